Source: an optimization exercise on an open RTL-to-GDS flow (aim: small area). Production flows keep margins and buffers that such runs may drop.
At most, simulation tests tie the RTL to the original design; equivalence was not proved.
The runs stand in the order in which they began. Some may have run side by side, so a run need not build on the results above it, and the first need not be the original design.
The series may have gaps, and a smaller design here may also do less where the tests do not look.
The RTL of runs 5 to 7 was laid out without a check of its function.

<file path="flow/config.mk">
export PLATFORM = sky130hd
export DESIGN_NAME = qam_rx
export DESIGN_NICKNAME = qam_rx
export VERILOG_FILES = /design/flow/design.v
export SDC_FILE = /design/flow/constraint.sdc
export NUM_CORES = 8
export LEC_CHECK = 0
export CAP_MARGIN = 20
export CORE_MARGIN = 2
export CORE_UTILIZATION = 40
export SLEW_MARGIN = 20
</file>
<file path="flow/constraint.sdc">
create_clock -name core_clock -period 12.0 [get_ports {clk}]
set_input_delay 2.4000 -clock core_clock [delete_from_list [all_inputs] [get_ports {clk}]]
set_output_delay 2.4000 -clock core_clock [all_outputs]
set_load 0.01 [all_outputs]
</file>
<file path="flow/design.v">
module down_sampler_2_1(input clk,
	input reset,
	input clk_en,
	input signed [17:0] x_in,
	output reg signed [17:0] y
);
reg sampler;
reg [1:0] counter;
always @ (posedge clk)
if(clk_en)
    y <= x_in;
endmodule
module down_sampler_2_2(input clk,
	input reset,
	input clk_en,
	input signed [17:0] x_in,
	output reg signed [17:0] y
);
reg sampler;
reg [1:0] counter;
always @ (posedge clk)
if(clk_en)
    y <= x_in;
endmodule
module down_sampler_4(input clk,
	input reset,
	input clk_en,
	input signed [17:0] x_in,
	output reg signed [17:0] y
);
reg sampler;
reg [1:0] counter;
always @ (posedge clk)
if(clk_en)
    y <= x_in;
endmodule
module half_band_filter_1(
        input clk,
        input clk_en,
		input reset,
		input signed [17:0] x_in,
		output reg signed [17:0] y 
);
wire signed [17:0] b = -18'sd16941;
wire signed [17:0] b1 = 18'sd105834;
reg signed [17:0] x[8:0];
reg signed [35:0] mult_out,mult_acc;
reg signed [17:0] sum_1, sum_2,mult_in,mult_val;
reg count;
integer i;
always @ (posedge clk)
if(reset||clk_en)
count <= 1'b1;
else
count <= count + 1'b1;
always @ (posedge clk)
if(clk_en)
x[0] <= {x_in[17],x_in[17:1]};
always @ (posedge clk)
if(clk_en)
for(i = 1; i < 9; i = i +1)
x[i]<= x[i-1];
always @ *
sum_1 <= x[1]+x[7];
always @ *
sum_2 <= x[3]+x[5];
always @ *
case(count)
1'b0: mult_in <= sum_1;
1'b1: mult_in <= sum_2;
endcase
always @ *
case(count)
1'b0: mult_val <= b;
1'b1: mult_val <= b1;
endcase
always @ (posedge clk)
mult_out <= mult_in*mult_val;
always @ (posedge clk)
if(clk_en)
mult_acc <= mult_out;
else
mult_acc <= mult_acc + mult_out;
reg signed [17:0] peak_delay;
always @ (posedge clk)
peak_delay <= x[5];
always @ (posedge clk)
if(clk_en)
y <= mult_acc[35:18] + $signed({peak_delay[17],peak_delay[17:1]})+$signed({{3{peak_delay[17]}},peak_delay[17:3]})+$signed({{4{peak_delay[17]}},peak_delay[17:4]})+$signed({{5{peak_delay[17]}},peak_delay[17:5]});
endmodule
module half_band_filter_2(
        input clk,
		input reset,
		input signed [17:0] x_in,
		output reg signed [17:0] y 
);
wire signed [17:0] b = -18'sd16941;
wire signed [17:0] b1 = 18'sd105834;
reg signed [17:0] x[8:0];
reg signed [35:0] mult_out[1:0];
reg signed [17:0] sum_1, sum_2;
integer i;
always @ (posedge clk)
x[0] <= {x_in[17],x_in[17:1]};
always @ (posedge clk)
for(i = 1; i < 9; i = i +1)
x[i]<= x[i-1];
always @ *
sum_1 <= x[1]+x[7];
always @ *
sum_2 <= x[3]+x[5];
always @ *
mult_out[0] <= sum_2*b1;
always @ *
mult_out[1] <= sum_1*b;
always @ (posedge clk)
y <= mult_out[1][35:18] + mult_out[0][35:18] + $signed({x[4][17],x[4][17:1]})+$signed({{3{x[4][17]}},x[4][17:3]})+$signed({{4{x[4][17]}},x[4][17:4]});
endmodule
module rx_red2(
          input clk,
          input clk_en,
          input sym_clk,
		input reset,
		   input signed [17:0] x_in,
		   output reg signed [17:0] y   );
integer i;
localparam signed [17:0] B_0 = -18'sd91;
localparam signed [17:0] B_1 = -18'sd35;
localparam signed [17:0] B_2 = 18'sd53;
localparam signed [17:0] B_3 = 18'sd110;
localparam signed [17:0] B_4 = 18'sd92;
localparam signed [17:0] B_5 = 18'sd6;
localparam signed [17:0] B_6 = -18'sd92;
localparam signed [17:0] B_7 = -18'sd130;
localparam signed [17:0] B_8 = -18'sd79;
localparam signed [17:0] B_9 = 18'sd32;
localparam signed [17:0] B_10 = 18'sd126;
localparam signed [17:0] B_11 = 18'sd135;
localparam signed [17:0] B_12 = 18'sd48;
localparam signed [17:0] B_13 = -18'sd77;
localparam signed [17:0] B_14 = -18'sd150;
localparam signed [17:0] B_15 = -18'sd117;
localparam signed [17:0] B_16 = 18'sd3;
localparam signed [17:0] B_17 = 18'sd123;
localparam signed [17:0] B_18 = 18'sd154;
localparam signed [17:0] B_19 = 18'sd68;
localparam signed [17:0] B_20 = -18'sd73;
localparam signed [17:0] B_21 = -18'sd164;
localparam signed [17:0] B_22 = -18'sd128;
localparam signed [17:0] B_23 = 18'sd17;
localparam signed [17:0] B_24 = 18'sd164;
localparam signed [17:0] B_25 = 18'sd191;
localparam signed [17:0] B_26 = 18'sd60;
localparam signed [17:0] B_27 = -18'sd146;
localparam signed [17:0] B_28 = -18'sd271;
localparam signed [17:0] B_29 = -18'sd194;
localparam signed [17:0] B_30 = 18'sd61;
localparam signed [17:0] B_31 = 18'sd327;
localparam signed [17:0] B_32 = 18'sd391;
localparam signed [17:0] B_33 = 18'sd160;
localparam signed [17:0] B_34 = -18'sd252;
localparam signed [17:0] B_35 = -18'sd566;
localparam signed [17:0] B_36 = -18'sd520;
localparam signed [17:0] B_37 = -18'sd72;
localparam signed [17:0] B_38 = 18'sd532;
localparam signed [17:0] B_39 = 18'sd875;
localparam signed [17:0] B_40 = 18'sd651;
localparam signed [17:0] B_41 = -18'sd95;
localparam signed [17:0] B_42 = -18'sd931;
localparam signed [17:0] B_43 = -18'sd1274;
localparam signed [17:0] B_44 = -18'sd778;
localparam signed [17:0] B_45 = 18'sd376;
localparam signed [17:0] B_46 = 18'sd1504;
localparam signed [17:0] B_47 = 18'sd1804;
localparam signed [17:0] B_48 = 18'sd893;
localparam signed [17:0] B_49 = -18'sd843;
localparam signed [17:0] B_50 = -18'sd2364;
localparam signed [17:0] B_51 = -18'sd2559;
localparam signed [17:0] B_52 = -18'sd991;
localparam signed [17:0] B_53 = 18'sd1661;
localparam signed [17:0] B_54 = 18'sd3809;
localparam signed [17:0] B_55 = 18'sd3816;
localparam signed [17:0] B_56 = 18'sd1065;
localparam signed [17:0] B_57 = -18'sd3370;
localparam signed [17:0] B_58 = -18'sd6943;
localparam signed [17:0] B_59 = -18'sd6760;
localparam signed [17:0] B_60 = -18'sd1111;
localparam signed [17:0] B_61 = 18'sd9397;
localparam signed [17:0] B_62 = 18'sd21758;
localparam signed [17:0] B_63 = 18'sd31692;
localparam signed [17:0] B_64 = 18'sd35490;
reg signed [17:0]	x[128:0];	
reg signed [35:0] mult_out;
reg signed [17:0] sum_level_0[64:0];
reg signed [17:0] sum_level_1[64:0];
reg signed [35:0] sum_level_5;
always @ (posedge clk)
if(clk_en)
x[0] <= {x_in[17],x_in[17:1]};
else
x[0] <= x[0];
always @ (posedge clk)
if(clk_en)
for(i=1; i<129;i=i+1)
x[i] <= x[i-1];
else
for(i=1; i<129;i=i+1)
x[i] <= x[i];
always @ *
for(i=0;i<=63;i=i+1)
sum_level_0[i] <= x[i]+x[128-i];
always @ *
sum_level_0[64] <= x[64];
always @ (posedge clk)
for(i=0;i<65;i=i+1)
sum_level_1[i] <= sum_level_0[i];
reg [1:0] sam_mult_count,sys_mult_count;
always @ (posedge clk)
if(reset)
sys_mult_count <= 2'b0;
else
sys_mult_count <= sys_mult_count +1'b1;
always @ (posedge clk)
if(reset)
sam_mult_count <= 2'b0;
else  
sam_mult_count <= sam_mult_count +1'b1;
reg signed [35:0] mult_1,mult_2,mult_3,mult_4,mult_5,mult_6,mult_7,mult_8,mult_9,mult_10,mult_11,mult_12,mult_13,mult_14,mult_15,mult_16;
reg signed [17:0] sam_out0,sam_out1,sam_out2,sam_out3,sam_out4,sam_out5,sam_out6,sam_out7,sam_out8,sam_out9,sam_out10,sam_out11,sam_out12,sam_out13,sam_out14,sam_out15;
reg signed [17:0] sam_out0a,sam_out1a,sam_out2a,sam_out3a,sam_out4a,sam_out5a,sam_out6a,sam_out7a,sam_out8a,sam_out9a,sam_out10a,sam_out11a,sam_out12a,sam_out13a,sam_out14a,sam_out15a;
reg signed [17:0] b_out0a,b_out1a,b_out2a,b_out3a,b_out4a,b_out5a,b_out6a,b_out7a,b_out8a,b_out9a,b_out10a,b_out11a,b_out12a,b_out13a,b_out14a,b_out15a;
reg signed [17:0] b_out0,b_out1,b_out2,b_out3,b_out4,b_out5,b_out6,b_out7,b_out8,b_out9,b_out10,b_out11,b_out12,b_out13,b_out14,b_out15;
reg signed [17:0] sys_out0,sys_out1,sys_out2,sys_out3;
reg signed [17:0] b_sys_out0,b_sys_out1,b_sys_out2,b_sys_out3;
always @ (*)
begin
case(sam_mult_count)
2'b00: sam_out0<= sum_level_1[0];
2'b01: sam_out0<= sum_level_1[1];
2'b10: sam_out0<= sum_level_1[2];
2'b11: sam_out0<= sum_level_1[3];
endcase
end
always @ (*)
begin
case(sam_mult_count)
2'b00: sam_out1<= sum_level_1[4];
2'b01: sam_out1<= sum_level_1[5];
2'b10: sam_out1<= sum_level_1[6];
2'b11: sam_out1<= sum_level_1[7];
endcase
end
always @ (*)
begin
case(sam_mult_count)
2'b00: sam_out2<= sum_level_1[8];
2'b01: sam_out2<= sum_level_1[9];
2'b10: sam_out2<= sum_level_1[10];
2'b11: sam_out2<= sum_level_1[11];
endcase
end
always @ (*)
begin
case(sam_mult_count)
2'b00: sam_out3<= sum_level_1[12];
2'b01: sam_out3<= sum_level_1[13];
2'b10: sam_out3<= sum_level_1[14];
2'b11: sam_out3<= sum_level_1[15];
endcase
end
always @ (*)
begin
case(sam_mult_count)
2'b00: sam_out4<= sum_level_1[16];
2'b01: sam_out4<= sum_level_1[17];
2'b10: sam_out4<= sum_level_1[18];
2'b11: sam_out4<= sum_level_1[19];
endcase
end
always @ (*)
begin
case(sam_mult_count)
2'b00: sam_out5<= sum_level_1[20];
2'b01: sam_out5<= sum_level_1[21];
2'b10: sam_out5<= sum_level_1[22];
2'b11: sam_out5<= sum_level_1[23];
endcase
end
always @ (*)
begin
case(sam_mult_count)
2'b00: sam_out6<= sum_level_1[24];
2'b01: sam_out6<= sum_level_1[25];
2'b10: sam_out6<= sum_level_1[26];
2'b11: sam_out6<= sum_level_1[27];
endcase
end
always @ (*)
begin
case(sam_mult_count)
2'b00: sam_out7<= sum_level_1[28];
2'b01: sam_out7<= sum_level_1[29];
2'b10: sam_out7<= sum_level_1[30];
2'b11: sam_out7<= sum_level_1[31];
endcase
end
always @ (*)
begin
case(sam_mult_count)
2'b00: sam_out8<= sum_level_1[32];
2'b01: sam_out8<= sum_level_1[33];
2'b10: sam_out8<= sum_level_1[34];
2'b11: sam_out8<= sum_level_1[35];
endcase
end
always @ (*)
begin
case(sam_mult_count)
2'b00: sam_out9<= sum_level_1[36];
2'b01: sam_out9<= sum_level_1[37];
2'b10: sam_out9<= sum_level_1[38];
2'b11: sam_out9<= sum_level_1[39];
endcase
end
always @ (*)
begin
case(sam_mult_count)
2'b00: sam_out10<= sum_level_1[40];
2'b01: sam_out10<= sum_level_1[41];
2'b10: sam_out10<= sum_level_1[42];
2'b11: sam_out10<= sum_level_1[43];
endcase
end
always @ (*)
begin
case(sam_mult_count)
2'b00: sam_out11<= sum_level_1[44];
2'b01: sam_out11<= sum_level_1[45];
2'b10: sam_out11<= sum_level_1[46];
2'b11: sam_out11<= sum_level_1[47];
endcase
end
always @ (*)
begin
case(sam_mult_count)
2'b00: sam_out12<= sum_level_1[48];
2'b01: sam_out12<= sum_level_1[49];
2'b10: sam_out12<= sum_level_1[50];
2'b11: sam_out12<= sum_level_1[51];
endcase
end
always @ (*)
begin
case(sam_mult_count)
2'b00: sam_out13<= sum_level_1[52];
2'b01: sam_out13<= sum_level_1[53];
2'b10: sam_out13<= sum_level_1[54];
2'b11: sam_out13<= sum_level_1[55];
endcase
end
always @ (*)
begin
case(sam_mult_count)
2'b00: sam_out14<= sum_level_1[56];
2'b01: sam_out14<= sum_level_1[57];
2'b10: sam_out14<= sum_level_1[58];
2'b11: sam_out14<= sum_level_1[59];
endcase
end
always @ (*)
begin
case(sam_mult_count)
2'b00: sam_out15<= sum_level_1[60];
2'b01: sam_out15<= sum_level_1[61];
2'b10: sam_out15<= sum_level_1[62];
2'b11: sam_out15<= sum_level_1[63];
endcase
end
always @ (posedge clk)
sam_out0a <= sam_out0;
always @ (posedge clk)
sam_out1a <= sam_out1;
always @ (posedge clk)
sam_out2a <= sam_out2;
always @ (posedge clk)
sam_out3a <= sam_out3;
always @ (posedge clk)
sam_out4a <= sam_out4;
always @ (posedge clk)
sam_out5a <= sam_out5;
always @ (posedge clk)
sam_out6a <= sam_out6;
always @ (posedge clk)
sam_out7a <= sam_out7;
always @ (posedge clk)
sam_out8a <= sam_out8;
always @ (posedge clk)
sam_out9a <= sam_out9;
always @ (posedge clk)
sam_out10a <= sam_out10;
always @ (posedge clk)
sam_out11a <= sam_out11;
always @ (posedge clk)
sam_out12a <= sam_out12;
always @ (posedge clk)
sam_out13a <= sam_out13;
always @ (posedge clk)
sam_out14a <= sam_out14;
always @ (posedge clk)
sam_out15a <= sam_out15;
always @ (*)
begin
case(sam_mult_count)
2'b00: b_out0<= B_0;
2'b01: b_out0<= B_1;
2'b10: b_out0<= B_2;
2'b11: b_out0<= B_3;
endcase
end
always @ (*)
begin
case(sam_mult_count)
2'b00: b_out1<= B_4;
2'b01: b_out1<= B_5;
2'b10: b_out1<= B_6;
2'b11: b_out1<= B_7;
endcase
end
always @ (*)
begin
case(sam_mult_count)
2'b00: b_out2<= B_8;
2'b01: b_out2<= B_9;
2'b10: b_out2<= B_10;
2'b11: b_out2<= B_11;
endcase
end
always @ (*)
begin
case(sam_mult_count)
2'b00: b_out3<= B_12;
2'b01: b_out3<= B_13;
2'b10: b_out3<= B_14;
2'b11: b_out3<= B_15;
endcase
end
always @ (*)
begin
case(sam_mult_count)
2'b00: b_out4<= B_16;
2'b01: b_out4<= B_17;
2'b10: b_out4<= B_18;
2'b11: b_out4<= B_19;
endcase
end
always @ (*)
begin
case(sam_mult_count)
2'b00: b_out5<= B_20;
2'b01: b_out5<= B_21;
2'b10: b_out5<= B_22;
2'b11: b_out5<= B_23;
endcase
end
always @ (*)
begin
case(sam_mult_count)
2'b00: b_out6<= B_24;
2'b01: b_out6<= B_25;
2'b10: b_out6<= B_26;
2'b11: b_out6<= B_27;
endcase
end
always @ (*)
begin
case(sam_mult_count)
2'b00: b_out7<= B_28;
2'b01: b_out7<= B_29;
2'b10: b_out7<= B_30;
2'b11: b_out7<= B_31;
endcase
end
always @ (*)
begin
case(sam_mult_count)
2'b00: b_out8<= B_32;
2'b01: b_out8<= B_33;
2'b10: b_out8<= B_34;
2'b11: b_out8<= B_35;
endcase
end
always @ (*)
begin
case(sam_mult_count)
2'b00: b_out9<= B_36;
2'b01: b_out9<= B_37;
2'b10: b_out9<= B_38;
2'b11: b_out9<= B_39;
endcase
end
always @ (*)
begin
case(sam_mult_count)
2'b00: b_out10<= B_40;
2'b01: b_out10<= B_41;
2'b10: b_out10<= B_42;
2'b11: b_out10<= B_43;
endcase
end
always @ (*)
begin
case(sam_mult_count)
2'b00: b_out11<= B_44;
2'b01: b_out11<= B_45;
2'b10: b_out11<= B_46;
2'b11: b_out11<= B_47;
endcase
end
always @ (*)
begin
case(sam_mult_count)
2'b00: b_out12<= B_48;
2'b01: b_out12<= B_49;
2'b10: b_out12<= B_50;
2'b11: b_out12<= B_51;
endcase
end
always @ (*)
begin
case(sam_mult_count)
2'b00: b_out13<= B_52;
2'b01: b_out13<= B_53;
2'b10: b_out13<= B_54;
2'b11: b_out13<= B_55;
endcase
end
always @ (*)
begin
case(sam_mult_count)
2'b00: b_out14<= B_56;
2'b01: b_out14<= B_57;
2'b10: b_out14<= B_58;
2'b11: b_out14<= B_59;
endcase
end
always @ (*)
begin
case(sam_mult_count)
2'b00: b_out15<= B_60;
2'b01: b_out15<= B_61;
2'b10: b_out15<= B_62;
2'b11: b_out15<= B_63;
endcase
end
always @ (posedge clk)
b_out0a <= b_out0;
always @ (posedge clk)
b_out1a <= b_out1;
always @ (posedge clk)
b_out2a <= b_out2;
always @ (posedge clk)
b_out3a <= b_out3;
always @ (posedge clk)
b_out4a <= b_out4;
always @ (posedge clk)
b_out5a <= b_out5;
always @ (posedge clk)
b_out6a <= b_out6;
always @ (posedge clk)
b_out7a <= b_out7;
always @ (posedge clk)
b_out8a <= b_out8;
always @ (posedge clk)
b_out9a <= b_out9;
always @ (posedge clk)
b_out10a <= b_out10;
always @ (posedge clk)
b_out11a <= b_out11;
always @ (posedge clk)
b_out12a <= b_out12;
always @ (posedge clk)
b_out13a <= b_out13;
always @ (posedge clk)
b_out14a <= b_out14;
always @ (posedge clk)
b_out15a <= b_out15;
reg signed [17:0] sys_out0a,sys_out1a,sys_out2a,sys_out3a,sys_out4a,sys_out5a,sys_out6a,sys_out7a;
reg signed [17:0] b_sys_out0a,b_sys_out1a,b_sys_out2a,b_sys_out3a,b_sys_out4a,b_sys_out5a,b_sys_out6a,b_sys_out7a;
always @ (posedge clk)
mult_1 <= sam_out0a*b_out0a;
always @ (posedge clk)
mult_2 <= sam_out1a*b_out1a;
always @ (posedge clk)
mult_3 <= sam_out2a*b_out2a;
always @ (posedge clk)
mult_4 <= sam_out3a*b_out3a;
always @ (posedge clk)
mult_5 <= sam_out4a*b_out4a;
always @ (posedge clk)
mult_6 <= sam_out5a*b_out5a;
always @ (posedge clk)
mult_7 <= sam_out6a*b_out6a;
always @ (posedge clk)
mult_8 <= sam_out7a*b_out7a;
always @ (posedge clk)
mult_9 <= sam_out8a*b_out8a;
always @ (posedge clk)
mult_10 <= sam_out9a*b_out9a;
always @ (posedge clk)
mult_11 <= sam_out10a*b_out10a;
always @ (posedge clk)
mult_12 <= sam_out11a*b_out11a;
always @ (posedge clk)
mult_13 <= sam_out12a*b_out12a;
always @ (posedge clk)
mult_14 <= sam_out13a*b_out13a;
always @ (posedge clk)
mult_15 <= sam_out14a*b_out14a;
always @ (posedge clk)
mult_16 <= sam_out15a*b_out15a;
reg signed [35:0] mult_acc1, mult_acc2, mult_acc3, mult_acc4,mult_acc5, mult_acc6, mult_acc7, mult_acc8,mult_acc9, mult_acc10, mult_acc11, mult_acc12,mult_acc13, mult_acc14, mult_acc15, mult_acc16;
reg signed [35:0] mult_acc1_delayed[2:0], mult_acc2_delayed[2:0], mult_acc3_delayed[2:0], mult_acc4_delayed[2:0],mult_out_delayed[2:0],mult_acc5_delayed[2:0], mult_acc6_delayed[2:0], mult_acc7_delayed[2:0], mult_acc8_delayed[2:0],mult_acc9_delayed[2:0], mult_acc10_delayed[2:0], mult_acc11_delayed[2:0], mult_acc12_delayed[2:0],mult_acc13_delayed[2:0], mult_acc14_delayed[2:0], mult_acc15_delayed[2:0], mult_acc16_delayed[2:0];
always @ (posedge clk)
if(clk_en)
mult_acc1 <= mult_1;
else
mult_acc1 <= mult_acc1 + mult_1;
always @ (posedge clk)
if(clk_en)
mult_acc2 <= mult_2;
else
mult_acc2 <= mult_acc2 + mult_2;
always @ (posedge clk)
if(clk_en)
mult_acc3 <= mult_3;
else
mult_acc3 <= mult_acc3 + mult_3;
always @ (posedge clk)
if(clk_en)
mult_acc4 <= mult_4;
else
mult_acc4 <= mult_acc4 + mult_4;
always @ (posedge clk)
if(clk_en)
mult_acc5 <= mult_5;
else
mult_acc5 <= mult_acc5 + mult_5;
always @ (posedge clk)
if(clk_en)
mult_acc6 <= mult_6;
else
mult_acc6 <= mult_acc6 + mult_6;
always @ (posedge clk)
if(clk_en)
mult_acc7 <= mult_7;
else
mult_acc7 <= mult_acc7 + mult_7;
always @ (posedge clk)
if(clk_en)
mult_acc8 <= mult_8;
else
mult_acc8 <= mult_acc8 + mult_8;
always @ (posedge clk)
if(clk_en)
mult_acc9 <= mult_9;
else
mult_acc9 <= mult_acc9 + mult_9;
always @ (posedge clk)
if(clk_en)
mult_acc10 <= mult_10;
else
mult_acc10 <= mult_acc10 + mult_10;
always @ (posedge clk)
if(clk_en)
mult_acc11 <= mult_11;
else
mult_acc11 <= mult_acc11 + mult_11;
always @ (posedge clk)
if(clk_en)
mult_acc12 <= mult_12;
else
mult_acc12 <= mult_acc12 + mult_12;
always @ (posedge clk)
if(clk_en)
mult_acc13 <= mult_13;
else
mult_acc13 <= mult_acc13 + mult_13;
always @ (posedge clk)
if(clk_en)
mult_acc14 <= mult_14;
else
mult_acc14 <= mult_acc14 + mult_14;
always @ (posedge clk)
if(clk_en)
mult_acc15 <= mult_15;
else
mult_acc15 <= mult_acc15 + mult_15;
always @ (posedge clk)
if(clk_en)
mult_acc16 <= mult_16;
else
mult_acc16 <= mult_acc16 + mult_16;
always @ (posedge clk)
if(clk_en)
mult_out <= sum_level_1[64] * B_64;
always @ (posedge clk)
if(clk_en)
mult_acc1_delayed[0] <= mult_acc1;
always @ (posedge clk)
if(clk_en)
mult_acc2_delayed[0] <= mult_acc2;
always @ (posedge clk)
if(clk_en)
mult_acc3_delayed[0] <= mult_acc3;
always @ (posedge clk)
if(clk_en)
mult_acc4_delayed[0] <= mult_acc4;
always @ (posedge clk)
if(clk_en)
mult_acc5_delayed[0] <= mult_acc5;
always @ (posedge clk)
if(clk_en)
mult_acc6_delayed[0] <= mult_acc6;
always @ (posedge clk)
if(clk_en)
mult_acc7_delayed[0] <= mult_acc7;
always @ (posedge clk)
if(clk_en)
mult_acc8_delayed[0] <= mult_acc8;
always @ (posedge clk)
if(clk_en)
mult_acc9_delayed[0] <= mult_acc9;
always @ (posedge clk)
if(clk_en)
mult_acc10_delayed[0] <= mult_acc10;
always @ (posedge clk)
if(clk_en)
mult_acc11_delayed[0] <= mult_acc11;
always @ (posedge clk)
if(clk_en)
mult_acc12_delayed[0] <= mult_acc12;
always @ (posedge clk)
if(clk_en)
mult_acc13_delayed[0] <= mult_acc13;
always @ (posedge clk)
if(clk_en)
mult_acc14_delayed[0] <= mult_acc14;
always @ (posedge clk)
if(clk_en)
mult_acc15_delayed[0] <= mult_acc15;
always @ (posedge clk)
if(clk_en)
mult_acc16_delayed[0] <= mult_acc16;
always @ (posedge clk)
if(clk_en)
mult_out_delayed[0] <= mult_out;
always @ (posedge clk)
for(i=1;i<3;i=i+1)
mult_acc1_delayed[i]<=mult_acc1_delayed[i-1];
always @ (posedge clk)
for(i=1;i<3;i=i+1)
mult_acc2_delayed[i]<=mult_acc2_delayed[i-1];
always @ (posedge clk)
for(i=1;i<3;i=i+1)
mult_acc3_delayed[i]<=mult_acc3_delayed[i-1];
always @ (posedge clk)
for(i=1;i<3;i=i+1)
mult_acc4_delayed[i]<=mult_acc4_delayed[i-1];
always @ (posedge clk)
for(i=1;i<3;i=i+1)
mult_out_delayed[i]<=mult_out_delayed[i-1];
always @ *
sum_level_5 <= mult_acc1_delayed[0]+mult_acc2_delayed[0]+mult_acc3_delayed[0]+mult_acc4_delayed[0]+mult_out_delayed[0]+mult_acc5_delayed[0]+mult_acc6_delayed[0]+mult_acc7_delayed[0]+mult_acc8_delayed[0]+mult_acc9_delayed[0]+mult_acc10_delayed[0]+mult_acc11_delayed[0]+mult_acc12_delayed[0]+mult_acc13_delayed[0]+mult_acc14_delayed[0]+mult_acc15_delayed[0]+mult_acc16_delayed[0];
always @ (posedge clk)
if(clk_en)
y <= sum_level_5[35:18];
   endmodule
module i_rx(
    input clk,
    input clk_50,
    input clear_accum,
	 input [3:0] sw,
    input sym_clk,
    input sam_clk,
    input clk_int,
    input signed [17:0] data_in,
    input reset,
    output reg signed [17:0] data_out
);
wire signed [17:0] data_up, tx_data, rx_data, data_down, tx_data1;
reg signed [17:0] delayed_rx1, delayed_rx2,delayed_rx3,delayed_rx4, rx, delayed_in;
always @ *
data_out <= data_down;
always @ (posedge clk)
if(sam_clk)
delayed_rx1 <= rx_data;
always @ (posedge clk)
if(sam_clk)
delayed_rx2 <= delayed_rx1;
always @ (posedge clk)
if(sam_clk)
delayed_rx3 <= delayed_rx2;
always @ (posedge clk)
if(sam_clk)
delayed_rx4 <= delayed_rx3;
always @ *
case(sw[2:0])
2'd0: rx <= delayed_rx1;
2'd1:rx <= delayed_rx2;
2'd2:rx <= delayed_rx3;
2'd3: rx <= delayed_rx4;
3'd4: rx <= rx_data;
default: rx <= rx_data;
endcase
wire signed [17:0] up1,half1,up2,half2,down1,half3,down2,half4;
always @ (posedge clk)
delayed_in <= data_in;
half_band_filter_2 HALF3(
    .clk(clk),
    .reset(reset),
    .x_in(delayed_in),
    .y(half3)
);
down_sampler_2_1 DOWN1(
    .clk(clk),
    .reset(reset),
    .clk_en(clk_int),
    .x_in(half3),
    .y(down1)
);
half_band_filter_1 HALF4(
    .clk(clk),
    .clk_en(clk_int),
    .reset(reset),
    .x_in(down1),
    .y(half4)
);
reg signed [17:0] half4_delay;
always @ (posedge clk)
if(clk_int)
half4_delay <= half4;
down_sampler_2_2 DOWN2(
    .clk(clk),
    .reset(reset),
    .clk_en(sam_clk),
    .x_in(half4),
    .y(down2)
);
rx_red2 RECEIVER(
    .clk(clk),
    .clk_en(sam_clk),
	 .sym_clk(sym_clk),
    .reset(reset),
    .x_in(down2),
    .y(rx_data)
);
down_sampler_4 DOWNER(
    .clk(clk),
    .clk_en(sym_clk),
    .x_in(rx),
    .y(data_down)
);
endmodule
module q_rx(
    input clk,
    input clk_50,
    input clear_accum,
	 input [3:0] sw,
    input sym_clk,
    input sam_clk,
    input clk_int,
    input signed [17:0] data_in,
    input reset,
    output reg signed [17:0] data_out
);
wire signed [17:0] data_up, tx_data, rx_data, data_down, tx_data1;
reg signed [17:0] delayed_rx1, delayed_rx2,delayed_rx3,delayed_rx4, rx;
always @ *
data_out <= data_down;
always @ (posedge clk)
if(sam_clk)
delayed_rx1 <= rx_data;
always @ (posedge clk)
if(sam_clk)
delayed_rx2 <= delayed_rx1;
always @ (posedge clk)
if(sam_clk)
delayed_rx3 <= delayed_rx2;
always @ (posedge clk)
if(sam_clk)
delayed_rx4 <= delayed_rx3;
always @ *
case(sw[2:0])
2'd0: rx <= delayed_rx1;
2'd1:rx <= delayed_rx2;
2'd2:rx <= delayed_rx3;
2'd3: rx <= delayed_rx4;
3'd4: rx <= rx_data;
default: rx <= rx_data;
endcase
wire signed [17:0] up1,half1,up2,half2,down1,half3,down2,half4;
half_band_filter_2 HALF3(
    .clk(clk),
    .reset(reset),
    .x_in(data_in),
    .y(half3)
);
down_sampler_2_1 DOWN1(
    .clk(clk),
    .reset(reset),
    .clk_en(clk_int),
    .x_in(half3),
    .y(down1)
);
half_band_filter_1 HALF4(
    .clk(clk),
    .clk_en(clk_int),
    .reset(reset),
    .x_in(down1),
    .y(half4)
);
reg signed [17:0] half4_delay;
always @ (posedge clk)
if(clk_int)
half4_delay <= half4;
down_sampler_2_2 DOWN2(
    .clk(clk),
    .reset(reset),
    .clk_en(sam_clk),
    .x_in(half4_delay),
    .y(down2)
);
rx_red2 RECEIVER(
    .clk(clk),
    .clk_en(sam_clk),
	 .sym_clk(sym_clk),
    .reset(reset),
    .x_in(down2),
    .y(rx_data)
);
down_sampler_4 DOWNER(
    .clk(clk),
    .clk_en(sym_clk),
    .x_in(rx),
    .y(data_down)
);
endmodule
module qam_rx(
    input clk,
    input reset,
    input [2:0] sw,
    input signed [17:0] rf_in,
    output signed [17:0] dec_var_i,
    output signed [17:0] dec_var_q
);
reg clk_smp, clk_sym, clk_int;
reg [3:0] clk_phase;
wire clear_accum_i = 1'b0;
always @ *
case(clk_phase[1:0])
2'b11: clk_smp <= 1'b1;
default: clk_smp <= 1'b0;
endcase
always @ *
case(clk_phase[0])
1'b1: clk_int <= 1'b1;
default: clk_int <= 1'b0;
endcase
always @ *
case(clk_phase)
4'b1111: clk_sym <= 1'b1;
default: clk_sym <= 1'b0;
endcase
always @ (posedge clk)
if(reset)
clk_phase <= 0;
else
clk_phase <= clk_phase +1'b1;
reg [1:0] up_counter;
always @ (posedge clk)
if(reset||clear_accum_i)
up_counter <= 1'b0;
else
up_counter <= up_counter + 1'b1;
wire signed [17:0] ch_out = rf_in;
reg signed [17:0] down_i,down_q;
always @ *
case(up_counter)
2'd0: down_i <= ch_out;
2'd2: down_i <= -ch_out;
default: down_i <= 18'sd0;
endcase
always @ *
case(up_counter)
2'd1: down_q <= -ch_out;
2'd3: down_q <= ch_out;
default: down_q <= 18'sd0;
endcase
i_rx RXI(
    .clk(clk),
    .clk_50(1'b0),
    .clk_int(clk_int),
    .clear_accum(clear_accum_i),
    .sw({1'b0,sw}),
    .sym_clk(clk_sym),
    .sam_clk(clk_smp),
    .reset(reset),
    .data_in(down_i),
    .data_out(dec_var_i)
);
q_rx RXQ(
    .clk(clk),
    .clk_50(1'b0),
    .clk_int(clk_int),
    .clear_accum(clear_accum_i),
    .sw({1'b0,sw}),
    .sym_clk(clk_sym),
    .sam_clk(clk_smp),
    .reset(reset),
    .data_in(down_q),
    .data_out(dec_var_q)
);
endmodule
</file>
<file path="flow/run.sh">
#!/bin/bash
# synth_recipe.tcl (not shown) runs the flow's synth.tcl, then flattens the netlist and writes it again
# the make line also repeats each setting of config.mk as NAME=value (left out here)
make -C /OpenROAD-flow-scripts/flow DESIGN_CONFIG=/design/flow/config.mk WORK_HOME=/design/flow/orfs CLKGATE_MAP_FILE= SYNTH_SCRIPT=/design/flow/synth_recipe.tcl finish
</file>
==> results of run 1 <==
state kept, by name, indices dropped and copies added, names as in the netlist, 136 cells and up:
register	flops
RXQ.RECEIVER.sum_level_1	1169
RXQ.RECEIVER.x	2193
RXQ.HALF4.x	136
RXQ.HALF3.x	136
RXI.HALF4.x	136
RXI.RECEIVER.sum_level_1	1169
RXI.RECEIVER.x	2193
RXI.HALF3.x	136
critical path, delay by kind of cell (launching register included):
| kind | cells | cell delay (ns) |
|---|---|---|
| buffers and inverters | 10 | 1.02 |
| AO/OA/AOI/OAI | 15 | 2.64 |
| adder cells (fa/ha/maj) | 13 | 5.15 |
| XOR/XNOR | 5 | 0.93 |
| AND/OR/NAND/NOR | 9 | 1.24 |
| flip-flops | 1 | 0.31 |
placed cells by master, fill, tap and decap left out, drive strengths merged, types with 138 or more instances in the layout:
cell and instances:
fa 11600, nor4 138, nor3 693, and2 2434, o21bai 404, a31oi 218
a222oi 578, a21oi 3511, clkbuf 1960, inv 16300, and3 289, or3 208
nor2b 637, xnor2 2891, o31ai 196, nand3 440, xor2 1136, o21ai 3591
edfxtp 6273, a211oi 410, buf 807, dfxtp 5749, nor2 3296, nand2 5213
o21a 354, ha 8020, a21o 1263, a21boi 559, clkinv 405, nand2b 915
timing repair:
action,in CTS,in global routing
pin swaps,0,8
setup endpoints to repair,2,7
setup buffers,0,2
gates resized for setup,3,27
endpoints found under the hold margin,0,0
worst max path at each step:
stage,startpoint,endpoint,slack [ns]
finish,RXQ.HALF3.x[1][0],RXQ.HALF3.y[17],0.66
global route,RXI.HALF3.x[1][0],RXI.HALF3.y[17],-0.04
CTS,RXI.HALF3.x[1][0],RXI.HALF3.y[17],0.02
detailed placement,RXQ.HALF3.x[1][0],RXQ.HALF3.y[17],-0.02
global placement,RXQ.HALF3.x[1][0],RXQ.HALF3.y[17],-0.33
floorplan,clk_phase[1],RXI.DOWN2.y[10],-128.44
kinds of logic (layout without fill, tap and decap cells):
kind of cell / count (synthesis) / after routing / share of synthesized area, %
muxes: 233 / 233 / 0.331
other: 1 / 139 / 0.000423
adders and majority gates: 19600 / 19600 / 37.4
xor gates and xnor gates: 4030 / 4030 / 3.98
DFF: 12000 / 12000 / 34.2
buffers and inverters: 17700 / 19700 / 7.50
AOI/OAI and AO/OA: 12200 / 12200 / 8.68
and+or+nand+nor: 14700 / 14700 / 7.86
layer usage:
metal | up-vias | global-route usage [%] | wire length [um]
met5 | - | 0 | 380
met4 | 58 | 4.94 | 60800
met3 | 2697 | 4.02 | 161000
met2 | 13600 | 32.7 | 1040000
met1 | 281000 | 30.4 | 1100000
li1 | 263000 | - | -
through the flow:
| stage | worst slack, ns | cell area [um^2] | util (%) | hold WS [ns] |
|---|---|---|---|---|
| floorplan | -128.44 | 887000 | - | 0.310 |
| global placement | -0.332 | 926000 | 41.8 | 0.313 |
| detailed placement | -0.0219 | 926000 | 41.8 | 0.312 |
| CTS | 0.0180 | 972000 | 43.9 | 0.324 |
| global route | -0.0408 | 972000 | 43.9 | 0.331 |
| finish | 0.657 | 973000 | 43.9 | 0.326 |
cells in the mapped netlist (54+ instances only):
library cell / count
a211o_1: 123
o211ai_1: 104
a221oi_1: 79
edfxtp_1: 6273
a21oi_1: 3510
nand4_1: 128
a311oi_1: 59
a21boi_0: 559
a31o_2: 64
nand3_1: 440
nand2_1: 5213
a211oi_1: 410
and3_1: 289
a31oi_1: 218
nor2_1: 3296
mux2_2: 121
nand2b_1: 915
dfxtp_1: 5749
nor2b_1: 637
clkbuf_1: 1350
inv_1: 16200
mux2i_1: 76
o21ai_0: 3590
a2111oi_0: 54
a311o_1: 86
xnor2_1: 2891
o21a_1: 354
fa_1: 11600
a22o_1: 67
ha_1: 8020
a21o_1: 1263
nor3_1: 692
or2_2: 122
buf_1: 109
a222oi_1: 578
or3_1: 202
and2_1: 2433
o31ai_1: 196
nor4_1: 138
xor2_1: 1136
o21bai_1: 404
area by class of cell:
type                    instances  area [um^2]
fillers                    207000      1240000
multi-input cells           50800       517000
flip-flops and latches      12000       304000
inverters                   16200        60900
clock buffers                1960        39400
well taps                   29400        36700
repair buffers                861         7320
clock inverters               609         7000
diodes                        135          338
==> out/results.txt, run 1 <==
Entering global routing, the biggest net connects 216 pins. The largest incremental delay on the critical path is 0.54 ns. TritonCTS built the clock tree. The area growth from synthesis to layout came out at 9.68%. The finished layout holds 112000 standard cells, fillers aside. The die width was 1490 um.

The startpoint of the worst-slack reg-to-reg timing path is RXQ.HALF3.x[1][0]. The run gives 0 as the residual overflow from global routing. In this run, post-CTS hold repair placed 0 buffers. For this configuration, the core starts out at a cell density of 40.0%.

The worst setup path is launched from a flop. The DRC marker count from the first detailed-route iteration was 43100; the total clock buffers created by CTS was 1374. By startpoint and endpoint, the worst setup path is classified as flop to flop.

The run gives 560000 as the number of vias in the routed layout. Cell with the largest stage delay on the worst path: fa_1. Static timing analysis puts the maximum clock frequency at 88.2 MHz. Routability-driven placement finished with a final weighted congestion of 0.932. The sequential share of the synthesized area was 34.2%. The logs give 584000 for the number of global-route vias before repair and 0 for the max-capacitance violation count. The logs give 21.0% for the overall fraction of global-route tracks in use and 0.144 ns for the clock tree skew after final layout. The final layout contains routed wiring with a total length of 2360000 um.

The run gives 0 as the final setup violation count. For the initial antenna violation count, the log shows 275. The synthesis-stage register bit count was 12000.

Each instance of the synthesized netlist takes up on average 11.0 um^2. The tools report the capture endpoint of the worst hold path as RXI.HALF3.x[1][5]. For the cell count after synthesis, the log shows 80500.

At the later pin of the worst-skew pair, clock insertion delay measures 1.58 ns. The count of buffers added on input and output ports is 58. The slack of the worst reg-to-reg path was 0.66 ns; the share of flip-flops with an asynchronous set or reset was 0%.

The number of levels the H-tree was split into came out at 7. The share of cells above drive strength 1 came out at 4.17%. The Yosys step of the flow raised 32 warnings. In this run the worst path has a maximum fanout of 4.

Sorting the synthesized cells by area gives the leading types as fa_1 26%, edfxtp_1 21%, dfxtp_1 13%. The depth of the worst hold-timing path is 0, and the remaining antenna violation count is 0. No sink is reached through more buffers than the 6 on the longest clock path.

The run gives 0 as the number of pins exceeding their max-slew limit in the final report. The data arrival time of the critical path was 12.75 ns; the clock transition time at the flip-flop clock pins of the worst setup and hold paths was 0.06 ns. The first global-routing pass estimated 3590000 um of wire.

The run finished with no timing, DRC or antenna violations. The required time at the worst-slack endpoint is 13.40 ns, and the net total in the final layout is 101000. The worst slew margin relative to its limit is 17.9%.

The placement row count is 547, and the time the final worst path needs with I/O delays and setup is 11.34 ns. The path class of the tightest hold or removal check is flop to flop. The residual DRC count came out at 0. The startpoint of the tightest hold check path was RXI.HALF3.x[0][5]. The tools report the number of search-and-repair iterations in the first detailed-routing pass as 9. The vertical die dimension is 1490 um. During I/O placement, the number of pins put on the boundary was 59. For this design, the sink count on the clock tree is 12000.

Endpoint class of the critical path: a flop. The logs give 0 for the final number of hold-violating endpoints and 1910000 um for the HPWL after detailed placement. The full die area is 2230000 um^2, and the transition time at the pin with the least slew margin is 1.23 ns.

The synthesized design devotes to its leading area cell type 26.1% of total area. The post-synthesis instance area was 887000 um^2; the ratio of routed vias to standard cells was 5.00. Average routed wire per standard cell: 21.0 um. The core region is 2210000 um^2. After layout, the worst path uses 94.5% of the clock period. Counting tap cells, the placed design contains a total of 109000 instances. Yosys mapped a number of flops with a built-in enable equal to 6273. The path depth of the worst reg2reg path came out at 52.

Cell seen most often among critical-path stages: fa_1. Clock tree synthesis selected as its root buffer the cell clkbuf_16. Adding up every negative setup slack in the final design gives 0 ns. The main flop type after synthesis is edfxtp_1.

In this run the critical register-to-register path is captured at RXQ.HALF3.y[17]. The post-synthesis cell type with the largest combined area was fa_1. For the number of distinct library cell variants in the gate-level netlist after synthesis, the log shows 92.
Power of run 1 is left out: the tool's default activity adds up to more than one toggle a clock period on the data nets, which glitch-free logic cannot reach.
==> run 2: too many edits to list; what changed since run 1 <==
flow/design.v: 1023 -> 5188 lines; modules unchanged: 0
  qr_fa: new, 4 lines
  qr_ha: new, 4 lines
  qr_out: new, 19 lines
  qr_hbf: new, 582 lines, not shown
  qr_th: new, 604 lines, not shown
  qr_engine: new, 3911 lines, shown in part
  qam_rx: edited, 76 -> 64 lines
  removed: down_sampler_2_1, down_sampler_2_2, down_sampler_4, half_band_filter_1, half_band_filter_2, rx_red2, i_rx, q_rx
==> module qr_fa as of run 2 <==
module qr_fa(input a, input b, input c, output s, output k);
assign s = a ^ b ^ c;
assign k = (a & b) | (a & c) | (b & c);
endmodule
==> module qr_ha as of run 2 <==
module qr_ha(input a, input b, output s, output k);
assign s = a ^ b;
assign k = a & b;
endmodule
==> module qr_out as of run 2 <==
module qr_out(
    input clk,
    input tick,
    input sym,
    input [2:0] sw,
    input signed [17:0] x,
    output reg signed [17:0] y
);
reg signed [17:0] r1, r2, r3, r4, rx;
always @(posedge clk) if (tick) begin r1 <= x; r2 <= r1; r3 <= r2; r4 <= r3; end
always @* case (sw)
    3'd0: rx = r1;
    3'd1: rx = r2;
    3'd2: rx = r3;
    3'd3: rx = r4;
    default: rx = x;
endcase
always @(posedge clk) if (sym) y <= rx;
endmodule
==> module qr_engine as of run 2, first 65 of 3911 lines <==
module qr_engine(
  input clk,
  input tick,         
  input act,          
  input [1:0] ph,     
  input wst,          
  input ptk,          
  input init,         
  input itv,          
  input [1:0] icl,    
  input signed [16:0] din,   
  output reg signed [17:0] y   
);
reg signed [16:0] ds, ds2;
always @(posedge clk) if (tick) begin ds <= din; ds2 <= ds; end
wire [16:0] src = ptk ? ds2 : ds;
wire [16:0] su = {~src[16], src[15:0]};
wire p0 = (ph == 2'd0);
wire np0 = ~p0;
wire p3 = (ph == 2'd3);
wire ph12 = ph[0] ^ ph[1];
reg [3:0] sdig;
always @* case (ph) 2'd0: sdig = su[3:0]; 2'd1: sdig = su[8:5]; 2'd2: sdig = su[12:9]; default: sdig = su[16:13]; endcase
reg [15:0] rg0; reg sd0;
reg [15:0] rg1; reg sd1;
reg [15:0] rg2; reg sd2;
reg [15:0] rg3; reg sd3;
reg [15:0] rg4; reg sd4;
reg [15:0] rg5; reg sd5;
reg [15:0] rg6; reg sd6;
reg [15:0] rg7; reg sd7;
reg [15:0] rg8; reg sd8;
reg [15:0] rg9; reg sd9;
reg [15:0] rg10; reg sd10;
reg [15:0] rg11; reg sd11;
reg [15:0] rg12; reg sd12;
reg [15:0] rg13; reg sd13;
reg [15:0] rg14; reg sd14;
reg [15:0] rg15; reg sd15;
reg [15:0] rg16; reg sd16;
reg [15:0] rg17; reg sd17;
reg [15:0] rg18; reg sd18;
reg [15:0] rg19; reg sd19;
reg [15:0] rg20; reg sd20;
reg [15:0] rg21; reg sd21;
reg [15:0] rg22; reg sd22;
reg [15:0] rg23; reg sd23;
reg [15:0] rg24; reg sd24;
reg [15:0] rg25; reg sd25;
reg [15:0] rg26; reg sd26;
reg [15:0] rg27; reg sd27;
reg [15:0] rg28; reg sd28;
reg [15:0] rg29; reg sd29;
reg [15:0] rg30; reg sd30;
reg [15:0] rg31; reg sd31;
reg [15:0] rg32; reg sd32;
reg [15:0] rg33; reg sd33;
reg [15:0] rg34; reg sd34;
reg [15:0] rg35; reg sd35;
reg [15:0] rg36; reg sd36;
reg [15:0] rg37; reg sd37;
reg [15:0] rg38; reg sd38;
reg [15:0] rg39; reg sd39;
reg [15:0] rg40; reg sd40;
reg [15:0] rg41; reg sd41;
==> module qam_rx as of run 2 <==
module qam_rx(
    input clk,
    input reset,
    input [2:0] sw,
    input signed [17:0] rf_in,
    output signed [17:0] dec_var_i,
    output signed [17:0] dec_var_q
);
reg [3:0] p;
always @(posedge clk) p <= reset ? 4'd0 : p + 4'd1;
wire [1:0] q = p[1:0];
wire tick = &q;
wire sym = &p;
wire p0 = p[0];
reg pp0;
always @(posedge clk) pp0 <= p0;
wire neg = q[1] ^ q[0];
wire [17:0] val = neg ? -rf_in : rf_in;
reg [17:0] fl0, fl1, fl2, fl3, fl4, fl5, fl6, fl7, fl8;
always @(posedge clk) begin
    fl0 <= {q[0], val[17:1]};
    fl1 <= fl0; fl2 <= fl1; fl3 <= fl2; fl4 <= fl3;
    fl5 <= fl4; fl6 <= fl5; fl7 <= fl6; fl8 <= fl7;
end
function signed [17:0] g(input [17:0] f, input b);
    g = (f[17] == b) ? {f[16], f[16:0]} : 18'd0;
endfunction
wire signed [17:0] ta = g(fl2, p0), tc = g(fl4, p0), te = g(fl5, p0), td = g(fl6, p0), tb = g(fl8, p0);
wire [17:0] th;
qr_th TH (.a(ta), .b(tb), .c(tc), .d(td), .e(te), .y(th));
reg signed [17:0] d1i, d1q;
always @(posedge clk) begin
    if (!p0) d1i <= th;
    if (p0) d1q <= th;
end
wire signed [17:0] y4i, y4q;
qr_hbf #(.OFF(1)) HI (.clk(clk), .p0(p0), .pp0(pp0), .din(d1i), .y(y4i));
qr_hbf #(.OFF(0)) HQ (.clk(clk), .p0(p0), .pp0(pp0), .din(d1q), .y(y4q));
reg signed [16:0] h4d;
always @(posedge clk) if (p0) h4d <= y4q[17:1];
reg [1:0] ph;                  
always @(posedge clk) ph <= ph + 2'd1;
reg pend, win, ptk;
reg [3:0] tk;
reg [1:0] qd1, qd2, qd3;
wire act = (ph == 2'd0) ? pend : win;
wire wst = (ph == 2'd0) & pend;
always @(posedge clk) begin
    pend <= tick | (pend & ~wst);
    win <= act & (ph != 2'd3);
    ptk <= act & (ph != 2'd3) & (ptk | tick);
    tk <= {tk[2:0], tick};
    qd1 <= q; qd2 <= qd1; qd3 <= qd2;
end
wire init = tk[0];
wire itv = ~|tk;
wire signed [17:0] yi, yq;
qr_engine EI (.clk(clk), .tick(tick), .act(act), .ph(ph), .wst(wst), .ptk(ptk), .init(init),
              .itv(itv), .icl(qd3), .din(y4i[17:1]), .y(yi));
qr_engine EQ (.clk(clk), .tick(tick), .act(act), .ph(ph), .wst(wst), .ptk(ptk), .init(init),
              .itv(itv), .icl(qd3), .din(h4d), .y(yq));
qr_out OI (.clk(clk), .tick(tick), .sym(sym), .sw(sw), .x(yi), .y(dec_var_i));
qr_out OQ (.clk(clk), .tick(tick), .sym(sym), .sw(sw), .x(yq), .y(dec_var_q));
endmodule
--- a/flow/config.mk
+++ b/flow/config.mk
@@ -11 +11,3 @@
 export SLEW_MARGIN = 20
+export SYNTH_HIERARCHICAL = 1
+export SYNTH_MINIMUM_KEEP_SIZE = 0
==> run 2 against run 1 <==
Net effect: critical path type unchanged; sequential share of layout area rose by 14 points; non-clock buffer count shrank 658; critical path depth fell by 24; still clean on timing, DRC and antenna; clock skew is 0.023 ns lower; die area fell by 69%.
==> out/results.txt, run 2 <==
The clock root buffer was clkbuf_16. In the final layout, the share of cells above drive strength 1 is 12.4%. The die width is 827 um.

The routed length on met3 was 36900 um; the vertical die dimension was 827 um. The worst register-to-register path has a setup slack of 1.0 ns. For the worst setup path, the data arrival time is 11.86 ns. Path type of the worst setup path: flop to flop.

Counting stages on the worst path, the most repeated cell is fa_1. The final critical path takes up 91.7% of the cycle. The residual overflow from global routing was 0.

The layout filler cell count was 59900; the total length of routed met2 wires was 346000 um. The clock passes through at most 4 buffers. The wire length of the first global-routing pass was 1070000 um; the post-synthesis average cell area was 14.9 um^2.

After detailed routing, the wire length on met1 is 320000 um. Together, buffers and inverters on the worst path number 3. The largest single stage delay on the critical path is 0.77 ns. The depth of the worst hold-timing path works out to 0. In the layout the commonest cells are 4469 x dfxtp_1, 3647 x fa_1, 1590 x edfxtp_1. CTS saw 6064 sinks. Detailed routing inserted a total of 139000 vias. Global routing used 21.7% of the available tracks. The routed design has 739000 um of wire.

The number of flip-flops in the largest register came out at 170. STA classifies the critical path startpoint as a flop. The tool flagged a number of max-cap violations equal to 0. Yosys printed 11 warnings.

Terminus of the critical flop-to-flop path: EI.A3[11]. The cell with the largest stage delay on the worst path was nor2b_1. The most common library cell in the layout ignoring fill and taps was dfxtp_1. The initial antenna violation count came out at 35. The endpoint class of the critical path was a flop. Tracing the worst setup path back leads to its startpoint at ph[0]. For the worst flop-to-flop path, the logic depth is 28. TritonCTS built the clock tree. The die covers 684000 um^2. The worst pin sits at a relative slew slack of 20.3%.

Entering global routing, the biggest net connects 149 pins. The clock period could shrink to 11.00 ns. Buffers placed on the I/O ports in this run total 58. Along the worst path, the maximum fanout reaches 49. The startpoint identified for the worst hold timing path is EI.rg23[4]. For the worst-skew pair, the clock arrives at the later sink with an insertion delay of 1.18 ns. The floorplan core area is 676000 um^2. Timing would allow up to 90.9 MHz.

From synthesis to final layout, the design area changed by 12.0%. Total clock buffers created by CTS: 600. The startpoint identified for the worst register-to-register timing path is ph[0]. The highest metal layer carrying signal wires in the routed design is met5.

The number of levels the H-tree was split into was 6; the final setup violation count was 0. For this block, the initial DRC count from the detailed router was 10300. Register with the most flip-flops: HI.xf. Once the clock tree was built, the resizer swapped 0 gates to a different size. Data on the critical path is required at its endpoint by 12.86 ns. The run gives 0 as the final number of hold-violating endpoints. The initial utilization of the core area, before any placement, comes to 40.1%.

The residual DRC count is 0. In this run, post-CTS hold repair placed 0 buffers. The number of global-route vias before repair was 149000. After detailed routing, the average wire length per cell comes to 26.3 um.

Routability-driven placement finished with a final weighted congestion of 0.965. Setup repair after global routing left no endpoint under its margin. The synthesized netlist occupies a cell area of 271000 um^2. The largest registers in the layout are HI.xf (170), HQ.xf (153).

The cell count after synthesis came out at 18200. For the remaining antenna violation count, the log shows 0. Once the clock tree was built, the setup fixing pass inserted 0 buffers. The run finished with no timing, DRC or antenna violations. The logs give 0 ns for the final setup TNS and 59 for the top-level I/O count. The ratio of routed vias to standard cells came out at 4.96.

Clock-pin slew was measured on the worst setup and hold paths at 0.06 ns. For this run, the post-layout net count is 23200. On the critical path the largest part of the delay comes from adder cells.

The first detailed-routing pass ran for 7 iterations. Number of pins exceeding their max-slew limit in the final report: 0. The path with the worst hold slack has its endpoint at EI.rg23[8]. The wire-length estimate of the detail-placed layout is 601000 um. At the pin with the least slew margin, the transition time is 1.19 ns.

The path type of the worst min-delay path is flop to flop. The clock arrives with 0.121 ns of skew. In this run the core area contains 302 standard-cell rows.
## run 2: changes by cell type in the layout (fill, tap and decap cells not counted), moves of 1249 or more
cell      previous run  this run
inv_1            16213      1409
fa_1             11564      3647
ha_1              8013       915
nand2_1           5213       503
edfxtp_1          6273      1590
o21ai_0           3586       348
a21oi_1           3460       407
nor2_1            3296       321
xnor2_1           2884       305
and2_1            2433       378
dfxtp_1           5718      4469
## run 2: how the worst max path moves through the flow
stage,slack [ns],to,cells after the start
after floorplan,0.07,d1i[14],34
after global placement,1.10,EI.A3[11],28
after detailed placement,1.10,EI.A3[11],28
after CTS,1.10,EI.A3[11],28
after global routing,0.60,d1i[16],32
final,1.0,EI.A3[11],28
## run 2: layout make-up
class,count,area [um^2],area share [%]
clock inverters,280,3700,1.22
multi-input cells,10300,127000,41.8
repair buffers,203,1780,0.588
clock buffers,815,17200,5.67
well taps,8968,11200,3.70
inverters,1411,5300,1.75
diodes,9,22.5,0.00743
flip-flops and latches,6064,137000,45.3
## run 2: per-stage QoR
stage	utilization (%)	hold WS [ns]	setup WS (ns)	instance area (um^2)	std cells
after floorplan	-	0.310	0.0716	271000	18200
after global placement	41.8	0.310	1.10	282000	27000
after detailed placement	41.8	0.312	1.10	282000	27000
after CTS	44.9	0.238	1.10	303000	28100
after global routing	44.9	0.247	0.603	303000	28100
final	44.9	0.246	0.998	303000	28100
## run 2: metal layers
metal | GRT usage, % | up-vias
li1 | - | 61400
met1 | 29.5 | 73200
met4 | 8.59 | 12
met2 | 35.1 | 3485
met3 | 3.25 | 1021
met5 | 0 | -
Power of run 2 is not shown: the default activity estimate is doubtful for this run.
==> inputs of run 3 (changes only) <==
--- a/flow/config.mk
+++ b/flow/config.mk
@@ -9,3 +9,5 @@
 export CORE_MARGIN = 2
-export CORE_UTILIZATION = 40
+export CORE_UTILIZATION = 65
+export CTS_BUF_LIST = sky130_fd_sc_hd__clkbuf_8
+export CTS_CLUSTER_SIZE = 24
 export SLEW_MARGIN = 20
==> run 3 against run 2 <==
Net effect: global-route usage up 14 points; largest cell class unchanged; count of clock-buffer cells in the layout up 275; still clean; core utilization up 27 points; synthesized cell count unchanged; via count up 3.7%; flip-flop and latch count unchanged; cell count down 11%; wire length down 1.1%; critical path depth down 1.
==> out/results.txt, run 3 <==
Before CTS, the worst setup slack after placement is 1.28 ns. At the end of the flow, the number of nets in the layout was 23400. The largest registers in the layout are HI.xf (170), HQ.xf (153). For this run the aggregate overflow at the end of global routing stands at 0.

The tools report the fmax as 92.2 MHz. The register with the most flip-flops in the final layout is HI.xf. Leaving out fill and tap cells, the most frequent cells in the layout are 4469 x dfxtp_1, 3647 x fa_1, 1680 x inv_1. In the routed design, unresolved DRC markers number 0. The worst pin sits at a relative slew slack of 27.0%. The longest clock path from root to sink contains 4 buffers.

Summed over all nets, wire length on met3 after detailed routing comes to 67200 um. Top-level I/O count: 59. The logs give 11 for the synthesis warning total and 0.107 ns for the clock tree skew after final layout.

The die width is 650 um. The final number of hold-violating endpoints is 0, and the number of I/O port buffers is 58. The logs give 11.85 ns for the data arrival time of the critical path and 873 for the total clock buffers created by CTS. The number of setup buffers added after CTS was 0. For the final setup violation count, the log shows 0. Setup repair after global routing left no endpoint under its margin.

TritonCTS built the clock tree. Across every metal layer, demand over resource in global routing totals 35.2%. After legalization and detailed placement, the total HPWL measured 586000 um.

The area taken by multi-input logic gates is 127000 um^2, and the number of search-and-repair iterations in the first detailed-routing pass is 9. The path type of the worst min-delay path was flop to flop. For the wire length of the first global-routing pass, the log shows 1060000 um. The post-synthesis instance area was 271000 um^2; the vertical die dimension was 650 um. The worst setup path is launched from a flop. Adding up every negative setup slack in the final design gives 0 ns. The run finished with no timing, DRC or antenna violations. The clock network latency to the later pin of the worst-skew pair was 1.32 ns. Clock-pin slew was measured on the worst setup and hold paths at 0.07 ns. The highest metal layer used by the detailed router is met5. The floorplan step defined a die boundary enclosing 422000 um^2.

At the end of routability-driven placement, the weighted congestion stood at 1.02. The final route contains 144000 vias. At the worst endpoint, the required time is 13.01 ns.

Entering global routing, the biggest net connects 170 pins. Counting I/O delays and the setup requirement, the final critical path takes 10.85 ns. After floorplanning, the core was sized to cover 416000 um^2. The path type of the worst setup path is flop to flop. In the final routing, the length of wire on met1 measures 316000 um. The area growth from synthesis to layout is 9.64%.

Cells fill 71.4% of the core in the end. The share of the cycle needed by the critical path after routing is 90.4%, and the number of global-route vias before repair is 153000. Starting density of the core: 65.2%.

The total length of routed met2 wires is 323000 um, and the ratio of routed vias to standard cells is 5.75. The root buffer cell chosen for the clock tree is clkbuf_8. For this design, the CTS-stage hold fixing added 0 buffers. The logs give 0 for the max-capacitance violation count and 237 for the placement row count. The library cell used most frequently in the layout, excluding fill and tap cells, is dfxtp_1.

The number of pins exceeding their max-slew limit in the final report is 0, and the average routed wire per standard cell is 29.1 um. The layout filler cell count came out at 26300. For the sequential cell area, the log shows 137000 um^2. The initial antenna violation count is 30, and the transition time at the pin with the least slew margin is 1.09 ns. The clock tree synthesis step divided the H-tree into 6 levels.

The share of cells above drive strength 1 was 13.7%; the worst-case setup margin in the final layout was 1.15 ns. The average instance in the mapped netlist occupies 14.9 um^2. The number of flip-flops in the largest register came out at 170. The clock sink count came out at 6064. STA classifies the critical path endpoint as a flop.

The number of gates resized after CTS was 0. For the final wirelength, the log shows 731000 um. The run gives 18200 as the cell count after synthesis. The top fanout value on the critical path was 32. Once detail routing completed, the nets flagged for antenna violations numbered 0.

The DRC marker count from the first detailed-route iteration came out at 14400.
run 3: changes by cell type in the layout (fill, tap and decap cells not counted), moves of 5 or more:
cell        before   now
buf_4          135   102
clkbuf_1        98     0
clkbuf_16      620     0
clkbuf_8        94  1090
clkinv_16       36    16
clkinv_2        97   105
clkinv_4        21     8
clkinv_8         9     2
clkinvlp_4      23    17
inv_1         1409  1680
inv_12           0    13
inv_4            9     2
inv_8            1     6
run 3: final timing paths:
check | startpoint | endpoint | slack, ns | cells past startpoint
max | ph[0] | EQ.A3[20] | 1.15 | 27
min | EQ.rg112[8] | EQ.rg112[12] | 0.25 | 0
max reg2reg | ph[0] | EQ.A3[20] | 1.15 | 27
min reg2reg | EQ.rg112[8] | EQ.rg112[12] | 0.25 | 0
run 3: layout make-up:
| cell class | instances | area share [%] |
|---|---|---|
| Multi-Input combinational cell | 10300 | 42.7 |
| Tap cell | 5497 | 2.32 |
| Clock inverter | 520 | 1.38 |
| Sequential cell | 6064 | 46.2 |
| Inverter | 1411 | 1.78 |
| Timing Repair Buffer | 172 | 0.531 |
| Clock buffer | 1090 | 5.05 |
| Antenna cell | 9 | 0.00758 |
run 3: worst max-delay path: stages, from the launching register on:
cell and delay [ns]:
dfxtp_1 0.46, inv_1 0.20, ha_4 0.47, buf_4 0.39
nor2b_1 0.10, fa_1 0.39, fa_1 0.40, fa_1 0.41
fa_1 0.42, fa_1 0.89, nand2b_1 0.36, fa_1 0.49
fa_1 0.61, fa_1 0.44, fa_1 0.41, fa_1 0.51
fa_1 0.43, fa_1 0.53, fa_1 0.41, ha_1 0.39
and3_1 0.24, o211ai_1 0.17, and2_1 0.21, o41ai_2 0.41
o21ai_1 0.15, xnor2_1 0.26, nor2_1 0.13, a21o_1 0.22
run 3: routing by layer:
metal  vias up  track usage (%)
met5         -                0
li1      62000                -
met3      1071             9.25
met4        14             10.7
met2      5853             52.2
met1     75300             51.6
run 3: stage by stage:
step                instances  hold WS (ns)  instance area (um^2)
floorplan               18200         0.310                271000
global placement        23500         0.309                278000
detailed placement      23500         0.312                278000
CTS                     25100         0.238                297000
global route            25100         0.250                297000
finish                  25100         0.249                297000
Power of run 3 is not shown: the default activity estimate is doubtful for this run.
==> inputs of run 4 (changes only) <==
--- a/flow/config.mk
+++ b/flow/config.mk
@@ -10,4 +10,2 @@
 export CORE_UTILIZATION = 65
-export CTS_BUF_LIST = sky130_fd_sc_hd__clkbuf_8
-export CTS_CLUSTER_SIZE = 24
 export SLEW_MARGIN = 20
==> run 4 against run 3 <==
Net effect: critical path type unchanged; design area is 0.15% higher; cell count is 2.3% lower; still clean on timing, DRC and antenna; first-iteration DRC count is 2.7% lower; highest routed layer unchanged; non-clock buffer count stayed put; count of clock-buffer cells in the layout is 267 lower; setup slack worse by 0.041 ns; largest cell class unchanged.
==> out/results.txt, run 4 <==
At the end of routability-driven placement, the weighted congestion stood at 1.02. The worst setup path is of the flop to flop kind. TritonCTS built the clock tree. The die is 650 um tall.

Fmax: 91.8 MHz. After synthesis, the mean cell area works out to 14.9 um^2. Buffers added to address setup during post-CTS repair amount to 0.

For the number of pins exceeding their max-slew limit in the final report, the log shows 0. After routing, the total negative slack on setup checks comes to 0 ns. For this run, the total global-route usage over all layers was measured as 35.7%. The run gives 152000 as the number of global-route vias before repair.

The pre-antenna-repair detailed-routing pass consisted of 9 iterations. The count of instances resized after the clock tree is built came out at 0. Along the worst hold path, the cell count comes to 0.

59 I/O pins were placed. Clock transition time at the flip-flop clock pins of the worst setup and hold paths: 0.07 ns. The flow ran to the end and the layout has no timing, DRC or antenna violations. In the layout the commonest cells are 4469 x dfxtp_1, 3647 x fa_1, 1590 x edfxtp_1.

By instance count, the cell type seen most on the critical path is fa_1. Cell count after synthesis: 18200. The transition time at the pin with the least slew margin was 1.12 ns; the residual overflow from global routing was 0. Setup repair after global routing left no endpoint under its margin.

For the worst-case clock buffer depth, the log shows 4. The post-synthesis instance area was 271000 um^2; the starting density of the core was 65.2%. For this block, the initial DRC count from the detailed router was 14000.

The worst register-to-register path has a depth of 27. The full die area was 422000 um^2; the ratio of routed vias to standard cells was 5.86. From synthesis to final layout, the design area changed by 9.81%. Clock skew on the completed layout was measured at 0.0540 ns. Clock root buffer: clkbuf_16. The synthesis warning total is 11. Measured against its own limit, the worst slew margin works out to 25.2%. The final number of hold-violating endpoints was 0; the number of flip-flops in the largest register was 170. The number of buffers and inverters on the critical path came out at 2.

The placement row count is 237. The cell with the largest stage delay on the worst path is fa_1. The logs give 23 for the initial antenna violation count and 144000 for the number of vias in the routed layout.

The tools report the HPWL after detailed placement as 586000 um. Path type of the worst min-delay path: flop to flop. The clock sink count was 6064; the wire length of the first global-routing pass was 1070000 um. The final layout contains routed wiring with a total length of 741000 um. The share of cells above drive strength 1 was 11.9%; the clock network latency to the later pin of the worst-skew pair was 1.08 ns.

The run gives 170 as the maximum number of pins on one net before global-route repair. The most common library cell in the layout ignoring fill and taps is dfxtp_1. The die width came out at 650 um.

Dividing the detail-routed wire length by the instance count gives 30.2 um. The cell depth of the worst setup path was 27. After layout, the worst path uses 90.7% of the clock period. Counting the buffers created by CTS gives 568.

The number of levels the H-tree was split into is 6. The top fanout value on the critical path was 32; the floorplan core area was 416000 um^2. The run gives 12.79 ns as the required time at the worst-slack endpoint. The post-cts hold buffer count is 0, and the remaining antenna violation count is 0. For flop-to-flop paths, the worst setup slack is 1.11 ns. Setup violations remaining at the end of the flow were counted as 0. Max-cap violations in this run came to 0.

The register with the most flip-flops was HI.xf. The worst setup path is launched from a flop. The routed design could run at a clock period as short as 10.89 ns.

The number of I/O port buffers was 58; the net total in the final layout was 23100. The largest incremental delay on the critical path was 0.97 ns. The data arrival time of the critical path was 11.68 ns. STA classifies the critical path endpoint as a flop.

Kind of cell with the highest combined delay on the critical path: adder cells. The residual DRC count was 0. The largest registers in the layout are HI.xf (170), HQ.xf (153).
==> run 4: area by class of cell <==
| cell class | instances | area (um^2) |
|---|---|---|
| Sequential cell | 6064 | 137000 |
| Multi-Input combinational cell | 10300 | 127000 |
| Fill cell | 26100 | 118000 |
| Clock buffer | 823 | 16800 |
| Tap cell | 5497 | 6880 |
| Inverter | 1411 | 5300 |
| Clock inverter | 217 | 2770 |
| Timing Repair Buffer | 172 | 1580 |
| Antenna cell | 14 | 35.0 |
==> run 4: routing by layer <==
| layer | global-route usage, % | part of all wire (%) | vias up | routed length, um |
|---|---|---|---|---|
| met3 | 9.72 | 9.6 | 1162 | 71100 |
| met5 | 0 | 0.0097 | - | 72 |
| met4 | 11.4 | 3.7 | 10 | 27500 |
| li1 | - | - | 61300 | - |
| met2 | 53.1 | 44 | 5927 | 329000 |
| met1 | 51.7 | 42 | 75300 | 314000 |
==> run 4: worst paths after layout <==
path,endpoint,from
min reg2reg,EQ.rg110[15],EQ.rg110[11]
min,EQ.rg110[15],EQ.rg110[11]
max,EQ.A3[21],ph[0]
max reg2reg,EQ.A3[21],ph[0]
==> run 4: stage by stage <==
step / cells / instance area, um^2 / hold WS, ns / utilization, % / setup slack [ns]
2_1_floorplan: 18200 / 271000 / 0.310 / - / 0.0716
3_3_place_gp: 23500 / 278000 / 0.309 / 66.8 / 1.33
3_5_place_dp: 23500 / 278000 / 0.312 / 66.8 / 1.28
4_1_cts: 24500 / 297000 / 0.279 / 71.5 / 1.23
5_1_grt: 24500 / 297000 / 0.288 / 71.5 / 0.764
6_report: 24500 / 297000 / 0.287 / 71.5 / 1.11
Power of run 4 is not shown: the default activity estimate is doubtful for this run.
==> run 5: too many edits to list; what changed since run 4 <==
flow/design.v: 5188 -> 6269 lines; modules unchanged: 4
  qr_hbf: edited, 582 -> 832 lines, not shown
  qr_th: edited, 604 -> 902 lines, not shown
  qr_engine: edited, 3911 -> 4444 lines, shown in part
==> module qr_engine, changes in run 5, first 19 of 563 lines <==
@@ -1890,3 +1890,63 @@
 wire [17:0] x0_rb = {x0_s581, x0_s579, x0_s577, x0_s575, x0_s573, x0_s571, x0_s569, x0_s567, x0_s565, x0_s563, x0_s561, x0_s559, x0_s557, x0_s555, x0_s553, x0_s551, x0_s549, x0_s547};
-wire signed [17:0] acc0 = x0_ra + x0_rb;
+wire ka0_g0, ka0_p0; qr_ha ka0_h0 (.a(x0_ra[0]), .b(x0_rb[0]), .s(ka0_p0), .k(ka0_g0));
+wire ka0_g1, ka0_p1; qr_ha ka0_h1 (.a(x0_ra[1]), .b(x0_rb[1]), .s(ka0_p1), .k(ka0_g1));
+wire ka0_g2, ka0_p2; qr_ha ka0_h2 (.a(x0_ra[2]), .b(x0_rb[2]), .s(ka0_p2), .k(ka0_g2));
+wire ka0_g3, ka0_p3; qr_ha ka0_h3 (.a(x0_ra[3]), .b(x0_rb[3]), .s(ka0_p3), .k(ka0_g3));
+wire ka0_g4, ka0_p4; qr_ha ka0_h4 (.a(x0_ra[4]), .b(x0_rb[4]), .s(ka0_p4), .k(ka0_g4));
+wire ka0_g5, ka0_p5; qr_ha ka0_h5 (.a(x0_ra[5]), .b(x0_rb[5]), .s(ka0_p5), .k(ka0_g5));
+wire ka0_g6, ka0_p6; qr_ha ka0_h6 (.a(x0_ra[6]), .b(x0_rb[6]), .s(ka0_p6), .k(ka0_g6));
+wire ka0_g7, ka0_p7; qr_ha ka0_h7 (.a(x0_ra[7]), .b(x0_rb[7]), .s(ka0_p7), .k(ka0_g7));
+wire ka0_g8, ka0_p8; qr_ha ka0_h8 (.a(x0_ra[8]), .b(x0_rb[8]), .s(ka0_p8), .k(ka0_g8));
+wire ka0_g9, ka0_p9; qr_ha ka0_h9 (.a(x0_ra[9]), .b(x0_rb[9]), .s(ka0_p9), .k(ka0_g9));
+wire ka0_g10, ka0_p10; qr_ha ka0_h10 (.a(x0_ra[10]), .b(x0_rb[10]), .s(ka0_p10), .k(ka0_g10));
+wire ka0_g11, ka0_p11; qr_ha ka0_h11 (.a(x0_ra[11]), .b(x0_rb[11]), .s(ka0_p11), .k(ka0_g11));
+wire ka0_g12, ka0_p12; qr_ha ka0_h12 (.a(x0_ra[12]), .b(x0_rb[12]), .s(ka0_p12), .k(ka0_g12));
+wire ka0_g13, ka0_p13; qr_ha ka0_h13 (.a(x0_ra[13]), .b(x0_rb[13]), .s(ka0_p13), .k(ka0_g13));
+wire ka0_g14, ka0_p14; qr_ha ka0_h14 (.a(x0_ra[14]), .b(x0_rb[14]), .s(ka0_p14), .k(ka0_g14));
+wire ka0_g15, ka0_p15; qr_ha ka0_h15 (.a(x0_ra[15]), .b(x0_rb[15]), .s(ka0_p15), .k(ka0_g15));
--- a/flow/config.mk
+++ b/flow/config.mk
@@ -9,3 +9,4 @@
 export CORE_MARGIN = 2
-export CORE_UTILIZATION = 65
+export CORE_UTILIZATION = 75
+export CTS_CLUSTER_SIZE = 30
 export SLEW_MARGIN = 20
==> run 5 against run 4 <==
Net effect: first-iteration DRC count up 27%; design area down 2.3%; cell count down 7.3%; sequential share of layout area up 1.1 points; hold slack better by 0.0020 ns; count of clock-buffer cells in the layout down 34; synthesized area down 2.1%; critical path type unchanged.
==> out/results.txt, run 5 <==
The flow ran to the end and the layout has no timing, DRC or antenna violations. The H-tree generated during clock tree synthesis spans 6 levels. The ratio of routed vias to standard cells is 6.30. Summed over all failing endpoints, the final setup total negative slack is 0 ns. In this run, post-CTS repair resized a total of 0 instances.

The largest incremental delay on the critical path was 0.88 ns; the number of setup buffers added after CTS was 0. In this run the remaining antenna-violating nets after routing total 0. The number of global-route vias before repair was 157000. The library cell used most frequently in the layout, excluding fill and tap cells, is dfxtp_1. For this configuration, the core starts out at a cell density of 75.3%. Post-synthesis average cell area: 15.5 um^2.

Ranked by flip-flop count, first place goes to HI.xf. In this run the critical register-to-register path is launched from ph[0]. The critical path crosses 32 cells after its start point. The total clock buffers created by CTS was 558; the HPWL after detailed placement was 557000 um. In this run the cell area of the synthesized design comes to 265000 um^2.

The placement row count was 218. The residual overflow from global routing was 0. The run gives 352000 um^2 as the floorplan core area. The transition time at the pin with the least slew margin was 1.18 ns; the clock transition time at the flip-flop clock pins of the worst setup and hold paths was 0.07 ns. In the routed design, unresolved DRC markers number 0. The later pin in the worst-skew pair is clocked with a latency of 1.08 ns.

Entering global routing, the biggest net connects 158 pins. The tool flagged a number of max-cap violations equal to 0. After routing the design area is 291000 um^2. In the final layout, flip-flops and latches occupy 137000 um^2.

The time the final worst path needs with I/O delays and setup was 11.16 ns; the number of search-and-repair iterations in the first detailed-routing pass was 10. In the final layout, the registers with the most flip-flops are HI.xf (170), HQ.xf (153). Number of buffers and inverters on the critical path: 2. TritonCTS built the clock tree.

The kind of cell with the highest combined delay along the critical path is adder cells. The run gives 143000 as the number of vias in the routed layout. Full die area: 358000 um^2.

The run gives 89.6 MHz as the fmax. The final critical path takes up 93.0% of the cycle. The tools report the kind of start point of the critical path as a flop.

Global routing consumed, over all layers together, 43.8% of the routing resources. The cell that appears most often on the critical path is fa_1. The number of flip-flops in the largest register is 170. The final wirelength is 768000 um, and the worst-case clock buffer depth is 4. The worst slew margin relative to its limit is 21.5%. The post-cts hold buffer count is 0. Clock tree synthesis selected as its root buffer the cell clkbuf_16. Along the worst path, the maximum fanout reaches 96. After filler insertion, the fill cell instance count of the layout stands at 16000.

The endpoint class of the critical path was a flop. The area taken by multi-input logic gates was 122000 um^2. The final number of hold-violating endpoints was 0.

Clock skew on the completed layout was measured at 0.0634 ns. Once placement finished, the instance area stood at 271000 um^2. From left edge to right edge, the die measures 599 um. Last element of the critical path: EQ.A3[14].

After detailed routing, the average wire length per cell comes to 33.8 um. The run gives 37 as the initial antenna violation count. The tools report the terminus of the critical flop-to-flop path as EQ.A3[14].

Data on the critical path is required at its endpoint by 12.77 ns. For this design the top-level I/O count stands at 59. On the critical path, the stage with the largest delay is an instance of fa_1. For the net total in the final layout, the log shows 22300. Setup repair after global routing left no endpoint under its margin. Leaving out fill and tap cells, the most frequent cells in the layout are 4469 x dfxtp_1, 3626 x fa_1, 1590 x edfxtp_1. In this run the vertical extent of the chip is 599 um.

The share of cells above drive strength 1 works out to 12.5%. For this block, the initial DRC count from the detailed router was 17900. The path type of the worst min-delay path was flop to flop. The setup path with the least slack is of type flop to flop. Data arrives at the worst endpoint at 11.93 ns. The first global-routing pass estimated 1100000 um of wire.

The slack of the worst reg-to-reg path was 0.84 ns; the synthesis warning total was 11. Synthesis produced 17100 cells. The clock sink count was 6064. The run gives 0 as the number of pins exceeding their max-slew limit in the final report. Tracing the worst setup path back leads to its startpoint at ph[0]. The count of buffers added on input and output ports is 58.

Setup violations remaining at the end of the flow were counted as 0. The path depth of the worst reg2reg path was 32. The area growth from synthesis to layout is 9.56%.

The congestion estimate from routability-driven global placement came to 1.05.
-- run 5: layout make-up --
| class | instances | share of cell area, % |
|---|---|---|
| antenna | 29 | 0.0250 |
| clock buffer | 789 | 5.58 |
| sequential | 6064 | 47.3 |
| inverter | 1320 | 1.70 |
| multi-input combinational | 9377 | 41.9 |
| clock inverter | 246 | 1.01 |
| timing repair buffer | 161 | 0.497 |
| tap | 4730 | 2.04 |
-- run 5: stage by stage --
step / setup WS, ns / hold WS (ns) / cells / utilization [%]
2_1_floorplan: 0.0728 / 0.310 / 17100 / -
3_3_place_gp: 1.46 / 0.309 / 21700 / 77.0
3_5_place_dp: 1.16 / 0.312 / 21700 / 77.0
4_1_cts: 0.951 / 0.276 / 22700 / 82.4
5_1_grt: 0.400 / 0.275 / 22700 / 82.4
6_report: 0.842 / 0.289 / 22700 / 82.5
-- run 5: layer usage --
layer  track usage, %  vias up  wire length (um)
li1                 -    57200                 -
met1             56.8    74600            279000
met2             66.7     9092            350000
met3             15.2     2222             92300
met4             21.6       18             46400
met5                0        -               116
-- run 5: worst min-delay path by stage --
stage | to | from | cells after the start | slack [ns]
after floorplan | EI.rg0[10] | EI.rg0[6] | 0 | 0.31
after global placement | qd3[0] | qd2[0] | 0 | 0.31
after detailed placement | EQ.rg1[4] | EQ.rg1[0] | 0 | 0.31
after CTS | EI.rg47[4] | EI.rg47[0] | 0 | 0.28
after global routing | EI.rg80[13] | EI.rg80[9] | 0 | 0.28
final | EI.rg6[5] | EI.rg6[1] | 0 | 0.29
Power of run 5 is not shown: the default activity estimate is doubtful for this run.
--- run 6: outline of the changes from run 5 ---
flow/design.v: 6269 -> 6173 lines; modules unchanged: 6
  qr_hbf: edited, 832 -> 736 lines, shown in part
==> module qr_hbf, changes in run 6, first 30 of 869 lines <==
@@ -78,159 +78,159 @@
 wire h_s1, h_c2;
-qr_ha uh_s1 (.a(~(pp0 & sa[15])), .b((npp0 & sa[14])), .s(h_s1), .k(h_c2));
+qr_ha uh_s1 (.a((pp0 & sa[13])), .b(sa[12]), .s(h_s1), .k(h_c2));
 wire h_s3, h_c4;
-qr_ha uh_s3 (.a(~(pp0 & sa[16])), .b((npp0 & sa[15])), .s(h_s3), .k(h_c4));
+qr_fa uh_s3 (.a((pp0 & sa[14])), .b(sa[13]), .c((npp0 & sa[11])), .s(h_s3), .k(h_c4));
 wire h_s5, h_c6;
-qr_fa uh_s5 (.a((pp0 & sa[17])), .b((npp0 & sa[16])), .c((pp0 & sa[15])), .s(h_s5), .k(h_c6));
+qr_ha uh_s5 (.a(~(pp0 & sa[10])), .b(~sa[9]), .s(h_s5), .k(h_c6));
 wire h_s7, h_c8;
-qr_ha uh_s7 (.a((npp0 & sa[14])), .b((pp0 & sa[13])), .s(h_s7), .k(h_c8));
+qr_fa uh_s7 (.a((pp0 & sa[15])), .b(sa[14]), .c((npp0 & sa[12])), .s(h_s7), .k(h_c8));
 wire h_s9, h_c10;
-qr_fa uh_s9 (.a(~(npp0 & sa[17])), .b((pp0 & sa[16])), .c((npp0 & sa[15])), .s(h_s9), .k(h_c10));
+qr_ha uh_s9 (.a(~(pp0 & sa[11])), .b(~sa[10]), .s(h_s9), .k(h_c10));
 wire h_s11, h_c12;
-qr_ha uh_s11 (.a(~(pp0 & sa[7])), .b((npp0 & sa[6])), .s(h_s11), .k(h_c12));
+qr_fa uh_s11 (.a((pp0 & sa[16])), .b(sa[15]), .c((npp0 & sa[13])), .s(h_s11), .k(h_c12));
 wire h_s13, h_c14;
-qr_ha uh_s13 (.a(~(pp0 & sa[8])), .b((npp0 & sa[7])), .s(h_s13), .k(h_c14));
+qr_ha uh_s13 (.a(~(pp0 & sa[12])), .b(~sa[11]), .s(h_s13), .k(h_c14));
 wire h_s15, h_c16;
-qr_fa uh_s15 (.a(~(pp0 & sa[9])), .b((npp0 & sa[8])), .c((pp0 & sa[7])), .s(h_s15), .k(h_c16));
+qr_fa uh_s15 (.a(~(pp0 & sa[17])), .b(sa[16]), .c((npp0 & sa[14])), .s(h_s15), .k(h_c16));
 wire h_s17, h_c18;
-qr_ha uh_s17 (.a((npp0 & sa[6])), .b((pp0 & sa[5])), .s(h_s17), .k(h_c18));
+qr_fa uh_s17 (.a(~(pp0 & sa[13])), .b(~sa[12]), .c(~(npp0 & sa[10])), .s(h_s17), .k(h_c18));
 wire h_s19, h_c20;
-qr_fa uh_s19 (.a(~(pp0 & sa[10])), .b((npp0 & sa[9])), .c((pp0 & sa[8])), .s(h_s19), .k(h_c20));
--- a/flow/config.mk
+++ b/flow/config.mk
@@ -9,4 +9,5 @@
 export CORE_MARGIN = 2
-export CORE_UTILIZATION = 75
-export CTS_CLUSTER_SIZE = 30
+export CORE_UTILIZATION = 70
+export CTS_CLUSTER_DIAMETER = 60
+export CTS_CLUSTER_SIZE = 28
 export SLEW_MARGIN = 20
==> run 6 against run 5 <==
Net effect: core utilization fell by 7.2 points; first-iteration DRC count fell by 31%; flip-flop and latch count did not move; maximum frequency rose by 3.1%; non-clock buffer count fell by 1; count of clock-buffer cells in the layout fell by 393; setup slack improved by 0.34 ns; global-route usage fell by 7.2 points; critical path depth fell by 1; sequential share of layout area rose by 1.4 points; wire length fell by 11%; critical endpoint is now EI.A3[15]; highest routed layer unchanged.
==> out/results.txt, run 6 <==
For this run, the number of Yosys warnings is 11. The register with the most flip-flops is HI.xf. Counting I/O delays and the setup requirement, the final critical path takes 10.82 ns.

In this run the vertical extent of the chip is 617 um. The run gives 92.4 MHz as the fmax. The transition time at the pin with the least slew margin is 1.17 ns, and the clock network latency to the later pin of the worst-skew pair is 1.05 ns. In the routed design, unresolved DRC markers number 0.

The net total in the final layout is 21900. From synthesis to final layout, the design area changed by 7.22%. The number of global-route vias before repair is 140000. Port buffering added 58 buffers. The cell count after synthesis is 17000.

After routing the design area is 282000 um^2. After clock tree synthesis, the flow added hold-fix buffers numbering 0. Detailed placement finished with a half-perimeter wire length of 546000 um. On the critical path, the stage with the largest delay is an instance of fa_1. The library cell used most frequently in the layout, excluding fill and tap cells, is dfxtp_1.

Between clock sinks in the finished design, the worst skew comes to 0.117 ns. The pre-antenna-repair detailed-routing pass consisted of 8 iterations. Dividing the final minimum period by the clock period gives 90.1%. In this run the worst path has a maximum fanout of 58. In this run the worst hold path is classified as flop to flop.

The total clock buffers created by CTS is 341. Dividing the detail-routed via count by the number of cells gives 5.86. The tools report the kind of start point of the critical path as a flop. In this run the number of H-tree levels came out at 5. The tools report the number of pins exceeding their max-slew limit in the final report as 0.

The logs give 681000 um for the final wirelength and 0.270 ns for the worst hold-check slack. In the final layout, flip-flops and latches occupy 137000 um^2. The number of setup buffers added after CTS is 0. After clock tree synthesis, the clock-pin slew on the worst setup and hold paths is 0.10 ns.

Setup repair after global routing left no endpoint under its margin. At the end of routability-driven placement, the weighted congestion stood at 1.00. Global routing used 36.6% of the available tracks. The max-capacitance violation count was 0. The path type of the worst setup path is flop to flop. The die is 617 um wide.

The post-synthesis instance area was 263000 um^2. STA classifies the critical path endpoint as a flop. Entering global routing, the biggest net connects 174 pins. The average routed wire per standard cell works out to 30.3 um.

The cell seen most often among critical-path stages is fa_1. 59 I/O pins were placed. The remaining antenna violation count is 0, and the clock sink count is 6064.

In the layout the commonest cells are 4469 x dfxtp_1, 3522 x fa_1, 1590 x edfxtp_1. Wire length of the first global-routing pass: 985000 um. Final number of hold-violating endpoints: 0. For the placed instance area, the log shows 270000 um^2. The largest single stage delay on the critical path is 0.66 ns.

A synthesized cell averages 15.5 um^2. The run finished with no timing, DRC or antenna violations. The number of placed instances, taps included is 21800, and the final setup violation count is 0.

The tools report the final setup TNS as 0 ns. The run gives 132000 as the number of vias in the routed layout. The number of gates resized after CTS was 0.

TritonCTS built the clock tree. Fill cells in the final layout number 21900. The required time at the worst-slack endpoint was 12.69 ns.

For the residual overflow from global routing, the log shows 0. The count of cells in the finished layout, fillers not included, comes to 22500. The run gives 21.6% as the worst slew margin relative to its limit. The largest registers in the layout are HI.xf (170), HQ.xf (153). The logs give 4 for the worst-case clock buffer depth and 375000 um^2 for the floorplan core area. The share of cells above drive strength 1 was 11.2%.

The first routing iteration left 12300 violations. The full die area was 381000 um^2; the number of flip-flops in the largest register was 170. The area taken by multi-input logic gates was 120000 um^2. The slack of the worst reg-to-reg path was 1.18 ns. Starting density of the core: 70.2%.

The tools report the placement row count as 225. Data arrival time of the critical path: 11.51 ns. Initial antenna violation count: 48.

Clock root buffer: clkbuf_16.
==> run 6: layout make-up <==
cell class              count  area share, %
multi-input cells        9271           42.4
diodes                     39         0.0346
clock inverters           221           1.18
well taps                4994           2.21
inverters                1330           1.77
flip-flops and latches   6064           48.7
repair buffers            160          0.532
clock buffers             396           3.20
==> run 6: final timing paths <==
| kind | start | to | cells after the start |
|---|---|---|---|
| worst max-delay path | ph[0] | EI.A3[15] | 31 |
| worst min-delay path | EI.rg18[1] | EI.rg18[5] | 0 |
| worst max register to register | ph[0] | EI.A3[15] | 31 |
| worst min register to register | EI.rg18[1] | EI.rg18[5] | 0 |
==> run 6: metal layers <==
metal  global-route usage [%]  vias up  wire (um)
met5                        0        -        148
met4                     8.96       22      19300
met3                     12.5      894      75400
met2                     54.7     5176     305000
met1                     52.4    69300     281000
li1                         -    56300          -
==> run 6: through the flow <==
step	worst slack (ns)	utilization [%]
3_3_place_gp	1.42	71.9
2_1_floorplan	0.105	-
6_report	1.18	75.3
3_5_place_dp	1.28	71.9
4_1_cts	1.18	75.2
5_1_grt	0.749	75.2
==> run 6: worst max-delay path: cells and delay by family, from the launching register on <==
| family | cells | cell delay, ns |
|---|---|---|
| compound gates | 6 | 1.28 |
| xor+xnor | 1 | 0.14 |
| fa+ha+maj | 16 | 6.93 |
| buf+inv | 2 | 0.70 |
| flops | 1 | 0.46 |
| simple gates | 6 | 0.92 |
Power of run 6 is not shown: the default activity estimate is doubtful for this run.
==> inputs of run 7 (changes only) <==
--- a/flow/config.mk
+++ b/flow/config.mk
@@ -10,4 +10,4 @@
 export CORE_UTILIZATION = 70
-export CTS_CLUSTER_DIAMETER = 60
-export CTS_CLUSTER_SIZE = 28
+export CTS_CLUSTER_DIAMETER = 80
+export CTS_CLUSTER_SIZE = 24
 export SLEW_MARGIN = 20
==> run 7 against run 6 <==
Net effect: still clean on timing, DRC and antenna; synthesized area unchanged; clock skew shrank 0.055 ns; die area is the same; non-clock buffer count is 1 higher; global-route usage fell by 0.34 points; count of clock-buffer cells in the layout increased by 60; design area shrank 1.1%; via count fell by 0.56%; critical path type unchanged; largest cell class unchanged.
==> out/results.txt, run 7 <==
For this block, the via count after detailed routing is 131000. The first global-routing pass estimated 975000 um of wire. The congestion estimate from routability-driven global placement came to 1.00. For this design, the slowest cell found on the critical path is fa_1. The net total in the final layout is 21900, and the maximum number of pins on one net before global-route repair is 174.

The post-synthesis instance area came out at 263000 um^2. The worst path needs 10.76 ns of the cycle, external delays included. The tree built by TritonCTS fans out to 6064 sinks.

For the worst setup path, the data arrival time is 11.56 ns. In this run the register-to-register setup slack is 1.24 ns. For the max-capacitance violation count, the log shows 0.

Global routing used 36.3% of the available tracks across all layers. Measured along the y axis, the die boundary spans 617 um. In this run the post-CTS setup repair buffer count came out at 0. The ratio of routed vias to standard cells was 5.86. The run gives 0 as the residual overflow from global routing. Leaving out fill and tap cells, the most frequent cells in the layout are 4469 x dfxtp_1, 3522 x fa_1, 1590 x edfxtp_1. The library cell used most frequently in the layout, excluding fill and tap cells, is dfxtp_1.

The path depth of the worst reg2reg path was 31; the final setup violation count was 0. The worst setup path is launched from a flop. Number of pins exceeding their max-slew limit in the final report: 0. The routing usage on met1 was 52.8%; the number of I/O port buffers was 58. The die is 617 um wide. After routing, the total negative slack on setup checks comes to 0 ns. In this run the worst hold path is classified as flop to flop.

The tools report the startpoint of the tightest hold check path as EQ.rg37[3]. In this run, post-CTS hold repair placed 0 buffers. The clock tree skew after final layout is 0.0619 ns.

The average routed wire per standard cell works out to 30.1 um. Timing would allow up to 92.9 MHz. TritonCTS built the clock tree.

The first routing iteration left 13300 violations. The startpoint of the worst-slack reg-to-reg timing path was ph[0]. The cell count after synthesis is 17000, and the total clock buffers created by CTS is 304. For met3 alone, demand over resource in global routing was 11.2%. No sink is reached through more buffers than the 4 on the longest clock path. The worst path uses 89.7% of the clock period. The number of flip-flops in the largest register was 170; the share of cells above drive strength 1 was 9.98%. The run gives 0 as the remaining antenna violation count. The largest single stage delay on the critical path is 0.66 ns. The starting density of the core is 70.2%. The run gives 0 as the final number of hold-violating endpoints. Layer with the highest usage: met2. Global routing used 54.1% of the available met2 tracks.

The tools report the placement row count as 225. Setup repair after global routing left no endpoint under its margin. Post-synthesis average cell area: 15.5 um^2. During synthesis, Yosys emitted a total of 11 warnings. Clock-pin slew was measured on the worst setup and hold paths at 0.09 ns.

The cell that appears most often on the critical path is fa_1. Depth of the worst hold-timing path: 0. The worst setup path is captured at a flop. For the pin with the worst max-slew slack, the measured transition is 1.16 ns.

The tools report the final wirelength as 674000 um. In this run the cell area measured after placement is 270000 um^2. Clock latency on the worst-skew pair, taken at its later pin, is 0.98 ns. The cell sitting at the root of the clock tree is a clkbuf_16. In this run the worst path has a maximum fanout of 58. The run finished with no timing, DRC or antenna violations.

The largest registers in the layout are HI.xf (170), HQ.xf (153). Headroom to the max-slew limit came out at 22.4%. Relative to the synthesized area, the layout overhead comes to 5.99%.

Required time at the worst-slack endpoint: 12.80 ns. In the routed design, unresolved DRC markers number 0. The endpoint identified for the worst register-to-register timing path is EI.A3[15]. The setup path with the least slack is of type flop to flop. The die covers 381000 um^2.

After clock tree synthesis, the repair step resized 0 gates. The tools report the HPWL after detailed placement as 546000 um. The register with the most flip-flops was HI.xf. The clock tree synthesis step divided the H-tree into 5 levels. The tools report the capture endpoint of the worst hold path as EQ.rg37[7]. The core region is 375000 um^2.

The first TritonRoute pass finished after 10 iterations. For the initial antenna violation count, the log shows 48. The tools report the number of global-route vias before repair as 139000.

The finished cells cover 279000 um^2. 59 I/O pins were placed.
==> run 7: how the worst max path moves through the flow <==
stage	from	end	slack, ns	cells past startpoint
detailed placement	p[0]	d1q[15]	1.28	34
global placement	ph[0]	EQ.A0[12]	1.42	33
global route	ph[1]	EI.A3[15]	0.84	31
CTS	p[0]	d1i[15]	1.25	34
floorplan	p[0]	d1i[15]	0.10	35
finish	ph[0]	EI.A3[15]	1.24	31
==> run 7: through the flow <==
| step | instances | hold slack (ns) | util [%] | setup WS [ns] |
|---|---|---|---|---|
| floorplan | 17000 | 0.310 | - | 0.105 |
| global placement | 21800 | 0.310 | 71.9 | 1.42 |
| detailed placement | 21800 | 0.312 | 71.9 | 1.28 |
| CTS | 22300 | 0.289 | 74.4 | 1.25 |
| global route | 22300 | 0.301 | 74.4 | 0.845 |
| finish | 22400 | 0.287 | 74.4 | 1.24 |
==> run 7: per-layer routing <==
layer  share of wire [%]  up-vias
li1                    -    56100
met1                  42    69000
met2                  45     5045
met3                  11      834
met4                 2.8       26
met5               0.027        -
==> run 7: cell type report <==
class,instances,area [um^2]
tap,4994,6250
clock inverter,48,796
clock buffer,456,8350
fill,22400,96000
multi-input combinational,9271,120000
sequential,6064,137000
inverter,1330,4990
timing repair buffer,161,1510
antenna,28,70.1
==> run 7: critical path, delay by kind of cell, from the launching register on <==
family / cells / cell delay [ns]
xor+xnor: 1 / 0.21
buf+inv: 2 / 0.71
flops: 1 / 0.46
simple gates: 6 / 0.93
compound gates: 6 / 1.26
fa+ha+maj: 16 / 6.94
Power of run 7 is not shown: the default activity estimate is doubtful for this run.
--- run 8: outline of the changes from run 7 ---
flow/design.v: 6173 -> 6110 lines; modules unchanged: 6
  qr_engine: edited, 4444 -> 4381 lines, shown in part
==> module qr_engine, changes in run 8, first 39 of 1096 lines <==
@@ -279,133 +279,133 @@
 always @(posedge clk) begin rg127 <= {rg127[11:0], act ? rg126[15:12] : rg127[15:12]}; if (act & p0) sd127 <= sd126; end
-wire [4:0] tp0 = {p0 & su[4], sdig};
-wire [4:0] tp1 = {p0 & sd0, rg0[15:12]};
-wire [4:0] tp2 = {p0 & sd1, rg1[15:12]};
-wire [4:0] tp3 = {p0 & sd2, rg2[15:12]};
-wire [4:0] tp4 = {p0 & sd3, rg3[15:12]};
-wire [4:0] tp5 = {p0 & sd4, rg4[15:12]};
-wire [4:0] tp6 = {p0 & sd5, rg5[15:12]};
-wire [4:0] tp7 = {p0 & sd6, rg6[15:12]};
-wire [4:0] tp8 = {p0 & sd7, rg7[15:12]};
-wire [4:0] tp9 = {p0 & sd8, rg8[15:12]};
-wire [4:0] tp10 = {p0 & sd9, rg9[15:12]};
-wire [4:0] tp11 = {p0 & sd10, rg10[15:12]};
-wire [4:0] tp12 = {p0 & sd11, rg11[15:12]};
-wire [4:0] tp13 = {p0 & sd12, rg12[15:12]};
-wire [4:0] tp14 = {p0 & sd13, rg13[15:12]};
-wire [4:0] tp15 = {p0 & sd14, rg14[15:12]};
-wire [4:0] tp16 = {p0 & sd15, rg15[15:12]};
-wire [4:0] tp17 = {p0 & sd16, rg16[15:12]};
-wire [4:0] tp18 = {p0 & sd17, rg17[15:12]};
-wire [4:0] tp19 = {p0 & sd18, rg18[15:12]};
-wire [4:0] tp20 = {p0 & sd19, rg19[15:12]};
-wire [4:0] tp21 = {p0 & sd20, rg20[15:12]};
-wire [4:0] tp22 = {p0 & sd21, rg21[15:12]};
-wire [4:0] tp23 = {p0 & sd22, rg22[15:12]};
-wire [4:0] tp24 = {p0 & sd23, rg23[15:12]};
-wire [4:0] tp25 = {p0 & sd24, rg24[15:12]};
-wire [4:0] tp26 = {p0 & sd25, rg25[15:12]};
-wire [4:0] tp27 = {p0 & sd26, rg26[15:12]};
-wire [4:0] tp28 = {p0 & sd27, rg27[15:12]};
-wire [4:0] tp29 = {p0 & sd28, rg28[15:12]};
-wire [4:0] tp30 = {p0 & sd29, rg29[15:12]};
-wire [4:0] tp31 = {p0 & sd30, rg30[15:12]};
-wire [4:0] tp32 = {p0 & sd31, rg31[15:12]};
-wire [4:0] tp33 = {p0 & sd32, rg32[15:12]};
-wire [4:0] tp34 = {p0 & sd33, rg33[15:12]};
-wire [4:0] tp35 = {p0 & sd34, rg34[15:12]};
-wire [4:0] tp36 = {p0 & sd35, rg35[15:12]};
==> run 8 against run 7 <==
Net effect: critical path depth shrank 1; first-iteration DRC count grew 7.6%; die area shrank 0.26%; wire length grew 2.0%; flip-flop and latch count is the same; critical path type unchanged.
==> out/results.txt, run 8 <==
Dividing the detail-routed via count by the number of cells gives 5.97. The worst register-to-register path begins at ph[0]. Path type of the worst min-delay path: flop to flop. The time the final worst path needs with I/O delays and setup was 10.96 ns; the area growth from synthesis to layout was 6.18%. Measured against its own limit, the worst slew margin works out to 20.1%. Routability congestion estimate: 1.05. The number of pins exceeding their max-slew limit in the final report is 0, and the net total in the final layout is 22000. The remaining antenna violation count was 0. STA puts the critical path data required time at 12.68 ns. The run finished with no timing, DRC or antenna violations. The clock root buffer was clkbuf_16. The vertical die dimension was 616 um. The clock network latency to the later pin of the worst-skew pair is 1.02 ns, and the residual overflow from global routing is 0.

Yosys printed 11 warnings. Dividing the synthesized area by the synthesized cell count gives 15.4 um^2. The logs give 11.64 ns for the data arrival time of the critical path and 133000 for the number of vias in the routed layout.

The path type of the worst setup path is flop to flop. The region available for standard cell placement spans 373000 um^2. The first global-routing pass estimated 998000 um of wire. Cell seen most often among critical-path stages: fa_1.

The logs give 0 for the post-cts hold buffer count and 0 ns for the final setup TNS. The transition time at the pin with the least slew margin was 1.19 ns; the worst-case clock buffer depth was 4. The cell count after synthesis came out at 17000.

Max-cap violations in this run came to 0. The largest individual stage delay along the critical path comes from the cell dfxtp_1. Startpoint of the tightest hold check path: EI.rg96[4]. The number of clock buffers added by TritonCTS is 311. The logs give 0 for the final setup violation count and 0 for the number of setup buffers added after CTS. Wires add up to 687000 um. After the first detailed-routing iteration, the DRC count stood at 14300.

In the routed design, unresolved DRC markers number 0. Number of I/O port buffers: 58. The filler cells instantiated in the layout total 22000. The tree built by TritonCTS fans out to 6064 sinks. In this run the number of H-tree levels came out at 5.

Post-CTS repair changed the size of 0 cells. Dividing the detail-routed wire length by the instance count gives 30.7 um. The worst setup path is captured at a flop. For the overall fraction of global-route tracks in use, the log shows 37.1%. The largest registers in the layout are HI.xf (170), HQ.xf (153). In this run the horizontal extent of the chip is 616 um.

Clock-pin slew was measured on the worst setup and hold paths at 0.10 ns. For this run, the detailed router's first-pass iteration total came to 10. For the top-level I/O count, the log shows 59. The top cell types in the final layout, fill and taps aside, are 4469 x dfxtp_1, 3394 x fa_1, 1590 x edfxtp_1. The initial antenna violation count was 41. Summing every instance area after synthesis gives 263000 um^2. The register with the most flip-flops in the layout has 170 of them. More flip-flops sit in one register than any other, and that register is HI.xf. HPWL after detailed placement: 553000 um.

The run gives 91.2 MHz as the fmax. The share of cells above drive strength 1 was 10.2%. On the final layout, the worst clock skew is 0.0867 ns.

TritonCTS built the clock tree. The share of the cycle needed by the critical path after routing was 91.3%. STA classifies the critical path startpoint as a flop. Of all nets on the critical path, the largest fanout is 9.

The most critical setup path has its startpoint at ph[0]. The maximum number of pins on one net before global-route repair is 156, and the placement row count is 224. Leaving out fill and tap cells, the most frequent cell in the layout is dfxtp_1. For this configuration, the core starts out at a cell density of 70.4%. Setup repair after global routing left no endpoint under its margin.

The largest incremental delay on the critical path came out at 0.65 ns. The die covers 380000 um^2. For the final number of hold-violating endpoints, the log shows 0. The number of global-route vias before repair was 143000.
==> run 8: changes by cell type in the layout (fill, tap and decap cells not counted), sizes merged, moves of 86 or more <==
cell    change
and2      -266
ha        +256
nand2     +226
nor2b     -130
fa        -128
o21ai     +128
nand2b    -116
a22o      +114
a21o       -86
==> run 8: area by class of cell <==
| cell class | instances | area [um^2] | area share (%) |
|---|---|---|---|
| Antenna cell | 22 | 55.1 | 0.0197 |
| Clock buffer | 448 | 8400 | 3.01 |
| Clock inverter | 66 | 1200 | 0.430 |
| Inverter | 1330 | 4990 | 1.79 |
| Multi-Input combinational cell | 9289 | 119000 | 42.7 |
| Sequential cell | 6064 | 137000 | 49.3 |
| Tap cell | 4972 | 6220 | 2.23 |
| Timing Repair Buffer | 171 | 1500 | 0.539 |
==> run 8: path summary, 6_finish.rpt <==
kind,endpoint,slack (ns),cells after the start
worst max-delay path,EQ.A0[12],1.04,30
worst min-delay path,EI.rg96[8],0.28,0
worst max register to register,EQ.A0[12],1.04,30
worst min register to register,EI.rg96[8],0.28,0
==> run 8: metrics by stage <==
step	hold WS (ns)	setup slack [ns]	instance area, um^2	cells	utilization, %
floorplan	0.310	0.105	263000	17000	-
global placement	0.310	1.24	269000	21800	72.2
detailed placement	0.312	1.21	269000	21800	72.2
CTS	0.281	1.13	279000	22300	74.8
global route	0.294	0.710	279000	22300	74.8
finish	0.280	1.04	279000	22400	74.8
==> run 8: per-layer routing <==
metal  up-vias  routed length (um)  track usage, %  part of all wire [%]
met1     70100              284000            53.3                    41
met4        26               22000            9.98                   3.2
met2      5654              307000            55.7                    45
met5         -                 143               0                 0.021
met3      1044               73900            11.4                    11
li1      56700                   -               -                     -
==> run 8: worst max-delay path: cells and delay by family (launching register included) <==
family	cells	cell delay [ns]
AO/OA/AOI/OAI	9	2.38
XOR/XNOR	1	0.10
adder cells (fa/ha/maj)	15	6.19
buffers and inverters	2	0.28
flip-flops	1	0.65
multiplexers	1	0.52
AND/OR/NAND/NOR	2	0.50
Power of run 8 is not shown: the default activity estimate is doubtful for this run.
==> inputs of run 9 (changes only) <==
--- a/flow/config.mk
+++ b/flow/config.mk
@@ -11,3 +11,3 @@
 export CTS_CLUSTER_DIAMETER = 80
-export CTS_CLUSTER_SIZE = 24
+export CTS_CLUSTER_SIZE = 30
 export SLEW_MARGIN = 20
==> run 9 against run 8 <==
Net effect: design area decreased by 0.34%; first-iteration DRC count rose by 0.16%; synthesized cell count is the same; clock skew down 0.029 ns; sequential share of layout area increased by 0.17 points; register-to-register slack got worse by 0.07 ns; global-route usage down 0.19 points; via count shrank 0.21%; die area stayed put; core utilization down 0.25 points; critical endpoint unchanged.
==> out/results.txt, run 9 <==
The run finished with no timing, DRC or antenna violations. Clock tree synthesis inserted a total of 265 buffers. The run gives 553000 um as the HPWL after detailed placement. After clock tree synthesis, the repair step resized 0 gates. The tools report the starting density of the core as 70.4%. In this run, post-CTS hold repair placed 0 buffers.

The post-synthesis average cell area works out to 15.4 um^2. The worst setup path is captured at a flop. The max-capacitance violation count was 0.

No sink is reached through more buffers than the 4 on the longest clock path. In this run the remaining antenna-violating nets after routing total 0. Synthesis produced 17000 cells. The number of pins exceeding their max-slew limit in the final report is 0. The residual overflow from global routing is 0, and the full die area is 380000 um^2. The run gives 142000 as the number of global-route vias before repair. In this run the worst path has a maximum fanout of 9. Path type of the worst setup path: flop to flop.

The die is 616 um wide. The cell seen most often among critical-path stages was fa_1. In this design, the stage delay of the slowest critical-path cell is 0.65 ns. The path type of the worst min-delay path was flop to flop.

The run gives 11.67 ns as the data arrival time of the critical path. CTS built an H-tree with a depth of 5. The routability congestion estimate is 1.05, and the number of I/O port buffers is 58. The cell with the largest stage delay on the worst path is dfxtp_1. Ranked by flip-flop count, first place goes to HI.xf. DRC marker count from the first detailed-route iteration: 14300.

Cells fill 74.5% of the core in the end. The run gives 156 as the maximum number of pins on one net before global-route repair. Setup violations remaining at the end of the flow were counted as 0.

The clock transition time at the flip-flop clock pins of the worst setup and hold paths was 0.11 ns. The tools report the fmax as 90.7 MHz. Initial antenna violation count: 42. Global routing used 36.9% of the available tracks across all layers. The logs give 0 for the final number of hold-violating endpoints and 224 for the placement row count. Of the available clock period, the critical path in the final layout requires 91.9%. The tools report the slack of the worst reg-to-reg path as 0.97 ns.

For the final database, setup skew stands at 0.0578 ns. The register with the most flip-flops in the layout has 170 of them. Headroom to the max-slew limit came out at 18.2%. In the routed design, unresolved DRC markers number 0. The tree is rooted in a clkbuf_16. The routed layout has 133000 vias. The average routed wire per standard cell is 30.7 um, and the final setup TNS is 0 ns. The wire length of the first global-routing pass is 993000 um.

TritonCTS built the clock tree. For this design the top-level I/O count stands at 59. Clock latency on the worst-skew pair, taken at its later pin, is 0.97 ns. The Yosys step of the flow raised 11 warnings.

Area growth from synthesis to layout: 5.82%. The largest registers in the layout are HI.xf (170), HQ.xf (153). After synthesis the cells add up to 263000 um^2. Leaving out fill and tap cells, the most frequent cells in the layout are 4469 x dfxtp_1, 3394 x fa_1, 1590 x edfxtp_1. Summed over all layers, the routed wires come to 683000 um.

Leaving out fill and tap cells, the most frequent cell in the layout is dfxtp_1. The post-route netlist has 10.0% of its cells at a drive strength greater than 1. Transition time at the pin with the least slew margin: 1.21 ns. The ratio of routed vias to standard cells was 5.98. The kind of start point of the critical path was a flop. Before antenna repair, the detailed router went through 10 iterations. The number of setup buffers added after CTS is 0. The clock period could shrink to 11.03 ns.

Setup repair after global routing left no endpoint under its margin. The clock sink count is 6064, and the floorplan core area is 373000 um^2. For the required time at the worst-slack endpoint, the log shows 12.65 ns.

After the last flow step, the layout net total stands at 22000. In this run the vertical extent of the chip is 616 um.
-- run 9: cell count changes in the layout (fill, tap and decap cells not counted), moves of 4 or more --
cell	change
clkbuf_1	-32
clkbuf_16	-42
clkinv_16	+5
clkinv_8	+8
diode_2	-4
inv_12	-5
-- run 9: worst paths after layout --
kind / start / end / depth (start not counted)
worst max register to register: ph[0] / EQ.A0[12] / 30
worst max-delay path: ph[0] / EQ.A0[12] / 30
worst min register to register: EQ.rg62[7] / EQ.rg62[11] / 0
worst min-delay path: EQ.rg62[7] / EQ.rg62[11] / 0
-- run 9: worst max-delay path, delay by kind of cell, from the launching register on --
family	cells	cell delay [ns]
simple gates	2	0.51
fa+ha+maj	15	6.25
compound gates	9	2.39
buf+inv	2	0.27
mux	1	0.51
flops	1	0.65
xor+xnor	1	0.10
-- run 9: through the flow --
stage          cells  setup WS, ns  area [um^2]  hold slack [ns]
2_1_floorplan  17000         0.105       263000            0.310
3_3_place_gp   21800          1.24       269000            0.310
3_5_place_dp   21800          1.21       269000            0.312
4_1_cts        22300          1.06       278000            0.296
5_1_grt        22300         0.712       278000            0.290
6_report       22300         0.973       278000            0.291
-- run 9: layout make-up --
| class | instances | area (um^2) |
|---|---|---|
| flip-flops and latches | 6064 | 137000 |
| multi-input cells | 9289 | 119000 |
| fillers | 22200 | 94900 |
| clock buffers | 375 | 7250 |
| well taps | 4972 | 6220 |
| inverters | 1330 | 4990 |
| repair buffers | 170 | 1470 |
| clock inverters | 73 | 1450 |
| diodes | 18 | 45.0 |
-- run 9: routing by layer --
layer | global-route usage, % | share of wire, % | up-vias
met4 | 9.76 | 3.2 | 22
met1 | 53.3 | 42 | 70000
li1 | - | - | 56600
met5 | 0 | 0.022 | -
met2 | 55.4 | 45 | 5618
met3 | 11.1 | 11 | 1016
Power of run 9 is not shown: the default activity estimate is doubtful for this run.
--- run 10: outline of the changes from run 9 ---
flow/design.v: 6110 -> 5925 lines; modules unchanged: 5
  qr_hbf: edited, 736 -> 695 lines, not shown
  qr_engine: edited, 4381 -> 4237 lines, shown in part
==> module qr_engine, changes in run 10, first 18 of 382 lines <==
@@ -4114,132 +4114,60 @@
 wire [35:0] xf_rb = {1'b0, xf_c2552, xf_s2551, xf_s2549, xf_s2547, xf_s2545, xf_s2543, xf_s2541, xf_s2539, xf_s2537, xf_s2535, xf_s2533, xf_s2531, xf_s2529, xf_s2527, xf_s2525, xf_s2523, xf_s2521, xf_s2519, xf_s2517, xf_s2515, xf_s2513, xf_s2511, xf_s2509, xf_s2507, xf_s2505, xf_s2503, xf_s2501, xf_s2499, xf_s2497, xf_s2495, xf_s2493, xf_s2491, xf_s2489, xf_s2487, xf_s2485};
-wire kf_g0, kf_p0; qr_ha kf_h0 (.a(xf_ra[0]), .b(xf_rb[0]), .s(kf_p0), .k(kf_g0));
-wire kf_g1, kf_p1; qr_ha kf_h1 (.a(xf_ra[1]), .b(xf_rb[1]), .s(kf_p1), .k(kf_g1));
-wire kf_g2, kf_p2; qr_ha kf_h2 (.a(xf_ra[2]), .b(xf_rb[2]), .s(kf_p2), .k(kf_g2));
-wire kf_g3, kf_p3; qr_ha kf_h3 (.a(xf_ra[3]), .b(xf_rb[3]), .s(kf_p3), .k(kf_g3));
-wire kf_g4, kf_p4; qr_ha kf_h4 (.a(xf_ra[4]), .b(xf_rb[4]), .s(kf_p4), .k(kf_g4));
-wire kf_g5, kf_p5; qr_ha kf_h5 (.a(xf_ra[5]), .b(xf_rb[5]), .s(kf_p5), .k(kf_g5));
-wire kf_g6, kf_p6; qr_ha kf_h6 (.a(xf_ra[6]), .b(xf_rb[6]), .s(kf_p6), .k(kf_g6));
-wire kf_g7, kf_p7; qr_ha kf_h7 (.a(xf_ra[7]), .b(xf_rb[7]), .s(kf_p7), .k(kf_g7));
-wire kf_g8, kf_p8; qr_ha kf_h8 (.a(xf_ra[8]), .b(xf_rb[8]), .s(kf_p8), .k(kf_g8));
-wire kf_g9, kf_p9; qr_ha kf_h9 (.a(xf_ra[9]), .b(xf_rb[9]), .s(kf_p9), .k(kf_g9));
-wire kf_g10, kf_p10; qr_ha kf_h10 (.a(xf_ra[10]), .b(xf_rb[10]), .s(kf_p10), .k(kf_g10));
-wire kf_g11, kf_p11; qr_ha kf_h11 (.a(xf_ra[11]), .b(xf_rb[11]), .s(kf_p11), .k(kf_g11));
-wire kf_g12, kf_p12; qr_ha kf_h12 (.a(xf_ra[12]), .b(xf_rb[12]), .s(kf_p12), .k(kf_g12));
-wire kf_g13, kf_p13; qr_ha kf_h13 (.a(xf_ra[13]), .b(xf_rb[13]), .s(kf_p13), .k(kf_g13));
-wire kf_g14, kf_p14; qr_ha kf_h14 (.a(xf_ra[14]), .b(xf_rb[14]), .s(kf_p14), .k(kf_g14));
-wire kf_g15, kf_p15; qr_ha kf_h15 (.a(xf_ra[15]), .b(xf_rb[15]), .s(kf_p15), .k(kf_g15));
--- a/flow/config.mk
+++ b/flow/config.mk
@@ -11,3 +11,3 @@
 export CTS_CLUSTER_DIAMETER = 80
-export CTS_CLUSTER_SIZE = 30
+export CTS_CLUSTER_SIZE = 24
 export SLEW_MARGIN = 20
==> run 10 against run 9 <==
Net effect: still clean on timing, DRC and antenna; via count shrank 3.1%; cell count down 1.7%; wire length down 3.5%; clock skew up 0.012 ns; count of clock-buffer cells in the layout grew 63; register-to-register slack better by 0.35 ns; global-route usage decreased by 1.2 points; core utilization rose by 0.089 points; critical path type unchanged.
==> out/results.txt, run 10 <==
The register with the most flip-flops in the layout has 170 of them. The final setup violation count was 0. For this block, the routed nets add up to 659000 um of wire. In the final timing run, aggregate negative setup slack is 0 ns. The routed length on met3 was 69600 um. The area growth from synthesis to layout came out at 6.07%.

Synthesis produced 16600 cells. The number of gates resized after CTS was 0. In the detailed route, the total length drawn on met2 is 292000 um. On the final layout, the worst hold slack is 0.293 ns. In this run the worst path has a maximum fanout of 9. By instance count, the cell type seen most on the critical path is fa_1. The run gives 29 as the initial antenna violation count. The number of vias in the routed layout came out at 129000. The number of pins exceeding their max-slew limit in the final report was 0; the largest incremental delay on the critical path was 0.62 ns. Once detail routing completed, the nets flagged for antenna violations numbered 0. CTS saw 6064 sinks.

Counting I/O delays and the setup requirement, the final critical path takes 10.68 ns. Cells with a size suffix above 1 make up 10.2% of the layout. A synthesized cell averages 15.8 um^2. In the layout the commonest cells are 4469 x dfxtp_1, 3634 x fa_1, 1590 x edfxtp_1.

Headroom to the max-slew limit came out at 26.9%. The logs give 959000 um for the wire length of the first global-routing pass and 5 for the number of levels the H-tree was split into. The worst hold path belongs to the class flop to flop. The run gives 93.6 MHz as the fmax. For the required time at the worst-slack endpoint, the log shows 12.66 ns. After legalization and detailed placement, the total HPWL measured 534000 um. The die is 616 um wide.

Highest metal layer used by the detailed router: met5. The flow ran to the end and the layout has no timing, DRC or antenna violations. The clock root buffer is clkbuf_16. The largest registers in the layout are HI.xf (170), HQ.xf (153). The register with the most flip-flops in the final layout is HI.xf.

The run gives 0 as the post-cts hold buffer count. The path type of the worst setup path was flop to flop. For the max-capacitance violation count, the log shows 0. Routability-driven placement finished with a final weighted congestion of 1.03. Measured along the y axis, the die boundary spans 616 um. Buffers placed on the I/O ports in this run total 58.

The largest individual stage delay along the critical path comes from the cell dfxtp_1. The detailed router finished its first iteration with 13300 violations. The ratio of routed vias to standard cells works out to 5.89. Setup repair after global routing left no endpoint under its margin. For this configuration, the core starts out at a cell density of 70.4%.

The number of search-and-repair iterations in the first detailed-routing pass is 8. For this run the aggregate overflow at the end of global routing stands at 0. The logs give 74.6% for the core utilization of the finished layout and 59 for the top-level I/O count. Across every metal layer, demand over resource in global routing totals 35.8%. At the pin with the least slew margin, the transition time is 1.10 ns. No sink is reached through more buffers than the 4 on the longest clock path.

For the placement row count, the log shows 224. The data arrival time of the critical path came out at 11.34 ns. The floorplan step defined a die boundary enclosing 379000 um^2.

The tools report the clock tree skew after final layout as 0.0694 ns. Kind of start point of the critical path: a flop. TritonCTS built the clock tree. In the finished design, the share of the clock period the worst path needs comes to 89.0%. The clock network latency to the later pin of the worst-skew pair is 1.00 ns, and the layout filler cell count is 22700.

The length of routed wiring on met1 is 278000 um, and the clock transition time at the flip-flop clock pins of the worst setup and hold paths is 0.10 ns. Yosys printed 11 warnings. Buffers inserted during clock tree synthesis total 305. Kind of cell with the highest combined delay on the critical path: adder cells. The final number of hold-violating endpoints was 0. The logs give 262000 um^2 for the post-synthesis instance area and 21600 for the net total in the final layout. The endpoint class of the critical path was a flop. The number of buffers and inverters on the critical path is 4. The number of setup buffers added after CTS came out at 0. The average routed wire per standard cell was 30.1 um; the number of global-route vias before repair was 137000. Most common library cell in the layout ignoring fill and taps: dfxtp_1. The run gives 153 as the maximum number of pins on one net before global-route repair. In the routed design, unresolved DRC markers number 0. The floorplan core area is 372000 um^2.
run 10: path summary, 6_finish.rpt:
path / from / end / slack (ns) / depth (start not counted)
min: EI.rg40[7] / EI.rg40[11] / 0.29 / 0
max: ph[0] / EQ.A0[11] / 1.32 / 32
min reg2reg: EI.rg40[7] / EI.rg40[11] / 0.29 / 0
max reg2reg: ph[0] / EQ.A0[11] / 1.32 / 32
run 10: layer usage:
metal,global-route usage [%],vias to the layer above
li1,-,54900
met1,52.3,68100
met2,53.0,5095
met3,10.9,965
met4,9.27,10
met5,0,-
run 10: cell type report:
class | count | area [um^2] | share of cell area (%)
inverter | 1302 | 4890 | 1.76
clock inverter | 60 | 1170 | 0.423
clock buffer | 438 | 8210 | 2.96
tap | 4972 | 6220 | 2.24
antenna | 8 | 20.0 | 0.00721
sequential | 6064 | 137000 | 49.4
timing repair buffer | 164 | 1450 | 0.523
multi-input combinational | 8903 | 118000 | 42.6
run 10: metrics by stage:
stage,area (um^2),instances,setup slack [ns]
final,278000,21900,1.32
after CTS,278000,21900,1.40
after global placement,268000,21400,1.52
after global routing,278000,21900,0.893
after floorplan,262000,16600,0.0583
after detailed placement,268000,21400,1.48
Power of run 10 is not shown: the default activity estimate is doubtful for this run.
==> inputs of run 11 (changes only) <==
--- a/flow/design.v
+++ b/flow/design.v
@@ -5799,3 +5799,3 @@
 reg [35:0] gsel;
-always @* case (icl) 2'd0: gsel = {{5{GR0[30]}}, GR0}; 2'd1: gsel = {{3{GR1[32]}}, GR1}; default: gsel = {{2{GR2[33]}}, GR2}; endcase
+always @* if (!itv) gsel = 36'd0; else case (icl) 2'd0: gsel = {{5{GR0[30]}}, GR0}; 2'd1: gsel = {{3{GR1[32]}}, GR1}; default: gsel = {{2{GR2[33]}}, GR2}; endcase
 wire ki_ls0, ki_lk0; qr_ha ki_lu0 (.a(IA[0]), .b(gsel[0]), .s(ki_ls0), .k(ki_lk0));
@@ -5858,3 +5858,4 @@
 wire [35:0] IAn = {ki_lk17 ? ki_h1 : ki_h0, ki_lo};
-always @(posedge clk) if (init) begin IA <= FR; Z <= IA[35:18]; end else if (itv) IA <= IAn;
+always @(posedge clk) IA <= init ? FR : IAn;
+always @(posedge clk) if (init) Z <= IA[35:18];
 always @(posedge clk) if (tick) y <= Z;
==> run 11 against run 10 <==
Net effect: the layout now fails its checks (antenna rules); register-to-register slack gained 0.14 ns; maximum frequency increased by 1.3%; hold slack lost 0.016 ns; count of clock-buffer cells in the layout down 10; core utilization is 0.090 points lower; first-iteration DRC count increased by 3.4%; via count about the same; critical endpoint is now EI.A0[12]; highest routed layer unchanged.
==> out/results.txt, run 11 <==
The flow ran to the end, but the layout failed its checks. For the top-level I/O count, the log shows 59. The tools report the starting density of the core as 70.3%. Register with the most flip-flops: HI.xf.

The number of pins exceeding their max-slew limit in the final report was 0. The die covers 378000 um^2. The tools report the number of search-and-repair iterations in the first detailed-routing pass as 14. The final setup TNS was 0 ns. In this run, post-CTS repair resized a total of 0 instances. For the HPWL after detailed placement, the log shows 539000 um. The logs give 137000 for the number of global-route vias before repair and 0.0860 ns for the clock tree skew after final layout. The DRC marker count from the first detailed-route iteration was 13700; the fmax was 94.8 MHz. The number of flip-flops in the largest register works out to 170. The time the final worst path needs with I/O delays and setup came out at 10.54 ns.

The post-synthesis average cell area is 15.8 um^2. The final layout contains routed wiring with a total length of 661000 um. The overall fraction of global-route tracks in use came out at 35.8%. The ratio of routed vias to standard cells is 5.89.

TritonCTS built the clock tree. At the worst endpoint, the required time is 12.70 ns. After layout, the worst path uses 87.9% of the clock period.

Across the run, the number of max-cap violations was 0. The area growth from synthesis to layout was 6.10%; the vertical die dimension was 615 um. The worst-case clock buffer depth is 4, and the number of levels the H-tree was split into is 5.

The routability congestion estimate came out at 1.05. The most numerous cell type found on the critical path is fa_1. The top cell types in the final layout, fill and taps aside, are 4542 x dfxtp_1, 3636 x fa_1, 1518 x edfxtp_1. Clock tree synthesis found a total of 6064 sinks. The later pin in the worst-skew pair is clocked with a latency of 1.01 ns. The tools report the initial antenna violation count as 46.

The die width was 615 um. The first global-routing pass estimated 958000 um of wire. Entering global routing, the biggest net connects 181 pins. Hold repair after CTS inserted 0 buffers. The final number of hold-violating endpoints came out at 0.

In this run the worst hold path is classified as flop to flop. The largest registers in the layout are HI.xf (170), HQ.xf (153). After the last flow step, the layout net total stands at 21600. The logs give 224 for the placement row count and 372000 um^2 for the floorplan core area.

Of all nets on the critical path, the largest fanout is 38. The remaining antenna violation count was 1; the residual overflow from global routing was 0. The run gives 16600 as the cell count after synthesis. STA classifies the critical path endpoint as a flop.

The clock transition time at the flip-flop clock pins of the worst setup and hold paths works out to 0.10 ns. Setup repair after global routing left no endpoint under its margin. The largest incremental delay on the critical path is 0.63 ns, and the data arrival time of the critical path is 11.25 ns. Number of vias in the routed layout: 129000.

STA classifies the critical path startpoint as a flop. Cell with the largest stage delay on the worst path: fa_1. The average routed wire per standard cell works out to 30.2 um. Transition time at the pin with the least slew margin: 1.22 ns.

The path type of the worst setup path was flop to flop. Cells with a size suffix above 1 make up 10.3% of the layout. The final setup violation count is 0. The tools report the post-synthesis instance area as 261000 um^2. Headroom to the max-slew limit came out at 18.6%. In this run the tool buffered the top-level ports with 58 buffer cells.

Leaving out fill and tap cells, the most frequent cell in the layout is dfxtp_1. The synthesis warning total is 11. For the number of setup buffers added after CTS, the log shows 0. Clock root buffer: clkbuf_16.

The tools report the residual DRC count as 0. The checks that failed: antenna rules. For the total clock buffers created by CTS, the log shows 307.
[run 11: critical path: cells and delay by family, from the launching register on]
kind                       cells  cell delay (ns)
AOI/OAI and AO/OA             10             2.56
buffers and inverters          4             0.33
and+or+nand+nor                1             0.12
muxes                          1             0.54
adders and majority gates     15             6.01
xor gates and xnor gates       1             0.12
DFF                            1             0.62
[run 11: layer usage]
metal	vias up	share of wire (%)	global-route usage (%)
met1	68000	42	52.6
met4	24	3.3	9.82
met2	5192	44	52.4
li1	54900	-	-
met5	-	0.076	0.669
met3	979	11	11.2
[run 11: through the flow]
| step | utilization (%) | instance area [um^2] | worst slack [ns] | hold WS [ns] | instances |
|---|---|---|---|---|---|
| floorplan | - | 262000 | 0.0583 | 0.310 | 16600 |
| global placement | 72.0 | 268000 | 1.50 | 0.309 | 21400 |
| detailed placement | 72.0 | 268000 | 1.35 | 0.312 | 21400 |
| CTS | 74.5 | 277000 | 1.40 | 0.262 | 21900 |
| global route | 74.5 | 277000 | 0.971 | 0.290 | 21900 |
| finish | 74.5 | 277000 | 1.46 | 0.277 | 21900 |
[run 11: final timing paths]
check / start / end / slack [ns] / depth (start not counted)
hold / removal: EI.rg123[9] / EI.rg123[13] / 0.28 / 0
setup reg to reg: ph[0] / EI.A0[12] / 1.46 / 32
hold reg to reg: EI.rg123[9] / EI.rg123[13] / 0.28 / 0
setup / recovery: ph[0] / EI.A0[12] / 1.46 / 32
[run 11: area by class of cell]
class / instances / area, um^2
inverter: 1304 / 4890
sequential: 6064 / 137000
multi-input combinational: 8905 / 119000
timing repair buffer: 172 / 1500
fill: 22800 / 94800
clock inverter: 62 / 1140
clock buffer: 428 / 8230
antenna: 20 / 50.0
tap: 4972 / 6220
Power of run 11 is not shown: the default activity estimate is doubtful for this run.
==> inputs of run 12 (changes only) <==
--- a/flow/config.mk
+++ b/flow/config.mk
@@ -12,2 +12,3 @@
 export CTS_CLUSTER_SIZE = 24
+export PLACE_DENSITY = 0.75
 export SLEW_MARGIN = 20
==> run 12 against run 11 <==
Net effect: still fails the layout checks on antenna rules; core utilization did not move; cell count stayed put; wire length unchanged; synthesized area is the same; hold slack stayed put; count of clock-buffer cells in the layout unchanged; non-clock buffer count did not move; maximum frequency is the same; die area is the same; first-iteration DRC count unchanged; critical endpoint unchanged; highest routed layer unchanged.
==> out/results.txt, run 12 <==
The longest clock path from root to sink contains 4 buffers. The time the final worst path needs with I/O delays and setup came out at 10.54 ns. The logs give 378000 um^2 for the full die area and 74.5% for the core utilization of the finished layout.

The min-delay analysis places its worst path in the category flop to flop. Transition time at the pin with the least slew margin: 1.22 ns. The final number of hold-violating endpoints is 0. The clock tree skew after final layout came out at 0.0860 ns. Endpoint class of the critical path: a flop. The average routed wire per standard cell was 30.2 um. Global routing used 35.8% of the available tracks across all layers. In this run the cell area measured after placement is 268000 um^2. After floorplanning, the core was sized to cover 372000 um^2. Synthesis handed over a netlist of 16600 instances. For this run, design rule violations remaining after detail routing come to 0. The area taken by multi-input logic gates is 119000 um^2, and the share of the cycle needed by the critical path after routing is 87.9%. Global routing consumed, on the met1 layer, 52.6% of the routing resources. The tool flagged a number of max-cap violations equal to 0. Setup violations remaining at the end of the flow were counted as 0. Residual overflow from global routing: 0. The startpoint of the tightest hold check path is EI.rg123[9]. The clock transition time at the flip-flop clock pins of the worst setup and hold paths came out at 0.10 ns. The logs give 261000 um^2 for the post-synthesis instance area and 129000 for the number of vias in the routed layout.

The count of instances resized after the clock tree is built is 0. CTS built an H-tree with a depth of 5. Across the whole layout, storage elements account for 137000 um^2. The top fanout value on the critical path is 38, and the clock sink count is 6064. The most common library cell in the layout ignoring fill and taps was dfxtp_1. The tools report the start point of the critical path as ph[0].

The ratio of routed vias to standard cells is 5.89, and the worst slew margin relative to its limit is 18.6%. Detailed placement finished with a half-perimeter wire length of 539000 um. Input and output buffers added on the ports amount to 58. Data on the critical path is required at its endpoint by 12.70 ns.

The tools report the clock root buffer as clkbuf_16. By instance count, the cell type seen most on the critical path is fa_1. The placement row count was 224; the layout filler cell count was 22800. The tools report the number of global-route vias before repair as 137000. Path type of the worst setup path: flop to flop. The run gives 11.2% as the global routing met3 resource utilization.

The run gives 307 as the total clock buffers created by CTS. The area growth from synthesis to layout is 6.10%. The number of flip-flops in the largest register was 170; the routability congestion estimate was 1.05. For this block, the initial DRC count from the detailed router was 13700.

The maximum number of pins on one net before global-route repair came out at 181. In this run the critical register-to-register path is launched from ph[0]. The logs give 0 for the number of pins exceeding their max-slew limit in the final report and 1.01 ns for the clock network latency to the later pin of the worst-skew pair.

Before antenna repair, the detailed router went through 14 iterations. Setup slack closes at 1.46 ns. The kind of start point of the critical path is a flop.

For the post-cts hold buffer count, the log shows 0. The register with the most flip-flops in the final layout is HI.xf. The final wirelength came out at 661000 um.

The number of setup buffers added after CTS is 0, and the remaining antenna violation count is 1. Summing all non-filler instances in the final layout gives an area of 277000 um^2. OpenSTA, run right after detailed placement, puts the worst setup slack at 1.35 ns.

Die width: 615 um. Data on the critical path arrives at its endpoint at 11.25 ns. The layer with the highest usage is met1. The run did not pass the layout checks because of antenna rules.

For this run, global-route usage on met2 was measured as 52.4%. The largest incremental delay on the critical path works out to 0.63 ns. Setup repair after global routing left no endpoint under its margin. Cells with a size suffix above 1 make up 10.3% of the layout. Leaving out fill and tap cells, the most frequent cells in the layout are 4542 x dfxtp_1, 3636 x fa_1, 1518 x edfxtp_1.

For this run, the post-layout net count is 21600. TritonCTS built the clock tree. The cell with the largest stage delay on the worst path was fa_1. Measured along the y axis, the die boundary spans 615 um. In the final layout, the registers with the most flip-flops are HI.xf (170), HQ.xf (153). During synthesis, Yosys emitted a total of 11 warnings. For the wire length of the first global-routing pass, the log shows 958000 um. Static timing analysis puts the maximum clock frequency at 94.8 MHz. The final setup TNS was 0 ns.

For this design the top-level I/O count stands at 59. In this run the mean area of a mapped cell was 15.8 um^2. The flow ran to the end, but the layout failed its checks.

The tools report the initial antenna violation count as 46. The tools report the starting density of the core as 70.3%.
==> run 12: critical path, delay by kind of cell (launching register included) <==
family | cells | cell delay (ns)
flip-flops | 1 | 0.62
AND/OR/NAND/NOR | 1 | 0.12
buffers and inverters | 4 | 0.33
multiplexers | 1 | 0.54
XOR/XNOR | 1 | 0.12
AO/OA/AOI/OAI | 10 | 2.56
adder cells (fa/ha/maj) | 15 | 6.01
==> run 12: final cells by class <==
type                       instances  share of cell area, %
sequential                      6064                   49.2
multi-input combinational       8905                   42.8
clock buffer                     428                   2.97
tap                             4972                   2.24
inverter                        1304                   1.76
timing repair buffer             172                  0.541
clock inverter                    62                  0.412
antenna                           20                 0.0180
==> run 12: path summary, 6_finish.rpt <==
kind | end | cells past startpoint | slack [ns]
worst min register to register | EI.rg123[13] | 0 | 0.28
worst max-delay path | EI.A0[12] | 32 | 1.46
worst max register to register | EI.A0[12] | 32 | 1.46
worst min-delay path | EI.rg123[13] | 0 | 0.28
==> run 12: routing by layer <==
| layer | vias to the layer above | share of wire (%) |
|---|---|---|
| li1 | 54900 | - |
| met1 | 68000 | 42 |
| met2 | 5192 | 44 |
| met3 | 979 | 11 |
| met4 | 24 | 3.3 |
| met5 | - | 0.076 |
==> run 12: through the flow <==
| step | cells | hold WS, ns |
|---|---|---|
| after floorplan | 16600 | 0.310 |
| after global placement | 21400 | 0.309 |
| after detailed placement | 21400 | 0.312 |
| after CTS | 21900 | 0.262 |
| after global routing | 21900 | 0.290 |
| final | 21900 | 0.277 |
Power of run 12 is not shown: the default activity estimate is doubtful for this run.
==> inputs of run 13 (changes only) <==
--- a/flow/design.v
+++ b/flow/design.v
@@ -32,3 +32,3 @@
     input signed [17:0] din,
-    output reg signed [17:0] y
+    output signed [16:0] yh    
 );
@@ -720,3 +720,5 @@
 wire [17:0] yn = {ky_s17, ky_s16, ky_s15, ky_s14, ky_s13, ky_s12, ky_s11, ky_s10, ky_s9, ky_s8, ky_s7, ky_s6, ky_s5, ky_s4, ky_s3, ky_s2, ky_s1, ky_s0};
-always @(posedge clk) if (p0) y <= yn;
+reg [17:1] y;
+always @(posedge clk) if (p0) y <= yn[17:1];
+assign yh = y;
 endmodule
@@ -1637,5 +1639,5 @@
 );
-reg signed [16:0] ds, ds2;
-always @(posedge clk) if (tick) begin ds <= din; ds2 <= ds; end
-wire [16:0] src = ptk ? ds2 : ds;
+reg signed [16:0] ds; reg [16:5] ds2;   
+always @(posedge clk) if (tick) begin ds <= din; ds2 <= ds[16:5]; end
+wire [16:0] src = ptk ? {ds2, ds[4:0]} : ds;
 wire [16:0] su = {~src[16], src[15:0]};
@@ -5897,7 +5899,7 @@
 end
-wire signed [17:0] y4i, y4q;
-qr_hbf #(.OFF(1)) HI (.clk(clk), .p0(p0), .pp0(pp0), .din(d1i), .y(y4i));
-qr_hbf #(.OFF(0)) HQ (.clk(clk), .p0(p0), .pp0(pp0), .din(d1q), .y(y4q));
+wire signed [16:0] y4i, y4q;
+qr_hbf #(.OFF(1)) HI (.clk(clk), .p0(p0), .pp0(pp0), .din(d1i), .yh(y4i));
+qr_hbf #(.OFF(0)) HQ (.clk(clk), .p0(p0), .pp0(pp0), .din(d1q), .yh(y4q));
 reg signed [16:0] h4d;
-always @(posedge clk) if (p0) h4d <= y4q[17:1];
+always @(posedge clk) if (p0) h4d <= y4q;
 reg [1:0] ph;                  
@@ -5920,3 +5922,3 @@
 qr_engine EI (.clk(clk), .tick(tick), .act(act), .ph(ph), .wst(wst), .ptk(ptk), .init(init),
-              .itv(itv), .icl(qd3), .din(y4i[17:1]), .y(yi));
+              .itv(itv), .icl(qd3), .din(y4i), .y(yi));
 qr_engine EQ (.clk(clk), .tick(tick), .act(act), .ph(ph), .wst(wst), .ptk(ptk), .init(init),
--- a/flow/config.mk
+++ b/flow/config.mk
@@ -12,3 +12,2 @@
 export CTS_CLUSTER_SIZE = 24
-export PLACE_DENSITY = 0.75
 export SLEW_MARGIN = 20
==> run 13 against run 12 <==
Net effect: now clean on timing, DRC and antenna; first-iteration DRC count up 5.6%; die area shrank 0.12%; design area is 0.17% lower; clock skew up 0.0011 ns; hold slack got worse by 0.012 ns; via count is 0.80% higher; synthesized cell count about the same; synthesized area shrank 0.12%; flip-flop and latch count is 10 lower; sequential share of layout area hardly changed; critical path depth decreased by 1; critical path type unchanged; largest cell class unchanged.
==> out/results.txt, run 13 <==
Summed over all layers, the routed wires come to 677000 um. The run gives 0 as the number of pins exceeding their max-slew limit in the final report. Cells fill 74.5% of the core in the end. Static timing analysis puts the maximum clock frequency at 97.6 MHz. At the end of the flow, the number of nets in the layout was 21600.

The logs give 10.93 ns for the data arrival time of the critical path and 0 for the final number of hold-violating endpoints. The run gives 0 as the number of setup buffers added after CTS. The clock transition time at the flip-flop clock pins of the worst setup and hold paths was 0.10 ns; the post-synthesis instance area was 261000 um^2. The ratio of routed vias to standard cells is 5.94, and the worst-case setup margin in the final layout is 1.75 ns.

The tools report the length of routed wiring on met1 as 285000 um. The number of vias in the routed layout is 130000. From left edge to right edge, the die measures 615 um. The largest registers in the layout are HI.xf (170), HQ.xf (153). For the residual DRC count, the log shows 0. Setup violations remaining at the end of the flow were counted as 0. In the detailed route, the total length drawn on met2 is 299000 um.

Max-cap violations in this run came to 0. The share of cells above drive strength 1 works out to 10.2%. The logs give 1.75 ns for the slack of the worst reg-to-reg path and 0.0871 ns for the clock tree skew after final layout.

In this run, post-CTS hold repair placed 0 buffers. The setup path with the least slack is of type flop to flop. Pin placement for this block handled 59 I/O pins. The most critical setup path has its endpoint at EI.A0[12].

Measured against its own limit, the worst slew margin works out to 18.5%. The initial antenna violation count came out at 52. The flow ran to the end and the layout has no timing, DRC or antenna violations. The tools report the startpoint of the worst-slack reg-to-reg timing path as ptk.

The routability congestion estimate was 1.03; the DRC marker count from the first detailed-route iteration was 14500. Timing analysis after detailed placement gives a worst setup slack of 1.54 ns. The placement row count came out at 224. STA classifies the critical path startpoint as a flop. The terminus of the critical flop-to-flop path was EI.A0[12]. The register with the most flip-flops in the final layout is HI.xf. The wire length of the first global-routing pass was 980000 um.

Once the clock tree was built, the resizer swapped 0 gates to a different size. Once detailed placement completed, the half-perimeter wirelength came to 548000 um. CTS built an H-tree with a depth of 5. By instance count, the cell type seen most on the critical path is fa_1.

The clock sink count was 6054; the number of search-and-repair iterations in the first detailed-routing pass was 9. For the residual overflow from global routing, the log shows 0. Setup repair after global routing left no endpoint under its margin.

The top fanout value on the critical path was 16; the full die area was 378000 um^2. TritonCTS built the clock tree. The post-synthesis average cell area was 15.7 um^2; the area growth from synthesis to layout was 6.05%.

The synthesis warning total is 11. The path type of the worst min-delay path was flop to flop. The time the final worst path needs with I/O delays and setup came out at 10.25 ns. For the number of global-route vias before repair, the log shows 139000.

The worst-case clock buffer depth was 4. The remaining antenna violation count came out at 0. Global routing used 36.7% of the available tracks.

Measured in cells, the most critical reg-to-reg path has a length of 31. Leaving out fill and tap cells, the most frequent cell in the layout is dfxtp_1. On the worst path, the slowest cell contributes a delay of 0.72 ns. The clock network latency to the later pin of the worst-skew pair is 0.99 ns, and the vertical die dimension is 615 um. The average routed wire per standard cell is 30.9 um, and the floorplan core area is 372000 um^2.

For the worst setup path, the data required time is 12.68 ns. In the layout the commonest cells are 4542 x dfxtp_1, 3636 x fa_1, 1508 x edfxtp_1. In the synthesized netlist, the number of instances is 16600. The tree is rooted in a clkbuf_16. In this run the worst setup path begins at ptk. Entering global routing, the biggest net connects 148 pins.

Share of the cycle needed by the critical path after routing: 85.4%. The total clock buffers created by CTS was 304; the transition time at the pin with the least slew margin was 1.21 ns. The final setup TNS is 0 ns. Number of flip-flops in the largest register: 170. The highest metal layer used by the detailed router is met5. The cell with the largest stage delay on the worst path was dfxtp_1. The initial utilization of the core area, before any placement, comes to 70.2%.

The tools report the routed length on met3 as 70800 um. The worst setup path is captured at a flop. In this run the tool buffered the top-level ports with 58 buffer cells.
-- run 13: final cells by class --
| cell class | instances | area [um^2] |
|---|---|---|
| tap | 4972 | 6220 |
| multi-input combinational | 8925 | 119000 |
| sequential | 6054 | 136000 |
| inverter | 1290 | 4840 |
| clock buffer | 437 | 8260 |
| antenna | 18 | 45.0 |
| timing repair buffer | 166 | 1480 |
| fill | 22300 | 95000 |
| clock inverter | 57 | 958 |
-- run 13: worst max-delay path: cells and delay by family, from the launching register on --
kind | cells | cell delay [ns]
AND/OR/NAND/NOR | 1 | 0.12
adder cells (fa/ha/maj) | 14 | 5.67
multiplexers | 1 | 0.36
buffers and inverters | 3 | 0.43
XOR/XNOR | 1 | 0.10
flip-flops | 1 | 0.72
AO/OA/AOI/OAI | 11 | 2.58
-- run 13: worst min path at each step --
| stage | startpoint | cells after the start | to | slack, ns |
|---|---|---|---|---|
| CTS | EI.rg46[4] | 0 | EI.rg46[8] | 0.28 |
| detailed placement | EQ.rg48[9] | 0 | EQ.rg48[13] | 0.31 |
| global route | EQ.rg27[8] | 0 | EQ.rg27[12] | 0.30 |
| global placement | EQ.rg25[5] | 0 | EQ.rg25[9] | 0.31 |
| finish | EI.rg46[4] | 0 | EI.rg46[8] | 0.26 |
| floorplan | EI.rg0[6] | 0 | EI.rg0[10] | 0.31 |
-- run 13: stage by stage --
step / instance area [um^2] / std cells / hold slack [ns]
global placement: 268000 / 21400 / 0.310
detailed placement: 268000 / 21400 / 0.312
global route: 277000 / 21900 / 0.301
floorplan: 261000 / 16600 / 0.310
CTS: 277000 / 21900 / 0.282
finish: 277000 / 21900 / 0.264
-- run 13: layer usage --
layer,vias up,GRT usage [%]
met5,-,0
met4,20,10.2
met3,1033,10.2
met2,5595,54.1
met1,68600,54.3
li1,54900,-
Power of run 13 is not shown: the default activity estimate is doubtful for this run.
==> inputs of run 14 (changes only) <==
--- a/flow/design.v
+++ b/flow/design.v
@@ -910,3 +910,3 @@
 qr_fa um1_s61 (.a(s1[16]), .b(~s1[14]), .c(~s1[11]), .s(m1_s61), .k(m1_c62));
-wire m1_s63 = ~~s1[6];
+wire m1_s63 = s1[6];
 wire m1_c64 = ~s1[6];
@@ -1002,9 +1002,9 @@
 qr_fa um1_s153 (.a(s1[17]), .b(~s1[12]), .c(m1_c108), .s(m1_s153), .k(m1_c154));
-wire m1_s155 = ~~s1[13];
+wire m1_s155 = s1[13];
 wire m1_c156 = ~s1[13];
-wire m1_s157 = ~~s1[14];
+wire m1_s157 = s1[14];
 wire m1_c158 = ~s1[14];
-wire m1_s159 = ~~s1[15];
+wire m1_s159 = s1[15];
 wire m1_c160 = ~s1[15];
-wire m1_s161 = ~~s1[16];
+wire m1_s161 = s1[16];
 wire m1_c162 = ~s1[16];
==> run 14 against run 13 <==
Net effect: still clean on timing, DRC and antenna; non-clock buffer count is the same; count of clock-buffer cells in the layout is the same; core utilization did not move; sequential share of layout area unchanged; clock skew is the same; cell count did not move.
==> out/results.txt, run 14 <==
The worst slew margin relative to its limit is 18.5%. The vertical die dimension was 615 um; the cell count after synthesis was 16600. The cell with the largest stage delay on the worst path is dfxtp_1. The floorplan has 224 rows.

Data on the critical path arrives at its endpoint at 10.93 ns. In this run, CTS created clock tree buffers numbering 304. At the later pin of the worst-skew pair, clock insertion delay measures 0.99 ns. The tools report the number of global-route vias before repair as 139000. The run gives 0 as the final number of hold-violating endpoints.

The tools report the number of setup buffers added after CTS as 0. In the routed layout, each cell is associated on average with a via count of 5.94. Startpoint of the worst-slack reg-to-reg timing path: ptk. In this run the horizontal extent of the chip is 615 um. The clock transition time at the flip-flop clock pins of the worst setup and hold paths is 0.10 ns. The final layout contains 21600 nets. The floorplan step defined a die boundary enclosing 378000 um^2. After synthesis the cells add up to 261000 um^2.

Wires add up to 677000 um. The transition time at the pin with the least slew margin was 1.21 ns. The tool flagged a number of max-cap violations equal to 0.

TritonCTS built the clock tree. The largest registers in the layout are HI.xf (170), HQ.xf (153). In the final layout, the share of cells above drive strength 1 is 10.2%. Setup repair after global routing left no endpoint under its margin. Clock tree synthesis selected as its root buffer the cell clkbuf_16. For the HPWL after detailed placement, the log shows 548000 um. The wire length of the first global-routing pass is 980000 um, and the clock tree skew after final layout is 0.0871 ns.

Setup violations remaining at the end of the flow were counted as 0. The tools report the initial antenna violation count as 52. The flow ran to the end and the layout has no timing, DRC or antenna violations.

In this run the number of H-tree levels came out at 5. In this run the worst setup path begins at ptk. Remaining antenna violation count: 0. Along the worst path, the maximum fanout reaches 16. The post-cts hold buffer count is 0, and the largest incremental delay on the critical path is 0.72 ns. In this run, post-CTS repair resized a total of 0 instances. In the layout the commonest cells are 4542 x dfxtp_1, 3636 x fa_1, 1508 x edfxtp_1. 59 I/O pins were placed.

The number of pins exceeding their max-slew limit in the final report was 0. In the finished design, the share of the clock period the worst path needs comes to 85.4%. The run gives 130000 as the number of vias in the routed layout. Startpoint of the tightest hold check path: EI.rg46[4]. Counting I/O delays and the setup requirement, the final critical path takes 10.25 ns.

Counting the fill cells in the layout gives 22300. The min-delay analysis places its worst path in the category flop to flop. The synthesis warning total is 11, and the routability congestion estimate is 1.03. The tools report the floorplan core area as 372000 um^2. Summed over all layers, the global routing overflow is 0.

The number of flip-flops in the largest register works out to 170. The logs give 1.75 ns for the slack of the worst reg-to-reg path and 14500 for the DRC marker count from the first detailed-route iteration. The tools report the clock sink count as 6054. Most common library cell in the layout ignoring fill and taps: dfxtp_1.

The area growth from synthesis to layout is 6.05%. By instance count, the cell type seen most on the critical path is fa_1. The run gives 36.7% as the overall fraction of global-route tracks in use. More flip-flops sit in one register than any other, and that register is HI.xf.

Entering global routing, the biggest net connects 148 pins. The worst setup path is captured at a flop. Dividing the detail-routed wire length by the instance count gives 30.9 um. The fmax was 97.6 MHz. In this run the tool buffered the top-level ports with 58 buffer cells. At the worst endpoint, the required time is 12.68 ns.

No sink is reached through more buffers than the 4 on the longest clock path. The logs give 0 ns for the final setup TNS and 70.2% for the starting density of the core. The tools report the number of search-and-repair iterations in the first detailed-routing pass as 9.

The worst setup path is launched from a flop. The path type of the worst setup path was flop to flop. For this run, design rule violations remaining after detail routing come to 0. A synthesized cell averages 15.7 um^2.
run 14: cell counts in the layout (fill, tap and decap cells not counted):
No cell type changed its count.
run 14: metrics by stage:
| stage | std cells | hold slack [ns] | cell area, um^2 | utilization [%] | worst slack [ns] |
|---|---|---|---|---|---|
| after floorplan | 16600 | 0.310 | 261000 | - | 0.0583 |
| after global placement | 21400 | 0.310 | 268000 | 72.0 | 1.50 |
| after detailed placement | 21400 | 0.312 | 268000 | 72.0 | 1.54 |
| after CTS | 21900 | 0.282 | 277000 | 74.4 | 1.56 |
| after global routing | 21900 | 0.301 | 277000 | 74.5 | 1.12 |
| final | 21900 | 0.264 | 277000 | 74.5 | 1.75 |
run 14: critical path: cells and delay by family, from the launching register on:
family,cells,cell delay (ns)
adder cells (fa/ha/maj),14,5.67
AO/OA/AOI/OAI,11,2.58
flip-flops,1,0.72
buffers and inverters,3,0.43
multiplexers,1,0.36
AND/OR/NAND/NOR,1,0.12
XOR/XNOR,1,0.10
run 14: area by class of cell:
cell class	instances	area [um^2]	share of cell area, %
diodes	18	45.0	0.0163
flip-flops and latches	6054	136000	49.2
clock inverters	57	958	0.346
multi-input cells	8925	119000	42.9
clock buffers	437	8260	2.98
well taps	4972	6220	2.25
repair buffers	166	1480	0.535
inverters	1290	4840	1.75
run 14: worst paths after layout:
check / end / cells past startpoint
worst max-delay path: EI.A0[12] / 31
worst min-delay path: EI.rg46[8] / 0
worst max register to register: EI.A0[12] / 31
worst min register to register: EI.rg46[8] / 0
run 14: metal layers:
layer  share of wire, %  vias to the layer above  GRT usage, %
met4                3.4                       20          10.2
met1                 42                    68600          54.3
met5              0.020                        -             0
met3                 10                     1033          10.2
met2                 44                     5595          54.1
li1                   -                    54900             -
Power of run 14 is not shown: the default activity estimate is doubtful for this run.
==> inputs of run 15 (changes only) <==
--- a/flow/design.v
+++ b/flow/design.v
@@ -1631,4 +1631,2 @@
   input [1:0] ph,     
-  input wst,          
-  input ptk,          
   input init,         
@@ -1639,5 +1637,5 @@
 );
-reg signed [16:0] ds; reg [16:5] ds2;   
-always @(posedge clk) if (tick) begin ds <= din; ds2 <= ds[16:5]; end
-wire [16:0] src = ptk ? {ds2, ds[4:0]} : ds;
+reg signed [16:0] ds, x0;   
+always @(posedge clk) if (tick) begin ds <= din; x0 <= ds; end
+wire [16:0] src = x0;
 wire [16:0] su = {~src[16], src[15:0]};
@@ -1777,130 +1775,130 @@
 reg [15:0] rg127; reg sd127;
-always @(posedge clk) begin rg0 <= {rg0[11:0], act ? sdig : rg0[15:12]}; if (act & p0) sd0 <= su[4]; end
-always @(posedge clk) begin rg1 <= {rg1[11:0], act ? rg0[15:12] : rg1[15:12]}; if (act & p0) sd1 <= sd0; end
-always @(posedge clk) begin rg2 <= {rg2[11:0], act ? rg1[15:12] : rg2[15:12]}; if (act & p0) sd2 <= sd1; end
-always @(posedge clk) begin rg3 <= {rg3[11:0], act ? rg2[15:12] : rg3[15:12]}; if (act & p0) sd3 <= sd2; end
-always @(posedge clk) begin rg4 <= {rg4[11:0], act ? rg3[15:12] : rg4[15:12]}; if (act & p0) sd4 <= sd3; end
-always @(posedge clk) begin rg5 <= {rg5[11:0], act ? rg4[15:12] : rg5[15:12]}; if (act & p0) sd5 <= sd4; end
-always @(posedge clk) begin rg6 <= {rg6[11:0], act ? rg5[15:12] : rg6[15:12]}; if (act & p0) sd6 <= sd5; end
-always @(posedge clk) begin rg7 <= {rg7[11:0], act ? rg6[15:12] : rg7[15:12]}; if (act & p0) sd7 <= sd6; end
-always @(posedge clk) begin rg8 <= {rg8[11:0], act ? rg7[15:12] : rg8[15:12]}; if (act & p0) sd8 <= sd7; end
-always @(posedge clk) begin rg9 <= {rg9[11:0], act ? rg8[15:12] : rg9[15:12]}; if (act & p0) sd9 <= sd8; end
-always @(posedge clk) begin rg10 <= {rg10[11:0], act ? rg9[15:12] : rg10[15:12]}; if (act & p0) sd10 <= sd9; end
-always @(posedge clk) begin rg11 <= {rg11[11:0], act ? rg10[15:12] : rg11[15:12]}; if (act & p0) sd11 <= sd10; end
-always @(posedge clk) begin rg12 <= {rg12[11:0], act ? rg11[15:12] : rg12[15:12]}; if (act & p0) sd12 <= sd11; end
-always @(posedge clk) begin rg13 <= {rg13[11:0], act ? rg12[15:12] : rg13[15:12]}; if (act & p0) sd13 <= sd12; end
-always @(posedge clk) begin rg14 <= {rg14[11:0], act ? rg13[15:12] : rg14[15:12]}; if (act & p0) sd14 <= sd13; end
-always @(posedge clk) begin rg15 <= {rg15[11:0], act ? rg14[15:12] : rg15[15:12]}; if (act & p0) sd15 <= sd14; end
-always @(posedge clk) begin rg16 <= {rg16[11:0], act ? rg15[15:12] : rg16[15:12]}; if (act & p0) sd16 <= sd15; end
-always @(posedge clk) begin rg17 <= {rg17[11:0], act ? rg16[15:12] : rg17[15:12]}; if (act & p0) sd17 <= sd16; end
-always @(posedge clk) begin rg18 <= {rg18[11:0], act ? rg17[15:12] : rg18[15:12]}; if (act & p0) sd18 <= sd17; end
-always @(posedge clk) begin rg19 <= {rg19[11:0], act ? rg18[15:12] : rg19[15:12]}; if (act & p0) sd19 <= sd18; end
-always @(posedge clk) begin rg20 <= {rg20[11:0], act ? rg19[15:12] : rg20[15:12]}; if (act & p0) sd20 <= sd19; end
-always @(posedge clk) begin rg21 <= {rg21[11:0], act ? rg20[15:12] : rg21[15:12]}; if (act & p0) sd21 <= sd20; end
-always @(posedge clk) begin rg22 <= {rg22[11:0], act ? rg21[15:12] : rg22[15:12]}; if (act & p0) sd22 <= sd21; end
-always @(posedge clk) begin rg23 <= {rg23[11:0], act ? rg22[15:12] : rg23[15:12]}; if (act & p0) sd23 <= sd22; end
-always @(posedge clk) begin rg24 <= {rg24[11:0], act ? rg23[15:12] : rg24[15:12]}; if (act & p0) sd24 <= sd23; end
-always @(posedge clk) begin rg25 <= {rg25[11:0], act ? rg24[15:12] : rg25[15:12]}; if (act & p0) sd25 <= sd24; end
-always @(posedge clk) begin rg26 <= {rg26[11:0], act ? rg25[15:12] : rg26[15:12]}; if (act & p0) sd26 <= sd25; end
-always @(posedge clk) begin rg27 <= {rg27[11:0], act ? rg26[15:12] : rg27[15:12]}; if (act & p0) sd27 <= sd26; end
-always @(posedge clk) begin rg28 <= {rg28[11:0], act ? rg27[15:12] : rg28[15:12]}; if (act & p0) sd28 <= sd27; end
-always @(posedge clk) begin rg29 <= {rg29[11:0], act ? rg28[15:12] : rg29[15:12]}; if (act & p0) sd29 <= sd28; end
-always @(posedge clk) begin rg30 <= {rg30[11:0], act ? rg29[15:12] : rg30[15:12]}; if (act & p0) sd30 <= sd29; end
-always @(posedge clk) begin rg31 <= {rg31[11:0], act ? rg30[15:12] : rg31[15:12]}; if (act & p0) sd31 <= sd30; end
-always @(posedge clk) begin rg32 <= {rg32[11:0], act ? rg31[15:12] : rg32[15:12]}; if (act & p0) sd32 <= sd31; end
-always @(posedge clk) begin rg33 <= {rg33[11:0], act ? rg32[15:12] : rg33[15:12]}; if (act & p0) sd33 <= sd32; end
-always @(posedge clk) begin rg34 <= {rg34[11:0], act ? rg33[15:12] : rg34[15:12]}; if (act & p0) sd34 <= sd33; end
-always @(posedge clk) begin rg35 <= {rg35[11:0], act ? rg34[15:12] : rg35[15:12]}; if (act & p0) sd35 <= sd34; end
-always @(posedge clk) begin rg36 <= {rg36[11:0], act ? rg35[15:12] : rg36[15:12]}; if (act & p0) sd36 <= sd35; end
-always @(posedge clk) begin rg37 <= {rg37[11:0], act ? rg36[15:12] : rg37[15:12]}; if (act & p0) sd37 <= sd36; end
-always @(posedge clk) begin rg38 <= {rg38[11:0], act ? rg37[15:12] : rg38[15:12]}; if (act & p0) sd38 <= sd37; end
-always @(posedge clk) begin rg39 <= {rg39[11:0], act ? rg38[15:12] : rg39[15:12]}; if (act & p0) sd39 <= sd38; end
-always @(posedge clk) begin rg40 <= {rg40[11:0], act ? rg39[15:12] : rg40[15:12]}; if (act & p0) sd40 <= sd39; end
-always @(posedge clk) begin rg41 <= {rg41[11:0], act ? rg40[15:12] : rg41[15:12]}; if (act & p0) sd41 <= sd40; end
-always @(posedge clk) begin rg42 <= {rg42[11:0], act ? rg41[15:12] : rg42[15:12]}; if (act & p0) sd42 <= sd41; end
-always @(posedge clk) begin rg43 <= {rg43[11:0], act ? rg42[15:12] : rg43[15:12]}; if (act & p0) sd43 <= sd42; end
-always @(posedge clk) begin rg44 <= {rg44[11:0], act ? rg43[15:12] : rg44[15:12]}; if (act & p0) sd44 <= sd43; end
-always @(posedge clk) begin rg45 <= {rg45[11:0], act ? rg44[15:12] : rg45[15:12]}; if (act & p0) sd45 <= sd44; end
-always @(posedge clk) begin rg46 <= {rg46[11:0], act ? rg45[15:12] : rg46[15:12]}; if (act & p0) sd46 <= sd45; end
-always @(posedge clk) begin rg47 <= {rg47[11:0], act ? rg46[15:12] : rg47[15:12]}; if (act & p0) sd47 <= sd46; end
-always @(posedge clk) begin rg48 <= {rg48[11:0], act ? rg47[15:12] : rg48[15:12]}; if (act & p0) sd48 <= sd47; end
-always @(posedge clk) begin rg49 <= {rg49[11:0], act ? rg48[15:12] : rg49[15:12]}; if (act & p0) sd49 <= sd48; end
-always @(posedge clk) begin rg50 <= {rg50[11:0], act ? rg49[15:12] : rg50[15:12]}; if (act & p0) sd50 <= sd49; end
-always @(posedge clk) begin rg51 <= {rg51[11:0], act ? rg50[15:12] : rg51[15:12]}; if (act & p0) sd51 <= sd50; end
-always @(posedge clk) begin rg52 <= {rg52[11:0], act ? rg51[15:12] : rg52[15:12]}; if (act & p0) sd52 <= sd51; end
-always @(posedge clk) begin rg53 <= {rg53[11:0], act ? rg52[15:12] : rg53[15:12]}; if (act & p0) sd53 <= sd52; end
-always @(posedge clk) begin rg54 <= {rg54[11:0], act ? rg53[15:12] : rg54[15:12]}; if (act & p0) sd54 <= sd53; end
-always @(posedge clk) begin rg55 <= {rg55[11:0], act ? rg54[15:12] : rg55[15:12]}; if (act & p0) sd55 <= sd54; end
-always @(posedge clk) begin rg56 <= {rg56[11:0], act ? rg55[15:12] : rg56[15:12]}; if (act & p0) sd56 <= sd55; end
-always @(posedge clk) begin rg57 <= {rg57[11:0], act ? rg56[15:12] : rg57[15:12]}; if (act & p0) sd57 <= sd56; end
-always @(posedge clk) begin rg58 <= {rg58[11:0], act ? rg57[15:12] : rg58[15:12]}; if (act & p0) sd58 <= sd57; end
-always @(posedge clk) begin rg59 <= {rg59[11:0], act ? rg58[15:12] : rg59[15:12]}; if (act & p0) sd59 <= sd58; end
-always @(posedge clk) begin rg60 <= {rg60[11:0], act ? rg59[15:12] : rg60[15:12]}; if (act & p0) sd60 <= sd59; end
-always @(posedge clk) begin rg61 <= {rg61[11:0], act ? rg60[15:12] : rg61[15:12]}; if (act & p0) sd61 <= sd60; end
-always @(posedge clk) begin rg62 <= {rg62[11:0], act ? rg61[15:12] : rg62[15:12]}; if (act & p0) sd62 <= sd61; end
-always @(posedge clk) begin rg63 <= {rg63[11:0], act ? rg62[15:12] : rg63[15:12]}; if (act & p0) sd63 <= sd62; end
-always @(posedge clk) begin rg64 <= {rg64[11:0], act ? rg63[15:12] : rg64[15:12]}; if (act & p0) sd64 <= sd63; end
-always @(posedge clk) begin rg65 <= {rg65[11:0], act ? rg64[15:12] : rg65[15:12]}; if (act & p0) sd65 <= sd64; end
-always @(posedge clk) begin rg66 <= {rg66[11:0], act ? rg65[15:12] : rg66[15:12]}; if (act & p0) sd66 <= sd65; end
-always @(posedge clk) begin rg67 <= {rg67[11:0], act ? rg66[15:12] : rg67[15:12]}; if (act & p0) sd67 <= sd66; end
-always @(posedge clk) begin rg68 <= {rg68[11:0], act ? rg67[15:12] : rg68[15:12]}; if (act & p0) sd68 <= sd67; end
-always @(posedge clk) begin rg69 <= {rg69[11:0], act ? rg68[15:12] : rg69[15:12]}; if (act & p0) sd69 <= sd68; end
-always @(posedge clk) begin rg70 <= {rg70[11:0], act ? rg69[15:12] : rg70[15:12]}; if (act & p0) sd70 <= sd69; end
-always @(posedge clk) begin rg71 <= {rg71[11:0], act ? rg70[15:12] : rg71[15:12]}; if (act & p0) sd71 <= sd70; end
-always @(posedge clk) begin rg72 <= {rg72[11:0], act ? rg71[15:12] : rg72[15:12]}; if (act & p0) sd72 <= sd71; end
-always @(posedge clk) begin rg73 <= {rg73[11:0], act ? rg72[15:12] : rg73[15:12]}; if (act & p0) sd73 <= sd72; end
-always @(posedge clk) begin rg74 <= {rg74[11:0], act ? rg73[15:12] : rg74[15:12]}; if (act & p0) sd74 <= sd73; end
-always @(posedge clk) begin rg75 <= {rg75[11:0], act ? rg74[15:12] : rg75[15:12]}; if (act & p0) sd75 <= sd74; end
-always @(posedge clk) begin rg76 <= {rg76[11:0], act ? rg75[15:12] : rg76[15:12]}; if (act & p0) sd76 <= sd75; end
-always @(posedge clk) begin rg77 <= {rg77[11:0], act ? rg76[15:12] : rg77[15:12]}; if (act & p0) sd77 <= sd76; end
-always @(posedge clk) begin rg78 <= {rg78[11:0], act ? rg77[15:12] : rg78[15:12]}; if (act & p0) sd78 <= sd77; end
-always @(posedge clk) begin rg79 <= {rg79[11:0], act ? rg78[15:12] : rg79[15:12]}; if (act & p0) sd79 <= sd78; end
-always @(posedge clk) begin rg80 <= {rg80[11:0], act ? rg79[15:12] : rg80[15:12]}; if (act & p0) sd80 <= sd79; end
-always @(posedge clk) begin rg81 <= {rg81[11:0], act ? rg80[15:12] : rg81[15:12]}; if (act & p0) sd81 <= sd80; end
-always @(posedge clk) begin rg82 <= {rg82[11:0], act ? rg81[15:12] : rg82[15:12]}; if (act & p0) sd82 <= sd81; end
-always @(posedge clk) begin rg83 <= {rg83[11:0], act ? rg82[15:12] : rg83[15:12]}; if (act & p0) sd83 <= sd82; end
-always @(posedge clk) begin rg84 <= {rg84[11:0], act ? rg83[15:12] : rg84[15:12]}; if (act & p0) sd84 <= sd83; end
-always @(posedge clk) begin rg85 <= {rg85[11:0], act ? rg84[15:12] : rg85[15:12]}; if (act & p0) sd85 <= sd84; end
-always @(posedge clk) begin rg86 <= {rg86[11:0], act ? rg85[15:12] : rg86[15:12]}; if (act & p0) sd86 <= sd85; end
-always @(posedge clk) begin rg87 <= {rg87[11:0], act ? rg86[15:12] : rg87[15:12]}; if (act & p0) sd87 <= sd86; end
-always @(posedge clk) begin rg88 <= {rg88[11:0], act ? rg87[15:12] : rg88[15:12]}; if (act & p0) sd88 <= sd87; end
-always @(posedge clk) begin rg89 <= {rg89[11:0], act ? rg88[15:12] : rg89[15:12]}; if (act & p0) sd89 <= sd88; end
-always @(posedge clk) begin rg90 <= {rg90[11:0], act ? rg89[15:12] : rg90[15:12]}; if (act & p0) sd90 <= sd89; end
-always @(posedge clk) begin rg91 <= {rg91[11:0], act ? rg90[15:12] : rg91[15:12]}; if (act & p0) sd91 <= sd90; end
-always @(posedge clk) begin rg92 <= {rg92[11:0], act ? rg91[15:12] : rg92[15:12]}; if (act & p0) sd92 <= sd91; end
-always @(posedge clk) begin rg93 <= {rg93[11:0], act ? rg92[15:12] : rg93[15:12]}; if (act & p0) sd93 <= sd92; end
-always @(posedge clk) begin rg94 <= {rg94[11:0], act ? rg93[15:12] : rg94[15:12]}; if (act & p0) sd94 <= sd93; end
-always @(posedge clk) begin rg95 <= {rg95[11:0], act ? rg94[15:12] : rg95[15:12]}; if (act & p0) sd95 <= sd94; end
-always @(posedge clk) begin rg96 <= {rg96[11:0], act ? rg95[15:12] : rg96[15:12]}; if (act & p0) sd96 <= sd95; end
-always @(posedge clk) begin rg97 <= {rg97[11:0], act ? rg96[15:12] : rg97[15:12]}; if (act & p0) sd97 <= sd96; end
-always @(posedge clk) begin rg98 <= {rg98[11:0], act ? rg97[15:12] : rg98[15:12]}; if (act & p0) sd98 <= sd97; end
-always @(posedge clk) begin rg99 <= {rg99[11:0], act ? rg98[15:12] : rg99[15:12]}; if (act & p0) sd99 <= sd98; end
-always @(posedge clk) begin rg100 <= {rg100[11:0], act ? rg99[15:12] : rg100[15:12]}; if (act & p0) sd100 <= sd99; end
-always @(posedge clk) begin rg101 <= {rg101[11:0], act ? rg100[15:12] : rg101[15:12]}; if (act & p0) sd101 <= sd100; end
-always @(posedge clk) begin rg102 <= {rg102[11:0], act ? rg101[15:12] : rg102[15:12]}; if (act & p0) sd102 <= sd101; end
-always @(posedge clk) begin rg103 <= {rg103[11:0], act ? rg102[15:12] : rg103[15:12]}; if (act & p0) sd103 <= sd102; end
-always @(posedge clk) begin rg104 <= {rg104[11:0], act ? rg103[15:12] : rg104[15:12]}; if (act & p0) sd104 <= sd103; end
-always @(posedge clk) begin rg105 <= {rg105[11:0], act ? rg104[15:12] : rg105[15:12]}; if (act & p0) sd105 <= sd104; end
-always @(posedge clk) begin rg106 <= {rg106[11:0], act ? rg105[15:12] : rg106[15:12]}; if (act & p0) sd106 <= sd105; end
-always @(posedge clk) begin rg107 <= {rg107[11:0], act ? rg106[15:12] : rg107[15:12]}; if (act & p0) sd107 <= sd106; end
-always @(posedge clk) begin rg108 <= {rg108[11:0], act ? rg107[15:12] : rg108[15:12]}; if (act & p0) sd108 <= sd107; end
-always @(posedge clk) begin rg109 <= {rg109[11:0], act ? rg108[15:12] : rg109[15:12]}; if (act & p0) sd109 <= sd108; end
-always @(posedge clk) begin rg110 <= {rg110[11:0], act ? rg109[15:12] : rg110[15:12]}; if (act & p0) sd110 <= sd109; end
-always @(posedge clk) begin rg111 <= {rg111[11:0], act ? rg110[15:12] : rg111[15:12]}; if (act & p0) sd111 <= sd110; end
-always @(posedge clk) begin rg112 <= {rg112[11:0], act ? rg111[15:12] : rg112[15:12]}; if (act & p0) sd112 <= sd111; end
-always @(posedge clk) begin rg113 <= {rg113[11:0], act ? rg112[15:12] : rg113[15:12]}; if (act & p0) sd113 <= sd112; end
-always @(posedge clk) begin rg114 <= {rg114[11:0], act ? rg113[15:12] : rg114[15:12]}; if (act & p0) sd114 <= sd113; end
-always @(posedge clk) begin rg115 <= {rg115[11:0], act ? rg114[15:12] : rg115[15:12]}; if (act & p0) sd115 <= sd114; end
-always @(posedge clk) begin rg116 <= {rg116[11:0], act ? rg115[15:12] : rg116[15:12]}; if (act & p0) sd116 <= sd115; end
-always @(posedge clk) begin rg117 <= {rg117[11:0], act ? rg116[15:12] : rg117[15:12]}; if (act & p0) sd117 <= sd116; end
-always @(posedge clk) begin rg118 <= {rg118[11:0], act ? rg117[15:12] : rg118[15:12]}; if (act & p0) sd118 <= sd117; end
-always @(posedge clk) begin rg119 <= {rg119[11:0], act ? rg118[15:12] : rg119[15:12]}; if (act & p0) sd119 <= sd118; end
-always @(posedge clk) begin rg120 <= {rg120[11:0], act ? rg119[15:12] : rg120[15:12]}; if (act & p0) sd120 <= sd119; end
-always @(posedge clk) begin rg121 <= {rg121[11:0], act ? rg120[15:12] : rg121[15:12]}; if (act & p0) sd121 <= sd120; end
-always @(posedge clk) begin rg122 <= {rg122[11:0], act ? rg121[15:12] : rg122[15:12]}; if (act & p0) sd122 <= sd121; end
-always @(posedge clk) begin rg123 <= {rg123[11:0], act ? rg122[15:12] : rg123[15:12]}; if (act & p0) sd123 <= sd122; end
-always @(posedge clk) begin rg124 <= {rg124[11:0], act ? rg123[15:12] : rg124[15:12]}; if (act & p0) sd124 <= sd123; end
-always @(posedge clk) begin rg125 <= {rg125[11:0], act ? rg124[15:12] : rg125[15:12]}; if (act & p0) sd125 <= sd124; end
-always @(posedge clk) begin rg126 <= {rg126[11:0], act ? rg125[15:12] : rg126[15:12]}; if (act & p0) sd126 <= sd125; end
-always @(posedge clk) begin rg127 <= {rg127[11:0], act ? rg126[15:12] : rg127[15:12]}; if (act & p0) sd127 <= sd126; end
+always @(posedge clk) begin if (act) rg0 <= {rg0[11:0], sdig}; if (act & p0) sd0 <= su[4]; end
+always @(posedge clk) begin if (act) rg1 <= {rg1[11:0], rg0[15:12]}; if (act & p0) sd1 <= sd0; end
+always @(posedge clk) begin if (act) rg2 <= {rg2[11:0], rg1[15:12]}; if (act & p0) sd2 <= sd1; end
+always @(posedge clk) begin if (act) rg3 <= {rg3[11:0], rg2[15:12]}; if (act & p0) sd3 <= sd2; end
+always @(posedge clk) begin if (act) rg4 <= {rg4[11:0], rg3[15:12]}; if (act & p0) sd4 <= sd3; end
+always @(posedge clk) begin if (act) rg5 <= {rg5[11:0], rg4[15:12]}; if (act & p0) sd5 <= sd4; end
+always @(posedge clk) begin if (act) rg6 <= {rg6[11:0], rg5[15:12]}; if (act & p0) sd6 <= sd5; end
+always @(posedge clk) begin if (act) rg7 <= {rg7[11:0], rg6[15:12]}; if (act & p0) sd7 <= sd6; end
+always @(posedge clk) begin if (act) rg8 <= {rg8[11:0], rg7[15:12]}; if (act & p0) sd8 <= sd7; end
+always @(posedge clk) begin if (act) rg9 <= {rg9[11:0], rg8[15:12]}; if (act & p0) sd9 <= sd8; end
+always @(posedge clk) begin if (act) rg10 <= {rg10[11:0], rg9[15:12]}; if (act & p0) sd10 <= sd9; end
+always @(posedge clk) begin if (act) rg11 <= {rg11[11:0], rg10[15:12]}; if (act & p0) sd11 <= sd10; end
+always @(posedge clk) begin if (act) rg12 <= {rg12[11:0], rg11[15:12]}; if (act & p0) sd12 <= sd11; end
+always @(posedge clk) begin if (act) rg13 <= {rg13[11:0], rg12[15:12]}; if (act & p0) sd13 <= sd12; end
+always @(posedge clk) begin if (act) rg14 <= {rg14[11:0], rg13[15:12]}; if (act & p0) sd14 <= sd13; end
+always @(posedge clk) begin if (act) rg15 <= {rg15[11:0], rg14[15:12]}; if (act & p0) sd15 <= sd14; end
+always @(posedge clk) begin if (act) rg16 <= {rg16[11:0], rg15[15:12]}; if (act & p0) sd16 <= sd15; end
+always @(posedge clk) begin if (act) rg17 <= {rg17[11:0], rg16[15:12]}; if (act & p0) sd17 <= sd16; end
+always @(posedge clk) begin if (act) rg18 <= {rg18[11:0], rg17[15:12]}; if (act & p0) sd18 <= sd17; end
+always @(posedge clk) begin if (act) rg19 <= {rg19[11:0], rg18[15:12]}; if (act & p0) sd19 <= sd18; end
+always @(posedge clk) begin if (act) rg20 <= {rg20[11:0], rg19[15:12]}; if (act & p0) sd20 <= sd19; end
+always @(posedge clk) begin if (act) rg21 <= {rg21[11:0], rg20[15:12]}; if (act & p0) sd21 <= sd20; end
+always @(posedge clk) begin if (act) rg22 <= {rg22[11:0], rg21[15:12]}; if (act & p0) sd22 <= sd21; end
+always @(posedge clk) begin if (act) rg23 <= {rg23[11:0], rg22[15:12]}; if (act & p0) sd23 <= sd22; end
+always @(posedge clk) begin if (act) rg24 <= {rg24[11:0], rg23[15:12]}; if (act & p0) sd24 <= sd23; end
+always @(posedge clk) begin if (act) rg25 <= {rg25[11:0], rg24[15:12]}; if (act & p0) sd25 <= sd24; end
+always @(posedge clk) begin if (act) rg26 <= {rg26[11:0], rg25[15:12]}; if (act & p0) sd26 <= sd25; end
+always @(posedge clk) begin if (act) rg27 <= {rg27[11:0], rg26[15:12]}; if (act & p0) sd27 <= sd26; end
+always @(posedge clk) begin if (act) rg28 <= {rg28[11:0], rg27[15:12]}; if (act & p0) sd28 <= sd27; end
+always @(posedge clk) begin if (act) rg29 <= {rg29[11:0], rg28[15:12]}; if (act & p0) sd29 <= sd28; end
+always @(posedge clk) begin if (act) rg30 <= {rg30[11:0], rg29[15:12]}; if (act & p0) sd30 <= sd29; end
+always @(posedge clk) begin if (act) rg31 <= {rg31[11:0], rg30[15:12]}; if (act & p0) sd31 <= sd30; end
+always @(posedge clk) begin if (act) rg32 <= {rg32[11:0], rg31[15:12]}; if (act & p0) sd32 <= sd31; end
+always @(posedge clk) begin if (act) rg33 <= {rg33[11:0], rg32[15:12]}; if (act & p0) sd33 <= sd32; end
+always @(posedge clk) begin if (act) rg34 <= {rg34[11:0], rg33[15:12]}; if (act & p0) sd34 <= sd33; end
+always @(posedge clk) begin if (act) rg35 <= {rg35[11:0], rg34[15:12]}; if (act & p0) sd35 <= sd34; end
+always @(posedge clk) begin if (act) rg36 <= {rg36[11:0], rg35[15:12]}; if (act & p0) sd36 <= sd35; end
+always @(posedge clk) begin if (act) rg37 <= {rg37[11:0], rg36[15:12]}; if (act & p0) sd37 <= sd36; end
+always @(posedge clk) begin if (act) rg38 <= {rg38[11:0], rg37[15:12]}; if (act & p0) sd38 <= sd37; end
+always @(posedge clk) begin if (act) rg39 <= {rg39[11:0], rg38[15:12]}; if (act & p0) sd39 <= sd38; end
+always @(posedge clk) begin if (act) rg40 <= {rg40[11:0], rg39[15:12]}; if (act & p0) sd40 <= sd39; end
+always @(posedge clk) begin if (act) rg41 <= {rg41[11:0], rg40[15:12]}; if (act & p0) sd41 <= sd40; end
+always @(posedge clk) begin if (act) rg42 <= {rg42[11:0], rg41[15:12]}; if (act & p0) sd42 <= sd41; end
+always @(posedge clk) begin if (act) rg43 <= {rg43[11:0], rg42[15:12]}; if (act & p0) sd43 <= sd42; end
+always @(posedge clk) begin if (act) rg44 <= {rg44[11:0], rg43[15:12]}; if (act & p0) sd44 <= sd43; end
+always @(posedge clk) begin if (act) rg45 <= {rg45[11:0], rg44[15:12]}; if (act & p0) sd45 <= sd44; end
+always @(posedge clk) begin if (act) rg46 <= {rg46[11:0], rg45[15:12]}; if (act & p0) sd46 <= sd45; end
+always @(posedge clk) begin if (act) rg47 <= {rg47[11:0], rg46[15:12]}; if (act & p0) sd47 <= sd46; end
+always @(posedge clk) begin if (act) rg48 <= {rg48[11:0], rg47[15:12]}; if (act & p0) sd48 <= sd47; end
+always @(posedge clk) begin if (act) rg49 <= {rg49[11:0], rg48[15:12]}; if (act & p0) sd49 <= sd48; end
+always @(posedge clk) begin if (act) rg50 <= {rg50[11:0], rg49[15:12]}; if (act & p0) sd50 <= sd49; end
+always @(posedge clk) begin if (act) rg51 <= {rg51[11:0], rg50[15:12]}; if (act & p0) sd51 <= sd50; end
+always @(posedge clk) begin if (act) rg52 <= {rg52[11:0], rg51[15:12]}; if (act & p0) sd52 <= sd51; end
+always @(posedge clk) begin if (act) rg53 <= {rg53[11:0], rg52[15:12]}; if (act & p0) sd53 <= sd52; end
+always @(posedge clk) begin if (act) rg54 <= {rg54[11:0], rg53[15:12]}; if (act & p0) sd54 <= sd53; end
+always @(posedge clk) begin if (act) rg55 <= {rg55[11:0], rg54[15:12]}; if (act & p0) sd55 <= sd54; end
+always @(posedge clk) begin if (act) rg56 <= {rg56[11:0], rg55[15:12]}; if (act & p0) sd56 <= sd55; end
+always @(posedge clk) begin if (act) rg57 <= {rg57[11:0], rg56[15:12]}; if (act & p0) sd57 <= sd56; end
+always @(posedge clk) begin if (act) rg58 <= {rg58[11:0], rg57[15:12]}; if (act & p0) sd58 <= sd57; end
+always @(posedge clk) begin if (act) rg59 <= {rg59[11:0], rg58[15:12]}; if (act & p0) sd59 <= sd58; end
+always @(posedge clk) begin if (act) rg60 <= {rg60[11:0], rg59[15:12]}; if (act & p0) sd60 <= sd59; end
+always @(posedge clk) begin if (act) rg61 <= {rg61[11:0], rg60[15:12]}; if (act & p0) sd61 <= sd60; end
+always @(posedge clk) begin if (act) rg62 <= {rg62[11:0], rg61[15:12]}; if (act & p0) sd62 <= sd61; end
+always @(posedge clk) begin if (act) rg63 <= {rg63[11:0], rg62[15:12]}; if (act & p0) sd63 <= sd62; end
+always @(posedge clk) begin if (act) rg64 <= {rg64[11:0], rg63[15:12]}; if (act & p0) sd64 <= sd63; end
+always @(posedge clk) begin if (act) rg65 <= {rg65[11:0], rg64[15:12]}; if (act & p0) sd65 <= sd64; end
+always @(posedge clk) begin if (act) rg66 <= {rg66[11:0], rg65[15:12]}; if (act & p0) sd66 <= sd65; end
+always @(posedge clk) begin if (act) rg67 <= {rg67[11:0], rg66[15:12]}; if (act & p0) sd67 <= sd66; end
+always @(posedge clk) begin if (act) rg68 <= {rg68[11:0], rg67[15:12]}; if (act & p0) sd68 <= sd67; end
+always @(posedge clk) begin if (act) rg69 <= {rg69[11:0], rg68[15:12]}; if (act & p0) sd69 <= sd68; end
+always @(posedge clk) begin if (act) rg70 <= {rg70[11:0], rg69[15:12]}; if (act & p0) sd70 <= sd69; end
+always @(posedge clk) begin if (act) rg71 <= {rg71[11:0], rg70[15:12]}; if (act & p0) sd71 <= sd70; end
+always @(posedge clk) begin if (act) rg72 <= {rg72[11:0], rg71[15:12]}; if (act & p0) sd72 <= sd71; end
+always @(posedge clk) begin if (act) rg73 <= {rg73[11:0], rg72[15:12]}; if (act & p0) sd73 <= sd72; end
+always @(posedge clk) begin if (act) rg74 <= {rg74[11:0], rg73[15:12]}; if (act & p0) sd74 <= sd73; end
+always @(posedge clk) begin if (act) rg75 <= {rg75[11:0], rg74[15:12]}; if (act & p0) sd75 <= sd74; end
+always @(posedge clk) begin if (act) rg76 <= {rg76[11:0], rg75[15:12]}; if (act & p0) sd76 <= sd75; end
+always @(posedge clk) begin if (act) rg77 <= {rg77[11:0], rg76[15:12]}; if (act & p0) sd77 <= sd76; end
+always @(posedge clk) begin if (act) rg78 <= {rg78[11:0], rg77[15:12]}; if (act & p0) sd78 <= sd77; end
+always @(posedge clk) begin if (act) rg79 <= {rg79[11:0], rg78[15:12]}; if (act & p0) sd79 <= sd78; end
+always @(posedge clk) begin if (act) rg80 <= {rg80[11:0], rg79[15:12]}; if (act & p0) sd80 <= sd79; end
+always @(posedge clk) begin if (act) rg81 <= {rg81[11:0], rg80[15:12]}; if (act & p0) sd81 <= sd80; end
+always @(posedge clk) begin if (act) rg82 <= {rg82[11:0], rg81[15:12]}; if (act & p0) sd82 <= sd81; end
+always @(posedge clk) begin if (act) rg83 <= {rg83[11:0], rg82[15:12]}; if (act & p0) sd83 <= sd82; end
+always @(posedge clk) begin if (act) rg84 <= {rg84[11:0], rg83[15:12]}; if (act & p0) sd84 <= sd83; end
+always @(posedge clk) begin if (act) rg85 <= {rg85[11:0], rg84[15:12]}; if (act & p0) sd85 <= sd84; end
+always @(posedge clk) begin if (act) rg86 <= {rg86[11:0], rg85[15:12]}; if (act & p0) sd86 <= sd85; end
+always @(posedge clk) begin if (act) rg87 <= {rg87[11:0], rg86[15:12]}; if (act & p0) sd87 <= sd86; end
+always @(posedge clk) begin if (act) rg88 <= {rg88[11:0], rg87[15:12]}; if (act & p0) sd88 <= sd87; end
+always @(posedge clk) begin if (act) rg89 <= {rg89[11:0], rg88[15:12]}; if (act & p0) sd89 <= sd88; end
+always @(posedge clk) begin if (act) rg90 <= {rg90[11:0], rg89[15:12]}; if (act & p0) sd90 <= sd89; end
+always @(posedge clk) begin if (act) rg91 <= {rg91[11:0], rg90[15:12]}; if (act & p0) sd91 <= sd90; end
+always @(posedge clk) begin if (act) rg92 <= {rg92[11:0], rg91[15:12]}; if (act & p0) sd92 <= sd91; end
+always @(posedge clk) begin if (act) rg93 <= {rg93[11:0], rg92[15:12]}; if (act & p0) sd93 <= sd92; end
+always @(posedge clk) begin if (act) rg94 <= {rg94[11:0], rg93[15:12]}; if (act & p0) sd94 <= sd93; end
+always @(posedge clk) begin if (act) rg95 <= {rg95[11:0], rg94[15:12]}; if (act & p0) sd95 <= sd94; end
+always @(posedge clk) begin if (act) rg96 <= {rg96[11:0], rg95[15:12]}; if (act & p0) sd96 <= sd95; end
+always @(posedge clk) begin if (act) rg97 <= {rg97[11:0], rg96[15:12]}; if (act & p0) sd97 <= sd96; end
+always @(posedge clk) begin if (act) rg98 <= {rg98[11:0], rg97[15:12]}; if (act & p0) sd98 <= sd97; end
+always @(posedge clk) begin if (act) rg99 <= {rg99[11:0], rg98[15:12]}; if (act & p0) sd99 <= sd98; end
+always @(posedge clk) begin if (act) rg100 <= {rg100[11:0], rg99[15:12]}; if (act & p0) sd100 <= sd99; end
+always @(posedge clk) begin if (act) rg101 <= {rg101[11:0], rg100[15:12]}; if (act & p0) sd101 <= sd100; end
+always @(posedge clk) begin if (act) rg102 <= {rg102[11:0], rg101[15:12]}; if (act & p0) sd102 <= sd101; end
+always @(posedge clk) begin if (act) rg103 <= {rg103[11:0], rg102[15:12]}; if (act & p0) sd103 <= sd102; end
+always @(posedge clk) begin if (act) rg104 <= {rg104[11:0], rg103[15:12]}; if (act & p0) sd104 <= sd103; end
+always @(posedge clk) begin if (act) rg105 <= {rg105[11:0], rg104[15:12]}; if (act & p0) sd105 <= sd104; end
+always @(posedge clk) begin if (act) rg106 <= {rg106[11:0], rg105[15:12]}; if (act & p0) sd106 <= sd105; end
+always @(posedge clk) begin if (act) rg107 <= {rg107[11:0], rg106[15:12]}; if (act & p0) sd107 <= sd106; end
+always @(posedge clk) begin if (act) rg108 <= {rg108[11:0], rg107[15:12]}; if (act & p0) sd108 <= sd107; end
+always @(posedge clk) begin if (act) rg109 <= {rg109[11:0], rg108[15:12]}; if (act & p0) sd109 <= sd108; end
+always @(posedge clk) begin if (act) rg110 <= {rg110[11:0], rg109[15:12]}; if (act & p0) sd110 <= sd109; end
+always @(posedge clk) begin if (act) rg111 <= {rg111[11:0], rg110[15:12]}; if (act & p0) sd111 <= sd110; end
+always @(posedge clk) begin if (act) rg112 <= {rg112[11:0], rg111[15:12]}; if (act & p0) sd112 <= sd111; end
+always @(posedge clk) begin if (act) rg113 <= {rg113[11:0], rg112[15:12]}; if (act & p0) sd113 <= sd112; end
+always @(posedge clk) begin if (act) rg114 <= {rg114[11:0], rg113[15:12]}; if (act & p0) sd114 <= sd113; end
+always @(posedge clk) begin if (act) rg115 <= {rg115[11:0], rg114[15:12]}; if (act & p0) sd115 <= sd114; end
+always @(posedge clk) begin if (act) rg116 <= {rg116[11:0], rg115[15:12]}; if (act & p0) sd116 <= sd115; end
+always @(posedge clk) begin if (act) rg117 <= {rg117[11:0], rg116[15:12]}; if (act & p0) sd117 <= sd116; end
+always @(posedge clk) begin if (act) rg118 <= {rg118[11:0], rg117[15:12]}; if (act & p0) sd118 <= sd117; end
+always @(posedge clk) begin if (act) rg119 <= {rg119[11:0], rg118[15:12]}; if (act & p0) sd119 <= sd118; end
+always @(posedge clk) begin if (act) rg120 <= {rg120[11:0], rg119[15:12]}; if (act & p0) sd120 <= sd119; end
+always @(posedge clk) begin if (act) rg121 <= {rg121[11:0], rg120[15:12]}; if (act & p0) sd121 <= sd120; end
+always @(posedge clk) begin if (act) rg122 <= {rg122[11:0], rg121[15:12]}; if (act & p0) sd122 <= sd121; end
+always @(posedge clk) begin if (act) rg123 <= {rg123[11:0], rg122[15:12]}; if (act & p0) sd123 <= sd122; end
+always @(posedge clk) begin if (act) rg124 <= {rg124[11:0], rg123[15:12]}; if (act & p0) sd124 <= sd123; end
+always @(posedge clk) begin if (act) rg125 <= {rg125[11:0], rg124[15:12]}; if (act & p0) sd125 <= sd124; end
+always @(posedge clk) begin if (act) rg126 <= {rg126[11:0], rg125[15:12]}; if (act & p0) sd126 <= sd125; end
+always @(posedge clk) begin if (act) rg127 <= {rg127[11:0], rg126[15:12]}; if (act & p0) sd127 <= sd126; end
 wire [3:0] tp0 = sdig; wire tq0 = su[4];
@@ -5798,6 +5796,5 @@
 wire [35:0] F = {kf_lk17 ? kf_h1 : kf_h0, kf_lo};
-reg [30:0] GR0; reg [32:0] GR1; reg [33:0] GR2; reg [35:0] FR, IA; reg [17:0] Z;
-always @(posedge clk) if (wst) begin GR0 <= G0; GR1 <= G1; GR2 <= G2; FR <= F; end
+reg [35:0] IA; reg [17:0] Z;
 reg [35:0] gsel;
-always @* if (!itv) gsel = 36'd0; else case (icl) 2'd0: gsel = {{5{GR0[30]}}, GR0}; 2'd1: gsel = {{3{GR1[32]}}, GR1}; default: gsel = {{2{GR2[33]}}, GR2}; endcase
+always @* if (!itv) gsel = 36'd0; else case (icl) 2'd0: gsel = {{5{G0[30]}}, G0}; 2'd1: gsel = {{3{G1[32]}}, G1}; default: gsel = {{2{G2[33]}}, G2}; endcase
 wire ki_ls0, ki_lk0; qr_ha ki_lu0 (.a(IA[0]), .b(gsel[0]), .s(ki_ls0), .k(ki_lk0));
@@ -5860,3 +5857,3 @@
 wire [35:0] IAn = {ki_lk17 ? ki_h1 : ki_h0, ki_lo};
-always @(posedge clk) IA <= init ? FR : IAn;
+always @(posedge clk) IA <= init ? F : IAn;
 always @(posedge clk) if (init) Z <= IA[35:18];
@@ -5904,13 +5901,5 @@
 always @(posedge clk) if (p0) h4d <= y4q;
-reg [1:0] ph;                  
-always @(posedge clk) ph <= ph + 2'd1;
-reg pend, win, ptk;
-reg [3:0] tk;
+reg [3:0] tk;                  
 reg [1:0] qd1, qd2, qd3;
-wire act = (ph == 2'd0) ? pend : win;
-wire wst = (ph == 2'd0) & pend;
 always @(posedge clk) begin
-    pend <= tick | (pend & ~wst);
-    win <= act & (ph != 2'd3);
-    ptk <= act & (ph != 2'd3) & (ptk | tick);
     tk <= {tk[2:0], tick};
@@ -5918,2 +5907,4 @@
 end
+wire act = |tk;
+wire [1:0] ph = {~(tk[0] | tk[1]), ~(tk[0] | tk[2])};   
 wire init = tk[0];
@@ -5921,5 +5912,5 @@
 wire signed [17:0] yi, yq;
-qr_engine EI (.clk(clk), .tick(tick), .act(act), .ph(ph), .wst(wst), .ptk(ptk), .init(init),
+qr_engine EI (.clk(clk), .tick(tick), .act(act), .ph(ph), .init(init),
               .itv(itv), .icl(qd3), .din(y4i), .y(yi));
-qr_engine EQ (.clk(clk), .tick(tick), .act(act), .ph(ph), .wst(wst), .ptk(ptk), .init(init),
+qr_engine EQ (.clk(clk), .tick(tick), .act(act), .ph(ph), .init(init),
               .itv(itv), .icl(qd3), .din(h4d), .y(yq));
==> run 15 against run 14 <==
Net effect: highest routed layer unchanged; count of clock-buffer cells in the layout rose by 25; maximum frequency shrank 3.8%; die area grew 7.9%; global-route usage up 0.90 points; cell count is 4.3% lower; hold slack better by 0.068 ns; design area increased by 8.0%; core utilization barely moved; synthesized area grew 8.0%; critical path depth increased by 3; wire length increased by 10%; sequential share of layout area is 7.4 points higher.
==> out/results.txt, run 15 <==
Subtracting the final worst setup slack from the clock period gives 10.66 ns. In the final design database the tool counted 20300 nets. The detailed router put a total of 264000 um of wire on met1. The tools report the placement row count as 233. The total length of routed met2 wires is 357000 um. The run gives 20 as the initial antenna violation count.

The tools report the full die area as 408000 um^2. The tools report the final number of hold-violating endpoints as 0. At the later pin of the worst-skew pair, clock insertion delay measures 1.01 ns.

Once the floorplan was initialized, standard cells occupied 70.2% of the core. The largest registers in the layout are HI.xf (170), HQ.xf (153). The placed instance area was 290000 um^2.

The largest single stage delay on the critical path is 0.89 ns. The top fanout value on the critical path is 17, and the total clock buffers created by CTS is 296. The library cells used most frequently in the layout, excluding fill and tap cells, are 5346 x edfxtp_1, 3601 x fa_1, 1295 x inv_1. Fill cells in the final layout number 22000. The number of vias in the routed layout was 134000. The worst setup path is launched from a flop. Dividing the detail-routed wire length by the instance count gives 35.6 um. After floorplanning, the core was sized to cover 402000 um^2.

Register with the most flip-flops: HI.xf. Cell with the largest stage delay on the worst path: xnor2_1. The worst pin sits at a relative slew slack of 18.1%. The maximum number of pins on one net before global-route repair was 222. The run gives 1.01 as the routability congestion estimate. 59 I/O pins were placed. The final setup violation count came out at 0. Once detail routing completed, the nets flagged for antenna violations numbered 0.

For the worst hold-check slack, the log shows 0.333 ns. The library cell used most frequently in the layout, excluding fill and tap cells, is edfxtp_1. The number of flip-flops in the largest register was 170; the core utilization of the finished layout was 74.4%.

The routed length on met3 is 58100 um. The path type of the worst min-delay path is flop to flop. The clock net in this run drives a total of 5791 sinks. After detailed routing, the number of remaining DRC violations is 0. The tools report the required time at the worst-slack endpoint as 12.71 ns. On the final layout, the worst clock skew is 0.0572 ns. The ratio of routed vias to standard cells came out at 6.38. Each instance of the synthesized netlist takes up on average 18.6 um^2. In the final timing run, aggregate negative setup slack is 0 ns. Cell count after synthesis: 15200. The tools report the slack of the worst reg-to-reg path as 1.34 ns.

Number of search-and-repair iterations in the first detailed-routing pass: 10. The residual overflow from global routing was 0; the overall fraction of global-route tracks in use was 37.6%. The start point of the critical path was p[0]. Compared with the post-synthesis result, the final layout area differs by 6.09%.

The max-capacitance violation count was 0. The critical path in this run is classified as flop to flop. Signal routing reaches up to met5. The number of pins exceeding their max-slew limit in the final report came out at 0. The run gives 5 as the number of levels the H-tree was split into. In this run the critical register-to-register path is launched from p[0]. The floorplan step set the die height to 639 um.

The share of cells above drive strength 1 is 4.80%. The number of global-route vias before repair is 146000. Endpoint class of the critical path: a flop. For the pin with the worst max-slew slack, the measured transition is 1.23 ns. The worst hold path begins at fl1[14]. The logs give 4 for the worst-case clock buffer depth and 93.8 MHz for the fmax. For the worst setup path, the data arrival time is 11.37 ns. For the post-synthesis instance area, the log shows 282000 um^2. The die is 639 um wide. The first global-routing pass estimated 1060000 um of wire. For this run, the number of Yosys warnings is 11.

Of the available clock period, the critical path in the final layout requires 88.8%. Buffers placed on the I/O ports in this run total 58. Once the clock tree was built, the resizer swapped 0 gates to a different size.

Clock transition time at the flip-flop clock pins of the worst setup and hold paths: 0.11 ns. The run finished with no timing, DRC or antenna violations. TritonCTS built the clock tree.

Detailed placement finished with a half-perimeter wire length of 570000 um. Setup repair after global routing left no endpoint under its margin. For the number of setup buffers added after CTS, the log shows 0.

CTS placed an instance of clkbuf_16 at the clock tree root. The DRC marker count from the first detailed-route iteration was 16200. The final design instance area without fill is 299000 um^2. Summed over all layers, the routed wires come to 746000 um.

For this design, the CTS-stage hold fixing added 0 buffers.
-- run 15: worst paths after layout --
check	to	cells past startpoint
worst min register to register	fl2[14]	0
worst min-delay path	fl2[14]	0
worst max-delay path	d1q[15]	34
worst max register to register	d1q[15]	34
-- run 15: per-layer routing --
layer  global-route usage, %  vias to the layer above
li1                        -                    53700
met1                    48.3                    71300
met2                    59.3                     7135
met3                    6.74                     1608
met4                    26.2                       12
met5                       0                        -
-- run 15: critical path, delay by kind of cell (launching register included) --
family	cells	cell delay (ns)
AO/OA/AOI/OAI	11	2.21
adder cells (fa/ha/maj)	14	5.01
flip-flops	1	0.46
AND/OR/NAND/NOR	5	0.76
XOR/XNOR	3	1.56
buffers and inverters	1	0.32
-- run 15: layout make-up --
type	count	area, um^2	area share [%]
Timing Repair Buffer	202	1900	0.636
Sequential cell	5791	169000	56.6
Antenna cell	8	20.0	0.00669
Multi-Input combinational cell	7858	107000	35.8
Clock buffer	462	8120	2.71
Tap cell	5287	6620	2.21
Clock inverter	64	1020	0.342
Inverter	1300	4880	1.63
-- run 15: metrics by stage --
stage	instances	setup slack [ns]
2_1_floorplan	15200	-16.36
3_3_place_gp	20400	1.78
3_5_place_dp	20400	1.42
4_1_cts	21000	1.31
5_1_grt	21000	0.872
6_report	21000	1.34
Power of run 15 is not shown: default switching activity piles up to over one toggle a cycle in this logic, so the estimate is an artifact.
==> inputs of run 16 (changes only) <==
==> flow/design.v: back to that of run 14 <==
--- a/flow/config.mk
+++ b/flow/config.mk
@@ -9,3 +9,3 @@
 export CORE_MARGIN = 2
-export CORE_UTILIZATION = 70
+export CORE_UTILIZATION = 76
 export CTS_CLUSTER_DIAMETER = 80
==> run 16 against run 15 <==
Net effect: synthesized cell count rose by 9.5%; via count shrank 1.6%; maximum frequency is 0.59% higher; still clean on timing, DRC and antenna; register-to-register slack improved by 0.06 ns; design area decreased by 7.7%; die area fell by 15%; core utilization grew 6.3 points; first-iteration DRC count decreased by 11%; critical endpoint is now EQ.A0[10].
==> out/results.txt, run 16 <==
For this run, the number of Yosys warnings is 11. The tools report the final wirelength as 675000 um. Summing all flip-flop and latch instances after layout gives 136000 um^2. The logs give 0 for the remaining antenna violation count and 76.3% for the starting density of the core.

The tools report the cell count after synthesis as 16600. Summing all multi-input logic gate instances after layout gives 119000 um^2. Number of pins exceeding their max-slew limit in the final report: 0. The library cell used most frequently in the layout, excluding fill and tap cells, is dfxtp_1. The longest clock path from root to sink contains 4 buffers.

In the global route stage, overall resource usage came out at 39.9%. Number of global-route vias before repair: 142000. The clock network latency to the later pin of the worst-skew pair was 1.01 ns; the net total in the final layout was 21600. STA classifies the critical path endpoint as a flop. The register with the most flip-flops in the layout has 170 of them. Across all layers, the routed design uses 132000 vias. The run gives 342000 um^2 as the floorplan core area. The total clock buffers created by CTS is 304. The final cell count without fillers is 21500, and the vertical die dimension is 590 um. Entering global routing, the biggest net connects 164 pins. The tools report the top-level I/O count as 59.

Setup repair after global routing left no endpoint under its margin. In this run the worst path has a maximum fanout of 16. In the routed layout, each cell is associated on average with a via count of 6.13.

The routability congestion estimate was 1.06; the number of setup buffers added after CTS was 0. In the final routed layout, each cell accounts on average for 31.4 um. After clock tree synthesis, the repair step resized 0 gates. In the routed design, unresolved DRC markers number 0. The transition time at the pin with the least slew margin works out to 1.24 ns.

The post-synthesis average cell area works out to 15.7 um^2. For the global routing met3 resource utilization, the log shows 14.6%. STA puts the critical path data arrival time at 11.38 ns.

The tools report the placement row count as 215. For the number of search-and-repair iterations in the first detailed-routing pass, the log shows 10. The worst pin sits at a relative slew slack of 17.4%. The tools report the kind of start point of the critical path as a flop. For the finished layout, the period the worst path requires is 10.59 ns. The global routing usage on met2 came out at 59.5%. The initial antenna violation count came out at 42. Clock transition time at the flip-flop clock pins of the worst setup and hold paths: 0.09 ns. The largest registers in the layout are HI.xf (170), HQ.xf (153). Share of cells above drive strength 1: 10.1%. Summed over all nets, the half-perimeter wirelength after detailed placement is 534000 um.

During placement, the flow inserted port buffers numbering 58. The cell sitting at the root of the clock tree is a clkbuf_16. The die is 590 um wide.

Ranked by flip-flop count, first place goes to HI.xf. Largest incremental delay on the critical path: 0.75 ns. Static timing analysis puts the maximum clock frequency at 94.4 MHz. By startpoint and endpoint, the worst setup path is classified as flop to flop.

By instance count, the cell type seen most on the critical path is fa_1. The DRC marker count from the first detailed-route iteration came out at 14500. In this run the worst hold path is classified as flop to flop. Routing usage on met1: 54.8%.

The run finished with no timing, DRC or antenna violations. For the residual overflow from global routing, the log shows 0. In the layout the commonest cells are 4542 x dfxtp_1, 3634 x fa_1, 1508 x edfxtp_1.

The final number of hold-violating endpoints was 0. The filler cells instantiated in the layout total 17600. From synthesis to final layout, the design area changed by 5.79%. met2 is the most crowded layer. For the max-capacitance violation count, the log shows 0. The share of the cycle needed by the critical path after routing was 88.3%. TritonCTS built the clock tree. The required time at the worst-slack endpoint was 12.79 ns; the wire length of the first global-routing pass was 979000 um. The tools report the post-cts hold buffer count as 0. The number of levels the H-tree was split into was 5; the final setup violation count was 0. On the critical path, the stage with the largest delay is an instance of dfxtp_1.

The logs give 6054 for the clock sink count and 348000 um^2 for the full die area. Between clock sinks in the finished design, the worst skew comes to 0.0500 ns. For the final routed database, the setup TNS stands at 0 ns.

The post-synthesis instance area is 261000 um^2. The number of placed instances, taps included was 21000.
==> run 16: final cells by class <==
class / count / area share (%)
diodes: 16 / 0.0145
clock buffers: 449 / 3.03
clock inverters: 48 / 0.282
inverters: 1290 / 1.75
multi-input cells: 8925 / 43.0
flip-flops and latches: 6054 / 49.3
well taps: 4557 / 2.06
repair buffers: 153 / 0.505
==> run 16: final timing paths <==
| kind | from | slack [ns] | end | cells past startpoint |
|---|---|---|---|---|
| worst max-delay path | ptk | 1.41 | EQ.A0[10] | 31 |
| worst min-delay path | EI.rg30[8] | 0.31 | EI.rg30[12] | 0 |
| worst max register to register | ptk | 1.41 | EQ.A0[10] | 31 |
| worst min register to register | EI.rg30[8] | 0.31 | EI.rg30[12] | 0 |
==> run 16: per-stage QoR <==
stage,hold WS (ns),instance area [um^2],util [%],setup slack [ns]
floorplan,0.310,261000,-,0.0583
detailed placement,0.312,267000,78.0,1.63
CTS,0.307,276000,80.7,1.47
global route,0.310,276000,80.7,0.884
finish,0.307,276000,80.7,1.41
global placement,0.310,267000,78.0,1.75
==> run 16: metal layers <==
metal | vias to the layer above | part of all wire (%) | routed length [um]
met5 | - | 0.017 | 117
met4 | 14 | 4.4 | 29900
met3 | 1384 | 12 | 81700
met2 | 6313 | 45 | 303000
met1 | 69100 | 39 | 260000
li1 | 54900 | - | -
==> run 16: worst max-delay path, delay by kind of cell (launching register included) <==
family	cells	cell delay, ns
DFF	1	0.75
muxes	1	0.37
buffers and inverters	3	0.46
and+or+nand+nor	2	0.23
adders and majority gates	14	5.75
AOI/OAI and AO/OA	10	2.65
xor gates and xnor gates	1	0.19
Power of run 16 is not shown: the default activity estimate is doubtful for this run.
--- run 17: outline of the changes from run 16 ---
flow/design.v: 5928 -> 5610 lines; modules unchanged: 6
  qr_engine: edited, 4238 -> 3920 lines, shown in part
==> module qr_engine, changes in run 17, first 19 of 4252 lines <==
@@ -1242,189 +1242,231 @@
 wire [4:0] o64 = o64p;
+wire w52_60_s0, w52_60_k0; qr_ha w52_60_u0 (.a(o52[0]), .b(o60[0]), .s(w52_60_s0), .k(w52_60_k0));
+wire w52_60_s1, w52_60_k1; qr_fa w52_60_u1 (.a(o52[1]), .b(o60[1]), .c(w52_60_k0), .s(w52_60_s1), .k(w52_60_k1));
+wire w52_60_s2, w52_60_k2; qr_fa w52_60_u2 (.a(o52[2]), .b(o60[2]), .c(w52_60_k1), .s(w52_60_s2), .k(w52_60_k2));
+wire w52_60_s3, w52_60_k3; qr_fa w52_60_u3 (.a(o52[3]), .b(o60[3]), .c(w52_60_k2), .s(w52_60_s3), .k(w52_60_k3));
+wire w52_60_s4, w52_60_k4; qr_fa w52_60_u4 (.a(o52[4]), .b(o60[4]), .c(w52_60_k3), .s(w52_60_s4), .k(w52_60_k4));
+wire [4:0] w52_60s = {w52_60_s4, w52_60_s3, w52_60_s2, w52_60_s1, w52_60_s0};
+wire [5:0] w52_60 = {w52_60_k4, w52_60s};
+wire w4_24_s0, w4_24_k0; qr_fa w4_24_u0 (.a(o4[0]), .b(~o24[0]), .c(1'b1), .s(w4_24_s0), .k(w4_24_k0));
+wire w4_24_s1, w4_24_k1; qr_fa w4_24_u1 (.a(o4[1]), .b(~o24[1]), .c(w4_24_k0), .s(w4_24_s1), .k(w4_24_k1));
+wire w4_24_s2, w4_24_k2; qr_fa w4_24_u2 (.a(o4[2]), .b(~o24[2]), .c(w4_24_k1), .s(w4_24_s2), .k(w4_24_k2));
+wire w4_24_s3, w4_24_k3; qr_fa w4_24_u3 (.a(o4[3]), .b(~o24[3]), .c(w4_24_k2), .s(w4_24_s3), .k(w4_24_k3));
+wire w4_24_s4, w4_24_k4; qr_fa w4_24_u4 (.a(o4[4]), .b(~o24[4]), .c(w4_24_k3), .s(w4_24_s4), .k(w4_24_k4));
+wire [4:0] w4_24s = {w4_24_s4, w4_24_s3, w4_24_s2, w4_24_s1, w4_24_s0};
+wire [5:0] w4_24 = {~w4_24_k4, w4_24s};
+wire w8_28_s0, w8_28_k0; qr_ha w8_28_u0 (.a(o8[0]), .b(o28[0]), .s(w8_28_s0), .k(w8_28_k0));
+wire w8_28_s1, w8_28_k1; qr_fa w8_28_u1 (.a(o8[1]), .b(o28[1]), .c(w8_28_k0), .s(w8_28_s1), .k(w8_28_k1));
+wire w8_28_s2, w8_28_k2; qr_fa w8_28_u2 (.a(o8[2]), .b(o28[2]), .c(w8_28_k1), .s(w8_28_s2), .k(w8_28_k2));
--- a/flow/config.mk
+++ b/flow/config.mk
@@ -9,3 +9,3 @@
 export CORE_MARGIN = 2
-export CORE_UTILIZATION = 76
+export CORE_UTILIZATION = 70
 export CTS_CLUSTER_DIAMETER = 80
==> run 17 against run 16 <==
Net effect: via count fell by 3.4%; synthesized area fell by 1.6%; first-iteration DRC count fell by 8.7%; synthesized cell count fell by 0.46%; count of clock-buffer cells in the layout rose by 5; core utilization fell by 6.1 points; wire length fell by 3.7%; clock skew rose by 0.0075 ns.
==> out/results.txt, run 17 <==
The number of pins exceeding their max-slew limit in the final report is 0. On the critical path, the stage with the largest delay is an instance of xor2_1. The time the final worst path needs with I/O delays and setup came out at 9.98 ns.

The library cells used most frequently in the layout, excluding fill and tap cells, are 4542 x dfxtp_1, 3401 x fa_1, 1508 x edfxtp_1. The congestion estimate from routability-driven global placement came to 1.03. TritonCTS built the clock tree. For the DRC marker count from the first detailed-route iteration, the log shows 13200. The tools report the synthesis warning total as 11. After floorplanning, the core was sized to cover 366000 um^2. The share of cells above drive strength 1 works out to 10.1%. The die width was 610 um; the clock network latency to the later pin of the worst-skew pair was 0.98 ns. The logs give 163 for the maximum number of pins on one net before global-route repair and 0 for the max-capacitance violation count. The clock sink count was 6054; the final setup TNS was 0 ns. The tools report the total clock buffers created by CTS as 304. After detailed placement, the total cell area comes to 263000 um^2. Setup repair after global routing left no endpoint under its margin. The routed design has 650000 um of wire. Synthesis handed over a netlist of 16500 instances.

Before antenna repair, the detailed router went through 9 iterations. The number of vias in the routed layout came out at 127000. The HPWL after detailed placement is 528000 um. The tools report the clock root buffer as clkbuf_16. STA puts the critical path data arrival time at 10.69 ns. Headroom to the max-slew limit came out at 23.3%. The run finished with no timing, DRC or antenna violations. The transition time at the pin with the least slew margin was 1.15 ns. For the full die area, the log shows 372000 um^2. The run gives 0 as the number of setup buffers added after CTS. The number of flip-flops in the largest register works out to 170. Path type of the worst setup path: flop to flop. The overall fraction of global-route tracks in use was 35.8%.

The ratio of routed vias to standard cells was 5.85; the final setup violation count was 0. The first global-routing pass estimated 939000 um of wire. In this run the tool buffered the top-level ports with 58 buffer cells.

The number of global-route vias before repair is 134000, and the largest incremental delay on the critical path is 0.60 ns. The largest registers in the layout are HI.xf (170), HQ.xf (153). Path type of the worst min-delay path: flop to flop.

Compared with the post-synthesis result, the final layout area differs by 6.08%. The logs give 41 for the initial antenna violation count and 0 for the final number of hold-violating endpoints. Top-level I/O count: 59. The logs give 5 for the number of levels the H-tree was split into and 0 for the remaining antenna violation count. The library cell used most frequently in the layout, excluding fill and tap cells, is dfxtp_1. For the final design instance area without fill, the log shows 273000 um^2.

The endpoint class of the critical path is a flop. The clock tree skew after final layout came out at 0.0575 ns. STA classifies the critical path startpoint as a flop.

The average routed wire per standard cell came out at 29.9 um. For the starting density of the core, the log shows 70.3%. Each instance of the synthesized netlist takes up on average 15.6 um^2. Dividing the final minimum period by the clock period gives 83.2%. Of all nets on the critical path, the largest fanout is 17. The post-cts hold buffer count was 0. The register with the most flip-flops was HI.xf.

The fmax was 100 MHz; the worst-case clock buffer depth was 4. The run gives 0 as the count of instances resized after the clock tree is built. In the final design database the tool counted 21300 nets. The vertical die dimension is 610 um. The mapped netlist covers 257000 um^2. The logs give 0 for the residual overflow from global routing and 0 for the residual DRC count. For the worst setup path, the data required time is 12.70 ns. The floorplan has 222 rows. Clock-pin slew was measured on the worst setup and hold paths at 0.10 ns.
==> run 17: cell type report <==
cell class | instances | area (um^2)
fillers | 22100 | 92900
repair buffers | 159 | 1470
multi-input cells | 8720 | 114000
inverters | 1446 | 5430
clock buffers | 454 | 8210
well taps | 4816 | 6030
diodes | 14 | 35.0
flip-flops and latches | 6054 | 136000
clock inverters | 57 | 971
==> run 17: path summary, 6_finish.rpt <==
path | from | cells after the start | to | slack, ns
worst max-delay path | p[0] | 35 | d1q[15] | 2.02
worst min-delay path | EQ.rg81[11] | 0 | EQ.rg81[15] | 0.28
worst max register to register | p[0] | 35 | d1q[15] | 2.02
worst min register to register | EQ.rg81[11] | 0 | EQ.rg81[15] | 0.28
==> run 17: stage by stage <==
stage	util [%]	hold WS, ns	setup slack (ns)	cells
2_1_floorplan	-	0.310	0.0595	16600
3_3_place_gp	72.1	0.309	2.21	21200
3_5_place_dp	72.1	0.312	2.03	21200
4_1_cts	74.6	0.289	1.98	21700
5_1_grt	74.6	0.293	1.37	21700
6_report	74.6	0.278	2.02	21700
==> run 17: layer usage <==
| layer | up-vias | wire length (um) | GRT usage, % |
|---|---|---|---|
| li1 | 54500 | - | - |
| met3 | 892 | 68800 | 11.1 |
| met4 | 22 | 21500 | 10.2 |
| met1 | 66800 | 277000 | 52.8 |
| met2 | 4890 | 283000 | 52.0 |
| met5 | - | 133 | 0 |
==> run 17: critical path: cells and delay by family (launching register included) <==
kind | cells | cell delay (ns)
adders and majority gates | 14 | 5.02
AOI/OAI and AO/OA | 11 | 2.18
DFF | 1 | 0.53
buffers and inverters | 2 | 0.50
and+or+nand+nor | 5 | 0.66
xor gates and xnor gates | 3 | 0.82
Power of run 17 is not shown: the default activity estimate is doubtful for this run.
==> inputs of run 18 (changes only) <==
--- a/flow/design.v
+++ b/flow/design.v
@@ -1631,4 +1631,2 @@
   input [1:0] ph,     
-  input wst,          
-  input ptk,          
   input init,         
@@ -1639,5 +1637,5 @@
 );
-reg signed [16:0] ds; reg [16:5] ds2;   
-always @(posedge clk) if (tick) begin ds <= din; ds2 <= ds[16:5]; end
-wire [16:0] src = ptk ? {ds2, ds[4:0]} : ds;
+reg signed [16:0] ds, x0;   
+always @(posedge clk) if (tick) begin ds <= din; x0 <= ds; end
+wire [16:0] src = x0;
 wire [16:0] su = {~src[16], src[15:0]};
@@ -1777,130 +1775,130 @@
 reg [15:0] rg127; reg sd127;
-always @(posedge clk) begin rg0 <= {rg0[11:0], act ? sdig : rg0[15:12]}; if (act & p0) sd0 <= su[4]; end
-always @(posedge clk) begin rg1 <= {rg1[11:0], act ? rg0[15:12] : rg1[15:12]}; if (act & p0) sd1 <= sd0; end
-always @(posedge clk) begin rg2 <= {rg2[11:0], act ? rg1[15:12] : rg2[15:12]}; if (act & p0) sd2 <= sd1; end
-always @(posedge clk) begin rg3 <= {rg3[11:0], act ? rg2[15:12] : rg3[15:12]}; if (act & p0) sd3 <= sd2; end
-always @(posedge clk) begin rg4 <= {rg4[11:0], act ? rg3[15:12] : rg4[15:12]}; if (act & p0) sd4 <= sd3; end
-always @(posedge clk) begin rg5 <= {rg5[11:0], act ? rg4[15:12] : rg5[15:12]}; if (act & p0) sd5 <= sd4; end
-always @(posedge clk) begin rg6 <= {rg6[11:0], act ? rg5[15:12] : rg6[15:12]}; if (act & p0) sd6 <= sd5; end
-always @(posedge clk) begin rg7 <= {rg7[11:0], act ? rg6[15:12] : rg7[15:12]}; if (act & p0) sd7 <= sd6; end
-always @(posedge clk) begin rg8 <= {rg8[11:0], act ? rg7[15:12] : rg8[15:12]}; if (act & p0) sd8 <= sd7; end
-always @(posedge clk) begin rg9 <= {rg9[11:0], act ? rg8[15:12] : rg9[15:12]}; if (act & p0) sd9 <= sd8; end
-always @(posedge clk) begin rg10 <= {rg10[11:0], act ? rg9[15:12] : rg10[15:12]}; if (act & p0) sd10 <= sd9; end
-always @(posedge clk) begin rg11 <= {rg11[11:0], act ? rg10[15:12] : rg11[15:12]}; if (act & p0) sd11 <= sd10; end
-always @(posedge clk) begin rg12 <= {rg12[11:0], act ? rg11[15:12] : rg12[15:12]}; if (act & p0) sd12 <= sd11; end
-always @(posedge clk) begin rg13 <= {rg13[11:0], act ? rg12[15:12] : rg13[15:12]}; if (act & p0) sd13 <= sd12; end
-always @(posedge clk) begin rg14 <= {rg14[11:0], act ? rg13[15:12] : rg14[15:12]}; if (act & p0) sd14 <= sd13; end
-always @(posedge clk) begin rg15 <= {rg15[11:0], act ? rg14[15:12] : rg15[15:12]}; if (act & p0) sd15 <= sd14; end
-always @(posedge clk) begin rg16 <= {rg16[11:0], act ? rg15[15:12] : rg16[15:12]}; if (act & p0) sd16 <= sd15; end
-always @(posedge clk) begin rg17 <= {rg17[11:0], act ? rg16[15:12] : rg17[15:12]}; if (act & p0) sd17 <= sd16; end
-always @(posedge clk) begin rg18 <= {rg18[11:0], act ? rg17[15:12] : rg18[15:12]}; if (act & p0) sd18 <= sd17; end
-always @(posedge clk) begin rg19 <= {rg19[11:0], act ? rg18[15:12] : rg19[15:12]}; if (act & p0) sd19 <= sd18; end
-always @(posedge clk) begin rg20 <= {rg20[11:0], act ? rg19[15:12] : rg20[15:12]}; if (act & p0) sd20 <= sd19; end
-always @(posedge clk) begin rg21 <= {rg21[11:0], act ? rg20[15:12] : rg21[15:12]}; if (act & p0) sd21 <= sd20; end
-always @(posedge clk) begin rg22 <= {rg22[11:0], act ? rg21[15:12] : rg22[15:12]}; if (act & p0) sd22 <= sd21; end
-always @(posedge clk) begin rg23 <= {rg23[11:0], act ? rg22[15:12] : rg23[15:12]}; if (act & p0) sd23 <= sd22; end
-always @(posedge clk) begin rg24 <= {rg24[11:0], act ? rg23[15:12] : rg24[15:12]}; if (act & p0) sd24 <= sd23; end
-always @(posedge clk) begin rg25 <= {rg25[11:0], act ? rg24[15:12] : rg25[15:12]}; if (act & p0) sd25 <= sd24; end
-always @(posedge clk) begin rg26 <= {rg26[11:0], act ? rg25[15:12] : rg26[15:12]}; if (act & p0) sd26 <= sd25; end
-always @(posedge clk) begin rg27 <= {rg27[11:0], act ? rg26[15:12] : rg27[15:12]}; if (act & p0) sd27 <= sd26; end
-always @(posedge clk) begin rg28 <= {rg28[11:0], act ? rg27[15:12] : rg28[15:12]}; if (act & p0) sd28 <= sd27; end
-always @(posedge clk) begin rg29 <= {rg29[11:0], act ? rg28[15:12] : rg29[15:12]}; if (act & p0) sd29 <= sd28; end
-always @(posedge clk) begin rg30 <= {rg30[11:0], act ? rg29[15:12] : rg30[15:12]}; if (act & p0) sd30 <= sd29; end
-always @(posedge clk) begin rg31 <= {rg31[11:0], act ? rg30[15:12] : rg31[15:12]}; if (act & p0) sd31 <= sd30; end
-always @(posedge clk) begin rg32 <= {rg32[11:0], act ? rg31[15:12] : rg32[15:12]}; if (act & p0) sd32 <= sd31; end
-always @(posedge clk) begin rg33 <= {rg33[11:0], act ? rg32[15:12] : rg33[15:12]}; if (act & p0) sd33 <= sd32; end
-always @(posedge clk) begin rg34 <= {rg34[11:0], act ? rg33[15:12] : rg34[15:12]}; if (act & p0) sd34 <= sd33; end
-always @(posedge clk) begin rg35 <= {rg35[11:0], act ? rg34[15:12] : rg35[15:12]}; if (act & p0) sd35 <= sd34; end
-always @(posedge clk) begin rg36 <= {rg36[11:0], act ? rg35[15:12] : rg36[15:12]}; if (act & p0) sd36 <= sd35; end
-always @(posedge clk) begin rg37 <= {rg37[11:0], act ? rg36[15:12] : rg37[15:12]}; if (act & p0) sd37 <= sd36; end
-always @(posedge clk) begin rg38 <= {rg38[11:0], act ? rg37[15:12] : rg38[15:12]}; if (act & p0) sd38 <= sd37; end
-always @(posedge clk) begin rg39 <= {rg39[11:0], act ? rg38[15:12] : rg39[15:12]}; if (act & p0) sd39 <= sd38; end
-always @(posedge clk) begin rg40 <= {rg40[11:0], act ? rg39[15:12] : rg40[15:12]}; if (act & p0) sd40 <= sd39; end
-always @(posedge clk) begin rg41 <= {rg41[11:0], act ? rg40[15:12] : rg41[15:12]}; if (act & p0) sd41 <= sd40; end
-always @(posedge clk) begin rg42 <= {rg42[11:0], act ? rg41[15:12] : rg42[15:12]}; if (act & p0) sd42 <= sd41; end
-always @(posedge clk) begin rg43 <= {rg43[11:0], act ? rg42[15:12] : rg43[15:12]}; if (act & p0) sd43 <= sd42; end
-always @(posedge clk) begin rg44 <= {rg44[11:0], act ? rg43[15:12] : rg44[15:12]}; if (act & p0) sd44 <= sd43; end
-always @(posedge clk) begin rg45 <= {rg45[11:0], act ? rg44[15:12] : rg45[15:12]}; if (act & p0) sd45 <= sd44; end
-always @(posedge clk) begin rg46 <= {rg46[11:0], act ? rg45[15:12] : rg46[15:12]}; if (act & p0) sd46 <= sd45; end
-always @(posedge clk) begin rg47 <= {rg47[11:0], act ? rg46[15:12] : rg47[15:12]}; if (act & p0) sd47 <= sd46; end
-always @(posedge clk) begin rg48 <= {rg48[11:0], act ? rg47[15:12] : rg48[15:12]}; if (act & p0) sd48 <= sd47; end
-always @(posedge clk) begin rg49 <= {rg49[11:0], act ? rg48[15:12] : rg49[15:12]}; if (act & p0) sd49 <= sd48; end
-always @(posedge clk) begin rg50 <= {rg50[11:0], act ? rg49[15:12] : rg50[15:12]}; if (act & p0) sd50 <= sd49; end
-always @(posedge clk) begin rg51 <= {rg51[11:0], act ? rg50[15:12] : rg51[15:12]}; if (act & p0) sd51 <= sd50; end
-always @(posedge clk) begin rg52 <= {rg52[11:0], act ? rg51[15:12] : rg52[15:12]}; if (act & p0) sd52 <= sd51; end
-always @(posedge clk) begin rg53 <= {rg53[11:0], act ? rg52[15:12] : rg53[15:12]}; if (act & p0) sd53 <= sd52; end
-always @(posedge clk) begin rg54 <= {rg54[11:0], act ? rg53[15:12] : rg54[15:12]}; if (act & p0) sd54 <= sd53; end
-always @(posedge clk) begin rg55 <= {rg55[11:0], act ? rg54[15:12] : rg55[15:12]}; if (act & p0) sd55 <= sd54; end
-always @(posedge clk) begin rg56 <= {rg56[11:0], act ? rg55[15:12] : rg56[15:12]}; if (act & p0) sd56 <= sd55; end
-always @(posedge clk) begin rg57 <= {rg57[11:0], act ? rg56[15:12] : rg57[15:12]}; if (act & p0) sd57 <= sd56; end
-always @(posedge clk) begin rg58 <= {rg58[11:0], act ? rg57[15:12] : rg58[15:12]}; if (act & p0) sd58 <= sd57; end
-always @(posedge clk) begin rg59 <= {rg59[11:0], act ? rg58[15:12] : rg59[15:12]}; if (act & p0) sd59 <= sd58; end
-always @(posedge clk) begin rg60 <= {rg60[11:0], act ? rg59[15:12] : rg60[15:12]}; if (act & p0) sd60 <= sd59; end
-always @(posedge clk) begin rg61 <= {rg61[11:0], act ? rg60[15:12] : rg61[15:12]}; if (act & p0) sd61 <= sd60; end
-always @(posedge clk) begin rg62 <= {rg62[11:0], act ? rg61[15:12] : rg62[15:12]}; if (act & p0) sd62 <= sd61; end
-always @(posedge clk) begin rg63 <= {rg63[11:0], act ? rg62[15:12] : rg63[15:12]}; if (act & p0) sd63 <= sd62; end
-always @(posedge clk) begin rg64 <= {rg64[11:0], act ? rg63[15:12] : rg64[15:12]}; if (act & p0) sd64 <= sd63; end
-always @(posedge clk) begin rg65 <= {rg65[11:0], act ? rg64[15:12] : rg65[15:12]}; if (act & p0) sd65 <= sd64; end
-always @(posedge clk) begin rg66 <= {rg66[11:0], act ? rg65[15:12] : rg66[15:12]}; if (act & p0) sd66 <= sd65; end
-always @(posedge clk) begin rg67 <= {rg67[11:0], act ? rg66[15:12] : rg67[15:12]}; if (act & p0) sd67 <= sd66; end
-always @(posedge clk) begin rg68 <= {rg68[11:0], act ? rg67[15:12] : rg68[15:12]}; if (act & p0) sd68 <= sd67; end
-always @(posedge clk) begin rg69 <= {rg69[11:0], act ? rg68[15:12] : rg69[15:12]}; if (act & p0) sd69 <= sd68; end
-always @(posedge clk) begin rg70 <= {rg70[11:0], act ? rg69[15:12] : rg70[15:12]}; if (act & p0) sd70 <= sd69; end
-always @(posedge clk) begin rg71 <= {rg71[11:0], act ? rg70[15:12] : rg71[15:12]}; if (act & p0) sd71 <= sd70; end
-always @(posedge clk) begin rg72 <= {rg72[11:0], act ? rg71[15:12] : rg72[15:12]}; if (act & p0) sd72 <= sd71; end
-always @(posedge clk) begin rg73 <= {rg73[11:0], act ? rg72[15:12] : rg73[15:12]}; if (act & p0) sd73 <= sd72; end
-always @(posedge clk) begin rg74 <= {rg74[11:0], act ? rg73[15:12] : rg74[15:12]}; if (act & p0) sd74 <= sd73; end
-always @(posedge clk) begin rg75 <= {rg75[11:0], act ? rg74[15:12] : rg75[15:12]}; if (act & p0) sd75 <= sd74; end
-always @(posedge clk) begin rg76 <= {rg76[11:0], act ? rg75[15:12] : rg76[15:12]}; if (act & p0) sd76 <= sd75; end
-always @(posedge clk) begin rg77 <= {rg77[11:0], act ? rg76[15:12] : rg77[15:12]}; if (act & p0) sd77 <= sd76; end
-always @(posedge clk) begin rg78 <= {rg78[11:0], act ? rg77[15:12] : rg78[15:12]}; if (act & p0) sd78 <= sd77; end
-always @(posedge clk) begin rg79 <= {rg79[11:0], act ? rg78[15:12] : rg79[15:12]}; if (act & p0) sd79 <= sd78; end
-always @(posedge clk) begin rg80 <= {rg80[11:0], act ? rg79[15:12] : rg80[15:12]}; if (act & p0) sd80 <= sd79; end
-always @(posedge clk) begin rg81 <= {rg81[11:0], act ? rg80[15:12] : rg81[15:12]}; if (act & p0) sd81 <= sd80; end
-always @(posedge clk) begin rg82 <= {rg82[11:0], act ? rg81[15:12] : rg82[15:12]}; if (act & p0) sd82 <= sd81; end
-always @(posedge clk) begin rg83 <= {rg83[11:0], act ? rg82[15:12] : rg83[15:12]}; if (act & p0) sd83 <= sd82; end
-always @(posedge clk) begin rg84 <= {rg84[11:0], act ? rg83[15:12] : rg84[15:12]}; if (act & p0) sd84 <= sd83; end
-always @(posedge clk) begin rg85 <= {rg85[11:0], act ? rg84[15:12] : rg85[15:12]}; if (act & p0) sd85 <= sd84; end
-always @(posedge clk) begin rg86 <= {rg86[11:0], act ? rg85[15:12] : rg86[15:12]}; if (act & p0) sd86 <= sd85; end
-always @(posedge clk) begin rg87 <= {rg87[11:0], act ? rg86[15:12] : rg87[15:12]}; if (act & p0) sd87 <= sd86; end
-always @(posedge clk) begin rg88 <= {rg88[11:0], act ? rg87[15:12] : rg88[15:12]}; if (act & p0) sd88 <= sd87; end
-always @(posedge clk) begin rg89 <= {rg89[11:0], act ? rg88[15:12] : rg89[15:12]}; if (act & p0) sd89 <= sd88; end
-always @(posedge clk) begin rg90 <= {rg90[11:0], act ? rg89[15:12] : rg90[15:12]}; if (act & p0) sd90 <= sd89; end
-always @(posedge clk) begin rg91 <= {rg91[11:0], act ? rg90[15:12] : rg91[15:12]}; if (act & p0) sd91 <= sd90; end
-always @(posedge clk) begin rg92 <= {rg92[11:0], act ? rg91[15:12] : rg92[15:12]}; if (act & p0) sd92 <= sd91; end
-always @(posedge clk) begin rg93 <= {rg93[11:0], act ? rg92[15:12] : rg93[15:12]}; if (act & p0) sd93 <= sd92; end
-always @(posedge clk) begin rg94 <= {rg94[11:0], act ? rg93[15:12] : rg94[15:12]}; if (act & p0) sd94 <= sd93; end
-always @(posedge clk) begin rg95 <= {rg95[11:0], act ? rg94[15:12] : rg95[15:12]}; if (act & p0) sd95 <= sd94; end
-always @(posedge clk) begin rg96 <= {rg96[11:0], act ? rg95[15:12] : rg96[15:12]}; if (act & p0) sd96 <= sd95; end
-always @(posedge clk) begin rg97 <= {rg97[11:0], act ? rg96[15:12] : rg97[15:12]}; if (act & p0) sd97 <= sd96; end
-always @(posedge clk) begin rg98 <= {rg98[11:0], act ? rg97[15:12] : rg98[15:12]}; if (act & p0) sd98 <= sd97; end
-always @(posedge clk) begin rg99 <= {rg99[11:0], act ? rg98[15:12] : rg99[15:12]}; if (act & p0) sd99 <= sd98; end
-always @(posedge clk) begin rg100 <= {rg100[11:0], act ? rg99[15:12] : rg100[15:12]}; if (act & p0) sd100 <= sd99; end
-always @(posedge clk) begin rg101 <= {rg101[11:0], act ? rg100[15:12] : rg101[15:12]}; if (act & p0) sd101 <= sd100; end
-always @(posedge clk) begin rg102 <= {rg102[11:0], act ? rg101[15:12] : rg102[15:12]}; if (act & p0) sd102 <= sd101; end
-always @(posedge clk) begin rg103 <= {rg103[11:0], act ? rg102[15:12] : rg103[15:12]}; if (act & p0) sd103 <= sd102; end
-always @(posedge clk) begin rg104 <= {rg104[11:0], act ? rg103[15:12] : rg104[15:12]}; if (act & p0) sd104 <= sd103; end
-always @(posedge clk) begin rg105 <= {rg105[11:0], act ? rg104[15:12] : rg105[15:12]}; if (act & p0) sd105 <= sd104; end
-always @(posedge clk) begin rg106 <= {rg106[11:0], act ? rg105[15:12] : rg106[15:12]}; if (act & p0) sd106 <= sd105; end
-always @(posedge clk) begin rg107 <= {rg107[11:0], act ? rg106[15:12] : rg107[15:12]}; if (act & p0) sd107 <= sd106; end
-always @(posedge clk) begin rg108 <= {rg108[11:0], act ? rg107[15:12] : rg108[15:12]}; if (act & p0) sd108 <= sd107; end
-always @(posedge clk) begin rg109 <= {rg109[11:0], act ? rg108[15:12] : rg109[15:12]}; if (act & p0) sd109 <= sd108; end
-always @(posedge clk) begin rg110 <= {rg110[11:0], act ? rg109[15:12] : rg110[15:12]}; if (act & p0) sd110 <= sd109; end
-always @(posedge clk) begin rg111 <= {rg111[11:0], act ? rg110[15:12] : rg111[15:12]}; if (act & p0) sd111 <= sd110; end
-always @(posedge clk) begin rg112 <= {rg112[11:0], act ? rg111[15:12] : rg112[15:12]}; if (act & p0) sd112 <= sd111; end
-always @(posedge clk) begin rg113 <= {rg113[11:0], act ? rg112[15:12] : rg113[15:12]}; if (act & p0) sd113 <= sd112; end
-always @(posedge clk) begin rg114 <= {rg114[11:0], act ? rg113[15:12] : rg114[15:12]}; if (act & p0) sd114 <= sd113; end
-always @(posedge clk) begin rg115 <= {rg115[11:0], act ? rg114[15:12] : rg115[15:12]}; if (act & p0) sd115 <= sd114; end
-always @(posedge clk) begin rg116 <= {rg116[11:0], act ? rg115[15:12] : rg116[15:12]}; if (act & p0) sd116 <= sd115; end
-always @(posedge clk) begin rg117 <= {rg117[11:0], act ? rg116[15:12] : rg117[15:12]}; if (act & p0) sd117 <= sd116; end
-always @(posedge clk) begin rg118 <= {rg118[11:0], act ? rg117[15:12] : rg118[15:12]}; if (act & p0) sd118 <= sd117; end
-always @(posedge clk) begin rg119 <= {rg119[11:0], act ? rg118[15:12] : rg119[15:12]}; if (act & p0) sd119 <= sd118; end
-always @(posedge clk) begin rg120 <= {rg120[11:0], act ? rg119[15:12] : rg120[15:12]}; if (act & p0) sd120 <= sd119; end
-always @(posedge clk) begin rg121 <= {rg121[11:0], act ? rg120[15:12] : rg121[15:12]}; if (act & p0) sd121 <= sd120; end
-always @(posedge clk) begin rg122 <= {rg122[11:0], act ? rg121[15:12] : rg122[15:12]}; if (act & p0) sd122 <= sd121; end
-always @(posedge clk) begin rg123 <= {rg123[11:0], act ? rg122[15:12] : rg123[15:12]}; if (act & p0) sd123 <= sd122; end
-always @(posedge clk) begin rg124 <= {rg124[11:0], act ? rg123[15:12] : rg124[15:12]}; if (act & p0) sd124 <= sd123; end
-always @(posedge clk) begin rg125 <= {rg125[11:0], act ? rg124[15:12] : rg125[15:12]}; if (act & p0) sd125 <= sd124; end
-always @(posedge clk) begin rg126 <= {rg126[11:0], act ? rg125[15:12] : rg126[15:12]}; if (act & p0) sd126 <= sd125; end
-always @(posedge clk) begin rg127 <= {rg127[11:0], act ? rg126[15:12] : rg127[15:12]}; if (act & p0) sd127 <= sd126; end
+always @(posedge clk) begin if (act) rg0 <= {rg0[11:0], sdig}; if (act & p0) sd0 <= su[4]; end
+always @(posedge clk) begin if (act) rg1 <= {rg1[11:0], rg0[15:12]}; if (act & p0) sd1 <= sd0; end
+always @(posedge clk) begin if (act) rg2 <= {rg2[11:0], rg1[15:12]}; if (act & p0) sd2 <= sd1; end
+always @(posedge clk) begin if (act) rg3 <= {rg3[11:0], rg2[15:12]}; if (act & p0) sd3 <= sd2; end
+always @(posedge clk) begin if (act) rg4 <= {rg4[11:0], rg3[15:12]}; if (act & p0) sd4 <= sd3; end
+always @(posedge clk) begin if (act) rg5 <= {rg5[11:0], rg4[15:12]}; if (act & p0) sd5 <= sd4; end
+always @(posedge clk) begin if (act) rg6 <= {rg6[11:0], rg5[15:12]}; if (act & p0) sd6 <= sd5; end
+always @(posedge clk) begin if (act) rg7 <= {rg7[11:0], rg6[15:12]}; if (act & p0) sd7 <= sd6; end
+always @(posedge clk) begin if (act) rg8 <= {rg8[11:0], rg7[15:12]}; if (act & p0) sd8 <= sd7; end
+always @(posedge clk) begin if (act) rg9 <= {rg9[11:0], rg8[15:12]}; if (act & p0) sd9 <= sd8; end
+always @(posedge clk) begin if (act) rg10 <= {rg10[11:0], rg9[15:12]}; if (act & p0) sd10 <= sd9; end
+always @(posedge clk) begin if (act) rg11 <= {rg11[11:0], rg10[15:12]}; if (act & p0) sd11 <= sd10; end
+always @(posedge clk) begin if (act) rg12 <= {rg12[11:0], rg11[15:12]}; if (act & p0) sd12 <= sd11; end
+always @(posedge clk) begin if (act) rg13 <= {rg13[11:0], rg12[15:12]}; if (act & p0) sd13 <= sd12; end
+always @(posedge clk) begin if (act) rg14 <= {rg14[11:0], rg13[15:12]}; if (act & p0) sd14 <= sd13; end
+always @(posedge clk) begin if (act) rg15 <= {rg15[11:0], rg14[15:12]}; if (act & p0) sd15 <= sd14; end
+always @(posedge clk) begin if (act) rg16 <= {rg16[11:0], rg15[15:12]}; if (act & p0) sd16 <= sd15; end
+always @(posedge clk) begin if (act) rg17 <= {rg17[11:0], rg16[15:12]}; if (act & p0) sd17 <= sd16; end
+always @(posedge clk) begin if (act) rg18 <= {rg18[11:0], rg17[15:12]}; if (act & p0) sd18 <= sd17; end
+always @(posedge clk) begin if (act) rg19 <= {rg19[11:0], rg18[15:12]}; if (act & p0) sd19 <= sd18; end
+always @(posedge clk) begin if (act) rg20 <= {rg20[11:0], rg19[15:12]}; if (act & p0) sd20 <= sd19; end
+always @(posedge clk) begin if (act) rg21 <= {rg21[11:0], rg20[15:12]}; if (act & p0) sd21 <= sd20; end
+always @(posedge clk) begin if (act) rg22 <= {rg22[11:0], rg21[15:12]}; if (act & p0) sd22 <= sd21; end
+always @(posedge clk) begin if (act) rg23 <= {rg23[11:0], rg22[15:12]}; if (act & p0) sd23 <= sd22; end
+always @(posedge clk) begin if (act) rg24 <= {rg24[11:0], rg23[15:12]}; if (act & p0) sd24 <= sd23; end
+always @(posedge clk) begin if (act) rg25 <= {rg25[11:0], rg24[15:12]}; if (act & p0) sd25 <= sd24; end
+always @(posedge clk) begin if (act) rg26 <= {rg26[11:0], rg25[15:12]}; if (act & p0) sd26 <= sd25; end
+always @(posedge clk) begin if (act) rg27 <= {rg27[11:0], rg26[15:12]}; if (act & p0) sd27 <= sd26; end
+always @(posedge clk) begin if (act) rg28 <= {rg28[11:0], rg27[15:12]}; if (act & p0) sd28 <= sd27; end
+always @(posedge clk) begin if (act) rg29 <= {rg29[11:0], rg28[15:12]}; if (act & p0) sd29 <= sd28; end
+always @(posedge clk) begin if (act) rg30 <= {rg30[11:0], rg29[15:12]}; if (act & p0) sd30 <= sd29; end
+always @(posedge clk) begin if (act) rg31 <= {rg31[11:0], rg30[15:12]}; if (act & p0) sd31 <= sd30; end
+always @(posedge clk) begin if (act) rg32 <= {rg32[11:0], rg31[15:12]}; if (act & p0) sd32 <= sd31; end
+always @(posedge clk) begin if (act) rg33 <= {rg33[11:0], rg32[15:12]}; if (act & p0) sd33 <= sd32; end
+always @(posedge clk) begin if (act) rg34 <= {rg34[11:0], rg33[15:12]}; if (act & p0) sd34 <= sd33; end
+always @(posedge clk) begin if (act) rg35 <= {rg35[11:0], rg34[15:12]}; if (act & p0) sd35 <= sd34; end
+always @(posedge clk) begin if (act) rg36 <= {rg36[11:0], rg35[15:12]}; if (act & p0) sd36 <= sd35; end
+always @(posedge clk) begin if (act) rg37 <= {rg37[11:0], rg36[15:12]}; if (act & p0) sd37 <= sd36; end
+always @(posedge clk) begin if (act) rg38 <= {rg38[11:0], rg37[15:12]}; if (act & p0) sd38 <= sd37; end
+always @(posedge clk) begin if (act) rg39 <= {rg39[11:0], rg38[15:12]}; if (act & p0) sd39 <= sd38; end
+always @(posedge clk) begin if (act) rg40 <= {rg40[11:0], rg39[15:12]}; if (act & p0) sd40 <= sd39; end
+always @(posedge clk) begin if (act) rg41 <= {rg41[11:0], rg40[15:12]}; if (act & p0) sd41 <= sd40; end
+always @(posedge clk) begin if (act) rg42 <= {rg42[11:0], rg41[15:12]}; if (act & p0) sd42 <= sd41; end
+always @(posedge clk) begin if (act) rg43 <= {rg43[11:0], rg42[15:12]}; if (act & p0) sd43 <= sd42; end
+always @(posedge clk) begin if (act) rg44 <= {rg44[11:0], rg43[15:12]}; if (act & p0) sd44 <= sd43; end
+always @(posedge clk) begin if (act) rg45 <= {rg45[11:0], rg44[15:12]}; if (act & p0) sd45 <= sd44; end
+always @(posedge clk) begin if (act) rg46 <= {rg46[11:0], rg45[15:12]}; if (act & p0) sd46 <= sd45; end
+always @(posedge clk) begin if (act) rg47 <= {rg47[11:0], rg46[15:12]}; if (act & p0) sd47 <= sd46; end
+always @(posedge clk) begin if (act) rg48 <= {rg48[11:0], rg47[15:12]}; if (act & p0) sd48 <= sd47; end
+always @(posedge clk) begin if (act) rg49 <= {rg49[11:0], rg48[15:12]}; if (act & p0) sd49 <= sd48; end
+always @(posedge clk) begin if (act) rg50 <= {rg50[11:0], rg49[15:12]}; if (act & p0) sd50 <= sd49; end
+always @(posedge clk) begin if (act) rg51 <= {rg51[11:0], rg50[15:12]}; if (act & p0) sd51 <= sd50; end
+always @(posedge clk) begin if (act) rg52 <= {rg52[11:0], rg51[15:12]}; if (act & p0) sd52 <= sd51; end
+always @(posedge clk) begin if (act) rg53 <= {rg53[11:0], rg52[15:12]}; if (act & p0) sd53 <= sd52; end
+always @(posedge clk) begin if (act) rg54 <= {rg54[11:0], rg53[15:12]}; if (act & p0) sd54 <= sd53; end
+always @(posedge clk) begin if (act) rg55 <= {rg55[11:0], rg54[15:12]}; if (act & p0) sd55 <= sd54; end
+always @(posedge clk) begin if (act) rg56 <= {rg56[11:0], rg55[15:12]}; if (act & p0) sd56 <= sd55; end
+always @(posedge clk) begin if (act) rg57 <= {rg57[11:0], rg56[15:12]}; if (act & p0) sd57 <= sd56; end
+always @(posedge clk) begin if (act) rg58 <= {rg58[11:0], rg57[15:12]}; if (act & p0) sd58 <= sd57; end
+always @(posedge clk) begin if (act) rg59 <= {rg59[11:0], rg58[15:12]}; if (act & p0) sd59 <= sd58; end
+always @(posedge clk) begin if (act) rg60 <= {rg60[11:0], rg59[15:12]}; if (act & p0) sd60 <= sd59; end
+always @(posedge clk) begin if (act) rg61 <= {rg61[11:0], rg60[15:12]}; if (act & p0) sd61 <= sd60; end
+always @(posedge clk) begin if (act) rg62 <= {rg62[11:0], rg61[15:12]}; if (act & p0) sd62 <= sd61; end
+always @(posedge clk) begin if (act) rg63 <= {rg63[11:0], rg62[15:12]}; if (act & p0) sd63 <= sd62; end
+always @(posedge clk) begin if (act) rg64 <= {rg64[11:0], rg63[15:12]}; if (act & p0) sd64 <= sd63; end
+always @(posedge clk) begin if (act) rg65 <= {rg65[11:0], rg64[15:12]}; if (act & p0) sd65 <= sd64; end
+always @(posedge clk) begin if (act) rg66 <= {rg66[11:0], rg65[15:12]}; if (act & p0) sd66 <= sd65; end
+always @(posedge clk) begin if (act) rg67 <= {rg67[11:0], rg66[15:12]}; if (act & p0) sd67 <= sd66; end
+always @(posedge clk) begin if (act) rg68 <= {rg68[11:0], rg67[15:12]}; if (act & p0) sd68 <= sd67; end
+always @(posedge clk) begin if (act) rg69 <= {rg69[11:0], rg68[15:12]}; if (act & p0) sd69 <= sd68; end
+always @(posedge clk) begin if (act) rg70 <= {rg70[11:0], rg69[15:12]}; if (act & p0) sd70 <= sd69; end
+always @(posedge clk) begin if (act) rg71 <= {rg71[11:0], rg70[15:12]}; if (act & p0) sd71 <= sd70; end
+always @(posedge clk) begin if (act) rg72 <= {rg72[11:0], rg71[15:12]}; if (act & p0) sd72 <= sd71; end
+always @(posedge clk) begin if (act) rg73 <= {rg73[11:0], rg72[15:12]}; if (act & p0) sd73 <= sd72; end
+always @(posedge clk) begin if (act) rg74 <= {rg74[11:0], rg73[15:12]}; if (act & p0) sd74 <= sd73; end
+always @(posedge clk) begin if (act) rg75 <= {rg75[11:0], rg74[15:12]}; if (act & p0) sd75 <= sd74; end
+always @(posedge clk) begin if (act) rg76 <= {rg76[11:0], rg75[15:12]}; if (act & p0) sd76 <= sd75; end
+always @(posedge clk) begin if (act) rg77 <= {rg77[11:0], rg76[15:12]}; if (act & p0) sd77 <= sd76; end
+always @(posedge clk) begin if (act) rg78 <= {rg78[11:0], rg77[15:12]}; if (act & p0) sd78 <= sd77; end
+always @(posedge clk) begin if (act) rg79 <= {rg79[11:0], rg78[15:12]}; if (act & p0) sd79 <= sd78; end
+always @(posedge clk) begin if (act) rg80 <= {rg80[11:0], rg79[15:12]}; if (act & p0) sd80 <= sd79; end
+always @(posedge clk) begin if (act) rg81 <= {rg81[11:0], rg80[15:12]}; if (act & p0) sd81 <= sd80; end
+always @(posedge clk) begin if (act) rg82 <= {rg82[11:0], rg81[15:12]}; if (act & p0) sd82 <= sd81; end
+always @(posedge clk) begin if (act) rg83 <= {rg83[11:0], rg82[15:12]}; if (act & p0) sd83 <= sd82; end
+always @(posedge clk) begin if (act) rg84 <= {rg84[11:0], rg83[15:12]}; if (act & p0) sd84 <= sd83; end
+always @(posedge clk) begin if (act) rg85 <= {rg85[11:0], rg84[15:12]}; if (act & p0) sd85 <= sd84; end
+always @(posedge clk) begin if (act) rg86 <= {rg86[11:0], rg85[15:12]}; if (act & p0) sd86 <= sd85; end
+always @(posedge clk) begin if (act) rg87 <= {rg87[11:0], rg86[15:12]}; if (act & p0) sd87 <= sd86; end
+always @(posedge clk) begin if (act) rg88 <= {rg88[11:0], rg87[15:12]}; if (act & p0) sd88 <= sd87; end
+always @(posedge clk) begin if (act) rg89 <= {rg89[11:0], rg88[15:12]}; if (act & p0) sd89 <= sd88; end
+always @(posedge clk) begin if (act) rg90 <= {rg90[11:0], rg89[15:12]}; if (act & p0) sd90 <= sd89; end
+always @(posedge clk) begin if (act) rg91 <= {rg91[11:0], rg90[15:12]}; if (act & p0) sd91 <= sd90; end
+always @(posedge clk) begin if (act) rg92 <= {rg92[11:0], rg91[15:12]}; if (act & p0) sd92 <= sd91; end
+always @(posedge clk) begin if (act) rg93 <= {rg93[11:0], rg92[15:12]}; if (act & p0) sd93 <= sd92; end
+always @(posedge clk) begin if (act) rg94 <= {rg94[11:0], rg93[15:12]}; if (act & p0) sd94 <= sd93; end
+always @(posedge clk) begin if (act) rg95 <= {rg95[11:0], rg94[15:12]}; if (act & p0) sd95 <= sd94; end
+always @(posedge clk) begin if (act) rg96 <= {rg96[11:0], rg95[15:12]}; if (act & p0) sd96 <= sd95; end
+always @(posedge clk) begin if (act) rg97 <= {rg97[11:0], rg96[15:12]}; if (act & p0) sd97 <= sd96; end
+always @(posedge clk) begin if (act) rg98 <= {rg98[11:0], rg97[15:12]}; if (act & p0) sd98 <= sd97; end
+always @(posedge clk) begin if (act) rg99 <= {rg99[11:0], rg98[15:12]}; if (act & p0) sd99 <= sd98; end
+always @(posedge clk) begin if (act) rg100 <= {rg100[11:0], rg99[15:12]}; if (act & p0) sd100 <= sd99; end
+always @(posedge clk) begin if (act) rg101 <= {rg101[11:0], rg100[15:12]}; if (act & p0) sd101 <= sd100; end
+always @(posedge clk) begin if (act) rg102 <= {rg102[11:0], rg101[15:12]}; if (act & p0) sd102 <= sd101; end
+always @(posedge clk) begin if (act) rg103 <= {rg103[11:0], rg102[15:12]}; if (act & p0) sd103 <= sd102; end
+always @(posedge clk) begin if (act) rg104 <= {rg104[11:0], rg103[15:12]}; if (act & p0) sd104 <= sd103; end
+always @(posedge clk) begin if (act) rg105 <= {rg105[11:0], rg104[15:12]}; if (act & p0) sd105 <= sd104; end
+always @(posedge clk) begin if (act) rg106 <= {rg106[11:0], rg105[15:12]}; if (act & p0) sd106 <= sd105; end
+always @(posedge clk) begin if (act) rg107 <= {rg107[11:0], rg106[15:12]}; if (act & p0) sd107 <= sd106; end
+always @(posedge clk) begin if (act) rg108 <= {rg108[11:0], rg107[15:12]}; if (act & p0) sd108 <= sd107; end
+always @(posedge clk) begin if (act) rg109 <= {rg109[11:0], rg108[15:12]}; if (act & p0) sd109 <= sd108; end
+always @(posedge clk) begin if (act) rg110 <= {rg110[11:0], rg109[15:12]}; if (act & p0) sd110 <= sd109; end
+always @(posedge clk) begin if (act) rg111 <= {rg111[11:0], rg110[15:12]}; if (act & p0) sd111 <= sd110; end
+always @(posedge clk) begin if (act) rg112 <= {rg112[11:0], rg111[15:12]}; if (act & p0) sd112 <= sd111; end
+always @(posedge clk) begin if (act) rg113 <= {rg113[11:0], rg112[15:12]}; if (act & p0) sd113 <= sd112; end
+always @(posedge clk) begin if (act) rg114 <= {rg114[11:0], rg113[15:12]}; if (act & p0) sd114 <= sd113; end
+always @(posedge clk) begin if (act) rg115 <= {rg115[11:0], rg114[15:12]}; if (act & p0) sd115 <= sd114; end
+always @(posedge clk) begin if (act) rg116 <= {rg116[11:0], rg115[15:12]}; if (act & p0) sd116 <= sd115; end
+always @(posedge clk) begin if (act) rg117 <= {rg117[11:0], rg116[15:12]}; if (act & p0) sd117 <= sd116; end
+always @(posedge clk) begin if (act) rg118 <= {rg118[11:0], rg117[15:12]}; if (act & p0) sd118 <= sd117; end
+always @(posedge clk) begin if (act) rg119 <= {rg119[11:0], rg118[15:12]}; if (act & p0) sd119 <= sd118; end
+always @(posedge clk) begin if (act) rg120 <= {rg120[11:0], rg119[15:12]}; if (act & p0) sd120 <= sd119; end
+always @(posedge clk) begin if (act) rg121 <= {rg121[11:0], rg120[15:12]}; if (act & p0) sd121 <= sd120; end
+always @(posedge clk) begin if (act) rg122 <= {rg122[11:0], rg121[15:12]}; if (act & p0) sd122 <= sd121; end
+always @(posedge clk) begin if (act) rg123 <= {rg123[11:0], rg122[15:12]}; if (act & p0) sd123 <= sd122; end
+always @(posedge clk) begin if (act) rg124 <= {rg124[11:0], rg123[15:12]}; if (act & p0) sd124 <= sd123; end
+always @(posedge clk) begin if (act) rg125 <= {rg125[11:0], rg124[15:12]}; if (act & p0) sd125 <= sd124; end
+always @(posedge clk) begin if (act) rg126 <= {rg126[11:0], rg125[15:12]}; if (act & p0) sd126 <= sd125; end
+always @(posedge clk) begin if (act) rg127 <= {rg127[11:0], rg126[15:12]}; if (act & p0) sd127 <= sd126; end
 wire [3:0] tp0 = sdig; wire tq0 = su[4];
@@ -5480,6 +5478,5 @@
 wire [35:0] F = {kf_lk17 ? kf_h1 : kf_h0, kf_lo};
-reg [30:0] GR0; reg [32:0] GR1; reg [33:0] GR2; reg [35:0] FR, IA; reg [17:0] Z;
-always @(posedge clk) if (wst) begin GR0 <= G0; GR1 <= G1; GR2 <= G2; FR <= F; end
+reg [35:0] IA; reg [17:0] Z;
 reg [35:0] gsel;
-always @* if (!itv) gsel = 36'd0; else case (icl) 2'd0: gsel = {{5{GR0[30]}}, GR0}; 2'd1: gsel = {{3{GR1[32]}}, GR1}; default: gsel = {{2{GR2[33]}}, GR2}; endcase
+always @* if (!itv) gsel = 36'd0; else case (icl) 2'd0: gsel = {{5{G0[30]}}, G0}; 2'd1: gsel = {{3{G1[32]}}, G1}; default: gsel = {{2{G2[33]}}, G2}; endcase
 wire ki_ls0, ki_lk0; qr_ha ki_lu0 (.a(IA[0]), .b(gsel[0]), .s(ki_ls0), .k(ki_lk0));
@@ -5542,3 +5539,3 @@
 wire [35:0] IAn = {ki_lk17 ? ki_h1 : ki_h0, ki_lo};
-always @(posedge clk) IA <= init ? FR : IAn;
+always @(posedge clk) IA <= init ? F : IAn;
 always @(posedge clk) if (init) Z <= IA[35:18];
@@ -5586,13 +5583,5 @@
 always @(posedge clk) if (p0) h4d <= y4q;
-reg [1:0] ph;                  
-always @(posedge clk) ph <= ph + 2'd1;
-reg pend, win, ptk;
-reg [3:0] tk;
+reg [3:0] tk;                  
 reg [1:0] qd1, qd2, qd3;
-wire act = (ph == 2'd0) ? pend : win;
-wire wst = (ph == 2'd0) & pend;
 always @(posedge clk) begin
-    pend <= tick | (pend & ~wst);
-    win <= act & (ph != 2'd3);
-    ptk <= act & (ph != 2'd3) & (ptk | tick);
     tk <= {tk[2:0], tick};
@@ -5600,2 +5589,4 @@
 end
+wire act = |tk;
+wire [1:0] ph = {~(tk[0] | tk[1]), ~(tk[0] | tk[2])};   
 wire init = tk[0];
@@ -5603,5 +5594,5 @@
 wire signed [17:0] yi, yq;
-qr_engine EI (.clk(clk), .tick(tick), .act(act), .ph(ph), .wst(wst), .ptk(ptk), .init(init),
+qr_engine EI (.clk(clk), .tick(tick), .act(act), .ph(ph), .init(init),
               .itv(itv), .icl(qd3), .din(y4i), .y(yi));
-qr_engine EQ (.clk(clk), .tick(tick), .act(act), .ph(ph), .wst(wst), .ptk(ptk), .init(init),
+qr_engine EQ (.clk(clk), .tick(tick), .act(act), .ph(ph), .init(init),
               .itv(itv), .icl(qd3), .din(h4d), .y(yq));
==> run 18 against run 17 <==
Net effect: critical path depth decreased by 8; clock skew increased by 0.049 ns; maximum frequency decreased by 4.1%; cell count decreased by 3.9%; register-to-register slack got worse by 0.43 ns; still clean on timing, DRC and antenna; setup slack got worse by 0.43 ns; via count increased by 5.2%; synthesized area increased by 8.1%; critical path type unchanged; count of clock-buffer cells in the layout increased by 27; critical endpoint is now EI.A3[17]; flip-flop and latch count decreased by 263.
==> out/results.txt, run 18 <==
The run finished with no timing, DRC or antenna violations. The clock net in this run drives a total of 5791 sinks. The worst setup path is launched from a flop.

Data on the critical path is required at its endpoint by 12.75 ns. The tools report the startpoint of the tightest hold check path as fl3[16]. Setup repair after global routing left no endpoint under its margin. For this configuration, the core starts out at a cell density of 70.3%. The tools report the post-placement setup slack as 1.31 ns. Once detail routing completed, the nets flagged for antenna violations numbered 0. Clock tree synthesis selected as its root buffer the cell clkbuf_16. The register with the most flip-flops in the layout has 170 of them. Entering global routing, the biggest net connects 199 pins. Of all nets on the critical path, the largest fanout is 78. The number of pins exceeding their max-slew limit in the final report was 0; the number of levels the H-tree was split into was 5. The number of clock buffers added by TritonCTS is 298. The tool flagged a number of max-cap violations equal to 0.

The final number of hold-violating endpoints came out at 0. Cell with the largest stage delay on the worst path: nor2_1. The tools report the endpoint class of the critical path as a flop. At the end of routability-driven placement, the weighted congestion stood at 1.03. TritonCTS built the clock tree. The capture endpoint of the worst hold path is fl4[16].

The worst path uses 86.8% of the clock period. For this design, the CTS-stage hold fixing added 0 buffers. The run gives 1070000 um as the wire length of the first global-routing pass.

For the pin with the worst max-slew slack, the measured transition is 1.34 ns. For this run, design rule violations remaining after detail routing come to 0. Time the final worst path needs with I/O delays and setup: 10.41 ns. The clock network latency to the later pin of the worst-skew pair is 1.04 ns. The count of instances resized after the clock tree is built was 0; the DRC marker count from the first detailed-route iteration was 18500. Relative to the synthesized area, the layout overhead comes to 6.17%. The tools report the fmax as 96.1 MHz.

The tightest min-delay check is of the flop to flop type. For this design the top-level I/O count stands at 59. The placement row count was 231.

For the number of search-and-repair iterations in the first detailed-routing pass, the log shows 9. For this run, the post-layout net count is 20000. The worst register-to-register path has a depth of 27. Between clock sinks in the finished design, the worst skew comes to 0.106 ns. Register with the most flip-flops: HI.xf. The tools report the startpoint of the worst-slack reg-to-reg timing path as tk[0]. For the HPWL after detailed placement, the log shows 577000 um. In the final layout, the registers with the most flip-flops are HI.xf (170), HQ.xf (153). The final setup violation count was 0. The initial antenna violation count is 31, and the depth of the worst hold-timing path is 0. The floorplan step defined a die boundary enclosing 402000 um^2. The vertical die dimension came out at 634 um. During placement, the flow inserted port buffers numbering 58. For the worst slew margin relative to its limit, the log shows 10.9%. The final route contains 134000 vias. In this design, the stage delay of the slowest critical-path cell is 0.82 ns. The tools report the final setup TNS as 0 ns. The synthesis warning total was 11. Cell seen most often among critical-path stages: fa_1. The average routed wire per standard cell was 36.3 um. The overall fraction of global-route tracks in use was 38.9%. Number of setup buffers added after CTS: 0.

In this run the critical register-to-register path is captured at EI.A3[17]. Setup slack on the critical path of the routed design comes to 1.59 ns. The cell count after synthesis is 15100. The region available for standard cell placement spans 395000 um^2. The path type of the worst setup path was flop to flop. The setup check on the worst reg-to-reg path leaves a slack of 1.59 ns.

Including well taps, the total number of placed cells is 20300. For the number of global-route vias before repair, the log shows 143000. The clock transition time at the flip-flop clock pins of the worst setup and hold paths is 0.09 ns, and the die width is 634 um. The library cell used most frequently in the layout, excluding fill and tap cells, is edfxtp_1. The residual overflow from global routing came out at 0.

The logs give 278000 um^2 for the post-synthesis instance area and 4 for the worst-case clock buffer depth. Each instance of the synthesized netlist takes up on average 18.4 um^2. Leaving out fill and tap cells, the most frequent cells in the layout are 5346 x edfxtp_1, 3365 x fa_1, 1451 x inv_1.

In the final layout, the share of cells above drive strength 1 is 4.71%. The routed design has 757000 um of wire. Using the TritonRoute via totals, the vias-per-cell ratio works out to 6.41. The tools report the final cell count without fillers as 20900. At the worst endpoint, the arrival time is 11.16 ns.
==> run 18: final cells by class <==
class	count	area, um^2
repair buffers	179	1700
multi-input cells	7648	103000
fillers	21600	100000
clock inverters	61	961
clock buffers	481	8270
inverters	1456	5470
diodes	8	20.0
flip-flops and latches	5791	169000
well taps	5242	6560
==> run 18: worst max path at each step <==
| stage | start | end | slack [ns] | depth (start not counted) |
|---|---|---|---|---|
| 2_1_floorplan | tk[0] | EI.IA[35] | -16.36 | 25 |
| 3_3_place_gp | p[0] | d1i[15] | 1.36 | 36 |
| 3_5_place_dp | p[0] | d1q[15] | 1.31 | 34 |
| 4_1_cts | p[0] | d1q[15] | 1.22 | 34 |
| 5_1_grt | p[0] | d1q[15] | 1.03 | 34 |
| 6_report | tk[0] | EI.A3[17] | 1.59 | 27 |
==> run 18: stage by stage <==
stage / utilization [%] / cell area [um^2] / hold WS (ns)
after floorplan: - / 278000 / 0.310
after global placement: 72.2 / 286000 / 0.312
after detailed placement: 72.2 / 286000 / 0.312
after CTS: 74.6 / 295000 / 0.329
after global routing: 74.6 / 295000 / 0.334
final: 74.6 / 295000 / 0.329
==> run 18: worst max-delay path, delay by kind of cell, from the launching register on <==
kind	cells	cell delay, ns
AOI/OAI and AO/OA	6	1.59
xor gates and xnor gates	1	0.12
adders and majority gates	11	4.90
buffers and inverters	5	1.45
DFF	1	0.37
and+or+nand+nor	4	1.35
==> run 18: routing by layer <==
| metal | vias up | global-route usage [%] | share of wire (%) |
|---|---|---|---|
| met3 | 1933 | 7.67 | 8.9 |
| met2 | 8264 | 60.5 | 47 |
| li1 | 53300 | - | - |
| met5 | - | 0 | 0.012 |
| met1 | 70300 | 49.8 | 35 |
| met4 | 14 | 28.5 | 9.4 |
Power of run 18 is left out: the tool's default activity adds up to more than one toggle a clock period on the data nets, which glitch-free logic cannot reach.
==> inputs of run 19 (changes only) <==
--- a/flow/design.v
+++ b/flow/design.v
@@ -11,3 +11,5 @@
     input tick,
+    input ntick,
     input sym,
+    input nsym,
     input [2:0] sw,
@@ -17,3 +19,8 @@
 reg signed [17:0] r1, r2, r3, r4, rx;
-always @(posedge clk) if (tick) begin r1 <= x; r2 <= r1; r3 <= r2; r4 <= r3; end
+always @(posedge clk) begin
+    r1 <= ({18{tick}} & x) | ({18{ntick}} & r1);
+    r2 <= ({18{tick}} & r1) | ({18{ntick}} & r2);
+    r3 <= ({18{tick}} & r2) | ({18{ntick}} & r3);
+    r4 <= ({18{tick}} & r3) | ({18{ntick}} & r4);
+end
 always @* case (sw)
@@ -25,3 +32,3 @@
 endcase
-always @(posedge clk) if (sym) y <= rx;
+always @(posedge clk) y <= ({18{sym}} & rx) | ({18{nsym}} & y);
 endmodule
@@ -30,2 +37,3 @@
     input p0,
+    input np0,        
     input pp0,
@@ -36,3 +44,3 @@
 reg [17*N-1:0] xf;
-always @(posedge clk) if (p0) xf <= {xf[17*(N-1)-1:0], din[17:1]};
+always @(posedge clk) xf <= ({(17*N){p0}} & {xf[17*(N-1)-1:0], din[17:1]}) | ({(17*N){np0}} & xf);
 wire signed [16:0] x2 = xf[17*(2+OFF) +: 17], x3 = xf[17*(3+OFF) +: 17], x5 = xf[17*(5+OFF) +: 17], x8 = xf[17*(8+OFF) +: 17];
@@ -101,3 +109,2 @@
 wire [17:0] sa = {ks_p17 ^ ks_G16_0, ks_p16 ^ ks_G15_0, ks_p15 ^ ks_G14_0, ks_p14 ^ ks_G13_0, ks_p13 ^ ks_G12_0, ks_p12 ^ ks_G11_0, ks_p11 ^ ks_G10_0, ks_p10 ^ ks_G9_0, ks_p9 ^ ks_G8_0, ks_p8 ^ ks_G7_0, ks_p7 ^ ks_G6_0, ks_p6 ^ ks_G5_0, ks_p5 ^ ks_G4_0, ks_p4 ^ ks_G3_0, ks_p3 ^ ks_G2_0, ks_p2 ^ ks_G1_0, ks_p1 ^ ks_g0, ks_p0};
-wire np0 = ~p0;
 wire npp0 = ~pp0;
@@ -721,3 +728,3 @@
 reg [17:1] y;
-always @(posedge clk) if (p0) y <= yn[17:1];
+always @(posedge clk) y <= ({17{p0}} & yn[17:1]) | ({17{np0}} & y);
 assign yh = y;
@@ -1630,3 +1637,10 @@
   input act,          
+  input nact,         
+  input sden, nsden,  
+  input le1, nle1,    
+  input le2, nle2,    
+  input nwst, ninit, ntick,   
   input [1:0] ph,     
+  input wst,          
+  input ptk,          
   input init,         
@@ -1637,5 +1651,5 @@
 );
-reg signed [16:0] ds, x0;   
-always @(posedge clk) if (tick) begin ds <= din; x0 <= ds; end
-wire [16:0] src = x0;
+reg signed [16:0] ds; reg [16:5] ds2;   
+always @(posedge clk) begin ds <= ({17{tick}} & din) | ({17{ntick}} & ds); ds2 <= ({12{tick}} & ds[16:5]) | ({12{ntick}} & ds2); end
+wire [16:0] src = ptk ? {ds2, ds[4:0]} : ds;
 wire [16:0] su = {~src[16], src[15:0]};
@@ -1775,130 +1789,130 @@
 reg [15:0] rg127; reg sd127;
-always @(posedge clk) begin if (act) rg0 <= {rg0[11:0], sdig}; if (act & p0) sd0 <= su[4]; end
-always @(posedge clk) begin if (act) rg1 <= {rg1[11:0], rg0[15:12]}; if (act & p0) sd1 <= sd0; end
-always @(posedge clk) begin if (act) rg2 <= {rg2[11:0], rg1[15:12]}; if (act & p0) sd2 <= sd1; end
-always @(posedge clk) begin if (act) rg3 <= {rg3[11:0], rg2[15:12]}; if (act & p0) sd3 <= sd2; end
-always @(posedge clk) begin if (act) rg4 <= {rg4[11:0], rg3[15:12]}; if (act & p0) sd4 <= sd3; end
-always @(posedge clk) begin if (act) rg5 <= {rg5[11:0], rg4[15:12]}; if (act & p0) sd5 <= sd4; end
-always @(posedge clk) begin if (act) rg6 <= {rg6[11:0], rg5[15:12]}; if (act & p0) sd6 <= sd5; end
-always @(posedge clk) begin if (act) rg7 <= {rg7[11:0], rg6[15:12]}; if (act & p0) sd7 <= sd6; end
-always @(posedge clk) begin if (act) rg8 <= {rg8[11:0], rg7[15:12]}; if (act & p0) sd8 <= sd7; end
-always @(posedge clk) begin if (act) rg9 <= {rg9[11:0], rg8[15:12]}; if (act & p0) sd9 <= sd8; end
-always @(posedge clk) begin if (act) rg10 <= {rg10[11:0], rg9[15:12]}; if (act & p0) sd10 <= sd9; end
-always @(posedge clk) begin if (act) rg11 <= {rg11[11:0], rg10[15:12]}; if (act & p0) sd11 <= sd10; end
-always @(posedge clk) begin if (act) rg12 <= {rg12[11:0], rg11[15:12]}; if (act & p0) sd12 <= sd11; end
-always @(posedge clk) begin if (act) rg13 <= {rg13[11:0], rg12[15:12]}; if (act & p0) sd13 <= sd12; end
-always @(posedge clk) begin if (act) rg14 <= {rg14[11:0], rg13[15:12]}; if (act & p0) sd14 <= sd13; end
-always @(posedge clk) begin if (act) rg15 <= {rg15[11:0], rg14[15:12]}; if (act & p0) sd15 <= sd14; end
-always @(posedge clk) begin if (act) rg16 <= {rg16[11:0], rg15[15:12]}; if (act & p0) sd16 <= sd15; end
-always @(posedge clk) begin if (act) rg17 <= {rg17[11:0], rg16[15:12]}; if (act & p0) sd17 <= sd16; end
-always @(posedge clk) begin if (act) rg18 <= {rg18[11:0], rg17[15:12]}; if (act & p0) sd18 <= sd17; end
-always @(posedge clk) begin if (act) rg19 <= {rg19[11:0], rg18[15:12]}; if (act & p0) sd19 <= sd18; end
-always @(posedge clk) begin if (act) rg20 <= {rg20[11:0], rg19[15:12]}; if (act & p0) sd20 <= sd19; end
-always @(posedge clk) begin if (act) rg21 <= {rg21[11:0], rg20[15:12]}; if (act & p0) sd21 <= sd20; end
-always @(posedge clk) begin if (act) rg22 <= {rg22[11:0], rg21[15:12]}; if (act & p0) sd22 <= sd21; end
-always @(posedge clk) begin if (act) rg23 <= {rg23[11:0], rg22[15:12]}; if (act & p0) sd23 <= sd22; end
-always @(posedge clk) begin if (act) rg24 <= {rg24[11:0], rg23[15:12]}; if (act & p0) sd24 <= sd23; end
-always @(posedge clk) begin if (act) rg25 <= {rg25[11:0], rg24[15:12]}; if (act & p0) sd25 <= sd24; end
-always @(posedge clk) begin if (act) rg26 <= {rg26[11:0], rg25[15:12]}; if (act & p0) sd26 <= sd25; end
-always @(posedge clk) begin if (act) rg27 <= {rg27[11:0], rg26[15:12]}; if (act & p0) sd27 <= sd26; end
-always @(posedge clk) begin if (act) rg28 <= {rg28[11:0], rg27[15:12]}; if (act & p0) sd28 <= sd27; end
-always @(posedge clk) begin if (act) rg29 <= {rg29[11:0], rg28[15:12]}; if (act & p0) sd29 <= sd28; end
-always @(posedge clk) begin if (act) rg30 <= {rg30[11:0], rg29[15:12]}; if (act & p0) sd30 <= sd29; end
-always @(posedge clk) begin if (act) rg31 <= {rg31[11:0], rg30[15:12]}; if (act & p0) sd31 <= sd30; end
-always @(posedge clk) begin if (act) rg32 <= {rg32[11:0], rg31[15:12]}; if (act & p0) sd32 <= sd31; end
-always @(posedge clk) begin if (act) rg33 <= {rg33[11:0], rg32[15:12]}; if (act & p0) sd33 <= sd32; end
-always @(posedge clk) begin if (act) rg34 <= {rg34[11:0], rg33[15:12]}; if (act & p0) sd34 <= sd33; end
-always @(posedge clk) begin if (act) rg35 <= {rg35[11:0], rg34[15:12]}; if (act & p0) sd35 <= sd34; end
-always @(posedge clk) begin if (act) rg36 <= {rg36[11:0], rg35[15:12]}; if (act & p0) sd36 <= sd35; end
-always @(posedge clk) begin if (act) rg37 <= {rg37[11:0], rg36[15:12]}; if (act & p0) sd37 <= sd36; end
-always @(posedge clk) begin if (act) rg38 <= {rg38[11:0], rg37[15:12]}; if (act & p0) sd38 <= sd37; end
-always @(posedge clk) begin if (act) rg39 <= {rg39[11:0], rg38[15:12]}; if (act & p0) sd39 <= sd38; end
-always @(posedge clk) begin if (act) rg40 <= {rg40[11:0], rg39[15:12]}; if (act & p0) sd40 <= sd39; end
-always @(posedge clk) begin if (act) rg41 <= {rg41[11:0], rg40[15:12]}; if (act & p0) sd41 <= sd40; end
-always @(posedge clk) begin if (act) rg42 <= {rg42[11:0], rg41[15:12]}; if (act & p0) sd42 <= sd41; end
-always @(posedge clk) begin if (act) rg43 <= {rg43[11:0], rg42[15:12]}; if (act & p0) sd43 <= sd42; end
-always @(posedge clk) begin if (act) rg44 <= {rg44[11:0], rg43[15:12]}; if (act & p0) sd44 <= sd43; end
-always @(posedge clk) begin if (act) rg45 <= {rg45[11:0], rg44[15:12]}; if (act & p0) sd45 <= sd44; end
-always @(posedge clk) begin if (act) rg46 <= {rg46[11:0], rg45[15:12]}; if (act & p0) sd46 <= sd45; end
-always @(posedge clk) begin if (act) rg47 <= {rg47[11:0], rg46[15:12]}; if (act & p0) sd47 <= sd46; end
-always @(posedge clk) begin if (act) rg48 <= {rg48[11:0], rg47[15:12]}; if (act & p0) sd48 <= sd47; end
-always @(posedge clk) begin if (act) rg49 <= {rg49[11:0], rg48[15:12]}; if (act & p0) sd49 <= sd48; end
-always @(posedge clk) begin if (act) rg50 <= {rg50[11:0], rg49[15:12]}; if (act & p0) sd50 <= sd49; end
-always @(posedge clk) begin if (act) rg51 <= {rg51[11:0], rg50[15:12]}; if (act & p0) sd51 <= sd50; end
-always @(posedge clk) begin if (act) rg52 <= {rg52[11:0], rg51[15:12]}; if (act & p0) sd52 <= sd51; end
-always @(posedge clk) begin if (act) rg53 <= {rg53[11:0], rg52[15:12]}; if (act & p0) sd53 <= sd52; end
-always @(posedge clk) begin if (act) rg54 <= {rg54[11:0], rg53[15:12]}; if (act & p0) sd54 <= sd53; end
-always @(posedge clk) begin if (act) rg55 <= {rg55[11:0], rg54[15:12]}; if (act & p0) sd55 <= sd54; end
-always @(posedge clk) begin if (act) rg56 <= {rg56[11:0], rg55[15:12]}; if (act & p0) sd56 <= sd55; end
-always @(posedge clk) begin if (act) rg57 <= {rg57[11:0], rg56[15:12]}; if (act & p0) sd57 <= sd56; end
-always @(posedge clk) begin if (act) rg58 <= {rg58[11:0], rg57[15:12]}; if (act & p0) sd58 <= sd57; end
-always @(posedge clk) begin if (act) rg59 <= {rg59[11:0], rg58[15:12]}; if (act & p0) sd59 <= sd58; end
-always @(posedge clk) begin if (act) rg60 <= {rg60[11:0], rg59[15:12]}; if (act & p0) sd60 <= sd59; end
-always @(posedge clk) begin if (act) rg61 <= {rg61[11:0], rg60[15:12]}; if (act & p0) sd61 <= sd60; end
-always @(posedge clk) begin if (act) rg62 <= {rg62[11:0], rg61[15:12]}; if (act & p0) sd62 <= sd61; end
-always @(posedge clk) begin if (act) rg63 <= {rg63[11:0], rg62[15:12]}; if (act & p0) sd63 <= sd62; end
-always @(posedge clk) begin if (act) rg64 <= {rg64[11:0], rg63[15:12]}; if (act & p0) sd64 <= sd63; end
-always @(posedge clk) begin if (act) rg65 <= {rg65[11:0], rg64[15:12]}; if (act & p0) sd65 <= sd64; end
-always @(posedge clk) begin if (act) rg66 <= {rg66[11:0], rg65[15:12]}; if (act & p0) sd66 <= sd65; end
-always @(posedge clk) begin if (act) rg67 <= {rg67[11:0], rg66[15:12]}; if (act & p0) sd67 <= sd66; end
-always @(posedge clk) begin if (act) rg68 <= {rg68[11:0], rg67[15:12]}; if (act & p0) sd68 <= sd67; end
-always @(posedge clk) begin if (act) rg69 <= {rg69[11:0], rg68[15:12]}; if (act & p0) sd69 <= sd68; end
-always @(posedge clk) begin if (act) rg70 <= {rg70[11:0], rg69[15:12]}; if (act & p0) sd70 <= sd69; end
-always @(posedge clk) begin if (act) rg71 <= {rg71[11:0], rg70[15:12]}; if (act & p0) sd71 <= sd70; end
-always @(posedge clk) begin if (act) rg72 <= {rg72[11:0], rg71[15:12]}; if (act & p0) sd72 <= sd71; end
-always @(posedge clk) begin if (act) rg73 <= {rg73[11:0], rg72[15:12]}; if (act & p0) sd73 <= sd72; end
-always @(posedge clk) begin if (act) rg74 <= {rg74[11:0], rg73[15:12]}; if (act & p0) sd74 <= sd73; end
-always @(posedge clk) begin if (act) rg75 <= {rg75[11:0], rg74[15:12]}; if (act & p0) sd75 <= sd74; end
-always @(posedge clk) begin if (act) rg76 <= {rg76[11:0], rg75[15:12]}; if (act & p0) sd76 <= sd75; end
-always @(posedge clk) begin if (act) rg77 <= {rg77[11:0], rg76[15:12]}; if (act & p0) sd77 <= sd76; end
-always @(posedge clk) begin if (act) rg78 <= {rg78[11:0], rg77[15:12]}; if (act & p0) sd78 <= sd77; end
-always @(posedge clk) begin if (act) rg79 <= {rg79[11:0], rg78[15:12]}; if (act & p0) sd79 <= sd78; end
-always @(posedge clk) begin if (act) rg80 <= {rg80[11:0], rg79[15:12]}; if (act & p0) sd80 <= sd79; end
-always @(posedge clk) begin if (act) rg81 <= {rg81[11:0], rg80[15:12]}; if (act & p0) sd81 <= sd80; end
-always @(posedge clk) begin if (act) rg82 <= {rg82[11:0], rg81[15:12]}; if (act & p0) sd82 <= sd81; end
-always @(posedge clk) begin if (act) rg83 <= {rg83[11:0], rg82[15:12]}; if (act & p0) sd83 <= sd82; end
-always @(posedge clk) begin if (act) rg84 <= {rg84[11:0], rg83[15:12]}; if (act & p0) sd84 <= sd83; end
-always @(posedge clk) begin if (act) rg85 <= {rg85[11:0], rg84[15:12]}; if (act & p0) sd85 <= sd84; end
-always @(posedge clk) begin if (act) rg86 <= {rg86[11:0], rg85[15:12]}; if (act & p0) sd86 <= sd85; end
-always @(posedge clk) begin if (act) rg87 <= {rg87[11:0], rg86[15:12]}; if (act & p0) sd87 <= sd86; end
-always @(posedge clk) begin if (act) rg88 <= {rg88[11:0], rg87[15:12]}; if (act & p0) sd88 <= sd87; end
-always @(posedge clk) begin if (act) rg89 <= {rg89[11:0], rg88[15:12]}; if (act & p0) sd89 <= sd88; end
-always @(posedge clk) begin if (act) rg90 <= {rg90[11:0], rg89[15:12]}; if (act & p0) sd90 <= sd89; end
-always @(posedge clk) begin if (act) rg91 <= {rg91[11:0], rg90[15:12]}; if (act & p0) sd91 <= sd90; end
-always @(posedge clk) begin if (act) rg92 <= {rg92[11:0], rg91[15:12]}; if (act & p0) sd92 <= sd91; end
-always @(posedge clk) begin if (act) rg93 <= {rg93[11:0], rg92[15:12]}; if (act & p0) sd93 <= sd92; end
-always @(posedge clk) begin if (act) rg94 <= {rg94[11:0], rg93[15:12]}; if (act & p0) sd94 <= sd93; end
-always @(posedge clk) begin if (act) rg95 <= {rg95[11:0], rg94[15:12]}; if (act & p0) sd95 <= sd94; end
-always @(posedge clk) begin if (act) rg96 <= {rg96[11:0], rg95[15:12]}; if (act & p0) sd96 <= sd95; end
-always @(posedge clk) begin if (act) rg97 <= {rg97[11:0], rg96[15:12]}; if (act & p0) sd97 <= sd96; end
-always @(posedge clk) begin if (act) rg98 <= {rg98[11:0], rg97[15:12]}; if (act & p0) sd98 <= sd97; end
-always @(posedge clk) begin if (act) rg99 <= {rg99[11:0], rg98[15:12]}; if (act & p0) sd99 <= sd98; end
-always @(posedge clk) begin if (act) rg100 <= {rg100[11:0], rg99[15:12]}; if (act & p0) sd100 <= sd99; end
-always @(posedge clk) begin if (act) rg101 <= {rg101[11:0], rg100[15:12]}; if (act & p0) sd101 <= sd100; end
-always @(posedge clk) begin if (act) rg102 <= {rg102[11:0], rg101[15:12]}; if (act & p0) sd102 <= sd101; end
-always @(posedge clk) begin if (act) rg103 <= {rg103[11:0], rg102[15:12]}; if (act & p0) sd103 <= sd102; end
-always @(posedge clk) begin if (act) rg104 <= {rg104[11:0], rg103[15:12]}; if (act & p0) sd104 <= sd103; end
-always @(posedge clk) begin if (act) rg105 <= {rg105[11:0], rg104[15:12]}; if (act & p0) sd105 <= sd104; end
-always @(posedge clk) begin if (act) rg106 <= {rg106[11:0], rg105[15:12]}; if (act & p0) sd106 <= sd105; end
-always @(posedge clk) begin if (act) rg107 <= {rg107[11:0], rg106[15:12]}; if (act & p0) sd107 <= sd106; end
-always @(posedge clk) begin if (act) rg108 <= {rg108[11:0], rg107[15:12]}; if (act & p0) sd108 <= sd107; end
-always @(posedge clk) begin if (act) rg109 <= {rg109[11:0], rg108[15:12]}; if (act & p0) sd109 <= sd108; end
-always @(posedge clk) begin if (act) rg110 <= {rg110[11:0], rg109[15:12]}; if (act & p0) sd110 <= sd109; end
-always @(posedge clk) begin if (act) rg111 <= {rg111[11:0], rg110[15:12]}; if (act & p0) sd111 <= sd110; end
-always @(posedge clk) begin if (act) rg112 <= {rg112[11:0], rg111[15:12]}; if (act & p0) sd112 <= sd111; end
-always @(posedge clk) begin if (act) rg113 <= {rg113[11:0], rg112[15:12]}; if (act & p0) sd113 <= sd112; end
-always @(posedge clk) begin if (act) rg114 <= {rg114[11:0], rg113[15:12]}; if (act & p0) sd114 <= sd113; end
-always @(posedge clk) begin if (act) rg115 <= {rg115[11:0], rg114[15:12]}; if (act & p0) sd115 <= sd114; end
-always @(posedge clk) begin if (act) rg116 <= {rg116[11:0], rg115[15:12]}; if (act & p0) sd116 <= sd115; end
-always @(posedge clk) begin if (act) rg117 <= {rg117[11:0], rg116[15:12]}; if (act & p0) sd117 <= sd116; end
-always @(posedge clk) begin if (act) rg118 <= {rg118[11:0], rg117[15:12]}; if (act & p0) sd118 <= sd117; end
-always @(posedge clk) begin if (act) rg119 <= {rg119[11:0], rg118[15:12]}; if (act & p0) sd119 <= sd118; end
-always @(posedge clk) begin if (act) rg120 <= {rg120[11:0], rg119[15:12]}; if (act & p0) sd120 <= sd119; end
-always @(posedge clk) begin if (act) rg121 <= {rg121[11:0], rg120[15:12]}; if (act & p0) sd121 <= sd120; end
-always @(posedge clk) begin if (act) rg122 <= {rg122[11:0], rg121[15:12]}; if (act & p0) sd122 <= sd121; end
-always @(posedge clk) begin if (act) rg123 <= {rg123[11:0], rg122[15:12]}; if (act & p0) sd123 <= sd122; end
-always @(posedge clk) begin if (act) rg124 <= {rg124[11:0], rg123[15:12]}; if (act & p0) sd124 <= sd123; end
-always @(posedge clk) begin if (act) rg125 <= {rg125[11:0], rg124[15:12]}; if (act & p0) sd125 <= sd124; end
-always @(posedge clk) begin if (act) rg126 <= {rg126[11:0], rg125[15:12]}; if (act & p0) sd126 <= sd125; end
-always @(posedge clk) begin if (act) rg127 <= {rg127[11:0], rg126[15:12]}; if (act & p0) sd127 <= sd126; end
+always @(posedge clk) begin rg0 <= {rg0[11:0], ({4{act}} & sdig) | ({4{nact}} & rg0[15:12])}; sd0 <= (sden & su[4]) | (nsden & sd0); end
+always @(posedge clk) begin rg1 <= {rg1[11:0], ({4{act}} & rg0[15:12]) | ({4{nact}} & rg1[15:12])}; sd1 <= (sden & sd0) | (nsden & sd1); end
+always @(posedge clk) begin rg2 <= {rg2[11:0], ({4{act}} & rg1[15:12]) | ({4{nact}} & rg2[15:12])}; sd2 <= (sden & sd1) | (nsden & sd2); end
+always @(posedge clk) begin rg3 <= {rg3[11:0], ({4{act}} & rg2[15:12]) | ({4{nact}} & rg3[15:12])}; sd3 <= (sden & sd2) | (nsden & sd3); end
+always @(posedge clk) begin rg4 <= {rg4[11:0], ({4{act}} & rg3[15:12]) | ({4{nact}} & rg4[15:12])}; sd4 <= (sden & sd3) | (nsden & sd4); end
+always @(posedge clk) begin rg5 <= {rg5[11:0], ({4{act}} & rg4[15:12]) | ({4{nact}} & rg5[15:12])}; sd5 <= (sden & sd4) | (nsden & sd5); end
+always @(posedge clk) begin rg6 <= {rg6[11:0], ({4{act}} & rg5[15:12]) | ({4{nact}} & rg6[15:12])}; sd6 <= (sden & sd5) | (nsden & sd6); end
+always @(posedge clk) begin rg7 <= {rg7[11:0], ({4{act}} & rg6[15:12]) | ({4{nact}} & rg7[15:12])}; sd7 <= (sden & sd6) | (nsden & sd7); end
+always @(posedge clk) begin rg8 <= {rg8[11:0], ({4{act}} & rg7[15:12]) | ({4{nact}} & rg8[15:12])}; sd8 <= (sden & sd7) | (nsden & sd8); end
+always @(posedge clk) begin rg9 <= {rg9[11:0], ({4{act}} & rg8[15:12]) | ({4{nact}} & rg9[15:12])}; sd9 <= (sden & sd8) | (nsden & sd9); end
+always @(posedge clk) begin rg10 <= {rg10[11:0], ({4{act}} & rg9[15:12]) | ({4{nact}} & rg10[15:12])}; sd10 <= (sden & sd9) | (nsden & sd10); end
+always @(posedge clk) begin rg11 <= {rg11[11:0], ({4{act}} & rg10[15:12]) | ({4{nact}} & rg11[15:12])}; sd11 <= (sden & sd10) | (nsden & sd11); end
+always @(posedge clk) begin rg12 <= {rg12[11:0], ({4{act}} & rg11[15:12]) | ({4{nact}} & rg12[15:12])}; sd12 <= (sden & sd11) | (nsden & sd12); end
+always @(posedge clk) begin rg13 <= {rg13[11:0], ({4{act}} & rg12[15:12]) | ({4{nact}} & rg13[15:12])}; sd13 <= (sden & sd12) | (nsden & sd13); end
+always @(posedge clk) begin rg14 <= {rg14[11:0], ({4{act}} & rg13[15:12]) | ({4{nact}} & rg14[15:12])}; sd14 <= (sden & sd13) | (nsden & sd14); end
+always @(posedge clk) begin rg15 <= {rg15[11:0], ({4{act}} & rg14[15:12]) | ({4{nact}} & rg15[15:12])}; sd15 <= (sden & sd14) | (nsden & sd15); end
+always @(posedge clk) begin rg16 <= {rg16[11:0], ({4{act}} & rg15[15:12]) | ({4{nact}} & rg16[15:12])}; sd16 <= (sden & sd15) | (nsden & sd16); end
+always @(posedge clk) begin rg17 <= {rg17[11:0], ({4{act}} & rg16[15:12]) | ({4{nact}} & rg17[15:12])}; sd17 <= (sden & sd16) | (nsden & sd17); end
+always @(posedge clk) begin rg18 <= {rg18[11:0], ({4{act}} & rg17[15:12]) | ({4{nact}} & rg18[15:12])}; sd18 <= (sden & sd17) | (nsden & sd18); end
+always @(posedge clk) begin rg19 <= {rg19[11:0], ({4{act}} & rg18[15:12]) | ({4{nact}} & rg19[15:12])}; sd19 <= (sden & sd18) | (nsden & sd19); end
+always @(posedge clk) begin rg20 <= {rg20[11:0], ({4{act}} & rg19[15:12]) | ({4{nact}} & rg20[15:12])}; sd20 <= (sden & sd19) | (nsden & sd20); end
+always @(posedge clk) begin rg21 <= {rg21[11:0], ({4{act}} & rg20[15:12]) | ({4{nact}} & rg21[15:12])}; sd21 <= (sden & sd20) | (nsden & sd21); end
+always @(posedge clk) begin rg22 <= {rg22[11:0], ({4{act}} & rg21[15:12]) | ({4{nact}} & rg22[15:12])}; sd22 <= (sden & sd21) | (nsden & sd22); end
+always @(posedge clk) begin rg23 <= {rg23[11:0], ({4{act}} & rg22[15:12]) | ({4{nact}} & rg23[15:12])}; sd23 <= (sden & sd22) | (nsden & sd23); end
+always @(posedge clk) begin rg24 <= {rg24[11:0], ({4{act}} & rg23[15:12]) | ({4{nact}} & rg24[15:12])}; sd24 <= (sden & sd23) | (nsden & sd24); end
+always @(posedge clk) begin rg25 <= {rg25[11:0], ({4{act}} & rg24[15:12]) | ({4{nact}} & rg25[15:12])}; sd25 <= (sden & sd24) | (nsden & sd25); end
+always @(posedge clk) begin rg26 <= {rg26[11:0], ({4{act}} & rg25[15:12]) | ({4{nact}} & rg26[15:12])}; sd26 <= (sden & sd25) | (nsden & sd26); end
+always @(posedge clk) begin rg27 <= {rg27[11:0], ({4{act}} & rg26[15:12]) | ({4{nact}} & rg27[15:12])}; sd27 <= (sden & sd26) | (nsden & sd27); end
+always @(posedge clk) begin rg28 <= {rg28[11:0], ({4{act}} & rg27[15:12]) | ({4{nact}} & rg28[15:12])}; sd28 <= (sden & sd27) | (nsden & sd28); end
+always @(posedge clk) begin rg29 <= {rg29[11:0], ({4{act}} & rg28[15:12]) | ({4{nact}} & rg29[15:12])}; sd29 <= (sden & sd28) | (nsden & sd29); end
+always @(posedge clk) begin rg30 <= {rg30[11:0], ({4{act}} & rg29[15:12]) | ({4{nact}} & rg30[15:12])}; sd30 <= (sden & sd29) | (nsden & sd30); end
+always @(posedge clk) begin rg31 <= {rg31[11:0], ({4{act}} & rg30[15:12]) | ({4{nact}} & rg31[15:12])}; sd31 <= (sden & sd30) | (nsden & sd31); end
+always @(posedge clk) begin rg32 <= {rg32[11:0], ({4{act}} & rg31[15:12]) | ({4{nact}} & rg32[15:12])}; sd32 <= (sden & sd31) | (nsden & sd32); end
+always @(posedge clk) begin rg33 <= {rg33[11:0], ({4{act}} & rg32[15:12]) | ({4{nact}} & rg33[15:12])}; sd33 <= (sden & sd32) | (nsden & sd33); end
+always @(posedge clk) begin rg34 <= {rg34[11:0], ({4{act}} & rg33[15:12]) | ({4{nact}} & rg34[15:12])}; sd34 <= (sden & sd33) | (nsden & sd34); end
+always @(posedge clk) begin rg35 <= {rg35[11:0], ({4{act}} & rg34[15:12]) | ({4{nact}} & rg35[15:12])}; sd35 <= (sden & sd34) | (nsden & sd35); end
+always @(posedge clk) begin rg36 <= {rg36[11:0], ({4{act}} & rg35[15:12]) | ({4{nact}} & rg36[15:12])}; sd36 <= (sden & sd35) | (nsden & sd36); end
+always @(posedge clk) begin rg37 <= {rg37[11:0], ({4{act}} & rg36[15:12]) | ({4{nact}} & rg37[15:12])}; sd37 <= (sden & sd36) | (nsden & sd37); end
+always @(posedge clk) begin rg38 <= {rg38[11:0], ({4{act}} & rg37[15:12]) | ({4{nact}} & rg38[15:12])}; sd38 <= (sden & sd37) | (nsden & sd38); end
+always @(posedge clk) begin rg39 <= {rg39[11:0], ({4{act}} & rg38[15:12]) | ({4{nact}} & rg39[15:12])}; sd39 <= (sden & sd38) | (nsden & sd39); end
+always @(posedge clk) begin rg40 <= {rg40[11:0], ({4{act}} & rg39[15:12]) | ({4{nact}} & rg40[15:12])}; sd40 <= (sden & sd39) | (nsden & sd40); end
+always @(posedge clk) begin rg41 <= {rg41[11:0], ({4{act}} & rg40[15:12]) | ({4{nact}} & rg41[15:12])}; sd41 <= (sden & sd40) | (nsden & sd41); end
+always @(posedge clk) begin rg42 <= {rg42[11:0], ({4{act}} & rg41[15:12]) | ({4{nact}} & rg42[15:12])}; sd42 <= (sden & sd41) | (nsden & sd42); end
+always @(posedge clk) begin rg43 <= {rg43[11:0], ({4{act}} & rg42[15:12]) | ({4{nact}} & rg43[15:12])}; sd43 <= (sden & sd42) | (nsden & sd43); end
+always @(posedge clk) begin rg44 <= {rg44[11:0], ({4{act}} & rg43[15:12]) | ({4{nact}} & rg44[15:12])}; sd44 <= (sden & sd43) | (nsden & sd44); end
+always @(posedge clk) begin rg45 <= {rg45[11:0], ({4{act}} & rg44[15:12]) | ({4{nact}} & rg45[15:12])}; sd45 <= (sden & sd44) | (nsden & sd45); end
+always @(posedge clk) begin rg46 <= {rg46[11:0], ({4{act}} & rg45[15:12]) | ({4{nact}} & rg46[15:12])}; sd46 <= (sden & sd45) | (nsden & sd46); end
+always @(posedge clk) begin rg47 <= {rg47[11:0], ({4{act}} & rg46[15:12]) | ({4{nact}} & rg47[15:12])}; sd47 <= (sden & sd46) | (nsden & sd47); end
+always @(posedge clk) begin rg48 <= {rg48[11:0], ({4{act}} & rg47[15:12]) | ({4{nact}} & rg48[15:12])}; sd48 <= (sden & sd47) | (nsden & sd48); end
+always @(posedge clk) begin rg49 <= {rg49[11:0], ({4{act}} & rg48[15:12]) | ({4{nact}} & rg49[15:12])}; sd49 <= (sden & sd48) | (nsden & sd49); end
+always @(posedge clk) begin rg50 <= {rg50[11:0], ({4{act}} & rg49[15:12]) | ({4{nact}} & rg50[15:12])}; sd50 <= (sden & sd49) | (nsden & sd50); end
+always @(posedge clk) begin rg51 <= {rg51[11:0], ({4{act}} & rg50[15:12]) | ({4{nact}} & rg51[15:12])}; sd51 <= (sden & sd50) | (nsden & sd51); end
+always @(posedge clk) begin rg52 <= {rg52[11:0], ({4{act}} & rg51[15:12]) | ({4{nact}} & rg52[15:12])}; sd52 <= (sden & sd51) | (nsden & sd52); end
+always @(posedge clk) begin rg53 <= {rg53[11:0], ({4{act}} & rg52[15:12]) | ({4{nact}} & rg53[15:12])}; sd53 <= (sden & sd52) | (nsden & sd53); end
+always @(posedge clk) begin rg54 <= {rg54[11:0], ({4{act}} & rg53[15:12]) | ({4{nact}} & rg54[15:12])}; sd54 <= (sden & sd53) | (nsden & sd54); end
+always @(posedge clk) begin rg55 <= {rg55[11:0], ({4{act}} & rg54[15:12]) | ({4{nact}} & rg55[15:12])}; sd55 <= (sden & sd54) | (nsden & sd55); end
+always @(posedge clk) begin rg56 <= {rg56[11:0], ({4{act}} & rg55[15:12]) | ({4{nact}} & rg56[15:12])}; sd56 <= (sden & sd55) | (nsden & sd56); end
+always @(posedge clk) begin rg57 <= {rg57[11:0], ({4{act}} & rg56[15:12]) | ({4{nact}} & rg57[15:12])}; sd57 <= (sden & sd56) | (nsden & sd57); end
+always @(posedge clk) begin rg58 <= {rg58[11:0], ({4{act}} & rg57[15:12]) | ({4{nact}} & rg58[15:12])}; sd58 <= (sden & sd57) | (nsden & sd58); end
+always @(posedge clk) begin rg59 <= {rg59[11:0], ({4{act}} & rg58[15:12]) | ({4{nact}} & rg59[15:12])}; sd59 <= (sden & sd58) | (nsden & sd59); end
+always @(posedge clk) begin rg60 <= {rg60[11:0], ({4{act}} & rg59[15:12]) | ({4{nact}} & rg60[15:12])}; sd60 <= (sden & sd59) | (nsden & sd60); end
+always @(posedge clk) begin rg61 <= {rg61[11:0], ({4{act}} & rg60[15:12]) | ({4{nact}} & rg61[15:12])}; sd61 <= (sden & sd60) | (nsden & sd61); end
+always @(posedge clk) begin rg62 <= {rg62[11:0], ({4{act}} & rg61[15:12]) | ({4{nact}} & rg62[15:12])}; sd62 <= (sden & sd61) | (nsden & sd62); end
+always @(posedge clk) begin rg63 <= {rg63[11:0], ({4{act}} & rg62[15:12]) | ({4{nact}} & rg63[15:12])}; sd63 <= (sden & sd62) | (nsden & sd63); end
+always @(posedge clk) begin rg64 <= {rg64[11:0], ({4{act}} & rg63[15:12]) | ({4{nact}} & rg64[15:12])}; sd64 <= (sden & sd63) | (nsden & sd64); end
+always @(posedge clk) begin rg65 <= {rg65[11:0], ({4{act}} & rg64[15:12]) | ({4{nact}} & rg65[15:12])}; sd65 <= (sden & sd64) | (nsden & sd65); end
+always @(posedge clk) begin rg66 <= {rg66[11:0], ({4{act}} & rg65[15:12]) | ({4{nact}} & rg66[15:12])}; sd66 <= (sden & sd65) | (nsden & sd66); end
+always @(posedge clk) begin rg67 <= {rg67[11:0], ({4{act}} & rg66[15:12]) | ({4{nact}} & rg67[15:12])}; sd67 <= (sden & sd66) | (nsden & sd67); end
+always @(posedge clk) begin rg68 <= {rg68[11:0], ({4{act}} & rg67[15:12]) | ({4{nact}} & rg68[15:12])}; sd68 <= (sden & sd67) | (nsden & sd68); end
+always @(posedge clk) begin rg69 <= {rg69[11:0], ({4{act}} & rg68[15:12]) | ({4{nact}} & rg69[15:12])}; sd69 <= (sden & sd68) | (nsden & sd69); end
+always @(posedge clk) begin rg70 <= {rg70[11:0], ({4{act}} & rg69[15:12]) | ({4{nact}} & rg70[15:12])}; sd70 <= (sden & sd69) | (nsden & sd70); end
+always @(posedge clk) begin rg71 <= {rg71[11:0], ({4{act}} & rg70[15:12]) | ({4{nact}} & rg71[15:12])}; sd71 <= (sden & sd70) | (nsden & sd71); end
+always @(posedge clk) begin rg72 <= {rg72[11:0], ({4{act}} & rg71[15:12]) | ({4{nact}} & rg72[15:12])}; sd72 <= (sden & sd71) | (nsden & sd72); end
+always @(posedge clk) begin rg73 <= {rg73[11:0], ({4{act}} & rg72[15:12]) | ({4{nact}} & rg73[15:12])}; sd73 <= (sden & sd72) | (nsden & sd73); end
+always @(posedge clk) begin rg74 <= {rg74[11:0], ({4{act}} & rg73[15:12]) | ({4{nact}} & rg74[15:12])}; sd74 <= (sden & sd73) | (nsden & sd74); end
+always @(posedge clk) begin rg75 <= {rg75[11:0], ({4{act}} & rg74[15:12]) | ({4{nact}} & rg75[15:12])}; sd75 <= (sden & sd74) | (nsden & sd75); end
+always @(posedge clk) begin rg76 <= {rg76[11:0], ({4{act}} & rg75[15:12]) | ({4{nact}} & rg76[15:12])}; sd76 <= (sden & sd75) | (nsden & sd76); end
+always @(posedge clk) begin rg77 <= {rg77[11:0], ({4{act}} & rg76[15:12]) | ({4{nact}} & rg77[15:12])}; sd77 <= (sden & sd76) | (nsden & sd77); end
+always @(posedge clk) begin rg78 <= {rg78[11:0], ({4{act}} & rg77[15:12]) | ({4{nact}} & rg78[15:12])}; sd78 <= (sden & sd77) | (nsden & sd78); end
+always @(posedge clk) begin rg79 <= {rg79[11:0], ({4{act}} & rg78[15:12]) | ({4{nact}} & rg79[15:12])}; sd79 <= (sden & sd78) | (nsden & sd79); end
+always @(posedge clk) begin rg80 <= {rg80[11:0], ({4{act}} & rg79[15:12]) | ({4{nact}} & rg80[15:12])}; sd80 <= (sden & sd79) | (nsden & sd80); end
+always @(posedge clk) begin rg81 <= {rg81[11:0], ({4{act}} & rg80[15:12]) | ({4{nact}} & rg81[15:12])}; sd81 <= (sden & sd80) | (nsden & sd81); end
+always @(posedge clk) begin rg82 <= {rg82[11:0], ({4{act}} & rg81[15:12]) | ({4{nact}} & rg82[15:12])}; sd82 <= (sden & sd81) | (nsden & sd82); end
+always @(posedge clk) begin rg83 <= {rg83[11:0], ({4{act}} & rg82[15:12]) | ({4{nact}} & rg83[15:12])}; sd83 <= (sden & sd82) | (nsden & sd83); end
+always @(posedge clk) begin rg84 <= {rg84[11:0], ({4{act}} & rg83[15:12]) | ({4{nact}} & rg84[15:12])}; sd84 <= (sden & sd83) | (nsden & sd84); end
+always @(posedge clk) begin rg85 <= {rg85[11:0], ({4{act}} & rg84[15:12]) | ({4{nact}} & rg85[15:12])}; sd85 <= (sden & sd84) | (nsden & sd85); end
+always @(posedge clk) begin rg86 <= {rg86[11:0], ({4{act}} & rg85[15:12]) | ({4{nact}} & rg86[15:12])}; sd86 <= (sden & sd85) | (nsden & sd86); end
+always @(posedge clk) begin rg87 <= {rg87[11:0], ({4{act}} & rg86[15:12]) | ({4{nact}} & rg87[15:12])}; sd87 <= (sden & sd86) | (nsden & sd87); end
+always @(posedge clk) begin rg88 <= {rg88[11:0], ({4{act}} & rg87[15:12]) | ({4{nact}} & rg88[15:12])}; sd88 <= (sden & sd87) | (nsden & sd88); end
+always @(posedge clk) begin rg89 <= {rg89[11:0], ({4{act}} & rg88[15:12]) | ({4{nact}} & rg89[15:12])}; sd89 <= (sden & sd88) | (nsden & sd89); end
+always @(posedge clk) begin rg90 <= {rg90[11:0], ({4{act}} & rg89[15:12]) | ({4{nact}} & rg90[15:12])}; sd90 <= (sden & sd89) | (nsden & sd90); end
+always @(posedge clk) begin rg91 <= {rg91[11:0], ({4{act}} & rg90[15:12]) | ({4{nact}} & rg91[15:12])}; sd91 <= (sden & sd90) | (nsden & sd91); end
+always @(posedge clk) begin rg92 <= {rg92[11:0], ({4{act}} & rg91[15:12]) | ({4{nact}} & rg92[15:12])}; sd92 <= (sden & sd91) | (nsden & sd92); end
+always @(posedge clk) begin rg93 <= {rg93[11:0], ({4{act}} & rg92[15:12]) | ({4{nact}} & rg93[15:12])}; sd93 <= (sden & sd92) | (nsden & sd93); end
+always @(posedge clk) begin rg94 <= {rg94[11:0], ({4{act}} & rg93[15:12]) | ({4{nact}} & rg94[15:12])}; sd94 <= (sden & sd93) | (nsden & sd94); end
+always @(posedge clk) begin rg95 <= {rg95[11:0], ({4{act}} & rg94[15:12]) | ({4{nact}} & rg95[15:12])}; sd95 <= (sden & sd94) | (nsden & sd95); end
+always @(posedge clk) begin rg96 <= {rg96[11:0], ({4{act}} & rg95[15:12]) | ({4{nact}} & rg96[15:12])}; sd96 <= (sden & sd95) | (nsden & sd96); end
+always @(posedge clk) begin rg97 <= {rg97[11:0], ({4{act}} & rg96[15:12]) | ({4{nact}} & rg97[15:12])}; sd97 <= (sden & sd96) | (nsden & sd97); end
+always @(posedge clk) begin rg98 <= {rg98[11:0], ({4{act}} & rg97[15:12]) | ({4{nact}} & rg98[15:12])}; sd98 <= (sden & sd97) | (nsden & sd98); end
+always @(posedge clk) begin rg99 <= {rg99[11:0], ({4{act}} & rg98[15:12]) | ({4{nact}} & rg99[15:12])}; sd99 <= (sden & sd98) | (nsden & sd99); end
+always @(posedge clk) begin rg100 <= {rg100[11:0], ({4{act}} & rg99[15:12]) | ({4{nact}} & rg100[15:12])}; sd100 <= (sden & sd99) | (nsden & sd100); end
+always @(posedge clk) begin rg101 <= {rg101[11:0], ({4{act}} & rg100[15:12]) | ({4{nact}} & rg101[15:12])}; sd101 <= (sden & sd100) | (nsden & sd101); end
+always @(posedge clk) begin rg102 <= {rg102[11:0], ({4{act}} & rg101[15:12]) | ({4{nact}} & rg102[15:12])}; sd102 <= (sden & sd101) | (nsden & sd102); end
+always @(posedge clk) begin rg103 <= {rg103[11:0], ({4{act}} & rg102[15:12]) | ({4{nact}} & rg103[15:12])}; sd103 <= (sden & sd102) | (nsden & sd103); end
+always @(posedge clk) begin rg104 <= {rg104[11:0], ({4{act}} & rg103[15:12]) | ({4{nact}} & rg104[15:12])}; sd104 <= (sden & sd103) | (nsden & sd104); end
+always @(posedge clk) begin rg105 <= {rg105[11:0], ({4{act}} & rg104[15:12]) | ({4{nact}} & rg105[15:12])}; sd105 <= (sden & sd104) | (nsden & sd105); end
+always @(posedge clk) begin rg106 <= {rg106[11:0], ({4{act}} & rg105[15:12]) | ({4{nact}} & rg106[15:12])}; sd106 <= (sden & sd105) | (nsden & sd106); end
+always @(posedge clk) begin rg107 <= {rg107[11:0], ({4{act}} & rg106[15:12]) | ({4{nact}} & rg107[15:12])}; sd107 <= (sden & sd106) | (nsden & sd107); end
+always @(posedge clk) begin rg108 <= {rg108[11:0], ({4{act}} & rg107[15:12]) | ({4{nact}} & rg108[15:12])}; sd108 <= (sden & sd107) | (nsden & sd108); end
+always @(posedge clk) begin rg109 <= {rg109[11:0], ({4{act}} & rg108[15:12]) | ({4{nact}} & rg109[15:12])}; sd109 <= (sden & sd108) | (nsden & sd109); end
+always @(posedge clk) begin rg110 <= {rg110[11:0], ({4{act}} & rg109[15:12]) | ({4{nact}} & rg110[15:12])}; sd110 <= (sden & sd109) | (nsden & sd110); end
+always @(posedge clk) begin rg111 <= {rg111[11:0], ({4{act}} & rg110[15:12]) | ({4{nact}} & rg111[15:12])}; sd111 <= (sden & sd110) | (nsden & sd111); end
+always @(posedge clk) begin rg112 <= {rg112[11:0], ({4{act}} & rg111[15:12]) | ({4{nact}} & rg112[15:12])}; sd112 <= (sden & sd111) | (nsden & sd112); end
+always @(posedge clk) begin rg113 <= {rg113[11:0], ({4{act}} & rg112[15:12]) | ({4{nact}} & rg113[15:12])}; sd113 <= (sden & sd112) | (nsden & sd113); end
+always @(posedge clk) begin rg114 <= {rg114[11:0], ({4{act}} & rg113[15:12]) | ({4{nact}} & rg114[15:12])}; sd114 <= (sden & sd113) | (nsden & sd114); end
+always @(posedge clk) begin rg115 <= {rg115[11:0], ({4{act}} & rg114[15:12]) | ({4{nact}} & rg115[15:12])}; sd115 <= (sden & sd114) | (nsden & sd115); end
+always @(posedge clk) begin rg116 <= {rg116[11:0], ({4{act}} & rg115[15:12]) | ({4{nact}} & rg116[15:12])}; sd116 <= (sden & sd115) | (nsden & sd116); end
+always @(posedge clk) begin rg117 <= {rg117[11:0], ({4{act}} & rg116[15:12]) | ({4{nact}} & rg117[15:12])}; sd117 <= (sden & sd116) | (nsden & sd117); end
+always @(posedge clk) begin rg118 <= {rg118[11:0], ({4{act}} & rg117[15:12]) | ({4{nact}} & rg118[15:12])}; sd118 <= (sden & sd117) | (nsden & sd118); end
+always @(posedge clk) begin rg119 <= {rg119[11:0], ({4{act}} & rg118[15:12]) | ({4{nact}} & rg119[15:12])}; sd119 <= (sden & sd118) | (nsden & sd119); end
+always @(posedge clk) begin rg120 <= {rg120[11:0], ({4{act}} & rg119[15:12]) | ({4{nact}} & rg120[15:12])}; sd120 <= (sden & sd119) | (nsden & sd120); end
+always @(posedge clk) begin rg121 <= {rg121[11:0], ({4{act}} & rg120[15:12]) | ({4{nact}} & rg121[15:12])}; sd121 <= (sden & sd120) | (nsden & sd121); end
+always @(posedge clk) begin rg122 <= {rg122[11:0], ({4{act}} & rg121[15:12]) | ({4{nact}} & rg122[15:12])}; sd122 <= (sden & sd121) | (nsden & sd122); end
+always @(posedge clk) begin rg123 <= {rg123[11:0], ({4{act}} & rg122[15:12]) | ({4{nact}} & rg123[15:12])}; sd123 <= (sden & sd122) | (nsden & sd123); end
+always @(posedge clk) begin rg124 <= {rg124[11:0], ({4{act}} & rg123[15:12]) | ({4{nact}} & rg124[15:12])}; sd124 <= (sden & sd123) | (nsden & sd124); end
+always @(posedge clk) begin rg125 <= {rg125[11:0], ({4{act}} & rg124[15:12]) | ({4{nact}} & rg125[15:12])}; sd125 <= (sden & sd124) | (nsden & sd125); end
+always @(posedge clk) begin rg126 <= {rg126[11:0], ({4{act}} & rg125[15:12]) | ({4{nact}} & rg126[15:12])}; sd126 <= (sden & sd125) | (nsden & sd126); end
+always @(posedge clk) begin rg127 <= {rg127[11:0], ({4{act}} & rg126[15:12]) | ({4{nact}} & rg127[15:12])}; sd127 <= (sden & sd126) | (nsden & sd127); end
 wire [3:0] tp0 = sdig; wire tq0 = su[4];
@@ -3446,8 +3460,10 @@
 wire signed [17:0] acc0 = accu0;
-always @(posedge clk) if (act) case (ph)
-  2'd0: begin L0[4:0] <= acc0[4:0]; A0 <= acc0 >>> 5; end
-  2'd1: begin L0[8:5] <= acc0[3:0]; A0 <= acc0 >>> 4; end
-  2'd2: begin L0[12:9] <= acc0[3:0]; A0 <= acc0 >>> 4; end
-  default: A0 <= acc0;
-endcase
+reg signed [17:0] An0;
+always @* case (ph) 2'd0: An0 = acc0 >>> 5; 2'd1, 2'd2: An0 = acc0 >>> 4; default: An0 = acc0; endcase
+always @(posedge clk) begin
+  A0 <= ({18{act}} & An0) | ({18{nact}} & A0);
+  L0[4:0] <= ({5{sden}} & acc0[4:0]) | ({5{nsden}} & L0[4:0]);
+  L0[8:5] <= ({4{le1}} & acc0[3:0]) | ({4{nle1}} & L0[8:5]);
+  L0[12:9] <= ({4{le2}} & acc0[3:0]) | ({4{nle2}} & L0[12:9]);
+end
 wire [30:0] G0 = {A0[17:0], L0};
@@ -4023,8 +4039,10 @@
 wire signed [19:0] acc1 = accu1;
-always @(posedge clk) if (act) case (ph)
-  2'd0: begin L1[4:0] <= acc1[4:0]; A1 <= acc1 >>> 5; end
-  2'd1: begin L1[8:5] <= acc1[3:0]; A1 <= acc1 >>> 4; end
-  2'd2: begin L1[12:9] <= acc1[3:0]; A1 <= acc1 >>> 4; end
-  default: A1 <= acc1;
-endcase
+reg signed [19:0] An1;
+always @* case (ph) 2'd0: An1 = acc1 >>> 5; 2'd1, 2'd2: An1 = acc1 >>> 4; default: An1 = acc1; endcase
+always @(posedge clk) begin
+  A1 <= ({20{act}} & An1) | ({20{nact}} & A1);
+  L1[4:0] <= ({5{sden}} & acc1[4:0]) | ({5{nsden}} & L1[4:0]);
+  L1[8:5] <= ({4{le1}} & acc1[3:0]) | ({4{nle1}} & L1[8:5]);
+  L1[12:9] <= ({4{le2}} & acc1[3:0]) | ({4{nle2}} & L1[12:9]);
+end
 wire [32:0] G1 = {A1[19:0], L1};
@@ -4604,8 +4622,10 @@
 wire signed [20:0] acc2 = accu2;
-always @(posedge clk) if (act) case (ph)
-  2'd0: begin L2[4:0] <= acc2[4:0]; A2 <= acc2 >>> 5; end
-  2'd1: begin L2[8:5] <= acc2[3:0]; A2 <= acc2 >>> 4; end
-  2'd2: begin L2[12:9] <= acc2[3:0]; A2 <= acc2 >>> 4; end
-  default: A2 <= acc2;
-endcase
+reg signed [20:0] An2;
+always @* case (ph) 2'd0: An2 = acc2 >>> 5; 2'd1, 2'd2: An2 = acc2 >>> 4; default: An2 = acc2; endcase
+always @(posedge clk) begin
+  A2 <= ({21{act}} & An2) | ({21{nact}} & A2);
+  L2[4:0] <= ({5{sden}} & acc2[4:0]) | ({5{nsden}} & L2[4:0]);
+  L2[8:5] <= ({4{le1}} & acc2[3:0]) | ({4{nle1}} & L2[8:5]);
+  L2[12:9] <= ({4{le2}} & acc2[3:0]) | ({4{nle2}} & L2[12:9]);
+end
 wire [33:0] G2 = {A2[20:0], L2};
@@ -5273,8 +5293,10 @@
 wire signed [22:0] acc3 = accu3;
-always @(posedge clk) if (act) case (ph)
-  2'd0: begin L3[4:0] <= acc3[4:0]; A3 <= acc3 >>> 5; end
-  2'd1: begin L3[8:5] <= acc3[3:0]; A3 <= acc3 >>> 4; end
-  2'd2: begin L3[12:9] <= acc3[3:0]; A3 <= acc3 >>> 4; end
-  default: A3 <= acc3;
-endcase
+reg signed [21:0] An3;
+always @* case (ph) 2'd0: An3 = acc3 >>> 5; 2'd1, 2'd2: An3 = acc3 >>> 4; default: An3 = acc3; endcase
+always @(posedge clk) begin
+  A3 <= ({22{act}} & An3) | ({22{nact}} & A3);
+  L3[4:0] <= ({5{sden}} & acc3[4:0]) | ({5{nsden}} & L3[4:0]);
+  L3[8:5] <= ({4{le1}} & acc3[3:0]) | ({4{nle1}} & L3[8:5]);
+  L3[12:9] <= ({4{le2}} & acc3[3:0]) | ({4{nle2}} & L3[12:9]);
+end
 wire [34:0] G3 = {A3[21:0], L3};
@@ -5478,5 +5500,6 @@
 wire [35:0] F = {kf_lk17 ? kf_h1 : kf_h0, kf_lo};
-reg [35:0] IA; reg [17:0] Z;
+reg [30:0] GR0; reg [32:0] GR1; reg [33:0] GR2; reg [35:0] FR, IA; reg [17:0] Z;
+always @(posedge clk) begin GR0 <= ({31{wst}} & G0) | ({31{nwst}} & GR0); GR1 <= ({33{wst}} & G1) | ({33{nwst}} & GR1); GR2 <= ({34{wst}} & G2) | ({34{nwst}} & GR2); FR <= ({36{wst}} & F) | ({36{nwst}} & FR); end
 reg [35:0] gsel;
-always @* if (!itv) gsel = 36'd0; else case (icl) 2'd0: gsel = {{5{G0[30]}}, G0}; 2'd1: gsel = {{3{G1[32]}}, G1}; default: gsel = {{2{G2[33]}}, G2}; endcase
+always @* if (!itv) gsel = 36'd0; else case (icl) 2'd0: gsel = {{5{GR0[30]}}, GR0}; 2'd1: gsel = {{3{GR1[32]}}, GR1}; default: gsel = {{2{GR2[33]}}, GR2}; endcase
 wire ki_ls0, ki_lk0; qr_ha ki_lu0 (.a(IA[0]), .b(gsel[0]), .s(ki_ls0), .k(ki_lk0));
@@ -5539,5 +5562,4 @@
 wire [35:0] IAn = {ki_lk17 ? ki_h1 : ki_h0, ki_lo};
-always @(posedge clk) IA <= init ? F : IAn;
-always @(posedge clk) if (init) Z <= IA[35:18];
-always @(posedge clk) if (tick) y <= Z;
+always @(posedge clk) IA <= init ? FR : IAn;
+always @(posedge clk) begin Z <= ({18{init}} & IA[35:18]) | ({18{ninit}} & Z); y <= ({18{tick}} & Z) | ({18{ntick}} & y); end
 endmodule
@@ -5579,9 +5601,17 @@
 wire signed [16:0] y4i, y4q;
-qr_hbf #(.OFF(1)) HI (.clk(clk), .p0(p0), .pp0(pp0), .din(d1i), .yh(y4i));
-qr_hbf #(.OFF(0)) HQ (.clk(clk), .p0(p0), .pp0(pp0), .din(d1q), .yh(y4q));
+qr_hbf #(.OFF(1)) HI (.clk(clk), .p0(p0), .np0(~p0), .pp0(pp0), .din(d1i), .yh(y4i));
+qr_hbf #(.OFF(0)) HQ (.clk(clk), .p0(p0), .np0(~p0), .pp0(pp0), .din(d1q), .yh(y4q));
 reg signed [16:0] h4d;
 always @(posedge clk) if (p0) h4d <= y4q;
-reg [3:0] tk;                  
+reg [1:0] ph;                  
+always @(posedge clk) ph <= ph + 2'd1;
+reg pend, win, ptk;
+reg [3:0] tk;
 reg [1:0] qd1, qd2, qd3;
+wire act = (ph == 2'd0) ? pend : win;
+wire wst = (ph == 2'd0) & pend;
 always @(posedge clk) begin
+    pend <= tick | (pend & ~wst);
+    win <= act & (ph != 2'd3);
+    ptk <= act & (ph != 2'd3) & (ptk | tick);
     tk <= {tk[2:0], tick};
@@ -5589,13 +5619,16 @@
 end
-wire act = |tk;
-wire [1:0] ph = {~(tk[0] | tk[1]), ~(tk[0] | tk[2])};   
 wire init = tk[0];
 wire itv = ~|tk;
+wire sden = act & (ph == 2'd0), le1 = act & (ph == 2'd1), le2 = act & (ph == 2'd2);
 wire signed [17:0] yi, yq;
-qr_engine EI (.clk(clk), .tick(tick), .act(act), .ph(ph), .init(init),
+qr_engine EI (.clk(clk), .tick(tick), .act(act), .nact(~act), .sden(sden), .nsden(~sden),
+              .le1(le1), .nle1(~le1), .le2(le2), .nle2(~le2), .nwst(~wst), .ninit(~init), .ntick(~tick),
+              .ph(ph), .wst(wst), .ptk(ptk), .init(init),
               .itv(itv), .icl(qd3), .din(y4i), .y(yi));
-qr_engine EQ (.clk(clk), .tick(tick), .act(act), .ph(ph), .init(init),
+qr_engine EQ (.clk(clk), .tick(tick), .act(act), .nact(~act), .sden(sden), .nsden(~sden),
+              .le1(le1), .nle1(~le1), .le2(le2), .nle2(~le2), .nwst(~wst), .ninit(~init), .ntick(~tick),
+              .ph(ph), .wst(wst), .ptk(ptk), .init(init),
               .itv(itv), .icl(qd3), .din(h4d), .y(yq));
-qr_out OI (.clk(clk), .tick(tick), .sym(sym), .sw(sw), .x(yi), .y(dec_var_i));
-qr_out OQ (.clk(clk), .tick(tick), .sym(sym), .sw(sw), .x(yq), .y(dec_var_q));
+qr_out OI (.clk(clk), .tick(tick), .ntick(~tick), .sym(sym), .nsym(~sym), .sw(sw), .x(yi), .y(dec_var_i));
+qr_out OQ (.clk(clk), .tick(tick), .ntick(~tick), .sym(sym), .nsym(~sym), .sw(sw), .x(yq), .y(dec_var_q));
 endmodule
==> run 19 against run 18 <==
Net effect: wire length shrank 6.5%; cell count increased by 11%; via count is 8.5% higher; count of clock-buffer cells in the layout decreased by 158; sequential share of layout area decreased by 12 points; core utilization down 0.51 points; flip-flop and latch count grew 263; maximum frequency grew 1.6%; first-iteration DRC count fell by 10%; clock skew fell by 0.044 ns; critical endpoint is now EI.A0[16]; die area shrank 8.6%; non-clock buffer count grew 12.
==> out/results.txt, run 19 <==
The run gives 39.0% as the overall fraction of global-route tracks in use. For the worst setup path, the data required time is 12.91 ns. Number of pins exceeding their max-slew limit in the final report: 0. Average routed wire per standard cell: 30.7 um. On the critical path the largest part of the delay comes from adder cells.

Among all stages on the critical path, the largest delay is contributed by dfxtp_1. The tools report the layout filler cell count as 22900. TritonCTS built the clock tree. The layer with the highest usage was met2.

The tools report the clock root buffer as clkbuf_16. For this block, the via count after detailed routing is 145000. The vertical die dimension is 606 um. The run gives 149000 as the number of global-route vias before repair. The cell area that synthesis handed to floorplanning was 254000 um^2.

For the final database, setup skew stands at 0.0621 ns. Leaving out fill and tap cells, the most frequent cell in the layout is dfxtp_1. The tools report the number of levels the H-tree was split into as 5. The slack of the worst reg-to-reg path was 1.75 ns. Setup repair after global routing left no endpoint under its margin. The final critical path takes up 85.4% of the cycle. The critical path in this run is classified as flop to flop. The multi-input combinational cells in the finished layout cover a total of 124000 um^2. In the final layout, the share of cells above drive strength 1 is 4.05%. The residual overflow from global routing was 0. The worst register-to-register path ends at EI.A0[16]. The clock sink count is 6054. Across all hold checks on the routed design, the worst slack comes to 0.286 ns. Buffers inserted during clock tree synthesis total 307.

For the residual DRC count, the log shows 0. The congestion estimate from routability-driven global placement came to 1.04. The routed design has 708000 um of wire. In the global route stage, met2 resource usage came out at 56.9%.

The die covers 368000 um^2. The final setup TNS is 0 ns, and the post-synthesis average cell area is 13.8 um^2. The transition time at the pin with the least slew margin works out to 1.18 ns.

The worst slew margin relative to its limit is 21.3%, and the wire length of the first global-routing pass is 1030000 um. Row generation in the floorplan step produced 221 rows. During synthesis, Yosys emitted a total of 11 warnings. The kind of start point of the critical path is a flop. The number of buffers and inverters on the critical path was 1.

For the number of placed instances, taps included, the log shows 22700. The worst register-to-register path begins at ptk. Global routing used 10.6% of the available met3 tracks.

The path depth of the worst reg2reg path is 31, and the final number of hold-violating endpoints is 0. The run gives 122000 um^2 as the sequential cell area. For this block, the initial DRC count from the detailed router was 16600.

The startpoint identified for the worst hold timing path is EI.rg64[3]. The later pin in the worst-skew pair is clocked with a latency of 1.02 ns. The run gives 18400 as the cell count after synthesis.

The endpoint class of the critical path was a flop. Setup violations remaining at the end of the flow were counted as 0. The die is 606 um wide.

The critical path crosses 31 cells after its start point. The final layout contains 22800 nets. The number of flip-flops in the largest register was 170. The flow ran to the end and the layout has no timing, DRC or antenna violations.

The capture endpoint of the worst hold path is EI.rg64[7]. The top cell types in the final layout, fill and taps aside, are 5999 x dfxtp_1, 3400 x fa_1, 2393 x a22o_1. The number of setup buffers added after CTS is 0.

The run gives 4 as the worst-case clock buffer depth. Counting flops per register, the top entry is HI.xf. Data on the critical path arrives at its endpoint at 11.16 ns.

The number of I/O port buffers was 58. By instance count, the cell type seen most on the critical path is fa_1. After routing the design area is 268000 um^2. Across the run, the number of max-cap violations was 0.

The area growth from synthesis to layout was 5.55%. The starting density of the core is 70.2%. The clock period could shrink to 10.25 ns.

The run gives 59 as the top-level I/O count. The min-delay analysis places its worst path in the category flop to flop. In this run the remaining antenna-violating nets after routing total 0. Counting instances, the worst hold path has a depth of 0. The number of search-and-repair iterations in the first detailed-routing pass is 6. The ratio of routed vias to standard cells was 6.29; the HPWL after detailed placement was 556000 um.

The final cell count without fillers is 23100. Entering global routing, the biggest net connects 177 pins. The largest incremental delay on the critical path came out at 0.74 ns.

The largest registers in the layout are HI.xf (170), HQ.xf (153). Clock-pin slew was measured on the worst setup and hold paths at 0.11 ns. The total area inside the core boundary comes to 362000 um^2. The run gives 18 as the initial antenna violation count.

After clock tree synthesis, the flow added hold-fix buffers numbering 0. Fmax: 97.6 MHz. The top fanout value on the critical path was 16. In this run the cell area measured after placement is 259000 um^2. The run gives 0 as the count of instances resized after the clock tree is built. Global routing used 56.1% of the available met1 tracks.
run 19: how the worst max path moves through the flow:
stage,startpoint,to,slack [ns]
2_1_floorplan,ph[0],EI.A0[12],1.63
3_3_place_gp,ptk,EI.A0[15],1.83
6_report,ptk,EI.A0[16],1.75
3_5_place_dp,ptk,EI.A0[12],1.85
4_1_cts,ptk,EI.A0[12],1.77
5_1_grt,ptk,EI.A0[16],1.26
run 19: metrics by stage:
step / setup slack, ns / utilization, %
3_5_place_dp: 1.85 / 71.6
3_3_place_gp: 1.83 / 71.6
5_1_grt: 1.26 / 74.1
6_report: 1.75 / 74.1
2_1_floorplan: 1.63 / -
4_1_cts: 1.77 / 74.1
run 19: final cells by class:
type | count | area share [%]
Inverter | 1437 | 2.03
Sequential cell | 6054 | 45.4
Multi-Input combinational cell | 10200 | 46.3
Clock buffer | 323 | 2.90
Timing Repair Buffer | 191 | 0.635
Antenna cell | 8 | 0.00747
Tap cell | 4794 | 2.24
Clock inverter | 61 | 0.452
run 19: routing by layer:
layer	vias up	share of wire (%)
met3	1352	10
li1	61400	-
met5	-	0.028
met2	6768	43
met1	75600	41
met4	22	4.7
Power of run 19 is left out for the same reason.
==> inputs of run 20 (changes only) <==
--- a/flow/design.v
+++ b/flow/design.v
@@ -39,2 +39,3 @@
     input pp0,
+    input npp0,       
     input signed [17:0] din,
@@ -46,4 +47,4 @@
 wire signed [16:0] x2 = xf[17*(2+OFF) +: 17], x3 = xf[17*(3+OFF) +: 17], x5 = xf[17*(5+OFF) +: 17], x8 = xf[17*(8+OFF) +: 17];
-wire signed [16:0] ma = pp0 ? x2 : x3;
-wire signed [16:0] mb = pp0 ? x8 : x5;
+wire signed [16:0] ma = ({17{pp0}} & x2) | ({17{npp0}} & x3);
+wire signed [16:0] mb = ({17{pp0}} & x8) | ({17{npp0}} & x5);
 wire [17:0] mae = {ma[16], ma}, mbe = {mb[16], mb};
@@ -109,3 +110,2 @@
 wire [17:0] sa = {ks_p17 ^ ks_G16_0, ks_p16 ^ ks_G15_0, ks_p15 ^ ks_G14_0, ks_p14 ^ ks_G13_0, ks_p13 ^ ks_G12_0, ks_p12 ^ ks_G11_0, ks_p11 ^ ks_G10_0, ks_p10 ^ ks_G9_0, ks_p9 ^ ks_G8_0, ks_p8 ^ ks_G7_0, ks_p7 ^ ks_G6_0, ks_p6 ^ ks_G5_0, ks_p5 ^ ks_G4_0, ks_p4 ^ ks_G3_0, ks_p3 ^ ks_G2_0, ks_p2 ^ ks_G1_0, ks_p1 ^ ks_g0, ks_p0};
-wire npp0 = ~pp0;
 reg [35:0] acc;
@@ -1641,6 +1641,4 @@
   input le2, nle2,    
-  input nwst, ninit, ntick,   
+  input ninit, ntick,   
   input [1:0] ph,     
-  input wst,          
-  input ptk,          
   input init,         
@@ -1651,5 +1649,5 @@
 );
-reg signed [16:0] ds; reg [16:5] ds2;   
-always @(posedge clk) begin ds <= ({17{tick}} & din) | ({17{ntick}} & ds); ds2 <= ({12{tick}} & ds[16:5]) | ({12{ntick}} & ds2); end
-wire [16:0] src = ptk ? {ds2, ds[4:0]} : ds;
+reg signed [16:0] ds, x0;   
+always @(posedge clk) begin ds <= ({17{tick}} & din) | ({17{ntick}} & ds); x0 <= ({17{tick}} & ds) | ({17{ntick}} & x0); end
+wire [16:0] src = x0;
 wire [16:0] su = {~src[16], src[15:0]};
@@ -1789,130 +1787,130 @@
 reg [15:0] rg127; reg sd127;
-always @(posedge clk) begin rg0 <= {rg0[11:0], ({4{act}} & sdig) | ({4{nact}} & rg0[15:12])}; sd0 <= (sden & su[4]) | (nsden & sd0); end
-always @(posedge clk) begin rg1 <= {rg1[11:0], ({4{act}} & rg0[15:12]) | ({4{nact}} & rg1[15:12])}; sd1 <= (sden & sd0) | (nsden & sd1); end
-always @(posedge clk) begin rg2 <= {rg2[11:0], ({4{act}} & rg1[15:12]) | ({4{nact}} & rg2[15:12])}; sd2 <= (sden & sd1) | (nsden & sd2); end
-always @(posedge clk) begin rg3 <= {rg3[11:0], ({4{act}} & rg2[15:12]) | ({4{nact}} & rg3[15:12])}; sd3 <= (sden & sd2) | (nsden & sd3); end
-always @(posedge clk) begin rg4 <= {rg4[11:0], ({4{act}} & rg3[15:12]) | ({4{nact}} & rg4[15:12])}; sd4 <= (sden & sd3) | (nsden & sd4); end
-always @(posedge clk) begin rg5 <= {rg5[11:0], ({4{act}} & rg4[15:12]) | ({4{nact}} & rg5[15:12])}; sd5 <= (sden & sd4) | (nsden & sd5); end
-always @(posedge clk) begin rg6 <= {rg6[11:0], ({4{act}} & rg5[15:12]) | ({4{nact}} & rg6[15:12])}; sd6 <= (sden & sd5) | (nsden & sd6); end
-always @(posedge clk) begin rg7 <= {rg7[11:0], ({4{act}} & rg6[15:12]) | ({4{nact}} & rg7[15:12])}; sd7 <= (sden & sd6) | (nsden & sd7); end
-always @(posedge clk) begin rg8 <= {rg8[11:0], ({4{act}} & rg7[15:12]) | ({4{nact}} & rg8[15:12])}; sd8 <= (sden & sd7) | (nsden & sd8); end
-always @(posedge clk) begin rg9 <= {rg9[11:0], ({4{act}} & rg8[15:12]) | ({4{nact}} & rg9[15:12])}; sd9 <= (sden & sd8) | (nsden & sd9); end
-always @(posedge clk) begin rg10 <= {rg10[11:0], ({4{act}} & rg9[15:12]) | ({4{nact}} & rg10[15:12])}; sd10 <= (sden & sd9) | (nsden & sd10); end
-always @(posedge clk) begin rg11 <= {rg11[11:0], ({4{act}} & rg10[15:12]) | ({4{nact}} & rg11[15:12])}; sd11 <= (sden & sd10) | (nsden & sd11); end
-always @(posedge clk) begin rg12 <= {rg12[11:0], ({4{act}} & rg11[15:12]) | ({4{nact}} & rg12[15:12])}; sd12 <= (sden & sd11) | (nsden & sd12); end
-always @(posedge clk) begin rg13 <= {rg13[11:0], ({4{act}} & rg12[15:12]) | ({4{nact}} & rg13[15:12])}; sd13 <= (sden & sd12) | (nsden & sd13); end
-always @(posedge clk) begin rg14 <= {rg14[11:0], ({4{act}} & rg13[15:12]) | ({4{nact}} & rg14[15:12])}; sd14 <= (sden & sd13) | (nsden & sd14); end
-always @(posedge clk) begin rg15 <= {rg15[11:0], ({4{act}} & rg14[15:12]) | ({4{nact}} & rg15[15:12])}; sd15 <= (sden & sd14) | (nsden & sd15); end
-always @(posedge clk) begin rg16 <= {rg16[11:0], ({4{act}} & rg15[15:12]) | ({4{nact}} & rg16[15:12])}; sd16 <= (sden & sd15) | (nsden & sd16); end
-always @(posedge clk) begin rg17 <= {rg17[11:0], ({4{act}} & rg16[15:12]) | ({4{nact}} & rg17[15:12])}; sd17 <= (sden & sd16) | (nsden & sd17); end
-always @(posedge clk) begin rg18 <= {rg18[11:0], ({4{act}} & rg17[15:12]) | ({4{nact}} & rg18[15:12])}; sd18 <= (sden & sd17) | (nsden & sd18); end
-always @(posedge clk) begin rg19 <= {rg19[11:0], ({4{act}} & rg18[15:12]) | ({4{nact}} & rg19[15:12])}; sd19 <= (sden & sd18) | (nsden & sd19); end
-always @(posedge clk) begin rg20 <= {rg20[11:0], ({4{act}} & rg19[15:12]) | ({4{nact}} & rg20[15:12])}; sd20 <= (sden & sd19) | (nsden & sd20); end
-always @(posedge clk) begin rg21 <= {rg21[11:0], ({4{act}} & rg20[15:12]) | ({4{nact}} & rg21[15:12])}; sd21 <= (sden & sd20) | (nsden & sd21); end
-always @(posedge clk) begin rg22 <= {rg22[11:0], ({4{act}} & rg21[15:12]) | ({4{nact}} & rg22[15:12])}; sd22 <= (sden & sd21) | (nsden & sd22); end
-always @(posedge clk) begin rg23 <= {rg23[11:0], ({4{act}} & rg22[15:12]) | ({4{nact}} & rg23[15:12])}; sd23 <= (sden & sd22) | (nsden & sd23); end
-always @(posedge clk) begin rg24 <= {rg24[11:0], ({4{act}} & rg23[15:12]) | ({4{nact}} & rg24[15:12])}; sd24 <= (sden & sd23) | (nsden & sd24); end
-always @(posedge clk) begin rg25 <= {rg25[11:0], ({4{act}} & rg24[15:12]) | ({4{nact}} & rg25[15:12])}; sd25 <= (sden & sd24) | (nsden & sd25); end
-always @(posedge clk) begin rg26 <= {rg26[11:0], ({4{act}} & rg25[15:12]) | ({4{nact}} & rg26[15:12])}; sd26 <= (sden & sd25) | (nsden & sd26); end
-always @(posedge clk) begin rg27 <= {rg27[11:0], ({4{act}} & rg26[15:12]) | ({4{nact}} & rg27[15:12])}; sd27 <= (sden & sd26) | (nsden & sd27); end
-always @(posedge clk) begin rg28 <= {rg28[11:0], ({4{act}} & rg27[15:12]) | ({4{nact}} & rg28[15:12])}; sd28 <= (sden & sd27) | (nsden & sd28); end
-always @(posedge clk) begin rg29 <= {rg29[11:0], ({4{act}} & rg28[15:12]) | ({4{nact}} & rg29[15:12])}; sd29 <= (sden & sd28) | (nsden & sd29); end
-always @(posedge clk) begin rg30 <= {rg30[11:0], ({4{act}} & rg29[15:12]) | ({4{nact}} & rg30[15:12])}; sd30 <= (sden & sd29) | (nsden & sd30); end
-always @(posedge clk) begin rg31 <= {rg31[11:0], ({4{act}} & rg30[15:12]) | ({4{nact}} & rg31[15:12])}; sd31 <= (sden & sd30) | (nsden & sd31); end
-always @(posedge clk) begin rg32 <= {rg32[11:0], ({4{act}} & rg31[15:12]) | ({4{nact}} & rg32[15:12])}; sd32 <= (sden & sd31) | (nsden & sd32); end
-always @(posedge clk) begin rg33 <= {rg33[11:0], ({4{act}} & rg32[15:12]) | ({4{nact}} & rg33[15:12])}; sd33 <= (sden & sd32) | (nsden & sd33); end
-always @(posedge clk) begin rg34 <= {rg34[11:0], ({4{act}} & rg33[15:12]) | ({4{nact}} & rg34[15:12])}; sd34 <= (sden & sd33) | (nsden & sd34); end
-always @(posedge clk) begin rg35 <= {rg35[11:0], ({4{act}} & rg34[15:12]) | ({4{nact}} & rg35[15:12])}; sd35 <= (sden & sd34) | (nsden & sd35); end
-always @(posedge clk) begin rg36 <= {rg36[11:0], ({4{act}} & rg35[15:12]) | ({4{nact}} & rg36[15:12])}; sd36 <= (sden & sd35) | (nsden & sd36); end
-always @(posedge clk) begin rg37 <= {rg37[11:0], ({4{act}} & rg36[15:12]) | ({4{nact}} & rg37[15:12])}; sd37 <= (sden & sd36) | (nsden & sd37); end
-always @(posedge clk) begin rg38 <= {rg38[11:0], ({4{act}} & rg37[15:12]) | ({4{nact}} & rg38[15:12])}; sd38 <= (sden & sd37) | (nsden & sd38); end
-always @(posedge clk) begin rg39 <= {rg39[11:0], ({4{act}} & rg38[15:12]) | ({4{nact}} & rg39[15:12])}; sd39 <= (sden & sd38) | (nsden & sd39); end
-always @(posedge clk) begin rg40 <= {rg40[11:0], ({4{act}} & rg39[15:12]) | ({4{nact}} & rg40[15:12])}; sd40 <= (sden & sd39) | (nsden & sd40); end
-always @(posedge clk) begin rg41 <= {rg41[11:0], ({4{act}} & rg40[15:12]) | ({4{nact}} & rg41[15:12])}; sd41 <= (sden & sd40) | (nsden & sd41); end
-always @(posedge clk) begin rg42 <= {rg42[11:0], ({4{act}} & rg41[15:12]) | ({4{nact}} & rg42[15:12])}; sd42 <= (sden & sd41) | (nsden & sd42); end
-always @(posedge clk) begin rg43 <= {rg43[11:0], ({4{act}} & rg42[15:12]) | ({4{nact}} & rg43[15:12])}; sd43 <= (sden & sd42) | (nsden & sd43); end
-always @(posedge clk) begin rg44 <= {rg44[11:0], ({4{act}} & rg43[15:12]) | ({4{nact}} & rg44[15:12])}; sd44 <= (sden & sd43) | (nsden & sd44); end
-always @(posedge clk) begin rg45 <= {rg45[11:0], ({4{act}} & rg44[15:12]) | ({4{nact}} & rg45[15:12])}; sd45 <= (sden & sd44) | (nsden & sd45); end
-always @(posedge clk) begin rg46 <= {rg46[11:0], ({4{act}} & rg45[15:12]) | ({4{nact}} & rg46[15:12])}; sd46 <= (sden & sd45) | (nsden & sd46); end
-always @(posedge clk) begin rg47 <= {rg47[11:0], ({4{act}} & rg46[15:12]) | ({4{nact}} & rg47[15:12])}; sd47 <= (sden & sd46) | (nsden & sd47); end
-always @(posedge clk) begin rg48 <= {rg48[11:0], ({4{act}} & rg47[15:12]) | ({4{nact}} & rg48[15:12])}; sd48 <= (sden & sd47) | (nsden & sd48); end
-always @(posedge clk) begin rg49 <= {rg49[11:0], ({4{act}} & rg48[15:12]) | ({4{nact}} & rg49[15:12])}; sd49 <= (sden & sd48) | (nsden & sd49); end
-always @(posedge clk) begin rg50 <= {rg50[11:0], ({4{act}} & rg49[15:12]) | ({4{nact}} & rg50[15:12])}; sd50 <= (sden & sd49) | (nsden & sd50); end
-always @(posedge clk) begin rg51 <= {rg51[11:0], ({4{act}} & rg50[15:12]) | ({4{nact}} & rg51[15:12])}; sd51 <= (sden & sd50) | (nsden & sd51); end
-always @(posedge clk) begin rg52 <= {rg52[11:0], ({4{act}} & rg51[15:12]) | ({4{nact}} & rg52[15:12])}; sd52 <= (sden & sd51) | (nsden & sd52); end
-always @(posedge clk) begin rg53 <= {rg53[11:0], ({4{act}} & rg52[15:12]) | ({4{nact}} & rg53[15:12])}; sd53 <= (sden & sd52) | (nsden & sd53); end
-always @(posedge clk) begin rg54 <= {rg54[11:0], ({4{act}} & rg53[15:12]) | ({4{nact}} & rg54[15:12])}; sd54 <= (sden & sd53) | (nsden & sd54); end
-always @(posedge clk) begin rg55 <= {rg55[11:0], ({4{act}} & rg54[15:12]) | ({4{nact}} & rg55[15:12])}; sd55 <= (sden & sd54) | (nsden & sd55); end
-always @(posedge clk) begin rg56 <= {rg56[11:0], ({4{act}} & rg55[15:12]) | ({4{nact}} & rg56[15:12])}; sd56 <= (sden & sd55) | (nsden & sd56); end
-always @(posedge clk) begin rg57 <= {rg57[11:0], ({4{act}} & rg56[15:12]) | ({4{nact}} & rg57[15:12])}; sd57 <= (sden & sd56) | (nsden & sd57); end
-always @(posedge clk) begin rg58 <= {rg58[11:0], ({4{act}} & rg57[15:12]) | ({4{nact}} & rg58[15:12])}; sd58 <= (sden & sd57) | (nsden & sd58); end
-always @(posedge clk) begin rg59 <= {rg59[11:0], ({4{act}} & rg58[15:12]) | ({4{nact}} & rg59[15:12])}; sd59 <= (sden & sd58) | (nsden & sd59); end
-always @(posedge clk) begin rg60 <= {rg60[11:0], ({4{act}} & rg59[15:12]) | ({4{nact}} & rg60[15:12])}; sd60 <= (sden & sd59) | (nsden & sd60); end
-always @(posedge clk) begin rg61 <= {rg61[11:0], ({4{act}} & rg60[15:12]) | ({4{nact}} & rg61[15:12])}; sd61 <= (sden & sd60) | (nsden & sd61); end
-always @(posedge clk) begin rg62 <= {rg62[11:0], ({4{act}} & rg61[15:12]) | ({4{nact}} & rg62[15:12])}; sd62 <= (sden & sd61) | (nsden & sd62); end
-always @(posedge clk) begin rg63 <= {rg63[11:0], ({4{act}} & rg62[15:12]) | ({4{nact}} & rg63[15:12])}; sd63 <= (sden & sd62) | (nsden & sd63); end
-always @(posedge clk) begin rg64 <= {rg64[11:0], ({4{act}} & rg63[15:12]) | ({4{nact}} & rg64[15:12])}; sd64 <= (sden & sd63) | (nsden & sd64); end
-always @(posedge clk) begin rg65 <= {rg65[11:0], ({4{act}} & rg64[15:12]) | ({4{nact}} & rg65[15:12])}; sd65 <= (sden & sd64) | (nsden & sd65); end
-always @(posedge clk) begin rg66 <= {rg66[11:0], ({4{act}} & rg65[15:12]) | ({4{nact}} & rg66[15:12])}; sd66 <= (sden & sd65) | (nsden & sd66); end
-always @(posedge clk) begin rg67 <= {rg67[11:0], ({4{act}} & rg66[15:12]) | ({4{nact}} & rg67[15:12])}; sd67 <= (sden & sd66) | (nsden & sd67); end
-always @(posedge clk) begin rg68 <= {rg68[11:0], ({4{act}} & rg67[15:12]) | ({4{nact}} & rg68[15:12])}; sd68 <= (sden & sd67) | (nsden & sd68); end
-always @(posedge clk) begin rg69 <= {rg69[11:0], ({4{act}} & rg68[15:12]) | ({4{nact}} & rg69[15:12])}; sd69 <= (sden & sd68) | (nsden & sd69); end
-always @(posedge clk) begin rg70 <= {rg70[11:0], ({4{act}} & rg69[15:12]) | ({4{nact}} & rg70[15:12])}; sd70 <= (sden & sd69) | (nsden & sd70); end
-always @(posedge clk) begin rg71 <= {rg71[11:0], ({4{act}} & rg70[15:12]) | ({4{nact}} & rg71[15:12])}; sd71 <= (sden & sd70) | (nsden & sd71); end
-always @(posedge clk) begin rg72 <= {rg72[11:0], ({4{act}} & rg71[15:12]) | ({4{nact}} & rg72[15:12])}; sd72 <= (sden & sd71) | (nsden & sd72); end
-always @(posedge clk) begin rg73 <= {rg73[11:0], ({4{act}} & rg72[15:12]) | ({4{nact}} & rg73[15:12])}; sd73 <= (sden & sd72) | (nsden & sd73); end
-always @(posedge clk) begin rg74 <= {rg74[11:0], ({4{act}} & rg73[15:12]) | ({4{nact}} & rg74[15:12])}; sd74 <= (sden & sd73) | (nsden & sd74); end
-always @(posedge clk) begin rg75 <= {rg75[11:0], ({4{act}} & rg74[15:12]) | ({4{nact}} & rg75[15:12])}; sd75 <= (sden & sd74) | (nsden & sd75); end
-always @(posedge clk) begin rg76 <= {rg76[11:0], ({4{act}} & rg75[15:12]) | ({4{nact}} & rg76[15:12])}; sd76 <= (sden & sd75) | (nsden & sd76); end
-always @(posedge clk) begin rg77 <= {rg77[11:0], ({4{act}} & rg76[15:12]) | ({4{nact}} & rg77[15:12])}; sd77 <= (sden & sd76) | (nsden & sd77); end
-always @(posedge clk) begin rg78 <= {rg78[11:0], ({4{act}} & rg77[15:12]) | ({4{nact}} & rg78[15:12])}; sd78 <= (sden & sd77) | (nsden & sd78); end
-always @(posedge clk) begin rg79 <= {rg79[11:0], ({4{act}} & rg78[15:12]) | ({4{nact}} & rg79[15:12])}; sd79 <= (sden & sd78) | (nsden & sd79); end
-always @(posedge clk) begin rg80 <= {rg80[11:0], ({4{act}} & rg79[15:12]) | ({4{nact}} & rg80[15:12])}; sd80 <= (sden & sd79) | (nsden & sd80); end
-always @(posedge clk) begin rg81 <= {rg81[11:0], ({4{act}} & rg80[15:12]) | ({4{nact}} & rg81[15:12])}; sd81 <= (sden & sd80) | (nsden & sd81); end
-always @(posedge clk) begin rg82 <= {rg82[11:0], ({4{act}} & rg81[15:12]) | ({4{nact}} & rg82[15:12])}; sd82 <= (sden & sd81) | (nsden & sd82); end
-always @(posedge clk) begin rg83 <= {rg83[11:0], ({4{act}} & rg82[15:12]) | ({4{nact}} & rg83[15:12])}; sd83 <= (sden & sd82) | (nsden & sd83); end
-always @(posedge clk) begin rg84 <= {rg84[11:0], ({4{act}} & rg83[15:12]) | ({4{nact}} & rg84[15:12])}; sd84 <= (sden & sd83) | (nsden & sd84); end
-always @(posedge clk) begin rg85 <= {rg85[11:0], ({4{act}} & rg84[15:12]) | ({4{nact}} & rg85[15:12])}; sd85 <= (sden & sd84) | (nsden & sd85); end
-always @(posedge clk) begin rg86 <= {rg86[11:0], ({4{act}} & rg85[15:12]) | ({4{nact}} & rg86[15:12])}; sd86 <= (sden & sd85) | (nsden & sd86); end
-always @(posedge clk) begin rg87 <= {rg87[11:0], ({4{act}} & rg86[15:12]) | ({4{nact}} & rg87[15:12])}; sd87 <= (sden & sd86) | (nsden & sd87); end
-always @(posedge clk) begin rg88 <= {rg88[11:0], ({4{act}} & rg87[15:12]) | ({4{nact}} & rg88[15:12])}; sd88 <= (sden & sd87) | (nsden & sd88); end
-always @(posedge clk) begin rg89 <= {rg89[11:0], ({4{act}} & rg88[15:12]) | ({4{nact}} & rg89[15:12])}; sd89 <= (sden & sd88) | (nsden & sd89); end
-always @(posedge clk) begin rg90 <= {rg90[11:0], ({4{act}} & rg89[15:12]) | ({4{nact}} & rg90[15:12])}; sd90 <= (sden & sd89) | (nsden & sd90); end
-always @(posedge clk) begin rg91 <= {rg91[11:0], ({4{act}} & rg90[15:12]) | ({4{nact}} & rg91[15:12])}; sd91 <= (sden & sd90) | (nsden & sd91); end
-always @(posedge clk) begin rg92 <= {rg92[11:0], ({4{act}} & rg91[15:12]) | ({4{nact}} & rg92[15:12])}; sd92 <= (sden & sd91) | (nsden & sd92); end
-always @(posedge clk) begin rg93 <= {rg93[11:0], ({4{act}} & rg92[15:12]) | ({4{nact}} & rg93[15:12])}; sd93 <= (sden & sd92) | (nsden & sd93); end
-always @(posedge clk) begin rg94 <= {rg94[11:0], ({4{act}} & rg93[15:12]) | ({4{nact}} & rg94[15:12])}; sd94 <= (sden & sd93) | (nsden & sd94); end
-always @(posedge clk) begin rg95 <= {rg95[11:0], ({4{act}} & rg94[15:12]) | ({4{nact}} & rg95[15:12])}; sd95 <= (sden & sd94) | (nsden & sd95); end
-always @(posedge clk) begin rg96 <= {rg96[11:0], ({4{act}} & rg95[15:12]) | ({4{nact}} & rg96[15:12])}; sd96 <= (sden & sd95) | (nsden & sd96); end
-always @(posedge clk) begin rg97 <= {rg97[11:0], ({4{act}} & rg96[15:12]) | ({4{nact}} & rg97[15:12])}; sd97 <= (sden & sd96) | (nsden & sd97); end
-always @(posedge clk) begin rg98 <= {rg98[11:0], ({4{act}} & rg97[15:12]) | ({4{nact}} & rg98[15:12])}; sd98 <= (sden & sd97) | (nsden & sd98); end
-always @(posedge clk) begin rg99 <= {rg99[11:0], ({4{act}} & rg98[15:12]) | ({4{nact}} & rg99[15:12])}; sd99 <= (sden & sd98) | (nsden & sd99); end
-always @(posedge clk) begin rg100 <= {rg100[11:0], ({4{act}} & rg99[15:12]) | ({4{nact}} & rg100[15:12])}; sd100 <= (sden & sd99) | (nsden & sd100); end
-always @(posedge clk) begin rg101 <= {rg101[11:0], ({4{act}} & rg100[15:12]) | ({4{nact}} & rg101[15:12])}; sd101 <= (sden & sd100) | (nsden & sd101); end
-always @(posedge clk) begin rg102 <= {rg102[11:0], ({4{act}} & rg101[15:12]) | ({4{nact}} & rg102[15:12])}; sd102 <= (sden & sd101) | (nsden & sd102); end
-always @(posedge clk) begin rg103 <= {rg103[11:0], ({4{act}} & rg102[15:12]) | ({4{nact}} & rg103[15:12])}; sd103 <= (sden & sd102) | (nsden & sd103); end
-always @(posedge clk) begin rg104 <= {rg104[11:0], ({4{act}} & rg103[15:12]) | ({4{nact}} & rg104[15:12])}; sd104 <= (sden & sd103) | (nsden & sd104); end
-always @(posedge clk) begin rg105 <= {rg105[11:0], ({4{act}} & rg104[15:12]) | ({4{nact}} & rg105[15:12])}; sd105 <= (sden & sd104) | (nsden & sd105); end
-always @(posedge clk) begin rg106 <= {rg106[11:0], ({4{act}} & rg105[15:12]) | ({4{nact}} & rg106[15:12])}; sd106 <= (sden & sd105) | (nsden & sd106); end
-always @(posedge clk) begin rg107 <= {rg107[11:0], ({4{act}} & rg106[15:12]) | ({4{nact}} & rg107[15:12])}; sd107 <= (sden & sd106) | (nsden & sd107); end
-always @(posedge clk) begin rg108 <= {rg108[11:0], ({4{act}} & rg107[15:12]) | ({4{nact}} & rg108[15:12])}; sd108 <= (sden & sd107) | (nsden & sd108); end
-always @(posedge clk) begin rg109 <= {rg109[11:0], ({4{act}} & rg108[15:12]) | ({4{nact}} & rg109[15:12])}; sd109 <= (sden & sd108) | (nsden & sd109); end
-always @(posedge clk) begin rg110 <= {rg110[11:0], ({4{act}} & rg109[15:12]) | ({4{nact}} & rg110[15:12])}; sd110 <= (sden & sd109) | (nsden & sd110); end
-always @(posedge clk) begin rg111 <= {rg111[11:0], ({4{act}} & rg110[15:12]) | ({4{nact}} & rg111[15:12])}; sd111 <= (sden & sd110) | (nsden & sd111); end
-always @(posedge clk) begin rg112 <= {rg112[11:0], ({4{act}} & rg111[15:12]) | ({4{nact}} & rg112[15:12])}; sd112 <= (sden & sd111) | (nsden & sd112); end
-always @(posedge clk) begin rg113 <= {rg113[11:0], ({4{act}} & rg112[15:12]) | ({4{nact}} & rg113[15:12])}; sd113 <= (sden & sd112) | (nsden & sd113); end
-always @(posedge clk) begin rg114 <= {rg114[11:0], ({4{act}} & rg113[15:12]) | ({4{nact}} & rg114[15:12])}; sd114 <= (sden & sd113) | (nsden & sd114); end
-always @(posedge clk) begin rg115 <= {rg115[11:0], ({4{act}} & rg114[15:12]) | ({4{nact}} & rg115[15:12])}; sd115 <= (sden & sd114) | (nsden & sd115); end
-always @(posedge clk) begin rg116 <= {rg116[11:0], ({4{act}} & rg115[15:12]) | ({4{nact}} & rg116[15:12])}; sd116 <= (sden & sd115) | (nsden & sd116); end
-always @(posedge clk) begin rg117 <= {rg117[11:0], ({4{act}} & rg116[15:12]) | ({4{nact}} & rg117[15:12])}; sd117 <= (sden & sd116) | (nsden & sd117); end
-always @(posedge clk) begin rg118 <= {rg118[11:0], ({4{act}} & rg117[15:12]) | ({4{nact}} & rg118[15:12])}; sd118 <= (sden & sd117) | (nsden & sd118); end
-always @(posedge clk) begin rg119 <= {rg119[11:0], ({4{act}} & rg118[15:12]) | ({4{nact}} & rg119[15:12])}; sd119 <= (sden & sd118) | (nsden & sd119); end
-always @(posedge clk) begin rg120 <= {rg120[11:0], ({4{act}} & rg119[15:12]) | ({4{nact}} & rg120[15:12])}; sd120 <= (sden & sd119) | (nsden & sd120); end
-always @(posedge clk) begin rg121 <= {rg121[11:0], ({4{act}} & rg120[15:12]) | ({4{nact}} & rg121[15:12])}; sd121 <= (sden & sd120) | (nsden & sd121); end
-always @(posedge clk) begin rg122 <= {rg122[11:0], ({4{act}} & rg121[15:12]) | ({4{nact}} & rg122[15:12])}; sd122 <= (sden & sd121) | (nsden & sd122); end
-always @(posedge clk) begin rg123 <= {rg123[11:0], ({4{act}} & rg122[15:12]) | ({4{nact}} & rg123[15:12])}; sd123 <= (sden & sd122) | (nsden & sd123); end
-always @(posedge clk) begin rg124 <= {rg124[11:0], ({4{act}} & rg123[15:12]) | ({4{nact}} & rg124[15:12])}; sd124 <= (sden & sd123) | (nsden & sd124); end
-always @(posedge clk) begin rg125 <= {rg125[11:0], ({4{act}} & rg124[15:12]) | ({4{nact}} & rg125[15:12])}; sd125 <= (sden & sd124) | (nsden & sd125); end
-always @(posedge clk) begin rg126 <= {rg126[11:0], ({4{act}} & rg125[15:12]) | ({4{nact}} & rg126[15:12])}; sd126 <= (sden & sd125) | (nsden & sd126); end
-always @(posedge clk) begin rg127 <= {rg127[11:0], ({4{act}} & rg126[15:12]) | ({4{nact}} & rg127[15:12])}; sd127 <= (sden & sd126) | (nsden & sd127); end
+always @(posedge clk) begin rg0 <= ({16{act}} & {rg0[11:0], sdig}) | ({16{nact}} & rg0); sd0 <= (sden & su[4]) | (nsden & sd0); end
+always @(posedge clk) begin rg1 <= ({16{act}} & {rg1[11:0], rg0[15:12]}) | ({16{nact}} & rg1); sd1 <= (sden & sd0) | (nsden & sd1); end
+always @(posedge clk) begin rg2 <= ({16{act}} & {rg2[11:0], rg1[15:12]}) | ({16{nact}} & rg2); sd2 <= (sden & sd1) | (nsden & sd2); end
+always @(posedge clk) begin rg3 <= ({16{act}} & {rg3[11:0], rg2[15:12]}) | ({16{nact}} & rg3); sd3 <= (sden & sd2) | (nsden & sd3); end
+always @(posedge clk) begin rg4 <= ({16{act}} & {rg4[11:0], rg3[15:12]}) | ({16{nact}} & rg4); sd4 <= (sden & sd3) | (nsden & sd4); end
+always @(posedge clk) begin rg5 <= ({16{act}} & {rg5[11:0], rg4[15:12]}) | ({16{nact}} & rg5); sd5 <= (sden & sd4) | (nsden & sd5); end
+always @(posedge clk) begin rg6 <= ({16{act}} & {rg6[11:0], rg5[15:12]}) | ({16{nact}} & rg6); sd6 <= (sden & sd5) | (nsden & sd6); end
+always @(posedge clk) begin rg7 <= ({16{act}} & {rg7[11:0], rg6[15:12]}) | ({16{nact}} & rg7); sd7 <= (sden & sd6) | (nsden & sd7); end
+always @(posedge clk) begin rg8 <= ({16{act}} & {rg8[11:0], rg7[15:12]}) | ({16{nact}} & rg8); sd8 <= (sden & sd7) | (nsden & sd8); end
+always @(posedge clk) begin rg9 <= ({16{act}} & {rg9[11:0], rg8[15:12]}) | ({16{nact}} & rg9); sd9 <= (sden & sd8) | (nsden & sd9); end
+always @(posedge clk) begin rg10 <= ({16{act}} & {rg10[11:0], rg9[15:12]}) | ({16{nact}} & rg10); sd10 <= (sden & sd9) | (nsden & sd10); end
+always @(posedge clk) begin rg11 <= ({16{act}} & {rg11[11:0], rg10[15:12]}) | ({16{nact}} & rg11); sd11 <= (sden & sd10) | (nsden & sd11); end
+always @(posedge clk) begin rg12 <= ({16{act}} & {rg12[11:0], rg11[15:12]}) | ({16{nact}} & rg12); sd12 <= (sden & sd11) | (nsden & sd12); end
+always @(posedge clk) begin rg13 <= ({16{act}} & {rg13[11:0], rg12[15:12]}) | ({16{nact}} & rg13); sd13 <= (sden & sd12) | (nsden & sd13); end
+always @(posedge clk) begin rg14 <= ({16{act}} & {rg14[11:0], rg13[15:12]}) | ({16{nact}} & rg14); sd14 <= (sden & sd13) | (nsden & sd14); end
+always @(posedge clk) begin rg15 <= ({16{act}} & {rg15[11:0], rg14[15:12]}) | ({16{nact}} & rg15); sd15 <= (sden & sd14) | (nsden & sd15); end
+always @(posedge clk) begin rg16 <= ({16{act}} & {rg16[11:0], rg15[15:12]}) | ({16{nact}} & rg16); sd16 <= (sden & sd15) | (nsden & sd16); end
+always @(posedge clk) begin rg17 <= ({16{act}} & {rg17[11:0], rg16[15:12]}) | ({16{nact}} & rg17); sd17 <= (sden & sd16) | (nsden & sd17); end
+always @(posedge clk) begin rg18 <= ({16{act}} & {rg18[11:0], rg17[15:12]}) | ({16{nact}} & rg18); sd18 <= (sden & sd17) | (nsden & sd18); end
+always @(posedge clk) begin rg19 <= ({16{act}} & {rg19[11:0], rg18[15:12]}) | ({16{nact}} & rg19); sd19 <= (sden & sd18) | (nsden & sd19); end
+always @(posedge clk) begin rg20 <= ({16{act}} & {rg20[11:0], rg19[15:12]}) | ({16{nact}} & rg20); sd20 <= (sden & sd19) | (nsden & sd20); end
+always @(posedge clk) begin rg21 <= ({16{act}} & {rg21[11:0], rg20[15:12]}) | ({16{nact}} & rg21); sd21 <= (sden & sd20) | (nsden & sd21); end
+always @(posedge clk) begin rg22 <= ({16{act}} & {rg22[11:0], rg21[15:12]}) | ({16{nact}} & rg22); sd22 <= (sden & sd21) | (nsden & sd22); end
+always @(posedge clk) begin rg23 <= ({16{act}} & {rg23[11:0], rg22[15:12]}) | ({16{nact}} & rg23); sd23 <= (sden & sd22) | (nsden & sd23); end
+always @(posedge clk) begin rg24 <= ({16{act}} & {rg24[11:0], rg23[15:12]}) | ({16{nact}} & rg24); sd24 <= (sden & sd23) | (nsden & sd24); end
+always @(posedge clk) begin rg25 <= ({16{act}} & {rg25[11:0], rg24[15:12]}) | ({16{nact}} & rg25); sd25 <= (sden & sd24) | (nsden & sd25); end
+always @(posedge clk) begin rg26 <= ({16{act}} & {rg26[11:0], rg25[15:12]}) | ({16{nact}} & rg26); sd26 <= (sden & sd25) | (nsden & sd26); end
+always @(posedge clk) begin rg27 <= ({16{act}} & {rg27[11:0], rg26[15:12]}) | ({16{nact}} & rg27); sd27 <= (sden & sd26) | (nsden & sd27); end
+always @(posedge clk) begin rg28 <= ({16{act}} & {rg28[11:0], rg27[15:12]}) | ({16{nact}} & rg28); sd28 <= (sden & sd27) | (nsden & sd28); end
+always @(posedge clk) begin rg29 <= ({16{act}} & {rg29[11:0], rg28[15:12]}) | ({16{nact}} & rg29); sd29 <= (sden & sd28) | (nsden & sd29); end
+always @(posedge clk) begin rg30 <= ({16{act}} & {rg30[11:0], rg29[15:12]}) | ({16{nact}} & rg30); sd30 <= (sden & sd29) | (nsden & sd30); end
+always @(posedge clk) begin rg31 <= ({16{act}} & {rg31[11:0], rg30[15:12]}) | ({16{nact}} & rg31); sd31 <= (sden & sd30) | (nsden & sd31); end
+always @(posedge clk) begin rg32 <= ({16{act}} & {rg32[11:0], rg31[15:12]}) | ({16{nact}} & rg32); sd32 <= (sden & sd31) | (nsden & sd32); end
+always @(posedge clk) begin rg33 <= ({16{act}} & {rg33[11:0], rg32[15:12]}) | ({16{nact}} & rg33); sd33 <= (sden & sd32) | (nsden & sd33); end
+always @(posedge clk) begin rg34 <= ({16{act}} & {rg34[11:0], rg33[15:12]}) | ({16{nact}} & rg34); sd34 <= (sden & sd33) | (nsden & sd34); end
+always @(posedge clk) begin rg35 <= ({16{act}} & {rg35[11:0], rg34[15:12]}) | ({16{nact}} & rg35); sd35 <= (sden & sd34) | (nsden & sd35); end
+always @(posedge clk) begin rg36 <= ({16{act}} & {rg36[11:0], rg35[15:12]}) | ({16{nact}} & rg36); sd36 <= (sden & sd35) | (nsden & sd36); end
+always @(posedge clk) begin rg37 <= ({16{act}} & {rg37[11:0], rg36[15:12]}) | ({16{nact}} & rg37); sd37 <= (sden & sd36) | (nsden & sd37); end
+always @(posedge clk) begin rg38 <= ({16{act}} & {rg38[11:0], rg37[15:12]}) | ({16{nact}} & rg38); sd38 <= (sden & sd37) | (nsden & sd38); end
+always @(posedge clk) begin rg39 <= ({16{act}} & {rg39[11:0], rg38[15:12]}) | ({16{nact}} & rg39); sd39 <= (sden & sd38) | (nsden & sd39); end
+always @(posedge clk) begin rg40 <= ({16{act}} & {rg40[11:0], rg39[15:12]}) | ({16{nact}} & rg40); sd40 <= (sden & sd39) | (nsden & sd40); end
+always @(posedge clk) begin rg41 <= ({16{act}} & {rg41[11:0], rg40[15:12]}) | ({16{nact}} & rg41); sd41 <= (sden & sd40) | (nsden & sd41); end
+always @(posedge clk) begin rg42 <= ({16{act}} & {rg42[11:0], rg41[15:12]}) | ({16{nact}} & rg42); sd42 <= (sden & sd41) | (nsden & sd42); end
+always @(posedge clk) begin rg43 <= ({16{act}} & {rg43[11:0], rg42[15:12]}) | ({16{nact}} & rg43); sd43 <= (sden & sd42) | (nsden & sd43); end
+always @(posedge clk) begin rg44 <= ({16{act}} & {rg44[11:0], rg43[15:12]}) | ({16{nact}} & rg44); sd44 <= (sden & sd43) | (nsden & sd44); end
+always @(posedge clk) begin rg45 <= ({16{act}} & {rg45[11:0], rg44[15:12]}) | ({16{nact}} & rg45); sd45 <= (sden & sd44) | (nsden & sd45); end
+always @(posedge clk) begin rg46 <= ({16{act}} & {rg46[11:0], rg45[15:12]}) | ({16{nact}} & rg46); sd46 <= (sden & sd45) | (nsden & sd46); end
+always @(posedge clk) begin rg47 <= ({16{act}} & {rg47[11:0], rg46[15:12]}) | ({16{nact}} & rg47); sd47 <= (sden & sd46) | (nsden & sd47); end
+always @(posedge clk) begin rg48 <= ({16{act}} & {rg48[11:0], rg47[15:12]}) | ({16{nact}} & rg48); sd48 <= (sden & sd47) | (nsden & sd48); end
+always @(posedge clk) begin rg49 <= ({16{act}} & {rg49[11:0], rg48[15:12]}) | ({16{nact}} & rg49); sd49 <= (sden & sd48) | (nsden & sd49); end
+always @(posedge clk) begin rg50 <= ({16{act}} & {rg50[11:0], rg49[15:12]}) | ({16{nact}} & rg50); sd50 <= (sden & sd49) | (nsden & sd50); end
+always @(posedge clk) begin rg51 <= ({16{act}} & {rg51[11:0], rg50[15:12]}) | ({16{nact}} & rg51); sd51 <= (sden & sd50) | (nsden & sd51); end
+always @(posedge clk) begin rg52 <= ({16{act}} & {rg52[11:0], rg51[15:12]}) | ({16{nact}} & rg52); sd52 <= (sden & sd51) | (nsden & sd52); end
+always @(posedge clk) begin rg53 <= ({16{act}} & {rg53[11:0], rg52[15:12]}) | ({16{nact}} & rg53); sd53 <= (sden & sd52) | (nsden & sd53); end
+always @(posedge clk) begin rg54 <= ({16{act}} & {rg54[11:0], rg53[15:12]}) | ({16{nact}} & rg54); sd54 <= (sden & sd53) | (nsden & sd54); end
+always @(posedge clk) begin rg55 <= ({16{act}} & {rg55[11:0], rg54[15:12]}) | ({16{nact}} & rg55); sd55 <= (sden & sd54) | (nsden & sd55); end
+always @(posedge clk) begin rg56 <= ({16{act}} & {rg56[11:0], rg55[15:12]}) | ({16{nact}} & rg56); sd56 <= (sden & sd55) | (nsden & sd56); end
+always @(posedge clk) begin rg57 <= ({16{act}} & {rg57[11:0], rg56[15:12]}) | ({16{nact}} & rg57); sd57 <= (sden & sd56) | (nsden & sd57); end
+always @(posedge clk) begin rg58 <= ({16{act}} & {rg58[11:0], rg57[15:12]}) | ({16{nact}} & rg58); sd58 <= (sden & sd57) | (nsden & sd58); end
+always @(posedge clk) begin rg59 <= ({16{act}} & {rg59[11:0], rg58[15:12]}) | ({16{nact}} & rg59); sd59 <= (sden & sd58) | (nsden & sd59); end
+always @(posedge clk) begin rg60 <= ({16{act}} & {rg60[11:0], rg59[15:12]}) | ({16{nact}} & rg60); sd60 <= (sden & sd59) | (nsden & sd60); end
+always @(posedge clk) begin rg61 <= ({16{act}} & {rg61[11:0], rg60[15:12]}) | ({16{nact}} & rg61); sd61 <= (sden & sd60) | (nsden & sd61); end
+always @(posedge clk) begin rg62 <= ({16{act}} & {rg62[11:0], rg61[15:12]}) | ({16{nact}} & rg62); sd62 <= (sden & sd61) | (nsden & sd62); end
+always @(posedge clk) begin rg63 <= ({16{act}} & {rg63[11:0], rg62[15:12]}) | ({16{nact}} & rg63); sd63 <= (sden & sd62) | (nsden & sd63); end
+always @(posedge clk) begin rg64 <= ({16{act}} & {rg64[11:0], rg63[15:12]}) | ({16{nact}} & rg64); sd64 <= (sden & sd63) | (nsden & sd64); end
+always @(posedge clk) begin rg65 <= ({16{act}} & {rg65[11:0], rg64[15:12]}) | ({16{nact}} & rg65); sd65 <= (sden & sd64) | (nsden & sd65); end
+always @(posedge clk) begin rg66 <= ({16{act}} & {rg66[11:0], rg65[15:12]}) | ({16{nact}} & rg66); sd66 <= (sden & sd65) | (nsden & sd66); end
+always @(posedge clk) begin rg67 <= ({16{act}} & {rg67[11:0], rg66[15:12]}) | ({16{nact}} & rg67); sd67 <= (sden & sd66) | (nsden & sd67); end
+always @(posedge clk) begin rg68 <= ({16{act}} & {rg68[11:0], rg67[15:12]}) | ({16{nact}} & rg68); sd68 <= (sden & sd67) | (nsden & sd68); end
+always @(posedge clk) begin rg69 <= ({16{act}} & {rg69[11:0], rg68[15:12]}) | ({16{nact}} & rg69); sd69 <= (sden & sd68) | (nsden & sd69); end
+always @(posedge clk) begin rg70 <= ({16{act}} & {rg70[11:0], rg69[15:12]}) | ({16{nact}} & rg70); sd70 <= (sden & sd69) | (nsden & sd70); end
+always @(posedge clk) begin rg71 <= ({16{act}} & {rg71[11:0], rg70[15:12]}) | ({16{nact}} & rg71); sd71 <= (sden & sd70) | (nsden & sd71); end
+always @(posedge clk) begin rg72 <= ({16{act}} & {rg72[11:0], rg71[15:12]}) | ({16{nact}} & rg72); sd72 <= (sden & sd71) | (nsden & sd72); end
+always @(posedge clk) begin rg73 <= ({16{act}} & {rg73[11:0], rg72[15:12]}) | ({16{nact}} & rg73); sd73 <= (sden & sd72) | (nsden & sd73); end
+always @(posedge clk) begin rg74 <= ({16{act}} & {rg74[11:0], rg73[15:12]}) | ({16{nact}} & rg74); sd74 <= (sden & sd73) | (nsden & sd74); end
+always @(posedge clk) begin rg75 <= ({16{act}} & {rg75[11:0], rg74[15:12]}) | ({16{nact}} & rg75); sd75 <= (sden & sd74) | (nsden & sd75); end
+always @(posedge clk) begin rg76 <= ({16{act}} & {rg76[11:0], rg75[15:12]}) | ({16{nact}} & rg76); sd76 <= (sden & sd75) | (nsden & sd76); end
+always @(posedge clk) begin rg77 <= ({16{act}} & {rg77[11:0], rg76[15:12]}) | ({16{nact}} & rg77); sd77 <= (sden & sd76) | (nsden & sd77); end
+always @(posedge clk) begin rg78 <= ({16{act}} & {rg78[11:0], rg77[15:12]}) | ({16{nact}} & rg78); sd78 <= (sden & sd77) | (nsden & sd78); end
+always @(posedge clk) begin rg79 <= ({16{act}} & {rg79[11:0], rg78[15:12]}) | ({16{nact}} & rg79); sd79 <= (sden & sd78) | (nsden & sd79); end
+always @(posedge clk) begin rg80 <= ({16{act}} & {rg80[11:0], rg79[15:12]}) | ({16{nact}} & rg80); sd80 <= (sden & sd79) | (nsden & sd80); end
+always @(posedge clk) begin rg81 <= ({16{act}} & {rg81[11:0], rg80[15:12]}) | ({16{nact}} & rg81); sd81 <= (sden & sd80) | (nsden & sd81); end
+always @(posedge clk) begin rg82 <= ({16{act}} & {rg82[11:0], rg81[15:12]}) | ({16{nact}} & rg82); sd82 <= (sden & sd81) | (nsden & sd82); end
+always @(posedge clk) begin rg83 <= ({16{act}} & {rg83[11:0], rg82[15:12]}) | ({16{nact}} & rg83); sd83 <= (sden & sd82) | (nsden & sd83); end
+always @(posedge clk) begin rg84 <= ({16{act}} & {rg84[11:0], rg83[15:12]}) | ({16{nact}} & rg84); sd84 <= (sden & sd83) | (nsden & sd84); end
+always @(posedge clk) begin rg85 <= ({16{act}} & {rg85[11:0], rg84[15:12]}) | ({16{nact}} & rg85); sd85 <= (sden & sd84) | (nsden & sd85); end
+always @(posedge clk) begin rg86 <= ({16{act}} & {rg86[11:0], rg85[15:12]}) | ({16{nact}} & rg86); sd86 <= (sden & sd85) | (nsden & sd86); end
+always @(posedge clk) begin rg87 <= ({16{act}} & {rg87[11:0], rg86[15:12]}) | ({16{nact}} & rg87); sd87 <= (sden & sd86) | (nsden & sd87); end
+always @(posedge clk) begin rg88 <= ({16{act}} & {rg88[11:0], rg87[15:12]}) | ({16{nact}} & rg88); sd88 <= (sden & sd87) | (nsden & sd88); end
+always @(posedge clk) begin rg89 <= ({16{act}} & {rg89[11:0], rg88[15:12]}) | ({16{nact}} & rg89); sd89 <= (sden & sd88) | (nsden & sd89); end
+always @(posedge clk) begin rg90 <= ({16{act}} & {rg90[11:0], rg89[15:12]}) | ({16{nact}} & rg90); sd90 <= (sden & sd89) | (nsden & sd90); end
+always @(posedge clk) begin rg91 <= ({16{act}} & {rg91[11:0], rg90[15:12]}) | ({16{nact}} & rg91); sd91 <= (sden & sd90) | (nsden & sd91); end
+always @(posedge clk) begin rg92 <= ({16{act}} & {rg92[11:0], rg91[15:12]}) | ({16{nact}} & rg92); sd92 <= (sden & sd91) | (nsden & sd92); end
+always @(posedge clk) begin rg93 <= ({16{act}} & {rg93[11:0], rg92[15:12]}) | ({16{nact}} & rg93); sd93 <= (sden & sd92) | (nsden & sd93); end
+always @(posedge clk) begin rg94 <= ({16{act}} & {rg94[11:0], rg93[15:12]}) | ({16{nact}} & rg94); sd94 <= (sden & sd93) | (nsden & sd94); end
+always @(posedge clk) begin rg95 <= ({16{act}} & {rg95[11:0], rg94[15:12]}) | ({16{nact}} & rg95); sd95 <= (sden & sd94) | (nsden & sd95); end
+always @(posedge clk) begin rg96 <= ({16{act}} & {rg96[11:0], rg95[15:12]}) | ({16{nact}} & rg96); sd96 <= (sden & sd95) | (nsden & sd96); end
+always @(posedge clk) begin rg97 <= ({16{act}} & {rg97[11:0], rg96[15:12]}) | ({16{nact}} & rg97); sd97 <= (sden & sd96) | (nsden & sd97); end
+always @(posedge clk) begin rg98 <= ({16{act}} & {rg98[11:0], rg97[15:12]}) | ({16{nact}} & rg98); sd98 <= (sden & sd97) | (nsden & sd98); end
+always @(posedge clk) begin rg99 <= ({16{act}} & {rg99[11:0], rg98[15:12]}) | ({16{nact}} & rg99); sd99 <= (sden & sd98) | (nsden & sd99); end
+always @(posedge clk) begin rg100 <= ({16{act}} & {rg100[11:0], rg99[15:12]}) | ({16{nact}} & rg100); sd100 <= (sden & sd99) | (nsden & sd100); end
+always @(posedge clk) begin rg101 <= ({16{act}} & {rg101[11:0], rg100[15:12]}) | ({16{nact}} & rg101); sd101 <= (sden & sd100) | (nsden & sd101); end
+always @(posedge clk) begin rg102 <= ({16{act}} & {rg102[11:0], rg101[15:12]}) | ({16{nact}} & rg102); sd102 <= (sden & sd101) | (nsden & sd102); end
+always @(posedge clk) begin rg103 <= ({16{act}} & {rg103[11:0], rg102[15:12]}) | ({16{nact}} & rg103); sd103 <= (sden & sd102) | (nsden & sd103); end
+always @(posedge clk) begin rg104 <= ({16{act}} & {rg104[11:0], rg103[15:12]}) | ({16{nact}} & rg104); sd104 <= (sden & sd103) | (nsden & sd104); end
+always @(posedge clk) begin rg105 <= ({16{act}} & {rg105[11:0], rg104[15:12]}) | ({16{nact}} & rg105); sd105 <= (sden & sd104) | (nsden & sd105); end
+always @(posedge clk) begin rg106 <= ({16{act}} & {rg106[11:0], rg105[15:12]}) | ({16{nact}} & rg106); sd106 <= (sden & sd105) | (nsden & sd106); end
+always @(posedge clk) begin rg107 <= ({16{act}} & {rg107[11:0], rg106[15:12]}) | ({16{nact}} & rg107); sd107 <= (sden & sd106) | (nsden & sd107); end
+always @(posedge clk) begin rg108 <= ({16{act}} & {rg108[11:0], rg107[15:12]}) | ({16{nact}} & rg108); sd108 <= (sden & sd107) | (nsden & sd108); end
+always @(posedge clk) begin rg109 <= ({16{act}} & {rg109[11:0], rg108[15:12]}) | ({16{nact}} & rg109); sd109 <= (sden & sd108) | (nsden & sd109); end
+always @(posedge clk) begin rg110 <= ({16{act}} & {rg110[11:0], rg109[15:12]}) | ({16{nact}} & rg110); sd110 <= (sden & sd109) | (nsden & sd110); end
+always @(posedge clk) begin rg111 <= ({16{act}} & {rg111[11:0], rg110[15:12]}) | ({16{nact}} & rg111); sd111 <= (sden & sd110) | (nsden & sd111); end
+always @(posedge clk) begin rg112 <= ({16{act}} & {rg112[11:0], rg111[15:12]}) | ({16{nact}} & rg112); sd112 <= (sden & sd111) | (nsden & sd112); end
+always @(posedge clk) begin rg113 <= ({16{act}} & {rg113[11:0], rg112[15:12]}) | ({16{nact}} & rg113); sd113 <= (sden & sd112) | (nsden & sd113); end
+always @(posedge clk) begin rg114 <= ({16{act}} & {rg114[11:0], rg113[15:12]}) | ({16{nact}} & rg114); sd114 <= (sden & sd113) | (nsden & sd114); end
+always @(posedge clk) begin rg115 <= ({16{act}} & {rg115[11:0], rg114[15:12]}) | ({16{nact}} & rg115); sd115 <= (sden & sd114) | (nsden & sd115); end
+always @(posedge clk) begin rg116 <= ({16{act}} & {rg116[11:0], rg115[15:12]}) | ({16{nact}} & rg116); sd116 <= (sden & sd115) | (nsden & sd116); end
+always @(posedge clk) begin rg117 <= ({16{act}} & {rg117[11:0], rg116[15:12]}) | ({16{nact}} & rg117); sd117 <= (sden & sd116) | (nsden & sd117); end
+always @(posedge clk) begin rg118 <= ({16{act}} & {rg118[11:0], rg117[15:12]}) | ({16{nact}} & rg118); sd118 <= (sden & sd117) | (nsden & sd118); end
+always @(posedge clk) begin rg119 <= ({16{act}} & {rg119[11:0], rg118[15:12]}) | ({16{nact}} & rg119); sd119 <= (sden & sd118) | (nsden & sd119); end
+always @(posedge clk) begin rg120 <= ({16{act}} & {rg120[11:0], rg119[15:12]}) | ({16{nact}} & rg120); sd120 <= (sden & sd119) | (nsden & sd120); end
+always @(posedge clk) begin rg121 <= ({16{act}} & {rg121[11:0], rg120[15:12]}) | ({16{nact}} & rg121); sd121 <= (sden & sd120) | (nsden & sd121); end
+always @(posedge clk) begin rg122 <= ({16{act}} & {rg122[11:0], rg121[15:12]}) | ({16{nact}} & rg122); sd122 <= (sden & sd121) | (nsden & sd122); end
+always @(posedge clk) begin rg123 <= ({16{act}} & {rg123[11:0], rg122[15:12]}) | ({16{nact}} & rg123); sd123 <= (sden & sd122) | (nsden & sd123); end
+always @(posedge clk) begin rg124 <= ({16{act}} & {rg124[11:0], rg123[15:12]}) | ({16{nact}} & rg124); sd124 <= (sden & sd123) | (nsden & sd124); end
+always @(posedge clk) begin rg125 <= ({16{act}} & {rg125[11:0], rg124[15:12]}) | ({16{nact}} & rg125); sd125 <= (sden & sd124) | (nsden & sd125); end
+always @(posedge clk) begin rg126 <= ({16{act}} & {rg126[11:0], rg125[15:12]}) | ({16{nact}} & rg126); sd126 <= (sden & sd125) | (nsden & sd126); end
+always @(posedge clk) begin rg127 <= ({16{act}} & {rg127[11:0], rg126[15:12]}) | ({16{nact}} & rg127); sd127 <= (sden & sd126) | (nsden & sd127); end
 wire [3:0] tp0 = sdig; wire tq0 = su[4];
@@ -5500,6 +5498,5 @@
 wire [35:0] F = {kf_lk17 ? kf_h1 : kf_h0, kf_lo};
-reg [30:0] GR0; reg [32:0] GR1; reg [33:0] GR2; reg [35:0] FR, IA; reg [17:0] Z;
-always @(posedge clk) begin GR0 <= ({31{wst}} & G0) | ({31{nwst}} & GR0); GR1 <= ({33{wst}} & G1) | ({33{nwst}} & GR1); GR2 <= ({34{wst}} & G2) | ({34{nwst}} & GR2); FR <= ({36{wst}} & F) | ({36{nwst}} & FR); end
+reg [35:0] IA; reg [17:0] Z;
 reg [35:0] gsel;
-always @* if (!itv) gsel = 36'd0; else case (icl) 2'd0: gsel = {{5{GR0[30]}}, GR0}; 2'd1: gsel = {{3{GR1[32]}}, GR1}; default: gsel = {{2{GR2[33]}}, GR2}; endcase
+always @* if (!itv) gsel = 36'd0; else case (icl) 2'd0: gsel = {{5{G0[30]}}, G0}; 2'd1: gsel = {{3{G1[32]}}, G1}; default: gsel = {{2{G2[33]}}, G2}; endcase
 wire ki_ls0, ki_lk0; qr_ha ki_lu0 (.a(IA[0]), .b(gsel[0]), .s(ki_ls0), .k(ki_lk0));
@@ -5562,3 +5559,3 @@
 wire [35:0] IAn = {ki_lk17 ? ki_h1 : ki_h0, ki_lo};
-always @(posedge clk) IA <= init ? FR : IAn;
+always @(posedge clk) IA <= ({36{init}} & F) | ({36{ninit}} & IAn);
 always @(posedge clk) begin Z <= ({18{init}} & IA[35:18]) | ({18{ninit}} & Z); y <= ({18{tick}} & Z) | ({18{ntick}} & y); end
@@ -5601,17 +5598,9 @@
 wire signed [16:0] y4i, y4q;
-qr_hbf #(.OFF(1)) HI (.clk(clk), .p0(p0), .np0(~p0), .pp0(pp0), .din(d1i), .yh(y4i));
-qr_hbf #(.OFF(0)) HQ (.clk(clk), .p0(p0), .np0(~p0), .pp0(pp0), .din(d1q), .yh(y4q));
+qr_hbf #(.OFF(1)) HI (.clk(clk), .p0(p0), .np0(~p0), .pp0(pp0), .npp0(~pp0), .din(d1i), .yh(y4i));
+qr_hbf #(.OFF(0)) HQ (.clk(clk), .p0(p0), .np0(~p0), .pp0(pp0), .npp0(~pp0), .din(d1q), .yh(y4q));
 reg signed [16:0] h4d;
 always @(posedge clk) if (p0) h4d <= y4q;
-reg [1:0] ph;                  
-always @(posedge clk) ph <= ph + 2'd1;
-reg pend, win, ptk;
-reg [3:0] tk;
+reg [3:0] tk;                  
 reg [1:0] qd1, qd2, qd3;
-wire act = (ph == 2'd0) ? pend : win;
-wire wst = (ph == 2'd0) & pend;
 always @(posedge clk) begin
-    pend <= tick | (pend & ~wst);
-    win <= act & (ph != 2'd3);
-    ptk <= act & (ph != 2'd3) & (ptk | tick);
     tk <= {tk[2:0], tick};
@@ -5619,13 +5608,15 @@
 end
+wire act = |tk;
+wire [1:0] ph = {~(tk[0] | tk[1]), ~(tk[0] | tk[2])};   
 wire init = tk[0];
 wire itv = ~|tk;
-wire sden = act & (ph == 2'd0), le1 = act & (ph == 2'd1), le2 = act & (ph == 2'd2);
+wire sden = tk[0], le1 = tk[1], le2 = tk[2];
 wire signed [17:0] yi, yq;
 qr_engine EI (.clk(clk), .tick(tick), .act(act), .nact(~act), .sden(sden), .nsden(~sden),
-              .le1(le1), .nle1(~le1), .le2(le2), .nle2(~le2), .nwst(~wst), .ninit(~init), .ntick(~tick),
-              .ph(ph), .wst(wst), .ptk(ptk), .init(init),
+              .le1(le1), .nle1(~le1), .le2(le2), .nle2(~le2), .ninit(~init), .ntick(~tick),
+              .ph(ph), .init(init),
               .itv(itv), .icl(qd3), .din(y4i), .y(yi));
 qr_engine EQ (.clk(clk), .tick(tick), .act(act), .nact(~act), .sden(sden), .nsden(~sden),
-              .le1(le1), .nle1(~le1), .le2(le2), .nle2(~le2), .nwst(~wst), .ninit(~init), .ntick(~tick),
-              .ph(ph), .wst(wst), .ptk(ptk), .init(init),
+              .le1(le1), .nle1(~le1), .le2(le2), .nle2(~le2), .ninit(~init), .ntick(~tick),
+              .ph(ph), .init(init),
               .itv(itv), .icl(qd3), .din(h4d), .y(yq));
==> run 20 against run 19 <==
Net effect: count of clock-buffer cells in the layout grew 2; sequential share of layout area shrank 4.9 points; flip-flop and latch count shrank 263; global-route usage shrank 1.7 points; maximum frequency shrank 5.9%; critical path depth grew 1; setup slack lost 0.64 ns; largest cell class unchanged.
==> out/results.txt, run 20 <==
Data on the critical path arrives at its endpoint at 11.83 ns. The final wirelength is 741000 um, and the DRC marker count from the first detailed-route iteration is 15900. After routing, the total negative slack on setup checks comes to 0 ns. Headroom to the max-slew limit came out at 11.6%. Post-CTS timing repair inserted 0 buffers for setup. The required time at the worst-slack endpoint was 12.94 ns; the transition time at the pin with the least slew margin was 1.32 ns.

Buffers placed on the I/O ports in this run total 58. The flow ran to the end and the layout has no timing, DRC or antenna violations. The library cell used most frequently in the layout, excluding fill and tap cells, is dfxtp_1. Clock transition time at the flip-flop clock pins of the worst setup and hold paths: 0.10 ns. The register with the most flip-flops is HI.xf. The filler cells instantiated in the layout total 26300. The worst path needs 10.89 ns of the cycle, external delays included.

The post-synthesis average cell area came out at 12.8 um^2. The run gives 11 as the synthesis warning total. Based on the critical path, the design can be clocked at up to 91.8 MHz. The initial utilization of the core area, before any placement, comes to 70.2%. The tightest min-delay check is of the flop to flop type. The number of flip-flops in the largest register works out to 170. The largest incremental delay on the critical path is 0.63 ns.

In the synthesized netlist, the number of instances is 21600. The tools report the initial antenna violation count as 14. In this run the worst setup path begins at tk[0]. Dividing the detail-routed wire length by the instance count gives 28.5 um.

The floorplan has 230 rows. The clock tree synthesis step divided the H-tree into 5 levels. Path type of the worst setup path: flop to flop.

For the max-capacitance violation count, the log shows 0. Maximum number of pins on one net before global-route repair: 283. The cell sitting at the root of the clock tree is a clkbuf_16.

The largest registers in the layout are HI.xf (170), HQ.xf (153). The logs give 0 for the number of pins exceeding their max-slew limit in the final report and 298 for the total clock buffers created by CTS. The tools report the global routing met3 resource utilization as 6.23%. Number of global-route vias before repair: 171000.

The clock tree skew after final layout is 0.0628 ns, and the top fanout value on the critical path is 21. For the HPWL after detailed placement, the log shows 573000 um. The routing usage on met1 was 49.3%. For this run, the total global-route usage over all layers was measured as 37.4%. The kind of start point of the critical path was a flop. For this run, the post-layout net count is 25300. The logs give 59 for the top-level I/O count and 0 for the post-cts hold buffer count. On the critical path, the stage with the largest delay is an instance of a22o_1. In this run the most used layer during global routing was met2.

CTS saw 5791 sinks. In this run the cell area of the synthesized design comes to 275000 um^2. The number of search-and-repair iterations in the first detailed-routing pass was 6; the share of the cycle needed by the critical path after routing was 90.8%.

Leaving out fill and tap cells, the most frequent cells in the layout are 5736 x dfxtp_1, 5347 x a22o_1, 3402 x fa_1. The logs give 0 for the residual overflow from global routing and 1110000 um for the wire length of the first global-routing pass. Setup repair after global routing left no endpoint under its margin. The number of vias in the routed layout was 169000; the count of instances resized after the clock tree is built was 0. The area growth from synthesis to layout was 4.54%.

The die covers 398000 um^2. The vertical die dimension was 631 um. Setup violations remaining at the end of the flow were counted as 0. The longest clock path from root to sink contains 4 buffers.

In this design, the critical path's most frequently occurring cell is fa_1. In this run the remaining antenna-violating nets after routing total 0. The startpoint of the worst-slack reg-to-reg timing path was tk[0].

The core region is 392000 um^2. Using the TritonRoute via totals, the vias-per-cell ratio works out to 6.49. The congestion estimate from routability-driven global placement came to 1.07. TritonCTS built the clock tree. In the global route stage, met2 resource usage came out at 56.6%. Endpoint class of the critical path: a flop.

The tools report the final number of hold-violating endpoints as 0. Of the cells placed in the final design, the portion with a size suffix greater than 1 is 3.36%. For the clock network latency to the later pin of the worst-skew pair, the log shows 1.02 ns. The die width was 631 um.

Startpoint of the tightest hold check path: qd2[0]. For this run, design rule violations remaining after detail routing come to 0.
-- run 20: worst paths after layout --
check              endpoint  slack [ns]  cells past startpoint
setup / recovery  EQ.A0[15]        1.11                     32
hold / removal       qd3[0]        0.32                      0
setup reg to reg  EQ.A0[15]        1.11                     32
hold reg to reg      qd3[0]        0.32                      0
-- run 20: per-layer routing --
layer / routed length [um] / part of all wire, %
met2: 331000 / 45
met4: 65500 / 8.8
met5: 24 / 0.0032
met3: 50300 / 6.8
met1: 293000 / 40
-- run 20: metrics by stage --
step / std cells / hold WS, ns / cell area, um^2 / utilization (%) / setup slack [ns]
2_1_floorplan: 21600 / 0.310 / 275000 / - / 1.65
3_3_place_gp: 25600 / 0.310 / 279000 / 71.1 / 1.39
3_5_place_dp: 25600 / 0.312 / 279000 / 71.1 / 1.32
4_1_cts: 26000 / 0.324 / 288000 / 73.4 / 1.23
5_1_grt: 26000 / 0.332 / 288000 / 73.4 / 0.549
6_report: 26000 / 0.324 / 288000 / 73.4 / 1.11
-- run 20: final cells by class --
cell class,count,area [um^2],share of cell area [%]
inverter,1437,5430,1.89
tap,5220,6530,2.27
antenna,13,32.5,0.0113
sequential,5791,116000,40.5
clock buffer,325,7790,2.71
timing repair buffer,216,2100,0.731
multi-input combinational,13000,148000,51.5
clock inverter,58,1050,0.367
-- run 20: critical path, delay by kind of cell (launching register included) --
kind / cells / cell delay, ns
adders and majority gates: 14 / 5.75
AOI/OAI and AO/OA: 11 / 3.13
and+or+nand+nor: 5 / 1.12
DFF: 1 / 0.44
buffers and inverters: 1 / 0.21
xor gates and xnor gates: 1 / 0.18
Power of run 20 is left out for the same reason.
==> inputs of run 21 (changes only) <==
--- a/flow/design.v
+++ b/flow/design.v
@@ -1642,3 +1642,6 @@
   input ninit, ntick,   
+  input nwst, nptk,   
   input [1:0] ph,     
+  input wst,          
+  input ptk,          
   input init,         
@@ -1649,5 +1652,5 @@
 );
-reg signed [16:0] ds, x0;   
-always @(posedge clk) begin ds <= ({17{tick}} & din) | ({17{ntick}} & ds); x0 <= ({17{tick}} & ds) | ({17{ntick}} & x0); end
-wire [16:0] src = x0;
+reg signed [16:0] ds; reg [16:5] ds2;   
+always @(posedge clk) begin ds <= ({17{tick}} & din) | ({17{ntick}} & ds); ds2 <= ({12{tick}} & ds[16:5]) | ({12{ntick}} & ds2); end
+wire [16:0] src = {({12{ptk}} & ds2) | ({12{nptk}} & ds[16:5]), ds[4:0]};
 wire [16:0] su = {~src[16], src[15:0]};
@@ -1787,130 +1790,130 @@
 reg [15:0] rg127; reg sd127;
-always @(posedge clk) begin rg0 <= ({16{act}} & {rg0[11:0], sdig}) | ({16{nact}} & rg0); sd0 <= (sden & su[4]) | (nsden & sd0); end
-always @(posedge clk) begin rg1 <= ({16{act}} & {rg1[11:0], rg0[15:12]}) | ({16{nact}} & rg1); sd1 <= (sden & sd0) | (nsden & sd1); end
-always @(posedge clk) begin rg2 <= ({16{act}} & {rg2[11:0], rg1[15:12]}) | ({16{nact}} & rg2); sd2 <= (sden & sd1) | (nsden & sd2); end
-always @(posedge clk) begin rg3 <= ({16{act}} & {rg3[11:0], rg2[15:12]}) | ({16{nact}} & rg3); sd3 <= (sden & sd2) | (nsden & sd3); end
-always @(posedge clk) begin rg4 <= ({16{act}} & {rg4[11:0], rg3[15:12]}) | ({16{nact}} & rg4); sd4 <= (sden & sd3) | (nsden & sd4); end
-always @(posedge clk) begin rg5 <= ({16{act}} & {rg5[11:0], rg4[15:12]}) | ({16{nact}} & rg5); sd5 <= (sden & sd4) | (nsden & sd5); end
-always @(posedge clk) begin rg6 <= ({16{act}} & {rg6[11:0], rg5[15:12]}) | ({16{nact}} & rg6); sd6 <= (sden & sd5) | (nsden & sd6); end
-always @(posedge clk) begin rg7 <= ({16{act}} & {rg7[11:0], rg6[15:12]}) | ({16{nact}} & rg7); sd7 <= (sden & sd6) | (nsden & sd7); end
-always @(posedge clk) begin rg8 <= ({16{act}} & {rg8[11:0], rg7[15:12]}) | ({16{nact}} & rg8); sd8 <= (sden & sd7) | (nsden & sd8); end
-always @(posedge clk) begin rg9 <= ({16{act}} & {rg9[11:0], rg8[15:12]}) | ({16{nact}} & rg9); sd9 <= (sden & sd8) | (nsden & sd9); end
-always @(posedge clk) begin rg10 <= ({16{act}} & {rg10[11:0], rg9[15:12]}) | ({16{nact}} & rg10); sd10 <= (sden & sd9) | (nsden & sd10); end
-always @(posedge clk) begin rg11 <= ({16{act}} & {rg11[11:0], rg10[15:12]}) | ({16{nact}} & rg11); sd11 <= (sden & sd10) | (nsden & sd11); end
-always @(posedge clk) begin rg12 <= ({16{act}} & {rg12[11:0], rg11[15:12]}) | ({16{nact}} & rg12); sd12 <= (sden & sd11) | (nsden & sd12); end
-always @(posedge clk) begin rg13 <= ({16{act}} & {rg13[11:0], rg12[15:12]}) | ({16{nact}} & rg13); sd13 <= (sden & sd12) | (nsden & sd13); end
-always @(posedge clk) begin rg14 <= ({16{act}} & {rg14[11:0], rg13[15:12]}) | ({16{nact}} & rg14); sd14 <= (sden & sd13) | (nsden & sd14); end
-always @(posedge clk) begin rg15 <= ({16{act}} & {rg15[11:0], rg14[15:12]}) | ({16{nact}} & rg15); sd15 <= (sden & sd14) | (nsden & sd15); end
-always @(posedge clk) begin rg16 <= ({16{act}} & {rg16[11:0], rg15[15:12]}) | ({16{nact}} & rg16); sd16 <= (sden & sd15) | (nsden & sd16); end
-always @(posedge clk) begin rg17 <= ({16{act}} & {rg17[11:0], rg16[15:12]}) | ({16{nact}} & rg17); sd17 <= (sden & sd16) | (nsden & sd17); end
-always @(posedge clk) begin rg18 <= ({16{act}} & {rg18[11:0], rg17[15:12]}) | ({16{nact}} & rg18); sd18 <= (sden & sd17) | (nsden & sd18); end
-always @(posedge clk) begin rg19 <= ({16{act}} & {rg19[11:0], rg18[15:12]}) | ({16{nact}} & rg19); sd19 <= (sden & sd18) | (nsden & sd19); end
-always @(posedge clk) begin rg20 <= ({16{act}} & {rg20[11:0], rg19[15:12]}) | ({16{nact}} & rg20); sd20 <= (sden & sd19) | (nsden & sd20); end
-always @(posedge clk) begin rg21 <= ({16{act}} & {rg21[11:0], rg20[15:12]}) | ({16{nact}} & rg21); sd21 <= (sden & sd20) | (nsden & sd21); end
-always @(posedge clk) begin rg22 <= ({16{act}} & {rg22[11:0], rg21[15:12]}) | ({16{nact}} & rg22); sd22 <= (sden & sd21) | (nsden & sd22); end
-always @(posedge clk) begin rg23 <= ({16{act}} & {rg23[11:0], rg22[15:12]}) | ({16{nact}} & rg23); sd23 <= (sden & sd22) | (nsden & sd23); end
-always @(posedge clk) begin rg24 <= ({16{act}} & {rg24[11:0], rg23[15:12]}) | ({16{nact}} & rg24); sd24 <= (sden & sd23) | (nsden & sd24); end
-always @(posedge clk) begin rg25 <= ({16{act}} & {rg25[11:0], rg24[15:12]}) | ({16{nact}} & rg25); sd25 <= (sden & sd24) | (nsden & sd25); end
-always @(posedge clk) begin rg26 <= ({16{act}} & {rg26[11:0], rg25[15:12]}) | ({16{nact}} & rg26); sd26 <= (sden & sd25) | (nsden & sd26); end
-always @(posedge clk) begin rg27 <= ({16{act}} & {rg27[11:0], rg26[15:12]}) | ({16{nact}} & rg27); sd27 <= (sden & sd26) | (nsden & sd27); end
-always @(posedge clk) begin rg28 <= ({16{act}} & {rg28[11:0], rg27[15:12]}) | ({16{nact}} & rg28); sd28 <= (sden & sd27) | (nsden & sd28); end
-always @(posedge clk) begin rg29 <= ({16{act}} & {rg29[11:0], rg28[15:12]}) | ({16{nact}} & rg29); sd29 <= (sden & sd28) | (nsden & sd29); end
-always @(posedge clk) begin rg30 <= ({16{act}} & {rg30[11:0], rg29[15:12]}) | ({16{nact}} & rg30); sd30 <= (sden & sd29) | (nsden & sd30); end
-always @(posedge clk) begin rg31 <= ({16{act}} & {rg31[11:0], rg30[15:12]}) | ({16{nact}} & rg31); sd31 <= (sden & sd30) | (nsden & sd31); end
-always @(posedge clk) begin rg32 <= ({16{act}} & {rg32[11:0], rg31[15:12]}) | ({16{nact}} & rg32); sd32 <= (sden & sd31) | (nsden & sd32); end
-always @(posedge clk) begin rg33 <= ({16{act}} & {rg33[11:0], rg32[15:12]}) | ({16{nact}} & rg33); sd33 <= (sden & sd32) | (nsden & sd33); end
-always @(posedge clk) begin rg34 <= ({16{act}} & {rg34[11:0], rg33[15:12]}) | ({16{nact}} & rg34); sd34 <= (sden & sd33) | (nsden & sd34); end
-always @(posedge clk) begin rg35 <= ({16{act}} & {rg35[11:0], rg34[15:12]}) | ({16{nact}} & rg35); sd35 <= (sden & sd34) | (nsden & sd35); end
-always @(posedge clk) begin rg36 <= ({16{act}} & {rg36[11:0], rg35[15:12]}) | ({16{nact}} & rg36); sd36 <= (sden & sd35) | (nsden & sd36); end
-always @(posedge clk) begin rg37 <= ({16{act}} & {rg37[11:0], rg36[15:12]}) | ({16{nact}} & rg37); sd37 <= (sden & sd36) | (nsden & sd37); end
-always @(posedge clk) begin rg38 <= ({16{act}} & {rg38[11:0], rg37[15:12]}) | ({16{nact}} & rg38); sd38 <= (sden & sd37) | (nsden & sd38); end
-always @(posedge clk) begin rg39 <= ({16{act}} & {rg39[11:0], rg38[15:12]}) | ({16{nact}} & rg39); sd39 <= (sden & sd38) | (nsden & sd39); end
-always @(posedge clk) begin rg40 <= ({16{act}} & {rg40[11:0], rg39[15:12]}) | ({16{nact}} & rg40); sd40 <= (sden & sd39) | (nsden & sd40); end
-always @(posedge clk) begin rg41 <= ({16{act}} & {rg41[11:0], rg40[15:12]}) | ({16{nact}} & rg41); sd41 <= (sden & sd40) | (nsden & sd41); end
-always @(posedge clk) begin rg42 <= ({16{act}} & {rg42[11:0], rg41[15:12]}) | ({16{nact}} & rg42); sd42 <= (sden & sd41) | (nsden & sd42); end
-always @(posedge clk) begin rg43 <= ({16{act}} & {rg43[11:0], rg42[15:12]}) | ({16{nact}} & rg43); sd43 <= (sden & sd42) | (nsden & sd43); end
-always @(posedge clk) begin rg44 <= ({16{act}} & {rg44[11:0], rg43[15:12]}) | ({16{nact}} & rg44); sd44 <= (sden & sd43) | (nsden & sd44); end
-always @(posedge clk) begin rg45 <= ({16{act}} & {rg45[11:0], rg44[15:12]}) | ({16{nact}} & rg45); sd45 <= (sden & sd44) | (nsden & sd45); end
-always @(posedge clk) begin rg46 <= ({16{act}} & {rg46[11:0], rg45[15:12]}) | ({16{nact}} & rg46); sd46 <= (sden & sd45) | (nsden & sd46); end
-always @(posedge clk) begin rg47 <= ({16{act}} & {rg47[11:0], rg46[15:12]}) | ({16{nact}} & rg47); sd47 <= (sden & sd46) | (nsden & sd47); end
-always @(posedge clk) begin rg48 <= ({16{act}} & {rg48[11:0], rg47[15:12]}) | ({16{nact}} & rg48); sd48 <= (sden & sd47) | (nsden & sd48); end
-always @(posedge clk) begin rg49 <= ({16{act}} & {rg49[11:0], rg48[15:12]}) | ({16{nact}} & rg49); sd49 <= (sden & sd48) | (nsden & sd49); end
-always @(posedge clk) begin rg50 <= ({16{act}} & {rg50[11:0], rg49[15:12]}) | ({16{nact}} & rg50); sd50 <= (sden & sd49) | (nsden & sd50); end
-always @(posedge clk) begin rg51 <= ({16{act}} & {rg51[11:0], rg50[15:12]}) | ({16{nact}} & rg51); sd51 <= (sden & sd50) | (nsden & sd51); end
-always @(posedge clk) begin rg52 <= ({16{act}} & {rg52[11:0], rg51[15:12]}) | ({16{nact}} & rg52); sd52 <= (sden & sd51) | (nsden & sd52); end
-always @(posedge clk) begin rg53 <= ({16{act}} & {rg53[11:0], rg52[15:12]}) | ({16{nact}} & rg53); sd53 <= (sden & sd52) | (nsden & sd53); end
-always @(posedge clk) begin rg54 <= ({16{act}} & {rg54[11:0], rg53[15:12]}) | ({16{nact}} & rg54); sd54 <= (sden & sd53) | (nsden & sd54); end
-always @(posedge clk) begin rg55 <= ({16{act}} & {rg55[11:0], rg54[15:12]}) | ({16{nact}} & rg55); sd55 <= (sden & sd54) | (nsden & sd55); end
-always @(posedge clk) begin rg56 <= ({16{act}} & {rg56[11:0], rg55[15:12]}) | ({16{nact}} & rg56); sd56 <= (sden & sd55) | (nsden & sd56); end
-always @(posedge clk) begin rg57 <= ({16{act}} & {rg57[11:0], rg56[15:12]}) | ({16{nact}} & rg57); sd57 <= (sden & sd56) | (nsden & sd57); end
-always @(posedge clk) begin rg58 <= ({16{act}} & {rg58[11:0], rg57[15:12]}) | ({16{nact}} & rg58); sd58 <= (sden & sd57) | (nsden & sd58); end
-always @(posedge clk) begin rg59 <= ({16{act}} & {rg59[11:0], rg58[15:12]}) | ({16{nact}} & rg59); sd59 <= (sden & sd58) | (nsden & sd59); end
-always @(posedge clk) begin rg60 <= ({16{act}} & {rg60[11:0], rg59[15:12]}) | ({16{nact}} & rg60); sd60 <= (sden & sd59) | (nsden & sd60); end
-always @(posedge clk) begin rg61 <= ({16{act}} & {rg61[11:0], rg60[15:12]}) | ({16{nact}} & rg61); sd61 <= (sden & sd60) | (nsden & sd61); end
-always @(posedge clk) begin rg62 <= ({16{act}} & {rg62[11:0], rg61[15:12]}) | ({16{nact}} & rg62); sd62 <= (sden & sd61) | (nsden & sd62); end
-always @(posedge clk) begin rg63 <= ({16{act}} & {rg63[11:0], rg62[15:12]}) | ({16{nact}} & rg63); sd63 <= (sden & sd62) | (nsden & sd63); end
-always @(posedge clk) begin rg64 <= ({16{act}} & {rg64[11:0], rg63[15:12]}) | ({16{nact}} & rg64); sd64 <= (sden & sd63) | (nsden & sd64); end
-always @(posedge clk) begin rg65 <= ({16{act}} & {rg65[11:0], rg64[15:12]}) | ({16{nact}} & rg65); sd65 <= (sden & sd64) | (nsden & sd65); end
-always @(posedge clk) begin rg66 <= ({16{act}} & {rg66[11:0], rg65[15:12]}) | ({16{nact}} & rg66); sd66 <= (sden & sd65) | (nsden & sd66); end
-always @(posedge clk) begin rg67 <= ({16{act}} & {rg67[11:0], rg66[15:12]}) | ({16{nact}} & rg67); sd67 <= (sden & sd66) | (nsden & sd67); end
-always @(posedge clk) begin rg68 <= ({16{act}} & {rg68[11:0], rg67[15:12]}) | ({16{nact}} & rg68); sd68 <= (sden & sd67) | (nsden & sd68); end
-always @(posedge clk) begin rg69 <= ({16{act}} & {rg69[11:0], rg68[15:12]}) | ({16{nact}} & rg69); sd69 <= (sden & sd68) | (nsden & sd69); end
-always @(posedge clk) begin rg70 <= ({16{act}} & {rg70[11:0], rg69[15:12]}) | ({16{nact}} & rg70); sd70 <= (sden & sd69) | (nsden & sd70); end
-always @(posedge clk) begin rg71 <= ({16{act}} & {rg71[11:0], rg70[15:12]}) | ({16{nact}} & rg71); sd71 <= (sden & sd70) | (nsden & sd71); end
-always @(posedge clk) begin rg72 <= ({16{act}} & {rg72[11:0], rg71[15:12]}) | ({16{nact}} & rg72); sd72 <= (sden & sd71) | (nsden & sd72); end
-always @(posedge clk) begin rg73 <= ({16{act}} & {rg73[11:0], rg72[15:12]}) | ({16{nact}} & rg73); sd73 <= (sden & sd72) | (nsden & sd73); end
-always @(posedge clk) begin rg74 <= ({16{act}} & {rg74[11:0], rg73[15:12]}) | ({16{nact}} & rg74); sd74 <= (sden & sd73) | (nsden & sd74); end
-always @(posedge clk) begin rg75 <= ({16{act}} & {rg75[11:0], rg74[15:12]}) | ({16{nact}} & rg75); sd75 <= (sden & sd74) | (nsden & sd75); end
-always @(posedge clk) begin rg76 <= ({16{act}} & {rg76[11:0], rg75[15:12]}) | ({16{nact}} & rg76); sd76 <= (sden & sd75) | (nsden & sd76); end
-always @(posedge clk) begin rg77 <= ({16{act}} & {rg77[11:0], rg76[15:12]}) | ({16{nact}} & rg77); sd77 <= (sden & sd76) | (nsden & sd77); end
-always @(posedge clk) begin rg78 <= ({16{act}} & {rg78[11:0], rg77[15:12]}) | ({16{nact}} & rg78); sd78 <= (sden & sd77) | (nsden & sd78); end
-always @(posedge clk) begin rg79 <= ({16{act}} & {rg79[11:0], rg78[15:12]}) | ({16{nact}} & rg79); sd79 <= (sden & sd78) | (nsden & sd79); end
-always @(posedge clk) begin rg80 <= ({16{act}} & {rg80[11:0], rg79[15:12]}) | ({16{nact}} & rg80); sd80 <= (sden & sd79) | (nsden & sd80); end
-always @(posedge clk) begin rg81 <= ({16{act}} & {rg81[11:0], rg80[15:12]}) | ({16{nact}} & rg81); sd81 <= (sden & sd80) | (nsden & sd81); end
-always @(posedge clk) begin rg82 <= ({16{act}} & {rg82[11:0], rg81[15:12]}) | ({16{nact}} & rg82); sd82 <= (sden & sd81) | (nsden & sd82); end
-always @(posedge clk) begin rg83 <= ({16{act}} & {rg83[11:0], rg82[15:12]}) | ({16{nact}} & rg83); sd83 <= (sden & sd82) | (nsden & sd83); end
-always @(posedge clk) begin rg84 <= ({16{act}} & {rg84[11:0], rg83[15:12]}) | ({16{nact}} & rg84); sd84 <= (sden & sd83) | (nsden & sd84); end
-always @(posedge clk) begin rg85 <= ({16{act}} & {rg85[11:0], rg84[15:12]}) | ({16{nact}} & rg85); sd85 <= (sden & sd84) | (nsden & sd85); end
-always @(posedge clk) begin rg86 <= ({16{act}} & {rg86[11:0], rg85[15:12]}) | ({16{nact}} & rg86); sd86 <= (sden & sd85) | (nsden & sd86); end
-always @(posedge clk) begin rg87 <= ({16{act}} & {rg87[11:0], rg86[15:12]}) | ({16{nact}} & rg87); sd87 <= (sden & sd86) | (nsden & sd87); end
-always @(posedge clk) begin rg88 <= ({16{act}} & {rg88[11:0], rg87[15:12]}) | ({16{nact}} & rg88); sd88 <= (sden & sd87) | (nsden & sd88); end
-always @(posedge clk) begin rg89 <= ({16{act}} & {rg89[11:0], rg88[15:12]}) | ({16{nact}} & rg89); sd89 <= (sden & sd88) | (nsden & sd89); end
-always @(posedge clk) begin rg90 <= ({16{act}} & {rg90[11:0], rg89[15:12]}) | ({16{nact}} & rg90); sd90 <= (sden & sd89) | (nsden & sd90); end
-always @(posedge clk) begin rg91 <= ({16{act}} & {rg91[11:0], rg90[15:12]}) | ({16{nact}} & rg91); sd91 <= (sden & sd90) | (nsden & sd91); end
-always @(posedge clk) begin rg92 <= ({16{act}} & {rg92[11:0], rg91[15:12]}) | ({16{nact}} & rg92); sd92 <= (sden & sd91) | (nsden & sd92); end
-always @(posedge clk) begin rg93 <= ({16{act}} & {rg93[11:0], rg92[15:12]}) | ({16{nact}} & rg93); sd93 <= (sden & sd92) | (nsden & sd93); end
-always @(posedge clk) begin rg94 <= ({16{act}} & {rg94[11:0], rg93[15:12]}) | ({16{nact}} & rg94); sd94 <= (sden & sd93) | (nsden & sd94); end
-always @(posedge clk) begin rg95 <= ({16{act}} & {rg95[11:0], rg94[15:12]}) | ({16{nact}} & rg95); sd95 <= (sden & sd94) | (nsden & sd95); end
-always @(posedge clk) begin rg96 <= ({16{act}} & {rg96[11:0], rg95[15:12]}) | ({16{nact}} & rg96); sd96 <= (sden & sd95) | (nsden & sd96); end
-always @(posedge clk) begin rg97 <= ({16{act}} & {rg97[11:0], rg96[15:12]}) | ({16{nact}} & rg97); sd97 <= (sden & sd96) | (nsden & sd97); end
-always @(posedge clk) begin rg98 <= ({16{act}} & {rg98[11:0], rg97[15:12]}) | ({16{nact}} & rg98); sd98 <= (sden & sd97) | (nsden & sd98); end
-always @(posedge clk) begin rg99 <= ({16{act}} & {rg99[11:0], rg98[15:12]}) | ({16{nact}} & rg99); sd99 <= (sden & sd98) | (nsden & sd99); end
-always @(posedge clk) begin rg100 <= ({16{act}} & {rg100[11:0], rg99[15:12]}) | ({16{nact}} & rg100); sd100 <= (sden & sd99) | (nsden & sd100); end
-always @(posedge clk) begin rg101 <= ({16{act}} & {rg101[11:0], rg100[15:12]}) | ({16{nact}} & rg101); sd101 <= (sden & sd100) | (nsden & sd101); end
-always @(posedge clk) begin rg102 <= ({16{act}} & {rg102[11:0], rg101[15:12]}) | ({16{nact}} & rg102); sd102 <= (sden & sd101) | (nsden & sd102); end
-always @(posedge clk) begin rg103 <= ({16{act}} & {rg103[11:0], rg102[15:12]}) | ({16{nact}} & rg103); sd103 <= (sden & sd102) | (nsden & sd103); end
-always @(posedge clk) begin rg104 <= ({16{act}} & {rg104[11:0], rg103[15:12]}) | ({16{nact}} & rg104); sd104 <= (sden & sd103) | (nsden & sd104); end
-always @(posedge clk) begin rg105 <= ({16{act}} & {rg105[11:0], rg104[15:12]}) | ({16{nact}} & rg105); sd105 <= (sden & sd104) | (nsden & sd105); end
-always @(posedge clk) begin rg106 <= ({16{act}} & {rg106[11:0], rg105[15:12]}) | ({16{nact}} & rg106); sd106 <= (sden & sd105) | (nsden & sd106); end
-always @(posedge clk) begin rg107 <= ({16{act}} & {rg107[11:0], rg106[15:12]}) | ({16{nact}} & rg107); sd107 <= (sden & sd106) | (nsden & sd107); end
-always @(posedge clk) begin rg108 <= ({16{act}} & {rg108[11:0], rg107[15:12]}) | ({16{nact}} & rg108); sd108 <= (sden & sd107) | (nsden & sd108); end
-always @(posedge clk) begin rg109 <= ({16{act}} & {rg109[11:0], rg108[15:12]}) | ({16{nact}} & rg109); sd109 <= (sden & sd108) | (nsden & sd109); end
-always @(posedge clk) begin rg110 <= ({16{act}} & {rg110[11:0], rg109[15:12]}) | ({16{nact}} & rg110); sd110 <= (sden & sd109) | (nsden & sd110); end
-always @(posedge clk) begin rg111 <= ({16{act}} & {rg111[11:0], rg110[15:12]}) | ({16{nact}} & rg111); sd111 <= (sden & sd110) | (nsden & sd111); end
-always @(posedge clk) begin rg112 <= ({16{act}} & {rg112[11:0], rg111[15:12]}) | ({16{nact}} & rg112); sd112 <= (sden & sd111) | (nsden & sd112); end
-always @(posedge clk) begin rg113 <= ({16{act}} & {rg113[11:0], rg112[15:12]}) | ({16{nact}} & rg113); sd113 <= (sden & sd112) | (nsden & sd113); end
-always @(posedge clk) begin rg114 <= ({16{act}} & {rg114[11:0], rg113[15:12]}) | ({16{nact}} & rg114); sd114 <= (sden & sd113) | (nsden & sd114); end
-always @(posedge clk) begin rg115 <= ({16{act}} & {rg115[11:0], rg114[15:12]}) | ({16{nact}} & rg115); sd115 <= (sden & sd114) | (nsden & sd115); end
-always @(posedge clk) begin rg116 <= ({16{act}} & {rg116[11:0], rg115[15:12]}) | ({16{nact}} & rg116); sd116 <= (sden & sd115) | (nsden & sd116); end
-always @(posedge clk) begin rg117 <= ({16{act}} & {rg117[11:0], rg116[15:12]}) | ({16{nact}} & rg117); sd117 <= (sden & sd116) | (nsden & sd117); end
-always @(posedge clk) begin rg118 <= ({16{act}} & {rg118[11:0], rg117[15:12]}) | ({16{nact}} & rg118); sd118 <= (sden & sd117) | (nsden & sd118); end
-always @(posedge clk) begin rg119 <= ({16{act}} & {rg119[11:0], rg118[15:12]}) | ({16{nact}} & rg119); sd119 <= (sden & sd118) | (nsden & sd119); end
-always @(posedge clk) begin rg120 <= ({16{act}} & {rg120[11:0], rg119[15:12]}) | ({16{nact}} & rg120); sd120 <= (sden & sd119) | (nsden & sd120); end
-always @(posedge clk) begin rg121 <= ({16{act}} & {rg121[11:0], rg120[15:12]}) | ({16{nact}} & rg121); sd121 <= (sden & sd120) | (nsden & sd121); end
-always @(posedge clk) begin rg122 <= ({16{act}} & {rg122[11:0], rg121[15:12]}) | ({16{nact}} & rg122); sd122 <= (sden & sd121) | (nsden & sd122); end
-always @(posedge clk) begin rg123 <= ({16{act}} & {rg123[11:0], rg122[15:12]}) | ({16{nact}} & rg123); sd123 <= (sden & sd122) | (nsden & sd123); end
-always @(posedge clk) begin rg124 <= ({16{act}} & {rg124[11:0], rg123[15:12]}) | ({16{nact}} & rg124); sd124 <= (sden & sd123) | (nsden & sd124); end
-always @(posedge clk) begin rg125 <= ({16{act}} & {rg125[11:0], rg124[15:12]}) | ({16{nact}} & rg125); sd125 <= (sden & sd124) | (nsden & sd125); end
-always @(posedge clk) begin rg126 <= ({16{act}} & {rg126[11:0], rg125[15:12]}) | ({16{nact}} & rg126); sd126 <= (sden & sd125) | (nsden & sd126); end
-always @(posedge clk) begin rg127 <= ({16{act}} & {rg127[11:0], rg126[15:12]}) | ({16{nact}} & rg127); sd127 <= (sden & sd126) | (nsden & sd127); end
+always @(posedge clk) begin rg0 <= {rg0[11:0], ({4{act}} & sdig) | ({4{nact}} & rg0[15:12])}; sd0 <= (sden & su[4]) | (nsden & sd0); end
+always @(posedge clk) begin rg1 <= {rg1[11:0], ({4{act}} & rg0[15:12]) | ({4{nact}} & rg1[15:12])}; sd1 <= (sden & sd0) | (nsden & sd1); end
+always @(posedge clk) begin rg2 <= {rg2[11:0], ({4{act}} & rg1[15:12]) | ({4{nact}} & rg2[15:12])}; sd2 <= (sden & sd1) | (nsden & sd2); end
+always @(posedge clk) begin rg3 <= {rg3[11:0], ({4{act}} & rg2[15:12]) | ({4{nact}} & rg3[15:12])}; sd3 <= (sden & sd2) | (nsden & sd3); end
+always @(posedge clk) begin rg4 <= {rg4[11:0], ({4{act}} & rg3[15:12]) | ({4{nact}} & rg4[15:12])}; sd4 <= (sden & sd3) | (nsden & sd4); end
+always @(posedge clk) begin rg5 <= {rg5[11:0], ({4{act}} & rg4[15:12]) | ({4{nact}} & rg5[15:12])}; sd5 <= (sden & sd4) | (nsden & sd5); end
+always @(posedge clk) begin rg6 <= {rg6[11:0], ({4{act}} & rg5[15:12]) | ({4{nact}} & rg6[15:12])}; sd6 <= (sden & sd5) | (nsden & sd6); end
+always @(posedge clk) begin rg7 <= {rg7[11:0], ({4{act}} & rg6[15:12]) | ({4{nact}} & rg7[15:12])}; sd7 <= (sden & sd6) | (nsden & sd7); end
+always @(posedge clk) begin rg8 <= {rg8[11:0], ({4{act}} & rg7[15:12]) | ({4{nact}} & rg8[15:12])}; sd8 <= (sden & sd7) | (nsden & sd8); end
+always @(posedge clk) begin rg9 <= {rg9[11:0], ({4{act}} & rg8[15:12]) | ({4{nact}} & rg9[15:12])}; sd9 <= (sden & sd8) | (nsden & sd9); end
+always @(posedge clk) begin rg10 <= {rg10[11:0], ({4{act}} & rg9[15:12]) | ({4{nact}} & rg10[15:12])}; sd10 <= (sden & sd9) | (nsden & sd10); end
+always @(posedge clk) begin rg11 <= {rg11[11:0], ({4{act}} & rg10[15:12]) | ({4{nact}} & rg11[15:12])}; sd11 <= (sden & sd10) | (nsden & sd11); end
+always @(posedge clk) begin rg12 <= {rg12[11:0], ({4{act}} & rg11[15:12]) | ({4{nact}} & rg12[15:12])}; sd12 <= (sden & sd11) | (nsden & sd12); end
+always @(posedge clk) begin rg13 <= {rg13[11:0], ({4{act}} & rg12[15:12]) | ({4{nact}} & rg13[15:12])}; sd13 <= (sden & sd12) | (nsden & sd13); end
+always @(posedge clk) begin rg14 <= {rg14[11:0], ({4{act}} & rg13[15:12]) | ({4{nact}} & rg14[15:12])}; sd14 <= (sden & sd13) | (nsden & sd14); end
+always @(posedge clk) begin rg15 <= {rg15[11:0], ({4{act}} & rg14[15:12]) | ({4{nact}} & rg15[15:12])}; sd15 <= (sden & sd14) | (nsden & sd15); end
+always @(posedge clk) begin rg16 <= {rg16[11:0], ({4{act}} & rg15[15:12]) | ({4{nact}} & rg16[15:12])}; sd16 <= (sden & sd15) | (nsden & sd16); end
+always @(posedge clk) begin rg17 <= {rg17[11:0], ({4{act}} & rg16[15:12]) | ({4{nact}} & rg17[15:12])}; sd17 <= (sden & sd16) | (nsden & sd17); end
+always @(posedge clk) begin rg18 <= {rg18[11:0], ({4{act}} & rg17[15:12]) | ({4{nact}} & rg18[15:12])}; sd18 <= (sden & sd17) | (nsden & sd18); end
+always @(posedge clk) begin rg19 <= {rg19[11:0], ({4{act}} & rg18[15:12]) | ({4{nact}} & rg19[15:12])}; sd19 <= (sden & sd18) | (nsden & sd19); end
+always @(posedge clk) begin rg20 <= {rg20[11:0], ({4{act}} & rg19[15:12]) | ({4{nact}} & rg20[15:12])}; sd20 <= (sden & sd19) | (nsden & sd20); end
+always @(posedge clk) begin rg21 <= {rg21[11:0], ({4{act}} & rg20[15:12]) | ({4{nact}} & rg21[15:12])}; sd21 <= (sden & sd20) | (nsden & sd21); end
+always @(posedge clk) begin rg22 <= {rg22[11:0], ({4{act}} & rg21[15:12]) | ({4{nact}} & rg22[15:12])}; sd22 <= (sden & sd21) | (nsden & sd22); end
+always @(posedge clk) begin rg23 <= {rg23[11:0], ({4{act}} & rg22[15:12]) | ({4{nact}} & rg23[15:12])}; sd23 <= (sden & sd22) | (nsden & sd23); end
+always @(posedge clk) begin rg24 <= {rg24[11:0], ({4{act}} & rg23[15:12]) | ({4{nact}} & rg24[15:12])}; sd24 <= (sden & sd23) | (nsden & sd24); end
+always @(posedge clk) begin rg25 <= {rg25[11:0], ({4{act}} & rg24[15:12]) | ({4{nact}} & rg25[15:12])}; sd25 <= (sden & sd24) | (nsden & sd25); end
+always @(posedge clk) begin rg26 <= {rg26[11:0], ({4{act}} & rg25[15:12]) | ({4{nact}} & rg26[15:12])}; sd26 <= (sden & sd25) | (nsden & sd26); end
+always @(posedge clk) begin rg27 <= {rg27[11:0], ({4{act}} & rg26[15:12]) | ({4{nact}} & rg27[15:12])}; sd27 <= (sden & sd26) | (nsden & sd27); end
+always @(posedge clk) begin rg28 <= {rg28[11:0], ({4{act}} & rg27[15:12]) | ({4{nact}} & rg28[15:12])}; sd28 <= (sden & sd27) | (nsden & sd28); end
+always @(posedge clk) begin rg29 <= {rg29[11:0], ({4{act}} & rg28[15:12]) | ({4{nact}} & rg29[15:12])}; sd29 <= (sden & sd28) | (nsden & sd29); end
+always @(posedge clk) begin rg30 <= {rg30[11:0], ({4{act}} & rg29[15:12]) | ({4{nact}} & rg30[15:12])}; sd30 <= (sden & sd29) | (nsden & sd30); end
+always @(posedge clk) begin rg31 <= {rg31[11:0], ({4{act}} & rg30[15:12]) | ({4{nact}} & rg31[15:12])}; sd31 <= (sden & sd30) | (nsden & sd31); end
+always @(posedge clk) begin rg32 <= {rg32[11:0], ({4{act}} & rg31[15:12]) | ({4{nact}} & rg32[15:12])}; sd32 <= (sden & sd31) | (nsden & sd32); end
+always @(posedge clk) begin rg33 <= {rg33[11:0], ({4{act}} & rg32[15:12]) | ({4{nact}} & rg33[15:12])}; sd33 <= (sden & sd32) | (nsden & sd33); end
+always @(posedge clk) begin rg34 <= {rg34[11:0], ({4{act}} & rg33[15:12]) | ({4{nact}} & rg34[15:12])}; sd34 <= (sden & sd33) | (nsden & sd34); end
+always @(posedge clk) begin rg35 <= {rg35[11:0], ({4{act}} & rg34[15:12]) | ({4{nact}} & rg35[15:12])}; sd35 <= (sden & sd34) | (nsden & sd35); end
+always @(posedge clk) begin rg36 <= {rg36[11:0], ({4{act}} & rg35[15:12]) | ({4{nact}} & rg36[15:12])}; sd36 <= (sden & sd35) | (nsden & sd36); end
+always @(posedge clk) begin rg37 <= {rg37[11:0], ({4{act}} & rg36[15:12]) | ({4{nact}} & rg37[15:12])}; sd37 <= (sden & sd36) | (nsden & sd37); end
+always @(posedge clk) begin rg38 <= {rg38[11:0], ({4{act}} & rg37[15:12]) | ({4{nact}} & rg38[15:12])}; sd38 <= (sden & sd37) | (nsden & sd38); end
+always @(posedge clk) begin rg39 <= {rg39[11:0], ({4{act}} & rg38[15:12]) | ({4{nact}} & rg39[15:12])}; sd39 <= (sden & sd38) | (nsden & sd39); end
+always @(posedge clk) begin rg40 <= {rg40[11:0], ({4{act}} & rg39[15:12]) | ({4{nact}} & rg40[15:12])}; sd40 <= (sden & sd39) | (nsden & sd40); end
+always @(posedge clk) begin rg41 <= {rg41[11:0], ({4{act}} & rg40[15:12]) | ({4{nact}} & rg41[15:12])}; sd41 <= (sden & sd40) | (nsden & sd41); end
+always @(posedge clk) begin rg42 <= {rg42[11:0], ({4{act}} & rg41[15:12]) | ({4{nact}} & rg42[15:12])}; sd42 <= (sden & sd41) | (nsden & sd42); end
+always @(posedge clk) begin rg43 <= {rg43[11:0], ({4{act}} & rg42[15:12]) | ({4{nact}} & rg43[15:12])}; sd43 <= (sden & sd42) | (nsden & sd43); end
+always @(posedge clk) begin rg44 <= {rg44[11:0], ({4{act}} & rg43[15:12]) | ({4{nact}} & rg44[15:12])}; sd44 <= (sden & sd43) | (nsden & sd44); end
+always @(posedge clk) begin rg45 <= {rg45[11:0], ({4{act}} & rg44[15:12]) | ({4{nact}} & rg45[15:12])}; sd45 <= (sden & sd44) | (nsden & sd45); end
+always @(posedge clk) begin rg46 <= {rg46[11:0], ({4{act}} & rg45[15:12]) | ({4{nact}} & rg46[15:12])}; sd46 <= (sden & sd45) | (nsden & sd46); end
+always @(posedge clk) begin rg47 <= {rg47[11:0], ({4{act}} & rg46[15:12]) | ({4{nact}} & rg47[15:12])}; sd47 <= (sden & sd46) | (nsden & sd47); end
+always @(posedge clk) begin rg48 <= {rg48[11:0], ({4{act}} & rg47[15:12]) | ({4{nact}} & rg48[15:12])}; sd48 <= (sden & sd47) | (nsden & sd48); end
+always @(posedge clk) begin rg49 <= {rg49[11:0], ({4{act}} & rg48[15:12]) | ({4{nact}} & rg49[15:12])}; sd49 <= (sden & sd48) | (nsden & sd49); end
+always @(posedge clk) begin rg50 <= {rg50[11:0], ({4{act}} & rg49[15:12]) | ({4{nact}} & rg50[15:12])}; sd50 <= (sden & sd49) | (nsden & sd50); end
+always @(posedge clk) begin rg51 <= {rg51[11:0], ({4{act}} & rg50[15:12]) | ({4{nact}} & rg51[15:12])}; sd51 <= (sden & sd50) | (nsden & sd51); end
+always @(posedge clk) begin rg52 <= {rg52[11:0], ({4{act}} & rg51[15:12]) | ({4{nact}} & rg52[15:12])}; sd52 <= (sden & sd51) | (nsden & sd52); end
+always @(posedge clk) begin rg53 <= {rg53[11:0], ({4{act}} & rg52[15:12]) | ({4{nact}} & rg53[15:12])}; sd53 <= (sden & sd52) | (nsden & sd53); end
+always @(posedge clk) begin rg54 <= {rg54[11:0], ({4{act}} & rg53[15:12]) | ({4{nact}} & rg54[15:12])}; sd54 <= (sden & sd53) | (nsden & sd54); end
+always @(posedge clk) begin rg55 <= {rg55[11:0], ({4{act}} & rg54[15:12]) | ({4{nact}} & rg55[15:12])}; sd55 <= (sden & sd54) | (nsden & sd55); end
+always @(posedge clk) begin rg56 <= {rg56[11:0], ({4{act}} & rg55[15:12]) | ({4{nact}} & rg56[15:12])}; sd56 <= (sden & sd55) | (nsden & sd56); end
+always @(posedge clk) begin rg57 <= {rg57[11:0], ({4{act}} & rg56[15:12]) | ({4{nact}} & rg57[15:12])}; sd57 <= (sden & sd56) | (nsden & sd57); end
+always @(posedge clk) begin rg58 <= {rg58[11:0], ({4{act}} & rg57[15:12]) | ({4{nact}} & rg58[15:12])}; sd58 <= (sden & sd57) | (nsden & sd58); end
+always @(posedge clk) begin rg59 <= {rg59[11:0], ({4{act}} & rg58[15:12]) | ({4{nact}} & rg59[15:12])}; sd59 <= (sden & sd58) | (nsden & sd59); end
+always @(posedge clk) begin rg60 <= {rg60[11:0], ({4{act}} & rg59[15:12]) | ({4{nact}} & rg60[15:12])}; sd60 <= (sden & sd59) | (nsden & sd60); end
+always @(posedge clk) begin rg61 <= {rg61[11:0], ({4{act}} & rg60[15:12]) | ({4{nact}} & rg61[15:12])}; sd61 <= (sden & sd60) | (nsden & sd61); end
+always @(posedge clk) begin rg62 <= {rg62[11:0], ({4{act}} & rg61[15:12]) | ({4{nact}} & rg62[15:12])}; sd62 <= (sden & sd61) | (nsden & sd62); end
+always @(posedge clk) begin rg63 <= {rg63[11:0], ({4{act}} & rg62[15:12]) | ({4{nact}} & rg63[15:12])}; sd63 <= (sden & sd62) | (nsden & sd63); end
+always @(posedge clk) begin rg64 <= {rg64[11:0], ({4{act}} & rg63[15:12]) | ({4{nact}} & rg64[15:12])}; sd64 <= (sden & sd63) | (nsden & sd64); end
+always @(posedge clk) begin rg65 <= {rg65[11:0], ({4{act}} & rg64[15:12]) | ({4{nact}} & rg65[15:12])}; sd65 <= (sden & sd64) | (nsden & sd65); end
+always @(posedge clk) begin rg66 <= {rg66[11:0], ({4{act}} & rg65[15:12]) | ({4{nact}} & rg66[15:12])}; sd66 <= (sden & sd65) | (nsden & sd66); end
+always @(posedge clk) begin rg67 <= {rg67[11:0], ({4{act}} & rg66[15:12]) | ({4{nact}} & rg67[15:12])}; sd67 <= (sden & sd66) | (nsden & sd67); end
+always @(posedge clk) begin rg68 <= {rg68[11:0], ({4{act}} & rg67[15:12]) | ({4{nact}} & rg68[15:12])}; sd68 <= (sden & sd67) | (nsden & sd68); end
+always @(posedge clk) begin rg69 <= {rg69[11:0], ({4{act}} & rg68[15:12]) | ({4{nact}} & rg69[15:12])}; sd69 <= (sden & sd68) | (nsden & sd69); end
+always @(posedge clk) begin rg70 <= {rg70[11:0], ({4{act}} & rg69[15:12]) | ({4{nact}} & rg70[15:12])}; sd70 <= (sden & sd69) | (nsden & sd70); end
+always @(posedge clk) begin rg71 <= {rg71[11:0], ({4{act}} & rg70[15:12]) | ({4{nact}} & rg71[15:12])}; sd71 <= (sden & sd70) | (nsden & sd71); end
+always @(posedge clk) begin rg72 <= {rg72[11:0], ({4{act}} & rg71[15:12]) | ({4{nact}} & rg72[15:12])}; sd72 <= (sden & sd71) | (nsden & sd72); end
+always @(posedge clk) begin rg73 <= {rg73[11:0], ({4{act}} & rg72[15:12]) | ({4{nact}} & rg73[15:12])}; sd73 <= (sden & sd72) | (nsden & sd73); end
+always @(posedge clk) begin rg74 <= {rg74[11:0], ({4{act}} & rg73[15:12]) | ({4{nact}} & rg74[15:12])}; sd74 <= (sden & sd73) | (nsden & sd74); end
+always @(posedge clk) begin rg75 <= {rg75[11:0], ({4{act}} & rg74[15:12]) | ({4{nact}} & rg75[15:12])}; sd75 <= (sden & sd74) | (nsden & sd75); end
+always @(posedge clk) begin rg76 <= {rg76[11:0], ({4{act}} & rg75[15:12]) | ({4{nact}} & rg76[15:12])}; sd76 <= (sden & sd75) | (nsden & sd76); end
+always @(posedge clk) begin rg77 <= {rg77[11:0], ({4{act}} & rg76[15:12]) | ({4{nact}} & rg77[15:12])}; sd77 <= (sden & sd76) | (nsden & sd77); end
+always @(posedge clk) begin rg78 <= {rg78[11:0], ({4{act}} & rg77[15:12]) | ({4{nact}} & rg78[15:12])}; sd78 <= (sden & sd77) | (nsden & sd78); end
+always @(posedge clk) begin rg79 <= {rg79[11:0], ({4{act}} & rg78[15:12]) | ({4{nact}} & rg79[15:12])}; sd79 <= (sden & sd78) | (nsden & sd79); end
+always @(posedge clk) begin rg80 <= {rg80[11:0], ({4{act}} & rg79[15:12]) | ({4{nact}} & rg80[15:12])}; sd80 <= (sden & sd79) | (nsden & sd80); end
+always @(posedge clk) begin rg81 <= {rg81[11:0], ({4{act}} & rg80[15:12]) | ({4{nact}} & rg81[15:12])}; sd81 <= (sden & sd80) | (nsden & sd81); end
+always @(posedge clk) begin rg82 <= {rg82[11:0], ({4{act}} & rg81[15:12]) | ({4{nact}} & rg82[15:12])}; sd82 <= (sden & sd81) | (nsden & sd82); end
+always @(posedge clk) begin rg83 <= {rg83[11:0], ({4{act}} & rg82[15:12]) | ({4{nact}} & rg83[15:12])}; sd83 <= (sden & sd82) | (nsden & sd83); end
+always @(posedge clk) begin rg84 <= {rg84[11:0], ({4{act}} & rg83[15:12]) | ({4{nact}} & rg84[15:12])}; sd84 <= (sden & sd83) | (nsden & sd84); end
+always @(posedge clk) begin rg85 <= {rg85[11:0], ({4{act}} & rg84[15:12]) | ({4{nact}} & rg85[15:12])}; sd85 <= (sden & sd84) | (nsden & sd85); end
+always @(posedge clk) begin rg86 <= {rg86[11:0], ({4{act}} & rg85[15:12]) | ({4{nact}} & rg86[15:12])}; sd86 <= (sden & sd85) | (nsden & sd86); end
+always @(posedge clk) begin rg87 <= {rg87[11:0], ({4{act}} & rg86[15:12]) | ({4{nact}} & rg87[15:12])}; sd87 <= (sden & sd86) | (nsden & sd87); end
+always @(posedge clk) begin rg88 <= {rg88[11:0], ({4{act}} & rg87[15:12]) | ({4{nact}} & rg88[15:12])}; sd88 <= (sden & sd87) | (nsden & sd88); end
+always @(posedge clk) begin rg89 <= {rg89[11:0], ({4{act}} & rg88[15:12]) | ({4{nact}} & rg89[15:12])}; sd89 <= (sden & sd88) | (nsden & sd89); end
+always @(posedge clk) begin rg90 <= {rg90[11:0], ({4{act}} & rg89[15:12]) | ({4{nact}} & rg90[15:12])}; sd90 <= (sden & sd89) | (nsden & sd90); end
+always @(posedge clk) begin rg91 <= {rg91[11:0], ({4{act}} & rg90[15:12]) | ({4{nact}} & rg91[15:12])}; sd91 <= (sden & sd90) | (nsden & sd91); end
+always @(posedge clk) begin rg92 <= {rg92[11:0], ({4{act}} & rg91[15:12]) | ({4{nact}} & rg92[15:12])}; sd92 <= (sden & sd91) | (nsden & sd92); end
+always @(posedge clk) begin rg93 <= {rg93[11:0], ({4{act}} & rg92[15:12]) | ({4{nact}} & rg93[15:12])}; sd93 <= (sden & sd92) | (nsden & sd93); end
+always @(posedge clk) begin rg94 <= {rg94[11:0], ({4{act}} & rg93[15:12]) | ({4{nact}} & rg94[15:12])}; sd94 <= (sden & sd93) | (nsden & sd94); end
+always @(posedge clk) begin rg95 <= {rg95[11:0], ({4{act}} & rg94[15:12]) | ({4{nact}} & rg95[15:12])}; sd95 <= (sden & sd94) | (nsden & sd95); end
+always @(posedge clk) begin rg96 <= {rg96[11:0], ({4{act}} & rg95[15:12]) | ({4{nact}} & rg96[15:12])}; sd96 <= (sden & sd95) | (nsden & sd96); end
+always @(posedge clk) begin rg97 <= {rg97[11:0], ({4{act}} & rg96[15:12]) | ({4{nact}} & rg97[15:12])}; sd97 <= (sden & sd96) | (nsden & sd97); end
+always @(posedge clk) begin rg98 <= {rg98[11:0], ({4{act}} & rg97[15:12]) | ({4{nact}} & rg98[15:12])}; sd98 <= (sden & sd97) | (nsden & sd98); end
+always @(posedge clk) begin rg99 <= {rg99[11:0], ({4{act}} & rg98[15:12]) | ({4{nact}} & rg99[15:12])}; sd99 <= (sden & sd98) | (nsden & sd99); end
+always @(posedge clk) begin rg100 <= {rg100[11:0], ({4{act}} & rg99[15:12]) | ({4{nact}} & rg100[15:12])}; sd100 <= (sden & sd99) | (nsden & sd100); end
+always @(posedge clk) begin rg101 <= {rg101[11:0], ({4{act}} & rg100[15:12]) | ({4{nact}} & rg101[15:12])}; sd101 <= (sden & sd100) | (nsden & sd101); end
+always @(posedge clk) begin rg102 <= {rg102[11:0], ({4{act}} & rg101[15:12]) | ({4{nact}} & rg102[15:12])}; sd102 <= (sden & sd101) | (nsden & sd102); end
+always @(posedge clk) begin rg103 <= {rg103[11:0], ({4{act}} & rg102[15:12]) | ({4{nact}} & rg103[15:12])}; sd103 <= (sden & sd102) | (nsden & sd103); end
+always @(posedge clk) begin rg104 <= {rg104[11:0], ({4{act}} & rg103[15:12]) | ({4{nact}} & rg104[15:12])}; sd104 <= (sden & sd103) | (nsden & sd104); end
+always @(posedge clk) begin rg105 <= {rg105[11:0], ({4{act}} & rg104[15:12]) | ({4{nact}} & rg105[15:12])}; sd105 <= (sden & sd104) | (nsden & sd105); end
+always @(posedge clk) begin rg106 <= {rg106[11:0], ({4{act}} & rg105[15:12]) | ({4{nact}} & rg106[15:12])}; sd106 <= (sden & sd105) | (nsden & sd106); end
+always @(posedge clk) begin rg107 <= {rg107[11:0], ({4{act}} & rg106[15:12]) | ({4{nact}} & rg107[15:12])}; sd107 <= (sden & sd106) | (nsden & sd107); end
+always @(posedge clk) begin rg108 <= {rg108[11:0], ({4{act}} & rg107[15:12]) | ({4{nact}} & rg108[15:12])}; sd108 <= (sden & sd107) | (nsden & sd108); end
+always @(posedge clk) begin rg109 <= {rg109[11:0], ({4{act}} & rg108[15:12]) | ({4{nact}} & rg109[15:12])}; sd109 <= (sden & sd108) | (nsden & sd109); end
+always @(posedge clk) begin rg110 <= {rg110[11:0], ({4{act}} & rg109[15:12]) | ({4{nact}} & rg110[15:12])}; sd110 <= (sden & sd109) | (nsden & sd110); end
+always @(posedge clk) begin rg111 <= {rg111[11:0], ({4{act}} & rg110[15:12]) | ({4{nact}} & rg111[15:12])}; sd111 <= (sden & sd110) | (nsden & sd111); end
+always @(posedge clk) begin rg112 <= {rg112[11:0], ({4{act}} & rg111[15:12]) | ({4{nact}} & rg112[15:12])}; sd112 <= (sden & sd111) | (nsden & sd112); end
+always @(posedge clk) begin rg113 <= {rg113[11:0], ({4{act}} & rg112[15:12]) | ({4{nact}} & rg113[15:12])}; sd113 <= (sden & sd112) | (nsden & sd113); end
+always @(posedge clk) begin rg114 <= {rg114[11:0], ({4{act}} & rg113[15:12]) | ({4{nact}} & rg114[15:12])}; sd114 <= (sden & sd113) | (nsden & sd114); end
+always @(posedge clk) begin rg115 <= {rg115[11:0], ({4{act}} & rg114[15:12]) | ({4{nact}} & rg115[15:12])}; sd115 <= (sden & sd114) | (nsden & sd115); end
+always @(posedge clk) begin rg116 <= {rg116[11:0], ({4{act}} & rg115[15:12]) | ({4{nact}} & rg116[15:12])}; sd116 <= (sden & sd115) | (nsden & sd116); end
+always @(posedge clk) begin rg117 <= {rg117[11:0], ({4{act}} & rg116[15:12]) | ({4{nact}} & rg117[15:12])}; sd117 <= (sden & sd116) | (nsden & sd117); end
+always @(posedge clk) begin rg118 <= {rg118[11:0], ({4{act}} & rg117[15:12]) | ({4{nact}} & rg118[15:12])}; sd118 <= (sden & sd117) | (nsden & sd118); end
+always @(posedge clk) begin rg119 <= {rg119[11:0], ({4{act}} & rg118[15:12]) | ({4{nact}} & rg119[15:12])}; sd119 <= (sden & sd118) | (nsden & sd119); end
+always @(posedge clk) begin rg120 <= {rg120[11:0], ({4{act}} & rg119[15:12]) | ({4{nact}} & rg120[15:12])}; sd120 <= (sden & sd119) | (nsden & sd120); end
+always @(posedge clk) begin rg121 <= {rg121[11:0], ({4{act}} & rg120[15:12]) | ({4{nact}} & rg121[15:12])}; sd121 <= (sden & sd120) | (nsden & sd121); end
+always @(posedge clk) begin rg122 <= {rg122[11:0], ({4{act}} & rg121[15:12]) | ({4{nact}} & rg122[15:12])}; sd122 <= (sden & sd121) | (nsden & sd122); end
+always @(posedge clk) begin rg123 <= {rg123[11:0], ({4{act}} & rg122[15:12]) | ({4{nact}} & rg123[15:12])}; sd123 <= (sden & sd122) | (nsden & sd123); end
+always @(posedge clk) begin rg124 <= {rg124[11:0], ({4{act}} & rg123[15:12]) | ({4{nact}} & rg124[15:12])}; sd124 <= (sden & sd123) | (nsden & sd124); end
+always @(posedge clk) begin rg125 <= {rg125[11:0], ({4{act}} & rg124[15:12]) | ({4{nact}} & rg125[15:12])}; sd125 <= (sden & sd124) | (nsden & sd125); end
+always @(posedge clk) begin rg126 <= {rg126[11:0], ({4{act}} & rg125[15:12]) | ({4{nact}} & rg126[15:12])}; sd126 <= (sden & sd125) | (nsden & sd126); end
+always @(posedge clk) begin rg127 <= {rg127[11:0], ({4{act}} & rg126[15:12]) | ({4{nact}} & rg127[15:12])}; sd127 <= (sden & sd126) | (nsden & sd127); end
 wire [3:0] tp0 = sdig; wire tq0 = su[4];
@@ -5498,5 +5501,6 @@
 wire [35:0] F = {kf_lk17 ? kf_h1 : kf_h0, kf_lo};
-reg [35:0] IA; reg [17:0] Z;
+reg [30:0] GR0; reg [32:0] GR1; reg [33:0] GR2; reg [35:0] FR, IA; reg [17:0] Z;
+always @(posedge clk) begin GR0 <= ({31{wst}} & G0) | ({31{nwst}} & GR0); GR1 <= ({33{wst}} & G1) | ({33{nwst}} & GR1); GR2 <= ({34{wst}} & G2) | ({34{nwst}} & GR2); FR <= ({36{wst}} & F) | ({36{nwst}} & FR); end
 reg [35:0] gsel;
-always @* if (!itv) gsel = 36'd0; else case (icl) 2'd0: gsel = {{5{G0[30]}}, G0}; 2'd1: gsel = {{3{G1[32]}}, G1}; default: gsel = {{2{G2[33]}}, G2}; endcase
+always @* if (!itv) gsel = 36'd0; else case (icl) 2'd0: gsel = {{5{GR0[30]}}, GR0}; 2'd1: gsel = {{3{GR1[32]}}, GR1}; default: gsel = {{2{GR2[33]}}, GR2}; endcase
 wire ki_ls0, ki_lk0; qr_ha ki_lu0 (.a(IA[0]), .b(gsel[0]), .s(ki_ls0), .k(ki_lk0));
@@ -5559,3 +5563,3 @@
 wire [35:0] IAn = {ki_lk17 ? ki_h1 : ki_h0, ki_lo};
-always @(posedge clk) IA <= ({36{init}} & F) | ({36{ninit}} & IAn);
+always @(posedge clk) IA <= ({36{init}} & FR) | ({36{ninit}} & IAn);
 always @(posedge clk) begin Z <= ({18{init}} & IA[35:18]) | ({18{ninit}} & Z); y <= ({18{tick}} & Z) | ({18{ntick}} & y); end
@@ -5602,5 +5606,13 @@
 always @(posedge clk) if (p0) h4d <= y4q;
-reg [3:0] tk;                  
+reg [1:0] ph;                  
+always @(posedge clk) ph <= ph + 2'd1;
+reg pend, win, ptk;
+reg [3:0] tk;
 reg [1:0] qd1, qd2, qd3;
+wire act = (ph == 2'd0) ? pend : win;
+wire wst = (ph == 2'd0) & pend;
 always @(posedge clk) begin
+    pend <= tick | (pend & ~wst);
+    win <= act & (ph != 2'd3);
+    ptk <= act & (ph != 2'd3) & (ptk | tick);
     tk <= {tk[2:0], tick};
@@ -5608,15 +5620,13 @@
 end
-wire act = |tk;
-wire [1:0] ph = {~(tk[0] | tk[1]), ~(tk[0] | tk[2])};   
 wire init = tk[0];
 wire itv = ~|tk;
-wire sden = tk[0], le1 = tk[1], le2 = tk[2];
+wire sden = act & (ph == 2'd0), le1 = act & (ph == 2'd1), le2 = act & (ph == 2'd2);
 wire signed [17:0] yi, yq;
 qr_engine EI (.clk(clk), .tick(tick), .act(act), .nact(~act), .sden(sden), .nsden(~sden),
-              .le1(le1), .nle1(~le1), .le2(le2), .nle2(~le2), .ninit(~init), .ntick(~tick),
-              .ph(ph), .init(init),
+              .le1(le1), .nle1(~le1), .le2(le2), .nle2(~le2), .nwst(~wst), .nptk(~ptk), .ninit(~init), .ntick(~tick),
+              .ph(ph), .wst(wst), .ptk(ptk), .init(init),
               .itv(itv), .icl(qd3), .din(y4i), .y(yi));
 qr_engine EQ (.clk(clk), .tick(tick), .act(act), .nact(~act), .sden(sden), .nsden(~sden),
-              .le1(le1), .nle1(~le1), .le2(le2), .nle2(~le2), .ninit(~init), .ntick(~tick),
-              .ph(ph), .init(init),
+              .le1(le1), .nle1(~le1), .le2(le2), .nle2(~le2), .nwst(~wst), .nptk(~ptk), .ninit(~init), .ntick(~tick),
+              .ph(ph), .wst(wst), .ptk(ptk), .init(init),
               .itv(itv), .icl(qd3), .din(h4d), .y(yq));
--- a/flow/config.mk
+++ b/flow/config.mk
@@ -9,5 +9,5 @@
 export CORE_MARGIN = 2
-export CORE_UTILIZATION = 70
+export CORE_UTILIZATION = 74
 export CTS_CLUSTER_DIAMETER = 80
-export CTS_CLUSTER_SIZE = 24
+export CTS_CLUSTER_SIZE = 28
 export SLEW_MARGIN = 20
==> run 21 against run 20 <==
Net effect: via count fell by 11%; register-to-register slack improved by 0.59 ns; count of clock-buffer cells in the layout fell by 35; highest routed layer unchanged; global-route usage rose by 6.2 points; maximum frequency rose by 5.7%; still clean on timing, DRC and antenna; wire length rose by 1.1%; critical path type unchanged; non-clock buffer count fell by 37.
==> out/results.txt, run 21 <==
The clock transition time at the flip-flop clock pins of the worst setup and hold paths came out at 0.11 ns. Setup violations remaining at the end of the flow were counted as 0. Clock latency on the worst-skew pair, taken at its later pin, is 1.03 ns. Across the run, the number of max-cap violations was 0.

The cell count after synthesis came out at 18400. The number of global-route vias before repair was 157000. The count of nets left with antenna violations once routing finished came out at 0. After layout, the minimum clock period comes to 10.30 ns.

The die is 590 um wide. The average instance in the mapped netlist occupies 13.8 um^2. Once the floorplan was initialized, standard cells occupied 74.2% of the core.

In the finished design, the share of the clock period the worst path needs comes to 85.8%. Startpoint of the worst-slack reg-to-reg timing path: p[0]. After detailed routing, the number of vias per cell comes to 6.56. Summing all multi-input logic gate instances after layout gives 124000 um^2.

The share of cells above drive strength 1 is 3.55%. Global routing used 43.6% of the available tracks across all layers. Setup total negative slack on the finished layout was measured at 0 ns.

For this run, the number of Yosys warnings is 11. Prior to clock tree synthesis, the placed netlist has a worst setup slack of 1.52 ns. Setup repair after global routing left no endpoint under its margin. The data arrival time of the critical path was 11.04 ns. Routability-driven placement finished with a final weighted congestion of 1.07.

For the final design instance area without fill, the log shows 267000 um^2. CTS placed an instance of clkbuf_16 at the clock tree root. Counting instances, the worst hold path has a depth of 0. Entering global routing, the biggest net connects 212 pins. For the layout filler cell count, the log shows 18800. The clock sink count came out at 6054. The final wirelength was 749000 um. In this run the cell area measured after placement is 258000 um^2.

The top fanout value on the critical path is 17. The worst setup path is captured at a flop. Across the whole layout, storage elements account for 122000 um^2.

The clock tree skew after final layout came out at 0.0731 ns. For the full die area, the log shows 348000 um^2. In this run the most critical hold path is launched from EI.rg109[7]. Based on the critical path, the design can be clocked at up to 97.1 MHz. DRC marker count from the first detailed-route iteration: 18200.

TritonCTS built the clock tree. Across all layers, the routed design uses 150000 vias. The number of levels the H-tree was split into was 5.

After detailed routing, the average wire length per cell comes to 32.9 um. The core region is 342000 um^2. The tools report the worst-case clock buffer depth as 4. In the final layout, the registers with the most flip-flops are HI.xf (170), HQ.xf (153).

Post-synthesis instance area: 254000 um^2. In this run the vertical extent of the chip is 590 um. The tools report the capture endpoint of the worst hold path as EI.rg109[11]. In this run the worst hold path is classified as flop to flop. 59 I/O pins were placed. For the number of pins exceeding their max-slew limit in the final report, the log shows 0. The cell seen most often among critical-path stages was ha_1. The worst setup path is launched from a flop. The count of instances resized after the clock tree is built was 0; the number of search-and-repair iterations in the first detailed-routing pass was 8.

The top cell types in the final layout, fill and taps aside, are 5999 x dfxtp_1, 3402 x fa_1, 2549 x a22o_1. After detailed routing, the number of remaining DRC violations is 0. Setup slack on the worst reg-to-reg path comes out at 1.70 ns.

The cell with the largest stage delay on the worst path is xnor2_2. By startpoint and endpoint, the worst setup path is classified as flop to flop. The first global-routing pass estimated 1090000 um of wire. Buffers placed on the I/O ports in this run total 58.

The initial antenna violation count was 27; the path depth of the worst reg2reg path was 36. Once routing completed, OpenROAD measured the worst setup slack at 1.70 ns. The largest incremental delay on the critical path is 0.67 ns. In the final design database the tool counted 22800 nets. The number of hold buffers added after CTS was 0. Clock tree synthesis inserted a total of 272 buffers.

The final number of hold-violating endpoints came out at 0. Leaving out fill and tap cells, the most frequent cell in the layout is dfxtp_1. Across all hold checks on the routed design, the worst slack comes to 0.303 ns.

The flow ran to the end and the layout has no timing, DRC or antenna violations. The register with the most flip-flops in the layout has 170 of them. The placement row count is 215. The residual overflow from global routing is 0. The tools report the number of setup buffers added after CTS as 0. Register with the most flip-flops: HI.xf.

The terminus of the critical flop-to-flop path was d1q[15]. The transition time at the pin with the least slew margin is 1.24 ns. For the worst setup path, the data required time is 12.74 ns. The logs give 573000 um for the HPWL after detailed placement and 17.2% for the worst slew margin relative to its limit. The area growth from synthesis to layout is 5.08%.
[run 21: how the worst max path moves through the flow]
stage | start | to | slack (ns) | cells after the start
after global placement | p[0] | d1i[13] | 1.40 | 36
after floorplan | ph[0] | EI.A0[12] | 1.70 | 29
after CTS | p[0] | d1i[15] | 1.49 | 34
after detailed placement | p[0] | d1q[15] | 1.52 | 34
after global routing | p[0] | d1i[15] | 1.16 | 36
final | p[0] | d1q[15] | 1.70 | 36
[run 21: critical path: cells and delay by family (launching register included)]
| family | cells | cell delay [ns] |
|---|---|---|
| compound gates | 11 | 2.31 |
| flops | 1 | 0.44 |
| xor+xnor | 3 | 1.33 |
| simple gates | 5 | 0.76 |
| fa+ha+maj | 14 | 4.84 |
| buf+inv | 3 | 0.36 |
[run 21: stage by stage]
stage               std cells  util (%)
finish                  22800      77.9
global route            22800      77.9
CTS                     22800      77.9
detailed placement      22400      75.5
global placement        22400      75.5
floorplan               18500         -
[run 21: cell type report]
class | count | area share (%)
clock inverters | 63 | 0.418
diodes | 13 | 0.0122
clock buffers | 290 | 2.63
well taps | 4557 | 2.14
multi-input cells | 10200 | 46.5
inverters | 1446 | 2.05
flip-flops and latches | 6054 | 45.6
repair buffers | 179 | 0.615
[run 21: per-layer routing]
metal	global-route usage, %	part of all wire (%)	wire length (um)
met5	0	0.026	195
met4	20.1	5.7	42700
met3	14.7	12	93000
met2	63.8	44	327000
met1	59.3	38	286000
Power of run 21 is left out for the same reason.

==> separate check: timing with driven ports <==
Ports are ideal in the flow. The routed layouts listed here were re-timed in OpenROAD.
Step 1 (the two cells are an assumption about what drives the block):
set clk [get_ports {clk}]
set_driving_cell -lib_cell sky130_fd_sc_hd__clkbuf_16 $clk
set_driving_cell -lib_cell sky130_fd_sc_hd__buf_2 [delete_from_list [all_inputs] $clk]
Step 2 adds t to the input delays and takes it off the output delays; t is the mean of the earliest and latest rising clock arrival at the registers after step 1. Input paths then give back, and output paths get back, about the clock's delay inside the block.
Three values: ideal, step 1, step 2; two values: the first two.
run	t (ns)	setup WS [ns]	worst hold slack (ns)	clock arrival spread, ns	worst register clock-pin slew, ns
run 1	1.711	0.657 / 0.657 / 0.657	0.326 / 0.326 / 0.326	0.180 / 0.179	0.08 / 0.08
run 2	1.244	0.998 / 0.998 / 0.998	0.246 / 0.246 / 0.246	0.142 / 0.141	0.08 / 0.08
run 3	1.393	1.151 / 1.151 / 1.151	0.249 / 0.249 / 0.249	0.120 / 0.120	0.09 / 0.09
run 4	1.175	1.110 / 1.110 / 1.110	0.287 / 0.287 / 0.287	0.060 / 0.059	0.08 / 0.08
run 5	1.177	0.842 / 0.842 / 0.842	0.289 / 0.289 / 0.289	0.078 / 0.078	0.08 / 0.08
run 6	1.118	1.182 / 1.182 / 1.182	0.270 / 0.270 / 0.270	0.118 / 0.118	0.11 / 0.11
run 7	1.071	1.237 / 1.237 / 1.237	0.287 / 0.287 / 0.287	0.071 / 0.071	0.10 / 0.10
run 8	1.089	1.040 / 1.040 / 1.040	0.280 / 0.280 / 0.280	0.097 / 0.097	0.10 / 0.10
run 9	1.069	0.973 / 0.973 / 0.973	0.291 / 0.291 / 0.291	0.084 / 0.084	0.12 / 0.12
run 10	1.066	1.320 / 1.320 / 1.320	0.293 / 0.293 / 0.293	0.091 / 0.091	0.11 / 0.11
run 11	1.067	1.456 / 1.456 / 1.456	0.277 / 0.277 / 0.277	0.103 / 0.103	0.10 / 0.10
run 12	1.067	1.456 / 1.456 / 1.456	0.277 / 0.277 / 0.277	0.103 / 0.103	0.10 / 0.10
run 13	1.067	1.753 / 1.753 / 1.753	0.264 / 0.264 / 0.264	0.089 / 0.089	0.11 / 0.11
run 14	1.067	1.753 / 1.753 / 1.753	0.264 / 0.264 / 0.264	0.089 / 0.089	0.11 / 0.11
run 15	1.106	1.344 / 1.344 / 1.344	0.333 / 0.333 / 0.333	0.095 / 0.095	0.11 / 0.11
run 16	1.107	1.406 / 1.406 / 1.406	0.307 / 0.307 / 0.307	0.060 / 0.060	0.11 / 0.11
run 17	1.075	2.017 / 2.017 / 2.017	0.278 / 0.278 / 0.278	0.074 / 0.074	0.10 / 0.10
run 18	1.107	1.589 / 1.589 / 1.589	0.329 / 0.329 / 0.329	0.108 / 0.107	0.11 / 0.11
run 19	1.087	1.750 / 1.750 / 1.750	0.286 / 0.286 / 0.286	0.083 / 0.083	0.11 / 0.11
run 20	1.107	1.108 / 1.108 / 1.108	0.324 / 0.324 / 0.324	0.066 / 0.065	0.10 / 0.10
run 21	1.099	1.699 / 1.699 / 1.699	0.303 / 0.303 / 0.303	0.080 / 0.081	0.12 / 0.12
